This is an optimization exercise on Yosys and OpenROAD, whose aim is small area, a short achievable clock period and few clock cycles per item, not a production implementation.
Where RTL was checked, it was by simulation tests only, not by an equivalence proof against the original.
The runs stand in the order in which they began. Some may have run side by side, so a run need not build on the results above it, and the first need not be the original design.
The series may have gaps, and a smaller design here may also do less where the tests do not look.
Only the layout flow was run in runs 5 to 8, 12, 16, 18, 22, 23, 26, 31, 34 and 35; the RTL was not checked for function there.
Power is estimated from default activity; no workload was simulated.

--- design/flow/config.mk ---
export PLATFORM = sky130hd
export DESIGN_NAME = MUL
export DESIGN_NICKNAME = MUL
export VERILOG_FILES = /design/flow/design.v
export SDC_FILE = /design/flow/constraint.sdc
export NUM_CORES = 4
export LEC_CHECK = 0
export CAP_MARGIN = 20
export CORE_MARGIN = 2
export CORE_UTILIZATION = 40
export SLEW_MARGIN = 20
--- design/flow/constraint.sdc ---
create_clock -name core_clock -period 4.0 [get_ports {clk}]
set_input_delay 0.8000 -clock core_clock [delete_from_list [all_inputs] [get_ports {clk}]]
set_output_delay 0.8000 -clock core_clock [all_outputs]
set_load 0.01 [all_outputs]
--- design/flow/design.v ---
module MUL #(
    parameter                               WIDTH = 32
) (
    input                   [ 0 : 0]            clk,
    input                   [ 0 : 0]            rst,
    input                   [ 0 : 0]            start,
    input                   [ 31 : 0]            a,
    input                   [ 31 : 0]            b,
    output      reg         [ 63 : 0]            res,
    output      reg         [ 0 : 0]            finish
);
reg [30 : 0]     multiplicand;        
reg [62 : 0]     product;             
reg [30 : 0]     add;
localparam IDLE = 2'b00;             
localparam INIT = 2'b01;             
localparam CALC = 2'b10;             
localparam DONE = 2'b11;             
reg [1:0] current_state, next_state;
reg [0:0] calc;
reg [4:0] count;
reg [0:0] flag;
always @(posedge clk) begin
    if(rst) begin
        current_state <= IDLE;
    end
    else begin
        current_state <= next_state;
    end
end
always @(*) begin
    next_state = current_state;
    calc = 0;
    case (current_state)
            IDLE: begin
                if(start) begin
                    next_state = INIT;
                end
            end
            INIT: begin
                next_state = CALC;
                calc = 0;
            end
            CALC: begin
                calc = 1;
                if(count==5'b11110) begin
                    calc = 0;
                    next_state = DONE;
                end
            end
            DONE: begin
                next_state = IDLE;
            end
    endcase
end
always @(posedge clk) begin
    if(current_state==INIT) begin
        multiplicand <= a[30:0];
        product <= {32'b0,{b[30:0]}};
        count <= 0;
        flag <= a[31]^b[31];
    end
    if(current_state==CALC)begin
        if(calc)begin
            product <= {1'b0,{product[62:31] + {1'b0,{add[30:0]}}},{product[30:1]}};
            count <= count+1;
        end
        else begin
            product <= {{product[62:31] + {1'b0,{add[30:0]}}},{product[30:0]}};
        end
    end
end
always @(*) begin
    if(product[0]==1)
        add = multiplicand;
    else
        add = 0;
end
always @(*)
    finish = (current_state == DONE);
always @(*) begin
    res = {{flag[0]},1'b0,{product[62:1]}};
end
endmodule
--- design/flow/run.sh ---
#!/bin/bash
# synth_recipe.tcl (not shown) runs the flow's synth.tcl, then flattens the netlist and writes it again
# the make line also repeats each setting of config.mk as NAME=value (left out here)
make -C /OpenROAD-flow-scripts/flow DESIGN_CONFIG=/design/flow/config.mk WORK_HOME=/design/flow/orfs CLKGATE_MAP_FILE= SYNTH_SCRIPT=/design/flow/synth_recipe.tcl finish
==> results of run 1 <==
==> state kept, by name (all words and copies together) (netlist names) <==
name,flops
current_state,2
product,63
count,5
multiplicand,31
flag,1
==> through the flow <==
stage               worst slack, ns  hold WS, ns
floorplan                    0.6071       0.4753
global placement             0.6204       0.4874
detailed placement           0.5449       0.5153
CTS                          0.5265       0.5259
global route                 0.3381       0.5490
finish                       0.5303       0.5249
==> layout make-up <==
type,instances,area (um^2)
tap,216,270.3
inverter,12,45.04
fill,1469,8039
sequential,102,2993
clock buffer,9,225.2
multi-input combinational,442,2882
clock inverter,7,62.56
timing repair buffer,139,1369
==> cells in the mapped netlist, types with 5 or more instances <==
| master | n | area, um^2 |
|---|---|---|
| clkbuf_1 | 29 | 108.9 |
| nor2_1 | 33 | 123.9 |
| nand4_1 | 9 | 56.30 |
| xnor2_1 | 16 | 140.1 |
| buf_4 | 64 | 480.5 |
| o22ai_1 | 5 | 31.28 |
| dfxtp_1 | 7 | 140.1 |
| nand2_1 | 82 | 307.8 |
| and2_1 | 37 | 231.5 |
| o21ai_1 | 7 | 35.03 |
| edfxtp_1 | 95 | 2853 |
| o2bb2ai_1 | 31 | 271.5 |
| o21ai_0 | 23 | 115.1 |
| ha_1 | 38 | 475.5 |
| a21o_1 | 13 | 97.59 |
| o21bai_1 | 9 | 67.56 |
| a21oi_1 | 45 | 225.2 |
| inv_1 | 11 | 41.29 |
| nand3_1 | 20 | 100.1 |
| xor2_1 | 11 | 96.34 |
| and3_1 | 7 | 43.79 |
| a211oi_1 | 5 | 37.54 |
==> worst max-delay path, delay by kind of cell (launching register included) <==
family | cells | cell delay [ns]
adder cells (fa/ha/maj) | 1 | 0.43
flip-flops | 1 | 0.43
buffers and inverters | 1 | 0.25
AO/OA/AOI/OAI | 5 | 0.98
AND/OR/NAND/NOR | 4 | 1.10
==> cell families (layout without fill, tap and decap cells) <==
group / Yosys count / count (layout)
and+or+nand+nor: 211 / 211
AOI/OAI and AO/OA: 162 / 162
buffers and inverters: 109 / 167
DFF: 102 / 102
adders and majority gates: 39 / 39
xor gates and xnor gates: 27 / 27
muxes: 2 / 2
other: 1 / 1
==> worst min path at each step <==
| stage | end | slack [ns] | cells past startpoint |
|---|---|---|---|
| global route | count[4]$_DFF_P_ | 0.55 | 2 |
| CTS | count[0]$_DFF_P_ | 0.53 | 2 |
| detailed placement | count[0]$_DFF_P_ | 0.52 | 2 |
| global placement | count[4]$_DFF_P_ | 0.49 | 2 |
| finish | count[0]$_DFF_P_ | 0.52 | 2 |
| floorplan | count[4]$_DFF_P_ | 0.48 | 2 |
==> power groups by stage <==
| stage | clock, mW | combinational (mW) | sequential (mW) |
|---|---|---|---|
| after detailed placement | 0 | 3.76 | 2.03 |
| after CTS | 0.911 | 3.78 | 2.02 |
| after floorplan | 0 | 2.84 | 1.94 |
| after global placement | 0 | 3.73 | 2.03 |
| final | 0.887 | 3.76 | 2.01 |
| after global routing | 0.950 | 4.14 | 2.06 |
==> routing by layer <==
metal / up-vias / routed length [um] / GRT usage / part of all wire
li1: 2409 / - / - / -
met5: - / 0 / 0 / 0
met1: 2344 / 7136 / 0.2323 / 0.44
met2: 164 / 7549 / 0.3109 / 0.47
met3: 18 / 1177 / 0.05941 / 0.073
met4: 0 / 212 / 0.05676 / 0.013
==> metrics.cfg, run 1 <==
[pwr]
vdd_ir_drop_max_v = 0.0003687
combPwrFrac = 0.565
finalPower_mw = 6.655
clkPwrFrac = 0.133
p_int_mw = 3.776
p_per_area_nw_per_um2 = 848.2
p_sw_frac = 0.4326
leakage_nw = 2.902
switching_power_mw = 2.879
p_seq_frac = 0.302

[synth]
yosys.area_share.adder = 0.07602
synth_top_family_by_area = compound AO/OA/AOI/OAI gates
avgSynthCellArea_um2 = 9.981
synth_xor_area_frac = 0.03628
yosysSeqAreaShare = 0.4592
yosys_warnings = 1
synthFlopType = edfxtp_1
async_reset_ff_frac = 0
ys_seq_elements = 102
muxShareOfSynthArea = 0.003264
synth_nets = 759
syn_area_um2 = 6518
synth-simple-area-share = 0.1559
synth-edff-count = 95
synth_compound_area_frac = 0.1691
syn_inst = 653
synth_cell_types = 58

[critical_path]
cp_max_fo = 28
reg2reg_from = product[0]$_DFFE_PP_
rrSetupSlack_ns = 0.53
arrival_ns = 3.55
cp_slowest_stage_delay_ns = 0.43
cp-start-kind = flip-flop
cp-endpoint = product[58]$_SDFFCE_PN0P_
path_cells = buf_4 -> and2_1 -> fa_1 -> a21o_1 -> a221oi_2 -> o21ai_2 -> or2_1 -> and3_1 -> or4_1 -> o211ai_2 -> o221ai_2
slowest_stage = edfxtp_1
end_kind = flip-flop
critPathKind = reg2reg
crit_start = product[0]$_DFFE_PP_
cp_data_required_time_ns = 4.08
r2r-end = product[58]$_SDFFCE_PN0P_
worstRegToRegCells = 11

[grt]
grt_pass1_wl_um = 26030
grt.overflow.total = 0
grt_max_degree = 57
grt_usage = 0.1870
antenna_found_initial = 0
grt_pass1_vias = 5149

[floorplanning]
dieArea_um2 = 17330
num_rows = 46
coreArea_um2 = 15890
start_util = 0.4103
dieWidth_um = 131.6
chipHeight_um = 131.6
io_pins = 132

[route]
vias = 4935
vias_per_cell = 5.324
post-route-drc-count = 0
drt-pass1-iter-count = 5
drtIter0Drc = 349
wire_per_inst_um = 17.34
drtAntennaViolNets = 0
wirelength_um = 16080

[layout]
synthToLayoutAreaGrowth_pct = 20.39
final_util = 0.4939
layout.cells.most_common = clkdlybuf4s50_1
diodes = 0
most-common-layout-cells = 130 x clkdlybuf4s50_1, 95 x edfxtp_1, 81 x nand2_1
num-nets-final = 812
design_area_um2 = 7846
finalNonFillerCells = 927
drive_gt1_frac = 0.05345

[placement]
dp_cells = 911
gp_congestion = 0.8416
dp_hpwl_um = 11460
portBuffers = 130
place_area_um2 = 7559

[timing]
grt_setup_unrepaired = no
fin_setup_tns_ns = 0
report.final.slew_viol_count = 0
min_period_ns = 3.470
fmaxAchievable_ghz = 0.2882
clock-skew-final_ns = 0.01304
fin_crit_sh = 0.8674
hold_viol_final = 0
setup_viol = 0
slew_headroom = 0.4869
tightestPinTransition_ns = 0.7697

[cts]
hold_buffers = 0
clock_latency_ns = 0.36
htree_num_levels = 3
cts_tree = done
cts_root_buffer = clkbuf_16
cts_resized = 0
clk_path_buf_depth = 2
clkSinkCount = 102
clk_pin_slew_ns = 0.08
numCtsBuffers = 9
cts_setup_buffers = 0

[job]
maxCapViolations = 0

[hold_path]
min_from = count[0]$_DFF_P_
hold_class = reg2reg

[outcome]
status = no timing/DRC/antenna violations

Testbench counts, summed over its fixed seeds: cycles 26,112, items 768.
==> run 2, diff against run 1 <==
==> design/flow/design.v (replaced) <==
module MUL #(
    parameter WIDTH = 32
) (
    input  [ 0:0] clk,
    input  [ 0:0] rst,
    input  [ 0:0] start,
    input  [31:0] a,
    input  [31:0] b,
    output [63:0] res,
    output [ 0:0] finish
);
reg  [5:0] p;
reg  [31:0] s_q, c_q;         
reg  [7:0] ls_q, lc_q;       
reg         cy_q;             
reg  [31:0] l_q;              
reg  [3:0] one_q, two_q, neg_q;  
reg         sgn_q;
wire first = p[0];
wire [31:0] sfb = first ? 32'h80000000 : s_q;
wire [31:0] cfb = first ? 32'h0 : c_q;
wire [32:0] am = {1'b0, a[30:0], 1'b0};    
wire [31:0] pp0;
wire [31:0] pp1;
wire [31:0] pp2;
wire [31:0] pp3;
genvar gj;
generate for (gj = 0; gj < 32; gj = gj + 1) begin : g_pp
    assign pp0[gj] = ((one_q[0] & am[gj+1]) | (two_q[0] & am[gj])) ^ neg_q[0];
    assign pp1[gj] = ((one_q[1] & am[gj+1]) | (two_q[1] & am[gj])) ^ neg_q[1];
    assign pp2[gj] = ((one_q[2] & am[gj+1]) | (two_q[2] & am[gj])) ^ neg_q[2];
    assign pp3[gj] = ((one_q[3] & am[gj+1]) | (two_q[3] & am[gj])) ^ neg_q[3];
end endgenerate
wire hs0;
wire hc0;
wire hs1;
wire hc1;
wire hs2;
wire hc2;
wire hs3;
wire hc3;
wire hs4;
wire hc4;
wire hs5;
wire hc5;
wire hs6;
wire hc6;
wire hs7;
wire hc7;
wire hs8;
wire hc8;
wire hs9;
wire hc9;
wire hs10;
wire hc10;
wire hs11;
wire hc11;
wire hs12;
wire hc12;
wire hs13;
wire hc13;
wire hs14;
wire hc14;
wire hs15;
wire hc15;
wire hs16;
wire hc16;
wire hs17;
wire hc17;
wire hs18;
wire hc18;
wire hs19;
wire hc19;
wire hs20;
wire hc20;
wire hs21;
wire hc21;
wire hs22;
wire hc22;
wire hs23;
wire hc23;
wire hs24;
wire hc24;
wire fs0;
wire fc0;
wire hs25;
wire hc25;
wire hs26;
wire hc26;
wire fs1;
wire fc1;
wire hs27;
wire hc27;
wire fs2;
wire fc2;
wire hs28;
wire hc28;
wire fs3;
wire fc3;
wire fs4;
wire fc4;
wire fs5;
wire fc5;
wire fs6;
wire fc6;
wire fs7;
wire fc7;
wire fs8;
wire fc8;
wire fs9;
wire fc9;
wire fs10;
wire fc10;
wire fs11;
wire fc11;
wire fs12;
wire fc12;
wire fs13;
wire fc13;
wire fs14;
wire fc14;
wire fs15;
wire fc15;
wire fs16;
wire fc16;
wire fs17;
wire fc17;
wire fs18;
wire fc18;
wire fs19;
wire fc19;
wire fs20;
wire fc20;
wire fs21;
wire fc21;
wire fs22;
wire fc22;
wire fs23;
wire fc23;
wire fs24;
wire fc24;
wire fs25;
wire fc25;
wire fs26;
wire fc26;
wire fs27;
wire fc27;
wire fs28;
wire fc28;
wire fs29;
wire fc29;
wire fs30;
wire fc30;
wire fs31;
wire fc31;
wire fs32;
wire fc32;
wire fs33;
wire fc33;
wire fs34;
wire fc34;
wire fs35;
wire fc35;
wire fs36;
wire fc36;
wire fs37;
wire fc37;
wire fs38;
wire fc38;
wire fs39;
wire fc39;
wire fs40;
wire fc40;
wire fs41;
wire fc41;
wire fs42;
wire fc42;
wire fs43;
wire fc43;
wire fs44;
wire fc44;
wire fs45;
wire fc45;
wire fs46;
wire fc46;
wire fs47;
wire fc47;
wire fs48;
wire fc48;
wire fs49;
wire fc49;
wire fs50;
wire fc50;
wire fs51;
wire fc51;
wire fs52;
wire fc52;
wire fs53;
wire fc53;
wire fs54;
wire fc54;
wire fs55;
wire fc55;
wire hs29;
wire hc29;
wire fs56;
wire fc56;
wire hs30;
wire hc30;
wire hs31;
wire hc31;
wire fs57;
wire fc57;
wire fs58;
wire fc58;
wire fs59;
wire fc59;
wire fs60;
wire fc60;
wire fs61;
wire fc61;
wire fs62;
wire fc62;
wire fs63;
wire fc63;
wire fs64;
wire fc64;
wire fs65;
wire fc65;
wire fs66;
wire fc66;
wire fs67;
wire fc67;
wire fs68;
wire fc68;
wire fs69;
wire fc69;
wire fs70;
wire fc70;
wire fs71;
wire fc71;
wire fs72;
wire fc72;
wire fs73;
wire fc73;
wire fs74;
wire fc74;
wire fs75;
wire fc75;
wire fs76;
wire fc76;
wire fs77;
wire fc77;
wire fs78;
wire fc78;
wire fs79;
wire fc79;
wire fs80;
wire fc80;
wire fs81;
wire fc81;
wire fs82;
wire fc82;
wire fs83;
wire fc83;
wire fs84;
wire fc84;
wire fs85;
wire fc85;
wire fs86;
wire fc86;
wire fs87;
wire fc87;
wire fs88;
wire fc88;
wire fs89;
wire fc89;
wire hs32;
wire hc32;
wire hs33;
wire hc33;
wire fs90;
wire fc90;
wire fs91;
wire fc91;
wire fs92;
wire fc92;
wire fs93;
wire fc93;
wire fs94;
wire fc94;
wire fs95;
wire fc95;
wire fs96;
wire fc96;
wire fs97;
wire fc97;
wire fs98;
wire fc98;
wire fs99;
wire fc99;
wire fs100;
wire fc100;
wire fs101;
wire fc101;
wire fs102;
wire fc102;
wire fs103;
wire fc103;
wire fs104;
wire fc104;
wire fs105;
wire fc105;
wire fs106;
wire fc106;
wire fs107;
wire fc107;
wire fs108;
wire fc108;
wire fs109;
wire fc109;
wire fs110;
wire fc110;
wire fs111;
wire fc111;
wire fs112;
wire fc112;
wire fs113;
wire fc113;
wire fs114;
wire fc114;
wire fs115;
wire fc115;
wire fs116;
wire fc116;
wire fs117;
wire fc117;
wire fs118;
wire fc118;
wire fs119;
wire fc119;
wire fs120;
wire fc120;
wire fs121;
wire fc121;
wire fs122;
wire fc122;
wire fs123;
wire fc123;
wire fs124;
wire fc124;
wire fs125;
wire fc125;
wire hs34;
wire hc34;
assign hs0 = sfb[6] ^ cfb[6];
assign hc0 = sfb[6] & cfb[6];
assign hs1 = sfb[7] ^ cfb[7];
assign hc1 = sfb[7] & cfb[7];
assign hs2 = sfb[8] ^ cfb[8];
assign hc2 = sfb[8] & cfb[8];
assign hs3 = sfb[9] ^ cfb[9];
assign hc3 = sfb[9] & cfb[9];
assign hs4 = sfb[10] ^ cfb[10];
assign hc4 = sfb[10] & cfb[10];
assign hs5 = sfb[11] ^ cfb[11];
assign hc5 = sfb[11] & cfb[11];
assign hs6 = sfb[12] ^ cfb[12];
assign hc6 = sfb[12] & cfb[12];
assign hs7 = sfb[13] ^ cfb[13];
assign hc7 = sfb[13] & cfb[13];
assign hs8 = sfb[14] ^ cfb[14];
assign hc8 = sfb[14] & cfb[14];
assign hs9 = sfb[15] ^ cfb[15];
assign hc9 = sfb[15] & cfb[15];
assign hs10 = sfb[16] ^ cfb[16];
assign hc10 = sfb[16] & cfb[16];
assign hs11 = sfb[17] ^ cfb[17];
assign hc11 = sfb[17] & cfb[17];
assign hs12 = sfb[18] ^ cfb[18];
assign hc12 = sfb[18] & cfb[18];
assign hs13 = sfb[19] ^ cfb[19];
assign hc13 = sfb[19] & cfb[19];
assign hs14 = sfb[20] ^ cfb[20];
assign hc14 = sfb[20] & cfb[20];
assign hs15 = sfb[21] ^ cfb[21];
assign hc15 = sfb[21] & cfb[21];
assign hs16 = sfb[22] ^ cfb[22];
assign hc16 = sfb[22] & cfb[22];
assign hs17 = sfb[23] ^ cfb[23];
assign hc17 = sfb[23] & cfb[23];
assign hs18 = sfb[24] ^ cfb[24];
assign hc18 = sfb[24] & cfb[24];
assign hs19 = sfb[25] ^ cfb[25];
assign hc19 = sfb[25] & cfb[25];
assign hs20 = sfb[26] ^ cfb[26];
assign hc20 = sfb[26] & cfb[26];
assign hs21 = sfb[27] ^ cfb[27];
assign hc21 = sfb[27] & cfb[27];
assign hs22 = sfb[28] ^ cfb[28];
assign hc22 = sfb[28] & cfb[28];
assign hs23 = sfb[29] ^ cfb[29];
assign hc23 = sfb[29] & cfb[29];
assign hs24 = sfb[30] ^ cfb[30];
assign hc24 = sfb[30] & cfb[30];
assign fs0 = 1'b1 ^ sfb[31] ^ cfb[31];
assign fc0 = (1'b1 & sfb[31]) | (1'b1 & cfb[31]) | (sfb[31] & cfb[31]);
assign hs25 = sfb[2] ^ cfb[2];
assign hc25 = sfb[2] & cfb[2];
assign hs26 = sfb[3] ^ cfb[3];
assign hc26 = sfb[3] & cfb[3];
assign fs1 = sfb[4] ^ cfb[4] ^ neg_q[2];
assign fc1 = (sfb[4] & cfb[4]) | (sfb[4] & neg_q[2]) | (cfb[4] & neg_q[2]);
assign hs27 = pp0[4] ^ pp1[2];
assign hc27 = pp0[4] & pp1[2];
assign fs2 = sfb[5] ^ cfb[5] ^ pp0[5];
assign fc2 = (sfb[5] & cfb[5]) | (sfb[5] & pp0[5]) | (cfb[5] & pp0[5]);
assign hs28 = pp1[3] ^ pp2[1];
assign hc28 = pp1[3] & pp2[1];
assign fs3 = neg_q[3] ^ hs0 ^ pp0[6];
assign fc3 = (neg_q[3] & hs0) | (neg_q[3] & pp0[6]) | (hs0 & pp0[6]);
assign fs4 = pp1[4] ^ pp2[2] ^ pp3[0];
assign fc4 = (pp1[4] & pp2[2]) | (pp1[4] & pp3[0]) | (pp2[2] & pp3[0]);
assign fs5 = hc0 ^ hs1 ^ pp0[7];
assign fc5 = (hc0 & hs1) | (hc0 & pp0[7]) | (hs1 & pp0[7]);
assign fs6 = pp1[5] ^ pp2[3] ^ pp3[1];
assign fc6 = (pp1[5] & pp2[3]) | (pp1[5] & pp3[1]) | (pp2[3] & pp3[1]);
assign fs7 = hc1 ^ hs2 ^ pp0[8];
assign fc7 = (hc1 & hs2) | (hc1 & pp0[8]) | (hs2 & pp0[8]);
assign fs8 = pp1[6] ^ pp2[4] ^ pp3[2];
assign fc8 = (pp1[6] & pp2[4]) | (pp1[6] & pp3[2]) | (pp2[4] & pp3[2]);
assign fs9 = hc2 ^ hs3 ^ pp0[9];
assign fc9 = (hc2 & hs3) | (hc2 & pp0[9]) | (hs3 & pp0[9]);
assign fs10 = pp1[7] ^ pp2[5] ^ pp3[3];
assign fc10 = (pp1[7] & pp2[5]) | (pp1[7] & pp3[3]) | (pp2[5] & pp3[3]);
assign fs11 = hc3 ^ hs4 ^ pp0[10];
assign fc11 = (hc3 & hs4) | (hc3 & pp0[10]) | (hs4 & pp0[10]);
assign fs12 = pp1[8] ^ pp2[6] ^ pp3[4];
assign fc12 = (pp1[8] & pp2[6]) | (pp1[8] & pp3[4]) | (pp2[6] & pp3[4]);
assign fs13 = hc4 ^ hs5 ^ pp0[11];
assign fc13 = (hc4 & hs5) | (hc4 & pp0[11]) | (hs5 & pp0[11]);
assign fs14 = pp1[9] ^ pp2[7] ^ pp3[5];
assign fc14 = (pp1[9] & pp2[7]) | (pp1[9] & pp3[5]) | (pp2[7] & pp3[5]);
assign fs15 = hc5 ^ hs6 ^ pp0[12];
assign fc15 = (hc5 & hs6) | (hc5 & pp0[12]) | (hs6 & pp0[12]);
assign fs16 = pp1[10] ^ pp2[8] ^ pp3[6];
assign fc16 = (pp1[10] & pp2[8]) | (pp1[10] & pp3[6]) | (pp2[8] & pp3[6]);
assign fs17 = hc6 ^ hs7 ^ pp0[13];
assign fc17 = (hc6 & hs7) | (hc6 & pp0[13]) | (hs7 & pp0[13]);
assign fs18 = pp1[11] ^ pp2[9] ^ pp3[7];
assign fc18 = (pp1[11] & pp2[9]) | (pp1[11] & pp3[7]) | (pp2[9] & pp3[7]);
assign fs19 = hc7 ^ hs8 ^ pp0[14];
assign fc19 = (hc7 & hs8) | (hc7 & pp0[14]) | (hs8 & pp0[14]);
assign fs20 = pp1[12] ^ pp2[10] ^ pp3[8];
assign fc20 = (pp1[12] & pp2[10]) | (pp1[12] & pp3[8]) | (pp2[10] & pp3[8]);
assign fs21 = hc8 ^ hs9 ^ pp0[15];
assign fc21 = (hc8 & hs9) | (hc8 & pp0[15]) | (hs9 & pp0[15]);
assign fs22 = pp1[13] ^ pp2[11] ^ pp3[9];
assign fc22 = (pp1[13] & pp2[11]) | (pp1[13] & pp3[9]) | (pp2[11] & pp3[9]);
assign fs23 = hc9 ^ hs10 ^ pp0[16];
assign fc23 = (hc9 & hs10) | (hc9 & pp0[16]) | (hs10 & pp0[16]);
assign fs24 = pp1[14] ^ pp2[12] ^ pp3[10];
assign fc24 = (pp1[14] & pp2[12]) | (pp1[14] & pp3[10]) | (pp2[12] & pp3[10]);
assign fs25 = hc10 ^ hs11 ^ pp0[17];
assign fc25 = (hc10 & hs11) | (hc10 & pp0[17]) | (hs11 & pp0[17]);
assign fs26 = pp1[15] ^ pp2[13] ^ pp3[11];
assign fc26 = (pp1[15] & pp2[13]) | (pp1[15] & pp3[11]) | (pp2[13] & pp3[11]);
assign fs27 = hc11 ^ hs12 ^ pp0[18];
assign fc27 = (hc11 & hs12) | (hc11 & pp0[18]) | (hs12 & pp0[18]);
assign fs28 = pp1[16] ^ pp2[14] ^ pp3[12];
assign fc28 = (pp1[16] & pp2[14]) | (pp1[16] & pp3[12]) | (pp2[14] & pp3[12]);
assign fs29 = hc12 ^ hs13 ^ pp0[19];
assign fc29 = (hc12 & hs13) | (hc12 & pp0[19]) | (hs13 & pp0[19]);
assign fs30 = pp1[17] ^ pp2[15] ^ pp3[13];
assign fc30 = (pp1[17] & pp2[15]) | (pp1[17] & pp3[13]) | (pp2[15] & pp3[13]);
assign fs31 = hc13 ^ hs14 ^ pp0[20];
assign fc31 = (hc13 & hs14) | (hc13 & pp0[20]) | (hs14 & pp0[20]);
assign fs32 = pp1[18] ^ pp2[16] ^ pp3[14];
assign fc32 = (pp1[18] & pp2[16]) | (pp1[18] & pp3[14]) | (pp2[16] & pp3[14]);
assign fs33 = hc14 ^ hs15 ^ pp0[21];
assign fc33 = (hc14 & hs15) | (hc14 & pp0[21]) | (hs15 & pp0[21]);
assign fs34 = pp1[19] ^ pp2[17] ^ pp3[15];
assign fc34 = (pp1[19] & pp2[17]) | (pp1[19] & pp3[15]) | (pp2[17] & pp3[15]);
assign fs35 = hc15 ^ hs16 ^ pp0[22];
assign fc35 = (hc15 & hs16) | (hc15 & pp0[22]) | (hs16 & pp0[22]);
assign fs36 = pp1[20] ^ pp2[18] ^ pp3[16];
assign fc36 = (pp1[20] & pp2[18]) | (pp1[20] & pp3[16]) | (pp2[18] & pp3[16]);
assign fs37 = hc16 ^ hs17 ^ pp0[23];
assign fc37 = (hc16 & hs17) | (hc16 & pp0[23]) | (hs17 & pp0[23]);
assign fs38 = pp1[21] ^ pp2[19] ^ pp3[17];
assign fc38 = (pp1[21] & pp2[19]) | (pp1[21] & pp3[17]) | (pp2[19] & pp3[17]);
assign fs39 = hc17 ^ hs18 ^ pp0[24];
assign fc39 = (hc17 & hs18) | (hc17 & pp0[24]) | (hs18 & pp0[24]);
assign fs40 = pp1[22] ^ pp2[20] ^ pp3[18];
assign fc40 = (pp1[22] & pp2[20]) | (pp1[22] & pp3[18]) | (pp2[20] & pp3[18]);
assign fs41 = hc18 ^ hs19 ^ pp0[25];
assign fc41 = (hc18 & hs19) | (hc18 & pp0[25]) | (hs19 & pp0[25]);
assign fs42 = pp1[23] ^ pp2[21] ^ pp3[19];
assign fc42 = (pp1[23] & pp2[21]) | (pp1[23] & pp3[19]) | (pp2[21] & pp3[19]);
assign fs43 = hc19 ^ hs20 ^ pp0[26];
assign fc43 = (hc19 & hs20) | (hc19 & pp0[26]) | (hs20 & pp0[26]);
assign fs44 = pp1[24] ^ pp2[22] ^ pp3[20];
assign fc44 = (pp1[24] & pp2[22]) | (pp1[24] & pp3[20]) | (pp2[22] & pp3[20]);
assign fs45 = hc20 ^ hs21 ^ pp0[27];
assign fc45 = (hc20 & hs21) | (hc20 & pp0[27]) | (hs21 & pp0[27]);
assign fs46 = pp1[25] ^ pp2[23] ^ pp3[21];
assign fc46 = (pp1[25] & pp2[23]) | (pp1[25] & pp3[21]) | (pp2[23] & pp3[21]);
assign fs47 = hc21 ^ hs22 ^ pp0[28];
assign fc47 = (hc21 & hs22) | (hc21 & pp0[28]) | (hs22 & pp0[28]);
assign fs48 = pp1[26] ^ pp2[24] ^ pp3[22];
assign fc48 = (pp1[26] & pp2[24]) | (pp1[26] & pp3[22]) | (pp2[24] & pp3[22]);
assign fs49 = hc22 ^ hs23 ^ pp0[29];
assign fc49 = (hc22 & hs23) | (hc22 & pp0[29]) | (hs23 & pp0[29]);
assign fs50 = pp1[27] ^ pp2[25] ^ pp3[23];
assign fc50 = (pp1[27] & pp2[25]) | (pp1[27] & pp3[23]) | (pp2[25] & pp3[23]);
assign fs51 = hc23 ^ hs24 ^ pp0[30];
assign fc51 = (hc23 & hs24) | (hc23 & pp0[30]) | (hs24 & pp0[30]);
assign fs52 = pp1[28] ^ pp2[26] ^ pp3[24];
assign fc52 = (pp1[28] & pp2[26]) | (pp1[28] & pp3[24]) | (pp2[26] & pp3[24]);
assign fs53 = hc24 ^ fs0 ^ pp0[31];
assign fc53 = (hc24 & fs0) | (hc24 & pp0[31]) | (fs0 & pp0[31]);
assign fs54 = pp1[29] ^ pp2[27] ^ pp3[25];
assign fc54 = (pp1[29] & pp2[27]) | (pp1[29] & pp3[25]) | (pp2[27] & pp3[25]);
assign fs55 = ~neg_q[0] ^ fc0 ^ pp1[30];
assign fc55 = (~neg_q[0] & fc0) | (~neg_q[0] & pp1[30]) | (fc0 & pp1[30]);
assign hs29 = pp2[28] ^ pp3[26];
assign hc29 = pp2[28] & pp3[26];
assign fs56 = 1'b1 ^ pp1[31] ^ pp2[29];
assign fc56 = (1'b1 & pp1[31]) | (1'b1 & pp2[29]) | (pp1[31] & pp2[29]);
assign hs30 = sfb[0] ^ cfb[0];
assign hc30 = sfb[0] & cfb[0];
assign hs31 = sfb[1] ^ cfb[1];
assign hc31 = sfb[1] & cfb[1];
assign fs57 = neg_q[1] ^ hs25 ^ pp0[2];
assign fc57 = (neg_q[1] & hs25) | (neg_q[1] & pp0[2]) | (hs25 & pp0[2]);
assign fs58 = hc25 ^ hs26 ^ pp0[3];
assign fc58 = (hc25 & hs26) | (hc25 & pp0[3]) | (hs26 & pp0[3]);
assign fs59 = hc26 ^ fs1 ^ pp2[0];
assign fc59 = (hc26 & fs1) | (hc26 & pp2[0]) | (fs1 & pp2[0]);
assign fs60 = fc1 ^ hc27 ^ hs28;
assign fc60 = (fc1 & hc27) | (fc1 & hs28) | (hc27 & hs28);
assign fs61 = hc28 ^ fc2 ^ fs3;
assign fc61 = (hc28 & fc2) | (hc28 & fs3) | (fc2 & fs3);
assign fs62 = fc3 ^ fc4 ^ fs5;
assign fc62 = (fc3 & fc4) | (fc3 & fs5) | (fc4 & fs5);
assign fs63 = fc5 ^ fc6 ^ fs7;
assign fc63 = (fc5 & fc6) | (fc5 & fs7) | (fc6 & fs7);
assign fs64 = fc7 ^ fc8 ^ fs9;
assign fc64 = (fc7 & fc8) | (fc7 & fs9) | (fc8 & fs9);
assign fs65 = fc9 ^ fc10 ^ fs11;
assign fc65 = (fc9 & fc10) | (fc9 & fs11) | (fc10 & fs11);
assign fs66 = fc11 ^ fc12 ^ fs13;
assign fc66 = (fc11 & fc12) | (fc11 & fs13) | (fc12 & fs13);
assign fs67 = fc13 ^ fc14 ^ fs15;
assign fc67 = (fc13 & fc14) | (fc13 & fs15) | (fc14 & fs15);
assign fs68 = fc15 ^ fc16 ^ fs17;
assign fc68 = (fc15 & fc16) | (fc15 & fs17) | (fc16 & fs17);
assign fs69 = fc17 ^ fc18 ^ fs19;
assign fc69 = (fc17 & fc18) | (fc17 & fs19) | (fc18 & fs19);
assign fs70 = fc19 ^ fc20 ^ fs21;
assign fc70 = (fc19 & fc20) | (fc19 & fs21) | (fc20 & fs21);
assign fs71 = fc21 ^ fc22 ^ fs23;
assign fc71 = (fc21 & fc22) | (fc21 & fs23) | (fc22 & fs23);
assign fs72 = fc23 ^ fc24 ^ fs25;
assign fc72 = (fc23 & fc24) | (fc23 & fs25) | (fc24 & fs25);
assign fs73 = fc25 ^ fc26 ^ fs27;
assign fc73 = (fc25 & fc26) | (fc25 & fs27) | (fc26 & fs27);
assign fs74 = fc27 ^ fc28 ^ fs29;
assign fc74 = (fc27 & fc28) | (fc27 & fs29) | (fc28 & fs29);
assign fs75 = fc29 ^ fc30 ^ fs31;
assign fc75 = (fc29 & fc30) | (fc29 & fs31) | (fc30 & fs31);
assign fs76 = fc31 ^ fc32 ^ fs33;
assign fc76 = (fc31 & fc32) | (fc31 & fs33) | (fc32 & fs33);
assign fs77 = fc33 ^ fc34 ^ fs35;
assign fc77 = (fc33 & fc34) | (fc33 & fs35) | (fc34 & fs35);
assign fs78 = fc35 ^ fc36 ^ fs37;
assign fc78 = (fc35 & fc36) | (fc35 & fs37) | (fc36 & fs37);
assign fs79 = fc37 ^ fc38 ^ fs39;
assign fc79 = (fc37 & fc38) | (fc37 & fs39) | (fc38 & fs39);
assign fs80 = fc39 ^ fc40 ^ fs41;
assign fc80 = (fc39 & fc40) | (fc39 & fs41) | (fc40 & fs41);
assign fs81 = fc41 ^ fc42 ^ fs43;
assign fc81 = (fc41 & fc42) | (fc41 & fs43) | (fc42 & fs43);
assign fs82 = fc43 ^ fc44 ^ fs45;
assign fc82 = (fc43 & fc44) | (fc43 & fs45) | (fc44 & fs45);
assign fs83 = fc45 ^ fc46 ^ fs47;
assign fc83 = (fc45 & fc46) | (fc45 & fs47) | (fc46 & fs47);
assign fs84 = fc47 ^ fc48 ^ fs49;
assign fc84 = (fc47 & fc48) | (fc47 & fs49) | (fc48 & fs49);
assign fs85 = fc49 ^ fc50 ^ fs51;
assign fc85 = (fc49 & fc50) | (fc49 & fs51) | (fc50 & fs51);
assign fs86 = fc51 ^ fc52 ^ fs53;
assign fc86 = (fc51 & fc52) | (fc51 & fs53) | (fc52 & fs53);
assign fs87 = hs29 ^ fc53 ^ fc54;
assign fc87 = (hs29 & fc53) | (hs29 & fc54) | (fc53 & fc54);
assign fs88 = pp3[27] ^ hc29 ^ fc55;
assign fc88 = (pp3[27] & hc29) | (pp3[27] & fc55) | (hc29 & fc55);
assign fs89 = ~neg_q[1] ^ pp2[30] ^ pp3[28];
assign fc89 = (~neg_q[1] & pp2[30]) | (~neg_q[1] & pp3[28]) | (pp2[30] & pp3[28]);
assign hs32 = 1'b1 ^ pp2[31];
assign hc32 = 1'b1 & pp2[31];
assign hs33 = neg_q[0] ^ hs30;
assign hc33 = neg_q[0] & hs30;
assign fs90 = hc30 ^ hs31 ^ pp0[1];
assign fc90 = (hc30 & hs31) | (hc30 & pp0[1]) | (hs31 & pp0[1]);
assign fs91 = hc31 ^ pp1[0] ^ fs57;
assign fc91 = (hc31 & pp1[0]) | (hc31 & fs57) | (pp1[0] & fs57);
assign fs92 = pp1[1] ^ fc57 ^ fs58;
assign fc92 = (pp1[1] & fc57) | (pp1[1] & fs58) | (fc57 & fs58);
assign fs93 = hs27 ^ fc58 ^ fs59;
assign fc93 = (hs27 & fc58) | (hs27 & fs59) | (fc58 & fs59);
assign fs94 = fc59 ^ fs2 ^ fs60;
assign fc94 = (fc59 & fs2) | (fc59 & fs60) | (fs2 & fs60);
assign fs95 = fs4 ^ fc60 ^ fs61;
assign fc95 = (fs4 & fc60) | (fs4 & fs61) | (fc60 & fs61);
assign fs96 = fs6 ^ fc61 ^ fs62;
assign fc96 = (fs6 & fc61) | (fs6 & fs62) | (fc61 & fs62);
assign fs97 = fs8 ^ fc62 ^ fs63;
assign fc97 = (fs8 & fc62) | (fs8 & fs63) | (fc62 & fs63);
assign fs98 = fs10 ^ fc63 ^ fs64;
assign fc98 = (fs10 & fc63) | (fs10 & fs64) | (fc63 & fs64);
assign fs99 = fs12 ^ fc64 ^ fs65;
assign fc99 = (fs12 & fc64) | (fs12 & fs65) | (fc64 & fs65);
assign fs100 = fs14 ^ fc65 ^ fs66;
assign fc100 = (fs14 & fc65) | (fs14 & fs66) | (fc65 & fs66);
assign fs101 = fs16 ^ fc66 ^ fs67;
assign fc101 = (fs16 & fc66) | (fs16 & fs67) | (fc66 & fs67);
assign fs102 = fs18 ^ fc67 ^ fs68;
assign fc102 = (fs18 & fc67) | (fs18 & fs68) | (fc67 & fs68);
assign fs103 = fs20 ^ fc68 ^ fs69;
assign fc103 = (fs20 & fc68) | (fs20 & fs69) | (fc68 & fs69);
assign fs104 = fs22 ^ fc69 ^ fs70;
assign fc104 = (fs22 & fc69) | (fs22 & fs70) | (fc69 & fs70);
assign fs105 = fs24 ^ fc70 ^ fs71;
assign fc105 = (fs24 & fc70) | (fs24 & fs71) | (fc70 & fs71);
assign fs106 = fs26 ^ fc71 ^ fs72;
assign fc106 = (fs26 & fc71) | (fs26 & fs72) | (fc71 & fs72);
assign fs107 = fs28 ^ fc72 ^ fs73;
assign fc107 = (fs28 & fc72) | (fs28 & fs73) | (fc72 & fs73);
assign fs108 = fs30 ^ fc73 ^ fs74;
assign fc108 = (fs30 & fc73) | (fs30 & fs74) | (fc73 & fs74);
assign fs109 = fs32 ^ fc74 ^ fs75;
assign fc109 = (fs32 & fc74) | (fs32 & fs75) | (fc74 & fs75);
assign fs110 = fs34 ^ fc75 ^ fs76;
assign fc110 = (fs34 & fc75) | (fs34 & fs76) | (fc75 & fs76);
assign fs111 = fs36 ^ fc76 ^ fs77;
assign fc111 = (fs36 & fc76) | (fs36 & fs77) | (fc76 & fs77);
assign fs112 = fs38 ^ fc77 ^ fs78;
assign fc112 = (fs38 & fc77) | (fs38 & fs78) | (fc77 & fs78);
assign fs113 = fs40 ^ fc78 ^ fs79;
assign fc113 = (fs40 & fc78) | (fs40 & fs79) | (fc78 & fs79);
assign fs114 = fs42 ^ fc79 ^ fs80;
assign fc114 = (fs42 & fc79) | (fs42 & fs80) | (fc79 & fs80);
assign fs115 = fs44 ^ fc80 ^ fs81;
assign fc115 = (fs44 & fc80) | (fs44 & fs81) | (fc80 & fs81);
assign fs116 = fs46 ^ fc81 ^ fs82;
assign fc116 = (fs46 & fc81) | (fs46 & fs82) | (fc81 & fs82);
assign fs117 = fs48 ^ fc82 ^ fs83;
assign fc117 = (fs48 & fc82) | (fs48 & fs83) | (fc82 & fs83);
assign fs118 = fs50 ^ fc83 ^ fs84;
assign fc118 = (fs50 & fc83) | (fs50 & fs84) | (fc83 & fs84);
assign fs119 = fs52 ^ fc84 ^ fs85;
assign fc119 = (fs52 & fc84) | (fs52 & fs85) | (fc84 & fs85);
assign fs120 = fs54 ^ fc85 ^ fs86;
assign fc120 = (fs54 & fc85) | (fs54 & fs86) | (fc85 & fs86);
assign fs121 = fs55 ^ fs87 ^ fc86;
assign fc121 = (fs55 & fs87) | (fs55 & fc86) | (fs87 & fc86);
assign fs122 = fs56 ^ fc87 ^ fs88;
assign fc122 = (fs56 & fc87) | (fs56 & fs88) | (fc87 & fs88);
assign fs123 = fc56 ^ fs89 ^ fc88;
assign fc123 = (fc56 & fs89) | (fc56 & fc88) | (fs89 & fc88);
assign fs124 = pp3[29] ^ hs32 ^ fc89;
assign fc124 = (pp3[29] & hs32) | (pp3[29] & fc89) | (hs32 & fc89);
assign fs125 = ~neg_q[2] ^ pp3[30] ^ hc32;
assign fc125 = (~neg_q[2] & pp3[30]) | (~neg_q[2] & hc32) | (pp3[30] & hc32);
assign hs34 = 1'b1 ^ pp3[31];
assign hc34 = 1'b1 & pp3[31];
wire [31:0] s_t = {1'b0, hc34, fc125, fc124, fc123, fc122, fc121, fc120, fc119, fc118, fc117, fc116, fc115, fc114, fc113, fc112, fc111, fc110, fc109, fc108, fc107, fc106, fc105, fc104, fc103, fc102, fc101, fc100, fc99, fc98, fc97, fc96};
wire [31:0] c_t = {1'b0, ~neg_q[3], hs34, fs125, fs124, fs123, fs122, fs121, fs120, fs119, fs118, fs117, fs116, fs115, fs114, fs113, fs112, fs111, fs110, fs109, fs108, fs107, fs106, fs105, fs104, fs103, fs102, fs101, fs100, fs99, fs98, fs97};
wire [7:0] ls_t = {fc95, fc94, fc93, fc92, fc91, fc90, hc33, hs33};
wire [7:0] lc_t = {fs96, fs95, fs94, fs93, fs92, fs91, fs90, pp0[0]};
wire cy_fb = cy_q & ~p[1];
wire [8:0] low = {1'b0, ls_q} + {1'b0, lc_q} + {8'b0, cy_fb};
wire [37:0] fin = {s_q[29:0], ls_q} + {c_q[29:0], lc_q} + {37'b0, cy_fb};
wire [32:0] bm = {1'b0, b[30:0], 1'b0};    
wire [8:0] w0 = bm[8:0];
wire [8:0] w1 = bm[16:8];
wire [8:0] w2 = bm[24:16];
wire [8:0] w3 = bm[32:24];
wire [8:0] wn = ({9{~|p[2:0]}} & w0) |
                  ({9{p[0]}} & w1) |
                  ({9{p[1]}} & w2) |
                  ({9{p[2]}} & w3);
wire [3:0] one_n, two_n, neg_n;
generate for (gj = 0; gj < 4; gj = gj + 1) begin : g_enc
    assign one_n[gj] = wn[2*gj+1] ^ wn[2*gj];
    assign two_n[gj] = (wn[2*gj+2] & ~wn[2*gj+1] & ~wn[2*gj]) | (~wn[2*gj+2] & wn[2*gj+1] & wn[2*gj]);
    assign neg_n[gj] = wn[2*gj+2];
end endgenerate
always @(posedge clk) begin
    if (rst)
        p <= 6'b0;
    else
        p <= {p[4:0], start};
    one_q <= one_n;
    two_q <= two_n;
    neg_q <= neg_n;
    c_q   <= c_t;
    s_q   <= p[4] ? {s_t[31:30], fin[37:8]} : s_t;
    ls_q  <= ls_t;
    lc_q  <= lc_t;
    cy_q  <= low[8];
    l_q   <= {low[7:0], l_q[31:8]};
    sgn_q <= a[31] ^ b[31];
end
assign finish = p[5];
assign res = {sgn_q, 1'b0, s_q[29:0], l_q};
endmodule
==> run 2 against run 1 <==
  * Flip-flop and latch count up 28
  * Final area grew 79%
  * Clock-buffer cell count up 8
  * Synthesized cell count is 100% higher
  * Critical path depth did not move
  * Core utilization fell by 2.2 points
  * Critical path type unchanged
==> metrics.cfg, run 2 <==
[outcome]
status = no timing/DRC/antenna violations

[synth]
yosys_warnings = 1
async_reset_ff_frac = 0
synth_nets = 1568
ys_seq_elements = 130
synthTopCellsByArea = dfxtp_1 22%, fa_1 21%, xnor2_1 10%
synth_area_leader_cell = dfxtp_1
yosysSeqAreaShare = 0.2150
yosysMostFrequentCell = xnor2_1
synth_cell_types = 70
synth_top_area_share = 0.2150
syn_inst = 1306
ys_top_cells_by_count = 139 x xnor2_1, 130 x dfxtp_1, 125 x fa_1, 125 x inv_1, 122 x a22oi_1
syn_area_um2 = 12100
avgSynthCellArea_um2 = 9.267
synth-edff-count = 0
synthFlopType = dfxtp_1

[cts]
numCtsBuffers = 17
clock_latency_ns = 0.45
clkSinkCount = 130
clk_path_buf_depth = 2
clk_pin_slew_ns = 0.07
cts_tree = done
htree_num_levels = 4
cts_setup_buffers = 0
cts_root_buffer = clkbuf_16
cts_resized = 0
hold_buffers = 0

[critical_path]
arrival_ns = 3.74
cp_max_fo = 6
end_kind = flip-flop
cpMostUsedCell = fa_1
crit_family = compound AO/OA/AOI/OAI gates
cp_slowest_stage_delay_ns = 0.78
cp-start-kind = flip-flop
rrSetupSlack_ns = 0.53
critPathBufInv = 1
slowest_stage = o311ai_0
path_cells = nor2b_1 -> fa_1 -> inv_1 -> fa_1 -> nor2b_4 -> o31a_4 -> o31ai_4 -> o211ai_4 -> and3_4 -> o311ai_0 -> nand3_1
cp_data_required_time_ns = 4.27
critPathKind = reg2reg

[placement]
gp_congestion = 0.9555
portBuffers = 130
dp_hpwl_um = 27410

[grt]
antenna_found_initial = 1
grt_max_degree = 37
grt_pass1_vias = 9690
grt.overflow.total = 0
grt_usage = 0.2305
grt_pass1_wl_um = 54860

[timing]
tightestPinTransition_ns = 0.8933
min_period_ns = 3.472
clock-skew-final_ns = 0.009177
fin_crit_sh = 0.8680
report.final.slew_viol_count = 0
fin_setup_tns_ns = 0
fmaxAchievable_ghz = 0.2880
slew_headroom = 0.3969
setup_viol = 0
grt_setup_unrepaired = no
hold_viol_final = 0

[floorplanning]
dieWidth_um = 177.9
chipHeight_um = 177.9
start_util = 0.4073
io_pins = 132
num_rows = 63
coreArea_um2 = 29720
dieArea_um2 = 31660

[layout]
synthToLayoutAreaGrowth_pct = 15.80
largest_reg_flops = 32
num-nets-final = 1603
final_util = 0.4716
largest_register = l_q
most-common-layout-cells = 139 x xnor2_1, 130 x clkdlybuf4s50_1, 126 x dfxtp_1
drive_gt1_frac = 0.07238
largest_registers = l_q: 32 flops, c_q: 31 flops, s_q: 31 flops
diodes = 0
layout.cells.most_common = xnor2_1

[route]
wire_per_inst_um = 19.89
vias = 9565
vias_per_cell = 5.485
drtIter0Drc = 823
drtAntennaViolNets = 0
post-route-drc-count = 0
wirelength_um = 34690
drt-pass1-iter-count = 5

[job]
maxCapViolations = 0

[hold_path]
hold_class = reg2reg

## run 2: changes by cell type in the layout (fill, tap and decap cells not counted), sizes merged, moves of 64 or more
cell | previous run | this run
nor2b | 2 | 66
edfxtp | 95 | 0
dfxtp | 7 | 130
fa | 1 | 125
a22oi | 0 | 122
xnor2 | 16 | 139
inv | 18 | 135
## run 2: final cells by class
| cell class | instances | area, um^2 |
|---|---|---|
| clock inverters | 15 | 183.9 |
| multi-input cells | 907 | 8284 |
| clock buffers | 17 | 425.4 |
| repair buffers | 158 | 1549 |
| well taps | 390 | 488.0 |
| inverters | 127 | 476.7 |
| fillers | 2809 | 15700 |
| flip-flops and latches | 130 | 2608 |
## run 2: kinds of logic after synthesis
| family | count (synthesis) | share of synthesized area |
|---|---|---|
| buffers and inverters | 269 | 0.1005 |
| AO/OA/AOI/OAI | 282 | 0.1639 |
| AND/OR/NAND/NOR | 248 | 0.1061 |
| other | 1 | 0.0003098 |
| flip-flops | 130 | 0.2150 |
| XOR/XNOR | 159 | 0.1151 |
| multiplexers | 22 | 0.02006 |
| adder cells (fa/ha/maj) | 195 | 0.2791 |
## run 2: through the flow
step | hold WS [ns] | setup slack (ns) | cell area (um^2) | cells
finish | 0.3412 | 0.5281 | 14010 | 1744
global route | 0.3489 | 0.3438 | 14010 | 1744
CTS | 0.3411 | 0.5823 | 14010 | 1744
detailed placement | 0.3352 | 0.1870 | 13410 | 1712
global placement | 0.3323 | 0.1803 | 13410 | 1712
floorplan | 0.3817 | 0.5888 | 12100 | 1306
## run 2: worst paths after layout
check	start	to	cells after the start
worst max-delay path	cy_q$_DFF_P_	s_q[24]$_DFF_P_	11
worst min-delay path	l_q[9]$_DFF_P_	l_q[1]$_DFF_P_	0
worst max register to register	cy_q$_DFF_P_	s_q[24]$_DFF_P_	11
worst min register to register	l_q[9]$_DFF_P_	l_q[1]$_DFF_P_	0
## run 2: layer usage
metal,up-vias,wire length (um),track usage
met5,-,8,0
met4,2,905,0.07343
met3,53,2354,0.04284
met2,371,16740,0.3882
met1,4718,14690,0.2983
li1,4421,-,-
Testbench counts for the RTL of run 2, summed over its fixed seeds: cycles 5,376, items 768.
Power of run 2 is not shown: the default activity estimate is doubtful for this run.
==> run 3, diff against run 2 <==
--- a/design/flow/config.mk
+++ b/design/flow/config.mk
@@ -9,3 +9,4 @@
 export CORE_MARGIN = 2
 export CORE_UTILIZATION = 40
+export SETUP_SLACK_MARGIN = 1.6
 export SLEW_MARGIN = 20
==> run 3 against run 2 <==
  * Final area up 7.2%
  * Worst setup slack improved by 0.57 ns
  * Synthesized cell count did not move
  * Via count is 0.25% higher
  * Fmax rose by 20%
  * Flip-flop and latch count unchanged
  * Synthesized area unchanged
  * Register-to-register slack better by 0.57 ns
  * Worst hold slack improved by 0.0066 ns
  * Critical endpoint is now s_q[15]$_DFF_P_
==> metrics.cfg, run 3 <==
[outcome]
status = no timing/DRC/antenna violations

[synth]
synthTopCellsByArea = dfxtp_1 22%, fa_1 21%, xnor2_1 10%
ys_top_cells_by_count = 139 x xnor2_1, 130 x dfxtp_1, 125 x fa_1, 125 x inv_1, 122 x a22oi_1
synth-edff-count = 0
avgSynthCellArea_um2 = 9.267
synth_top_area_share = 0.2150
synthFlopType = dfxtp_1
syn_area_um2 = 12100
synth_cell_types = 70
async_reset_ff_frac = 0
ys_seq_elements = 130
yosys_warnings = 1
synth_nets = 1568
yosysMostFrequentCell = xnor2_1
syn_inst = 1306
synth_area_leader_cell = dfxtp_1
yosysSeqAreaShare = 0.2150

[route]
vias_per_cell = 5.433
drtAntennaViolNets = 0
post-route-drc-count = 0
wirelength_um = 35150
drt-pass1-iter-count = 6
met3_length_um = 2578
maxUsedRoutingLayer = met4
wl_met1_um = 16890
drtIter0Drc = 758
vias = 9589
wire_per_inst_um = 19.91
route.met2.wl_um = 15170

[critical_path]
arrival_ns = 3.21
slowest_stage = fa_1
worstRegToRegCells = 10
crit_family = adder cells
reg2reg_from = p[0]$_SDFF_PP0_
critPathBufInv = 3
rrSetupSlack_ns = 1.10
end_kind = flip-flop
crit_start = p[0]$_SDFF_PP0_
cp_max_fo = 7
worstSetupPathDepth = 10
cpMostUsedCell = fa_1
cp_data_required_time_ns = 4.31
cp-endpoint = s_q[15]$_DFF_P_
path_cells = buf_12 -> nor2b_4 -> ha_4 -> inv_2 -> fa_1 -> inv_1 -> fa_1 -> fa_2 -> o2bb2ai_2 -> or3_1
r2r-end = s_q[15]$_DFF_P_
critPathKind = reg2reg
cp_slowest_stage_delay_ns = 0.49
cp-start-kind = flip-flop

[cts]
clkSinkCount = 130
clk_path_buf_depth = 2
clk_pin_slew_ns = 0.07
cts_tree = done
cts_root_buffer = clkbuf_16
numCtsBuffers = 17
htree_num_levels = 4
clock_latency_ns = 0.44
hold_buffers = 0

[hold_path]
hold-path-cell-count = 0
hold_class = reg2reg

[placement]
portBuffers = 130
dp_hpwl_um = 26900
place_ws_ns = 0.2172
gp_congestion = 0.9012

[floorplanning]
coreArea_um2 = 29720
start_util = 0.4073
num_rows = 63
chipHeight_um = 177.9
dieArea_um2 = 31660
dieWidth_um = 177.9
io_pins = 132

[timing]
fin_crit_sh = 0.7253
hold_viol_final = 0
slew_headroom = 0.4825
grt_setup_unrepaired = yes
tightestPinTransition_ns = 0.7714
report.final.slew_viol_count = 0
fin_ws_ns = 1.099
fmaxAchievable_ghz = 0.3447
clock-skew-final_ns = 0.01572
fin_setup_tns_ns = 0
min_period_ns = 2.901
setup_viol = 0

[layout]
largest_reg_flops = 32
diodes = 0
layout.cells.most_common = xnor2_1
largest_registers = l_q: 32 flops, c_q: 31 flops, s_q: 31 flops
largest_register = l_q
num-nets-final = 1624
most-common-layout-cells = 132 x xnor2_1, 116 x dfxtp_1, 115 x inv_1
drive_gt1_frac = 0.2349
synthToLayoutAreaGrowth_pct = 24.19

[job]
maxCapViolations = 0

[grt]
grt_max_degree = 39
grt.overflow.total = 0
grt_pass1_wl_um = 53720
antenna_found_initial = 0
grt_pass1_vias = 9403
grt_usage = 0.2247

-- run 3: cells by family after synthesis --
family,Yosys count,synth area share
other,1,0.0003098
multiplexers,22,0.02006
buffers and inverters,269,0.1005
AND/OR/NAND/NOR,248,0.1061
XOR/XNOR,159,0.1151
AO/OA/AOI/OAI,282,0.1639
flip-flops,130,0.2150
adder cells (fa/ha/maj),195,0.2791
-- run 3: layout make-up --
| type | count | area, um^2 |
|---|---|---|
| Fill cell | 2742 | 14690 |
| Multi-Input combinational cell | 907 | 9030 |
| Sequential cell | 130 | 2643 |
| Timing Repair Buffer | 179 | 1805 |
| Tap cell | 390 | 488.0 |
| Inverter | 127 | 483.0 |
| Clock buffer | 17 | 425.4 |
| Clock inverter | 15 | 156.4 |
-- run 3: how the worst min path moves through the flow --
stage / from / end / slack (ns)
6_report: l_q[8]$_DFF_P_ / l_q[0]$_DFF_P_ / 0.35
5_1_grt: l_q[14]$_DFF_P_ / l_q[6]$_DFF_P_ / 0.36
4_1_cts: l_q[8]$_DFF_P_ / l_q[0]$_DFF_P_ / 0.35
3_5_place_dp: l_q[8]$_DFF_P_ / l_q[0]$_DFF_P_ / 0.33
3_3_place_gp: l_q[24]$_DFF_P_ / l_q[16]$_DFF_P_ / 0.33
2_1_floorplan: l_q[8]$_DFF_P_ / l_q[0]$_DFF_P_ / 0.38
-- run 3: metrics by stage --
step | hold WS (ns) | cells | cell area [um^2] | utilization
floorplan | 0.3817 | 1306 | 13020 | -
CTS | 0.3485 | 1759 | 14780 | 0.4975
detailed placement | 0.3338 | 1714 | 13730 | 0.4620
finish | 0.3478 | 1765 | 15030 | 0.5058
global route | 0.3560 | 1765 | 15030 | 0.5058
global placement | 0.3324 | 1714 | 13730 | 0.4620
-- run 3: timing repair --
action                                  4_1_cts  5_1_grt
endpoints found under the hold margin         0        0
gates resized for setup                     169       65
buffers inserted                             12        5
pin swaps                                    24       20
endpoints found under the setup margin       70       62
gates cloned                                  1        1
-- run 3: per-layer routing --
metal / vias up / GRT usage
met5: - / 0
met4: 0 / 0.05840
met3: 34 / 0.04542
met2: 357 / 0.3314
met1: 4728 / 0.3328
li1: 4470 / -
Power of run 3 is not shown: the default activity estimate is doubtful for this run.
==> run 4, diff against run 3 <==
--- a/design/flow/config.mk
+++ b/design/flow/config.mk
@@ -9,4 +9,4 @@
 export CORE_MARGIN = 2
 export CORE_UTILIZATION = 40
-export SETUP_SLACK_MARGIN = 1.6
+export SETUP_SLACK_MARGIN = 2.0
 export SLEW_MARGIN = 20
==> run 4 against run 3 <==
  * Register-to-register slack better by 0.02 ns
  * Routed wire length up 1.7%
  * Final cell count up 1.3%
  * Sequential share of layout area about the same
  * Global-route usage up 0.37 points
  * Worst setup slack better by 0.020 ns
  * Synthesized cell count unchanged
  * First-iteration DRC count up 20%
  * Core utilization up 0.34 points
  * Clock-buffer cell count unchanged
  * Via count up 1.0%
  * Fmax up 0.69%
  * Critical path type unchanged
  * Critical endpoint is now s_q[0]$_DFF_P_
  * Largest cell class unchanged
==> metrics.cfg, run 4 <==
[critical_path]
worstRegToRegCells = 9
arrival_ns = 3.20
cp_data_required_time_ns = 4.32
r2r-end = s_q[0]$_DFF_P_
crit_start = p[0]$_SDFF_PP0_
rrSetupSlack_ns = 1.12
cp_max_fo = 30
cp-endpoint = s_q[0]$_DFF_P_
end_kind = flip-flop
critPathKind = reg2reg
cp-start-kind = flip-flop
reg2reg_from = p[0]$_SDFF_PP0_

[floorplanning]
dieWidth_um = 177.9
start_util = 0.4073
dieArea_um2 = 31660
io_pins = 132
num_rows = 63
chipHeight_um = 177.9
coreArea_um2 = 29720

[grt]
grt_max_degree = 38
grt_usage = 0.2284
antenna_found_initial = 0
grt.overflow.total = 0
grt_pass1_vias = 9461
grt_pass1_wl_um = 54790

[route]
wire_per_inst_um = 19.98
drt-pass1-iter-count = 5
vias_per_cell = 5.419
maxUsedRoutingLayer = met4
met3_length_um = 1949
drtAntennaViolNets = 0
drtIter0Drc = 908
wirelength_um = 35730
vias = 9689
wl_met1_um = 17560
post-route-drc-count = 0
route.met2.wl_um = 15720

[layout]
layout.cells.most_common = xnor2_1
diodes = 0
largest_reg_flops = 32
synthToLayoutAreaGrowth_pct = 25.02
fillerInstances = 2688
largest_registers = l_q: 32 flops, c_q: 31 flops, s_q: 31 flops
final_util = 0.5092
most-common-layout-cells = 132 x xnor2_1, 118 x inv_1, 107 x dfxtp_1
largest_register = l_q
drive_gt1_frac = 0.2589
num-nets-final = 1647

[synth]
yosys_warnings = 1
ys_top_cells_by_count = 139 x xnor2_1, 130 x dfxtp_1, 125 x fa_1, 125 x inv_1, 122 x a22oi_1
yosysSeqAreaShare = 0.2150
synth_area_leader_cell = dfxtp_1
syn_area_um2 = 12100
synth_top_area_share = 0.2150
ys_seq_elements = 130
synth_nets = 1568
async_reset_ff_frac = 0
syn_inst = 1306
synthFlopType = dfxtp_1
avgSynthCellArea_um2 = 9.267
synth-edff-count = 0
yosysMostFrequentCell = xnor2_1
synthTopCellsByArea = dfxtp_1 22%, fa_1 21%, xnor2_1 10%
synth_cell_types = 70

[timing]
slew_headroom = 0.5883
fin_crit_sh = 0.7204
clock-skew-final_ns = 0.01824
tightestPinTransition_ns = 0.6119
hold_viol_final = 0
setup_viol = 0
grt_setup_unrepaired = yes
fin_setup_tns_ns = 0
min_period_ns = 2.881
report.final.slew_viol_count = 0
fmaxAchievable_ghz = 0.3471

[cts]
numCtsBuffers = 17
clk_pin_slew_ns = 0.07
clock_latency_ns = 0.44
hold_buffers = 0
clk_path_buf_depth = 2
cts_tree = done
cts_root_buffer = clkbuf_16
clkSinkCount = 130
htree_num_levels = 4

[outcome]
status = no timing/DRC/antenna violations

[placement]
gp_congestion = 0.9091
portBuffers = 130
dp_hpwl_um = 27300

[hold_path]
hold_class = reg2reg

[job]
maxCapViolations = 0

## run 4: cell counts after synthesis
Identical to the previous run, type by type.
## run 4: what timing repair did
action | in CTS | in global routing
setup buffers | 21 | 19
pin swaps | 23 | 17
endpoints found under the setup margin | 138 | 81
gates cloned | 1 | 1
resized for setup | 273 | 38
## run 4: worst max-delay path, cell delays in order (launching register included)
cell and delay, ns:
dfxtp_4 0.44, buf_12 0.20, nor2b_1 0.09, ha_1 0.29, inv_1 0.06, fa_1 0.51
inv_1 0.06, fa_1 0.47, fa_2 0.36, mux2_2 0.28
## run 4: final cells by class
cell class / count / area [um^2] / share of cell area
multi-input combinational: 907 / 9034 / 0.5970
sequential: 130 / 2656 / 0.1756
timing repair buffer: 202 / 1882 / 0.1244
tap: 390 / 488.0 / 0.03225
inverter: 127 / 486.7 / 0.03217
clock buffer: 17 / 425.4 / 0.02812
clock inverter: 15 / 158.9 / 0.01050
## run 4: how the worst min path moves through the flow
stage	start	to	slack, ns	depth (start not counted)
final	l_q[24]$_DFF_P_	l_q[16]$_DFF_P_	0.34	0
after floorplan	l_q[8]$_DFF_P_	l_q[0]$_DFF_P_	0.38	0
after detailed placement	l_q[24]$_DFF_P_	l_q[16]$_DFF_P_	0.33	0
after global routing	l_q[22]$_DFF_P_	l_q[14]$_DFF_P_	0.35	0
after CTS	l_q[24]$_DFF_P_	l_q[16]$_DFF_P_	0.35	0
after global placement	l_q[16]$_DFF_P_	l_q[8]$_DFF_P_	0.33	0
## run 4: logic make-up after synthesis
family                   Yosys count  share of synthesized area
AO/OA/AOI/OAI                    282                     0.1639
XOR/XNOR                         159                     0.1151
adder cells (fa/ha/maj)          195                     0.2791
buffers and inverters            269                     0.1005
flip-flops                       130                     0.2150
multiplexers                      22                    0.02006
other                              1                  0.0003098
AND/OR/NAND/NOR                  248                     0.1061
## run 4: routing by layer
layer / global-route usage / vias to the layer above
met5: 0 / -
met4: 0.05020 / 0
met3: 0.03899 / 42
met2: 0.3422 / 339
met1: 0.3422 / 4810
li1: - / 4498
## run 4: metrics by stage
stage | hold WS, ns | instance area, um^2 | instances | setup slack, ns
after detailed placement | 0.3345 | 13780 | 1714 | 0.2507
after global placement | 0.3320 | 13780 | 1714 | 0.2356
after CTS | 0.3453 | 14840 | 1768 | 1.142
after floorplan | 0.3817 | 13130 | 1306 | 0.9992
final | 0.3438 | 15130 | 1788 | 1.119
after global routing | 0.3512 | 15130 | 1788 | 1.042
Power of run 4 is not shown: the default activity estimate is doubtful for this run.
--- run 5: outline of the changes from run 4 ---
design/flow/design.v: 718 -> 618 lines; modules unchanged: 0
  MUL: edited, 718 -> 618 lines, shown in part
==> module MUL, changes in run 5, first 119 of 742 lines <==
@@ -11,13 +11,15 @@
 );
 reg  [5:0] p;
-reg  [31:0] s_q, c_q;         
+reg  [32:0] s_q, c_q;         
 reg  [7:0] ls_q, lc_q;       
-reg         cy_q;             
+reg         n3_q;             
+reg  [1:0]  cy_q;             
 reg  [31:0] l_q;              
+reg  [29:0] h_q;              
 reg  [3:0] one_q, two_q, neg_q;  
 reg         sgn_q;
 wire first = p[0];
-wire [31:0] sfb = first ? 32'h80000000 : s_q;
-wire [31:0] cfb = first ? 32'h0 : c_q;
+wire [32:0] sfb = first ? 33'h100000000 : s_q;
+wire [32:0] cfb = first ? 33'h0 : c_q;
 wire [32:0] am = {1'b0, a[30:0], 1'b0};    
 wire [31:0] pp0;
@@ -36,64 +38,14 @@
 wire hs1;
 wire hc1;
-wire hs2;
-wire hc2;
-wire hs3;
-wire hc3;
-wire hs4;
-wire hc4;
-wire hs5;
-wire hc5;
-wire hs6;
-wire hc6;
-wire hs7;
-wire hc7;
-wire hs8;
-wire hc8;
-wire hs9;
-wire hc9;
-wire hs10;
-wire hc10;
-wire hs11;
-wire hc11;
-wire hs12;
-wire hc12;
-wire hs13;
-wire hc13;
-wire hs14;
-wire hc14;
-wire hs15;
-wire hc15;
-wire hs16;
-wire hc16;
-wire hs17;
-wire hc17;
-wire hs18;
-wire hc18;
-wire hs19;
-wire hc19;
-wire hs20;
-wire hc20;
-wire hs21;
-wire hc21;
-wire hs22;
-wire hc22;
-wire hs23;
-wire hc23;
-wire hs24;
-wire hc24;
 wire fs0;
 wire fc0;
-wire hs25;
-wire hc25;
-wire hs26;
-wire hc26;
+wire hs2;
+wire hc2;
 wire fs1;
 wire fc1;
-wire hs27;
-wire hc27;
+wire hs3;
+wire hc3;
 wire fs2;
 wire fc2;
-wire hs28;
-wire hc28;
 wire fs3;
 wire fc3;
@@ -202,12 +154,10 @@
 wire fs55;
 wire fc55;
-wire hs29;
-wire hc29;
 wire fs56;
 wire fc56;
-wire hs30;
-wire hc30;
-wire hs31;
-wire hc31;
+wire hs4;
+wire hc4;
+wire hs5;
+wire hc5;
 wire fs57;
 wire fc57;
@@ -276,8 +226,8 @@
 wire fs89;
 wire fc89;
-wire hs32;
-wire hc32;
-wire hs33;
-wire hc33;
+wire hs6;
+wire hc6;
+wire hs7;
+wire hc7;
 wire fs90;
 wire fc90;
--- a/design/flow/config.mk
+++ b/design/flow/config.mk
@@ -9,4 +9,4 @@
 export CORE_MARGIN = 2
 export CORE_UTILIZATION = 40
-export SETUP_SLACK_MARGIN = 2.0
+export SETUP_SLACK_MARGIN = 1.5
 export SLEW_MARGIN = 20
==> run 5 against run 4 <==
  * Still clean
  * Via count decreased by 7.3%
  * Synthesized area decreased by 1.8%
  * Worst setup slack got worse by 0.11 ns
  * Routed wire length decreased by 9.7%
  * Worst hold slack improved by 0.0071 ns
  * Flip-flop and latch count increased by 32
  * Final area increased by 1.8%
  * Clock skew increased by 0.0018 ns
  * Critical path type unchanged
==> metrics.cfg, run 5 <==
[critical_path]
worstRegToRegCells = 12
cp_max_fo = 3
arrival_ns = 3.34
end_kind = flip-flop
r2r-end = h_q[27]$_DFF_P_
reg2reg_from = p[1]$_SDFF_PP0_
cp_data_required_time_ns = 4.35
critPathKind = reg2reg
rrSetupSlack_ns = 1.00
cp-start-kind = flip-flop

[timing]
clock-skew-final_ns = 0.02003
fmaxAchievable_ghz = 0.3338
tightestPinTransition_ns = 0.5200
report.final.slew_viol_count = 0
slew_headroom = 0.6533
fin_crit_sh = 0.7489
hold_viol_final = 0
setup_viol = 0
fin_hold_ws_ns = 0.3509
fin_setup_tns_ns = 0
grt_setup_unrepaired = yes
min_period_ns = 2.996

[layout]
finalNonFillerCells = 1726
fillerInstances = 2666
multi_input_area_um2 = 8643
most-common-layout-cells = 153 x dfxtp_1, 109 x xnor2_1, 108 x nand2_1
drive_gt1_frac = 0.2431
seq_area_um2 = 3272
largest_register = l_q
synthToLayoutAreaGrowth_pct = 29.59
largest_registers = l_q: 32 flops, c_q: 31 flops, s_q: 31 flops
num-nets-final = 1593
layout.cells.most_common = dfxtp_1
largest_reg_flops = 32

[synth]
avgSynthCellArea_um2 = 9.830
syn_area_um2 = 11880
synth_top_area_share = 0.2729
ys_top_cells_by_count = 162 x dfxtp_1, 128 x xnor2_1, 126 x fa_1
yosys_warnings = 1
ys_seq_elements = 162
async_reset_ff_frac = 0
synth-edff-count = 0
yosysMostFrequentCell = dfxtp_1
synthFlopType = dfxtp_1
yosysSeqAreaShare = 0.2729
synth_area_leader_cell = dfxtp_1
synth_cell_types = 62
synth_nets = 1482
syn_inst = 1209
synthTopCellsByArea = dfxtp_1 27%, fa_1 21%, xnor2_1 9.4%

[cts]
clk_path_buf_depth = 2
numCtsBuffers = 17
clkSinkCount = 162
clk_pin_slew_ns = 0.09
htree_num_levels = 4
clock_latency_ns = 0.45
cts_root_buffer = clkbuf_16
cts_tree = done

[route]
vias_per_cell = 5.203
vias = 8980
drtIter0Drc = 493
post-route-drc-count = 0
drt-pass1-iter-count = 5
drtAntennaViolNets = 0
wire_per_inst_um = 18.70
wirelength_um = 32270

[grt]
grt.overflow.total = 0
grt_pass1_wl_um = 49960
grt_usage = 0.2073
grt_max_degree = 36
antenna_found_initial = 4
grt_pass1_vias = 9034

[floorplanning]
dieArea_um2 = 31100
chipHeight_um = 176.4
start_util = 0.4031
dieWidth_um = 176.4
coreArea_um2 = 29480
num_rows = 63
io_pins = 132

[placement]
dp_cells = 1651
gp_congestion = 0.8763
dp_hpwl_um = 22990
portBuffers = 130

[hold_path]
min_from = l_q[21]$_DFF_P_
hold-path-cell-count = 0
hold_class = reg2reg
worst_hold_path.endpoint = l_q[13]$_DFF_P_

[outcome]
status = no timing/DRC/antenna violations

[job]
maxCapViolations = 0

==> run 5: layer usage <==
metal / GRT usage / routed length (um) / up-vias
li1: - / - / 4269
met3: 0.03747 / 1739 / 37
met4: 0.06061 / 579 / 2
met5: 0 / 7 / -
met2: 0.3438 / 15500 / 271
met1: 0.2770 / 14450 / 4401
==> run 5: kinds of logic after synthesis <==
family	after synthesis	share of synthesized area
AOI/OAI and AO/OA	264	0.1595
xor gates and xnor gates	168	0.1238
adders and majority gates	206	0.2965
buffers and inverters	208	0.07128
DFF	162	0.2729
muxes	1	0.0009475
other	1	0.0003156
and+or+nand+nor	199	0.07475
==> run 5: layout make-up <==
| class | instances | share of cell area |
|---|---|---|
| multi-input combinational | 839 | 0.5613 |
| sequential | 162 | 0.2125 |
| timing repair buffer | 187 | 0.1234 |
| tap | 390 | 0.03169 |
| inverter | 112 | 0.02974 |
| clock buffer | 17 | 0.02762 |
| clock inverter | 15 | 0.01276 |
| timing repair inverter | 1 | 0.0005687 |
| antenna | 3 | 0.0004875 |
==> run 5: worst max-delay path by stage <==
stage / startpoint / endpoint / depth (start not counted)
after floorplan: a[21] / c_q[14]$_DFF_P_ / 7
after global placement: a[6] / lc_q[7]$_DFF_P_ / 7
after detailed placement: a[6] / lc_q[7]$_DFF_P_ / 7
after CTS: p[1]$_SDFF_PP0_ / h_q[29]$_DFF_P_ / 13
after global routing: p[1]$_SDFF_PP0_ / h_q[29]$_DFF_P_ / 13
final: p[1]$_SDFF_PP0_ / h_q[27]$_DFF_P_ / 12
==> run 5: critical path: stages, from the launching register on <==
cell and delay (ns):
dfxtp_4 0.39, nor2b_4 0.04, fa_2 0.55, ha_4 0.15
inv_2 0.03, fa_2 0.36, nor2b_4 0.16, o2111ai_4 0.14
a21oi_4 0.24, o31a_1 0.33, a31oi_4 0.13, o21a_1 0.20
nor4_1 0.15
==> run 5: timing repair <==
action | 4_1_cts | 5_1_grt
cloned | 5 | 2
hold buffers | 0 | 0
setup endpoints to repair | 93 | 80
pin swaps | 62 | 59
buffers inserted | 21 | 12
resized for setup | 269 | 104
==> run 5: through the flow <==
| stage | cell area [um^2] | setup slack, ns | util |
|---|---|---|---|
| after detailed placement | 13560 | 0.4844 | 0.4601 |
| after floorplan | 12170 | 1.200 | - |
| after CTS | 15000 | 1.002 | 0.5087 |
| final | 15400 | 1.004 | 0.5224 |
| after global routing | 15390 | 0.9240 | 0.5221 |
| after global placement | 13560 | 0.5073 | 0.4601 |
Power of run 5 is not shown: the default activity estimate is doubtful for this run.
==> run 6, diff against run 5 <==
--- a/design/flow/config.mk
+++ b/design/flow/config.mk
@@ -9,4 +9,4 @@
 export CORE_MARGIN = 2
 export CORE_UTILIZATION = 40
-export SETUP_SLACK_MARGIN = 1.5
+export SETUP_SLACK_MARGIN = 2.0
 export SLEW_MARGIN = 20
==> run 6 against run 5 <==
  * Worst hold slack got worse by 0.0031 ns
  * Die area unchanged
  * Worst setup slack gained 0.0011 ns
  * Clock skew shrank 0.012 ns
  * Via count rose by 2.8%
  * Critical path type unchanged
  * Routed wire length increased by 3.0%
  * First-iteration DRC count fell by 3.9%
  * Highest routed layer unchanged
  * Sequential share of layout area shrank 0.54 points
  * Final area grew 3.0%
==> metrics.cfg, run 6 <==
[route]
drt-pass1-iter-count = 5
drtAntennaViolNets = 0
drtIter0Drc = 474
vias = 9235
vias_per_cell = 5.304
wire_per_inst_um = 19.09
wirelength_um = 33230
post-route-drc-count = 0

[synth]
avgSynthCellArea_um2 = 9.830
synth_nets = 1482
syn_inst = 1209
synth_cell_types = 62
syn_area_um2 = 11880
yosys_warnings = 1
yosysMostFrequentCell = dfxtp_1
ys_top_cells_by_count = 162 x dfxtp_1, 128 x xnor2_1, 126 x fa_1
synth_area_leader_cell = dfxtp_1
ys_seq_elements = 162
synthFlopType = dfxtp_1
synth_top_area_share = 0.2729
synth-edff-count = 0
synthTopCellsByArea = dfxtp_1 27%, fa_1 21%, xnor2_1 9.4%
yosysSeqAreaShare = 0.2729
async_reset_ff_frac = 0

[grt]
grt.overflow.total = 0
use_met3 = 0.05103
grt_pass1_wl_um = 50770
antenna_found_initial = 7
grt_pass1_vias = 9321
grt_max_degree = 34
grt_usage = 0.2114
top_usage_layer = met2
grt_use_met2 = 0.3359
grtUsageMet1 = 0.2755

[critical_path]
arrival_ns = 3.37
end_kind = flip-flop
cp-start-kind = flip-flop
critPathKind = reg2reg
cp_max_fo = 3
cp_data_required_time_ns = 4.37

[timing]
min_period_ns = 2.995
fin_ws_ns = 1.006
report.final.slew_viol_count = 0
setup_viol = 0
clock-skew-final_ns = 0.008033
fin_setup_tns_ns = 0
fin_crit_sh = 0.7486
hold_viol_final = 0
slew_headroom = 0.5935
grt_setup_unrepaired = yes
fmaxAchievable_ghz = 0.3339
tightestPinTransition_ns = 0.6098

[floorplanning]
coreArea_um2 = 29480
start_util = 0.4031
chipHeight_um = 176.4
num_rows = 63
dieArea_um2 = 31100
io_pins = 132
dieWidth_um = 176.4

[hold_path]
hold_class = reg2reg

[layout]
finalNonFillerCells = 1741
num-nets-final = 1607
largest_reg_flops = 32
drive_gt1_frac = 0.2880
design_area_um2 = 15860
layout.cells.most_common = dfxtp_1
largest_registers = l_q: 32 flops, c_q: 31 flops, s_q: 31 flops
multi_input_area_um2 = 8890
synthToLayoutAreaGrowth_pct = 33.49
seq_area_um2 = 3284
most-common-layout-cells = 149 x dfxtp_1, 108 x nand2_1, 99 x inv_1
largest_register = l_q
fillerInstances = 2601

[cts]
clk_path_buf_depth = 2
hold_buffers = 0
numCtsBuffers = 17
cts_root_buffer = clkbuf_16
clk_pin_slew_ns = 0.08
htree_num_levels = 4
cts_tree = done
clkSinkCount = 162
clock_latency_ns = 0.44

[placement]
place_ws_ns = 0.5001
portBuffers = 130
dp_hpwl_um = 22900
gp_congestion = 0.8444
place_area_um2 = 13600
dp_cells = 1650

[job]
maxCapViolations = 0

[outcome]
status = no timing/DRC/antenna violations

-- run 6: cell count changes in the layout (fill, tap and decap cells not counted), moves of 12 or more --
| cell | before | now |
|---|---|---|
| a22oi_2 | 53 | 69 |
| fa_2 | 59 | 75 |
| clkdlybuf4s50_1 | 99 | 35 |
| fa_1 | 67 | 51 |
| xnor2_1 | 109 | 97 |
| dlygate4sd2_1 | 0 | 64 |
| xnor2_2 | 19 | 31 |
| a22oi_1 | 67 | 51 |
-- run 6: final cells by class --
cell class / count / share of cell area
sequential: 162 / 0.2070
multi-input combinational: 839 / 0.5604
inverter: 112 / 0.02816
antenna: 4 / 0.0006310
clock inverter: 15 / 0.01286
clock buffer: 17 / 0.02682
tap: 390 / 0.03076
timing repair buffer: 202 / 0.1334
-- run 6: cells by family (layout without fill, tap and decap cells) --
group | count (synthesis) | in the layout | synth area share
fa+ha+maj | 206 | 206 | 0.2965
xor+xnor | 168 | 168 | 0.1238
other cells | 1 | 5 | 0.0003156
flops | 162 | 162 | 0.2729
mux | 1 | 1 | 0.0009475
buf+inv | 208 | 346 | 0.07128
simple gates | 199 | 199 | 0.07475
compound gates | 264 | 264 | 0.1595
-- run 6: timing repair --
action / 4_1_cts / 5_1_grt
pin swaps: 79 / 66
resized for setup: 433 / 64
setup endpoints to repair: 168 / 102
setup buffers: 28 / 13
cloned: 10 / 4
-- run 6: final timing paths --
| path | end | cells past startpoint | slack (ns) | start |
|---|---|---|---|---|
| worst max-delay path | h_q[23]$_DFF_P_ | 12 | 1.01 | p[1]$_SDFF_PP0_ |
| worst max register to register | h_q[23]$_DFF_P_ | 12 | 1.01 | p[1]$_SDFF_PP0_ |
| worst min-delay path | l_q[15]$_DFF_P_ | 0 | 0.35 | l_q[23]$_DFF_P_ |
| worst min register to register | l_q[15]$_DFF_P_ | 0 | 0.35 | l_q[23]$_DFF_P_ |
-- run 6: worst max-delay path, cell delays in order, from the launching register on --
cell and delay (ns):
dfxtp_4 0.39, nor2b_4 0.04, fa_2 0.54, ha_4 0.14
inv_2 0.04, fa_2 0.36, nor2b_4 0.15, o2111ai_4 0.15
a21oi_4 0.25, o31a_1 0.32, o211ai_1 0.20, o21ai_1 0.20
xnor2_1 0.13
-- run 6: metal layers --
metal	share of wire	up-vias	wire length, um
met1	0.43	4492	14280
li1	-	4312	-
met3	0.068	81	2269
met4	0.038	4	1277
met5	0.00060	-	20
met2	0.46	346	15380
-- run 6: stage by stage --
stage / util / hold slack (ns)
2_1_floorplan: - / 0.3290
3_3_place_gp: 0.4613 / 0.3307
3_5_place_dp: 0.4613 / 0.3362
4_1_cts: 0.5208 / 0.3495
5_1_grt: 0.5379 / 0.3530
6_report: 0.5381 / 0.3478
Power of run 6 is not shown: the default activity estimate is doubtful for this run.
==> run 7: too many edits to list; what changed since run 6 <==
design/flow/design.v: 618 -> 624 lines; modules unchanged: 0
  MUL: edited, 618 -> 624 lines, shown in part
==> module MUL, changes in run 7, first 74 of 612 lines <==
@@ -14,5 +14,4 @@
 reg  [7:0] ls_q, lc_q;       
 reg         n3_q;             
-reg  [1:0]  cy_q;             
 reg  [31:0] l_q;              
 reg  [29:0] h_q;              
@@ -48,4 +47,6 @@
 wire fs2;
 wire fc2;
+wire hs4;
+wire hc4;
 wire fs3;
 wire fc3;
@@ -156,10 +157,8 @@
 wire fs56;
 wire fc56;
-wire hs4;
-wire hc4;
-wire hs5;
-wire hc5;
 wire fs57;
 wire fc57;
+wire hs5;
+wire hc5;
 wire fs58;
 wire fc58;
@@ -226,12 +225,12 @@
 wire fs89;
 wire fc89;
-wire hs6;
-wire hc6;
-wire hs7;
-wire hc7;
 wire fs90;
 wire fc90;
 wire fs91;
 wire fc91;
+wire hs6;
+wire hc6;
+wire hs7;
+wire hc7;
 wire fs92;
 wire fc92;
@@ -302,283 +301,291 @@
 wire fs125;
 wire fc125;
+wire fs126;
+wire fc126;
+wire fs127;
+wire fc127;
 wire hs8;
 wire hc8;
-assign hs0 = neg_q[1] ^ sfb[2];
-assign hc0 = neg_q[1] & sfb[2];
-assign hs1 = sfb[3] ^ cfb[3];
-assign hc1 = sfb[3] & cfb[3];
-assign fs0 = neg_q[2] ^ sfb[4] ^ cfb[4];
-assign fc0 = (neg_q[2] & sfb[4]) | (neg_q[2] & cfb[4]) | (sfb[4] & cfb[4]);
-assign hs2 = pp0[4] ^ pp1[2];
-assign hc2 = pp0[4] & pp1[2];
-assign fs1 = sfb[5] ^ cfb[5] ^ pp0[5];
-assign fc1 = (sfb[5] & cfb[5]) | (sfb[5] & pp0[5]) | (cfb[5] & pp0[5]);
-assign hs3 = pp1[3] ^ pp2[1];
-assign hc3 = pp1[3] & pp2[1];
-assign fs2 = sfb[6] ^ cfb[6] ^ pp0[6];
-assign fc2 = (sfb[6] & cfb[6]) | (sfb[6] & pp0[6]) | (cfb[6] & pp0[6]);
-assign fs3 = pp1[4] ^ pp2[2] ^ pp3[0];
-assign fc3 = (pp1[4] & pp2[2]) | (pp1[4] & pp3[0]) | (pp2[2] & pp3[0]);
-assign fs4 = sfb[7] ^ cfb[7] ^ pp0[7];
-assign fc4 = (sfb[7] & cfb[7]) | (sfb[7] & pp0[7]) | (cfb[7] & pp0[7]);
-assign fs5 = pp1[5] ^ pp2[3] ^ pp3[1];
-assign fc5 = (pp1[5] & pp2[3]) | (pp1[5] & pp3[1]) | (pp2[3] & pp3[1]);
-assign fs6 = sfb[8] ^ cfb[8] ^ pp0[8];
-assign fc6 = (sfb[8] & cfb[8]) | (sfb[8] & pp0[8]) | (cfb[8] & pp0[8]);
--- a/design/flow/config.mk
+++ b/design/flow/config.mk
@@ -9,4 +9,4 @@
 export CORE_MARGIN = 2
 export CORE_UTILIZATION = 40
-export SETUP_SLACK_MARGIN = 2.0
+export SETUP_SLACK_MARGIN = 1.5
 export SLEW_MARGIN = 20
==> run 7 against run 6 <==
  * Final area fell by 5.4%
  * Critical path depth rose by 1
  * Global-route usage is 0.26 points higher
  * Fmax is 14% higher
  * Worst hold slack improved by 0.0016 ns
  * First-iteration DRC count rose by 49%
  * Die area fell by 0.93%
  * Clock-buffer cell count unchanged
  * Critical endpoint is now lc_q[1]$_DFF_P_
  * Largest cell class unchanged
  * Core utilization shrank 1.8 points
==> metrics.cfg, run 7 <==
[layout]
most-common-layout-cells = 145 x dfxtp_1, 116 x xnor2_1, 111 x nand2_1, 111 x inv_1, 99 x clkdlybuf4s50_1
design_area_um2 = 15010
drive_gt1_frac = 0.2247
seq_area_um2 = 3242
final_util = 0.5202
diodes = 0
fillerInstances = 2655
multi_input_area_um2 = 8443
synthToLayoutAreaGrowth_pct = 27.53
largest_registers = l_q: 32 flops, c_q: 31 flops, s_q: 31 flops
layout.cells.most_common = dfxtp_1
largest_reg_flops = 32
num-nets-final = 1560
largest_register = l_q

[critical_path]
cp_slowest_stage_delay_ns = 0.50
reg2reg_from = ls_q[1]$_DFF_P_
worstRegToRegCells = 13
cp_data_required_time_ns = 4.35
cpMostUsedCell = ha_4
r2r-end = lc_q[1]$_DFF_P_
crit_start = ls_q[1]$_DFF_P_
arrival_ns = 2.97
critPathBufInv = 2
path_cells = ha_4 -> ha_4 -> inv_2 -> fa_2 -> o21bai_1 -> a21oi_2 -> nor2b_1 -> o21ai_1 -> nand2b_1 -> maj3_2 -> nand3_2 -> fa_1 -> inv_1
end_kind = flip-flop
rrSetupSlack_ns = 1.38
cp_max_fo = 2
cp-start-kind = flip-flop
slowest_stage = fa_1
critPathKind = reg2reg
crit_family = adder cells

[cts]
hold_buffers = 0
cts_root_buffer = clkbuf_16
clk_pin_slew_ns = 0.07
htree_num_levels = 4
clock_latency_ns = 0.45
numCtsBuffers = 17
cts_tree = done
clkSinkCount = 160
clk_path_buf_depth = 2

[timing]
slew_headroom = 0.6608
fin_crit_sh = 0.6555
tightestPinTransition_ns = 0.5081
report.final.slew_viol_count = 0
fin_setup_tns_ns = 0
fmaxAchievable_ghz = 0.3814
min_period_ns = 2.622
clock-skew-final_ns = 0.01343
hold_viol_final = 0
setup_viol = 0
grt_setup_unrepaired = yes

[placement]
gp_congestion = 0.8547
dp_hpwl_um = 23570
portBuffers = 130
place_area_um2 = 13490

[synth]
synthFlopType = dfxtp_1
ys_seq_elements = 160
synth-edff-count = 0
synth_xor_area_frac = 0.1235
syn_area_um2 = 11770
synth_compound_area_frac = 0.1581
avgSynthCellArea_um2 = 9.688
synth_top_family_by_area = adder cells
synth_top_area_share = 0.2721
yosys_warnings = 1
yosysMostFrequentCell = dfxtp_1
yosys.area_share.adder = 0.2808
syn_inst = 1215
synth_area_leader_cell = dfxtp_1
synth_cell_types = 64
ys_top_cells_by_count = 160 x dfxtp_1, 141 x xnor2_1, 131 x fa_1
synth_nets = 1466
yosysSeqAreaShare = 0.2721
synthTopCellsByArea = dfxtp_1 27%, fa_1 22%, xnor2_1 10%
synth-simple-area-share = 0.08642
muxShareOfSynthArea = 0.002764
async_reset_ff_frac = 0

[route]
vias_per_cell = 5.304
wirelength_um = 32670
post-route-drc-count = 0
drt-pass1-iter-count = 5
drtIter0Drc = 707
vias = 9049
wire_per_inst_um = 19.15
drtAntennaViolNets = 0

[hold_path]
hold-path-cell-count = 0
min_from = l_q[22]$_DFF_P_
hold_class = reg2reg
worst_hold_path.endpoint = l_q[14]$_DFF_P_

[floorplanning]
start_util = 0.4079
dieWidth_um = 175.5
dieArea_um2 = 30820
chipHeight_um = 175.5
num_rows = 62
coreArea_um2 = 28860
io_pins = 132

[grt]
antenna_found_initial = 0
grt_usage = 0.2141
grt_pass1_wl_um = 51070
grt.overflow.total = 0
grt_pass1_vias = 9292
grt_max_degree = 35

[job]
maxCapViolations = 0

[outcome]
status = no timing/DRC/antenna violations

run 7: through the flow:
step	hold slack (ns)	worst slack [ns]	instances
detailed placement	0.3355	0.4252	1650
floorplan	0.3290	1.216	1215
global route	0.3591	1.247	1706
CTS	0.3511	1.375	1698
finish	0.3494	1.378	1706
global placement	0.3301	0.4741	1650
run 7: cell families (layout without fill, tap and decap cells):
family                     Yosys count  in the layout
DFF                                160            160
buffers and inverters              217            324
adders and majority gates          186            186
xor gates and xnor gates           166            166
and+or+nand+nor                    216            216
other                                1              1
muxes                                3              3
AOI/OAI and AO/OA                  266            266
run 7: how the worst max path moves through the flow:
| stage | endpoint | slack (ns) | cells after the start |
|---|---|---|---|
| after floorplan | c_q[21]$_DFF_P_ | 1.22 | 7 |
| after global placement | c_q[1]$_DFF_P_ | 0.47 | 7 |
| after detailed placement | c_q[1]$_DFF_P_ | 0.43 | 7 |
| after CTS | lc_q[1]$_DFF_P_ | 1.38 | 13 |
| after global routing | lc_q[1]$_DFF_P_ | 1.25 | 13 |
| final | lc_q[1]$_DFF_P_ | 1.38 | 13 |
run 7: cell type report:
class / instances / share of cell area
inverters: 121 / 0.03142
repair buffers: 170 / 0.1168
multi-input cells: 838 / 0.5624
repair inverters: 1 / 0.0005834
well taps: 384 / 0.03201
clock buffers: 17 / 0.02834
clock inverters: 15 / 0.01250
flip-flops and latches: 160 / 0.2160
run 7: layer usage:
layer	vias to the layer above	global-route usage	share of wire
li1	4230	-	-
met2	372	0.3402	0.46
met5	-	0	0
met4	0	0.07404	0.031
met1	4390	0.2936	0.45
met3	57	0.03983	0.068
run 7: repair_timing:
| item | CTS | global route |
|---|---|---|
| setup endpoints to repair | 73 | 50 |
| pin swaps | 58 | 60 |
| gates cloned | 7 | 2 |
| buffers inserted | 9 | 6 |
| resized for setup | 258 | 68 |
| endpoints found under the hold margin | 0 | 0 |
Power of run 7 is not shown: the default activity estimate is doubtful for this run.
==> run 8, diff against run 7 <==
--- a/design/flow/config.mk
+++ b/design/flow/config.mk
@@ -6,4 +6,5 @@
 export NUM_CORES = 4
 export LEC_CHECK = 0
+export ABC_CLOCK_PERIOD_IN_PS = 2000
 export CAP_MARGIN = 20
 export CORE_MARGIN = 2
==> run 8 against run 7 <==
  * Worst hold slack unchanged
  * Global-route usage unchanged
  * Final cell count stayed put
  * Via count is the same
  * Flip-flop and latch count did not move
  * Critical path depth stayed put
  * Die area did not move
  * Fmax did not move
  * First-iteration DRC count did not move
  * Core utilization unchanged
  * Critical path type unchanged
==> metrics.cfg, run 8 <==
[layout]
num-nets-final = 1560
diodes = 0
most-common-layout-cells = 145 x dfxtp_1, 116 x xnor2_1, 111 x nand2_1, 111 x inv_1, 99 x clkdlybuf4s50_1
drive_gt1_frac = 0.2247
multi_input_area_um2 = 8443
largest_reg_flops = 32
synthToLayoutAreaGrowth_pct = 27.53
final_util = 0.5202
largest_register = l_q
fillerInstances = 2655
seq_area_um2 = 3242
layout.cells.most_common = dfxtp_1
largest_registers = l_q: 32 flops, c_q: 31 flops, s_q: 31 flops

[timing]
fmaxAchievable_ghz = 0.3814
report.final.slew_viol_count = 0
clock-skew-final_ns = 0.01343
fin_crit_sh = 0.6555
slew_headroom = 0.6608
fin_setup_tns_ns = 0
tightestPinTransition_ns = 0.5081
setup_viol = 0
grt_setup_unrepaired = yes
min_period_ns = 2.622
hold_viol_final = 0

[floorplanning]
dieWidth_um = 175.5
io_pins = 132
num_rows = 62
coreArea_um2 = 28860
chipHeight_um = 175.5
start_util = 0.4079
dieArea_um2 = 30820

[cts]
htree_num_levels = 4
clkSinkCount = 160
clk_path_buf_depth = 2
clk_pin_slew_ns = 0.07
cts_root_buffer = clkbuf_16
clock_latency_ns = 0.45
numCtsBuffers = 17
cts_tree = done
hold_buffers = 0

[route]
vias = 9049
drt-pass1-iter-count = 5
post-route-drc-count = 0
vias_per_cell = 5.304
wire_per_inst_um = 19.15
drtIter0Drc = 707
wirelength_um = 32670
drtAntennaViolNets = 0

[grt]
grt_pass1_wl_um = 51070
grt_usage = 0.2141
grt_max_degree = 35
grt_pass1_vias = 9292
grt.overflow.total = 0
antenna_found_initial = 0

[critical_path]
cp-start-kind = flip-flop
end_kind = flip-flop
cp_max_fo = 2
arrival_ns = 2.97
critPathKind = reg2reg
cp_data_required_time_ns = 4.35

[outcome]
status = no timing/DRC/antenna violations

[synth]
synth-edff-count = 0
syn_inst = 1215
synth_nets = 1466
avgSynthCellArea_um2 = 9.688
syn_area_um2 = 11770
synthFlopType = dfxtp_1
yosysMostFrequentCell = dfxtp_1
async_reset_ff_frac = 0
synth_area_leader_cell = dfxtp_1
yosysSeqAreaShare = 0.2721
synthTopCellsByArea = dfxtp_1 27%, fa_1 22%, xnor2_1 10%
ys_seq_elements = 160
yosys_warnings = 1
synth_cell_types = 64
ys_top_cells_by_count = 160 x dfxtp_1, 141 x xnor2_1, 131 x fa_1
synth_top_area_share = 0.2721

[placement]
portBuffers = 130
dp_hpwl_um = 23570
gp_congestion = 0.8547

[job]
maxCapViolations = 0

[hold_path]
hold_class = reg2reg

[run 8: critical path, stage by stage (launching register included)]
cell and delay, ns:
dfxtp_2 0.34, ha_4 0.28, ha_4 0.13, inv_2 0.03
fa_2 0.34, o21bai_1 0.21, a21oi_2 0.09, nor2b_1 0.12
o21ai_1 0.07, nand2b_1 0.11, maj3_2 0.20, nand3_2 0.07
fa_1 0.50, inv_1 0.04
[run 8: repair_timing]
action	4_1_cts	5_1_grt
gates resized for setup	258	68
pin swaps	58	60
endpoints found under the setup margin	73	50
setup buffers	9	6
gates cloned	7	2
[run 8: cell type report]
cell class	count	share of cell area
multi-input combinational	838	0.5624
inverter	121	0.03142
sequential	160	0.2160
timing repair buffer	170	0.1168
clock buffer	17	0.02834
timing repair inverter	1	0.0005834
tap	384	0.03201
clock inverter	15	0.01250
[run 8: path summary, 6_finish.rpt]
path | start | to | slack (ns) | depth (start not counted)
min reg2reg | l_q[22]$_DFF_P_ | l_q[14]$_DFF_P_ | 0.35 | 0
min | l_q[22]$_DFF_P_ | l_q[14]$_DFF_P_ | 0.35 | 0
max | ls_q[1]$_DFF_P_ | lc_q[1]$_DFF_P_ | 1.38 | 13
max reg2reg | ls_q[1]$_DFF_P_ | lc_q[1]$_DFF_P_ | 1.38 | 13
[run 8: stage by stage]
step	cells	instance area, um^2	setup WS [ns]	hold WS (ns)
final	1706	15010	1.378	0.3494
after floorplan	1215	12430	1.216	0.3290
after global placement	1650	13490	0.4741	0.3301
after CTS	1698	14650	1.375	0.3511
after global routing	1706	15010	1.247	0.3591
after detailed placement	1650	13490	0.4252	0.3355
[run 8: logic make-up after synthesis]
logic type / synth area share
buffers and inverters: 0.07600
and+or+nand+nor: 0.08642
DFF: 0.2721
AOI/OAI and AO/OA: 0.1581
xor gates and xnor gates: 0.1235
adders and majority gates: 0.2808
other: 0.0003186
muxes: 0.002764
[run 8: layer usage]
layer,vias up,GRT usage,part of all wire
li1,4230,-,-
met1,4390,0.2936,0.45
met2,372,0.3402,0.46
met3,57,0.03983,0.068
met4,0,0.07404,0.031
met5,-,0,0
Power of run 8 is not shown: the default activity estimate is doubtful for this run.
==> run 9, diff against run 8 <==
--- a/design/flow/design.v
+++ b/design/flow/design.v
@@ -33,20 +33,18 @@
     assign pp3[gj] = ((one_q[3] & am[gj+1]) | (two_q[3] & am[gj])) ^ neg_q[3];
 end endgenerate
+wire fs0;
+wire fc0;
 wire hs0;
 wire hc0;
 wire hs1;
 wire hc1;
-wire fs0;
-wire fc0;
-wire hs2;
-wire hc2;
 wire fs1;
 wire fc1;
-wire hs3;
-wire hc3;
+wire hs2;
+wire hc2;
 wire fs2;
 wire fc2;
-wire hs4;
-wire hc4;
+wire hs3;
+wire hc3;
 wire fs3;
 wire fc3;
@@ -159,6 +157,6 @@
 wire fs57;
 wire fc57;
-wire hs5;
-wire hc5;
+wire hs4;
+wire hc4;
 wire fs58;
 wire fc58;
@@ -229,8 +227,8 @@
 wire fs91;
 wire fc91;
+wire hs5;
+wire hc5;
 wire hs6;
 wire hc6;
-wire hs7;
-wire hc7;
 wire fs92;
 wire fc92;
@@ -305,22 +303,20 @@
 wire fs127;
 wire fc127;
-wire hs8;
-wire hc8;
-assign hs0 = neg_q[0] ^ sfb[0];
-assign hc0 = neg_q[0] & sfb[0];
-assign hs1 = sfb[1] ^ cfb[1];
-assign hc1 = sfb[1] & cfb[1];
-assign fs0 = neg_q[1] ^ sfb[2] ^ cfb[2];
-assign fc0 = (neg_q[1] & sfb[2]) | (neg_q[1] & cfb[2]) | (sfb[2] & cfb[2]);
-assign hs2 = sfb[3] ^ cfb[3];
-assign hc2 = sfb[3] & cfb[3];
+wire hs7;
+wire hc7;
+assign fs0 = neg_q[0] ^ sfb[0] ^ cfb[0];
+assign fc0 = (neg_q[0] & sfb[0]) | (neg_q[0] & cfb[0]) | (sfb[0] & cfb[0]);
+assign hs0 = neg_q[1] ^ sfb[2];
+assign hc0 = neg_q[1] & sfb[2];
+assign hs1 = sfb[3] ^ cfb[3];
+assign hc1 = sfb[3] & cfb[3];
 assign fs1 = neg_q[2] ^ sfb[4] ^ cfb[4];
 assign fc1 = (neg_q[2] & sfb[4]) | (neg_q[2] & cfb[4]) | (sfb[4] & cfb[4]);
-assign hs3 = pp0[4] ^ pp1[2];
-assign hc3 = pp0[4] & pp1[2];
+assign hs2 = pp0[4] ^ pp1[2];
+assign hc2 = pp0[4] & pp1[2];
 assign fs2 = sfb[5] ^ cfb[5] ^ pp0[5];
 assign fc2 = (sfb[5] & cfb[5]) | (sfb[5] & pp0[5]) | (cfb[5] & pp0[5]);
-assign hs4 = pp1[3] ^ pp2[1];
-assign hc4 = pp1[3] & pp2[1];
+assign hs3 = pp1[3] ^ pp2[1];
+assign hc3 = pp1[3] & pp2[1];
 assign fs3 = sfb[6] ^ cfb[6] ^ pp0[6];
 assign fc3 = (sfb[6] & cfb[6]) | (sfb[6] & pp0[6]) | (cfb[6] & pp0[6]);
@@ -433,18 +429,18 @@
 assign fs57 = 1'b1 ^ pp1[31] ^ pp2[29];
 assign fc57 = (1'b1 & pp1[31]) | (1'b1 & pp2[29]) | (pp1[31] & pp2[29]);
-assign hs5 = cfb[0] ^ pp0[0];
-assign hc5 = cfb[0] & pp0[0];
-assign fs58 = pp0[1] ^ hc0 ^ hs1;
-assign fc58 = (pp0[1] & hc0) | (pp0[1] & hs1) | (hc0 & hs1);
-assign fs59 = pp0[2] ^ pp1[0] ^ hc1;
-assign fc59 = (pp0[2] & pp1[0]) | (pp0[2] & hc1) | (pp1[0] & hc1);
-assign fs60 = pp0[3] ^ pp1[1] ^ hs2;
-assign fc60 = (pp0[3] & pp1[1]) | (pp0[3] & hs2) | (pp1[1] & hs2);
-assign fs61 = pp2[0] ^ hc2 ^ hs3;
-assign fc61 = (pp2[0] & hc2) | (pp2[0] & hs3) | (hc2 & hs3);
-assign fs62 = hc3 ^ hs4 ^ fc1;
-assign fc62 = (hc3 & hs4) | (hc3 & fc1) | (hs4 & fc1);
-assign fs63 = hc4 ^ fc2 ^ fs3;
-assign fc63 = (hc4 & fc2) | (hc4 & fs3) | (fc2 & fs3);
+assign hs4 = pp0[0] ^ lowc[0];
+assign hc4 = pp0[0] & lowc[0];
+assign fs58 = sfb[1] ^ cfb[1] ^ pp0[1];
+assign fc58 = (sfb[1] & cfb[1]) | (sfb[1] & pp0[1]) | (cfb[1] & pp0[1]);
+assign fs59 = cfb[2] ^ pp0[2] ^ pp1[0];
+assign fc59 = (cfb[2] & pp0[2]) | (cfb[2] & pp1[0]) | (pp0[2] & pp1[0]);
+assign fs60 = pp0[3] ^ pp1[1] ^ hc0;
+assign fc60 = (pp0[3] & pp1[1]) | (pp0[3] & hc0) | (pp1[1] & hc0);
+assign fs61 = pp2[0] ^ hc1 ^ hs2;
+assign fc61 = (pp2[0] & hc1) | (pp2[0] & hs2) | (hc1 & hs2);
+assign fs62 = hc2 ^ hs3 ^ fc1;
+assign fc62 = (hc2 & hs3) | (hc2 & fc1) | (hs3 & fc1);
+assign fs63 = hc3 ^ fc2 ^ fs3;
+assign fc63 = (hc3 & fc2) | (hc3 & fs3) | (fc2 & fs3);
 assign fs64 = fc3 ^ fc4 ^ fs5;
 assign fc64 = (fc3 & fc4) | (fc3 & fs5) | (fc4 & fs5);
@@ -503,14 +499,14 @@
 assign fs91 = ~neg_q[1] ^ pp2[30] ^ pp3[28];
 assign fc91 = (~neg_q[1] & pp2[30]) | (~neg_q[1] & pp3[28]) | (pp2[30] & pp3[28]);
-assign hs6 = 1'b1 ^ pp2[31];
-assign hc6 = 1'b1 & pp2[31];
-assign hs7 = hs0 ^ hs5;
-assign hc7 = hs0 & hs5;
-assign fs92 = hc5 ^ lowc[1] ^ fs58;
-assign fc92 = (hc5 & lowc[1]) | (hc5 & fs58) | (lowc[1] & fs58);
-assign fs93 = fs0 ^ fc58 ^ fs59;
-assign fc93 = (fs0 & fc58) | (fs0 & fs59) | (fc58 & fs59);
-assign fs94 = fc0 ^ fc59 ^ fs60;
-assign fc94 = (fc0 & fc59) | (fc0 & fs60) | (fc59 & fs60);
+assign hs5 = 1'b1 ^ pp2[31];
+assign hc5 = 1'b1 & pp2[31];
+assign hs6 = lowc[1] ^ fs0;
+assign hc6 = lowc[1] & fs0;
+assign fs92 = fc0 ^ fs58 ^ hc4;
+assign fc92 = (fc0 & fs58) | (fc0 & hc4) | (fs58 & hc4);
+assign fs93 = hs0 ^ fc58 ^ fs59;
+assign fc93 = (hs0 & fc58) | (hs0 & fs59) | (fc58 & fs59);
+assign fs94 = hs1 ^ fc59 ^ fs60;
+assign fc94 = (hs1 & fc59) | (hs1 & fs60) | (fc59 & fs60);
 assign fs95 = fs1 ^ fc60 ^ fs61;
 assign fc95 = (fs1 & fc60) | (fs1 & fs61) | (fc60 & fs61);
@@ -575,16 +571,17 @@
 assign fs125 = fc57 ^ fs91 ^ fc90;
 assign fc125 = (fc57 & fs91) | (fc57 & fc90) | (fs91 & fc90);
-assign fs126 = pp3[29] ^ hs6 ^ fc91;
-assign fc126 = (pp3[29] & hs6) | (pp3[29] & fc91) | (hs6 & fc91);
-assign fs127 = ~neg_q[2] ^ pp3[30] ^ hc6;
-assign fc127 = (~neg_q[2] & pp3[30]) | (~neg_q[2] & hc6) | (pp3[30] & hc6);
-assign hs8 = 1'b1 ^ pp3[31];
-assign hc8 = 1'b1 & pp3[31];
-wire [32:0] s_t = {1'b0, 1'b1, hc8, fc127, fc126, fc125, fc124, fc123, fc122, fc121, fc120, fc119, fc118, fc117, fc116, fc115, fc114, fc113, fc112, fc111, fc110, fc109, fc108, fc107, fc106, fc105, fc104, fc103, fc102, fc101, fc100, fc99, fc98};
-wire [32:0] c_t = {1'b0, 1'b0, ~neg_q[3], hs8, fs127, fs126, fs125, fs124, fs123, fs122, fs121, fs120, fs119, fs118, fs117, fs116, fs115, fs114, fs113, fs112, fs111, fs110, fs109, fs108, fs107, fs106, fs105, fs104, fs103, fs102, fs101, fs100, fs99};
-wire [7:0] ls_t = {fc97, fc96, fc95, fc94, fc93, fc92, hc7, hs7};
-wire [7:0] lc_t = {fs98, fs97, fs96, fs95, fs94, fs93, fs92, lowc[0]};
-wire [9:0] low = {2'b0, ls_q} + {2'b0, lc_q} + {2'b0, n3_q, 6'b0};
-wire [1:0] lowc = low[9:8] & {2{~first}};
+assign fs126 = pp3[29] ^ hs5 ^ fc91;
+assign fc126 = (pp3[29] & hs5) | (pp3[29] & fc91) | (hs5 & fc91);
+assign fs127 = ~neg_q[2] ^ pp3[30] ^ hc5;
+assign fc127 = (~neg_q[2] & pp3[30]) | (~neg_q[2] & hc5) | (pp3[30] & hc5);
+assign hs7 = 1'b1 ^ pp3[31];
+assign hc7 = 1'b1 & pp3[31];
+wire [32:0] s_t = {1'b0, 1'b1, hc7, fc127, fc126, fc125, fc124, fc123, fc122, fc121, fc120, fc119, fc118, fc117, fc116, fc115, fc114, fc113, fc112, fc111, fc110, fc109, fc108, fc107, fc106, fc105, fc104, fc103, fc102, fc101, fc100, fc99, fc98};
+wire [32:0] c_t = {1'b0, 1'b0, ~neg_q[3], hs7, fs127, fs126, fs125, fs124, fs123, fs122, fs121, fs120, fs119, fs118, fs117, fs116, fs115, fs114, fs113, fs112, fs111, fs110, fs109, fs108, fs107, fs106, fs105, fs104, fs103, fs102, fs101, fs100, fs99};
+wire [7:0] ls_t = {fc97, fc96, fc95, fc94, fc93, fc92, hc6, hs6};
+wire [7:0] lc_t = {fs98, fs97, fs96, fs95, fs94, fs93, fs92, hs4};
+wire [8:0] u = {1'b0, ls_q} + {1'b0, lc_q};
+wire [7:0] low = {u[7] ^ (u[6] & n3_q), u[6] ^ n3_q, u[5:0]};
+wire [1:0] lowc = {u[7] & u[6] & n3_q, u[8]} & {2{~first}};
 wire [37:0] fin = {s_q[29:0], ls_q} + {c_q[29:0], lc_q};
 wire [32:0] bm = {1'b0, b[30:0], 1'b0};    
--- a/design/flow/config.mk
+++ b/design/flow/config.mk
@@ -6,8 +6,7 @@
 export NUM_CORES = 4
 export LEC_CHECK = 0
-export ABC_CLOCK_PERIOD_IN_PS = 2000
 export CAP_MARGIN = 20
 export CORE_MARGIN = 2
 export CORE_UTILIZATION = 40
-export SETUP_SLACK_MARGIN = 1.5
+export SETUP_SLACK_MARGIN = 2.0
 export SLEW_MARGIN = 20
==> run 9 against run 8 <==
  * Synthesized cell count down 5.1%
  * Clock-buffer cell count is the same
  * Worst hold slack got worse by 0.0056 ns
  * Critical path type unchanged
  * Die area is 3.7% lower
  * Largest cell class unchanged
  * Final cell count down 0.88%
  * Clock skew is 0.0027 ns higher
  * Routed wire length is 2.9% higher
  * Global-route usage rose by 1.6 points
  * Core utilization rose by 4.8 points
  * Final area is 5.5% higher
==> metrics.cfg, run 9 <==
[synth]
avgSynthCellArea_um2 = 9.825
synth_top_area_share = 0.2827
synth_nets = 1392
synth_compound_area_frac = 0.1645
synth_top_family_by_area = adder cells
synthFlopType = dfxtp_1
muxShareOfSynthArea = 0.0009940
syn_area_um2 = 11330
synth_area_leader_cell = dfxtp_1
synth-simple-area-share = 0.07510
async_reset_ff_frac = 0
yosysMostFrequentCell = dfxtp_1
ys_seq_elements = 160
synthTopCellsByArea = dfxtp_1 28%, fa_1 22%, xnor2_1 11%
yosysSeqAreaShare = 0.2827
syn_inst = 1153
ys_top_cells_by_count = 160 x dfxtp_1, 145 x xnor2_1, 125 x fa_1
synth_xor_area_frac = 0.1314
yosys_warnings = 1
yosys.area_share.adder = 0.2728
synth_cell_types = 63
synth-edff-count = 0

[floorplanning]
num_rows = 61
dieArea_um2 = 29680
start_util = 0.4066
chipHeight_um = 172.3
dieWidth_um = 172.3
io_pins = 132
coreArea_um2 = 27860

[layout]
design_area_um2 = 15830
fillerInstances = 2377
largest_registers = l_q: 32 flops, c_q: 31 flops, s_q: 31 flops
largest_reg_flops = 32
largest_register = l_q
layout.cells.most_common = dfxtp_1
most-common-layout-cells = 135 x dfxtp_1, 103 x xnor2_1, 100 x nand2_1
num-nets-final = 1535
drive_gt1_frac = 0.3491
synthToLayoutAreaGrowth_pct = 39.76
finalNonFillerCells = 1691

[grt]
antenna_found_initial = 5
grt_pass1_vias = 9305
grt_usage = 0.2297
grt.overflow.total = 0
grt_pass1_wl_um = 51580
grt_max_degree = 36

[placement]
dp_hpwl_um = 22800
portBuffers = 130
place_area_um2 = 13240
place_ws_ns = 0.4732
gp_congestion = 0.8574
dp_cells = 1584

[job]
maxCapViolations = 0

[cts]
cts_root_buffer = clkbuf_16
clock_latency_ns = 0.44
numCtsBuffers = 17
clk_pin_slew_ns = 0.08
clk_path_buf_depth = 2
htree_num_levels = 4
clkSinkCount = 160
cts_tree = done

[critical_path]
end_kind = flip-flop
cp-start-kind = flip-flop
cp_data_required_time_ns = 4.39
cp_max_fo = 16
critPathKind = reg2reg
arrival_ns = 2.92

[timing]
slew_headroom = 0.6499
hold_viol_final = 0
fin_ws_ns = 1.475
fmaxAchievable_ghz = 0.3961
tightestPinTransition_ns = 0.5252
clock-skew-final_ns = 0.01610
setup_viol = 0
grt_setup_unrepaired = yes
fin_setup_tns_ns = 0
fin_crit_sh = 0.6312
report.final.slew_viol_count = 0
min_period_ns = 2.525

[route]
vias = 8947
vias_per_cell = 5.291
drt-pass1-iter-count = 5
wirelength_um = 33620
drtIter0Drc = 561
wire_per_inst_um = 19.88
drtAntennaViolNets = 0
post-route-drc-count = 0

[hold_path]
hold_class = reg2reg

[outcome]
status = no timing/DRC/antenna violations

run 9: path summary, 6_finish.rpt:
kind	start	cells after the start	endpoint	slack, ns
hold / removal	l_q[29]$_DFF_P_	0	l_q[21]$_DFF_P_	0.34
hold reg to reg	l_q[29]$_DFF_P_	0	l_q[21]$_DFF_P_	0.34
setup / recovery	one_q[0]$_DFF_P_	7	c_q[22]$_DFF_P_	1.48
setup reg to reg	one_q[0]$_DFF_P_	7	c_q[22]$_DFF_P_	1.48
run 9: cell type report:
type,count,area (um^2),share of cell area
clock inverters,15,211.5,0.01336
well taps,378,473.0,0.02987
multi-input cells,789,8768,0.5538
inverters,109,420.4,0.02655
flip-flops and latches,160,3267,0.2063
repair inverters,1,3.754,0.0002371
diodes,4,10.01,0.0006322
clock buffers,17,425.4,0.02687
repair buffers,218,2253,0.1423
run 9: worst max-delay path: stages, from the launching register on:
cell	delay (ns)
dfxtp_4	0.38
buf_12	0.16
a22oi_2	0.22
xnor2_2	0.15
fa_2	0.49
fa_1	0.49
inv_1	0.05
fa_2	0.51
run 9: cell families after synthesis:
kind of cell,count (synthesis)
compound gates,259
other cells,1
xor+xnor,170
flops,160
fa+ha+maj,172
simple gates,186
mux,1
buf+inv,204
run 9: through the flow:
step	hold slack, ns	util
after floorplan	0.3290	-
after global placement	0.3316	0.4752
after detailed placement	0.3371	0.4752
after CTS	0.3472	0.5419
after global routing	0.3533	0.5681
final	0.3438	0.5683
run 9: layer usage:
layer | wire length [um] | part of all wire | track usage
met1 | 14020 | 0.42 | 0.2889
met2 | 16970 | 0.50 | 0.4075
met3 | 1673 | 0.050 | 0.03548
met4 | 951 | 0.028 | 0.06759
met5 | 7 | 0.00021 | 0
run 9: timing repair:
item | 4_1_cts | 5_1_grt
resized for setup | 428 | 103
buffers inserted | 34 | 24
pin swaps | 121 | 79
setup endpoints to repair | 163 | 100
gates cloned | 8 | 5
hold buffers | 0 | 0
Testbench counts for the RTL of run 9, summed over its fixed seeds: cycles 5,376, items 768.
Power of run 9 is not shown: the default activity estimate is doubtful for this run.
==> run 10, diff against run 9 <==
--- a/design/flow/config.mk
+++ b/design/flow/config.mk
@@ -9,4 +9,4 @@
 export CORE_MARGIN = 2
 export CORE_UTILIZATION = 40
-export SETUP_SLACK_MARGIN = 2.0
+export SETUP_SLACK_MARGIN = 1.5
 export SLEW_MARGIN = 20
==> run 10 against run 9 <==
  * Flip-flop and latch count unchanged
  * Critical endpoint is now c_q[14]$_DFF_P_
  * Final area down 6.2%
  * Clock skew up 0.00097 ns
  * Clock-buffer cell count unchanged
  * Die area unchanged
  * Synthesized cell count unchanged
  * Global-route usage down 2.1 points
==> metrics.cfg, run 10 <==
[outcome]
status = no timing/DRC/antenna violations

[synth]
yosysSeqAreaShare = 0.2827
synth_nets = 1392
syn_area_um2 = 11330
synthFlopType = dfxtp_1
ys_seq_elements = 160
synth_area_leader_cell = dfxtp_1
synth_top_family_by_area = adder cells
synth_cell_types = 63
yosys_warnings = 1
synth-simple-area-share = 0.07510
yosys.area_share.adder = 0.2728
muxShareOfSynthArea = 0.0009940
ys_top_cells_by_count = 160 x dfxtp_1, 145 x xnor2_1, 125 x fa_1
synth_top_area_share = 0.2827
synth_compound_area_frac = 0.1645
avgSynthCellArea_um2 = 9.825
synth_xor_area_frac = 0.1314
yosysMostFrequentCell = dfxtp_1
syn_inst = 1153
synthTopCellsByArea = dfxtp_1 28%, fa_1 22%, xnor2_1 11%
synth-edff-count = 0
async_reset_ff_frac = 0

[critical_path]
cp-start-kind = flip-flop
cp_data_required_time_ns = 4.37
slowest_stage = fa_2
critPathKind = reg2reg
reg2reg_from = two_q[0]$_DFF_P_
arrival_ns = 2.94
cpMostUsedCell = fa_2
worstRegToRegCells = 7
cp_slowest_stage_delay_ns = 0.52
end_kind = flip-flop
path_cells = clkbuf_16 -> a22oi_2 -> xnor2_4 -> fa_2 -> fa_1 -> inv_1 -> fa_2
cp_max_fo = 6
crit_start = two_q[0]$_DFF_P_

[job]
maxCapViolations = 0

[timing]
report.final.slew_viol_count = 0
tightestPinTransition_ns = 0.5976
fin_hold_ws_ns = 0.3327
fin_setup_tns_ns = 0
hold_viol_final = 0
fin_crit_sh = 0.6421
fmaxAchievable_ghz = 0.3894
clock-skew-final_ns = 0.01707
slew_headroom = 0.6016
setup_viol = 0
min_period_ns = 2.568
grt_setup_unrepaired = yes

[cts]
clock_latency_ns = 0.43
clk_pin_slew_ns = 0.08
clk_path_buf_depth = 2
clkSinkCount = 160
htree_num_levels = 4
numCtsBuffers = 17
cts_root_buffer = clkbuf_16
cts_tree = done

[floorplanning]
dieArea_um2 = 29680
coreArea_um2 = 27860
start_util = 0.4066
num_rows = 61
chipHeight_um = 172.3
dieWidth_um = 172.3
io_pins = 132

[route]
vias = 8709
wirelength_um = 31470
drtAntennaViolNets = 0
wire_per_inst_um = 18.99
post-route-drc-count = 0
wl_met1_um = 13110
vias_per_cell = 5.256
route.met2.wl_um = 15720
met3_length_um = 1676
maxUsedRoutingLayer = met5
drtIter0Drc = 571
drt-pass1-iter-count = 5

[layout]
num-nets-final = 1502
layout.cells.most_common = dfxtp_1
fillerInstances = 2430
largest_registers = l_q: 32 flops, c_q: 31 flops, s_q: 31 flops
most-common-layout-cells = 146 x dfxtp_1, 117 x xnor2_1, 106 x nand2_1
drive_gt1_frac = 0.2524
largest_reg_flops = 32
synthToLayoutAreaGrowth_pct = 31.15
largest_register = l_q

[grt]
grt.overflow.total = 0
grt_max_degree = 48
grt_usage = 0.2084
antenna_found_initial = 5
grt_pass1_vias = 8805
grt_pass1_wl_um = 47460

[placement]
portBuffers = 130
gp_congestion = 0.8731
dp_hpwl_um = 22560

[hold_path]
hold-path-cell-count = 0
hold_class = reg2reg
min_from = l_q[15]$_DFF_P_

[run 10: path summary, 6_finish.rpt]
kind	to	slack, ns
hold / removal	l_q[7]$_DFF_P_	0.33
setup reg to reg	c_q[14]$_DFF_P_	1.43
setup / recovery	c_q[14]$_DFF_P_	1.43
hold reg to reg	l_q[7]$_DFF_P_	0.33
[run 10: logic make-up after synthesis]
group / after synthesis
AOI/OAI and AO/OA: 259
buffers and inverters: 204
and+or+nand+nor: 186
adders and majority gates: 172
xor gates and xnor gates: 170
DFF: 160
other: 1
muxes: 1
[run 10: area by class of cell]
type	count	area [um^2]	share of cell area
multi-input cells	789	8182	0.5507
flip-flops and latches	160	3236	0.2178
repair buffers	185	1921	0.1293
well taps	378	473.0	0.03183
clock buffers	17	425.4	0.02863
inverters	109	421.7	0.02838
clock inverters	15	182.7	0.01230
repair inverters	1	8.758	0.0005895
diodes	3	7.507	0.0005053
[run 10: per-layer routing]
layer,up-vias,track usage
met2,295,0.3665
met3,55,0.03868
li1,4064,-
met4,4,0.07125
met1,4291,0.2566
met5,-,0
[run 10: repair_timing]
| action | 4_1_cts | 5_1_grt |
|---|---|---|
| gates resized for setup | 266 | 90 |
| setup buffers | 12 | 15 |
| setup endpoints to repair | 74 | 47 |
| hold buffers | 0 | 0 |
| pin swaps | 35 | 65 |
| cloned | 1 | 9 |
[run 10: per-stage QoR]
stage               area (um^2)  setup WS (ns)  cells  utilization
floorplan                 12040          1.215   1153            -
detailed placement        13080         0.4427   1585       0.4697
global route              14850          1.394   1656       0.5332
CTS                       14200          1.443   1630       0.5098
global placement          13080         0.4614   1585       0.4697
finish                    14860          1.432   1657       0.5333
[run 10: critical path: cells and delay by family (launching register included)]
kind / cells / cell delay (ns)
AOI/OAI and AO/OA: 1 / 0.27
xor gates and xnor gates: 1 / 0.16
adders and majority gates: 3 / 1.46
buffers and inverters: 2 / 0.23
DFF: 1 / 0.39
Power of run 10 is not shown: the default activity estimate is doubtful for this run.
==> run 11, diff against run 10 <==
--- a/design/flow/config.mk
+++ b/design/flow/config.mk
@@ -9,4 +9,4 @@
 export CORE_MARGIN = 2
 export CORE_UTILIZATION = 40
-export SETUP_SLACK_MARGIN = 1.5
+export SETUP_SLACK_MARGIN = 1.2
 export SLEW_MARGIN = 20
==> run 11 against run 10 <==
  * Worst hold slack better by 0.013 ns
  * Global-route usage about the same
  * Clock-buffer cell count stayed put
  * Non-clock buffer count is 33 lower
  * Fmax decreased by 7.1%
  * Final cell count down 2.2%
  * Die area unchanged
  * Synthesized cell count did not move
  * Synthesized area unchanged
  * Sequential share of layout area rose by 1.9 points
  * Critical endpoint is now c_q[23]$_DFF_P_
==> metrics.cfg, run 11 <==
[hold_path]
min_from = l_q[24]$_DFF_P_
hold_class = reg2reg
hold-path-cell-count = 0
worst_hold_path.endpoint = l_q[16]$_DFF_P_

[synth]
yosys_warnings = 1
async_reset_ff_frac = 0
syn_inst = 1153
ys_seq_elements = 160
yosysMostFrequentCell = dfxtp_1
yosysSeqAreaShare = 0.2827
synth-edff-count = 0
synth_nets = 1392
syn_area_um2 = 11330
synth_cell_types = 63
synthTopCellsByArea = dfxtp_1 28%, fa_1 22%, xnor2_1 11%
synth_area_leader_cell = dfxtp_1
avgSynthCellArea_um2 = 9.825
synth_top_area_share = 0.2827
synthFlopType = dfxtp_1
ys_top_cells_by_count = 160 x dfxtp_1, 145 x xnor2_1, 125 x fa_1

[cts]
numCtsBuffers = 17
hold_buffers = 0
clk_pin_slew_ns = 0.07
clock_latency_ns = 0.45
cts_root_buffer = clkbuf_16
htree_num_levels = 4
cts_tree = done
clk_path_buf_depth = 2
clkSinkCount = 160

[grt]
grt_pass1_vias = 8540
grt_usage = 0.2084
antenna_found_initial = 2
grt_pass1_wl_um = 47040
grt_max_degree = 37
grt.overflow.total = 0

[job]
maxCapViolations = 0

[layout]
largest_reg_flops = 32
drive_gt1_frac = 0.08937
layout.cells.most_common = dfxtp_1
seq_area_um2 = 3213
synthToLayoutAreaGrowth_pct = 19.57
largest_registers = l_q: 32 flops, c_q: 31 flops, s_q: 31 flops
most-common-layout-cells = 156 x dfxtp_1, 144 x xnor2_1, 124 x fa_1
multi_input_area_um2 = 7426
fillerInstances = 2590
finalNonFillerCells = 1620
diodes = 0
num-nets-final = 1468
design_area_um2 = 13550
largest_register = l_q

[floorplanning]
coreArea_um2 = 27860
dieWidth_um = 172.3
dieArea_um2 = 29680
num_rows = 61
chipHeight_um = 172.3
start_util = 0.4066
io_pins = 132

[critical_path]
worstRegToRegCells = 7
worstSetupPathDepth = 7
cp_data_required_time_ns = 4.31
crit_family = adder cells
cp-start-kind = input port
arrival_ns = 3.08
reg2reg_from = one_q[0]$_DFF_P_
cpMostUsedCell = fa_1
critPathBufInv = 2
crit_start = a[30]
cp_max_fo = 3
rrSetupSlack_ns = 1.28
slowest_stage = fa_1
critPathKind = in2reg
r2r-end = c_q[17]$_DFF_P_
path_cells = clkdlybuf4s50_1 -> a22oi_1 -> xnor2_1 -> fa_1 -> fa_1 -> inv_1 -> fa_1
end_kind = flip-flop
cp_slowest_stage_delay_ns = 0.56

[timing]
clock-skew-final_ns = 0.01564
min_period_ns = 2.766
tightestPinTransition_ns = 0.6580
fmaxAchievable_ghz = 0.3615
fin_setup_tns_ns = 0
fin_ws_ns = 1.234
setup_viol = 0
fin_crit_sh = 0.6915
hold_viol_final = 0
grt_setup_unrepaired = yes
slew_headroom = 0.5613
report.final.slew_viol_count = 0

[route]
drtIter0Drc = 695
drtAntennaViolNets = 0
vias_per_cell = 5.194
post-route-drc-count = 0
wire_per_inst_um = 18.22
wirelength_um = 29510
vias = 8415
drt-pass1-iter-count = 5

[placement]
place_area_um2 = 12920
portBuffers = 130
dp_cells = 1584
gp_congestion = 0.8329
place_ws_ns = 0.5178
dp_hpwl_um = 21950

[outcome]
status = no timing/DRC/antenna violations

run 11: cell counts after synthesis:
Identical to the previous run, type by type.
run 11: per-layer routing:
| metal | GRT usage | share of wire | vias to the layer above |
|---|---|---|---|
| met3 | 0.03021 | 0.046 | 42 |
| li1 | - | - | 3971 |
| met2 | 0.3518 | 0.49 | 254 |
| met4 | 0.06796 | 0.022 | 4 |
| met5 | 0 | 0.00088 | - |
| met1 | 0.2753 | 0.44 | 4144 |
run 11: kinds of logic after synthesis:
family / count (synthesis) / synth area share
DFF: 160 / 0.2827
buffers and inverters: 204 / 0.07212
xor gates and xnor gates: 170 / 0.1314
muxes: 1 / 0.0009940
other: 1 / 0.0003310
AOI/OAI and AO/OA: 259 / 0.1645
adders and majority gates: 172 / 0.2728
and+or+nand+nor: 186 / 0.07511
run 11: area by class of cell:
type | instances | share of cell area
repair buffers | 152 | 0.1039
flip-flops and latches | 160 | 0.2372
clock buffers | 17 | 0.03141
inverters | 109 | 0.03085
well taps | 378 | 0.03492
multi-input cells | 789 | 0.5482
clock inverters | 15 | 0.01349
run 11: repair_timing:
item | CTS | global route
pin swaps | 0 | 4
resized for setup | 37 | 29
endpoints found under the setup margin | 59 | 35
setup buffers | 2 | 2
run 11: how the worst max path moves through the flow:
stage	endpoint	slack [ns]
floorplan	c_q[10]$_DFF_P_	1.19
global placement	c_q[7]$_DFF_P_	0.53
detailed placement	c_q[7]$_DFF_P_	0.52
CTS	c_q[7]$_DFF_P_	1.20
global route	c_q[22]$_DFF_P_	1.15
finish	c_q[23]$_DFF_P_	1.23
run 11: metrics by stage:
| stage | util | hold WS (ns) |
|---|---|---|
| floorplan | - | 0.3290 |
| global placement | 0.4636 | 0.3312 |
| detailed placement | 0.4636 | 0.3364 |
| CTS | 0.4856 | 0.3437 |
| global route | 0.4862 | 0.3479 |
| finish | 0.4862 | 0.3455 |
Power of run 11 is not shown: the default activity estimate is doubtful for this run.
==> run 12, diff against run 11 <==
--- a/design/flow/design.v
+++ b/design/flow/design.v
@@ -584,5 +584,142 @@
 wire [7:0] low = {u[7] ^ (u[6] & n3_q), u[6] ^ n3_q, u[5:0]};
 wire [1:0] lowc = {u[7] & u[6] & n3_q, u[8]} & {2{~first}};
-wire [37:0] fin = {s_q[29:0], ls_q} + {c_q[29:0], lc_q};
+wire [37:0] fa_x = {s_q[29:0], ls_q}, fa_y = {c_q[29:0], lc_q};
+wire [37:0] fg0 = fa_x & fa_y, fp0 = fa_x ^ fa_y;
+wire bg0 = fg0[1] | (fp0[1] & fg0[0]);
+wire bp0 = fp0[1] & fp0[0];
+wire bg1 = fg0[3] | (fp0[3] & fg0[2]);
+wire bp1 = fp0[3] & fp0[2];
+wire bg2 = fg0[5] | (fp0[5] & fg0[4]);
+wire bp2 = fp0[5] & fp0[4];
+wire bg3 = fg0[7] | (fp0[7] & fg0[6]);
+wire bp3 = fp0[7] & fp0[6];
+wire bg4 = fg0[9] | (fp0[9] & fg0[8]);
+wire bp4 = fp0[9] & fp0[8];
+wire bg5 = fg0[11] | (fp0[11] & fg0[10]);
+wire bp5 = fp0[11] & fp0[10];
+wire bg6 = fg0[13] | (fp0[13] & fg0[12]);
+wire bp6 = fp0[13] & fp0[12];
+wire bg7 = fg0[15] | (fp0[15] & fg0[14]);
+wire bp7 = fp0[15] & fp0[14];
+wire bg8 = fg0[17] | (fp0[17] & fg0[16]);
+wire bp8 = fp0[17] & fp0[16];
+wire bg9 = fg0[19] | (fp0[19] & fg0[18]);
+wire bp9 = fp0[19] & fp0[18];
+wire bg10 = fg0[21] | (fp0[21] & fg0[20]);
+wire bp10 = fp0[21] & fp0[20];
+wire bg11 = fg0[23] | (fp0[23] & fg0[22]);
+wire bp11 = fp0[23] & fp0[22];
+wire bg12 = fg0[25] | (fp0[25] & fg0[24]);
+wire bp12 = fp0[25] & fp0[24];
+wire bg13 = fg0[27] | (fp0[27] & fg0[26]);
+wire bp13 = fp0[27] & fp0[26];
+wire bg14 = fg0[29] | (fp0[29] & fg0[28]);
+wire bp14 = fp0[29] & fp0[28];
+wire bg15 = fg0[31] | (fp0[31] & fg0[30]);
+wire bp15 = fp0[31] & fp0[30];
+wire bg16 = fg0[33] | (fp0[33] & fg0[32]);
+wire bp16 = fp0[33] & fp0[32];
+wire bg17 = fg0[35] | (fp0[35] & fg0[34]);
+wire bp17 = fp0[35] & fp0[34];
+wire bg18 = fg0[37] | (fp0[37] & fg0[36]);
+wire bp18 = fp0[37] & fp0[36];
+wire bg19 = bg1 | (bp1 & bg0);
+wire bp19 = bp1 & bp0;
+wire bg20 = bg3 | (bp3 & bg2);
+wire bp20 = bp3 & bp2;
+wire bg21 = bg5 | (bp5 & bg4);
+wire bp21 = bp5 & bp4;
+wire bg22 = bg7 | (bp7 & bg6);
+wire bp22 = bp7 & bp6;
+wire bg23 = bg9 | (bp9 & bg8);
+wire bp23 = bp9 & bp8;
+wire bg24 = bg11 | (bp11 & bg10);
+wire bp24 = bp11 & bp10;
+wire bg25 = bg13 | (bp13 & bg12);
+wire bp25 = bp13 & bp12;
+wire bg26 = bg15 | (bp15 & bg14);
+wire bp26 = bp15 & bp14;
+wire bg27 = bg17 | (bp17 & bg16);
+wire bp27 = bp17 & bp16;
+wire bg28 = bg20 | (bp20 & bg19);
+wire bp28 = bp20 & bp19;
+wire bg29 = bg22 | (bp22 & bg21);
+wire bp29 = bp22 & bp21;
+wire bg30 = bg24 | (bp24 & bg23);
+wire bp30 = bp24 & bp23;
+wire bg31 = bg26 | (bp26 & bg25);
+wire bp31 = bp26 & bp25;
+wire bg32 = bg29 | (bp29 & bg28);
+wire bp32 = bp29 & bp28;
+wire bg33 = bg31 | (bp31 & bg30);
+wire bp33 = bp31 & bp30;
+wire bg34 = bg33 | (bp33 & bg32);
+wire bp34 = bp33 & bp32;
+wire bg35 = bg30 | (bp30 & bg32);
+wire bp35 = bp30 & bp32;
+wire bg36 = bg21 | (bp21 & bg28);
+wire bp36 = bp21 & bp28;
+wire bg37 = bg23 | (bp23 & bg32);
+wire bp37 = bp23 & bp32;
+wire bg38 = bg25 | (bp25 & bg35);
+wire bp38 = bp25 & bp35;
+wire bg39 = bg27 | (bp27 & bg34);
+wire bp39 = bp27 & bp34;
+wire bg40 = bg2 | (bp2 & bg19);
+wire bp40 = bp2 & bp19;
+wire bg41 = bg4 | (bp4 & bg28);
+wire bp41 = bp4 & bp28;
+wire bg42 = bg6 | (bp6 & bg36);
+wire bp42 = bp6 & bp36;
+wire bg43 = bg8 | (bp8 & bg32);
+wire bp43 = bp8 & bp32;
+wire bg44 = bg10 | (bp10 & bg37);
+wire bp44 = bp10 & bp37;
+wire bg45 = bg12 | (bp12 & bg35);
+wire bp45 = bp12 & bp35;
+wire bg46 = bg14 | (bp14 & bg38);
+wire bp46 = bp14 & bp38;
+wire bg47 = bg16 | (bp16 & bg34);
+wire bp47 = bp16 & bp34;
+wire bg48 = bg18 | (bp18 & bg39);
+wire bp48 = bp18 & bp39;
+wire bg49 = fg0[2] | (fp0[2] & bg0);
+wire bp49 = fp0[2] & bp0;
+wire bg50 = fg0[4] | (fp0[4] & bg19);
+wire bp50 = fp0[4] & bp19;
+wire bg51 = fg0[6] | (fp0[6] & bg40);
+wire bp51 = fp0[6] & bp40;
+wire bg52 = fg0[8] | (fp0[8] & bg28);
+wire bp52 = fp0[8] & bp28;
+wire bg53 = fg0[10] | (fp0[10] & bg41);
+wire bp53 = fp0[10] & bp41;
+wire bg54 = fg0[12] | (fp0[12] & bg36);
+wire bp54 = fp0[12] & bp36;
+wire bg55 = fg0[14] | (fp0[14] & bg42);
+wire bp55 = fp0[14] & bp42;
+wire bg56 = fg0[16] | (fp0[16] & bg32);
+wire bp56 = fp0[16] & bp32;
+wire bg57 = fg0[18] | (fp0[18] & bg43);
+wire bp57 = fp0[18] & bp43;
+wire bg58 = fg0[20] | (fp0[20] & bg37);
+wire bp58 = fp0[20] & bp37;
+wire bg59 = fg0[22] | (fp0[22] & bg44);
+wire bp59 = fp0[22] & bp44;
+wire bg60 = fg0[24] | (fp0[24] & bg35);
+wire bp60 = fp0[24] & bp35;
+wire bg61 = fg0[26] | (fp0[26] & bg45);
+wire bp61 = fp0[26] & bp45;
+wire bg62 = fg0[28] | (fp0[28] & bg38);
+wire bp62 = fp0[28] & bp38;
+wire bg63 = fg0[30] | (fp0[30] & bg46);
+wire bp63 = fp0[30] & bp46;
+wire bg64 = fg0[32] | (fp0[32] & bg34);
+wire bp64 = fp0[32] & bp34;
+wire bg65 = fg0[34] | (fp0[34] & bg47);
+wire bp65 = fp0[34] & bp47;
+wire bg66 = fg0[36] | (fp0[36] & bg39);
+wire bp66 = fp0[36] & bp39;
+wire [37:0] fcg = {bg48, bg66, bg39, bg65, bg47, bg64, bg34, bg63, bg46, bg62, bg38, bg61, bg45, bg60, bg35, bg59, bg44, bg58, bg37, bg57, bg43, bg56, bg32, bg55, bg42, bg54, bg36, bg53, bg41, bg52, bg28, bg51, bg40, bg50, bg19, bg49, bg0, fg0[0]};
+wire [37:0] fin = fp0 ^ {fcg[36:0], 1'b0};
 wire [32:0] bm = {1'b0, b[30:0], 1'b0};    
 wire [8:0] w0 = bm[8:0];
==> run 12 against run 11 <==
  * Flip-flop and latch count unchanged
  * Clock-buffer cell count unchanged
  * Synthesized area decreased by 5.1%
  * Non-clock buffer count rose by 10
  * Via count decreased by 9.6%
  * Critical endpoint is now h_q[28]$_DFF_P_
  * First-iteration DRC count fell by 29%
  * Clock skew is essentially flat
  * Sequential share of layout area up 0.45 points
  * Die area is 5.0% lower
==> metrics.cfg, run 12 <==
[outcome]
status = no timing/DRC/antenna violations

[pwr]
leakage_nw = 5.643
p_per_area_nw_per_um2 = 952.3
vdd_ir_drop_max_v = 0.0003759
finalPower_mw = 12.74

[cts]
clk_path_buf_depth = 2
hold_buffers = 0
clkSinkCount = 160
numCtsBuffers = 17
cts_tree = done
cts_root_buffer = clkbuf_16
clock_latency_ns = 0.45
htree_num_levels = 4
clk_pin_slew_ns = 0.08

[timing]
slew_headroom = 0.6353
grt_setup_unrepaired = yes
hold_viol_final = 0
fin_crit_sh = 0.7153
fmaxAchievable_ghz = 0.3495
min_period_ns = 2.861
report.final.slew_viol_count = 0
clock-skew-final_ns = 0.01601
fin_setup_tns_ns = 0
tightestPinTransition_ns = 0.5471
setup_viol = 0

[synth]
synth-edff-count = 0
yosys.area_share.adder = 0.3142
muxShareOfSynthArea = 0.0009310
yosys_warnings = 1
synth_nets = 1286
synth_xor_area_frac = 0.1271
synth-simple-area-share = 0.05283
syn_inst = 1033
synth_area_leader_cell = dfxtp_1
yosysSeqAreaShare = 0.2979
synth_compound_area_frac = 0.1321
synth_top_family_by_area = adder cells
yosysMostFrequentCell = dfxtp_1
async_reset_ff_frac = 0
synth_top_area_share = 0.2979
avgSynthCellArea_um2 = 10.41
syn_area_um2 = 10750
synth_cell_types = 46
ys_top_cells_by_count = 160 x dfxtp_1, 140 x fa_1, 140 x xnor2_1
synthTopCellsByArea = dfxtp_1 30%, fa_1 26%, xnor2_1 11%
ys_seq_elements = 160
synthFlopType = dfxtp_1

[grt]
grt.overflow.total = 0
antenna_found_initial = 4
grt_max_degree = 39
grt_pass1_wl_um = 44260
grt_pass1_vias = 8110
grt_usage = 0.2027

[route]
met3_length_um = 1699
vias = 7608
drtIter0Drc = 495
wirelength_um = 27270
route.met2.wl_um = 12620
maxUsedRoutingLayer = met5
wire_per_inst_um = 18.36
drt-pass1-iter-count = 5
vias_per_cell = 5.123
drtAntennaViolNets = 0
wl_met1_um = 12130
post-route-drc-count = 0

[critical_path]
cp-start-kind = flip-flop
end_kind = flip-flop
worstRegToRegCells = 9
critPathKind = reg2reg
cp_max_fo = 3
arrival_ns = 3.18
cp_data_required_time_ns = 4.32

[floorplanning]
start_util = 0.4034
coreArea_um2 = 26650
dieWidth_um = 167.9
dieArea_um2 = 28210
num_rows = 60
chipHeight_um = 167.9
io_pins = 132

[placement]
portBuffers = 130
gp_congestion = 0.8452
place_area_um2 = 12450
dp_hpwl_um = 20070

[hold_path]
hold-path-cell-count = 0
hold_class = reg2reg

[layout]
largest_registers = l_q: 32 flops, c_q: 31 flops, s_q: 31 flops
largest_reg_flops = 32
layout.cells.most_common = dfxtp_1
design_area_um2 = 13380
most-common-layout-cells = 142 x dfxtp_1, 139 x xnor2_1, 134 x fa_1
drive_gt1_frac = 0.1321
final_util = 0.5019
synthToLayoutAreaGrowth_pct = 24.42
num-nets-final = 1383
largest_register = l_q

[job]
maxCapViolations = 0

## run 12: cell types whose count changed after synthesis, moves of 5 or more
cell	previous run	this run
a21oi_1	38	14
buf_1	17	25
buf_2	5	0
clkbuf_1	46	39
clkbuf_2	24	17
fa_1	125	140
inv_1	108	118
nand2_1	106	89
nand3_1	13	1
nor2_1	24	8
o21ai_0	27	19
xnor2_1	145	140
xor2_1	25	16
## run 12: cells by family (layout without fill, tap and decap cells)
kind of cell | count (synthesis) | count (layout)
muxes | 1 | 1
DFF | 160 | 160
buffers and inverters | 205 | 315
and+or+nand+nor | 128 | 128
adders and majority gates | 186 | 186
AOI/OAI and AO/OA | 196 | 196
other | 1 | 2
xor gates and xnor gates | 156 | 156
## run 12: power by group
part | switching (mW) | internal, mW | leakage, nW | total [mW]
Sequential | 0.547 | 2.61 | 1.35 | 3.15
Combinational | 4.09 | 3.73 | 3.99 | 7.83
Clock | 0.880 | 0.879 | 0.308 | 1.76
Total | 5.52 | 7.22 | 5.64 | 12.7
## run 12: layout make-up
| cell class | count | area, um^2 |
|---|---|---|
| Tap cell | 341 | 426.7 |
| Clock inverter | 15 | 219.0 |
| Fill cell | 2391 | 13270 |
| Antenna cell | 1 | 2.502 |
| Clock buffer | 17 | 425.4 |
| Timing Repair Buffer | 162 | 1541 |
| Sequential cell | 160 | 3233 |
| Multi-Input combinational cell | 668 | 7064 |
| Inverter | 121 | 464.2 |
## run 12: repair_timing
| item | 4_1_cts | 5_1_grt |
|---|---|---|
| setup endpoints to repair | 70 | 51 |
| gates resized for setup | 73 | 55 |
| setup buffers | 9 | 6 |
| pin swaps | 17 | 7 |
## run 12: path summary, 6_finish.rpt
path                                       from         endpoint  slack (ns)
worst max-delay path             c_q[8]$_DFF_P_  h_q[28]$_DFF_P_        1.14
worst min-delay path            l_q[31]$_DFF_P_  l_q[23]$_DFF_P_        0.34
worst max register to register   c_q[8]$_DFF_P_  h_q[28]$_DFF_P_        1.14
worst min register to register  l_q[31]$_DFF_P_  l_q[23]$_DFF_P_        0.34
## run 12: stage by stage
| step | hold WS (ns) | std cells | setup slack [ns] |
|---|---|---|---|
| after CTS | 0.3462 | 1478 | 1.050 |
| after detailed placement | 0.3339 | 1437 | 0.4135 |
| after global placement | 0.3313 | 1437 | 0.4119 |
| final | 0.3445 | 1485 | 1.139 |
| after floorplan | 0.3290 | 1033 | 1.180 |
| after global routing | 0.3496 | 1484 | 1.035 |
## run 12: worst max-delay path: stages, from the launching register on
cell and delay, ns:
dfxtp_2 0.35, ha_1 0.28, nand2_1 0.09, or3_4 0.41, or3b_1 0.41, o211a_4 0.18
o211a_4 0.25, a21oi_4 0.15, a31o_1 0.18, fa_2 0.43
## run 12: routing by layer
layer / up-vias / track usage
met5: - / 0
met4: 4 / 0.07788
met3: 57 / 0.04748
met2: 252 / 0.3263
met1: 3767 / 0.2658
li1: 3528 / -
==> run 13, diff against run 12 <==
==> design/flow/design.v: back to that of run 9 <==
--- a/design/flow/config.mk
+++ b/design/flow/config.mk
@@ -9,4 +9,4 @@
 export CORE_MARGIN = 2
 export CORE_UTILIZATION = 40
-export SETUP_SLACK_MARGIN = 1.2
+export SETUP_SLACK_MARGIN = 0.9
 export SLEW_MARGIN = 20
==> run 13 against run 12 <==
  * Still clean on timing, DRC and antenna
  * Die area rose by 5.2%
  * Critical path depth fell by 2
  * Global-route usage rose by 0.22 points
  * Register-to-register slack got worse by 0.04 ns
  * Sequential share of layout area fell by 0.34 points
  * Worst setup slack got worse by 0.18 ns
  * First-iteration DRC count rose by 48%
  * Via count rose by 10%
  * Clock skew rose by 0.0013 ns
==> metrics.cfg, run 13 <==
[critical_path]
cp-start-kind = input port
cp_data_required_time_ns = 4.31
cp_max_fo = 8
critPathKind = in2reg
arrival_ns = 3.35
worstRegToRegCells = 7
reg2reg_from = neg_q[0]$_DFF_P_
r2r-end = c_q[7]$_DFF_P_
cp_slowest_stage_delay_ns = 0.71
path_cells = clkdlybuf4s50_1 -> a22oi_1 -> xnor2_1 -> fa_1 -> fa_1 -> inv_1 -> fa_1
slowest_stage = clkdlybuf4s50_1
cpMostUsedCell = fa_1
rrSetupSlack_ns = 1.10
end_kind = flip-flop

[route]
drtIter0Drc = 733
drt-pass1-iter-count = 5
wirelength_um = 28690
drtAntennaViolNets = 0
wire_per_inst_um = 17.78
post-route-drc-count = 0
vias = 8377
vias_per_cell = 5.190

[floorplanning]
chipHeight_um = 172.3
num_rows = 61
dieWidth_um = 172.3
coreArea_um2 = 27860
dieArea_um2 = 29680
start_util = 0.4066
io_pins = 132

[grt]
grt.overflow.total = 0
antenna_found_initial = 2
grt_max_degree = 45
grt_pass1_vias = 8581
grt_usage = 0.2049
grt_pass1_wl_um = 46620

[layout]
most-common-layout-cells = 157 x dfxtp_1, 145 x xnor2_1, 125 x fa_1, 125 x clkdlybuf4s50_1, 120 x a22oi_1
largest_reg_flops = 32
layout.cells.most_common = dfxtp_1
seq_area_um2 = 3207
multi_input_area_um2 = 7312
fillerInstances = 2632
drive_gt1_frac = 0.05749
num-nets-final = 1461
largest_register = l_q
synthToLayoutAreaGrowth_pct = 18.79
largest_registers = l_q: 32 flops, c_q: 31 flops, s_q: 31 flops

[hold_path]
hold_class = reg2reg
hold-path-cell-count = 0
worst_hold_path.endpoint = l_q[16]$_DFF_P_
min_from = l_q[24]$_DFF_P_

[synth]
synthFlopType = dfxtp_1
ys_seq_elements = 160
synth_area_leader_cell = dfxtp_1
ys_top_cells_by_count = 160 x dfxtp_1, 145 x xnor2_1, 125 x fa_1
avgSynthCellArea_um2 = 9.825
yosysMostFrequentCell = dfxtp_1
async_reset_ff_frac = 0
synth-edff-count = 0
syn_area_um2 = 11330
synth_nets = 1392
yosys_warnings = 1
yosysSeqAreaShare = 0.2827
syn_inst = 1153
synth_cell_types = 63
synthTopCellsByArea = dfxtp_1 28%, fa_1 22%, xnor2_1 11%
synth_top_area_share = 0.2827

[cts]
cts_tree = done
numCtsBuffers = 17
clkSinkCount = 160
clk_path_buf_depth = 2
clk_pin_slew_ns = 0.07
cts_setup_buffers = 0
clock_latency_ns = 0.44
cts_root_buffer = clkbuf_16
htree_num_levels = 4

[placement]
dp_hpwl_um = 22070
place_ws_ns = 0.4665
gp_congestion = 0.8168
portBuffers = 130

[timing]
fin_ws_ns = 0.9588
min_period_ns = 3.041
fin_hold_ws_ns = 0.3470
grt_setup_unrepaired = no
report.final.slew_viol_count = 0
clock-skew-final_ns = 0.01730
setup_viol = 0
fin_crit_sh = 0.7603
fmaxAchievable_ghz = 0.3288
slew_headroom = 0.3401
hold_viol_final = 0
fin_setup_tns_ns = 0
tightestPinTransition_ns = 0.9898

[outcome]
status = no timing/DRC/antenna violations

[job]
maxCapViolations = 0

[run 13: cell types whose count changed in the layout (fill, tap and decap cells not counted), moves of 11 or more]
cell             before  now
a22oi_2              26    0
clkbuf_2             14    0
clkdlybuf4s50_1      99  125
dfxtp_1             142  157
nor2_1                8   24
a22oi_1              93  120
inv_1               118  107
nand2_1              88  106
nand3_1               1   13
dfxtp_2              15    3
a21oi_1              12   37
[run 13: what timing repair did]
item | 4_1_cts | 5_1_grt
endpoints found under the setup margin | 0 | 7
hold buffers | 0 | 0
resized for setup | 0 | 6
[run 13: critical path, delay by kind of cell]
kind | cells | cell delay, ns
adders and majority gates | 3 | 1.38
buffers and inverters | 2 | 0.77
xor gates and xnor gates | 1 | 0.22
AOI/OAI and AO/OA | 1 | 0.17
[run 13: worst max path at each step]
stage / from / end / slack, ns / depth (start not counted)
final: a[18] / c_q[11]$_DFF_P_ / 0.96 / 7
after global routing: a[25] / c_q[18]$_DFF_P_ / 0.91 / 7
after CTS: a[14] / c_q[7]$_DFF_P_ / 0.93 / 7
after detailed placement: a[14] / c_q[7]$_DFF_P_ / 0.47 / 7
after global placement: a[15] / c_q[8]$_DFF_P_ / 0.49 / 7
after floorplan: neg_q[0]$_DFF_P_ / c_q[10]$_DFF_P_ / 1.06 / 9
[run 13: layout make-up]
cell class,instances,share of cell area
inverters,109,0.03040
clock inverters,15,0.01311
diodes,1,0.0001860
multi-input cells,789,0.5434
flip-flops and latches,160,0.2383
repair buffers,145,0.1079
well taps,378,0.03515
clock buffers,17,0.03161
[run 13: cell families after synthesis]
group                      count (synthesis)  synth area share
and+or+nand+nor                          186           0.07511
muxes                                      1         0.0009940
DFF                                      160            0.2827
adders and majority gates                172            0.2728
xor gates and xnor gates                 170            0.1314
other                                      1         0.0003310
AOI/OAI and AO/OA                        259            0.1645
buffers and inverters                    204           0.07212
[run 13: stage by stage]
step	instances	utilization	area [um^2]
final	1614	0.4830	13460
after detailed placement	1581	0.4608	12840
after global placement	1581	0.4608	12840
after global routing	1614	0.4830	13460
after CTS	1613	0.4824	13440
after floorplan	1153	-	11330
[run 13: metal layers]
metal	GRT usage	vias up	routed length, um
met1	0.2698	4103	12540
li1	-	3972	-
met3	0.02907	37	1390
met5	0	-	11
met2	0.3508	263	14140
met4	0.05992	2	608
Testbench counts for the RTL of run 13, summed over its fixed seeds: cycles 5,376, items 768.
Power of run 13 is not shown: the default activity estimate is doubtful for this run.
==> run 14, diff against run 13 <==
--- a/design/flow/config.mk
+++ b/design/flow/config.mk
@@ -6,7 +6,8 @@
 export NUM_CORES = 4
 export LEC_CHECK = 0
+export ABC_AREA = 1
 export CAP_MARGIN = 20
 export CORE_MARGIN = 2
 export CORE_UTILIZATION = 40
-export SETUP_SLACK_MARGIN = 0.9
+export SETUP_SLACK_MARGIN = 1.2
 export SLEW_MARGIN = 20
==> run 14 against run 13 <==
  * Final area rose by 9.8%
  * Flip-flop and latch count stayed put
  * Clock skew fell by 0.0087 ns
  * Synthesized cell count up 27%
  * First-iteration DRC count shrank 18%
  * Worst setup slack gained 0.28 ns
  * Worst hold slack hardly changed
  * Non-clock buffer count rose by 25
  * Register-to-register slack better by 0.14 ns
  * Fmax grew 10%
  * Synthesized area is 5.6% higher
  * Core utilization increased by 1.7 points
  * Critical path type is now reg2reg
  * Largest cell class unchanged
==> metrics.cfg, run 14 <==
[job]
maxCapViolations = 0

[critical_path]
cpMostUsedCell = fa_1
worstRegToRegCells = 8
crit_start = neg_q[0]$_DFF_P_
slowest_stage = fa_1
critPathBufInv = 4
r2r-end = c_q[16]$_DFF_P_
cp_max_fo = 16
end_kind = flip-flop
crit_family = adder cells
reg2reg_from = neg_q[0]$_DFF_P_
cp-start-kind = flip-flop
path_cells = clkinvlp_4 -> buf_4 -> buf_12 -> xor2_1 -> fa_1 -> fa_1 -> inv_1 -> fa_1
arrival_ns = 3.09
cp_slowest_stage_delay_ns = 0.52
rrSetupSlack_ns = 1.24
critPathKind = reg2reg
cp_data_required_time_ns = 4.32

[timing]
fin_ws_ns = 1.238
grt_setup_unrepaired = yes
fin_crit_sh = 0.6906
fin_setup_tns_ns = 0
min_period_ns = 2.762
hold_viol_final = 0
setup_viol = 0
tightestPinTransition_ns = 0.5900
fmaxAchievable_ghz = 0.3620
slew_headroom = 0.6067
report.final.slew_viol_count = 0
clock-skew-final_ns = 0.008639

[cts]
htree_num_levels = 4
cts_tree = done
hold_buffers = 0
clk_pin_slew_ns = 0.07
numCtsBuffers = 17
clkSinkCount = 160
clock_latency_ns = 0.45
clk_path_buf_depth = 2
cts_root_buffer = clkbuf_16

[route]
post-route-drc-count = 0
vias_per_cell = 4.844
wire_per_inst_um = 15.69
drt-pass1-iter-count = 5
wirelength_um = 31470
drtAntennaViolNets = 0
vias = 9712
drtIter0Drc = 602

[synth]
syn_inst = 1464
syn_area_um2 = 11960
synth-edff-count = 0
synth-simple-area-share = 0.1655
synth_nets = 1703
async_reset_ff_frac = 0
synth_cell_types = 39
yosys.area_share.adder = 0.2584
synthTopCellsByArea = dfxtp_1 27%, fa_1 21%, xor2_1 11%
synth_xor_area_frac = 0.1149
synth_top_area_share = 0.2679
synth_area_leader_cell = dfxtp_1
avgSynthCellArea_um2 = 8.168
synth_top_family_by_area = adder cells
yosysSeqAreaShare = 0.2679
ys_seq_elements = 160
muxShareOfSynthArea = 0
synthFlopType = dfxtp_1
synth_compound_area_frac = 0.08727
yosys_warnings = 1
yosysMostFrequentCell = nand2_1
ys_top_cells_by_count = 332 x nand2_1, 273 x inv_1, 160 x dfxtp_1

[layout]
largest_register = l_q
layout.cells.most_common = nand2_1
largest_reg_flops = 32
drive_gt1_frac = 0.1115
most-common-layout-cells = 332 x nand2_1, 236 x inv_1, 158 x dfxtp_1
synthToLayoutAreaGrowth_pct = 23.58
diodes = 0
largest_registers = l_q: 32 flops, c_q: 31 flops, s_q: 31 flops
num-nets-final = 1841
final_util = 0.4999

[hold_path]
hold-path-cell-count = 0
hold_class = reg2reg
min_from = l_q[15]$_DFF_P_
worst_hold_path.endpoint = l_q[7]$_DFF_P_

[outcome]
status = no timing/DRC/antenna violations

[floorplanning]
dieWidth_um = 176.9
io_pins = 132
dieArea_um2 = 31290
num_rows = 63
start_util = 0.4045
coreArea_um2 = 29560
chipHeight_um = 176.9

[grt]
grt_pass1_wl_um = 50240
antenna_found_initial = 0
grt_usage = 0.2068
grt_pass1_vias = 9555
grt_max_degree = 37
grt.overflow.total = 0

[placement]
place_ws_ns = 0.5452
dp_hpwl_um = 24910
portBuffers = 130
gp_congestion = 0.8806

[run 14: worst max path at each step]
stage,slack (ns),cells after the start,end
after floorplan,1.26,7,lc_q[7]$_DFF_P_
after global placement,0.57,8,lc_q[7]$_DFF_P_
after detailed placement,0.55,8,lc_q[6]$_DFF_P_
after CTS,1.15,8,c_q[16]$_DFF_P_
after global routing,1.18,9,c_q[0]$_DFF_P_
final,1.24,8,c_q[16]$_DFF_P_
[run 14: kinds of logic (layout without fill, tap and decap cells)]
family                   Yosys count  after routing
other                              1              1
buffers and inverters            326            477
AND/OR/NAND/NOR                  475            475
XOR/XNOR                         156            156
AO/OA/AOI/OAI                    174            174
adder cells (fa/ha/maj)          172            172
flip-flops                       160            160
[run 14: final cells by class]
type	count	area (um^2)
Multi-Input combinational cell	978	7749
Fill cell	2832	14780
Timing Repair Buffer	170	1649
Clock inverter	15	186.4
Tap cell	390	488.0
Inverter	275	1070
Sequential cell	160	3211
Clock buffer	17	425.4
[run 14: timing repair]
action,in CTS,in global routing
gates cloned,0,1
resized for setup,99,34
setup endpoints to repair,54,43
setup buffers,20,1
pin swaps,55,6
[run 14: per-layer routing]
layer | track usage | share of wire | up-vias
met5 | 0 | 0 | -
met4 | 0.04924 | 0.016 | 0
met3 | 0.04038 | 0.065 | 47
met2 | 0.3312 | 0.45 | 338
met1 | 0.2880 | 0.47 | 4517
li1 | - | - | 4810
[run 14: through the flow]
| step | hold WS (ns) | instance area, um^2 | cells |
|---|---|---|---|
| 3_5_place_dp | 0.3352 | 13680 | 1951 |
| 2_1_floorplan | 0.3572 | 11960 | 1464 |
| 4_1_cts | 0.3499 | 14630 | 2003 |
| 3_3_place_gp | 0.3320 | 13680 | 1951 |
| 5_1_grt | 0.3549 | 14780 | 2005 |
| 6_report | 0.3470 | 14780 | 2005 |
Power of run 14 is not shown: the default activity estimate is doubtful for this run.
==> run 15, diff against run 14 <==
--- a/design/flow/config.mk
+++ b/design/flow/config.mk
@@ -6,8 +6,7 @@
 export NUM_CORES = 4
 export LEC_CHECK = 0
-export ABC_AREA = 1
 export CAP_MARGIN = 20
 export CORE_MARGIN = 2
-export CORE_UTILIZATION = 40
+export CORE_UTILIZATION = 60
 export SETUP_SLACK_MARGIN = 1.2
 export SLEW_MARGIN = 20
==> run 15 against run 14 <==
  * Worst setup slack worse by 0.022 ns
  * Register-to-register slack gained 0.04 ns
  * Routed wire length decreased by 11%
  * First-iteration DRC count increased by 1.7%
  * Largest cell class unchanged
  * Highest routed layer is now met5
==> metrics.cfg, run 15 <==
[outcome]
status = no timing/DRC/antenna violations

[timing]
tightestPinTransition_ns = 0.5532
grt_setup_unrepaired = yes
fin_setup_tns_ns = 0
hold_viol_final = 0
min_period_ns = 2.784
fin_crit_sh = 0.6961
setup_viol = 0
fmaxAchievable_ghz = 0.3591
clock-skew-final_ns = 0.01101
fin_hold_ws_ns = 0.3466
fin_ws_ns = 1.216
report.final.slew_viol_count = 0
slew_headroom = 0.6312

[critical_path]
reg2reg_from = neg_q[0]$_DFF_P_
end_kind = flip-flop
arrival_ns = 3.11
cp_data_required_time_ns = 4.32
worstRegToRegCells = 7
critPathKind = in2reg
cp-start-kind = input port
r2r-end = lc_q[6]$_DFF_P_
rrSetupSlack_ns = 1.28
cp_max_fo = 8

[layout]
largest_registers = l_q: 32 flops, c_q: 31 flops, s_q: 31 flops
final_util = 0.7167
largest_reg_flops = 32
layout.cells.most_common = dfxtp_1
most-common-layout-cells = 157 x dfxtp_1, 145 x xnor2_1, 124 x fa_1
largest_register = l_q
synthToLayoutAreaGrowth_pct = 17.95
num-nets-final = 1465
drive_gt1_frac = 0.08475

[route]
drt-pass1-iter-count = 5
wirelength_um = 27940
drtAntennaViolNets = 0
vias_per_cell = 5.761
post-route-drc-count = 0
wire_per_inst_um = 18.95
drtIter0Drc = 612
vias = 8491

[cts]
clkSinkCount = 160
clk_path_buf_depth = 2
clk_pin_slew_ns = 0.08
htree_num_levels = 4
hold_buffers = 0
clock_latency_ns = 0.44
numCtsBuffers = 17
cts_root_buffer = clkbuf_16
cts_tree = done

[grt]
grt_pass1_vias = 8460
grt.overflow.total = 0
antenna_found_initial = 2
grt_pass1_wl_um = 44810
grt_max_degree = 36
grt_usage = 0.2913

[floorplanning]
dieArea_um2 = 20000
start_util = 0.6077
io_pins = 132
num_rows = 50
coreArea_um2 = 18640
dieWidth_um = 141.4
chipHeight_um = 141.4

[synth]
ys_seq_elements = 160
syn_area_um2 = 11330
synthTopCellsByArea = dfxtp_1 28%, fa_1 22%, xnor2_1 11%
yosysSeqAreaShare = 0.2827
async_reset_ff_frac = 0
yosys_warnings = 1
synthFlopType = dfxtp_1
synth_area_leader_cell = dfxtp_1
synth_cell_types = 63
synth_top_area_share = 0.2827
synth_nets = 1392
yosysMostFrequentCell = dfxtp_1
ys_top_cells_by_count = 160 x dfxtp_1, 145 x xnor2_1, 125 x fa_1
syn_inst = 1153
avgSynthCellArea_um2 = 9.825
synth-edff-count = 0

[job]
maxCapViolations = 0

[placement]
portBuffers = 130
gp_congestion = 0.8694
place_ws_ns = 0.5305
dp_hpwl_um = 20730

[hold_path]
worst_hold_path.endpoint = l_q[18]$_DFF_P_
min_from = l_q[26]$_DFF_P_
hold-path-cell-count = 0
hold_class = reg2reg

==> run 15: cell types whose count changed after synthesis, moves of 17 or more <==
cell / previous run / this run
nor2_1: 67 / 24
clkbuf_2: 0 / 24
a22oi_1: 0 / 120
clkbuf_1: 26 / 46
xnor2_1: 6 / 145
o22ai_1: 120 / 0
inv_1: 273 / 108
xor2_1: 149 / 25
nand3_1: 30 / 13
nand2_1: 332 / 106
==> run 15: logic make-up after synthesis <==
logic type | synth area share
AOI/OAI and AO/OA | 0.1645
buffers and inverters | 0.07212
and+or+nand+nor | 0.07511
adders and majority gates | 0.2728
xor gates and xnor gates | 0.1314
DFF | 0.2827
other | 0.0003310
muxes | 0.0009940
==> run 15: worst max-delay path by stage <==
| stage | start | end | slack [ns] | depth (start not counted) |
|---|---|---|---|---|
| 6_report | a[5] | lc_q[6]$_DFF_P_ | 1.22 | 7 |
| 3_3_place_gp | a[6] | lc_q[6]$_DFF_P_ | 0.55 | 7 |
| 4_1_cts | neg_q[0]$_DFF_P_ | c_q[19]$_DFF_P_ | 1.22 | 7 |
| 5_1_grt | a[6] | c_q[4]$_DFF_P_ | 1.19 | 8 |
| 2_1_floorplan | a[17] | c_q[10]$_DFF_P_ | 1.19 | 7 |
| 3_5_place_dp | a[18] | c_q[11]$_DFF_P_ | 0.53 | 7 |
==> run 15: worst max-delay path, cell delays in order <==
cell and delay, ns:
dlygate4sd2_1 0.39, a22oi_1 0.16, xnor2_1 0.36, fa_1 0.47, inv_1 0.08, fa_1 0.42
fa_1 0.43
==> run 15: area by class of cell <==
type                       count  area (um^2)
clock inverter                15        163.9
timing repair buffer         149         1413
multi-input combinational    789         7441
antenna                        1        2.502
clock buffer                  17        425.4
fill                        1470         5281
tap                          234        292.8
sequential                   160         3212
inverter                     109        411.6
==> run 15: layer usage <==
layer	vias to the layer above	routed length, um	global-route usage
li1	3975	-	-
met1	4181	12170	0.3903
met2	277	13490	0.4734
met3	56	1483	0.06075
met4	2	777	0.1016
met5	-	13	0
==> run 15: through the flow <==
stage | instances | area (um^2)
6_report | 1474 | 13360
2_1_floorplan | 1153 | 11410
5_1_grt | 1473 | 13360
3_3_place_gp | 1439 | 12730
3_5_place_dp | 1439 | 12730
4_1_cts | 1472 | 13310
==> run 15: repair_timing <==
item	in CTS	in global routing
setup buffers	1	1
resized for setup	38	24
endpoints found under the setup margin	58	42
pin swaps	3	1
Power of run 15 is not shown: the default activity estimate is doubtful for this run.
==> run 16, diff against run 15 <==
--- a/design/flow/design.v
+++ b/design/flow/design.v
@@ -18,8 +18,9 @@
 reg  [3:0] one_q, two_q, neg_q;  
 reg         sgn_q;
+reg  [30:0] a_q;              
 wire first = p[0];
 wire [32:0] sfb = first ? 33'h100000000 : s_q;
 wire [32:0] cfb = first ? 33'h0 : c_q;
-wire [32:0] am = {1'b0, a[30:0], 1'b0};    
+wire [32:0] am = {1'b0, a_q, 1'b0};    
 wire [31:0] pp0;
 wire [31:0] pp1;
@@ -616,4 +617,5 @@
     h_q   <= fin[37:8];
     sgn_q <= a[31] ^ b[31];
+    a_q   <= a[30:0];
 end
 assign finish = p[5];
--- a/design/flow/config.mk
+++ b/design/flow/config.mk
@@ -8,5 +8,6 @@
 export CAP_MARGIN = 20
 export CORE_MARGIN = 2
-export CORE_UTILIZATION = 60
-export SETUP_SLACK_MARGIN = 1.2
+export CORE_UTILIZATION = 40
+export CTS_BUF_LIST = sky130_fd_sc_hd__clkbuf_8
+export SETUP_SLACK_MARGIN = 1.5
 export SLEW_MARGIN = 20
==> run 16 against run 15 <==
  * Critical path depth unchanged
  * Non-clock buffer count up 23
  * Largest cell class unchanged
  * Final area up 10%
  * Die area up 56%
  * Register-to-register slack better by 0.19 ns
  * Synthesized cell count up 2.7%
  * Synthesized area up 5.5%
  * Final cell count up 14%
  * Sequential share of layout area up 2.3 points
  * Fmax up 9.9%
==> metrics.cfg, run 16 <==
[outcome]
status = no timing/DRC/antenna violations

[timing]
slew_headroom = 0.6557
setup_viol = 0
fin_setup_tns_ns = 0
report.final.slew_viol_count = 0
fin_crit_sh = 0.6337
grt_setup_unrepaired = yes
min_period_ns = 2.535
clock-skew-final_ns = 0.01391
fmaxAchievable_ghz = 0.3945
hold_viol_final = 0
tightestPinTransition_ns = 0.5158

[synth]
synth_top_area_share = 0.3200
synth_cell_types = 63
syn_inst = 1184
avgSynthCellArea_um2 = 10.09
synth_area_leader_cell = dfxtp_1
yosys_warnings = 1
synth_nets = 1423
synth-edff-count = 0
yosysSeqAreaShare = 0.3200
synthTopCellsByArea = dfxtp_1 32%, fa_1 21%, xnor2_1 11%
syn_area_um2 = 11950
yosysMostFrequentCell = dfxtp_1
ys_seq_elements = 191
async_reset_ff_frac = 0
ys_top_cells_by_count = 191 x dfxtp_1, 145 x xnor2_1, 125 x fa_1
synthFlopType = dfxtp_1

[critical_path]
cp_data_required_time_ns = 4.37
cpMostUsedCell = fa_1
critPathBufInv = 2
end_kind = flip-flop
cp_slowest_stage_delay_ns = 0.50
path_cells = buf_12 -> a22oi_2 -> xnor2_1 -> fa_1 -> fa_1 -> inv_1 -> fa_1
crit_family = adder cells
arrival_ns = 2.91
worstRegToRegCells = 7
cp-start-kind = flip-flop
reg2reg_from = two_q[0]$_DFF_P_
r2r-end = c_q[20]$_DFF_P_
critPathKind = reg2reg
cp_max_fo = 16
slowest_stage = fa_1
rrSetupSlack_ns = 1.47

[placement]
dp_hpwl_um = 22280
place_area_um2 = 13480
portBuffers = 130
gp_congestion = 0.8563

[cts]
clkSinkCount = 191
cts_tree = done
cts_root_buffer = clkbuf_8
numCtsBuffers = 17
clk_pin_slew_ns = 0.12
htree_num_levels = 4
clock_latency_ns = 0.49
clk_path_buf_depth = 2

[layout]
num-nets-final = 1519
design_area_um2 = 14730
largest_reg_flops = 32
drive_gt1_frac = 0.1377
layout.cells.most_common = dfxtp_1
diodes = 0
synthToLayoutAreaGrowth_pct = 23.30
largest_register = l_q
most-common-layout-cells = 165 x dfxtp_1, 142 x xnor2_1, 130 x clkdlybuf4s50_1

[route]
drtAntennaViolNets = 0
post-route-drc-count = 0
wirelength_um = 30910
vias = 8717
vias_per_cell = 5.179
drt-pass1-iter-count = 5
drtIter0Drc = 585
wire_per_inst_um = 18.37

[grt]
grt_pass1_vias = 8887
grt.overflow.total = 0
grt_usage = 0.2001
antenna_found_initial = 0
grt_pass1_wl_um = 47960
grt_max_degree = 36

[hold_path]
min_from = l_q[23]$_DFF_P_
worst_hold_path.endpoint = l_q[15]$_DFF_P_
hold_class = reg2reg
hold-path-cell-count = 0

[floorplanning]
dieWidth_um = 176.8
dieArea_um2 = 31270
start_util = 0.4042
coreArea_um2 = 29560
chipHeight_um = 176.8
io_pins = 132
num_rows = 63

[job]
maxCapViolations = 0

==> run 16: metrics by stage <==
step                worst slack [ns]    util  hold slack, ns  std cells
detailed placement             1.221  0.4560          0.3359       1624
finish                         1.465  0.4984          0.3478       1683
global placement               1.218  0.4560          0.3317       1624
global route                   1.393  0.4984          0.3502       1683
CTS                            1.454  0.4846          0.3444       1667
floorplan                      1.509       -          0.3290       1184
==> run 16: worst max-delay path by stage <==
stage          cells after the start  slack (ns)        startpoint         endpoint
6_report                           7        1.47  two_q[0]$_DFF_P_  c_q[20]$_DFF_P_
5_1_grt                            7        1.39  neg_q[0]$_DFF_P_   c_q[1]$_DFF_P_
4_1_cts                            7        1.45  neg_q[0]$_DFF_P_  c_q[22]$_DFF_P_
3_5_place_dp                       7        1.22  neg_q[0]$_DFF_P_  c_q[19]$_DFF_P_
3_3_place_gp                       7        1.22  neg_q[0]$_DFF_P_  c_q[22]$_DFF_P_
2_1_floorplan                      9        1.51  neg_q[0]$_DFF_P_  c_q[10]$_DFF_P_
==> run 16: cells by family (layout without fill, tap and decap cells) <==
group / Yosys count / after routing / share of synthesized area
compound gates: 259 / 259 / 0.1559
buf+inv: 204 / 313 / 0.06838
flops: 191 / 191 / 0.3200
simple gates: 186 / 186 / 0.07121
fa+ha+maj: 172 / 172 / 0.2586
xor+xnor: 170 / 170 / 0.1246
other cells: 1 / 1 / 0.0003138
mux: 1 / 1 / 0.0009423
==> run 16: worst reg2reg max path, delay by kind of cell, from the launching register on <==
family	cells	cell delay (ns)
XOR/XNOR	1	0.18
AO/OA/AOI/OAI	1	0.23
buffers and inverters	2	0.22
flip-flops	1	0.40
adder cells (fa/ha/maj)	3	1.41
==> run 16: cell type report <==
cell class	instances	area, um^2
multi-input combinational	789	7675
inverter	109	411.6
sequential	191	3874
clock buffer	17	234.0
tap	390	488.0
fill	2722	14830
timing repair buffer	172	1847
clock inverter	15	203.9
==> run 16: repair_timing <==
item / CTS / global route
gates resized for setup: 67 / 62
hold endpoints to repair: 0 / 0
pin swaps: 13 / 20
endpoints found under the setup margin: 70 / 60
gates cloned: 1 / 4
buffers inserted: 10 / 12
hold buffers: 0 / 0
==> run 16: routing by layer <==
metal  track usage  part of all wire  wire length, um
met1        0.2546              0.42            13020
met2        0.3470              0.50            15510
met3       0.03157             0.048             1494
met4       0.06543             0.029              884
met5             0                 0                0
Power of run 16 is not shown: the default activity estimate is doubtful for this run.
==> run 17, diff against run 16 <==
--- a/design/flow/design.v
+++ b/design/flow/design.v
@@ -18,9 +18,8 @@
 reg  [3:0] one_q, two_q, neg_q;  
 reg         sgn_q;
-reg  [30:0] a_q;              
 wire first = p[0];
 wire [32:0] sfb = first ? 33'h100000000 : s_q;
 wire [32:0] cfb = first ? 33'h0 : c_q;
-wire [32:0] am = {1'b0, a_q, 1'b0};    
+wire [32:0] am = {1'b0, a[30:0], 1'b0};    
 wire [31:0] pp0;
 wire [31:0] pp1;
@@ -617,5 +616,4 @@
     h_q   <= fin[37:8];
     sgn_q <= a[31] ^ b[31];
-    a_q   <= a[30:0];
 end
 assign finish = p[5];
--- a/design/flow/config.mk
+++ b/design/flow/config.mk
@@ -10,4 +10,4 @@
 export CORE_UTILIZATION = 40
 export CTS_BUF_LIST = sky130_fd_sc_hd__clkbuf_8
-export SETUP_SLACK_MARGIN = 1.5
+export SETUP_SLACK_MARGIN = 1.2
 export SLEW_MARGIN = 20
==> run 17 against run 16 <==
  * Register-to-register slack got worse by 0.17 ns
  * Worst setup slack worse by 0.20 ns
  * Fmax is 7.4% lower
  * Largest cell class unchanged
  * Routed wire length down 5.4%
  * First-iteration DRC count increased by 19%
  * Still clean
  * Highest routed layer is now met5
  * Non-clock buffer count decreased by 20
  * Via count decreased by 4.2%
  * Synthesized area decreased by 5.2%
  * Clock-buffer cell count stayed put
  * Sequential share of layout area shrank 2.3 points
  * Critical endpoint is now c_q[14]$_DFF_P_
  * Final area is 9.3% lower
  * Global-route usage increased by 0.68 points
==> metrics.cfg, run 17 <==
[timing]
fin_crit_sh = 0.6846
hold_viol_final = 0
fmaxAchievable_ghz = 0.3652
setup_viol = 0
grt_setup_unrepaired = yes
min_period_ns = 2.738
slew_headroom = 0.5718
clock-skew-final_ns = 0.02349
report.final.slew_viol_count = 0
fin_setup_tns_ns = 0
tightestPinTransition_ns = 0.6423
fin_hold_ws_ns = 0.3476

[synth]
synth_area_leader_cell = dfxtp_1
syn_inst = 1153
synthTopCellsByArea = dfxtp_1 28%, fa_1 22%, xnor2_1 11%
synth_cell_types = 63
yosysMostFrequentCell = dfxtp_1
synth_top_area_share = 0.2827
yosysSeqAreaShare = 0.2827
synthFlopType = dfxtp_1
synth_nets = 1392
synth-edff-count = 0
async_reset_ff_frac = 0
syn_area_um2 = 11330
yosys_warnings = 1
avgSynthCellArea_um2 = 9.825
ys_top_cells_by_count = 160 x dfxtp_1, 145 x xnor2_1, 125 x fa_1
ys_seq_elements = 160

[critical_path]
cp-start-kind = input port
critPathKind = in2reg
cp_data_required_time_ns = 4.35
cp_max_fo = 8
arrival_ns = 3.09
worstRegToRegCells = 8
end_kind = flip-flop

[floorplanning]
io_pins = 132
chipHeight_um = 172.3
num_rows = 61
dieArea_um2 = 29680
start_util = 0.4066
dieWidth_um = 172.3
coreArea_um2 = 27860

[route]
wire_per_inst_um = 18.03
drtAntennaViolNets = 0
drt-pass1-iter-count = 5
vias_per_cell = 5.151
drtIter0Drc = 698
post-route-drc-count = 0
wirelength_um = 29240
vias = 8355

[grt]
grt_usage = 0.2069
grt.overflow.total = 0
antenna_found_initial = 3
grt_pass1_wl_um = 46710
grt_pass1_vias = 8512
grt_max_degree = 37

[layout]
fillerInstances = 2610
layout.cells.most_common = dfxtp_1
drive_gt1_frac = 0.08293
largest_reg_flops = 32
most-common-layout-cells = 156 x dfxtp_1, 145 x xnor2_1, 124 x fa_1
largest_register = l_q
design_area_um2 = 13370
synthToLayoutAreaGrowth_pct = 18.00
num-nets-final = 1468
largest_registers = l_q: 32 flops, c_q: 31 flops, s_q: 31 flops
finalNonFillerCells = 1622

[cts]
clock_latency_ns = 0.48
clkSinkCount = 160
clk_pin_slew_ns = 0.11
hold_buffers = 0
clk_path_buf_depth = 2
numCtsBuffers = 17
cts_root_buffer = clkbuf_8
htree_num_levels = 4
cts_tree = done

[hold_path]
hold-path-cell-count = 0
hold_class = reg2reg

[placement]
gp_congestion = 0.8329
dp_hpwl_um = 21950
place_area_um2 = 12920
portBuffers = 130
dp_cells = 1584

[job]
maxCapViolations = 0

[outcome]
status = no timing/DRC/antenna violations

==> run 17: what timing repair did <==
| item | CTS | global route |
|---|---|---|
| gates resized for setup | 36 | 15 |
| endpoints found under the setup margin | 58 | 17 |
| buffers inserted | 2 | 2 |
| pin swaps | 0 | 4 |
==> run 17: cell families (layout without fill, tap and decap cells) <==
| family | Yosys count | count (layout) | synth area share |
|---|---|---|---|
| muxes | 1 | 1 | 0.0009940 |
| DFF | 160 | 160 | 0.2827 |
| xor gates and xnor gates | 170 | 170 | 0.1314 |
| and+or+nand+nor | 186 | 186 | 0.07511 |
| AOI/OAI and AO/OA | 259 | 259 | 0.1645 |
| buffers and inverters | 204 | 293 | 0.07212 |
| adders and majority gates | 172 | 172 | 0.2728 |
| other | 1 | 3 | 0.0003310 |
==> run 17: final cells by class <==
cell class	instances	area (um^2)	area share
diodes	2	5.005	0.0003744
clock buffers	17	234.0	0.01750
clock inverters	15	182.7	0.01367
inverters	109	417.9	0.03126
multi-input cells	789	7405	0.5539
flip-flops and latches	160	3213	0.2404
well taps	378	473.0	0.03538
repair buffers	152	1438	0.1075
==> run 17: layer usage <==
metal  vias to the layer above  share of wire  GRT usage
met5                         -        0.00044          0
met1                      4103           0.44     0.2738
li1                       3977              -          -
met3                        42          0.042    0.03090
met2                       231           0.49     0.3475
met4                         2          0.024    0.06832
==> run 17: worst paths after layout <==
path / startpoint / to / slack (ns)
hold / removal: l_q[11]$_DFF_P_ / l_q[3]$_DFF_P_ / 0.35
hold reg to reg: l_q[11]$_DFF_P_ / l_q[3]$_DFF_P_ / 0.35
setup / recovery: a[21] / c_q[14]$_DFF_P_ / 1.26
setup reg to reg: neg_q[0]$_DFF_P_ / c_q[6]$_DFF_P_ / 1.30
==> run 17: per-stage QoR <==
stage	setup slack, ns	util
5_1_grt	1.174	0.4797
3_5_place_dp	0.5178	0.4636
4_1_cts	1.205	0.4789
3_3_place_gp	0.5299	0.4636
2_1_floorplan	1.192	-
6_report	1.262	0.4799
==> run 17: critical path, cell delays in order <==
cell and delay (ns):
dlygate4sd2_1 0.48, a22oi_2 0.15, xnor2_1 0.20, fa_1 0.45, fa_1 0.50, inv_1 0.05, fa_1 0.44
Testbench counts for the RTL of run 17, summed over its fixed seeds: cycles 5,376, items 768.
Power of run 17 is not shown: the default activity estimate is doubtful for this run.
==> run 18, diff against run 17 <==
==> design/flow/design.v: back to that of run 12 <==
--- a/design/flow/config.mk
+++ b/design/flow/config.mk
@@ -10,4 +10,4 @@
 export CORE_UTILIZATION = 40
 export CTS_BUF_LIST = sky130_fd_sc_hd__clkbuf_8
-export SETUP_SLACK_MARGIN = 1.2
+export SETUP_SLACK_MARGIN = 1.4
 export SLEW_MARGIN = 20
==> run 18 against run 17 <==
  * Still clean on timing, DRC and antenna
  * Fmax fell by 4.9%
  * Core utilization rose by 3.4 points
  * Routed wire length fell by 6.1%
  * Critical endpoint is now h_q[28]$_DFF_P_
  * Largest cell class unchanged
==> metrics.cfg, run 18 <==
[synth]
yosys_warnings = 1
synthTopCellsByArea = dfxtp_1 30%, fa_1 26%, xnor2_1 11%
ys_seq_elements = 160
ys_top_cells_by_count = 160 x dfxtp_1, 140 x fa_1, 140 x xnor2_1
synth_cell_types = 46
synth_top_family_by_area = adder cells
syn_area_um2 = 10750
synth_xor_area_frac = 0.1271
syn_inst = 1033
synth-simple-area-share = 0.05283
muxShareOfSynthArea = 0.0009310
yosysMostFrequentCell = dfxtp_1
yosysSeqAreaShare = 0.2979
yosys.area_share.adder = 0.3142
avgSynthCellArea_um2 = 10.41
synth_nets = 1286
synth_area_leader_cell = dfxtp_1
synth_compound_area_frac = 0.1321
synth_top_area_share = 0.2979
async_reset_ff_frac = 0
synthFlopType = dfxtp_1
synth-edff-count = 0

[timing]
slew_headroom = 0.6207
fmaxAchievable_ghz = 0.3473
fin_ws_ns = 1.120
report.final.slew_viol_count = 0
min_period_ns = 2.880
fin_setup_tns_ns = 0
grt_setup_unrepaired = yes
fin_crit_sh = 0.7199
tightestPinTransition_ns = 0.5682
clock-skew-final_ns = 0.01879
setup_viol = 0
hold_viol_final = 0

[layout]
fillerInstances = 2346
largest_reg_flops = 32
num-nets-final = 1399
design_area_um2 = 13700
multi_input_area_um2 = 7343
largest_registers = l_q: 32 flops, c_q: 31 flops, s_q: 31 flops
final_util = 0.5141
layout.cells.most_common = dfxtp_1
seq_area_um2 = 3241
largest_register = l_q
synthToLayoutAreaGrowth_pct = 27.44
drive_gt1_frac = 0.2062
most-common-layout-cells = 144 x dfxtp_1, 120 x xnor2_1, 117 x fa_1

[placement]
place_area_um2 = 12540
portBuffers = 130
place_ws_ns = 0.4517
dp_hpwl_um = 19610
gp_congestion = 0.8009

[job]
maxCapViolations = 0

[cts]
htree_num_levels = 4
cts_root_buffer = clkbuf_8
clk_path_buf_depth = 2
cts_tree = done
numCtsBuffers = 17
clock_latency_ns = 0.48
clk_pin_slew_ns = 0.12
hold_buffers = 0
clkSinkCount = 160

[grt]
grt_max_degree = 39
antenna_found_initial = 3
grt_pass1_wl_um = 43790
grt_usage = 0.1997
grt.overflow.total = 0
grt_pass1_vias = 8048

[critical_path]
slowest_stage = fa_2
r2r-end = h_q[28]$_DFF_P_
cp_data_required_time_ns = 4.37
critPathKind = reg2reg
end_kind = flip-flop
crit_family = simple AND/OR/NAND/NOR gates
cpMostUsedCell = o211a_1
critPathBufInv = 0
reg2reg_from = c_q[13]$_DFF_P_
path_cells = ha_4 -> nand4_1 -> or3_4 -> or3b_1 -> o211a_1 -> o211a_1 -> a21oi_2 -> a31o_1 -> fa_2
cp_slowest_stage_delay_ns = 0.43
cp-start-kind = flip-flop
worstRegToRegCells = 9
rrSetupSlack_ns = 1.12
cp_max_fo = 4
arrival_ns = 3.25

[route]
vias = 7731
wirelength_um = 27460
post-route-drc-count = 0
drtIter0Drc = 443
vias_per_cell = 5.151
drt-pass1-iter-count = 5
wire_per_inst_um = 18.29
drtAntennaViolNets = 0

[floorplanning]
coreArea_um2 = 26650
start_util = 0.4034
io_pins = 132
dieArea_um2 = 28210
num_rows = 60
chipHeight_um = 167.9
dieWidth_um = 167.9

[hold_path]
worst_hold_path.endpoint = l_q[14]$_DFF_P_
hold_class = reg2reg
min_from = l_q[22]$_DFF_P_
hold-path-cell-count = 0

[outcome]
status = no timing/DRC/antenna violations

-- run 18: cell count changes in the layout (fill, tap and decap cells not counted), sizes merged, moves of 15 or more --
cell and delta:
buf +36, a21oi -27, dlygate4sd2 -24, nand2 -18
nor2 -16, fa +15
-- run 18: kinds of logic after synthesis --
| logic type | after synthesis |
|---|---|
| buffers and inverters | 205 |
| AO/OA/AOI/OAI | 196 |
| adder cells (fa/ha/maj) | 186 |
| flip-flops | 160 |
| XOR/XNOR | 156 |
| AND/OR/NAND/NOR | 128 |
| other | 1 |
| multiplexers | 1 |
-- run 18: routing by layer --
layer / GRT usage / wire length, um / up-vias
met2: 0.3342 / 13420 / 242
met4: 0.05520 / 438 / 4
met1: 0.2648 / 12000 / 3873
li1: - / - / 3574
met3: 0.03902 / 1569 / 38
met5: 0 / 33 / -
-- run 18: what timing repair did --
action,4_1_cts,5_1_grt
resized for setup,135,101
setup buffers,14,12
gates cloned,1,3
endpoints found under the setup margin,80,67
pin swaps,13,87
-- run 18: cell type report --
cell class / instances / share of cell area
Antenna cell: 1 / 0.0001826
Clock buffer: 17 / 0.01708
Clock inverter: 15 / 0.01598
Inverter: 121 / 0.03443
Multi-Input combinational cell: 668 / 0.5359
Sequential cell: 160 / 0.2365
Tap cell: 341 / 0.03114
Timing Repair Buffer: 178 / 0.1288
-- run 18: worst max path at each step --
stage                                 end            start  depth (start not counted)
after CTS                 h_q[29]$_DFF_P_  lc_q[0]$_DFF_P_                         11
after global placement     c_q[5]$_DFF_P_            a[12]                          7
after global routing      h_q[15]$_DFF_P_  lc_q[0]$_DFF_P_                         11
after detailed placement  c_q[20]$_DFF_P_            a[27]                          7
final                     h_q[28]$_DFF_P_  c_q[13]$_DFF_P_                          9
after floorplan           c_q[10]$_DFF_P_            a[17]                          7
-- run 18: through the flow --
| step | std cells | hold WS, ns |
|---|---|---|
| 2_1_floorplan | 1033 | 0.3290 |
| 3_3_place_gp | 1438 | 0.3317 |
| 3_5_place_dp | 1438 | 0.3339 |
| 4_1_cts | 1485 | 0.3485 |
| 5_1_grt | 1500 | 0.3479 |
| 6_report | 1501 | 0.3471 |
Power of run 18 is not shown: the default activity estimate is doubtful for this run.
==> run 19, diff against run 18 <==
==> design/flow/design.v: back to that of run 9 <==
--- a/design/flow/config.mk
+++ b/design/flow/config.mk
@@ -10,4 +10,4 @@
 export CORE_UTILIZATION = 40
 export CTS_BUF_LIST = sky130_fd_sc_hd__clkbuf_8
-export SETUP_SLACK_MARGIN = 1.4
+export SETUP_SLACK_MARGIN = 1.6
 export SLEW_MARGIN = 20
==> run 19 against run 18 <==
  * Synthesized area rose by 5.4%
  * Routed wire length up 18%
  * Synthesized cell count up 12%
  * Clock-buffer cell count stayed put
  * Non-clock buffer count increased by 39
  * Worst hold slack gained 0.0025 ns
  * Die area up 5.2%
  * Register-to-register slack gained 0.30 ns
  * Global-route usage rose by 2.3 points
==> metrics.cfg, run 19 <==
[synth]
ys_seq_elements = 160
synthTopCellsByArea = dfxtp_1 28%, fa_1 22%, xnor2_1 11%
ys_top_cells_by_count = 160 x dfxtp_1, 145 x xnor2_1, 125 x fa_1
synth_area_leader_cell = dfxtp_1
yosys_warnings = 1
synth_nets = 1392
async_reset_ff_frac = 0
syn_inst = 1153
syn_area_um2 = 11330
yosysSeqAreaShare = 0.2827
synth_top_area_share = 0.2827
avgSynthCellArea_um2 = 9.825
synthFlopType = dfxtp_1
synth-edff-count = 0
yosysMostFrequentCell = dfxtp_1
synth_cell_types = 63

[grt]
grt.overflow.total = 0
grt_pass1_wl_um = 50180
grt_max_degree = 46
use_met3 = 0.04669
grtUsageMet1 = 0.2687
grt_pass1_vias = 9340
grt_use_met2 = 0.3841
grt_usage = 0.2223
top_usage_layer = met2
antenna_found_initial = 5

[layout]
largest_registers = l_q: 32 flops, c_q: 31 flops, s_q: 31 flops
fillerInstances = 2416
largest_register = l_q
num-nets-final = 1533
largest_reg_flops = 32
most-common-layout-cells = 138 x dfxtp_1, 120 x xnor2_1, 103 x nand2_1
synthToLayoutAreaGrowth_pct = 34.33
final_util = 0.5462
layout.cells.most_common = dfxtp_1
drive_gt1_frac = 0.3022

[cts]
clk_path_buf_depth = 2
clkSinkCount = 160
cts_tree = done
cts_root_buffer = clkbuf_8
clock_latency_ns = 0.47
htree_num_levels = 4
numCtsBuffers = 17
clk_pin_slew_ns = 0.11
hold_buffers = 0

[timing]
report.final.slew_viol_count = 0
hold_viol_final = 0
fin_crit_sh = 0.6439
fin_setup_tns_ns = 0
setup_viol = 0
fin_ws_ns = 1.424
grt_setup_unrepaired = yes
min_period_ns = 2.576
fmaxAchievable_ghz = 0.3883
tightestPinTransition_ns = 0.5858
slew_headroom = 0.6095
clock-skew-final_ns = 0.02714

[floorplanning]
num_rows = 61
dieWidth_um = 172.3
chipHeight_um = 172.3
start_util = 0.4066
io_pins = 132
dieArea_um2 = 29680
coreArea_um2 = 27860

[hold_path]
hold_class = reg2reg
hold-path-cell-count = 0

[placement]
dp_hpwl_um = 22600
gp_congestion = 0.8303
place_ws_ns = 0.4450
portBuffers = 130

[route]
vias = 8899
vias_per_cell = 5.269
drtIter0Drc = 538
wirelength_um = 32480
wire_per_inst_um = 19.23
post-route-drc-count = 0
drtAntennaViolNets = 0
drt-pass1-iter-count = 5

[critical_path]
rrSetupSlack_ns = 1.42
worstRegToRegCells = 8
critPathKind = reg2reg
end_kind = flip-flop
cp-start-kind = flip-flop
arrival_ns = 2.99
cp_data_required_time_ns = 4.41
cp_max_fo = 8

[job]
maxCapViolations = 0

[outcome]
status = no timing/DRC/antenna violations

run 19: repair_timing:
action	CTS	global route
gates cloned	8	5
pin swaps	87	97
endpoints found under the setup margin	80	75
buffers inserted	27	8
resized for setup	298	89
run 19: per-layer routing:
layer	vias up	part of all wire
li1	4129	-
met1	4396	0.41
met5	-	0.00040
met4	2	0.041
met2	288	0.49
met3	84	0.054
run 19: final timing paths:
path | from | end
setup / recovery | one_q[0]$_DFF_P_ | c_q[18]$_DFF_P_
hold / removal | l_q[22]$_DFF_P_ | l_q[14]$_DFF_P_
setup reg to reg | one_q[0]$_DFF_P_ | c_q[18]$_DFF_P_
hold reg to reg | l_q[22]$_DFF_P_ | l_q[14]$_DFF_P_
run 19: cells by family after synthesis:
family	Yosys count	share of synthesized area
AOI/OAI and AO/OA	259	0.1645
buffers and inverters	204	0.07212
and+or+nand+nor	186	0.07511
adders and majority gates	172	0.2728
xor gates and xnor gates	170	0.1314
DFF	160	0.2827
other	1	0.0003310
muxes	1	0.0009940
run 19: metrics by stage:
stage                     hold WS [ns]  cell area, um^2  instances
after floorplan                 0.3290            12060       1153
after global placement          0.3323            13260       1605
after detailed placement        0.3372            13260       1605
after CTS                       0.3489            14680       1672
after global routing            0.3564            15210       1688
final                           0.3496            15220       1689
run 19: critical path: stages (launching register included):
cell and delay, ns:
dfxtp_4 0.41, buf_12 0.16, a22oi_2 0.17, xnor2_1 0.14
buf_4 0.13, fa_2 0.44, fa_1 0.50, inv_1 0.05
fa_2 0.51
run 19: area by class of cell:
class | count | area (um^2) | area share
sequential | 160 | 3253 | 0.2138
inverter | 109 | 416.7 | 0.02738
multi-input combinational | 789 | 8329 | 0.5474
clock inverter | 15 | 211.5 | 0.01390
tap | 378 | 473.0 | 0.03108
timing repair buffer | 217 | 2290 | 0.1505
clock buffer | 17 | 234.0 | 0.01538
antenna | 4 | 10.01 | 0.0006578
Testbench counts for the RTL of run 19, summed over its fixed seeds: cycles 5,376, items 768.
Power of run 19 is not shown: the default activity estimate is doubtful for this run.
==> run 20, diff against run 19 <==
--- a/design/flow/config.mk
+++ b/design/flow/config.mk
@@ -8,6 +8,7 @@
 export CAP_MARGIN = 20
 export CORE_MARGIN = 2
-export CORE_UTILIZATION = 40
+export CORE_UTILIZATION = 50
 export CTS_BUF_LIST = sky130_fd_sc_hd__clkbuf_8
-export SETUP_SLACK_MARGIN = 1.6
+export PLACE_DENSITY = 0.7
+export SETUP_SLACK_MARGIN = 1.4
 export SLEW_MARGIN = 20
==> run 20 against run 19 <==
  * Synthesized cell count stayed put
  * Sequential share of layout area is 1.7 points higher
  * Flip-flop and latch count stayed put
  * Register-to-register slack hardly changed
  * Routed wire length is 12% lower
  * Synthesized area stayed put
  * Core utilization is 7.6 points higher
  * Die area is 20% lower
  * Clock-buffer cell count stayed put
  * Critical endpoint is now c_q[7]$_DFF_P_
  * Largest cell class unchanged
==> metrics.cfg, run 20 <==
[synth]
synthFlopType = dfxtp_1
synth_cell_types = 63
yosys_warnings = 1
ys_top_cells_by_count = 160 x dfxtp_1, 145 x xnor2_1, 125 x fa_1
yosysSeqAreaShare = 0.2827
synth_top_area_share = 0.2827
synth_area_leader_cell = dfxtp_1
synthTopCellsByArea = dfxtp_1 28%, fa_1 22%, xnor2_1 11%
avgSynthCellArea_um2 = 9.825
syn_area_um2 = 11330
ys_seq_elements = 160
synth-edff-count = 0
synth_nets = 1392
yosysMostFrequentCell = dfxtp_1
async_reset_ff_frac = 0
syn_inst = 1153

[floorplanning]
dieArea_um2 = 23880
coreArea_um2 = 22430
io_pins = 132
num_rows = 55
chipHeight_um = 154.5
dieWidth_um = 154.5
start_util = 0.5050

[route]
wirelength_um = 28500
post-route-drc-count = 0
vias_per_cell = 5.512
wire_per_inst_um = 18.52
drtIter0Drc = 583
vias = 8483
drtAntennaViolNets = 0
drt-pass1-iter-count = 5

[layout]
seq_area_um2 = 3226
diodes = 0
multi_input_area_um2 = 7840
largest_registers = l_q: 32 flops, c_q: 31 flops, s_q: 31 flops
largest_register = l_q
drive_gt1_frac = 0.1858
design_area_um2 = 13950
largest_reg_flops = 32
fillerInstances = 1835
final_util = 0.6218
synthToLayoutAreaGrowth_pct = 23.13
layout.cells.most_common = dfxtp_1
most-common-layout-cells = 150 x dfxtp_1, 135 x xnor2_1, 108 x inv_1
num-nets-final = 1480

[placement]
portBuffers = 130
dp_hpwl_um = 21240
gp_congestion = 0.8498
place_area_um2 = 12940

[timing]
fin_hold_ws_ns = 0.3492
fmaxAchievable_ghz = 0.3838
clock-skew-final_ns = 0.01439
fin_setup_tns_ns = 0
tightestPinTransition_ns = 0.5547
slew_headroom = 0.6302
setup_viol = 0
hold_viol_final = 0
report.final.slew_viol_count = 0
min_period_ns = 2.605
grt_setup_unrepaired = yes
fin_crit_sh = 0.6513

[grt]
top_usage_layer = met2
grt_usage = 0.2388
grt_max_degree = 47
grt.overflow.total = 0
grt_use_met2 = 0.4077
antenna_found_initial = 2
grt_pass1_vias = 8509
grtUsageMet1 = 0.3104
use_met3 = 0.03839
grt_pass1_wl_um = 44730

[critical_path]
rrSetupSlack_ns = 1.43
reg2reg_from = neg_q[0]$_DFF_P_
cpMostUsedCell = fa_1
critPathKind = in2reg
cp_max_fo = 8
cp_slowest_stage_delay_ns = 0.51
cp_data_required_time_ns = 4.41
r2r-end = c_q[13]$_DFF_P_
arrival_ns = 3.01
crit_start = a[14]
path_cells = clkdlybuf4s15_2 -> a22oi_2 -> xnor2_2 -> fa_1 -> fa_1 -> inv_1 -> fa_2
end_kind = flip-flop
cp-endpoint = c_q[7]$_DFF_P_
worstRegToRegCells = 7
cp-start-kind = input port
slowest_stage = fa_1

[cts]
clkSinkCount = 160
hold_buffers = 0
htree_num_levels = 4
cts_root_buffer = clkbuf_8
clk_path_buf_depth = 2
clk_pin_slew_ns = 0.11
numCtsBuffers = 17
clock_latency_ns = 0.47
cts_tree = done

[outcome]
status = no timing/DRC/antenna violations

[job]
maxCapViolations = 0

[hold_path]
hold_class = reg2reg

## run 20: what timing repair did
item                       CTS  global route
cloned                       0             3
gates resized for setup    105           107
setup endpoints to repair   65            39
pin swaps                    3            25
setup buffers                5            10
## run 20: area by class of cell
type                            instances  area share
Clock buffer                           17     0.01677
Inverter                              109     0.02969
Timing Repair Buffer                  164      0.1198
Multi-Input combinational cell        789      0.5621
Tap cell                              285     0.02557
Clock inverter                         15     0.01480
Sequential cell                       160      0.2313
## run 20: worst min path at each step
stage                     start         endpoint  slack (ns)  cells past startpoint
2_1_floorplan  neg_q[3]$_DFF_P_     n3_q$_DFF_P_        0.33                      0
3_3_place_gp     l_q[9]$_DFF_P_   l_q[1]$_DFF_P_        0.33                      0
3_5_place_dp    l_q[11]$_DFF_P_   l_q[3]$_DFF_P_        0.34                      0
4_1_cts         l_q[14]$_DFF_P_   l_q[6]$_DFF_P_        0.35                      0
5_1_grt         l_q[14]$_DFF_P_   l_q[6]$_DFF_P_        0.36                      0
6_report        l_q[31]$_DFF_P_  l_q[23]$_DFF_P_        0.35                      0
## run 20: metrics by stage
step	worst slack, ns	std cells
3_5_place_dp	0.4806	1489
2_1_floorplan	1.215	1153
3_3_place_gp	0.5066	1489
6_report	1.395	1539
4_1_cts	1.383	1526
5_1_grt	1.336	1539
## run 20: logic make-up after synthesis
| logic type | count (synthesis) | synth area share |
|---|---|---|
| fa+ha+maj | 172 | 0.2728 |
| other cells | 1 | 0.0003310 |
| mux | 1 | 0.0009940 |
| simple gates | 186 | 0.07511 |
| xor+xnor | 170 | 0.1314 |
| flops | 160 | 0.2827 |
| buf+inv | 204 | 0.07212 |
| compound gates | 259 | 0.1645 |
## run 20: critical path, delay by kind of cell
family                     cells  cell delay, ns
xor gates and xnor gates       1            0.15
adders and majority gates      3            1.49
buffers and inverters          2            0.33
AOI/OAI and AO/OA              1            0.25
## run 20: per-layer routing
metal  up-vias  share of wire
met5         -        0.00095
met4         4          0.027
met3        46          0.050
met2       254           0.50
met1      4176           0.42
li1       4003              -
Power of run 20 is not shown: the default activity estimate is doubtful for this run.
==> run 21, diff against run 20 <==
--- a/design/flow/config.mk
+++ b/design/flow/config.mk
@@ -8,7 +8,6 @@
 export CAP_MARGIN = 20
 export CORE_MARGIN = 2
-export CORE_UTILIZATION = 50
+export CORE_UTILIZATION = 40
 export CTS_BUF_LIST = sky130_fd_sc_hd__clkbuf_8
-export PLACE_DENSITY = 0.7
 export SETUP_SLACK_MARGIN = 1.4
 export SLEW_MARGIN = 20
==> run 21 against run 20 <==
  * Still clean
  * Non-clock buffer count up 6
  * Clock skew up 0.013 ns
  * Synthesized cell count unchanged
  * Critical path depth up 1
  * Via count about the same
  * Synthesized area unchanged
  * Routed wire length up 6.2%
  * Die area up 24%
==> metrics.cfg, run 21 <==
[timing]
fmaxAchievable_ghz = 0.3894
report.final.slew_viol_count = 0
fin_hold_ws_ns = 0.3449
setup_viol = 0
hold_viol_final = 0
clock-skew-final_ns = 0.02729
slew_headroom = 0.6063
tightestPinTransition_ns = 0.5885
min_period_ns = 2.568
fin_crit_sh = 0.6420
grt_setup_unrepaired = yes
fin_setup_tns_ns = 0

[hold_path]
hold-path-cell-count = 0
hold_class = reg2reg
min_from = l_q[24]$_DFF_P_

[layout]
largest_reg_flops = 32
synthToLayoutAreaGrowth_pct = 23.87
fillerInstances = 2606
largest_registers = l_q: 32 flops, c_q: 31 flops, s_q: 31 flops
drive_gt1_frac = 0.1840
layout.cells.most_common = dfxtp_1
most-common-layout-cells = 152 x dfxtp_1, 132 x xnor2_1, 107 x inv_1
largest_register = l_q
num-nets-final = 1487
diodes = 0

[placement]
portBuffers = 130
dp_hpwl_um = 22380
gp_congestion = 0.8496

[critical_path]
worstSetupPathDepth = 8
worstRegToRegCells = 9
arrival_ns = 2.91
slowest_stage = fa_1
path_cells = clkdlybuf4s15_2 -> a22oi_2 -> xnor2_1 -> fa_1 -> inv_1 -> fa_1 -> inv_1 -> fa_2
cp_data_required_time_ns = 4.34
critPathBufInv = 3
cp_max_fo = 8
crit_family = adder cells
end_kind = flip-flop
cp-start-kind = input port
critPathKind = in2reg
reg2reg_from = ls_q[1]$_DFF_P_
cp_slowest_stage_delay_ns = 0.44
crit_start = a[5]

[grt]
grt.overflow.total = 0
grt_pass1_vias = 8701
grt_usage = 0.2077
antenna_found_initial = 1
grt_pass1_wl_um = 47550
grt_max_degree = 48

[floorplanning]
start_util = 0.4066
num_rows = 61
coreArea_um2 = 27860
dieWidth_um = 172.3
chipHeight_um = 172.3
dieArea_um2 = 29680
io_pins = 132

[synth]
synthFlopType = dfxtp_1
syn_inst = 1153
yosysSeqAreaShare = 0.2827
synth_area_leader_cell = dfxtp_1
synth-edff-count = 0
yosysMostFrequentCell = dfxtp_1
avgSynthCellArea_um2 = 9.825
synth_top_area_share = 0.2827
ys_seq_elements = 160
synth_nets = 1392
synthTopCellsByArea = dfxtp_1 28%, fa_1 22%, xnor2_1 11%
yosys_warnings = 1
async_reset_ff_frac = 0
syn_area_um2 = 11330
synth_cell_types = 63
ys_top_cells_by_count = 160 x dfxtp_1, 145 x xnor2_1, 125 x fa_1

[cts]
clock_latency_ns = 0.48
numCtsBuffers = 17
clkSinkCount = 160
htree_num_levels = 4
clk_path_buf_depth = 2
cts_root_buffer = clkbuf_8
clk_pin_slew_ns = 0.12
cts_tree = done

[route]
wire_per_inst_um = 18.46
post-route-drc-count = 0
vias = 8475
wirelength_um = 30260
vias_per_cell = 5.171
drtAntennaViolNets = 0
drtIter0Drc = 539
drt-pass1-iter-count = 5

[job]
maxCapViolations = 0

[outcome]
status = no timing/DRC/antenna violations

## run 21: cell counts after synthesis
Identical to the previous run, type by type.
## run 21: final cells by class
cell class,count,area (um^2),share of cell area
Clock buffer,17,234.0,0.01667
Clock inverter,15,185.2,0.01320
Inverter,109,429.2,0.03058
Multi-Input combinational cell,789,7799,0.5558
Sequential cell,160,3226,0.2299
Tap cell,378,473.0,0.03370
Timing Repair Buffer,170,1678,0.1196
Timing Repair inverter,1,8.758,0.0006242
## run 21: cell families (layout without fill, tap and decap cells)
family | Yosys count | in the layout | synth area share
AOI/OAI and AO/OA | 259 | 259 | 0.1645
xor gates and xnor gates | 170 | 170 | 0.1314
adders and majority gates | 172 | 172 | 0.2728
buffers and inverters | 204 | 312 | 0.07212
DFF | 160 | 160 | 0.2827
muxes | 1 | 1 | 0.0009940
other | 1 | 1 | 0.0003310
and+or+nand+nor | 186 | 186 | 0.07511
## run 21: timing repair
action | in CTS | in global routing
cloned | 0 | 4
endpoints found under the hold margin | 0 | 0
buffers inserted | 2 | 15
gates resized for setup | 115 | 104
endpoints found under the setup margin | 70 | 42
hold buffers | 0 | 0
pin swaps | 4 | 22
## run 21: path summary, 6_finish.rpt
kind | slack, ns | to
setup / recovery | 1.43 | c_q[2]$_DFF_P_
hold / removal | 0.34 | l_q[16]$_DFF_P_
setup reg to reg | 1.45 | h_q[27]$_DFF_P_
hold reg to reg | 0.34 | l_q[16]$_DFF_P_
## run 21: through the flow
| step | utilization | setup WS (ns) | std cells | area, um^2 |
|---|---|---|---|---|
| floorplan | - | 1.215 | 1153 | 11980 |
| global placement | 0.4683 | 0.4978 | 1586 | 13050 |
| detailed placement | 0.4683 | 0.4770 | 1586 | 13050 |
| CTS | 0.4893 | 1.392 | 1620 | 13630 |
| global route | 0.5037 | 1.355 | 1639 | 14030 |
| finish | 0.5037 | 1.432 | 1639 | 14030 |
## run 21: per-layer routing
| metal | global-route usage | vias to the layer above | share of wire |
|---|---|---|---|
| met2 | 0.3686 | 223 | 0.51 |
| li1 | - | 4028 | - |
| met3 | 0.03250 | 40 | 0.044 |
| met1 | 0.2584 | 4182 | 0.42 |
| met4 | 0.06686 | 2 | 0.025 |
| met5 | 0 | - | 0.00036 |
Power of run 21 is not shown: the default activity estimate is doubtful for this run.
==> run 22, diff against run 21 <==
==> design/flow/design.v (replaced) <==
module MUL #(
    parameter WIDTH = 32
) (
    input  [ 0:0] clk,
    input  [ 0:0] rst,
    input  [ 0:0] start,
    input  [31:0] a,
    input  [31:0] b,
    output [63:0] res,
    output [ 0:0] finish
);
reg  [5:0] p;
reg  [32:0] s_q, c_q;         
reg  [7:0] ls_q, lc_q;       
reg         n3_q;             
reg  [31:0] l_q;              
reg  [29:0] h_q;              
reg  [3:0] one_q, two_q, neg_q;  
reg         sgn_q;
wire first = p[0];
wire [32:0] sfb = first ? 33'h100000000 : s_q;
wire [32:0] cfb = first ? 33'h0 : c_q;
wire [32:0] am = {1'b0, a[30:0], 1'b0};    
wire [31:0] pp0;
wire [31:0] pp1;
wire [31:0] pp2;
wire [31:0] pp3;
genvar gj;
generate for (gj = 0; gj < 32; gj = gj + 1) begin : g_pp
    assign pp0[gj] = ((one_q[0] & am[gj+1]) | (two_q[0] & am[gj])) ^ neg_q[0];
    assign pp1[gj] = ((one_q[1] & am[gj+1]) | (two_q[1] & am[gj])) ^ neg_q[1];
    assign pp2[gj] = ((one_q[2] & am[gj+1]) | (two_q[2] & am[gj])) ^ neg_q[2];
    assign pp3[gj] = ((one_q[3] & am[gj+1]) | (two_q[3] & am[gj])) ^ neg_q[3];
end endgenerate
wire fs0;
wire fc0;
wire hs0;
wire hc0;
wire hs1;
wire hc1;
wire fs1;
wire fc1;
wire hs2;
wire hc2;
wire fs2;
wire fc2;
wire hs3;
wire hc3;
wire fs3;
wire fc3;
wire fs4;
wire fc4;
wire fs5;
wire fc5;
wire fs6;
wire fc6;
wire fs7;
wire fc7;
wire fs8;
wire fc8;
wire fs9;
wire fc9;
wire fs10;
wire fc10;
wire fs11;
wire fc11;
wire fs12;
wire fc12;
wire fs13;
wire fc13;
wire fs14;
wire fc14;
wire fs15;
wire fc15;
wire fs16;
wire fc16;
wire fs17;
wire fc17;
wire fs18;
wire fc18;
wire fs19;
wire fc19;
wire fs20;
wire fc20;
wire fs21;
wire fc21;
wire fs22;
wire fc22;
wire fs23;
wire fc23;
wire fs24;
wire fc24;
wire fs25;
wire fc25;
wire fs26;
wire fc26;
wire fs27;
wire fc27;
wire fs28;
wire fc28;
wire fs29;
wire fc29;
wire fs30;
wire fc30;
wire fs31;
wire fc31;
wire fs32;
wire fc32;
wire fs33;
wire fc33;
wire fs34;
wire fc34;
wire fs35;
wire fc35;
wire fs36;
wire fc36;
wire fs37;
wire fc37;
wire fs38;
wire fc38;
wire fs39;
wire fc39;
wire fs40;
wire fc40;
wire fs41;
wire fc41;
wire fs42;
wire fc42;
wire fs43;
wire fc43;
wire fs44;
wire fc44;
wire fs45;
wire fc45;
wire fs46;
wire fc46;
wire fs47;
wire fc47;
wire fs48;
wire fc48;
wire fs49;
wire fc49;
wire fs50;
wire fc50;
wire fs51;
wire fc51;
wire fs52;
wire fc52;
wire fs53;
wire fc53;
wire fs54;
wire fc54;
wire fs55;
wire fc55;
wire fs56;
wire fc56;
wire fs57;
wire fc57;
wire hs4;
wire hc4;
wire fs58;
wire fc58;
wire fs59;
wire fc59;
wire fs60;
wire fc60;
wire fs61;
wire fc61;
wire fs62;
wire fc62;
wire fs63;
wire fc63;
wire fs64;
wire fc64;
wire fs65;
wire fc65;
wire fs66;
wire fc66;
wire fs67;
wire fc67;
wire fs68;
wire fc68;
wire fs69;
wire fc69;
wire fs70;
wire fc70;
wire fs71;
wire fc71;
wire fs72;
wire fc72;
wire fs73;
wire fc73;
wire fs74;
wire fc74;
wire fs75;
wire fc75;
wire fs76;
wire fc76;
wire fs77;
wire fc77;
wire fs78;
wire fc78;
wire fs79;
wire fc79;
wire fs80;
wire fc80;
wire fs81;
wire fc81;
wire fs82;
wire fc82;
wire fs83;
wire fc83;
wire fs84;
wire fc84;
wire fs85;
wire fc85;
wire fs86;
wire fc86;
wire fs87;
wire fc87;
wire fs88;
wire fc88;
wire fs89;
wire fc89;
wire fs90;
wire fc90;
wire fs91;
wire fc91;
wire hs5;
wire hc5;
wire hs6;
wire hc6;
wire fs92;
wire fc92;
wire fs93;
wire fc93;
wire fs94;
wire fc94;
wire fs95;
wire fc95;
wire fs96;
wire fc96;
wire fs97;
wire fc97;
wire fs98;
wire fc98;
wire fs99;
wire fc99;
wire fs100;
wire fc100;
wire fs101;
wire fc101;
wire fs102;
wire fc102;
wire fs103;
wire fc103;
wire fs104;
wire fc104;
wire fs105;
wire fc105;
wire fs106;
wire fc106;
wire fs107;
wire fc107;
wire fs108;
wire fc108;
wire fs109;
wire fc109;
wire fs110;
wire fc110;
wire fs111;
wire fc111;
wire fs112;
wire fc112;
wire fs113;
wire fc113;
wire fs114;
wire fc114;
wire fs115;
wire fc115;
wire fs116;
wire fc116;
wire fs117;
wire fc117;
wire fs118;
wire fc118;
wire fs119;
wire fc119;
wire fs120;
wire fc120;
wire fs121;
wire fc121;
wire fs122;
wire fc122;
wire fs123;
wire fc123;
wire fs124;
wire fc124;
wire fs125;
wire fc125;
wire fs126;
wire fc126;
wire fs127;
wire fc127;
wire hs7;
wire hc7;
assign fs0 = neg_q[0] ^ sfb[0] ^ cfb[0];
assign fc0 = (neg_q[0] ^ sfb[0]) ? cfb[0] : neg_q[0];
assign hs0 = neg_q[1] ^ sfb[2];
assign hc0 = neg_q[1] & sfb[2];
assign hs1 = sfb[3] ^ cfb[3];
assign hc1 = sfb[3] & cfb[3];
assign fs1 = neg_q[2] ^ sfb[4] ^ cfb[4];
assign fc1 = (neg_q[2] ^ sfb[4]) ? cfb[4] : neg_q[2];
assign hs2 = pp0[4] ^ pp1[2];
assign hc2 = pp0[4] & pp1[2];
assign fs2 = sfb[5] ^ cfb[5] ^ pp0[5];
assign fc2 = (sfb[5] ^ cfb[5]) ? pp0[5] : sfb[5];
assign hs3 = pp1[3] ^ pp2[1];
assign hc3 = pp1[3] & pp2[1];
assign fs3 = sfb[6] ^ cfb[6] ^ pp0[6];
assign fc3 = (sfb[6] ^ cfb[6]) ? pp0[6] : sfb[6];
assign fs4 = pp1[4] ^ pp2[2] ^ pp3[0];
assign fc4 = (pp1[4] ^ pp2[2]) ? pp3[0] : pp1[4];
assign fs5 = sfb[7] ^ cfb[7] ^ pp0[7];
assign fc5 = (sfb[7] ^ cfb[7]) ? pp0[7] : sfb[7];
assign fs6 = pp1[5] ^ pp2[3] ^ pp3[1];
assign fc6 = (pp1[5] ^ pp2[3]) ? pp3[1] : pp1[5];
assign fs7 = sfb[8] ^ cfb[8] ^ pp0[8];
assign fc7 = (sfb[8] ^ cfb[8]) ? pp0[8] : sfb[8];
assign fs8 = pp1[6] ^ pp2[4] ^ pp3[2];
assign fc8 = (pp1[6] ^ pp2[4]) ? pp3[2] : pp1[6];
assign fs9 = sfb[9] ^ cfb[9] ^ pp0[9];
assign fc9 = (sfb[9] ^ cfb[9]) ? pp0[9] : sfb[9];
assign fs10 = pp1[7] ^ pp2[5] ^ pp3[3];
assign fc10 = (pp1[7] ^ pp2[5]) ? pp3[3] : pp1[7];
assign fs11 = sfb[10] ^ cfb[10] ^ pp0[10];
assign fc11 = (sfb[10] ^ cfb[10]) ? pp0[10] : sfb[10];
assign fs12 = pp1[8] ^ pp2[6] ^ pp3[4];
assign fc12 = (pp1[8] ^ pp2[6]) ? pp3[4] : pp1[8];
assign fs13 = sfb[11] ^ cfb[11] ^ pp0[11];
assign fc13 = (sfb[11] ^ cfb[11]) ? pp0[11] : sfb[11];
assign fs14 = pp1[9] ^ pp2[7] ^ pp3[5];
assign fc14 = (pp1[9] ^ pp2[7]) ? pp3[5] : pp1[9];
assign fs15 = sfb[12] ^ cfb[12] ^ pp0[12];
assign fc15 = (sfb[12] ^ cfb[12]) ? pp0[12] : sfb[12];
assign fs16 = pp1[10] ^ pp2[8] ^ pp3[6];
assign fc16 = (pp1[10] ^ pp2[8]) ? pp3[6] : pp1[10];
assign fs17 = sfb[13] ^ cfb[13] ^ pp0[13];
assign fc17 = (sfb[13] ^ cfb[13]) ? pp0[13] : sfb[13];
assign fs18 = pp1[11] ^ pp2[9] ^ pp3[7];
assign fc18 = (pp1[11] ^ pp2[9]) ? pp3[7] : pp1[11];
assign fs19 = sfb[14] ^ cfb[14] ^ pp0[14];
assign fc19 = (sfb[14] ^ cfb[14]) ? pp0[14] : sfb[14];
assign fs20 = pp1[12] ^ pp2[10] ^ pp3[8];
assign fc20 = (pp1[12] ^ pp2[10]) ? pp3[8] : pp1[12];
assign fs21 = sfb[15] ^ cfb[15] ^ pp0[15];
assign fc21 = (sfb[15] ^ cfb[15]) ? pp0[15] : sfb[15];
assign fs22 = pp1[13] ^ pp2[11] ^ pp3[9];
assign fc22 = (pp1[13] ^ pp2[11]) ? pp3[9] : pp1[13];
assign fs23 = sfb[16] ^ cfb[16] ^ pp0[16];
assign fc23 = (sfb[16] ^ cfb[16]) ? pp0[16] : sfb[16];
assign fs24 = pp1[14] ^ pp2[12] ^ pp3[10];
assign fc24 = (pp1[14] ^ pp2[12]) ? pp3[10] : pp1[14];
assign fs25 = sfb[17] ^ cfb[17] ^ pp0[17];
assign fc25 = (sfb[17] ^ cfb[17]) ? pp0[17] : sfb[17];
assign fs26 = pp1[15] ^ pp2[13] ^ pp3[11];
assign fc26 = (pp1[15] ^ pp2[13]) ? pp3[11] : pp1[15];
assign fs27 = sfb[18] ^ cfb[18] ^ pp0[18];
assign fc27 = (sfb[18] ^ cfb[18]) ? pp0[18] : sfb[18];
assign fs28 = pp1[16] ^ pp2[14] ^ pp3[12];
assign fc28 = (pp1[16] ^ pp2[14]) ? pp3[12] : pp1[16];
assign fs29 = sfb[19] ^ cfb[19] ^ pp0[19];
assign fc29 = (sfb[19] ^ cfb[19]) ? pp0[19] : sfb[19];
assign fs30 = pp1[17] ^ pp2[15] ^ pp3[13];
assign fc30 = (pp1[17] ^ pp2[15]) ? pp3[13] : pp1[17];
assign fs31 = sfb[20] ^ cfb[20] ^ pp0[20];
assign fc31 = (sfb[20] ^ cfb[20]) ? pp0[20] : sfb[20];
assign fs32 = pp1[18] ^ pp2[16] ^ pp3[14];
assign fc32 = (pp1[18] ^ pp2[16]) ? pp3[14] : pp1[18];
assign fs33 = sfb[21] ^ cfb[21] ^ pp0[21];
assign fc33 = (sfb[21] ^ cfb[21]) ? pp0[21] : sfb[21];
assign fs34 = pp1[19] ^ pp2[17] ^ pp3[15];
assign fc34 = (pp1[19] ^ pp2[17]) ? pp3[15] : pp1[19];
assign fs35 = sfb[22] ^ cfb[22] ^ pp0[22];
assign fc35 = (sfb[22] ^ cfb[22]) ? pp0[22] : sfb[22];
assign fs36 = pp1[20] ^ pp2[18] ^ pp3[16];
assign fc36 = (pp1[20] ^ pp2[18]) ? pp3[16] : pp1[20];
assign fs37 = sfb[23] ^ cfb[23] ^ pp0[23];
assign fc37 = (sfb[23] ^ cfb[23]) ? pp0[23] : sfb[23];
assign fs38 = pp1[21] ^ pp2[19] ^ pp3[17];
assign fc38 = (pp1[21] ^ pp2[19]) ? pp3[17] : pp1[21];
assign fs39 = sfb[24] ^ cfb[24] ^ pp0[24];
assign fc39 = (sfb[24] ^ cfb[24]) ? pp0[24] : sfb[24];
assign fs40 = pp1[22] ^ pp2[20] ^ pp3[18];
assign fc40 = (pp1[22] ^ pp2[20]) ? pp3[18] : pp1[22];
assign fs41 = sfb[25] ^ cfb[25] ^ pp0[25];
assign fc41 = (sfb[25] ^ cfb[25]) ? pp0[25] : sfb[25];
assign fs42 = pp1[23] ^ pp2[21] ^ pp3[19];
assign fc42 = (pp1[23] ^ pp2[21]) ? pp3[19] : pp1[23];
assign fs43 = sfb[26] ^ cfb[26] ^ pp0[26];
assign fc43 = (sfb[26] ^ cfb[26]) ? pp0[26] : sfb[26];
assign fs44 = pp1[24] ^ pp2[22] ^ pp3[20];
assign fc44 = (pp1[24] ^ pp2[22]) ? pp3[20] : pp1[24];
assign fs45 = sfb[27] ^ cfb[27] ^ pp0[27];
assign fc45 = (sfb[27] ^ cfb[27]) ? pp0[27] : sfb[27];
assign fs46 = pp1[25] ^ pp2[23] ^ pp3[21];
assign fc46 = (pp1[25] ^ pp2[23]) ? pp3[21] : pp1[25];
assign fs47 = sfb[28] ^ cfb[28] ^ pp0[28];
assign fc47 = (sfb[28] ^ cfb[28]) ? pp0[28] : sfb[28];
assign fs48 = pp1[26] ^ pp2[24] ^ pp3[22];
assign fc48 = (pp1[26] ^ pp2[24]) ? pp3[22] : pp1[26];
assign fs49 = sfb[29] ^ cfb[29] ^ pp0[29];
assign fc49 = (sfb[29] ^ cfb[29]) ? pp0[29] : sfb[29];
assign fs50 = pp1[27] ^ pp2[25] ^ pp3[23];
assign fc50 = (pp1[27] ^ pp2[25]) ? pp3[23] : pp1[27];
assign fs51 = sfb[30] ^ cfb[30] ^ pp0[30];
assign fc51 = (sfb[30] ^ cfb[30]) ? pp0[30] : sfb[30];
assign fs52 = pp1[28] ^ pp2[26] ^ pp3[24];
assign fc52 = (pp1[28] ^ pp2[26]) ? pp3[24] : pp1[28];
assign fs53 = sfb[31] ^ cfb[31] ^ pp0[31];
assign fc53 = (sfb[31] ^ cfb[31]) ? pp0[31] : sfb[31];
assign fs54 = pp1[29] ^ pp2[27] ^ pp3[25];
assign fc54 = (pp1[29] ^ pp2[27]) ? pp3[25] : pp1[29];
assign fs55 = ~neg_q[0] ^ sfb[32] ^ cfb[32];
assign fc55 = (~neg_q[0] ^ sfb[32]) ? cfb[32] : ~neg_q[0];
assign fs56 = pp1[30] ^ pp2[28] ^ pp3[26];
assign fc56 = (pp1[30] ^ pp2[28]) ? pp3[26] : pp1[30];
assign fs57 = 1'b1 ^ pp1[31] ^ pp2[29];
assign fc57 = (1'b1 ^ pp1[31]) ? pp2[29] : 1'b1;
assign hs4 = pp0[0] ^ lowc[0];
assign hc4 = pp0[0] & lowc[0];
assign fs58 = sfb[1] ^ cfb[1] ^ pp0[1];
assign fc58 = (sfb[1] ^ cfb[1]) ? pp0[1] : sfb[1];
assign fs59 = cfb[2] ^ pp0[2] ^ pp1[0];
assign fc59 = (cfb[2] ^ pp0[2]) ? pp1[0] : cfb[2];
assign fs60 = pp0[3] ^ pp1[1] ^ hc0;
assign fc60 = (pp0[3] ^ pp1[1]) ? hc0 : pp0[3];
assign fs61 = pp2[0] ^ hc1 ^ hs2;
assign fc61 = (pp2[0] ^ hc1) ? hs2 : pp2[0];
assign fs62 = hc2 ^ hs3 ^ fc1;
assign fc62 = (hc2 ^ hs3) ? fc1 : hc2;
assign fs63 = hc3 ^ fc2 ^ fs3;
assign fc63 = (hc3 ^ fc2) ? fs3 : hc3;
assign fs64 = fc3 ^ fc4 ^ fs5;
assign fc64 = (fc3 ^ fc4) ? fs5 : fc3;
assign fs65 = fc5 ^ fc6 ^ fs7;
assign fc65 = (fc5 ^ fc6) ? fs7 : fc5;
assign fs66 = fc7 ^ fc8 ^ fs9;
assign fc66 = (fc7 ^ fc8) ? fs9 : fc7;
assign fs67 = fc9 ^ fc10 ^ fs11;
assign fc67 = (fc9 ^ fc10) ? fs11 : fc9;
assign fs68 = fc11 ^ fc12 ^ fs13;
assign fc68 = (fc11 ^ fc12) ? fs13 : fc11;
assign fs69 = fc13 ^ fc14 ^ fs15;
assign fc69 = (fc13 ^ fc14) ? fs15 : fc13;
assign fs70 = fc15 ^ fc16 ^ fs17;
assign fc70 = (fc15 ^ fc16) ? fs17 : fc15;
assign fs71 = fc17 ^ fc18 ^ fs19;
assign fc71 = (fc17 ^ fc18) ? fs19 : fc17;
assign fs72 = fc19 ^ fc20 ^ fs21;
assign fc72 = (fc19 ^ fc20) ? fs21 : fc19;
assign fs73 = fc21 ^ fc22 ^ fs23;
assign fc73 = (fc21 ^ fc22) ? fs23 : fc21;
assign fs74 = fc23 ^ fc24 ^ fs25;
assign fc74 = (fc23 ^ fc24) ? fs25 : fc23;
assign fs75 = fc25 ^ fc26 ^ fs27;
assign fc75 = (fc25 ^ fc26) ? fs27 : fc25;
assign fs76 = fc27 ^ fc28 ^ fs29;
assign fc76 = (fc27 ^ fc28) ? fs29 : fc27;
assign fs77 = fc29 ^ fc30 ^ fs31;
assign fc77 = (fc29 ^ fc30) ? fs31 : fc29;
assign fs78 = fc31 ^ fc32 ^ fs33;
assign fc78 = (fc31 ^ fc32) ? fs33 : fc31;
assign fs79 = fc33 ^ fc34 ^ fs35;
assign fc79 = (fc33 ^ fc34) ? fs35 : fc33;
assign fs80 = fc35 ^ fc36 ^ fs37;
assign fc80 = (fc35 ^ fc36) ? fs37 : fc35;
assign fs81 = fc37 ^ fc38 ^ fs39;
assign fc81 = (fc37 ^ fc38) ? fs39 : fc37;
assign fs82 = fc39 ^ fc40 ^ fs41;
assign fc82 = (fc39 ^ fc40) ? fs41 : fc39;
assign fs83 = fc41 ^ fc42 ^ fs43;
assign fc83 = (fc41 ^ fc42) ? fs43 : fc41;
assign fs84 = fc43 ^ fc44 ^ fs45;
assign fc84 = (fc43 ^ fc44) ? fs45 : fc43;
assign fs85 = fc45 ^ fc46 ^ fs47;
assign fc85 = (fc45 ^ fc46) ? fs47 : fc45;
assign fs86 = fc47 ^ fc48 ^ fs49;
assign fc86 = (fc47 ^ fc48) ? fs49 : fc47;
assign fs87 = fc49 ^ fc50 ^ fs51;
assign fc87 = (fc49 ^ fc50) ? fs51 : fc49;
assign fs88 = fc51 ^ fc52 ^ fs53;
assign fc88 = (fc51 ^ fc52) ? fs53 : fc51;
assign fs89 = fc53 ^ fc54 ^ fs55;
assign fc89 = (fc53 ^ fc54) ? fs55 : fc53;
assign fs90 = pp3[27] ^ fc55 ^ fc56;
assign fc90 = (pp3[27] ^ fc55) ? fc56 : pp3[27];
assign fs91 = ~neg_q[1] ^ pp2[30] ^ pp3[28];
assign fc91 = (~neg_q[1] ^ pp2[30]) ? pp3[28] : ~neg_q[1];
assign hs5 = 1'b1 ^ pp2[31];
assign hc5 = 1'b1 & pp2[31];
assign hs6 = lowc[1] ^ fs0;
assign hc6 = lowc[1] & fs0;
assign fs92 = fc0 ^ fs58 ^ hc4;
assign fc92 = (fc0 ^ fs58) ? hc4 : fc0;
assign fs93 = hs0 ^ fc58 ^ fs59;
assign fc93 = (hs0 ^ fc58) ? fs59 : hs0;
assign fs94 = hs1 ^ fc59 ^ fs60;
assign fc94 = (hs1 ^ fc59) ? fs60 : hs1;
assign fs95 = fs1 ^ fc60 ^ fs61;
assign fc95 = (fs1 ^ fc60) ? fs61 : fs1;
assign fs96 = fs2 ^ fc61 ^ fs62;
assign fc96 = (fs2 ^ fc61) ? fs62 : fs2;
assign fs97 = fs4 ^ fc62 ^ fs63;
assign fc97 = (fs4 ^ fc62) ? fs63 : fs4;
assign fs98 = fs6 ^ fc63 ^ fs64;
assign fc98 = (fs6 ^ fc63) ? fs64 : fs6;
assign fs99 = fs8 ^ fc64 ^ fs65;
assign fc99 = (fs8 ^ fc64) ? fs65 : fs8;
assign fs100 = fs10 ^ fc65 ^ fs66;
assign fc100 = (fs10 ^ fc65) ? fs66 : fs10;
assign fs101 = fs12 ^ fc66 ^ fs67;
assign fc101 = (fs12 ^ fc66) ? fs67 : fs12;
assign fs102 = fs14 ^ fc67 ^ fs68;
assign fc102 = (fs14 ^ fc67) ? fs68 : fs14;
assign fs103 = fs16 ^ fc68 ^ fs69;
assign fc103 = (fs16 ^ fc68) ? fs69 : fs16;
assign fs104 = fs18 ^ fc69 ^ fs70;
assign fc104 = (fs18 ^ fc69) ? fs70 : fs18;
assign fs105 = fs20 ^ fc70 ^ fs71;
assign fc105 = (fs20 ^ fc70) ? fs71 : fs20;
assign fs106 = fs22 ^ fc71 ^ fs72;
assign fc106 = (fs22 ^ fc71) ? fs72 : fs22;
assign fs107 = fs24 ^ fc72 ^ fs73;
assign fc107 = (fs24 ^ fc72) ? fs73 : fs24;
assign fs108 = fs26 ^ fc73 ^ fs74;
assign fc108 = (fs26 ^ fc73) ? fs74 : fs26;
assign fs109 = fs28 ^ fc74 ^ fs75;
assign fc109 = (fs28 ^ fc74) ? fs75 : fs28;
assign fs110 = fs30 ^ fc75 ^ fs76;
assign fc110 = (fs30 ^ fc75) ? fs76 : fs30;
assign fs111 = fs32 ^ fc76 ^ fs77;
assign fc111 = (fs32 ^ fc76) ? fs77 : fs32;
assign fs112 = fs34 ^ fc77 ^ fs78;
assign fc112 = (fs34 ^ fc77) ? fs78 : fs34;
assign fs113 = fs36 ^ fc78 ^ fs79;
assign fc113 = (fs36 ^ fc78) ? fs79 : fs36;
assign fs114 = fs38 ^ fc79 ^ fs80;
assign fc114 = (fs38 ^ fc79) ? fs80 : fs38;
assign fs115 = fs40 ^ fc80 ^ fs81;
assign fc115 = (fs40 ^ fc80) ? fs81 : fs40;
assign fs116 = fs42 ^ fc81 ^ fs82;
assign fc116 = (fs42 ^ fc81) ? fs82 : fs42;
assign fs117 = fs44 ^ fc82 ^ fs83;
assign fc117 = (fs44 ^ fc82) ? fs83 : fs44;
assign fs118 = fs46 ^ fc83 ^ fs84;
assign fc118 = (fs46 ^ fc83) ? fs84 : fs46;
assign fs119 = fs48 ^ fc84 ^ fs85;
assign fc119 = (fs48 ^ fc84) ? fs85 : fs48;
assign fs120 = fs50 ^ fc85 ^ fs86;
assign fc120 = (fs50 ^ fc85) ? fs86 : fs50;
assign fs121 = fs52 ^ fc86 ^ fs87;
assign fc121 = (fs52 ^ fc86) ? fs87 : fs52;
assign fs122 = fs54 ^ fc87 ^ fs88;
assign fc122 = (fs54 ^ fc87) ? fs88 : fs54;
assign fs123 = fs56 ^ fs89 ^ fc88;
assign fc123 = (fs56 ^ fs89) ? fc88 : fs56;
assign fs124 = fs57 ^ fc89 ^ fs90;
assign fc124 = (fs57 ^ fc89) ? fs90 : fs57;
assign fs125 = fc57 ^ fs91 ^ fc90;
assign fc125 = (fc57 ^ fs91) ? fc90 : fc57;
assign fs126 = pp3[29] ^ hs5 ^ fc91;
assign fc126 = (pp3[29] ^ hs5) ? fc91 : pp3[29];
assign fs127 = ~neg_q[2] ^ pp3[30] ^ hc5;
assign fc127 = (~neg_q[2] ^ pp3[30]) ? hc5 : ~neg_q[2];
assign hs7 = 1'b1 ^ pp3[31];
assign hc7 = 1'b1 & pp3[31];
wire [32:0] s_t = {1'b0, 1'b1, hc7, fc127, fc126, fc125, fc124, fc123, fc122, fc121, fc120, fc119, fc118, fc117, fc116, fc115, fc114, fc113, fc112, fc111, fc110, fc109, fc108, fc107, fc106, fc105, fc104, fc103, fc102, fc101, fc100, fc99, fc98};
wire [32:0] c_t = {1'b0, 1'b0, ~neg_q[3], hs7, fs127, fs126, fs125, fs124, fs123, fs122, fs121, fs120, fs119, fs118, fs117, fs116, fs115, fs114, fs113, fs112, fs111, fs110, fs109, fs108, fs107, fs106, fs105, fs104, fs103, fs102, fs101, fs100, fs99};
wire [7:0] ls_t = {fc97, fc96, fc95, fc94, fc93, fc92, hc6, hs6};
wire [7:0] lc_t = {fs98, fs97, fs96, fs95, fs94, fs93, fs92, hs4};
wire [8:0] u = {1'b0, ls_q} + {1'b0, lc_q};
wire [7:0] low = {u[7] ^ (u[6] & n3_q), u[6] ^ n3_q, u[5:0]};
wire [1:0] lowc = {u[7] & u[6] & n3_q, u[8]} & {2{~first}};
wire [37:0] fin = {s_q[29:0], ls_q} + {c_q[29:0], lc_q};
wire [32:0] bm = {1'b0, b[30:0], 1'b0};    
wire [8:0] w0 = bm[8:0];
wire [8:0] w1 = bm[16:8];
wire [8:0] w2 = bm[24:16];
wire [8:0] w3 = bm[32:24];
wire [8:0] wn = ({9{~|p[2:0]}} & w0) |
                  ({9{p[0]}} & w1) |
                  ({9{p[1]}} & w2) |
                  ({9{p[2]}} & w3);
wire [3:0] one_n, two_n, neg_n;
generate for (gj = 0; gj < 4; gj = gj + 1) begin : g_enc
    assign one_n[gj] = wn[2*gj+1] ^ wn[2*gj];
    assign two_n[gj] = (wn[2*gj+2] & ~wn[2*gj+1] & ~wn[2*gj]) | (~wn[2*gj+2] & wn[2*gj+1] & wn[2*gj]);
    assign neg_n[gj] = wn[2*gj+2];
end endgenerate
always @(posedge clk) begin
    if (rst)
        p <= 6'b0;
    else
        p <= {p[4:0], start};
    one_q <= one_n;
    two_q <= two_n;
    neg_q <= neg_n;
    s_q   <= s_t;
    c_q   <= c_t;
    ls_q  <= ls_t;
    lc_q  <= lc_t;
    n3_q  <= neg_q[3];
    l_q   <= {low[7:0], l_q[31:8]};
    h_q   <= fin[37:8];
    sgn_q <= a[31] ^ b[31];
end
assign finish = p[5];
assign res = {sgn_q, 1'b0, h_q, l_q};
endmodule
==> run 22 against run 21 <==
  * Still clean
  * Synthesized cell count increased by 18%
  * Non-clock buffer count down 7
  * Routed wire length is 8.9% higher
  * Final cell count up 13%
  * Flip-flop and latch count is the same
  * Critical path depth increased by 1
  * Sequential share of layout area is 0.39 points lower
  * Worst setup slack got worse by 0.29 ns
  * Register-to-register slack lost 0.31 ns
  * Synthesized area rose by 5.8%
==> metrics.cfg, run 22 <==
[outcome]
status = no timing/DRC/antenna violations

[critical_path]
cp_data_required_time_ns = 4.38
crit_family = compound AO/OA/AOI/OAI gates
slowest_stage = dfxtp_2
cp-start-kind = flip-flop
cp_max_fo = 7
arrival_ns = 3.24
cp_slowest_stage_delay_ns = 0.43
end_kind = flip-flop
cpMostUsedCell = a221oi_4
critPathKind = reg2reg
path_cells = ha_4 -> and3_2 -> a221oi_4 -> o21ai_2 -> a221o_1 -> a221o_2 -> a221oi_4 -> o21ai_1 -> xor2_1
critPathBufInv = 0

[hold_path]
hold_class = reg2reg

[timing]
clock-skew-final_ns = 0.02079
slew_headroom = 0.4339
grt_setup_unrepaired = yes
hold_viol_final = 0
fin_crit_sh = 0.7139
report.final.slew_viol_count = 0
setup_viol = 0
fin_setup_tns_ns = 0
fin_hold_ws_ns = 0.3479
tightestPinTransition_ns = 0.8478
min_period_ns = 2.856
fmaxAchievable_ghz = 0.3502

[synth]
yosysSeqAreaShare = 0.2673
ys_top_cells_by_count = 365 x xnor2_1, 160 x dfxtp_1, 122 x a22oi_1
ys_seq_elements = 160
synth_top_area_share = 0.2673
syn_area_um2 = 11980
synth_area_leader_cell = dfxtp_1
syn_inst = 1366
async_reset_ff_frac = 0
synthFlopType = dfxtp_1
synth-edff-count = 0
synth_cell_types = 61
yosys_warnings = 1
yosysMostFrequentCell = xnor2_1
avgSynthCellArea_um2 = 8.771
synthTopCellsByArea = dfxtp_1 27%, xnor2_1 27%, maj3_1 7.8%
synth_nets = 1481

[route]
wire_per_inst_um = 17.80
post-route-drc-count = 0
drtAntennaViolNets = 0
vias = 9850
drt-pass1-iter-count = 6
drtIter0Drc = 581
wirelength_um = 32940
vias_per_cell = 5.321

[cts]
clkSinkCount = 160
cts_tree = done
hold_buffers = 0
clock_latency_ns = 0.50
clk_pin_slew_ns = 0.10
htree_num_levels = 4
cts_root_buffer = clkbuf_8
clk_path_buf_depth = 2
numCtsBuffers = 17

[placement]
portBuffers = 130
dp_cells = 1801
dp_hpwl_um = 24060
gp_congestion = 0.8362
place_area_um2 = 13540

[layout]
finalNonFillerCells = 1851
synthToLayoutAreaGrowth_pct = 20.06
drive_gt1_frac = 0.08973
design_area_um2 = 14390
layout.cells.most_common = xnor2_1
largest_register = l_q
largest_reg_flops = 32
largest_registers = l_q: 32 flops, c_q: 31 flops, s_q: 31 flops
fillerInstances = 2874
num-nets-final = 1563
most-common-layout-cells = 363 x xnor2_1, 142 x dfxtp_1, 120 x a22oi_1

[grt]
grt_max_degree = 46
grt_pass1_vias = 9579
antenna_found_initial = 4
grt.overflow.total = 0
grt_pass1_wl_um = 51850
grt_usage = 0.2134

[floorplanning]
chipHeight_um = 177.1
start_util = 0.4053
dieArea_um2 = 31350
coreArea_um2 = 29560
dieWidth_um = 177.1
io_pins = 132
num_rows = 63

[job]
maxCapViolations = 0

[run 22: final cells by class]
class	count	area [um^2]	share of cell area
tap	390	488.0	0.03392
clock inverter	14	156.4	0.01087
multi-input combinational	1084	8571	0.5958
sequential	160	3251	0.2260
inverter	22	82.58	0.005741
antenna	1	2.502	0.0001740
timing repair buffer	163	1600	0.1112
clock buffer	17	234.0	0.01627
[run 22: logic make-up (layout without fill, tap and decap cells)]
group           count (synthesis)  in the layout  share of synthesized area
mux                             1              1                  0.0009398
xor+xnor                      416            416                     0.3041
compound gates                321            321                     0.1814
flops                         160            160                     0.2673
simple gates                  204            204                    0.07571
other cells                     1              2                  0.0003130
fa+ha+maj                     141            141                     0.1284
buf+inv                       122            216                    0.04177
[run 22: what timing repair did]
item / CTS / global route
setup endpoints to repair: 57 / 67
setup buffers: 7 / 11
pin swaps: 13 / 30
gates resized for setup: 43 / 50
gates cloned: 0 / 0
[run 22: worst paths after layout]
path,from,to,slack (ns),depth (start not counted)
hold reg to reg,l_q[9]$_DFF_P_,l_q[1]$_DFF_P_,0.35,0
hold / removal,l_q[9]$_DFF_P_,l_q[1]$_DFF_P_,0.35,0
setup reg to reg,s_q[7]$_DFF_P_,h_q[24]$_DFF_P_,1.14,9
setup / recovery,s_q[7]$_DFF_P_,h_q[24]$_DFF_P_,1.14,9
[run 22: worst reg2reg max path: cells and delay by family, from the launching register on]
family                   cells  cell delay (ns)
AND/OR/NAND/NOR              1             0.22
flip-flops                   1             0.43
XOR/XNOR                     1             0.16
adder cells (fa/ha/maj)      1             0.26
AO/OA/AOI/OAI                6             1.68
[run 22: metrics by stage]
step	utilization	worst slack (ns)
3_3_place_gp	0.4581	0.7974
5_1_grt	0.4866	1.062
6_report	0.4866	1.144
2_1_floorplan	-	1.404
3_5_place_dp	0.4581	0.7628
4_1_cts	0.4778	1.089
[run 22: routing by layer]
metal,wire [um],part of all wire,track usage
met5,23,0.00070,0
met4,626,0.019,0.06853
met3,1635,0.050,0.03286
met2,15450,0.47,0.3533
met1,15200,0.46,0.2835
Power of run 22 is not shown: the default activity estimate is doubtful for this run.
==> run 23, diff against run 22 <==
--- a/design/flow/config.mk
+++ b/design/flow/config.mk
@@ -10,4 +10,4 @@
 export CORE_UTILIZATION = 40
 export CTS_BUF_LIST = sky130_fd_sc_hd__clkbuf_8
-export SETUP_SLACK_MARGIN = 1.4
+export SETUP_SLACK_MARGIN = 1.7
 export SLEW_MARGIN = 20
==> run 23 against run 22 <==
  * Clock-buffer cell count stayed put
  * Sequential share of layout area decreased by 1.8 points
  * Final cell count is 1.1% higher
  * Die area did not move
  * First-iteration DRC count shrank 9.0%
  * Worst setup slack about the same
  * Core utilization is 4.1 points higher
  * Still clean on timing, DRC and antenna
  * Clock skew is 0.00067 ns lower
  * Synthesized cell count stayed put
  * Synthesized area unchanged
  * Final area is 8.5% higher
==> metrics.cfg, run 23 <==
[critical_path]
reg2reg_from = s_q[9]$_DFF_P_
worstRegToRegCells = 9
rrSetupSlack_ns = 1.14
cp_max_fo = 7
cp_data_required_time_ns = 4.41
cp-start-kind = flip-flop
critPathKind = reg2reg
end_kind = flip-flop
r2r-end = h_q[28]$_DFF_P_
arrival_ns = 3.27

[floorplanning]
io_pins = 132
start_util = 0.4053
coreArea_um2 = 29560
num_rows = 63
dieArea_um2 = 31350
dieWidth_um = 177.1
chipHeight_um = 177.1

[layout]
largest_register = l_q
largest_registers = l_q: 32 flops, c_q: 31 flops, s_q: 31 flops
num-nets-final = 1580
drive_gt1_frac = 0.2869
fillerInstances = 2755
most-common-layout-cells = 328 x xnor2_1, 139 x dfxtp_1, 109 x nand2_1
final_util = 0.5280
synthToLayoutAreaGrowth_pct = 30.25
layout.cells.most_common = xnor2_1
largest_reg_flops = 32

[synth]
yosys_warnings = 1
synth-edff-count = 0
synth_top_area_share = 0.2673
synthFlopType = dfxtp_1
ys_top_cells_by_count = 365 x xnor2_1, 160 x dfxtp_1, 122 x a22oi_1
synthTopCellsByArea = dfxtp_1 27%, xnor2_1 27%, maj3_1 7.8%
synth_cell_types = 61
muxShareOfSynthArea = 0.0009398
syn_inst = 1366
ys_seq_elements = 160
synth-simple-area-share = 0.07571
yosysMostFrequentCell = xnor2_1
async_reset_ff_frac = 0
synth_area_leader_cell = dfxtp_1
synth_nets = 1481
synth_compound_area_frac = 0.1814
syn_area_um2 = 11980
synth_xor_area_frac = 0.3041
yosys.area_share.adder = 0.1284
yosysSeqAreaShare = 0.2673
avgSynthCellArea_um2 = 8.771
synth_top_family_by_area = XOR/XNOR gates

[grt]
grt_max_degree = 46
grt.overflow.total = 0
grt_pass1_vias = 9743
grt_usage = 0.2189
antenna_found_initial = 2
grt_pass1_wl_um = 53480

[hold_path]
hold_class = reg2reg
hold-path-cell-count = 0
min_from = l_q[15]$_DFF_P_
worst_hold_path.endpoint = l_q[7]$_DFF_P_

[route]
drtAntennaViolNets = 0
drt-pass1-iter-count = 5
vias = 9945
wirelength_um = 33740
route.met2.wl_um = 16670
wire_per_inst_um = 18.03
maxUsedRoutingLayer = met4
drtIter0Drc = 529
post-route-drc-count = 0
met3_length_um = 1145
vias_per_cell = 5.315
wl_met1_um = 15430

[cts]
clk_pin_slew_ns = 0.11
clkSinkCount = 160
cts_tree = done
clock_latency_ns = 0.49
numCtsBuffers = 17
cts_root_buffer = clkbuf_8
hold_buffers = 0
htree_num_levels = 4
clk_path_buf_depth = 2

[timing]
fin_crit_sh = 0.7139
report.final.slew_viol_count = 0
grt_setup_unrepaired = yes
fin_setup_tns_ns = 0
hold_viol_final = 0
slew_headroom = 0.6495
clock-skew-final_ns = 0.02013
setup_viol = 0
fin_hold_ws_ns = 0.3546
min_period_ns = 2.856
fmaxAchievable_ghz = 0.3502
tightestPinTransition_ns = 0.5258

[placement]
dp_hpwl_um = 24550
gp_congestion = 0.8306
portBuffers = 130

[outcome]
status = no timing/DRC/antenna violations

[job]
maxCapViolations = 0

==> run 23: what timing repair did <==
item / CTS / global route
pin swaps: 26 / 27
endpoints found under the setup margin: 88 / 84
resized for setup: 111 / 97
buffers inserted: 14 / 21
==> run 23: area by class of cell <==
class / instances / area (um^2) / share of cell area
well taps: 390 / 488.0 / 0.03127
multi-input cells: 1084 / 9639 / 0.6177
inverters: 22 / 85.08 / 0.005452
repair buffers: 180 / 1717 / 0.1100
flip-flops and latches: 160 / 3249 / 0.2082
clock inverters: 15 / 186.4 / 0.01195
diodes: 3 / 7.507 / 0.0004810
clock buffers: 17 / 234.0 / 0.01499
==> run 23: critical path, stage by stage (launching register included) <==
cell	delay, ns
dfxtp_1	0.46
ha_2	0.38
a21o_1	0.19
a21oi_1	0.17
o21ai_2	0.10
a221o_1	0.40
a221o_2	0.42
a221oi_4	0.36
o41a_1	0.19
xnor2_1	0.12
==> run 23: worst max-delay path by stage <==
stage	from	endpoint	slack (ns)	cells past startpoint
floorplan	ls_q[6]$_DFF_P_	h_q[24]$_DFF_P_	1.43	10
global placement	a[15]	s_q[10]$_DFF_P_	0.73	8
detailed placement	a[4]	lc_q[7]$_DFF_P_	0.69	9
CTS	ls_q[0]$_DFF_P_	h_q[28]$_DFF_P_	1.14	11
global route	c_q[6]$_DFF_P_	h_q[28]$_DFF_P_	1.07	9
finish	s_q[9]$_DFF_P_	h_q[28]$_DFF_P_	1.14	9
==> run 23: through the flow <==
stage	worst slack (ns)	cell area (um^2)	instances
2_1_floorplan	1.434	13360	1366
3_5_place_dp	0.6906	14430	1801
4_1_cts	1.135	15250	1847
5_1_grt	1.067	15600	1868
6_report	1.145	15610	1871
3_3_place_gp	0.7261	14430	1801
==> run 23: cell families (layout without fill, tap and decap cells) <==
family | after synthesis | after routing
buf+inv | 122 | 234
compound gates | 321 | 321
other cells | 1 | 4
mux | 1 | 1
xor+xnor | 416 | 416
flops | 160 | 160
simple gates | 204 | 204
fa+ha+maj | 141 | 141
==> run 23: per-layer routing <==
metal / GRT usage / vias to the layer above
met4: 0.05475 / 0
met3: 0.03243 / 31
li1: - / 4926
met2: 0.3854 / 169
met1: 0.2791 / 4819
met5: 0 / -
Power of run 23 is not shown: the default activity estimate is doubtful for this run.
==> run 24, diff against run 23 <==
==> design/flow/design.v: back to that of run 9 <==
--- a/design/flow/config.mk
+++ b/design/flow/config.mk
@@ -10,4 +10,4 @@
 export CORE_UTILIZATION = 40
 export CTS_BUF_LIST = sky130_fd_sc_hd__clkbuf_8
-export SETUP_SLACK_MARGIN = 1.7
+export SETUP_SLACK_MARGIN = 1.3
 export SLEW_MARGIN = 20
==> run 24 against run 23 <==
  * Synthesized area decreased by 5.5%
  * Synthesized cell count decreased by 16%
  * Critical path depth decreased by 2
  * Routed wire length decreased by 13%
  * Flip-flop and latch count unchanged
  * First-iteration DRC count decreased by 5.7%
  * Non-clock buffer count decreased by 26
  * Sequential share of layout area increased by 3.1 points
  * Die area decreased by 5.3%
  * Via count decreased by 16%
  * Clock-buffer cell count unchanged
  * Clock skew increased by 0.0080 ns
  * Largest cell class unchanged
==> metrics.cfg, run 24 <==
[grt]
grt_usage = 0.2048
grt.overflow.total = 0
grt_pass1_wl_um = 46440
antenna_found_initial = 0
grt_max_degree = 59
grt_pass1_vias = 8699

[timing]
slew_headroom = 0.6212
clock-skew-final_ns = 0.02813
hold_viol_final = 0
min_period_ns = 2.660
fin_crit_sh = 0.6649
tightestPinTransition_ns = 0.5683
report.final.slew_viol_count = 0
fin_ws_ns = 1.340
grt_setup_unrepaired = yes
fmaxAchievable_ghz = 0.3760
fin_setup_tns_ns = 0
setup_viol = 0

[layout]
num-nets-final = 1470
layout.cells.most_common = dfxtp_1
synthToLayoutAreaGrowth_pct = 18.90
drive_gt1_frac = 0.1141
fillerInstances = 2609
largest_reg_flops = 32
most-common-layout-cells = 155 x dfxtp_1, 143 x xnor2_1, 123 x fa_1
largest_registers = l_q: 32 flops, c_q: 31 flops, s_q: 31 flops
largest_register = l_q

[job]
maxCapViolations = 0

[critical_path]
cp_data_required_time_ns = 4.37
cp_max_fo = 8
cp-start-kind = input port
end_kind = flip-flop
arrival_ns = 3.03
critPathKind = in2reg

[route]
post-route-drc-count = 0
drtAntennaViolNets = 0
wire_per_inst_um = 18.07
vias = 8369
vias_per_cell = 5.153
wirelength_um = 29350
drt-pass1-iter-count = 5
drtIter0Drc = 499

[placement]
gp_congestion = 0.8385
place_ws_ns = 0.4837
dp_hpwl_um = 22120
portBuffers = 130

[cts]
clkSinkCount = 160
clk_path_buf_depth = 2
htree_num_levels = 4
clock_latency_ns = 0.48
cts_tree = done
clk_pin_slew_ns = 0.11
numCtsBuffers = 17
cts_root_buffer = clkbuf_8

[floorplanning]
coreArea_um2 = 27860
io_pins = 132
dieArea_um2 = 29680
start_util = 0.4066
num_rows = 61
dieWidth_um = 172.3
chipHeight_um = 172.3

[hold_path]
hold_class = reg2reg

[synth]
syn_inst = 1153
avgSynthCellArea_um2 = 9.825
synth_area_leader_cell = dfxtp_1
synth-edff-count = 0
yosys_warnings = 1
synthTopCellsByArea = dfxtp_1 28%, fa_1 22%, xnor2_1 11%
ys_top_cells_by_count = 160 x dfxtp_1, 145 x xnor2_1, 125 x fa_1
syn_area_um2 = 11330
synth_cell_types = 63
ys_seq_elements = 160
yosysSeqAreaShare = 0.2827
synthFlopType = dfxtp_1
yosysMostFrequentCell = dfxtp_1
async_reset_ff_frac = 0
synth_top_area_share = 0.2827
synth_nets = 1392

[outcome]
status = no timing/DRC/antenna violations

==> run 24: final timing paths <==
| kind | start | end | slack, ns | depth (start not counted) |
|---|---|---|---|---|
| setup reg to reg | one_q[0]$_DFF_P_ | c_q[20]$_DFF_P_ | 1.38 | 7 |
| hold / removal | l_q[22]$_DFF_P_ | l_q[14]$_DFF_P_ | 0.35 | 0 |
| setup / recovery | a[5] | lc_q[6]$_DFF_P_ | 1.34 | 7 |
| hold reg to reg | l_q[22]$_DFF_P_ | l_q[14]$_DFF_P_ | 0.35 | 0 |
==> run 24: metal layers <==
layer  GRT usage  routed length [um]  share of wire
met5           0                   0              0
met4     0.06978                 649          0.022
met3     0.03250                1397          0.048
met2      0.3649               14970           0.51
met1      0.2516               12340           0.42
==> run 24: final cells by class <==
type	instances	area, um^2	area share
well taps	378	473.0	0.03511
clock buffers	17	234.0	0.01737
inverters	109	412.9	0.03065
flip-flops and latches	160	3219	0.2390
diodes	2	5.005	0.0003716
repair buffers	154	1439	0.1068
clock inverters	15	178.9	0.01328
multi-input cells	789	7507	0.5574
==> run 24: what timing repair did <==
item,CTS,global route
resized for setup,44,66
cloned,0,1
hold buffers,0,0
pin swaps,1,5
setup buffers,2,3
setup endpoints to repair,60,45
==> run 24: cells by family (layout without fill, tap and decap cells) <==
group | count (synthesis) | after routing | share of synthesized area
multiplexers | 1 | 1 | 0.0009940
XOR/XNOR | 170 | 170 | 0.1314
flip-flops | 160 | 160 | 0.2827
adder cells (fa/ha/maj) | 172 | 172 | 0.2728
other | 1 | 3 | 0.0003310
AO/OA/AOI/OAI | 259 | 259 | 0.1645
buffers and inverters | 204 | 295 | 0.07212
AND/OR/NAND/NOR | 186 | 186 | 0.07511
==> run 24: worst max-delay path, cell delays in order <==
cell and delay, ns:
dlygate4sd2_1 0.44, a22oi_1 0.17, xnor2_1 0.25, fa_1 0.45
inv_1 0.08, fa_1 0.42, fa_1 0.43
==> run 24: through the flow <==
| step | hold WS [ns] | area (um^2) | util | std cells |
|---|---|---|---|---|
| after floorplan | 0.3290 | 11680 | - | 1153 |
| after global placement | 0.3327 | 12980 | 0.4659 | 1584 |
| after detailed placement | 0.3352 | 12980 | 0.4659 | 1584 |
| after CTS | 0.3372 | 13410 | 0.4813 | 1618 |
| after global routing | 0.3503 | 13460 | 0.4833 | 1622 |
| final | 0.3491 | 13470 | 0.4835 | 1624 |
Testbench counts for the RTL of run 24, summed over its fixed seeds: cycles 5,376, items 768.
Power of run 24 is not shown: the default activity estimate is doubtful for this run.
==> run 25, diff against run 24 <==
--- a/design/flow/config.mk
+++ b/design/flow/config.mk
@@ -8,6 +8,6 @@
 export CAP_MARGIN = 20
 export CORE_MARGIN = 2
-export CORE_UTILIZATION = 40
+export CORE_UTILIZATION = 45
 export CTS_BUF_LIST = sky130_fd_sc_hd__clkbuf_8
-export SETUP_SLACK_MARGIN = 1.3
+export SETUP_SLACK_MARGIN = 1.45
 export SLEW_MARGIN = 20
==> run 25 against run 24 <==
  * Worst hold slack got worse by 0.0011 ns
  * Critical endpoint is now c_q[19]$_DFF_P_
  * Global-route usage increased by 2.7 points
  * Final area grew 7.1%
  * Die area shrank 11%
  * Clock-buffer cell count did not move
  * Routed wire length rose by 5.7%
==> metrics.cfg, run 25 <==
[layout]
synthToLayoutAreaGrowth_pct = 27.32
most-common-layout-cells = 147 x dfxtp_1, 121 x xnor2_1, 106 x nand2_1, 106 x inv_1, 99 x clkdlybuf4s50_1
drive_gt1_frac = 0.2278
final_util = 0.5778
design_area_um2 = 14420
largest_reg_flops = 32
num-nets-final = 1512
largest_registers = l_q: 32 flops, c_q: 31 flops, s_q: 31 flops
largest_register = l_q
layout.cells.most_common = dfxtp_1

[critical_path]
slowest_stage = fa_2
path_cells = clkbuf_16 -> a22oi_2 -> xnor2_2 -> fa_1 -> fa_1 -> inv_1 -> fa_2
arrival_ns = 3.00
cp-start-kind = flip-flop
crit_family = adder cells
critPathBufInv = 2
cp_max_fo = 8
cp_slowest_stage_delay_ns = 0.51
critPathKind = reg2reg
end_kind = flip-flop
cpMostUsedCell = fa_1
cp_data_required_time_ns = 4.43

[synth]
synthTopCellsByArea = dfxtp_1 28%, fa_1 22%, xnor2_1 11%
synth_top_area_share = 0.2827
syn_inst = 1153
synthFlopType = dfxtp_1
synth_top_family_by_area = adder cells
synth-simple-area-share = 0.07510
yosys_warnings = 1
syn_area_um2 = 11330
synth_cell_types = 63
yosysMostFrequentCell = dfxtp_1
synth_compound_area_frac = 0.1645
muxShareOfSynthArea = 0.0009940
ys_top_cells_by_count = 160 x dfxtp_1, 145 x xnor2_1, 125 x fa_1
avgSynthCellArea_um2 = 9.825
yosysSeqAreaShare = 0.2827
synth-edff-count = 0
synth_xor_area_frac = 0.1314
ys_seq_elements = 160
synth_nets = 1392
async_reset_ff_frac = 0
synth_area_leader_cell = dfxtp_1
yosys.area_share.adder = 0.2728

[hold_path]
hold_class = reg2reg

[route]
post-route-drc-count = 0
drt-pass1-iter-count = 6
wirelength_um = 31030
wire_per_inst_um = 19.18
drtAntennaViolNets = 0
vias = 8686
vias_per_cell = 5.368
drtIter0Drc = 619

[grt]
grt_max_degree = 32
grt_usage = 0.2314
antenna_found_initial = 4
grt_pass1_wl_um = 46800
grt_pass1_vias = 8673
grt.overflow.total = 0

[placement]
gp_congestion = 0.8674
portBuffers = 130
place_area_um2 = 13010
place_ws_ns = 0.4545
dp_hpwl_um = 21990

[timing]
min_period_ns = 2.569
slew_headroom = 0.5832
fin_crit_sh = 0.6421
fin_ws_ns = 1.431
setup_viol = 0
tightestPinTransition_ns = 0.6253
report.final.slew_viol_count = 0
grt_setup_unrepaired = yes
clock-skew-final_ns = 0.02337
fin_setup_tns_ns = 0
hold_viol_final = 0
fmaxAchievable_ghz = 0.3893

[floorplanning]
dieWidth_um = 162.7
chipHeight_um = 162.7
coreArea_um2 = 24960
dieArea_um2 = 26460
num_rows = 58
io_pins = 132
start_util = 0.4538

[outcome]
status = no timing/DRC/antenna violations

[cts]
clkSinkCount = 160
clk_path_buf_depth = 2
numCtsBuffers = 17
cts_tree = done
clk_pin_slew_ns = 0.11
hold_buffers = 0
cts_root_buffer = clkbuf_8
clock_latency_ns = 0.48
htree_num_levels = 4

[job]
maxCapViolations = 0

==> run 25: cell counts after synthesis <==
No cell type changed its count.
==> run 25: routing by layer <==
layer | wire, um | vias up | GRT usage
met1 | 13300 | 4245 | 0.3007
li1 | - | 4083 | -
met5 | 14 | - | 0
met4 | 828 | 4 | 0.07080
met3 | 1861 | 55 | 0.04151
met2 | 15030 | 299 | 0.3944
==> run 25: final cells by class <==
type	count	area [um^2]
fillers	2184	10540
multi-input cells	789	7991
flip-flops and latches	160	3237
repair buffers	196	1941
inverters	109	417.9
well taps	330	412.9
clock buffers	17	234.0
clock inverters	15	185.2
diodes	2	5.005
==> run 25: timing repair <==
| item | CTS | global route |
|---|---|---|
| endpoints found under the setup margin | 75 | 43 |
| resized for setup | 153 | 115 |
| cloned | 2 | 4 |
| pin swaps | 19 | 63 |
| buffers inserted | 15 | 27 |
==> run 25: final timing paths <==
check                           slack [ns]         endpoint  depth (start not counted)        startpoint
worst max-delay path                  1.43  c_q[19]$_DFF_P_                          7  two_q[0]$_DFF_P_
worst min-delay path                  0.35   l_q[3]$_DFF_P_                          0   l_q[11]$_DFF_P_
worst max register to register        1.43  c_q[19]$_DFF_P_                          7  two_q[0]$_DFF_P_
worst min register to register        0.35   l_q[3]$_DFF_P_                          0   l_q[11]$_DFF_P_
==> run 25: logic make-up (layout without fill, tap and decap cells) <==
logic type	after synthesis	count (layout)
other	1	3
DFF	160	160
and+or+nand+nor	186	186
muxes	1	1
AOI/OAI and AO/OA	259	259
xor gates and xnor gates	170	170
adders and majority gates	172	172
buffers and inverters	204	337
==> run 25: stage by stage <==
stage / hold slack (ns) / std cells
after floorplan: 0.3290 / 1153
after global placement: 0.3312 / 1536
after detailed placement: 0.3352 / 1536
after CTS: 0.3526 / 1585
after global routing: 0.3607 / 1617
final: 0.3481 / 1618
Power of run 25 is not shown: the default activity estimate is doubtful for this run.
==> run 26, diff against run 25 <==
==> design/flow/design.v: back to that of run 22 <==
--- a/design/flow/config.mk
+++ b/design/flow/config.mk
@@ -8,6 +8,6 @@
 export CAP_MARGIN = 20
 export CORE_MARGIN = 2
-export CORE_UTILIZATION = 45
+export CORE_UTILIZATION = 40
 export CTS_BUF_LIST = sky130_fd_sc_hd__clkbuf_8
-export SETUP_SLACK_MARGIN = 1.45
+export SETUP_SLACK_MARGIN = 1.2
 export SLEW_MARGIN = 20
==> run 26 against run 25 <==
  * Synthesized cell count rose by 18%
  * Worst setup slack worse by 0.26 ns
  * Highest routed layer unchanged
  * Clock-buffer cell count did not move
  * Sequential share of layout area increased by 0.42 points
  * Routed wire length is 5.7% higher
  * Fmax fell by 9.3%
  * Global-route usage shrank 2.0 points
  * Via count increased by 14%
==> metrics.cfg, run 26 <==
[outcome]
status = no timing/DRC/antenna violations

[synth]
syn_inst = 1366
synth_nets = 1481
yosysSeqAreaShare = 0.2673
yosysMostFrequentCell = xnor2_1
ys_top_cells_by_count = 365 x xnor2_1, 160 x dfxtp_1, 122 x a22oi_1
avgSynthCellArea_um2 = 8.771
synth-edff-count = 0
synth_top_area_share = 0.2673
async_reset_ff_frac = 0
syn_area_um2 = 11980
synth_area_leader_cell = dfxtp_1
ys_seq_elements = 160
yosys_warnings = 1
synth_cell_types = 61
synthTopCellsByArea = dfxtp_1 27%, xnor2_1 27%, maj3_1 7.8%
synthFlopType = dfxtp_1

[placement]
dp_cells = 1800
gp_congestion = 0.8487
dp_hpwl_um = 24070
portBuffers = 130
place_area_um2 = 13460

[route]
drtAntennaViolNets = 0
wire_per_inst_um = 17.77
drtIter0Drc = 661
wirelength_um = 32800
vias = 9938
vias_per_cell = 5.384
post-route-drc-count = 0
drt-pass1-iter-count = 6

[cts]
clk_pin_slew_ns = 0.10
hold_buffers = 0
numCtsBuffers = 17
clkSinkCount = 160
htree_num_levels = 4
clock_latency_ns = 0.50
clk_path_buf_depth = 2
cts_root_buffer = clkbuf_8
cts_tree = done

[grt]
grt_max_degree = 46
grt_pass1_wl_um = 51660
antenna_found_initial = 3
grt_usage = 0.2118
grt.overflow.total = 0
grt_pass1_vias = 9456

[layout]
largest_register = l_q
design_area_um2 = 14180
seq_area_um2 = 3242
drive_gt1_frac = 0.07698
most-common-layout-cells = 364 x xnor2_1, 141 x dfxtp_1, 125 x clkdlybuf4s50_1
finalNonFillerCells = 1846
largest_reg_flops = 32
layout.cells.most_common = xnor2_1
num-nets-final = 1557
multi_input_area_um2 = 8467
largest_registers = l_q: 32 flops, c_q: 31 flops, s_q: 31 flops
fillerInstances = 2847
synthToLayoutAreaGrowth_pct = 18.38

[floorplanning]
start_util = 0.4053
chipHeight_um = 177.1
dieArea_um2 = 31350
dieWidth_um = 177.1
coreArea_um2 = 29560
num_rows = 63
io_pins = 132

[timing]
slew_headroom = 0.3766
hold_viol_final = 0
fmaxAchievable_ghz = 0.3530
report.final.slew_viol_count = 0
grt_setup_unrepaired = yes
fin_crit_sh = 0.7083
min_period_ns = 2.833
clock-skew-final_ns = 0.03042
tightestPinTransition_ns = 0.9351
setup_viol = 0
fin_setup_tns_ns = 0

[critical_path]
arrival_ns = 3.25
cp_data_required_time_ns = 4.41
critPathKind = reg2reg
cp_max_fo = 5
rrSetupSlack_ns = 1.17
cp-start-kind = flip-flop
end_kind = flip-flop

[hold_path]
hold_class = reg2reg

[job]
maxCapViolations = 0

run 26: cell count changes after synthesis, moves of 17 or more:
| cell | change |
|---|---|
| a21oi_1 | +26 |
| fa_1 | -124 |
| inv_1 | -88 |
| maj3_1 | +93 |
| o21ai_0 | +17 |
| xnor2_1 | +220 |
| xor2_1 | +26 |
run 26: logic make-up (layout without fill, tap and decap cells):
family | Yosys count | in the layout | share of synthesized area
muxes | 1 | 1 | 0.0009398
other | 1 | 2 | 0.0003130
and+or+nand+nor | 204 | 204 | 0.07571
AOI/OAI and AO/OA | 321 | 321 | 0.1814
xor gates and xnor gates | 416 | 416 | 0.3041
buffers and inverters | 122 | 211 | 0.04177
adders and majority gates | 141 | 141 | 0.1284
DFF | 160 | 160 | 0.2673
run 26: per-stage QoR:
step / hold WS (ns) / util / setup WS [ns]
final: 0.3455 / 0.4798 / 1.167
after detailed placement: 0.3358 / 0.4555 / 0.7738
after global routing: 0.3478 / 0.4798 / 1.069
after global placement: 0.3322 / 0.4555 / 0.7478
after CTS: 0.3444 / 0.4753 / 1.150
after floorplan: 0.3258 / - / 1.272
run 26: worst paths after layout:
path / to / startpoint / depth (start not counted)
max: h_q[28]$_DFF_P_ / s_q[4]$_DFF_P_ / 9
min: l_q[18]$_DFF_P_ / l_q[26]$_DFF_P_ / 0
max reg2reg: h_q[28]$_DFF_P_ / s_q[4]$_DFF_P_ / 9
min reg2reg: l_q[18]$_DFF_P_ / l_q[26]$_DFF_P_ / 0
run 26: area by class of cell:
cell class / instances / share of cell area
antenna: 1 / 0.0001764
timing repair buffer: 157 / 0.1069
sequential: 160 / 0.2286
inverter: 22 / 0.005822
tap: 390 / 0.03440
multi-input combinational: 1084 / 0.5969
clock inverter: 15 / 0.01067
clock buffer: 17 / 0.01650
run 26: worst max-delay path, stage by stage, from the launching register on:
cell      delay, ns
dfxtp_4        0.38
ha_4           0.26
a21o_4         0.24
a221oi_4       0.31
o21ai_2        0.10
a221o_1        0.40
a221o_2        0.41
a221oi_4       0.33
o41a_1         0.20
xnor2_1        0.12
run 26: timing repair:
action / CTS / global route
resized for setup: 33 / 23
hold endpoints to repair: 0 / 0
buffers inserted: 7 / 6
endpoints found under the setup margin: 12 / 36
pin swaps: 11 / 4
gates cloned: 0 / 0
run 26: per-layer routing:
| metal | part of all wire | up-vias | wire length, um | GRT usage |
|---|---|---|---|---|
| met5 | 0.00091 | - | 30 | 0 |
| met4 | 0.029 | 4 | 947 | 0.08471 |
| met3 | 0.054 | 57 | 1774 | 0.03114 |
| met2 | 0.46 | 292 | 15030 | 0.3372 |
| met1 | 0.46 | 4709 | 15020 | 0.2868 |
| li1 | - | 4876 | - | - |
Power of run 26 is not shown: the default activity estimate is doubtful for this run.
==> run 27, diff against run 26 <==
==> design/flow/design.v: back to that of run 9 <==
--- a/design/flow/config.mk
+++ b/design/flow/config.mk
@@ -10,4 +10,5 @@
 export CORE_UTILIZATION = 40
 export CTS_BUF_LIST = sky130_fd_sc_hd__clkbuf_8
-export SETUP_SLACK_MARGIN = 1.2
+export GPL_ROUTABILITY_DRIVEN = 0
+export SETUP_SLACK_MARGIN = 1.4
 export SLEW_MARGIN = 20
==> run 27 against run 26 <==
  * Still clean
  * Register-to-register slack better by 0.28 ns
  * First-iteration DRC count fell by 18%
  * Non-clock buffer count rose by 13
  * Die area decreased by 5.3%
  * Largest cell class unchanged
==> metrics.cfg, run 27 <==
[layout]
largest_reg_flops = 32
largest_registers = l_q: 32 flops, c_q: 31 flops, s_q: 31 flops
most-common-layout-cells = 152 x dfxtp_1, 132 x xnor2_1, 107 x inv_1
final_util = 0.5037
drive_gt1_frac = 0.1840
synthToLayoutAreaGrowth_pct = 23.87
layout.cells.most_common = dfxtp_1
num-nets-final = 1487
seq_area_um2 = 3226
fillerInstances = 2606
multi_input_area_um2 = 7799
diodes = 0
largest_register = l_q
design_area_um2 = 14030

[synth]
async_reset_ff_frac = 0
ys_top_cells_by_count = 160 x dfxtp_1, 145 x xnor2_1, 125 x fa_1
synth_cell_types = 63
synthTopCellsByArea = dfxtp_1 28%, fa_1 22%, xnor2_1 11%
synth_nets = 1392
synth_top_area_share = 0.2827
syn_inst = 1153
synth_area_leader_cell = dfxtp_1
ys_seq_elements = 160
yosys_warnings = 1
synth-edff-count = 0
yosysMostFrequentCell = dfxtp_1
yosysSeqAreaShare = 0.2827
synthFlopType = dfxtp_1
syn_area_um2 = 11330
avgSynthCellArea_um2 = 9.825

[timing]
fin_hold_ws_ns = 0.3449
slew_headroom = 0.6063
fin_crit_sh = 0.6420
fmaxAchievable_ghz = 0.3894
min_period_ns = 2.568
hold_viol_final = 0
setup_viol = 0
clock-skew-final_ns = 0.02729
grt_setup_unrepaired = yes
report.final.slew_viol_count = 0
tightestPinTransition_ns = 0.5885
fin_setup_tns_ns = 0

[grt]
grt_max_degree = 48
grt_pass1_vias = 8701
antenna_found_initial = 1
grt_usage = 0.2077
grt_pass1_wl_um = 47550
grt.overflow.total = 0

[placement]
portBuffers = 130
dp_hpwl_um = 22380
place_area_um2 = 13050

[floorplanning]
dieArea_um2 = 29680
dieWidth_um = 172.3
start_util = 0.4066
io_pins = 132
coreArea_um2 = 27860
num_rows = 61
chipHeight_um = 172.3

[route]
vias_per_cell = 5.171
wl_met1_um = 12670
vias = 8475
maxUsedRoutingLayer = met5
met3_length_um = 1335
post-route-drc-count = 0
wire_per_inst_um = 18.46
wirelength_um = 30260
drtAntennaViolNets = 0
drt-pass1-iter-count = 5
route.met2.wl_um = 15470
drtIter0Drc = 539

[cts]
cts_root_buffer = clkbuf_8
clkSinkCount = 160
clk_pin_slew_ns = 0.12
clk_path_buf_depth = 2
htree_num_levels = 4
numCtsBuffers = 17
cts_tree = done
clock_latency_ns = 0.48

[critical_path]
cp-start-kind = input port
critPathKind = in2reg
crit_family = adder cells
cp_slowest_stage_delay_ns = 0.44
path_cells = clkdlybuf4s15_2 -> a22oi_2 -> xnor2_1 -> fa_1 -> inv_1 -> fa_1 -> inv_1 -> fa_2
end_kind = flip-flop
reg2reg_from = ls_q[1]$_DFF_P_
arrival_ns = 2.91
cp_data_required_time_ns = 4.34
slowest_stage = fa_1
cp_max_fo = 8
rrSetupSlack_ns = 1.45
critPathBufInv = 3
r2r-end = h_q[27]$_DFF_P_
worstRegToRegCells = 9

[outcome]
status = no timing/DRC/antenna violations

[hold_path]
worst_hold_path.endpoint = l_q[16]$_DFF_P_
hold-path-cell-count = 0
min_from = l_q[24]$_DFF_P_
hold_class = reg2reg

[job]
maxCapViolations = 0

run 27: through the flow:
| stage | cells | setup slack (ns) |
|---|---|---|
| floorplan | 1153 | 1.215 |
| global placement | 1586 | 0.4978 |
| detailed placement | 1586 | 0.4770 |
| CTS | 1620 | 1.392 |
| global route | 1639 | 1.355 |
| finish | 1639 | 1.432 |
run 27: layout make-up:
cell class,count,share of cell area
Sequential cell,160,0.2299
Timing Repair Buffer,170,0.1196
Timing Repair inverter,1,0.0006242
Tap cell,378,0.03370
Multi-Input combinational cell,789,0.5558
Inverter,109,0.03058
Clock inverter,15,0.01320
Clock buffer,17,0.01667
run 27: cell families (layout without fill, tap and decap cells):
| family | count (synthesis) | after routing | synth area share |
|---|---|---|---|
| AO/OA/AOI/OAI | 259 | 259 | 0.1645 |
| XOR/XNOR | 170 | 170 | 0.1314 |
| adder cells (fa/ha/maj) | 172 | 172 | 0.2728 |
| buffers and inverters | 204 | 312 | 0.07212 |
| flip-flops | 160 | 160 | 0.2827 |
| multiplexers | 1 | 1 | 0.0009940 |
| other | 1 | 1 | 0.0003310 |
| AND/OR/NAND/NOR | 186 | 186 | 0.07511 |
run 27: how the worst max path moves through the flow:
| stage | startpoint | to | slack [ns] | depth (start not counted) |
|---|---|---|---|---|
| 2_1_floorplan | a[30] | c_q[22]$_DFF_P_ | 1.21 | 7 |
| 4_1_cts | a[27] | c_q[22]$_DFF_P_ | 1.39 | 8 |
| 3_5_place_dp | a[8] | c_q[1]$_DFF_P_ | 0.48 | 7 |
| 6_report | a[5] | c_q[2]$_DFF_P_ | 1.43 | 8 |
| 5_1_grt | ls_q[0]$_DFF_P_ | lc_q[1]$_DFF_P_ | 1.35 | 10 |
| 3_3_place_gp | a[28] | c_q[21]$_DFF_P_ | 0.50 | 7 |
run 27: timing repair:
item	CTS	global route
buffers inserted	2	15
hold buffers	0	0
gates cloned	0	4
gates resized for setup	115	104
endpoints found under the hold margin	0	0
pin swaps	4	22
setup endpoints to repair	70	42
run 27: routing by layer:
metal	vias up	track usage
met1	4182	0.2584
met5	-	0
li1	4028	-
met4	2	0.06686
met2	223	0.3686
met3	40	0.03250
Testbench counts for the RTL of run 27, summed over its fixed seeds: cycles 5,376, items 768.
Power of run 27 is not shown: the default activity estimate is doubtful for this run.
==> run 28, diff against run 27 <==
--- a/design/flow/config.mk
+++ b/design/flow/config.mk
@@ -10,5 +10,5 @@
 export CORE_UTILIZATION = 40
 export CTS_BUF_LIST = sky130_fd_sc_hd__clkbuf_8
-export GPL_ROUTABILITY_DRIVEN = 0
+export PLACE_DENSITY = 0.8
 export SETUP_SLACK_MARGIN = 1.4
 export SLEW_MARGIN = 20
==> run 28 against run 27 <==
  * Still clean on timing, DRC and antenna
  * Die area unchanged
  * Sequential share of layout area rose by 0.21 points
  * Core utilization is 0.45 points lower
  * Clock skew is 0.0062 ns lower
  * Final cell count down 0.31%
  * Fmax fell by 1.2%
  * Via count is 2.9% higher
  * Worst setup slack worse by 0.032 ns
  * Critical path depth is 1 lower
  * Clock-buffer cell count unchanged
  * Highest routed layer unchanged
==> metrics.cfg, run 28 <==
[job]
maxCapViolations = 0

[timing]
tightestPinTransition_ns = 0.5605
report.final.slew_viol_count = 0
clock-skew-final_ns = 0.02112
fin_hold_ws_ns = 0.3484
fmaxAchievable_ghz = 0.3845
setup_viol = 0
fin_crit_sh = 0.6501
grt_setup_unrepaired = yes
hold_viol_final = 0
slew_headroom = 0.6263
fin_setup_tns_ns = 0
min_period_ns = 2.600

[cts]
hold_buffers = 0
clk_path_buf_depth = 2
numCtsBuffers = 17
cts_root_buffer = clkbuf_8
cts_tree = done
clkSinkCount = 160
clock_latency_ns = 0.48
clk_pin_slew_ns = 0.11
htree_num_levels = 4

[layout]
num-nets-final = 1479
finalNonFillerCells = 1634
layout.cells.most_common = dfxtp_1
largest_register = l_q
design_area_um2 = 13910
fillerInstances = 2467
most-common-layout-cells = 152 x dfxtp_1, 136 x xnor2_1, 106 x nand2_1, 106 x inv_1, 100 x fa_1
synthToLayoutAreaGrowth_pct = 22.76
largest_registers = l_q: 32 flops, c_q: 31 flops, s_q: 31 flops
largest_reg_flops = 32
drive_gt1_frac = 0.1788

[critical_path]
cp_data_required_time_ns = 4.43
cpMostUsedCell = fa_1
cp_max_fo = 8
path_cells = clkdlybuf4s15_2 -> a22oi_2 -> xnor2_2 -> fa_1 -> fa_1 -> inv_1 -> fa_2
slowest_stage = fa_1
end_kind = flip-flop
critPathKind = in2reg
cp_slowest_stage_delay_ns = 0.57
arrival_ns = 3.03
cp-start-kind = input port

[synth]
synth-edff-count = 0
yosysSeqAreaShare = 0.2827
syn_area_um2 = 11330
yosys_warnings = 1
synthFlopType = dfxtp_1
async_reset_ff_frac = 0
synth_area_leader_cell = dfxtp_1
ys_seq_elements = 160
avgSynthCellArea_um2 = 9.825
syn_inst = 1153
synth_top_area_share = 0.2827
synth_cell_types = 63
synthTopCellsByArea = dfxtp_1 28%, fa_1 22%, xnor2_1 11%
yosysMostFrequentCell = dfxtp_1
synth_nets = 1392
ys_top_cells_by_count = 160 x dfxtp_1, 145 x xnor2_1, 125 x fa_1

[floorplanning]
io_pins = 132
dieWidth_um = 172.3
start_util = 0.4066
chipHeight_um = 172.3
num_rows = 61
coreArea_um2 = 27860
dieArea_um2 = 29680

[placement]
gp_congestion = 0.8958
place_area_um2 = 13050
dp_hpwl_um = 22150
dp_cells = 1586
portBuffers = 130

[grt]
grt_usage = 0.1993
grt.overflow.total = 0
grt_pass1_vias = 8627
grt_max_degree = 55
antenna_found_initial = 4
grt_pass1_wl_um = 45720

[route]
drt-pass1-iter-count = 6
wire_per_inst_um = 18.23
wirelength_um = 29790
vias_per_cell = 5.338
drtAntennaViolNets = 0
post-route-drc-count = 0
vias = 8723
drtIter0Drc = 560

[outcome]
status = no timing/DRC/antenna violations

[hold_path]
hold_class = reg2reg

-- run 28: cell families (layout without fill, tap and decap cells) --
group / Yosys count / in the layout / share of synthesized area
AO/OA/AOI/OAI: 259 / 259 / 0.1645
XOR/XNOR: 170 / 170 / 0.1314
adder cells (fa/ha/maj): 172 / 172 / 0.2728
buffers and inverters: 204 / 304 / 0.07212
flip-flops: 160 / 160 / 0.2827
multiplexers: 1 / 1 / 0.0009940
other: 1 / 4 / 0.0003310
AND/OR/NAND/NOR: 186 / 186 / 0.07511
-- run 28: per-layer routing --
layer,track usage,vias to the layer above,share of wire
li1,-,4014,-
met1,0.2434,4276,0.40
met2,0.3506,362,0.50
met3,0.03822,69,0.066
met4,0.07125,2,0.031
met5,0,-,0.00044
-- run 28: worst paths after layout --
check,depth (start not counted),to,slack (ns),startpoint
min reg2reg,0,l_q[18]$_DFF_P_,0.35,l_q[26]$_DFF_P_
max,7,c_q[19]$_DFF_P_,1.40,a[25]
min,0,l_q[18]$_DFF_P_,0.35,l_q[26]$_DFF_P_
max reg2reg,10,lc_q[1]$_DFF_P_,1.43,ls_q[0]$_DFF_P_
-- run 28: area by class of cell --
| class | instances | area [um^2] | area share |
|---|---|---|---|
| diodes | 3 | 7.507 | 0.0005398 |
| clock buffers | 17 | 234.0 | 0.01682 |
| clock inverters | 15 | 167.7 | 0.01206 |
| inverters | 109 | 435.4 | 0.03131 |
| multi-input cells | 789 | 7805 | 0.5612 |
| flip-flops and latches | 160 | 3226 | 0.2319 |
| well taps | 378 | 473.0 | 0.03401 |
| repair buffers | 163 | 1559 | 0.1121 |
-- run 28: worst max-delay path, delay by kind of cell --
family,cells,cell delay [ns]
XOR/XNOR,1,0.12
buffers and inverters,2,0.31
adder cells (fa/ha/maj),3,1.54
AO/OA/AOI/OAI,1,0.26
-- run 28: what timing repair did --
item / 4_1_cts / 5_1_grt
cloned: 0 / 2
endpoints found under the setup margin: 68 / 47
pin swaps: 2 / 28
buffers inserted: 2 / 9
gates resized for setup: 102 / 117
-- run 28: through the flow --
| step | setup WS, ns | util |
|---|---|---|
| 2_1_floorplan | 1.215 | - |
| 3_3_place_gp | 0.5027 | 0.4683 |
| 3_5_place_dp | 0.4924 | 0.4683 |
| 4_1_cts | 1.362 | 0.4873 |
| 5_1_grt | 1.333 | 0.4990 |
| 6_report | 1.400 | 0.4992 |
Power of run 28 is not shown: the default activity estimate is doubtful for this run.
==> run 29, diff against run 28 <==
--- a/design/flow/config.mk
+++ b/design/flow/config.mk
@@ -6,9 +6,8 @@
 export NUM_CORES = 4
 export LEC_CHECK = 0
-export CAP_MARGIN = 20
+export CAP_MARGIN = 10
 export CORE_MARGIN = 2
 export CORE_UTILIZATION = 40
 export CTS_BUF_LIST = sky130_fd_sc_hd__clkbuf_8
-export PLACE_DENSITY = 0.8
 export SETUP_SLACK_MARGIN = 1.4
-export SLEW_MARGIN = 20
+export SLEW_MARGIN = 10
==> run 29 against run 28 <==
  * Still clean
  * Final area increased by 0.90%
  * Critical path depth increased by 1
  * Synthesized cell count unchanged
  * Flip-flop and latch count unchanged
  * Via count decreased by 2.8%
  * Synthesized area unchanged
  * Routed wire length increased by 1.6%
  * Global-route usage increased by 0.84 points
  * Clock-buffer cell count unchanged
  * Sequential share of layout area decreased by 0.21 points
  * Highest routed layer unchanged
==> metrics.cfg, run 29 <==
[floorplanning]
dieArea_um2 = 29680
start_util = 0.4066
num_rows = 61
dieWidth_um = 172.3
chipHeight_um = 172.3
io_pins = 132
coreArea_um2 = 27860

[route]
drtIter0Drc = 539
vias_per_cell = 5.171
drt-pass1-iter-count = 5
vias = 8475
post-route-drc-count = 0
drtAntennaViolNets = 0
wirelength_um = 30260
wire_per_inst_um = 18.46

[synth]
synth_nets = 1392
synth-edff-count = 0
syn_area_um2 = 11330
synthFlopType = dfxtp_1
synth_cell_types = 63
yosysSeqAreaShare = 0.2827
ys_seq_elements = 160
syn_inst = 1153
async_reset_ff_frac = 0
ys_top_cells_by_count = 160 x dfxtp_1, 145 x xnor2_1, 125 x fa_1
avgSynthCellArea_um2 = 9.825
synth_area_leader_cell = dfxtp_1
yosys_warnings = 1
synth_top_area_share = 0.2827
synthTopCellsByArea = dfxtp_1 28%, fa_1 22%, xnor2_1 11%
yosysMostFrequentCell = dfxtp_1

[cts]
clk_pin_slew_ns = 0.12
htree_num_levels = 4
cts_tree = done
clock_latency_ns = 0.48
clk_path_buf_depth = 2
cts_root_buffer = clkbuf_8
clkSinkCount = 160
numCtsBuffers = 17

[critical_path]
critPathKind = in2reg
arrival_ns = 2.91
cp-start-kind = input port
cp_data_required_time_ns = 4.34
cp_max_fo = 8
end_kind = flip-flop

[timing]
min_period_ns = 2.568
setup_viol = 0
grt_setup_unrepaired = yes
fin_setup_tns_ns = 0
clock-skew-final_ns = 0.02729
hold_viol_final = 0
fin_hold_ws_ns = 0.3449
slew_headroom = 0.6063
fin_crit_sh = 0.6420
fmaxAchievable_ghz = 0.3894
report.final.slew_viol_count = 0
tightestPinTransition_ns = 0.5885

[placement]
portBuffers = 130
gp_congestion = 0.8496
dp_hpwl_um = 22380
place_area_um2 = 13050

[grt]
grt_pass1_wl_um = 47550
grt_max_degree = 48
grt_pass1_vias = 8701
grt_usage = 0.2077
grt.overflow.total = 0
antenna_found_initial = 1

[layout]
drive_gt1_frac = 0.1840
largest_reg_flops = 32
largest_register = l_q
design_area_um2 = 14030
most-common-layout-cells = 152 x dfxtp_1, 132 x xnor2_1, 107 x inv_1
layout.cells.most_common = dfxtp_1
diodes = 0
largest_registers = l_q: 32 flops, c_q: 31 flops, s_q: 31 flops
synthToLayoutAreaGrowth_pct = 23.87
num-nets-final = 1487

[job]
maxCapViolations = 0

[hold_path]
hold_class = reg2reg

[outcome]
status = no timing/DRC/antenna violations

run 29: cell types whose count changed in the layout (fill, tap and decap cells not counted), moves of 3 or more:
cell	delta
buf_4	+5
xnor2_1	-4
xnor2_2	+4
clkbuf_2	-3
diode_2	-3
run 29: critical path, stage by stage:
cell and delay (ns):
clkdlybuf4s15_2 0.30, a22oi_2 0.23, xnor2_1 0.11, fa_1 0.44, inv_1 0.10, fa_1 0.41, inv_1 0.08, fa_2 0.43
run 29: cell families (layout without fill, tap and decap cells):
group / after synthesis / in the layout / synth area share
compound gates: 259 / 259 / 0.1645
fa+ha+maj: 172 / 172 / 0.2728
other cells: 1 / 1 / 0.0003310
xor+xnor: 170 / 170 / 0.1314
buf+inv: 204 / 312 / 0.07212
mux: 1 / 1 / 0.0009940
flops: 160 / 160 / 0.2827
simple gates: 186 / 186 / 0.07511
run 29: final cells by class:
cell class / count / area, um^2
clock buffers: 17 / 234.0
clock inverters: 15 / 185.2
fillers: 2606 / 13830
inverters: 109 / 429.2
multi-input cells: 789 / 7799
flip-flops and latches: 160 / 3226
well taps: 378 / 473.0
repair buffers: 170 / 1678
repair inverters: 1 / 8.758
run 29: repair_timing:
action	in CTS	in global routing
hold buffers	0	0
resized for setup	115	104
setup buffers	2	15
cloned	0	4
pin swaps	4	22
endpoints found under the setup margin	70	42
endpoints found under the hold margin	0	0
run 29: metrics by stage:
step	util	worst slack, ns	instances
final	0.5037	1.432	1639
after floorplan	-	1.215	1153
after CTS	0.4893	1.392	1620
after detailed placement	0.4683	0.4770	1586
after global routing	0.5037	1.355	1639
after global placement	0.4683	0.4978	1586
run 29: layer usage:
| metal | global-route usage | vias to the layer above | share of wire |
|---|---|---|---|
| met1 | 0.2584 | 4182 | 0.42 |
| met2 | 0.3686 | 223 | 0.51 |
| li1 | - | 4028 | - |
| met4 | 0.06686 | 2 | 0.025 |
| met5 | 0 | - | 0.00036 |
| met3 | 0.03250 | 40 | 0.044 |
run 29: worst paths after layout:
check / startpoint / endpoint / slack, ns / cells after the start
setup / recovery: a[5] / c_q[2]$_DFF_P_ / 1.43 / 8
hold / removal: l_q[24]$_DFF_P_ / l_q[16]$_DFF_P_ / 0.34 / 0
setup reg to reg: ls_q[1]$_DFF_P_ / h_q[27]$_DFF_P_ / 1.45 / 9
hold reg to reg: l_q[24]$_DFF_P_ / l_q[16]$_DFF_P_ / 0.34 / 0
Power of run 29 is not shown: the default activity estimate is doubtful for this run.
==> run 30, diff against run 29 <==
--- a/design/flow/config.mk
+++ b/design/flow/config.mk
@@ -6,8 +6,8 @@
 export NUM_CORES = 4
 export LEC_CHECK = 0
-export CAP_MARGIN = 10
+export CAP_MARGIN = 0
 export CORE_MARGIN = 2
 export CORE_UTILIZATION = 40
 export CTS_BUF_LIST = sky130_fd_sc_hd__clkbuf_8
 export SETUP_SLACK_MARGIN = 1.4
-export SLEW_MARGIN = 10
+export SLEW_MARGIN = 0
==> run 30 against run 29 <==
  * Critical path depth did not move
  * First-iteration DRC count unchanged
  * Synthesized area unchanged
  * Non-clock buffer count stayed put
  * Sequential share of layout area stayed put
  * Flip-flop and latch count stayed put
  * Die area unchanged
  * Still clean
  * Critical endpoint unchanged
  * Largest cell class unchanged
  * Synthesized cell count unchanged
==> metrics.cfg, run 30 <==
[outcome]
status = no timing/DRC/antenna violations

[synth]
synth_nets = 1392
syn_inst = 1153
synth_top_area_share = 0.2827
ys_seq_elements = 160
synthFlopType = dfxtp_1
async_reset_ff_frac = 0
avgSynthCellArea_um2 = 9.825
synthTopCellsByArea = dfxtp_1 28%, fa_1 22%, xnor2_1 11%
synth_area_leader_cell = dfxtp_1
synth_cell_types = 63
yosysSeqAreaShare = 0.2827
syn_area_um2 = 11330
yosysMostFrequentCell = dfxtp_1
synth-edff-count = 0
yosys_warnings = 1
ys_top_cells_by_count = 160 x dfxtp_1, 145 x xnor2_1, 125 x fa_1

[timing]
setup_viol = 0
hold_viol_final = 0
grt_setup_unrepaired = yes
slew_headroom = 0.6063
fmaxAchievable_ghz = 0.3894
fin_ws_ns = 1.432
fin_crit_sh = 0.6420
report.final.slew_viol_count = 0
clock-skew-final_ns = 0.02729
min_period_ns = 2.568
tightestPinTransition_ns = 0.5885
fin_setup_tns_ns = 0

[floorplanning]
dieArea_um2 = 29680
coreArea_um2 = 27860
start_util = 0.4066
num_rows = 61
dieWidth_um = 172.3
chipHeight_um = 172.3
io_pins = 132

[layout]
multi_input_area_um2 = 7799
drive_gt1_frac = 0.1840
largest_register = l_q
num-nets-final = 1487
diodes = 0
largest_registers = l_q: 32 flops, c_q: 31 flops, s_q: 31 flops
final_util = 0.5037
most-common-layout-cells = 152 x dfxtp_1, 132 x xnor2_1, 107 x inv_1
layout.cells.most_common = dfxtp_1
seq_area_um2 = 3226
synthToLayoutAreaGrowth_pct = 23.87
fillerInstances = 2606
largest_reg_flops = 32

[cts]
numCtsBuffers = 17
cts_tree = done
clock_latency_ns = 0.48
clkSinkCount = 160
cts_root_buffer = clkbuf_8
clk_path_buf_depth = 2
htree_num_levels = 4
clk_pin_slew_ns = 0.12

[route]
wire_per_inst_um = 18.46
drt-pass1-iter-count = 5
post-route-drc-count = 0
vias = 8475
vias_per_cell = 5.171
drtAntennaViolNets = 0
wirelength_um = 30260
drtIter0Drc = 539

[grt]
grt_usage = 0.2077
grt_pass1_wl_um = 47550
grt.overflow.total = 0
antenna_found_initial = 1
grt_max_degree = 48
grt_pass1_vias = 8701

[placement]
place_ws_ns = 0.4770
gp_congestion = 0.8496
portBuffers = 130
dp_hpwl_um = 22380

[hold_path]
worst_hold_path.endpoint = l_q[16]$_DFF_P_
hold_class = reg2reg
hold-path-cell-count = 0
min_from = l_q[24]$_DFF_P_

[critical_path]
rrSetupSlack_ns = 1.45
cp_slowest_stage_delay_ns = 0.44
slowest_stage = fa_1
critPathKind = in2reg
critPathBufInv = 3
arrival_ns = 2.91
cp-start-kind = input port
cp_max_fo = 8
r2r-end = h_q[27]$_DFF_P_
cp_data_required_time_ns = 4.34
crit_family = adder cells
end_kind = flip-flop
reg2reg_from = ls_q[1]$_DFF_P_
path_cells = clkdlybuf4s15_2 -> a22oi_2 -> xnor2_1 -> fa_1 -> inv_1 -> fa_1 -> inv_1 -> fa_2
worstRegToRegCells = 9

[job]
maxCapViolations = 0

## run 30: how the worst max path moves through the flow
stage | startpoint | slack [ns] | cells past startpoint | end
after floorplan | a[30] | 1.21 | 7 | c_q[22]$_DFF_P_
after global placement | a[28] | 0.50 | 7 | c_q[21]$_DFF_P_
after detailed placement | a[8] | 0.48 | 7 | c_q[1]$_DFF_P_
after CTS | a[27] | 1.39 | 8 | c_q[22]$_DFF_P_
after global routing | ls_q[0]$_DFF_P_ | 1.35 | 10 | lc_q[1]$_DFF_P_
final | a[5] | 1.43 | 8 | c_q[2]$_DFF_P_
## run 30: repair_timing
item / 4_1_cts / 5_1_grt
resized for setup: 115 / 104
hold buffers: 0 / 0
gates cloned: 0 / 4
pin swaps: 4 / 22
setup endpoints to repair: 70 / 42
buffers inserted: 2 / 15
## run 30: cell families after synthesis
family | synth area share
AOI/OAI and AO/OA | 0.1645
buffers and inverters | 0.07212
and+or+nand+nor | 0.07511
adders and majority gates | 0.2728
xor gates and xnor gates | 0.1314
DFF | 0.2827
other | 0.0003310
muxes | 0.0009940
## run 30: final cells by class
cell class	count	area share
sequential	160	0.2299
timing repair buffer	170	0.1196
timing repair inverter	1	0.0006242
inverter	109	0.03058
clock buffer	17	0.01667
multi-input combinational	789	0.5558
clock inverter	15	0.01320
tap	378	0.03370
## run 30: metal layers
layer  GRT usage  routed length [um]  vias up
met5           0                  11        -
met1      0.2584               12670     4182
met3     0.03250                1335       40
met2      0.3686               15470      223
li1            -                   -     4028
met4     0.06686                 767        2
## run 30: worst register-to-register path: cells and delay by family (launching register included)
family	cells	cell delay, ns
flip-flops	1	0.35
AO/OA/AOI/OAI	6	1.56
XOR/XNOR	1	0.16
adder cells (fa/ha/maj)	1	0.30
AND/OR/NAND/NOR	1	0.11
## run 30: stage by stage
stage,hold WS [ns],area (um^2),instances
detailed placement,0.3352,13050,1586
floorplan,0.3290,11980,1153
finish,0.3449,14030,1639
global placement,0.3317,13050,1586
CTS,0.3496,13630,1620
global route,0.3624,14030,1639
Power of run 30 is not shown: the default activity estimate is doubtful for this run.
==> run 31, diff against run 30 <==
--- a/design/flow/design.v
+++ b/design/flow/design.v
@@ -18,8 +18,9 @@
 reg  [3:0] one_q, two_q, neg_q;  
 reg         sgn_q;
+reg  [30:0] a_q;              
 wire first = p[0];
 wire [32:0] sfb = first ? 33'h100000000 : s_q;
 wire [32:0] cfb = first ? 33'h0 : c_q;
-wire [32:0] am = {1'b0, a[30:0], 1'b0};    
+wire [32:0] am = {1'b0, a_q, 1'b0};    
 wire [31:0] pp0;
 wire [31:0] pp1;
@@ -504,75 +505,75 @@
 assign hc6 = lowc[1] & fs0;
 assign fs92 = fc0 ^ fs58 ^ hc4;
-assign fc92 = (fc0 & fs58) | (fc0 & hc4) | (fs58 & hc4);
+assign fc92 = (fc0 ^ fs58) ? hc4 : fc0;
 assign fs93 = hs0 ^ fc58 ^ fs59;
-assign fc93 = (hs0 & fc58) | (hs0 & fs59) | (fc58 & fs59);
+assign fc93 = (hs0 ^ fc58) ? fs59 : hs0;
 assign fs94 = hs1 ^ fc59 ^ fs60;
-assign fc94 = (hs1 & fc59) | (hs1 & fs60) | (fc59 & fs60);
+assign fc94 = (hs1 ^ fc59) ? fs60 : hs1;
 assign fs95 = fs1 ^ fc60 ^ fs61;
-assign fc95 = (fs1 & fc60) | (fs1 & fs61) | (fc60 & fs61);
+assign fc95 = (fs1 ^ fc60) ? fs61 : fs1;
 assign fs96 = fs2 ^ fc61 ^ fs62;
-assign fc96 = (fs2 & fc61) | (fs2 & fs62) | (fc61 & fs62);
+assign fc96 = (fs2 ^ fc61) ? fs62 : fs2;
 assign fs97 = fs4 ^ fc62 ^ fs63;
-assign fc97 = (fs4 & fc62) | (fs4 & fs63) | (fc62 & fs63);
+assign fc97 = (fs4 ^ fc62) ? fs63 : fs4;
 assign fs98 = fs6 ^ fc63 ^ fs64;
-assign fc98 = (fs6 & fc63) | (fs6 & fs64) | (fc63 & fs64);
+assign fc98 = (fs6 ^ fc63) ? fs64 : fs6;
 assign fs99 = fs8 ^ fc64 ^ fs65;
-assign fc99 = (fs8 & fc64) | (fs8 & fs65) | (fc64 & fs65);
+assign fc99 = (fs8 ^ fc64) ? fs65 : fs8;
 assign fs100 = fs10 ^ fc65 ^ fs66;
-assign fc100 = (fs10 & fc65) | (fs10 & fs66) | (fc65 & fs66);
+assign fc100 = (fs10 ^ fc65) ? fs66 : fs10;
 assign fs101 = fs12 ^ fc66 ^ fs67;
-assign fc101 = (fs12 & fc66) | (fs12 & fs67) | (fc66 & fs67);
+assign fc101 = (fs12 ^ fc66) ? fs67 : fs12;
 assign fs102 = fs14 ^ fc67 ^ fs68;
-assign fc102 = (fs14 & fc67) | (fs14 & fs68) | (fc67 & fs68);
+assign fc102 = (fs14 ^ fc67) ? fs68 : fs14;
 assign fs103 = fs16 ^ fc68 ^ fs69;
-assign fc103 = (fs16 & fc68) | (fs16 & fs69) | (fc68 & fs69);
+assign fc103 = (fs16 ^ fc68) ? fs69 : fs16;
 assign fs104 = fs18 ^ fc69 ^ fs70;
-assign fc104 = (fs18 & fc69) | (fs18 & fs70) | (fc69 & fs70);
+assign fc104 = (fs18 ^ fc69) ? fs70 : fs18;
 assign fs105 = fs20 ^ fc70 ^ fs71;
-assign fc105 = (fs20 & fc70) | (fs20 & fs71) | (fc70 & fs71);
+assign fc105 = (fs20 ^ fc70) ? fs71 : fs20;
 assign fs106 = fs22 ^ fc71 ^ fs72;
-assign fc106 = (fs22 & fc71) | (fs22 & fs72) | (fc71 & fs72);
+assign fc106 = (fs22 ^ fc71) ? fs72 : fs22;
 assign fs107 = fs24 ^ fc72 ^ fs73;
-assign fc107 = (fs24 & fc72) | (fs24 & fs73) | (fc72 & fs73);
+assign fc107 = (fs24 ^ fc72) ? fs73 : fs24;
 assign fs108 = fs26 ^ fc73 ^ fs74;
-assign fc108 = (fs26 & fc73) | (fs26 & fs74) | (fc73 & fs74);
+assign fc108 = (fs26 ^ fc73) ? fs74 : fs26;
 assign fs109 = fs28 ^ fc74 ^ fs75;
-assign fc109 = (fs28 & fc74) | (fs28 & fs75) | (fc74 & fs75);
+assign fc109 = (fs28 ^ fc74) ? fs75 : fs28;
 assign fs110 = fs30 ^ fc75 ^ fs76;
-assign fc110 = (fs30 & fc75) | (fs30 & fs76) | (fc75 & fs76);
+assign fc110 = (fs30 ^ fc75) ? fs76 : fs30;
 assign fs111 = fs32 ^ fc76 ^ fs77;
-assign fc111 = (fs32 & fc76) | (fs32 & fs77) | (fc76 & fs77);
+assign fc111 = (fs32 ^ fc76) ? fs77 : fs32;
 assign fs112 = fs34 ^ fc77 ^ fs78;
-assign fc112 = (fs34 & fc77) | (fs34 & fs78) | (fc77 & fs78);
+assign fc112 = (fs34 ^ fc77) ? fs78 : fs34;
 assign fs113 = fs36 ^ fc78 ^ fs79;
-assign fc113 = (fs36 & fc78) | (fs36 & fs79) | (fc78 & fs79);
+assign fc113 = (fs36 ^ fc78) ? fs79 : fs36;
 assign fs114 = fs38 ^ fc79 ^ fs80;
-assign fc114 = (fs38 & fc79) | (fs38 & fs80) | (fc79 & fs80);
+assign fc114 = (fs38 ^ fc79) ? fs80 : fs38;
 assign fs115 = fs40 ^ fc80 ^ fs81;
-assign fc115 = (fs40 & fc80) | (fs40 & fs81) | (fc80 & fs81);
+assign fc115 = (fs40 ^ fc80) ? fs81 : fs40;
 assign fs116 = fs42 ^ fc81 ^ fs82;
-assign fc116 = (fs42 & fc81) | (fs42 & fs82) | (fc81 & fs82);
+assign fc116 = (fs42 ^ fc81) ? fs82 : fs42;
 assign fs117 = fs44 ^ fc82 ^ fs83;
-assign fc117 = (fs44 & fc82) | (fs44 & fs83) | (fc82 & fs83);
+assign fc117 = (fs44 ^ fc82) ? fs83 : fs44;
 assign fs118 = fs46 ^ fc83 ^ fs84;
-assign fc118 = (fs46 & fc83) | (fs46 & fs84) | (fc83 & fs84);
+assign fc118 = (fs46 ^ fc83) ? fs84 : fs46;
 assign fs119 = fs48 ^ fc84 ^ fs85;
-assign fc119 = (fs48 & fc84) | (fs48 & fs85) | (fc84 & fs85);
+assign fc119 = (fs48 ^ fc84) ? fs85 : fs48;
 assign fs120 = fs50 ^ fc85 ^ fs86;
-assign fc120 = (fs50 & fc85) | (fs50 & fs86) | (fc85 & fs86);
+assign fc120 = (fs50 ^ fc85) ? fs86 : fs50;
 assign fs121 = fs52 ^ fc86 ^ fs87;
-assign fc121 = (fs52 & fc86) | (fs52 & fs87) | (fc86 & fs87);
+assign fc121 = (fs52 ^ fc86) ? fs87 : fs52;
 assign fs122 = fs54 ^ fc87 ^ fs88;
-assign fc122 = (fs54 & fc87) | (fs54 & fs88) | (fc87 & fs88);
+assign fc122 = (fs54 ^ fc87) ? fs88 : fs54;
 assign fs123 = fs56 ^ fs89 ^ fc88;
-assign fc123 = (fs56 & fs89) | (fs56 & fc88) | (fs89 & fc88);
+assign fc123 = (fs56 ^ fs89) ? fc88 : fs56;
 assign fs124 = fs57 ^ fc89 ^ fs90;
-assign fc124 = (fs57 & fc89) | (fs57 & fs90) | (fc89 & fs90);
+assign fc124 = (fs57 ^ fc89) ? fs90 : fs57;
 assign fs125 = fc57 ^ fs91 ^ fc90;
-assign fc125 = (fc57 & fs91) | (fc57 & fc90) | (fs91 & fc90);
+assign fc125 = (fc57 ^ fs91) ? fc90 : fc57;
 assign fs126 = pp3[29] ^ hs5 ^ fc91;
-assign fc126 = (pp3[29] & hs5) | (pp3[29] & fc91) | (hs5 & fc91);
+assign fc126 = (pp3[29] ^ hs5) ? fc91 : pp3[29];
 assign fs127 = ~neg_q[2] ^ pp3[30] ^ hc5;
-assign fc127 = (~neg_q[2] & pp3[30]) | (~neg_q[2] & hc5) | (pp3[30] & hc5);
+assign fc127 = (~neg_q[2] ^ pp3[30]) ? hc5 : ~neg_q[2];
 assign hs7 = 1'b1 ^ pp3[31];
 assign hc7 = 1'b1 & pp3[31];
@@ -616,4 +617,5 @@
     h_q   <= fin[37:8];
     sgn_q <= a[31] ^ b[31];
+    a_q   <= a[30:0];
 end
 assign finish = p[5];
==> design/flow/config.mk (replaced) <==
export PLATFORM = sky130hd
export DESIGN_NAME = MUL
export DESIGN_NICKNAME = MUL
export VERILOG_FILES = /design/flow/design.v
export SDC_FILE = /design/flow/constraint.sdc
export NUM_CORES = 4
export LEC_CHECK = 0
export CAP_MARGIN = 20
export CORE_MARGIN = 2
export CORE_UTILIZATION = 40
export SETUP_SLACK_MARGIN = 1.5
export SLEW_MARGIN = 20
==> run 31 against run 30 <==
  * Still clean
  * Die area grew 8.1%
  * Non-clock buffer count shrank 11
  * Critical path depth shrank 2
  * Clock-buffer cell count is the same
  * Final cell count grew 6.0%
  * Critical path type is now reg2reg
  * Largest cell class unchanged
==> metrics.cfg, run 31 <==
[outcome]
status = no timing/DRC/antenna violations

[floorplanning]
chipHeight_um = 179.1
dieWidth_um = 179.1
coreArea_um2 = 30430
start_util = 0.4031
num_rows = 64
dieArea_um2 = 32080
io_pins = 132

[timing]
clock-skew-final_ns = 0.01189
setup_viol = 0
fin_setup_tns_ns = 0
report.final.slew_viol_count = 0
min_period_ns = 2.473
hold_viol_final = 0
slew_headroom = 0.6570
fin_crit_sh = 0.6183
grt_setup_unrepaired = yes
fmaxAchievable_ghz = 0.4044
fin_ws_ns = 1.527
tightestPinTransition_ns = 0.5138

[grt]
use_met3 = 0.03159
top_usage_layer = met2
grt_usage = 0.1966
grt.overflow.total = 0
grt_use_met2 = 0.3253
grt_pass1_wl_um = 48560
grt_pass1_vias = 8938
grt_max_degree = 36
grtUsageMet1 = 0.2638
antenna_found_initial = 0

[cts]
hold_buffers = 0
clock_latency_ns = 0.45
htree_num_levels = 4
cts_tree = done
clk_path_buf_depth = 2
clkSinkCount = 191
numCtsBuffers = 17
cts_root_buffer = clkbuf_16
clk_pin_slew_ns = 0.09

[critical_path]
path_cells = clkbuf_16 -> a22oi_1 -> xnor2_1 -> fa_1 -> fa_1 -> maj3_1
rrSetupSlack_ns = 1.53
cpMostUsedCell = fa_1
critPathKind = reg2reg
cp_max_fo = 15
cp_slowest_stage_delay_ns = 0.48
arrival_ns = 2.81
cp-start-kind = flip-flop
slowest_stage = fa_1
cp_data_required_time_ns = 4.33
end_kind = flip-flop

[layout]
largest_register = l_q
fillerInstances = 2863
most-common-layout-cells = 176 x dfxtp_1, 155 x xnor2_1, 130 x clkdlybuf4s50_1
largest_reg_flops = 32
num-nets-final = 1532
diodes = 0
finalNonFillerCells = 1737
synthToLayoutAreaGrowth_pct = 20.79
drive_gt1_frac = 0.08203
layout.cells.most_common = dfxtp_1

[synth]
async_reset_ff_frac = 0
synth-edff-count = 0
synth_cell_types = 62
syn_inst = 1249
synth_nets = 1453
ys_seq_elements = 191
ys_top_cells_by_count = 191 x dfxtp_1, 156 x xnor2_1, 120 x a22oi_1
avgSynthCellArea_um2 = 9.820
yosysSeqAreaShare = 0.3117
synth_area_leader_cell = dfxtp_1
syn_area_um2 = 12270
synth_top_area_share = 0.3117
yosys_warnings = 1
synthFlopType = dfxtp_1
synthTopCellsByArea = dfxtp_1 31%, fa_1 15%, xnor2_1 11%
yosysMostFrequentCell = dfxtp_1

[route]
drtAntennaViolNets = 0
wire_per_inst_um = 17.81
drtIter0Drc = 746
drt-pass1-iter-count = 7
vias_per_cell = 5.190
post-route-drc-count = 0
wirelength_um = 30930
vias = 9015

[placement]
dp_cells = 1692
portBuffers = 130
place_ws_ns = 1.263
gp_congestion = 0.8327
dp_hpwl_um = 23230

[job]
maxCapViolations = 0

[hold_path]
hold_class = reg2reg

-- run 31: timing repair --
action | in CTS | in global routing
setup endpoints to repair | 60 | 46
pin swaps | 2 | 9
gates resized for setup | 21 | 45
buffers inserted | 1 | 9
gates cloned | 0 | 3
-- run 31: worst paths after layout --
path / cells after the start / end / startpoint
worst max-delay path: 6 / s_q[10]$_DFF_P_ / two_q[0]$_DFF_P_
worst min-delay path: 0 / l_q[20]$_DFF_P_ / l_q[28]$_DFF_P_
worst max register to register: 6 / s_q[10]$_DFF_P_ / two_q[0]$_DFF_P_
worst min register to register: 0 / l_q[20]$_DFF_P_ / l_q[28]$_DFF_P_
-- run 31: per-stage QoR --
| stage | cell area [um^2] | hold WS, ns | utilization |
|---|---|---|---|
| after global placement | 13780 | 0.3317 | 0.4528 |
| after global routing | 14820 | 0.3559 | 0.4869 |
| final | 14820 | 0.3504 | 0.4869 |
| after floorplan | 12270 | 0.3290 | - |
| after CTS | 14510 | 0.3496 | 0.4768 |
| after detailed placement | 13780 | 0.3358 | 0.4528 |
-- run 31: logic make-up after synthesis --
logic type / Yosys count / synth area share
buffers and inverters: 177 / 0.05702
other: 1 / 0.0003057
AOI/OAI and AO/OA: 265 / 0.1536
and+or+nand+nor: 206 / 0.08487
DFF: 191 / 0.3117
adders and majority gates: 168 / 0.2201
xor gates and xnor gates: 240 / 0.1714
muxes: 1 / 0.0009180
-- run 31: per-layer routing --
metal,part of all wire,up-vias
li1,-,4354
met1,0.46,4360
met2,0.47,268
met3,0.047,33
met4,0.019,0
met5,0,-
-- run 31: critical path: cells and delay by family (launching register included) --
| family | cells | cell delay, ns |
|---|---|---|
| AOI/OAI and AO/OA | 1 | 0.27 |
| xor gates and xnor gates | 1 | 0.19 |
| adders and majority gates | 3 | 1.32 |
| buffers and inverters | 1 | 0.19 |
| DFF | 1 | 0.39 |
-- run 31: final cells by class --
| class | instances | area [um^2] | area share |
|---|---|---|---|
| Multi-Input combinational cell | 881 | 7830 | 0.5285 |
| Sequential cell | 191 | 3860 | 0.2605 |
| Timing Repair Buffer | 159 | 1675 | 0.1131 |
| Tap cell | 396 | 495.5 | 0.03344 |
| Clock buffer | 17 | 425.4 | 0.02871 |
| Inverter | 78 | 300.3 | 0.02027 |
| Clock inverter | 15 | 229.0 | 0.01545 |
Power of run 31 is not shown: the default activity estimate is doubtful for this run.
==> run 32, diff against run 31 <==
--- a/design/flow/design.v
+++ b/design/flow/design.v
@@ -18,9 +18,8 @@
 reg  [3:0] one_q, two_q, neg_q;  
 reg         sgn_q;
-reg  [30:0] a_q;              
 wire first = p[0];
 wire [32:0] sfb = first ? 33'h100000000 : s_q;
 wire [32:0] cfb = first ? 33'h0 : c_q;
-wire [32:0] am = {1'b0, a_q, 1'b0};    
+wire [32:0] am = {1'b0, a[30:0], 1'b0};    
 wire [31:0] pp0;
 wire [31:0] pp1;
@@ -617,5 +616,4 @@
     h_q   <= fin[37:8];
     sgn_q <= a[31] ^ b[31];
-    a_q   <= a[30:0];
 end
 assign finish = p[5];
--- a/design/flow/config.mk
+++ b/design/flow/config.mk
@@ -9,4 +9,5 @@
 export CORE_MARGIN = 2
 export CORE_UTILIZATION = 40
-export SETUP_SLACK_MARGIN = 1.5
+export CTS_BUF_LIST = sky130_fd_sc_hd__clkbuf_8
+export SETUP_SLACK_MARGIN = 1.3
 export SLEW_MARGIN = 20
==> run 32 against run 31 <==
  * Still clean
  * Worst setup slack got worse by 0.16 ns
  * Die area fell by 4.9%
  * First-iteration DRC count down 20%
  * Routed wire length shrank 3.9%
  * Core utilization down 1.1 points
  * Critical path type is now in2reg
==> metrics.cfg, run 32 <==
[layout]
synthToLayoutAreaGrowth_pct = 17.27
drive_gt1_frac = 0.06385
fillerInstances = 2705
num-nets-final = 1491
largest_reg_flops = 32
layout.cells.most_common = xnor2_1
most-common-layout-cells = 156 x xnor2_1, 152 x dfxtp_1, 117 x a22oi_1
design_area_um2 = 13660
largest_register = l_q
largest_registers = l_q: 32 flops, c_q: 31 flops, s_q: 31 flops

[critical_path]
cp_data_required_time_ns = 4.36
slowest_stage = fa_1
cpMostUsedCell = fa_1
cp-start-kind = input port
end_kind = flip-flop
path_cells = dlygate4sd2_1 -> a22oi_1 -> xor2_1 -> fa_1 -> inv_1 -> fa_1 -> maj3_1
critPathKind = in2reg
arrival_ns = 3.00
rrSetupSlack_ns = 1.42
cp_max_fo = 8
cp_slowest_stage_delay_ns = 0.48

[grt]
grt_max_degree = 36
grt.overflow.total = 0
antenna_found_initial = 4
grt_pass1_wl_um = 48510
grt_pass1_vias = 8961
grt_usage = 0.2025

[synth]
synthTopCellsByArea = dfxtp_1 28%, fa_1 15%, xnor2_1 12%
yosysMostFrequentCell = dfxtp_1
ys_top_cells_by_count = 160 x dfxtp_1, 156 x xnor2_1, 120 x a22oi_1
synth-edff-count = 0
synth_top_area_share = 0.2751
async_reset_ff_frac = 0
avgSynthCellArea_um2 = 9.561
yosysSeqAreaShare = 0.2751
synth_cell_types = 62
syn_inst = 1218
synth_nets = 1422
synth_area_leader_cell = dfxtp_1
ys_seq_elements = 160
syn_area_um2 = 11640
synthFlopType = dfxtp_1
yosys_warnings = 1

[placement]
dp_hpwl_um = 23310
gp_congestion = 0.8170
portBuffers = 130
place_area_um2 = 13170

[cts]
clk_pin_slew_ns = 0.10
cts_tree = done
clock_latency_ns = 0.49
cts_root_buffer = clkbuf_8
clk_path_buf_depth = 2
htree_num_levels = 4
numCtsBuffers = 17
hold_buffers = 0
clkSinkCount = 160

[timing]
setup_viol = 0
hold_viol_final = 0
tightestPinTransition_ns = 0.5660
fin_setup_tns_ns = 0
min_period_ns = 2.634
report.final.slew_viol_count = 0
fin_hold_ws_ns = 0.3533
grt_setup_unrepaired = no
clock-skew-final_ns = 0.02474
slew_headroom = 0.6227
fin_crit_sh = 0.6586
fmaxAchievable_ghz = 0.3796

[floorplanning]
coreArea_um2 = 28700
dieWidth_um = 174.6
start_util = 0.4057
io_pins = 132
dieArea_um2 = 30490
chipHeight_um = 174.6
num_rows = 62

[route]
wire_per_inst_um = 17.63
vias = 8852
wirelength_um = 29730
drtIter0Drc = 597
drtAntennaViolNets = 0
drt-pass1-iter-count = 5
post-route-drc-count = 0
vias_per_cell = 5.250

[job]
maxCapViolations = 0

[outcome]
status = no timing/DRC/antenna violations

[hold_path]
hold_class = reg2reg

==> run 32: cell types whose count changed in the layout (fill, tap and decap cells not counted), moves of 6 or more <==
cell / before / now
clkbuf_8: 0 / 17
dlygate4sd2_1: 0 / 28
clkbuf_16: 20 / 0
dfxtp_1: 176 / 152
inv_12: 6 / 0
clkdlybuf4s50_1: 130 / 99
==> run 32: layer usage <==
metal,share of wire,vias to the layer above,global-route usage
met3,0.055,56,0.03612
met1,0.44,4235,0.2661
met5,0.00091,-,0
li1,-,4251,-
met4,0.025,4,0.07049
met2,0.47,306,0.3365
==> run 32: area by class of cell <==
class / instances / area, um^2 / share of cell area
inverter: 78 / 294.0 / 0.02153
clock buffer: 17 / 234.0 / 0.01713
sequential: 160 / 3226 / 0.2362
multi-input combinational: 881 / 7766 / 0.5687
tap: 384 / 480.5 / 0.03518
clock inverter: 15 / 210.2 / 0.01539
timing repair buffer: 149 / 1440 / 0.1055
antenna: 2 / 5.005 / 0.0003665
==> run 32: cell families (layout without fill, tap and decap cells) <==
logic type	after synthesis	in the layout	share of synthesized area
adders and majority gates	168	168	0.2319
xor gates and xnor gates	240	240	0.1805
DFF	160	160	0.2751
buffers and inverters	177	259	0.06006
AOI/OAI and AO/OA	265	265	0.1618
other	1	3	0.0003220
and+or+nand+nor	206	206	0.08940
muxes	1	1	0.0009669
==> run 32: stage by stage <==
stage          cells  setup slack (ns)  utilization
4_1_cts         1683             1.245       0.4739
3_5_place_dp    1651            0.6096       0.4589
5_1_grt         1685             1.314       0.4757
6_report        1686             1.366       0.4758
2_1_floorplan   1218             1.320            -
3_3_place_gp    1651            0.6352       0.4589
==> run 32: timing repair <==
action                                  in CTS  in global routing
endpoints found under the hold margin        0                  0
endpoints found under the setup margin      52                 38
pin swaps                                    0                  1
gates resized for setup                     36                 14
setup buffers                                0                  1
==> run 32: path summary, 6_finish.rpt <==
check	from	to	cells past startpoint
setup reg to reg	neg_q[0]$_DFF_P_	s_q[16]$_DFF_P_	5
hold / removal	l_q[31]$_DFF_P_	l_q[23]$_DFF_P_	0
hold reg to reg	l_q[31]$_DFF_P_	l_q[23]$_DFF_P_	0
setup / recovery	a[6]	s_q[3]$_DFF_P_	7
==> run 32: worst max-delay path: cells and delay by family <==
| family | cells | cell delay, ns |
|---|---|---|
| buf+inv | 2 | 0.56 |
| xor+xnor | 1 | 0.18 |
| compound gates | 1 | 0.16 |
| fa+ha+maj | 3 | 1.29 |
Testbench counts for the RTL of run 32, summed over its fixed seeds: cycles 5,376, items 768.
Power of run 32 is not shown: the default activity estimate is doubtful for this run.
==> run 33, diff against run 32 <==
--- a/design/flow/config.mk
+++ b/design/flow/config.mk
@@ -10,4 +10,4 @@
 export CORE_UTILIZATION = 40
 export CTS_BUF_LIST = sky130_fd_sc_hd__clkbuf_8
-export SETUP_SLACK_MARGIN = 1.3
+export SETUP_SLACK_MARGIN = 1.4
 export SLEW_MARGIN = 20
==> run 33 against run 32 <==
  * Still clean
  * First-iteration DRC count is 0.67% lower
  * Synthesized area stayed put
  * Sequential share of layout area is 0.14 points lower
  * Global-route usage is 0.36 points lower
  * Clock skew is 0.0075 ns lower
  * Core utilization is 0.13 points higher
  * Via count is 0.17% lower
  * Final cell count is 0.12% lower
  * Critical path depth is 1 lower
  * Worst hold slack hardly changed
  * Synthesized cell count stayed put
  * Critical endpoint is now ls_q[7]$_DFF_P_
  * Largest cell class unchanged
==> metrics.cfg, run 33 <==
[grt]
grt_pass1_wl_um = 47320
grt_pass1_vias = 8681
antenna_found_initial = 2
grt_usage = 0.1989
grt_max_degree = 57
grt.overflow.total = 0

[critical_path]
cp_max_fo = 8
arrival_ns = 2.95
r2r-end = s_q[2]$_DFF_P_
rrSetupSlack_ns = 1.49
end_kind = flip-flop
path_cells = dlygate4sd2_1 -> a22oi_1 -> xnor2_1 -> fa_1 -> fa_1 -> maj3_1
critPathKind = in2reg
cp_data_required_time_ns = 4.37
cpMostUsedCell = fa_1
reg2reg_from = two_q[0]$_DFF_P_
cp-start-kind = input port
critPathBufInv = 1
crit_start = a[6]
cp_slowest_stage_delay_ns = 0.50
worstRegToRegCells = 6
slowest_stage = fa_1
crit_family = adder cells

[floorplanning]
dieWidth_um = 174.6
num_rows = 62
start_util = 0.4057
io_pins = 132
chipHeight_um = 174.6
dieArea_um2 = 30490
coreArea_um2 = 28700

[synth]
synth-edff-count = 0
synth_cell_types = 62
async_reset_ff_frac = 0
synth_top_area_share = 0.2751
yosys_warnings = 1
synth_area_leader_cell = dfxtp_1
synth_nets = 1422
synthFlopType = dfxtp_1
syn_inst = 1218
ys_top_cells_by_count = 160 x dfxtp_1, 156 x xnor2_1, 120 x a22oi_1
ys_seq_elements = 160
avgSynthCellArea_um2 = 9.561
yosysMostFrequentCell = dfxtp_1
yosysSeqAreaShare = 0.2751
synthTopCellsByArea = dfxtp_1 28%, fa_1 15%, xnor2_1 12%
syn_area_um2 = 11640

[cts]
cts_root_buffer = clkbuf_8
hold_buffers = 0
clk_path_buf_depth = 2
numCtsBuffers = 17
cts_tree = done
clk_pin_slew_ns = 0.11
htree_num_levels = 4
clkSinkCount = 160
clock_latency_ns = 0.49

[timing]
min_period_ns = 2.582
fin_setup_tns_ns = 0
hold_viol_final = 0
report.final.slew_viol_count = 0
setup_viol = 0
tightestPinTransition_ns = 0.5775
fin_crit_sh = 0.6456
fmaxAchievable_ghz = 0.3872
grt_setup_unrepaired = yes
clock-skew-final_ns = 0.01723
slew_headroom = 0.6150

[route]
drtIter0Drc = 593
post-route-drc-count = 0
wire_per_inst_um = 17.67
vias = 8837
drtAntennaViolNets = 0
wirelength_um = 29760
drt-pass1-iter-count = 5
vias_per_cell = 5.248

[hold_path]
hold_class = reg2reg
min_from = l_q[31]$_DFF_P_
worst_hold_path.endpoint = l_q[23]$_DFF_P_
hold-path-cell-count = 0

[layout]
most-common-layout-cells = 155 x xnor2_1, 154 x dfxtp_1, 108 x a22oi_1
drive_gt1_frac = 0.07852
layout.cells.most_common = xnor2_1
largest_registers = l_q: 32 flops, c_q: 31 flops, s_q: 31 flops
synthToLayoutAreaGrowth_pct = 17.58
seq_area_um2 = 3216
largest_register = l_q
num-nets-final = 1490
largest_reg_flops = 32
multi_input_area_um2 = 7844
fillerInstances = 2759

[placement]
dp_hpwl_um = 23090
gp_congestion = 0.8324
portBuffers = 130

[outcome]
status = no timing/DRC/antenna violations

[job]
maxCapViolations = 0

## run 33: cell counts after synthesis
No cell type changed its count.
## run 33: area by class of cell
cell class / instances / area share
multi-input cells: 881 / 0.5729
clock inverters: 15 / 0.01581
repair buffers: 148 / 0.1027
clock buffers: 17 / 0.01709
inverters: 78 / 0.02138
diodes: 1 / 0.0001828
flip-flops and latches: 160 / 0.2349
well taps: 384 / 0.03509
## run 33: routing by layer
layer,track usage,up-vias,part of all wire
met2,0.3310,294,0.48
li1,-,4235,-
met4,0.06563,2,0.026
met1,0.2590,4261,0.44
met5,0,-,0.00027
met3,0.04091,45,0.058
## run 33: worst max-delay path by stage
stage | end | slack, ns | cells after the start
after global placement | s_q[10]$_DFF_P_ | 0.59 | 6
after CTS | s_q[2]$_DFF_P_ | 1.40 | 6
after floorplan | s_q[10]$_DFF_P_ | 1.32 | 6
after detailed placement | s_q[11]$_DFF_P_ | 0.61 | 6
final | ls_q[7]$_DFF_P_ | 1.42 | 6
after global routing | h_q[27]$_DFF_P_ | 1.34 | 8
## run 33: through the flow
step	area, um^2	worst slack [ns]	util	instances	hold slack [ns]
2_1_floorplan	11670	1.321	-	1218	0.3290
3_5_place_dp	13160	0.6149	0.4585	1649	0.3382
5_1_grt	13690	1.344	0.4769	1683	0.3580
3_3_place_gp	13160	0.5910	0.4585	1649	0.3318
4_1_cts	13630	1.398	0.4747	1681	0.3526
6_report	13690	1.418	0.4770	1684	0.3533
## run 33: timing repair
action	in CTS	in global routing
setup buffers	0	2
endpoints found under the setup margin	64	35
cloned	0	0
gates resized for setup	44	45
pin swaps	2	2
## run 33: kinds of logic (layout without fill, tap and decap cells)
group	Yosys count	after routing	synth area share
mux	1	1	0.0009669
flops	160	160	0.2751
simple gates	206	206	0.08940
xor+xnor	240	240	0.1805
other cells	1	2	0.0003220
compound gates	265	265	0.1618
fa+ha+maj	168	168	0.2319
buf+inv	177	258	0.06006
## run 33: worst reg2reg max path: stages (launching register included)
cell and delay (ns):
dfxtp_1 0.35, buf_8 0.25, a22oi_1 0.17, xnor2_1 0.28, fa_1 0.50, fa_1 0.49, maj3_1 0.36
Power of run 33 is not shown: the default activity estimate is doubtful for this run.
==> run 34, diff against run 33 <==
--- a/design/flow/design.v
+++ b/design/flow/design.v
@@ -306,5 +306,5 @@
 wire hc7;
 assign fs0 = neg_q[0] ^ sfb[0] ^ cfb[0];
-assign fc0 = (neg_q[0] & sfb[0]) | (neg_q[0] & cfb[0]) | (sfb[0] & cfb[0]);
+assign fc0 = (neg_q[0] ^ sfb[0]) ? cfb[0] : neg_q[0];
 assign hs0 = neg_q[1] ^ sfb[2];
 assign hc0 = neg_q[1] & sfb[2];
@@ -312,121 +312,121 @@
 assign hc1 = sfb[3] & cfb[3];
 assign fs1 = neg_q[2] ^ sfb[4] ^ cfb[4];
-assign fc1 = (neg_q[2] & sfb[4]) | (neg_q[2] & cfb[4]) | (sfb[4] & cfb[4]);
+assign fc1 = (neg_q[2] ^ sfb[4]) ? cfb[4] : neg_q[2];
 assign hs2 = pp0[4] ^ pp1[2];
 assign hc2 = pp0[4] & pp1[2];
 assign fs2 = sfb[5] ^ cfb[5] ^ pp0[5];
-assign fc2 = (sfb[5] & cfb[5]) | (sfb[5] & pp0[5]) | (cfb[5] & pp0[5]);
+assign fc2 = (sfb[5] ^ cfb[5]) ? pp0[5] : sfb[5];
 assign hs3 = pp1[3] ^ pp2[1];
 assign hc3 = pp1[3] & pp2[1];
 assign fs3 = sfb[6] ^ cfb[6] ^ pp0[6];
-assign fc3 = (sfb[6] & cfb[6]) | (sfb[6] & pp0[6]) | (cfb[6] & pp0[6]);
+assign fc3 = (sfb[6] ^ cfb[6]) ? pp0[6] : sfb[6];
 assign fs4 = pp1[4] ^ pp2[2] ^ pp3[0];
-assign fc4 = (pp1[4] & pp2[2]) | (pp1[4] & pp3[0]) | (pp2[2] & pp3[0]);
+assign fc4 = (pp1[4] ^ pp2[2]) ? pp3[0] : pp1[4];
 assign fs5 = sfb[7] ^ cfb[7] ^ pp0[7];
-assign fc5 = (sfb[7] & cfb[7]) | (sfb[7] & pp0[7]) | (cfb[7] & pp0[7]);
+assign fc5 = (sfb[7] ^ cfb[7]) ? pp0[7] : sfb[7];
 assign fs6 = pp1[5] ^ pp2[3] ^ pp3[1];
-assign fc6 = (pp1[5] & pp2[3]) | (pp1[5] & pp3[1]) | (pp2[3] & pp3[1]);
+assign fc6 = (pp1[5] ^ pp2[3]) ? pp3[1] : pp1[5];
 assign fs7 = sfb[8] ^ cfb[8] ^ pp0[8];
-assign fc7 = (sfb[8] & cfb[8]) | (sfb[8] & pp0[8]) | (cfb[8] & pp0[8]);
+assign fc7 = (sfb[8] ^ cfb[8]) ? pp0[8] : sfb[8];
 assign fs8 = pp1[6] ^ pp2[4] ^ pp3[2];
-assign fc8 = (pp1[6] & pp2[4]) | (pp1[6] & pp3[2]) | (pp2[4] & pp3[2]);
+assign fc8 = (pp1[6] ^ pp2[4]) ? pp3[2] : pp1[6];
 assign fs9 = sfb[9] ^ cfb[9] ^ pp0[9];
-assign fc9 = (sfb[9] & cfb[9]) | (sfb[9] & pp0[9]) | (cfb[9] & pp0[9]);
+assign fc9 = (sfb[9] ^ cfb[9]) ? pp0[9] : sfb[9];
 assign fs10 = pp1[7] ^ pp2[5] ^ pp3[3];
-assign fc10 = (pp1[7] & pp2[5]) | (pp1[7] & pp3[3]) | (pp2[5] & pp3[3]);
+assign fc10 = (pp1[7] ^ pp2[5]) ? pp3[3] : pp1[7];
 assign fs11 = sfb[10] ^ cfb[10] ^ pp0[10];
-assign fc11 = (sfb[10] & cfb[10]) | (sfb[10] & pp0[10]) | (cfb[10] & pp0[10]);
+assign fc11 = (sfb[10] ^ cfb[10]) ? pp0[10] : sfb[10];
 assign fs12 = pp1[8] ^ pp2[6] ^ pp3[4];
-assign fc12 = (pp1[8] & pp2[6]) | (pp1[8] & pp3[4]) | (pp2[6] & pp3[4]);
+assign fc12 = (pp1[8] ^ pp2[6]) ? pp3[4] : pp1[8];
 assign fs13 = sfb[11] ^ cfb[11] ^ pp0[11];
-assign fc13 = (sfb[11] & cfb[11]) | (sfb[11] & pp0[11]) | (cfb[11] & pp0[11]);
+assign fc13 = (sfb[11] ^ cfb[11]) ? pp0[11] : sfb[11];
 assign fs14 = pp1[9] ^ pp2[7] ^ pp3[5];
-assign fc14 = (pp1[9] & pp2[7]) | (pp1[9] & pp3[5]) | (pp2[7] & pp3[5]);
+assign fc14 = (pp1[9] ^ pp2[7]) ? pp3[5] : pp1[9];
 assign fs15 = sfb[12] ^ cfb[12] ^ pp0[12];
-assign fc15 = (sfb[12] & cfb[12]) | (sfb[12] & pp0[12]) | (cfb[12] & pp0[12]);
+assign fc15 = (sfb[12] ^ cfb[12]) ? pp0[12] : sfb[12];
 assign fs16 = pp1[10] ^ pp2[8] ^ pp3[6];
-assign fc16 = (pp1[10] & pp2[8]) | (pp1[10] & pp3[6]) | (pp2[8] & pp3[6]);
+assign fc16 = (pp1[10] ^ pp2[8]) ? pp3[6] : pp1[10];
 assign fs17 = sfb[13] ^ cfb[13] ^ pp0[13];
-assign fc17 = (sfb[13] & cfb[13]) | (sfb[13] & pp0[13]) | (cfb[13] & pp0[13]);
+assign fc17 = (sfb[13] ^ cfb[13]) ? pp0[13] : sfb[13];
 assign fs18 = pp1[11] ^ pp2[9] ^ pp3[7];
-assign fc18 = (pp1[11] & pp2[9]) | (pp1[11] & pp3[7]) | (pp2[9] & pp3[7]);
+assign fc18 = (pp1[11] ^ pp2[9]) ? pp3[7] : pp1[11];
 assign fs19 = sfb[14] ^ cfb[14] ^ pp0[14];
-assign fc19 = (sfb[14] & cfb[14]) | (sfb[14] & pp0[14]) | (cfb[14] & pp0[14]);
+assign fc19 = (sfb[14] ^ cfb[14]) ? pp0[14] : sfb[14];
 assign fs20 = pp1[12] ^ pp2[10] ^ pp3[8];
-assign fc20 = (pp1[12] & pp2[10]) | (pp1[12] & pp3[8]) | (pp2[10] & pp3[8]);
+assign fc20 = (pp1[12] ^ pp2[10]) ? pp3[8] : pp1[12];
 assign fs21 = sfb[15] ^ cfb[15] ^ pp0[15];
-assign fc21 = (sfb[15] & cfb[15]) | (sfb[15] & pp0[15]) | (cfb[15] & pp0[15]);
+assign fc21 = (sfb[15] ^ cfb[15]) ? pp0[15] : sfb[15];
 assign fs22 = pp1[13] ^ pp2[11] ^ pp3[9];
-assign fc22 = (pp1[13] & pp2[11]) | (pp1[13] & pp3[9]) | (pp2[11] & pp3[9]);
+assign fc22 = (pp1[13] ^ pp2[11]) ? pp3[9] : pp1[13];
 assign fs23 = sfb[16] ^ cfb[16] ^ pp0[16];
-assign fc23 = (sfb[16] & cfb[16]) | (sfb[16] & pp0[16]) | (cfb[16] & pp0[16]);
+assign fc23 = (sfb[16] ^ cfb[16]) ? pp0[16] : sfb[16];
 assign fs24 = pp1[14] ^ pp2[12] ^ pp3[10];
-assign fc24 = (pp1[14] & pp2[12]) | (pp1[14] & pp3[10]) | (pp2[12] & pp3[10]);
+assign fc24 = (pp1[14] ^ pp2[12]) ? pp3[10] : pp1[14];
 assign fs25 = sfb[17] ^ cfb[17] ^ pp0[17];
-assign fc25 = (sfb[17] & cfb[17]) | (sfb[17] & pp0[17]) | (cfb[17] & pp0[17]);
+assign fc25 = (sfb[17] ^ cfb[17]) ? pp0[17] : sfb[17];
 assign fs26 = pp1[15] ^ pp2[13] ^ pp3[11];
-assign fc26 = (pp1[15] & pp2[13]) | (pp1[15] & pp3[11]) | (pp2[13] & pp3[11]);
+assign fc26 = (pp1[15] ^ pp2[13]) ? pp3[11] : pp1[15];
 assign fs27 = sfb[18] ^ cfb[18] ^ pp0[18];
-assign fc27 = (sfb[18] & cfb[18]) | (sfb[18] & pp0[18]) | (cfb[18] & pp0[18]);
+assign fc27 = (sfb[18] ^ cfb[18]) ? pp0[18] : sfb[18];
 assign fs28 = pp1[16] ^ pp2[14] ^ pp3[12];
-assign fc28 = (pp1[16] & pp2[14]) | (pp1[16] & pp3[12]) | (pp2[14] & pp3[12]);
+assign fc28 = (pp1[16] ^ pp2[14]) ? pp3[12] : pp1[16];
 assign fs29 = sfb[19] ^ cfb[19] ^ pp0[19];
-assign fc29 = (sfb[19] & cfb[19]) | (sfb[19] & pp0[19]) | (cfb[19] & pp0[19]);
+assign fc29 = (sfb[19] ^ cfb[19]) ? pp0[19] : sfb[19];
 assign fs30 = pp1[17] ^ pp2[15] ^ pp3[13];
-assign fc30 = (pp1[17] & pp2[15]) | (pp1[17] & pp3[13]) | (pp2[15] & pp3[13]);
+assign fc30 = (pp1[17] ^ pp2[15]) ? pp3[13] : pp1[17];
 assign fs31 = sfb[20] ^ cfb[20] ^ pp0[20];
-assign fc31 = (sfb[20] & cfb[20]) | (sfb[20] & pp0[20]) | (cfb[20] & pp0[20]);
+assign fc31 = (sfb[20] ^ cfb[20]) ? pp0[20] : sfb[20];
 assign fs32 = pp1[18] ^ pp2[16] ^ pp3[14];
-assign fc32 = (pp1[18] & pp2[16]) | (pp1[18] & pp3[14]) | (pp2[16] & pp3[14]);
+assign fc32 = (pp1[18] ^ pp2[16]) ? pp3[14] : pp1[18];
 assign fs33 = sfb[21] ^ cfb[21] ^ pp0[21];
-assign fc33 = (sfb[21] & cfb[21]) | (sfb[21] & pp0[21]) | (cfb[21] & pp0[21]);
+assign fc33 = (sfb[21] ^ cfb[21]) ? pp0[21] : sfb[21];
 assign fs34 = pp1[19] ^ pp2[17] ^ pp3[15];
-assign fc34 = (pp1[19] & pp2[17]) | (pp1[19] & pp3[15]) | (pp2[17] & pp3[15]);
+assign fc34 = (pp1[19] ^ pp2[17]) ? pp3[15] : pp1[19];
 assign fs35 = sfb[22] ^ cfb[22] ^ pp0[22];
-assign fc35 = (sfb[22] & cfb[22]) | (sfb[22] & pp0[22]) | (cfb[22] & pp0[22]);
+assign fc35 = (sfb[22] ^ cfb[22]) ? pp0[22] : sfb[22];
 assign fs36 = pp1[20] ^ pp2[18] ^ pp3[16];
-assign fc36 = (pp1[20] & pp2[18]) | (pp1[20] & pp3[16]) | (pp2[18] & pp3[16]);
+assign fc36 = (pp1[20] ^ pp2[18]) ? pp3[16] : pp1[20];
 assign fs37 = sfb[23] ^ cfb[23] ^ pp0[23];
-assign fc37 = (sfb[23] & cfb[23]) | (sfb[23] & pp0[23]) | (cfb[23] & pp0[23]);
+assign fc37 = (sfb[23] ^ cfb[23]) ? pp0[23] : sfb[23];
 assign fs38 = pp1[21] ^ pp2[19] ^ pp3[17];
-assign fc38 = (pp1[21] & pp2[19]) | (pp1[21] & pp3[17]) | (pp2[19] & pp3[17]);
+assign fc38 = (pp1[21] ^ pp2[19]) ? pp3[17] : pp1[21];
 assign fs39 = sfb[24] ^ cfb[24] ^ pp0[24];
-assign fc39 = (sfb[24] & cfb[24]) | (sfb[24] & pp0[24]) | (cfb[24] & pp0[24]);
+assign fc39 = (sfb[24] ^ cfb[24]) ? pp0[24] : sfb[24];
 assign fs40 = pp1[22] ^ pp2[20] ^ pp3[18];
-assign fc40 = (pp1[22] & pp2[20]) | (pp1[22] & pp3[18]) | (pp2[20] & pp3[18]);
+assign fc40 = (pp1[22] ^ pp2[20]) ? pp3[18] : pp1[22];
 assign fs41 = sfb[25] ^ cfb[25] ^ pp0[25];
-assign fc41 = (sfb[25] & cfb[25]) | (sfb[25] & pp0[25]) | (cfb[25] & pp0[25]);
+assign fc41 = (sfb[25] ^ cfb[25]) ? pp0[25] : sfb[25];
 assign fs42 = pp1[23] ^ pp2[21] ^ pp3[19];
-assign fc42 = (pp1[23] & pp2[21]) | (pp1[23] & pp3[19]) | (pp2[21] & pp3[19]);
+assign fc42 = (pp1[23] ^ pp2[21]) ? pp3[19] : pp1[23];
 assign fs43 = sfb[26] ^ cfb[26] ^ pp0[26];
-assign fc43 = (sfb[26] & cfb[26]) | (sfb[26] & pp0[26]) | (cfb[26] & pp0[26]);
+assign fc43 = (sfb[26] ^ cfb[26]) ? pp0[26] : sfb[26];
 assign fs44 = pp1[24] ^ pp2[22] ^ pp3[20];
-assign fc44 = (pp1[24] & pp2[22]) | (pp1[24] & pp3[20]) | (pp2[22] & pp3[20]);
+assign fc44 = (pp1[24] ^ pp2[22]) ? pp3[20] : pp1[24];
 assign fs45 = sfb[27] ^ cfb[27] ^ pp0[27];
-assign fc45 = (sfb[27] & cfb[27]) | (sfb[27] & pp0[27]) | (cfb[27] & pp0[27]);
+assign fc45 = (sfb[27] ^ cfb[27]) ? pp0[27] : sfb[27];
 assign fs46 = pp1[25] ^ pp2[23] ^ pp3[21];
-assign fc46 = (pp1[25] & pp2[23]) | (pp1[25] & pp3[21]) | (pp2[23] & pp3[21]);
+assign fc46 = (pp1[25] ^ pp2[23]) ? pp3[21] : pp1[25];
 assign fs47 = sfb[28] ^ cfb[28] ^ pp0[28];
-assign fc47 = (sfb[28] & cfb[28]) | (sfb[28] & pp0[28]) | (cfb[28] & pp0[28]);
+assign fc47 = (sfb[28] ^ cfb[28]) ? pp0[28] : sfb[28];
 assign fs48 = pp1[26] ^ pp2[24] ^ pp3[22];
-assign fc48 = (pp1[26] & pp2[24]) | (pp1[26] & pp3[22]) | (pp2[24] & pp3[22]);
+assign fc48 = (pp1[26] ^ pp2[24]) ? pp3[22] : pp1[26];
 assign fs49 = sfb[29] ^ cfb[29] ^ pp0[29];
-assign fc49 = (sfb[29] & cfb[29]) | (sfb[29] & pp0[29]) | (cfb[29] & pp0[29]);
+assign fc49 = (sfb[29] ^ cfb[29]) ? pp0[29] : sfb[29];
 assign fs50 = pp1[27] ^ pp2[25] ^ pp3[23];
-assign fc50 = (pp1[27] & pp2[25]) | (pp1[27] & pp3[23]) | (pp2[25] & pp3[23]);
+assign fc50 = (pp1[27] ^ pp2[25]) ? pp3[23] : pp1[27];
 assign fs51 = sfb[30] ^ cfb[30] ^ pp0[30];
-assign fc51 = (sfb[30] & cfb[30]) | (sfb[30] & pp0[30]) | (cfb[30] & pp0[30]);
+assign fc51 = (sfb[30] ^ cfb[30]) ? pp0[30] : sfb[30];
 assign fs52 = pp1[28] ^ pp2[26] ^ pp3[24];
-assign fc52 = (pp1[28] & pp2[26]) | (pp1[28] & pp3[24]) | (pp2[26] & pp3[24]);
+assign fc52 = (pp1[28] ^ pp2[26]) ? pp3[24] : pp1[28];
 assign fs53 = sfb[31] ^ cfb[31] ^ pp0[31];
-assign fc53 = (sfb[31] & cfb[31]) | (sfb[31] & pp0[31]) | (cfb[31] & pp0[31]);
+assign fc53 = (sfb[31] ^ cfb[31]) ? pp0[31] : sfb[31];
 assign fs54 = pp1[29] ^ pp2[27] ^ pp3[25];
-assign fc54 = (pp1[29] & pp2[27]) | (pp1[29] & pp3[25]) | (pp2[27] & pp3[25]);
+assign fc54 = (pp1[29] ^ pp2[27]) ? pp3[25] : pp1[29];
 assign fs55 = ~neg_q[0] ^ sfb[32] ^ cfb[32];
-assign fc55 = (~neg_q[0] & sfb[32]) | (~neg_q[0] & cfb[32]) | (sfb[32] & cfb[32]);
+assign fc55 = (~neg_q[0] ^ sfb[32]) ? cfb[32] : ~neg_q[0];
 assign fs56 = pp1[30] ^ pp2[28] ^ pp3[26];
-assign fc56 = (pp1[30] & pp2[28]) | (pp1[30] & pp3[26]) | (pp2[28] & pp3[26]);
+assign fc56 = (pp1[30] ^ pp2[28]) ? pp3[26] : pp1[30];
 assign fs57 = 1'b1 ^ pp1[31] ^ pp2[29];
-assign fc57 = (1'b1 & pp1[31]) | (1'b1 & pp2[29]) | (pp1[31] & pp2[29]);
+assign fc57 = (1'b1 ^ pp1[31]) ? pp2[29] : 1'b1;
 assign hs4 = pp0[0] ^ lowc[0];
 assign hc4 = pp0[0] & lowc[0];
--- a/design/flow/config.mk
+++ b/design/flow/config.mk
@@ -10,4 +10,4 @@
 export CORE_UTILIZATION = 40
 export CTS_BUF_LIST = sky130_fd_sc_hd__clkbuf_8
-export SETUP_SLACK_MARGIN = 1.4
+export SETUP_SLACK_MARGIN = 1.55
 export SLEW_MARGIN = 20
==> run 34 against run 33 <==
  * Still clean on timing, DRC and antenna
  * Flip-flop and latch count unchanged
  * Final cell count grew 10%
  * Sequential share of layout area decreased by 2.7 points
  * Synthesized area up 4.1%
  * Routed wire length up 12%
  * Die area rose by 4.0%
  * Global-route usage rose by 1.3 points
  * Clock-buffer cell count did not move
  * Worst setup slack better by 0.20 ns
  * Via count increased by 14%
  * Critical path type is now reg2reg
  * Largest cell class unchanged
==> metrics.cfg, run 34 <==
[critical_path]
worstRegToRegCells = 9
cp_max_fo = 6
critPathKind = reg2reg
cp-start-kind = flip-flop
arrival_ns = 2.74
cp_data_required_time_ns = 4.36
end_kind = flip-flop

[cts]
hold_buffers = 0
clk_pin_slew_ns = 0.11
htree_num_levels = 4
clock_latency_ns = 0.49
cts_root_buffer = clkbuf_8
clkSinkCount = 160
cts_tree = done
numCtsBuffers = 17
clk_path_buf_depth = 2

[layout]
synthToLayoutAreaGrowth_pct = 28.61
multi_input_area_um2 = 9684
fillerInstances = 2713
num-nets-final = 1606
most-common-layout-cells = 237 x xnor2_1, 143 x dfxtp_1, 123 x nand2_1
largest_reg_flops = 32
layout.cells.most_common = xnor2_1
diodes = 0
seq_area_um2 = 3242
largest_registers = l_q: 32 flops, c_q: 31 flops, s_q: 31 flops
largest_register = l_q
drive_gt1_frac = 0.2653
design_area_um2 = 15590

[timing]
fin_ws_ns = 1.617
clock-skew-final_ns = 0.02069
setup_viol = 0
slew_headroom = 0.5851
grt_setup_unrepaired = yes
min_period_ns = 2.383
tightestPinTransition_ns = 0.6203
fin_setup_tns_ns = 0
hold_viol_final = 0
fin_crit_sh = 0.5957
report.final.slew_viol_count = 0
fmaxAchievable_ghz = 0.4197

[route]
drt-pass1-iter-count = 5
post-route-drc-count = 0
wire_per_inst_um = 17.99
drtIter0Drc = 589
drtAntennaViolNets = 0
wirelength_um = 33460
vias = 10114
vias_per_cell = 5.438

[synth]
synthTopCellsByArea = dfxtp_1 26%, xnor2_1 21%, a22oi_1 7.4%
async_reset_ff_frac = 0
syn_area_um2 = 12120
syn_inst = 1359
synth-edff-count = 0
synth_nets = 1508
synth_top_area_share = 0.2642
avgSynthCellArea_um2 = 8.920
ys_top_cells_by_count = 290 x xnor2_1, 160 x dfxtp_1, 123 x nand2_1
synth_cell_types = 75
yosys_warnings = 1
synthFlopType = dfxtp_1
ys_seq_elements = 160
synth_area_leader_cell = dfxtp_1
yosysSeqAreaShare = 0.2642
yosysMostFrequentCell = xnor2_1

[grt]
grt_pass1_vias = 9577
antenna_found_initial = 0
grt_max_degree = 47
grt.overflow.total = 0
grt_pass1_wl_um = 52640
grt_usage = 0.2117

[placement]
portBuffers = 130
gp_congestion = 0.8900
place_ws_ns = 0.6269
place_area_um2 = 14610
dp_hpwl_um = 25560

[floorplanning]
num_rows = 63
io_pins = 132
dieWidth_um = 178.1
coreArea_um2 = 29720
chipHeight_um = 178.1
start_util = 0.4079
dieArea_um2 = 31720

[hold_path]
hold_class = reg2reg
hold-path-cell-count = 0

[outcome]
status = no timing/DRC/antenna violations

[job]
maxCapViolations = 0

## run 34: cell types whose count changed after synthesis, moves of 20 or more
cell and delta:
nor2b_1 -49, inv_1 -58, o21ai_0 +20, buf_2 +21, xor2_1 -33, fa_1 -55, a21oi_1 +38, maj3_1 +26
xnor2_1 +134, nand2_1 +55
## run 34: cell type report
cell class / instances / share of cell area
Clock buffer: 17 / 0.01501
Clock inverter: 15 / 0.01436
Inverter: 19 / 0.004815
Multi-Input combinational cell: 1080 / 0.6211
Sequential cell: 160 / 0.2079
Tap cell: 390 / 0.03130
Timing Repair Buffer: 179 / 0.1054
## run 34: cells by family (layout without fill, tap and decap cells)
group | Yosys count | after routing | share of synthesized area
AOI/OAI and AO/OA | 359 | 359 | 0.2006
xor gates and xnor gates | 341 | 341 | 0.2464
and+or+nand+nor | 236 | 236 | 0.09041
DFF | 160 | 160 | 0.2642
adders and majority gates | 139 | 139 | 0.1534
buffers and inverters | 119 | 230 | 0.04118
muxes | 4 | 4 | 0.003509
other | 1 | 1 | 0.0003093
## run 34: critical path, stage by stage, from the launching register on
cell and delay (ns):
dfxtp_2 0.35, ha_4 0.13, fa_2 0.21, a21oi_2 0.07, o211ai_1 0.27, a21oi_2 0.09, buf_4 0.17, o311ai_4 0.41
or3b_1 0.38, nor4b_2 0.16
## run 34: worst paths after layout
| check | to | slack (ns) | start |
|---|---|---|---|
| worst max-delay path | h_q[26]$_DFF_P_ | 1.62 | lc_q[0]$_DFF_P_ |
| worst min-delay path | l_q[22]$_DFF_P_ | 0.34 | l_q[30]$_DFF_P_ |
| worst max register to register | h_q[26]$_DFF_P_ | 1.62 | lc_q[0]$_DFF_P_ |
| worst min register to register | l_q[22]$_DFF_P_ | 0.34 | l_q[30]$_DFF_P_ |
## run 34: layer usage
layer	up-vias	part of all wire	global-route usage
li1	4979	-	-
met1	4827	0.49	0.2988
met2	270	0.45	0.3341
met3	38	0.050	0.03645
met4	0	0.016	0.05294
met5	-	0	0
## run 34: per-stage QoR
| stage | util | hold WS [ns] | std cells |
|---|---|---|---|
| after floorplan | - | 0.3258 | 1359 |
| after global placement | 0.4916 | 0.3316 | 1799 |
| after detailed placement | 0.4916 | 0.3354 | 1799 |
| after CTS | 0.5108 | 0.3434 | 1835 |
| after global routing | 0.5247 | 0.3399 | 1860 |
| final | 0.5247 | 0.3447 | 1860 |
## run 34: timing repair
| item | in CTS | in global routing |
|---|---|---|
| resized for setup | 77 | 112 |
| endpoints found under the setup margin | 72 | 73 |
| pin swaps | 6 | 6 |
| buffers inserted | 4 | 25 |
| hold endpoints to repair | 0 | 0 |
Power of run 34 is not shown: the default activity estimate is doubtful for this run.
==> run 35, diff against run 34 <==
--- a/design/flow/config.mk
+++ b/design/flow/config.mk
@@ -10,4 +10,4 @@
 export CORE_UTILIZATION = 40
 export CTS_BUF_LIST = sky130_fd_sc_hd__clkbuf_8
-export SETUP_SLACK_MARGIN = 1.55
+export SETUP_SLACK_MARGIN = 1.4
 export SLEW_MARGIN = 20
==> run 35 against run 34 <==
  * Sequential share of layout area is 1.9 points higher
  * Highest routed layer is now met5
  * Critical path depth is 3 lower
  * Critical path type is now in2reg
  * Global-route usage is 0.20 points lower
  * Critical endpoint is now s_q[15]$_DFF_P_
==> metrics.cfg, run 35 <==
[grt]
grt_pass1_vias = 9659
grt_usage = 0.2097
grt_max_degree = 47
antenna_found_initial = 2
grt.overflow.total = 0
grt_pass1_wl_um = 51860

[route]
drt-pass1-iter-count = 5
vias_per_cell = 5.462
drtIter0Drc = 727
drtAntennaViolNets = 0
post-route-drc-count = 0
wire_per_inst_um = 17.76
vias = 10012
wirelength_um = 32560

[placement]
place_ws_ns = 0.7223
portBuffers = 130
gp_congestion = 0.8696
dp_hpwl_um = 24870
place_area_um2 = 13620

[synth]
synthTopCellsByArea = dfxtp_1 26%, xnor2_1 21%, a22oi_1 7.4%
ys_top_cells_by_count = 290 x xnor2_1, 160 x dfxtp_1, 123 x nand2_1
synth_area_leader_cell = dfxtp_1
ys_seq_elements = 160
yosysMostFrequentCell = xnor2_1
synth_nets = 1508
avgSynthCellArea_um2 = 8.920
synth_cell_types = 75
async_reset_ff_frac = 0
yosys_warnings = 1
syn_inst = 1359
synth_top_area_share = 0.2642
yosysSeqAreaShare = 0.2642
synth-edff-count = 0
syn_area_um2 = 12120
synthFlopType = dfxtp_1

[critical_path]
cp_slowest_stage_delay_ns = 0.51
slowest_stage = fa_1
cpMostUsedCell = maj3_1
cp_max_fo = 8
cp_data_required_time_ns = 4.38
end_kind = flip-flop
critPathKind = in2reg
arrival_ns = 2.88
path_cells = dlygate4sd2_1 -> a22oi_1 -> xnor2_1 -> maj3_1 -> fa_1 -> maj3_1
cp-start-kind = input port

[timing]
fin_setup_tns_ns = 0
grt_setup_unrepaired = yes
clock-skew-final_ns = 0.008306
hold_viol_final = 0
min_period_ns = 2.505
report.final.slew_viol_count = 0
tightestPinTransition_ns = 0.7019
slew_headroom = 0.5305
fin_ws_ns = 1.495
fmaxAchievable_ghz = 0.3993
fin_crit_sh = 0.6261
setup_viol = 0

[layout]
largest_register = l_q
layout.cells.most_common = xnor2_1
largest_registers = l_q: 32 flops, c_q: 31 flops, s_q: 31 flops
synthToLayoutAreaGrowth_pct = 17.04
largest_reg_flops = 32
most-common-layout-cells = 288 x xnor2_1, 155 x dfxtp_1, 123 x nand2_1
design_area_um2 = 14190
num-nets-final = 1579
diodes = 0
drive_gt1_frac = 0.06445

[cts]
clkSinkCount = 160
clk_path_buf_depth = 2
cts_tree = done
clk_pin_slew_ns = 0.10
clock_latency_ns = 0.50
cts_root_buffer = clkbuf_8
htree_num_levels = 4
hold_buffers = 0
numCtsBuffers = 17

[floorplanning]
io_pins = 132
dieWidth_um = 178.1
dieArea_um2 = 31720
coreArea_um2 = 29720
num_rows = 63
start_util = 0.4079
chipHeight_um = 178.1

[hold_path]
hold_class = reg2reg

[job]
maxCapViolations = 0

[outcome]
status = no timing/DRC/antenna violations

## run 35: cell types whose count changed in the layout (fill, tap and decap cells not counted), sizes merged
cell / before / now
clkbuf: 41 / 18
bufinv: 0 / 2
buf: 49 / 22
inv: 23 / 27
clkinv: 10 / 3
clkdlybuf4s15: 6 / 4
dlygate4sd2: 1 / 27
## run 35: final timing paths
kind | start | end | slack [ns] | cells past startpoint
setup reg to reg | two_q[1]$_DFF_P_ | s_q[11]$_DFF_P_ | 1.51 | 6
hold / removal | l_q[25]$_DFF_P_ | l_q[17]$_DFF_P_ | 0.35 | 0
setup / recovery | a[18] | s_q[15]$_DFF_P_ | 1.50 | 6
hold reg to reg | l_q[25]$_DFF_P_ | l_q[17]$_DFF_P_ | 0.35 | 0
## run 35: cell families (layout without fill, tap and decap cells)
logic type	count (synthesis)	count (layout)	synth area share
multiplexers	4	4	0.003509
buffers and inverters	119	203	0.04118
AO/OA/AOI/OAI	359	359	0.2006
XOR/XNOR	341	341	0.2464
AND/OR/NAND/NOR	236	236	0.09041
adder cells (fa/ha/maj)	139	139	0.1534
flip-flops	160	160	0.2642
other	1	1	0.0003093
## run 35: area by class of cell
cell class | count | area, um^2
Tap cell | 390 | 488.0
Timing Repair Buffer | 152 | 1451
Clock buffer | 18 | 247.7
Clock inverter | 14 | 188.9
Fill cell | 2811 | 15530
Sequential cell | 160 | 3214
Multi-Input combinational cell | 1080 | 8527
Inverter | 19 | 71.32
## run 35: worst max-delay path, delay by kind of cell
| family | cells | cell delay (ns) |
|---|---|---|
| AOI/OAI and AO/OA | 1 | 0.18 |
| xor gates and xnor gates | 1 | 0.19 |
| adders and majority gates | 3 | 1.26 |
| buffers and inverters | 1 | 0.45 |
## run 35: repair_timing
action                                  CTS  global route
endpoints found under the setup margin   60            47
hold endpoints to repair                  0             0
pin swaps                                 3             5
gates resized for setup                  41            32
buffers inserted                          2             3
## run 35: per-stage QoR
stage / hold WS, ns / cells / utilization
after detailed placement: 0.3368 / 1796 / 0.4582
after floorplan: 0.3258 / 1359 / -
after global routing: 0.3576 / 1833 / 0.4775
final: 0.3514 / 1833 / 0.4775
after global placement: 0.3327 / 1796 / 0.4582
after CTS: 0.3563 / 1830 / 0.4735
## run 35: metal layers
metal,up-vias,track usage,share of wire
met1,4753,0.2965,0.49
met5,-,0,0.00040
met4,2,0.06318,0.016
li1,4900,-,-
met3,37,0.04028,0.058
met2,320,0.3222,0.44
Power of run 35 is not shown: the default activity estimate is doubtful for this run.
==> run 36, diff against run 35 <==
==> design/flow/design.v: back to that of run 32 <==
--- a/design/flow/config.mk
+++ b/design/flow/config.mk
@@ -10,4 +10,4 @@
 export CORE_UTILIZATION = 40
 export CTS_BUF_LIST = sky130_fd_sc_hd__clkbuf_8
-export SETUP_SLACK_MARGIN = 1.4
+export SETUP_SLACK_MARGIN = 1.5
 export SLEW_MARGIN = 20
==> run 36 against run 35 <==
  * Still clean
  * Clock-buffer cell count shrank 1
  * Synthesized area down 3.9%
  * Core utilization grew 0.97 points
  * Sequential share of layout area up 0.38 points
  * Critical path type unchanged
  * Critical endpoint is now s_q[18]$_DFF_P_
  * Largest cell class unchanged
==> metrics.cfg, run 36 <==
[route]
vias = 8893
post-route-drc-count = 0
vias_per_cell = 5.253
drt-pass1-iter-count = 6
wirelength_um = 30470
drtAntennaViolNets = 0
wire_per_inst_um = 17.99
drtIter0Drc = 569

[cts]
htree_num_levels = 4
cts_root_buffer = clkbuf_8
numCtsBuffers = 17
clkSinkCount = 160
clock_latency_ns = 0.49
cts_tree = done
clk_path_buf_depth = 2
clk_pin_slew_ns = 0.12

[critical_path]
path_cells = clkdlybuf4s15_2 -> a22oi_2 -> xnor2_1 -> fa_1 -> fa_2 -> maj3_1
cp_max_fo = 8
crit_family = adder cells
arrival_ns = 2.84
cp-start-kind = input port
cp_data_required_time_ns = 4.35
end_kind = flip-flop
critPathBufInv = 1
slowest_stage = fa_1
cp_slowest_stage_delay_ns = 0.48
critPathKind = in2reg

[timing]
report.final.slew_viol_count = 0
tightestPinTransition_ns = 0.5765
fin_setup_tns_ns = 0
setup_viol = 0
hold_viol_final = 0
fin_crit_sh = 0.6232
grt_setup_unrepaired = yes
clock-skew-final_ns = 0.02624
fmaxAchievable_ghz = 0.4012
slew_headroom = 0.6157
min_period_ns = 2.493

[layout]
most-common-layout-cells = 154 x dfxtp_1, 151 x xnor2_1, 99 x clkdlybuf4s50_1
synthToLayoutAreaGrowth_pct = 20.07
largest_registers = l_q: 32 flops, c_q: 31 flops, s_q: 31 flops
drive_gt1_frac = 0.1277
largest_reg_flops = 32
largest_register = l_q
layout.cells.most_common = dfxtp_1
num-nets-final = 1499

[synth]
synth-edff-count = 0
yosys_warnings = 1
syn_inst = 1218
synth_area_leader_cell = dfxtp_1
ys_top_cells_by_count = 160 x dfxtp_1, 156 x xnor2_1, 120 x a22oi_1
async_reset_ff_frac = 0
synthTopCellsByArea = dfxtp_1 28%, fa_1 15%, xnor2_1 12%
syn_area_um2 = 11640
synth_nets = 1422
yosysSeqAreaShare = 0.2751
avgSynthCellArea_um2 = 9.561
synthFlopType = dfxtp_1
synth_cell_types = 62
synth_top_area_share = 0.2751
yosysMostFrequentCell = dfxtp_1
ys_seq_elements = 160

[grt]
grt_pass1_wl_um = 48350
grt_max_degree = 36
grt_usage = 0.2016
antenna_found_initial = 1
grt.overflow.total = 0
grt_pass1_vias = 8827

[hold_path]
hold_class = reg2reg

[floorplanning]
dieWidth_um = 174.6
dieArea_um2 = 30490
start_util = 0.4057
coreArea_um2 = 28700
io_pins = 132
num_rows = 62
chipHeight_um = 174.6

[outcome]
status = no timing/DRC/antenna violations

[placement]
dp_hpwl_um = 23110
portBuffers = 130
gp_congestion = 0.8687

[job]
maxCapViolations = 0

==> run 36: cell count changes in the layout (fill, tap and decap cells not counted), sizes merged, moves of 26 or more <==
| cell | change |
|---|---|
| xnor2 | -134 |
| inv | +57 |
| fa | +55 |
| nand2 | -54 |
| nor2b | +49 |
| a21oi | -37 |
| xor2 | +33 |
| maj3 | -26 |
==> run 36: through the flow <==
step | util | instances | hold WS [ns] | setup slack [ns] | instance area (um^2)
finish | 0.4871 | 1693 | 0.3369 | 1.507 | 13980
detailed placement | 0.4605 | 1651 | 0.3368 | 0.5855 | 13220
global placement | 0.4605 | 1651 | 0.3319 | 0.6000 | 13220
floorplan | - | 1218 | 0.3290 | 1.321 | 11780
global route | 0.4871 | 1692 | 0.3370 | 1.430 | 13980
CTS | 0.4809 | 1685 | 0.3362 | 1.470 | 13800
==> run 36: final cells by class <==
type	count	area [um^2]
clock buffers	17	234.0
flip-flops and latches	160	3221
diodes	1	2.502
inverters	78	301.5
well taps	384	480.5
multi-input cells	881	8004
clock inverters	15	201.4
fillers	2761	14720
repair buffers	157	1538
==> run 36: logic make-up after synthesis <==
logic type / share of synthesized area
AOI/OAI and AO/OA: 0.1618
xor gates and xnor gates: 0.1805
and+or+nand+nor: 0.08940
buffers and inverters: 0.06006
adders and majority gates: 0.2319
DFF: 0.2751
other: 0.0003220
muxes: 0.0009669
==> run 36: metal layers <==
| layer | up-vias | GRT usage | share of wire |
|---|---|---|---|
| li1 | 4254 | - | - |
| met1 | 4298 | 0.2692 | 0.45 |
| met2 | 300 | 0.3266 | 0.47 |
| met3 | 41 | 0.04178 | 0.055 |
| met4 | 0 | 0.06771 | 0.025 |
| met5 | - | 0 | 0 |
==> run 36: timing repair <==
item | CTS | global route
pin swaps | 3 | 10
resized for setup | 81 | 81
buffers inserted | 2 | 7
endpoints found under the setup margin | 69 | 45
hold buffers | 0 | 0
==> run 36: path summary, 6_finish.rpt <==
kind / cells past startpoint / slack [ns] / startpoint / endpoint
max reg2reg: 6 / 1.56 / two_q[0]$_DFF_P_ / s_q[18]$_DFF_P_
max: 6 / 1.51 / a[24] / s_q[18]$_DFF_P_
min reg2reg: 0 / 0.34 / l_q[24]$_DFF_P_ / l_q[16]$_DFF_P_
min: 0 / 0.34 / l_q[24]$_DFF_P_ / l_q[16]$_DFF_P_
==> run 36: worst reg2reg max path, stage by stage, from the launching register on <==
cell,delay [ns]
dfxtp_1,0.37
buf_12,0.23
a22oi_2,0.15
xnor2_1,0.24
fa_1,0.48
fa_2,0.45
maj3_1,0.40
Testbench counts for the RTL of run 36, summed over its fixed seeds: cycles 5,376, items 768.
Power of run 36 is not shown: the default activity estimate is doubtful for this run.
==> run 37, diff against run 36 <==
--- a/design/flow/config.mk
+++ b/design/flow/config.mk
@@ -9,5 +9,5 @@
 export CORE_MARGIN = 2
 export CORE_UTILIZATION = 40
-export CTS_BUF_LIST = sky130_fd_sc_hd__clkbuf_8
-export SETUP_SLACK_MARGIN = 1.5
+export CTS_BUF_LIST = sky130_fd_sc_hd__clkbuf_8 sky130_fd_sc_hd__clkbuf_16
+export SETUP_SLACK_MARGIN = 1.45
 export SLEW_MARGIN = 20
==> run 37 against run 36 <==
  * Still clean
  * Clock skew fell by 0.0045 ns
  * Core utilization increased by 0.14 points
  * Worst hold slack gained 0.0049 ns
  * Non-clock buffer count is 8 lower
  * Final cell count is 0.47% lower
  * Clock-buffer cell count stayed put
  * Worst setup slack got worse by 0.045 ns
  * Fmax fell by 1.8%
==> metrics.cfg, run 37 <==
[route]
post-route-drc-count = 0
vias_per_cell = 5.199
drtAntennaViolNets = 0
drtIter0Drc = 493
drt-pass1-iter-count = 5
wire_per_inst_um = 17.80
wirelength_um = 29990
vias = 8761

[critical_path]
slowest_stage = fa_1
cp_max_fo = 8
cpMostUsedCell = fa_1
cp_data_required_time_ns = 4.31
end_kind = flip-flop
path_cells = clkdlybuf4s15_2 -> a22oi_2 -> xor2_1 -> fa_1 -> inv_1 -> fa_1 -> maj3_1
cp-start-kind = input port
cp_slowest_stage_delay_ns = 0.50
critPathKind = in2reg
arrival_ns = 2.85

[cts]
numCtsBuffers = 17
cts_root_buffer = clkbuf_16
cts_tree = done
clock_latency_ns = 0.45
hold_buffers = 0
clk_pin_slew_ns = 0.08
clkSinkCount = 160
clk_path_buf_depth = 2
htree_num_levels = 4

[layout]
largest_registers = l_q: 32 flops, c_q: 31 flops, s_q: 31 flops
synthToLayoutAreaGrowth_pct = 20.41
num-nets-final = 1491
design_area_um2 = 14020
most-common-layout-cells = 156 x dfxtp_1, 155 x xnor2_1, 99 x clkdlybuf4s50_1
largest_reg_flops = 32
fillerInstances = 2762
largest_register = l_q
drive_gt1_frac = 0.1085
layout.cells.most_common = dfxtp_1

[synth]
ys_seq_elements = 160
yosysSeqAreaShare = 0.2751
yosysMostFrequentCell = dfxtp_1
synth_nets = 1422
syn_inst = 1218
synth_area_leader_cell = dfxtp_1
ys_top_cells_by_count = 160 x dfxtp_1, 156 x xnor2_1, 120 x a22oi_1
avgSynthCellArea_um2 = 9.561
syn_area_um2 = 11640
synthFlopType = dfxtp_1
synthTopCellsByArea = dfxtp_1 28%, fa_1 15%, xnor2_1 12%
synth_cell_types = 62
synth_top_area_share = 0.2751
synth-edff-count = 0
async_reset_ff_frac = 0
yosys_warnings = 1

[timing]
report.final.slew_viol_count = 0
grt_setup_unrepaired = yes
clock-skew-final_ns = 0.02173
tightestPinTransition_ns = 0.5700
setup_viol = 0
fin_crit_sh = 0.6344
slew_headroom = 0.6200
fin_setup_tns_ns = 0
hold_viol_final = 0
min_period_ns = 2.538
fmaxAchievable_ghz = 0.3941

[outcome]
status = no timing/DRC/antenna violations

[floorplanning]
start_util = 0.4057
chipHeight_um = 174.6
io_pins = 132
coreArea_um2 = 28700
num_rows = 62
dieArea_um2 = 30490
dieWidth_um = 174.6

[grt]
grt_usage = 0.2028
antenna_found_initial = 2
grt.overflow.total = 0
grt_pass1_wl_um = 48580
grt_max_degree = 60
grt_pass1_vias = 8995

[placement]
place_area_um2 = 13180
portBuffers = 130
dp_hpwl_um = 22850
gp_congestion = 0.8201

[job]
maxCapViolations = 0

[hold_path]
hold_class = reg2reg

run 37: final timing paths:
kind         slack [ns]        startpoint  cells past startpoint               to
max                1.46             a[15]                      7  s_q[11]$_DFF_P_
min                0.34   l_q[18]$_DFF_P_                      0  l_q[10]$_DFF_P_
max reg2reg        1.49  two_q[1]$_DFF_P_                      7  s_q[11]$_DFF_P_
min reg2reg        0.34   l_q[18]$_DFF_P_                      0  l_q[10]$_DFF_P_
run 37: layout make-up:
| type | count | area (um^2) | area share |
|---|---|---|---|
| multi-input cells | 881 | 7948 | 0.5668 |
| flip-flops and latches | 160 | 3213 | 0.2291 |
| repair buffers | 149 | 1455 | 0.1038 |
| well taps | 384 | 480.5 | 0.03426 |
| clock buffers | 17 | 425.4 | 0.03034 |
| inverters | 78 | 296.5 | 0.02115 |
| clock inverters | 15 | 201.4 | 0.01437 |
| diodes | 1 | 2.502 | 0.0001785 |
run 37: per-layer routing:
layer	up-vias	GRT usage	wire (um)
li1	4240	-	-
met3	38	0.03438	1359
met2	225	0.3446	14410
met4	0	0.06563	648
met5	-	0	0
met1	4258	0.2632	13570
run 37: logic make-up after synthesis:
| group | after synthesis | synth area share |
|---|---|---|
| AO/OA/AOI/OAI | 265 | 0.1618 |
| flip-flops | 160 | 0.2751 |
| adder cells (fa/ha/maj) | 168 | 0.2319 |
| other | 1 | 0.0003220 |
| XOR/XNOR | 240 | 0.1805 |
| AND/OR/NAND/NOR | 206 | 0.08940 |
| multiplexers | 1 | 0.0009669 |
| buffers and inverters | 177 | 0.06006 |
run 37: metrics by stage:
stage	hold slack, ns	util	worst slack [ns]	cells
2_1_floorplan	0.3290	-	1.321	1218
3_3_place_gp	0.3312	0.4590	0.6118	1647
3_5_place_dp	0.3351	0.4590	0.6149	1647
4_1_cts	0.3434	0.4831	1.430	1679
5_1_grt	0.3535	0.4884	1.395	1684
6_report	0.3418	0.4885	1.462	1685
run 37: critical path, delay by kind of cell:
family                   cells  cell delay, ns
AO/OA/AOI/OAI                1            0.09
adder cells (fa/ha/maj)      3            1.33
buffers and inverters        2            0.43
XOR/XNOR                     1            0.19
run 37: what timing repair did:
item	in CTS	in global routing
setup buffers	0	5
setup endpoints to repair	64	45
resized for setup	80	63
pin swaps	0	6
Power of run 37 is not shown: the default activity estimate is doubtful for this run.
==> run 38, diff against run 37 <==
--- a/design/flow/config.mk
+++ b/design/flow/config.mk
@@ -9,5 +9,4 @@
 export CORE_MARGIN = 2
 export CORE_UTILIZATION = 40
-export CTS_BUF_LIST = sky130_fd_sc_hd__clkbuf_8 sky130_fd_sc_hd__clkbuf_16
 export SETUP_SLACK_MARGIN = 1.45
 export SLEW_MARGIN = 20
==> run 38 against run 37 <==
  * Still clean
  * Synthesized area unchanged
  * Synthesized cell count did not move
  * Register-to-register slack is essentially flat
  * Critical path type unchanged
==> metrics.cfg, run 38 <==
[synth]
synthTopCellsByArea = dfxtp_1 28%, fa_1 15%, xnor2_1 12%
synth_area_leader_cell = dfxtp_1
synthFlopType = dfxtp_1
synth-edff-count = 0
syn_inst = 1218
avgSynthCellArea_um2 = 9.561
syn_area_um2 = 11640
yosysMostFrequentCell = dfxtp_1
synth_top_area_share = 0.2751
ys_top_cells_by_count = 160 x dfxtp_1, 156 x xnor2_1, 120 x a22oi_1
synth_cell_types = 62
yosys_warnings = 1
ys_seq_elements = 160
synth_nets = 1422
async_reset_ff_frac = 0
yosysSeqAreaShare = 0.2751

[layout]
num-nets-final = 1491
finalNonFillerCells = 1685
most-common-layout-cells = 156 x dfxtp_1, 155 x xnor2_1, 99 x clkdlybuf4s50_1
largest_register = l_q
largest_registers = l_q: 32 flops, c_q: 31 flops, s_q: 31 flops
layout.cells.most_common = dfxtp_1
drive_gt1_frac = 0.1085
synthToLayoutAreaGrowth_pct = 20.41
largest_reg_flops = 32
design_area_um2 = 14020

[timing]
clock-skew-final_ns = 0.02173
fin_hold_ws_ns = 0.3418
slew_headroom = 0.6200
setup_viol = 0
hold_viol_final = 0
fin_crit_sh = 0.6344
report.final.slew_viol_count = 0
fmaxAchievable_ghz = 0.3941
min_period_ns = 2.538
tightestPinTransition_ns = 0.5700
fin_setup_tns_ns = 0
grt_setup_unrepaired = yes

[grt]
grt_pass1_wl_um = 48580
grt_pass1_vias = 8995
grt_max_degree = 60
grt_usage = 0.2028
antenna_found_initial = 2
grt.overflow.total = 0

[outcome]
status = no timing/DRC/antenna violations

[cts]
clk_path_buf_depth = 2
cts_tree = done
htree_num_levels = 4
clkSinkCount = 160
clk_pin_slew_ns = 0.08
clock_latency_ns = 0.45
numCtsBuffers = 17
cts_root_buffer = clkbuf_16

[floorplanning]
chipHeight_um = 174.6
start_util = 0.4057
dieWidth_um = 174.6
num_rows = 62
coreArea_um2 = 28700
io_pins = 132
dieArea_um2 = 30490

[critical_path]
critPathBufInv = 2
cp_slowest_stage_delay_ns = 0.50
critPathKind = in2reg
path_cells = clkdlybuf4s15_2 -> a22oi_2 -> xor2_1 -> fa_1 -> inv_1 -> fa_1 -> maj3_1
crit_family = adder cells
slowest_stage = fa_1
cpMostUsedCell = fa_1
arrival_ns = 2.85
cp_max_fo = 8
cp_data_required_time_ns = 4.31
cp-start-kind = input port
end_kind = flip-flop

[route]
drtIter0Drc = 493
drtAntennaViolNets = 0
post-route-drc-count = 0
vias_per_cell = 5.199
drt-pass1-iter-count = 5
vias = 8761
wirelength_um = 29990
wire_per_inst_um = 17.80

[placement]
place_area_um2 = 13180
dp_cells = 1647
dp_hpwl_um = 22850
portBuffers = 130
gp_congestion = 0.8201

[job]
maxCapViolations = 0

[hold_path]
hold_class = reg2reg

[run 38: cell counts in the layout (fill, tap and decap cells not counted)]
Identical to the previous run, type by type.
[run 38: metal layers]
metal	vias up	GRT usage	part of all wire
met3	38	0.03438	0.045
met2	225	0.3446	0.48
met1	4258	0.2632	0.45
met5	-	0	0
met4	0	0.06563	0.022
li1	4240	-	-
[run 38: repair_timing]
action                                  4_1_cts  5_1_grt
gates cloned                                  0        0
hold buffers                                  0        0
endpoints found under the setup margin       64       45
gates resized for setup                      80       63
buffers inserted                              0        5
pin swaps                                     0        6
[run 38: cells by family after synthesis]
logic type	Yosys count	synth area share
compound gates	265	0.1618
mux	1	0.0009669
simple gates	206	0.08940
xor+xnor	240	0.1805
buf+inv	177	0.06006
fa+ha+maj	168	0.2319
flops	160	0.2751
other cells	1	0.0003220
[run 38: worst paths after layout]
kind	cells past startpoint	to	slack [ns]	from
setup / recovery	7	s_q[11]$_DFF_P_	1.46	a[15]
hold / removal	0	l_q[10]$_DFF_P_	0.34	l_q[18]$_DFF_P_
setup reg to reg	7	s_q[11]$_DFF_P_	1.49	two_q[1]$_DFF_P_
hold reg to reg	0	l_q[10]$_DFF_P_	0.34	l_q[18]$_DFF_P_
[run 38: layout make-up]
cell class                      instances  area (um^2)
Timing Repair Buffer                  149         1455
Clock buffer                           17        425.4
Clock inverter                         15        201.4
Tap cell                              384        480.5
Multi-Input combinational cell        881         7948
Inverter                               78        296.5
Fill cell                            2762        14680
Antenna cell                            1        2.502
Sequential cell                       160         3213
[run 38: through the flow]
step | setup WS (ns) | util
final | 1.462 | 0.4885
after global routing | 1.395 | 0.4884
after CTS | 1.430 | 0.4831
after detailed placement | 0.6149 | 0.4590
after global placement | 0.6118 | 0.4590
after floorplan | 1.321 | -
Power of run 38 is not shown: the default activity estimate is doubtful for this run.
==> run 39, diff against run 38 <==
--- a/design/flow/config.mk
+++ b/design/flow/config.mk
@@ -9,4 +9,5 @@
 export CORE_MARGIN = 2
 export CORE_UTILIZATION = 40
+export CTS_BUF_LIST = sky130_fd_sc_hd__clkbuf_8
 export SETUP_SLACK_MARGIN = 1.45
 export SLEW_MARGIN = 20
==> run 39 against run 38 <==
  * Still clean on timing, DRC and antenna
  * Fmax increased by 1.3%
  * Flip-flop and latch count unchanged
  * Worst hold slack improved by 0.0019 ns
==> metrics.cfg, run 39 <==
[synth]
avgSynthCellArea_um2 = 9.561
async_reset_ff_frac = 0
synth_nets = 1422
synth_top_area_share = 0.2751
syn_area_um2 = 11640
synth_cell_types = 62
synthTopCellsByArea = dfxtp_1 28%, fa_1 15%, xnor2_1 12%
synth-edff-count = 0
ys_seq_elements = 160
yosysSeqAreaShare = 0.2751
synthFlopType = dfxtp_1
ys_top_cells_by_count = 160 x dfxtp_1, 156 x xnor2_1, 120 x a22oi_1
synth_area_leader_cell = dfxtp_1
yosysMostFrequentCell = dfxtp_1
syn_inst = 1218
yosys_warnings = 1

[floorplanning]
dieArea_um2 = 30490
num_rows = 62
io_pins = 132
chipHeight_um = 174.6
start_util = 0.4057
dieWidth_um = 174.6
coreArea_um2 = 28700

[timing]
setup_viol = 0
tightestPinTransition_ns = 0.5049
min_period_ns = 2.505
slew_headroom = 0.6629
grt_setup_unrepaired = yes
fmaxAchievable_ghz = 0.3993
fin_setup_tns_ns = 0
report.final.slew_viol_count = 0
clock-skew-final_ns = 0.02944
hold_viol_final = 0
fin_crit_sh = 0.6261

[grt]
grt_usage = 0.2019
antenna_found_initial = 2
grt_max_degree = 60
grt_pass1_wl_um = 48220
grt.overflow.total = 0
grt_pass1_vias = 8895

[layout]
seq_area_um2 = 3213
final_util = 0.4795
largest_registers = l_q: 32 flops, c_q: 31 flops, s_q: 31 flops
drive_gt1_frac = 0.1015
synthToLayoutAreaGrowth_pct = 18.19
largest_reg_flops = 32
largest_register = l_q
num-nets-final = 1492
multi_input_area_um2 = 7915
fillerInstances = 2796
most-common-layout-cells = 156 x xnor2_1, 156 x dfxtp_1, 99 x clkdlybuf4s50_1

[route]
post-route-drc-count = 0
vias_per_cell = 5.195
drt-pass1-iter-count = 5
wire_per_inst_um = 17.76
drtAntennaViolNets = 0
wirelength_um = 29950
drtIter0Drc = 550
vias = 8759

[critical_path]
cp_slowest_stage_delay_ns = 0.48
cp_data_required_time_ns = 4.37
cpMostUsedCell = fa_1
path_cells = clkdlybuf4s15_1 -> a22oi_1 -> xnor2_1 -> fa_1 -> fa_1 -> maj3_1
arrival_ns = 2.87
rrSetupSlack_ns = 1.52
cp-start-kind = input port
cp_max_fo = 8
critPathBufInv = 1
crit_family = adder cells
end_kind = flip-flop
slowest_stage = fa_1
critPathKind = in2reg

[cts]
cts_tree = done
clk_path_buf_depth = 2
htree_num_levels = 4
clock_latency_ns = 0.50
numCtsBuffers = 17
hold_buffers = 0
cts_root_buffer = clkbuf_8
clkSinkCount = 160
clk_pin_slew_ns = 0.13

[outcome]
status = no timing/DRC/antenna violations

[placement]
portBuffers = 130
gp_congestion = 0.8201
dp_hpwl_um = 22850

[hold_path]
hold_class = reg2reg

[job]
maxCapViolations = 0

## run 39: stage by stage
stage	instance area (um^2)	hold WS [ns]	cells	worst slack, ns
after floorplan	11750	0.3290	1218	1.321
after global placement	13180	0.3312	1647	0.6118
after detailed placement	13180	0.3351	1647	0.6149
after CTS	13630	0.3430	1679	1.430
after global routing	13760	0.3512	1685	1.391
final	13760	0.3437	1686	1.495
## run 39: cells by family (layout without fill, tap and decap cells)
kind of cell / after synthesis / count (layout) / synth area share
buffers and inverters: 177 / 260 / 0.06006
adder cells (fa/ha/maj): 168 / 168 / 0.2319
other: 1 / 2 / 0.0003220
flip-flops: 160 / 160 / 0.2751
multiplexers: 1 / 1 / 0.0009669
AND/OR/NAND/NOR: 206 / 206 / 0.08940
AO/OA/AOI/OAI: 265 / 265 / 0.1618
XOR/XNOR: 240 / 240 / 0.1805
## run 39: path summary, 6_finish.rpt
kind,start,depth (start not counted),endpoint
hold / removal,l_q[18]$_DFF_P_,0,l_q[10]$_DFF_P_
setup / recovery,a[20],6,s_q[13]$_DFF_P_
setup reg to reg,p[0]$_SDFF_PP0_,5,s_q[2]$_DFF_P_
hold reg to reg,l_q[18]$_DFF_P_,0,l_q[10]$_DFF_P_
## run 39: final cells by class
class / count / area share
Clock inverter: 15 / 0.01464
Inverter: 78 / 0.02155
Multi-Input combinational cell: 881 / 0.5751
Tap cell: 384 / 0.03491
Timing Repair Buffer: 150 / 0.1032
Sequential cell: 160 / 0.2335
Clock buffer: 17 / 0.01700
Antenna cell: 1 / 0.0001818
## run 39: per-layer routing
layer	track usage	up-vias	wire, um
met4	0.06806	0	675
met1	0.2639	4226	13250
met2	0.3414	254	14470
met5	0	-	0
met3	0.03177	41	1553
li1	-	4238	-
## run 39: what timing repair did
action / 4_1_cts / 5_1_grt
buffers inserted: 0 / 6
setup endpoints to repair: 64 / 47
resized for setup: 48 / 82
pin swaps: 0 / 2
Power of run 39 is not shown: the default activity estimate is doubtful for this run.
==> run 40, diff against run 39 <==
--- a/design/flow/config.mk
+++ b/design/flow/config.mk
@@ -10,4 +10,5 @@
 export CORE_UTILIZATION = 40
 export CTS_BUF_LIST = sky130_fd_sc_hd__clkbuf_8
+export CTS_CLUSTER_SIZE = 12
 export SETUP_SLACK_MARGIN = 1.45
 export SLEW_MARGIN = 20
==> run 40 against run 39 <==
  * Worst setup slack stayed put
  * Synthesized cell count is the same
  * Flip-flop and latch count stayed put
  * Final cell count is the same
  * First-iteration DRC count unchanged
  * Via count is the same
  * Clock skew unchanged
  * Routed wire length stayed put
  * Die area unchanged
  * Register-to-register slack barely moved
  * Clock-buffer cell count unchanged
  * Non-clock buffer count is the same
==> metrics.cfg, run 40 <==
[route]
wirelength_um = 29950
vias = 8759
drt-pass1-iter-count = 5
drtIter0Drc = 550
drtAntennaViolNets = 0
post-route-drc-count = 0
vias_per_cell = 5.195
wire_per_inst_um = 17.76

[layout]
synthToLayoutAreaGrowth_pct = 18.19
largest_register = l_q
largest_reg_flops = 32
drive_gt1_frac = 0.1015
largest_registers = l_q: 32 flops, c_q: 31 flops, s_q: 31 flops
most-common-layout-cells = 156 x xnor2_1, 156 x dfxtp_1, 99 x clkdlybuf4s50_1
num-nets-final = 1492
final_util = 0.4795

[synth]
synthFlopType = dfxtp_1
ys_top_cells_by_count = 160 x dfxtp_1, 156 x xnor2_1, 120 x a22oi_1
yosysMostFrequentCell = dfxtp_1
synth_area_leader_cell = dfxtp_1
yosys_warnings = 1
synth_nets = 1422
ys_seq_elements = 160
synth-edff-count = 0
async_reset_ff_frac = 0
synth_cell_types = 62
syn_area_um2 = 11640
synth_top_area_share = 0.2751
syn_inst = 1218
synthTopCellsByArea = dfxtp_1 28%, fa_1 15%, xnor2_1 12%
yosysSeqAreaShare = 0.2751
avgSynthCellArea_um2 = 9.561

[cts]
clkSinkCount = 160
clk_path_buf_depth = 2
clock_latency_ns = 0.50
htree_num_levels = 4
cts_tree = done
cts_root_buffer = clkbuf_8
clk_pin_slew_ns = 0.13
numCtsBuffers = 17

[floorplanning]
dieArea_um2 = 30490
coreArea_um2 = 28700
chipHeight_um = 174.6
io_pins = 132
num_rows = 62
start_util = 0.4057
dieWidth_um = 174.6

[placement]
portBuffers = 130
dp_hpwl_um = 22850
gp_congestion = 0.8201
place_ws_ns = 0.6149

[timing]
clock-skew-final_ns = 0.02944
fin_crit_sh = 0.6261
grt_setup_unrepaired = yes
fmaxAchievable_ghz = 0.3993
fin_ws_ns = 1.495
min_period_ns = 2.505
slew_headroom = 0.6629
tightestPinTransition_ns = 0.5049
report.final.slew_viol_count = 0
setup_viol = 0
hold_viol_final = 0
fin_setup_tns_ns = 0

[grt]
grt.overflow.total = 0
antenna_found_initial = 2
grt_max_degree = 60
grt_pass1_wl_um = 48220
grt_usage = 0.2019
grt_pass1_vias = 8895

[critical_path]
crit_start = a[20]
slowest_stage = fa_1
reg2reg_from = p[0]$_SDFF_PP0_
arrival_ns = 2.87
cpMostUsedCell = fa_1
end_kind = flip-flop
cp_slowest_stage_delay_ns = 0.48
r2r-end = s_q[2]$_DFF_P_
cp-endpoint = s_q[13]$_DFF_P_
rrSetupSlack_ns = 1.52
cp_data_required_time_ns = 4.37
worstRegToRegCells = 5
path_cells = clkdlybuf4s15_1 -> a22oi_1 -> xnor2_1 -> fa_1 -> fa_1 -> maj3_1
cp-start-kind = input port
cp_max_fo = 8
critPathKind = in2reg

[job]
maxCapViolations = 0

[outcome]
status = no timing/DRC/antenna violations

[hold_path]
hold_class = reg2reg

-- run 40: cell counts in the layout (fill, tap and decap cells not counted) --
Identical to the previous run, type by type.
-- run 40: worst max-delay path, delay by kind of cell --
family	cells	cell delay, ns
XOR/XNOR	1	0.19
AO/OA/AOI/OAI	1	0.25
adder cells (fa/ha/maj)	3	1.31
buffers and inverters	1	0.32
-- run 40: kinds of logic after synthesis --
family	after synthesis	share of synthesized area
AOI/OAI and AO/OA	265	0.1618
other	1	0.0003220
DFF	160	0.2751
buffers and inverters	177	0.06006
adders and majority gates	168	0.2319
and+or+nand+nor	206	0.08940
muxes	1	0.0009669
xor gates and xnor gates	240	0.1805
-- run 40: layout make-up --
class | count | area (um^2)
fill | 2796 | 14940
multi-input combinational | 881 | 7915
sequential | 160 | 3213
timing repair buffer | 150 | 1420
tap | 384 | 480.5
inverter | 78 | 296.5
clock buffer | 17 | 234.0
clock inverter | 15 | 201.4
antenna | 1 | 2.502
-- run 40: layer usage --
layer / share of wire / vias up / GRT usage
met5: 0 / - / 0
met4: 0.023 / 0 / 0.06806
met3: 0.052 / 41 / 0.03177
met2: 0.48 / 254 / 0.3414
met1: 0.44 / 4226 / 0.2639
li1: - / 4238 / -
-- run 40: repair_timing --
item | CTS | global route
resized for setup | 48 | 82
setup buffers | 0 | 6
pin swaps | 0 | 2
endpoints found under the setup margin | 64 | 47
hold buffers | 0 | 0
-- run 40: worst min-delay path by stage --
stage / from / cells after the start / to
3_3_place_gp: l_q[8]$_DFF_P_ / 0 / l_q[0]$_DFF_P_
3_5_place_dp: l_q[9]$_DFF_P_ / 0 / l_q[1]$_DFF_P_
4_1_cts: l_q[24]$_DFF_P_ / 0 / l_q[16]$_DFF_P_
5_1_grt: l_q[24]$_DFF_P_ / 0 / l_q[16]$_DFF_P_
6_report: l_q[18]$_DFF_P_ / 0 / l_q[10]$_DFF_P_
2_1_floorplan: neg_q[3]$_DFF_P_ / 0 / n3_q$_DFF_P_
-- run 40: stage by stage --
stage	area (um^2)	hold WS (ns)	std cells
3_5_place_dp	13180	0.3351	1647
2_1_floorplan	11750	0.3290	1218
6_report	13760	0.3437	1686
4_1_cts	13630	0.3430	1679
5_1_grt	13760	0.3512	1685
3_3_place_gp	13180	0.3312	1647
Power of run 40 is not shown: the default activity estimate is doubtful for this run.
==> run 41, diff against run 40 <==
--- a/design/flow/config.mk
+++ b/design/flow/config.mk
@@ -8,7 +8,6 @@
 export CAP_MARGIN = 20
 export CORE_MARGIN = 2
-export CORE_UTILIZATION = 40
+export CORE_UTILIZATION = 45
 export CTS_BUF_LIST = sky130_fd_sc_hd__clkbuf_8
-export CTS_CLUSTER_SIZE = 12
-export SETUP_SLACK_MARGIN = 1.45
+export SETUP_SLACK_MARGIN = 1.5
 export SLEW_MARGIN = 20
==> run 41 against run 40 <==
  * Worst hold slack gained 0.0082 ns
  * Fmax rose by 0.60%
  * Core utilization grew 7.4 points
  * First-iteration DRC count grew 6.7%
  * Still clean
  * Critical path type is now reg2reg
  * Die area decreased by 11%
  * Synthesized area is the same
  * Critical endpoint is now h_q[27]$_DFF_P_
  * Final area rose by 1.8%
  * Non-clock buffer count rose by 10
==> metrics.cfg, run 41 <==
[synth]
synth_area_leader_cell = dfxtp_1
synth-edff-count = 0
avgSynthCellArea_um2 = 9.561
yosysMostFrequentCell = dfxtp_1
yosysSeqAreaShare = 0.2751
async_reset_ff_frac = 0
synthTopCellsByArea = dfxtp_1 28%, fa_1 15%, xnor2_1 12%
synth_nets = 1422
syn_area_um2 = 11640
yosys_warnings = 1
ys_seq_elements = 160
syn_inst = 1218
ys_top_cells_by_count = 160 x dfxtp_1, 156 x xnor2_1, 120 x a22oi_1
synthFlopType = dfxtp_1
synth_cell_types = 62
synth_top_area_share = 0.2751

[route]
drtAntennaViolNets = 0
drt-pass1-iter-count = 5
wirelength_um = 29830
wire_per_inst_um = 18.18
vias_per_cell = 5.435
vias = 8919
post-route-drc-count = 0
drtIter0Drc = 587

[floorplanning]
start_util = 0.4598
chipHeight_um = 164.9
dieArea_um2 = 27180
num_rows = 58
coreArea_um2 = 25330
dieWidth_um = 164.9
io_pins = 132

[cts]
cts_root_buffer = clkbuf_8
htree_num_levels = 4
cts_tree = done
clock_latency_ns = 0.48
numCtsBuffers = 17
clk_pin_slew_ns = 0.12
clkSinkCount = 160
clk_path_buf_depth = 2

[critical_path]
cp_data_required_time_ns = 4.39
cp-start-kind = flip-flop
arrival_ns = 2.88
cp_max_fo = 7
cp_slowest_stage_delay_ns = 0.43
rrSetupSlack_ns = 1.51
end_kind = flip-flop
critPathKind = reg2reg
slowest_stage = ha_1
path_cells = ha_1 -> a21oi_4 -> o21ai_0 -> a31oi_1 -> buf_4 -> nand4_1 -> o211ai_1 -> nand2_1 -> o311ai_1

[placement]
portBuffers = 130
dp_hpwl_um = 23100
dp_cells = 1597
place_ws_ns = 0.6112
gp_congestion = 0.8652

[timing]
report.final.slew_viol_count = 0
slew_headroom = 0.6412
grt_setup_unrepaired = yes
fin_crit_sh = 0.6224
fin_ws_ns = 1.510
clock-skew-final_ns = 0.02427
hold_viol_final = 0
tightestPinTransition_ns = 0.5382
setup_viol = 0
fmaxAchievable_ghz = 0.4017
fin_setup_tns_ns = 0
min_period_ns = 2.490

[layout]
diodes = 0
finalNonFillerCells = 1641
largest_reg_flops = 32
drive_gt1_frac = 0.1373
layout.cells.most_common = dfxtp_1
most-common-layout-cells = 155 x dfxtp_1, 151 x xnor2_1, 99 x clkdlybuf4s50_1
largest_registers = l_q: 32 flops, c_q: 31 flops, s_q: 31 flops
largest_register = l_q
synthToLayoutAreaGrowth_pct = 20.31
num-nets-final = 1502

[hold_path]
hold_class = reg2reg

[grt]
antenna_found_initial = 2
grt.overflow.total = 0
grt_max_degree = 34
grt_pass1_wl_um = 46990
grt_pass1_vias = 8659
grt_usage = 0.2250

[job]
maxCapViolations = 0

[outcome]
status = no timing/DRC/antenna violations

run 41: cell counts after synthesis:
No cell type changed its count.
run 41: worst paths after layout:
| check | start | end | cells past startpoint |
|---|---|---|---|
| worst max-delay path | s_q[6]$_DFF_P_ | h_q[27]$_DFF_P_ | 9 |
| worst min register to register | l_q[24]$_DFF_P_ | l_q[16]$_DFF_P_ | 0 |
| worst max register to register | s_q[6]$_DFF_P_ | h_q[27]$_DFF_P_ | 9 |
| worst min-delay path | l_q[24]$_DFF_P_ | l_q[16]$_DFF_P_ | 0 |
run 41: repair_timing:
| action | in CTS | in global routing |
|---|---|---|
| setup buffers | 3 | 9 |
| pin swaps | 3 | 9 |
| resized for setup | 91 | 80 |
| setup endpoints to repair | 67 | 43 |
| hold buffers | 0 | 0 |
run 41: layer usage:
layer	vias up	GRT usage	part of all wire
met3	45	0.04068	0.056
met2	291	0.3726	0.48
met5	-	0	0.0011
li1	4263	-	-
met1	4316	0.3039	0.45
met4	4	0.05771	0.018
run 41: layout make-up:
class | instances | area (um^2)
tap | 330 | 412.9
timing repair buffer | 160 | 1574
clock buffer | 17 | 234.0
fill | 2327 | 11320
clock inverter | 15 | 216.5
inverter | 78 | 296.5
multi-input combinational | 881 | 8054
sequential | 160 | 3222
run 41: stage by stage:
stage | cell area (um^2) | hold slack, ns | util
after global routing | 14010 | 0.3530 | 0.5532
after floorplan | 11780 | 0.3290 | -
after detailed placement | 13160 | 0.3356 | 0.5198
final | 14010 | 0.3519 | 0.5532
after global placement | 13160 | 0.3311 | 0.5198
after CTS | 13760 | 0.3491 | 0.5434
run 41: cell families (layout without fill, tap and decap cells):
| family | Yosys count | after routing | share of synthesized area |
|---|---|---|---|
| AO/OA/AOI/OAI | 265 | 265 | 0.1618 |
| XOR/XNOR | 240 | 240 | 0.1805 |
| AND/OR/NAND/NOR | 206 | 206 | 0.08940 |
| buffers and inverters | 177 | 270 | 0.06006 |
| adder cells (fa/ha/maj) | 168 | 168 | 0.2319 |
| flip-flops | 160 | 160 | 0.2751 |
| other | 1 | 1 | 0.0003220 |
| multiplexers | 1 | 1 | 0.0009669 |
run 41: critical path, delay by kind of cell, from the launching register on:
family	cells	cell delay (ns)
buffers and inverters	1	0.14
adders and majority gates	1	0.43
and+or+nand+nor	2	0.29
DFF	1	0.35
AOI/OAI and AO/OA	5	1.19
Power of run 41 is not shown: the default activity estimate is doubtful for this run.
==> run 42, diff against run 41 <==
--- a/design/flow/config.mk
+++ b/design/flow/config.mk
@@ -8,6 +8,6 @@
 export CAP_MARGIN = 20
 export CORE_MARGIN = 2
-export CORE_UTILIZATION = 45
+export CORE_UTILIZATION = 50
 export CTS_BUF_LIST = sky130_fd_sc_hd__clkbuf_8
-export SETUP_SLACK_MARGIN = 1.5
+export SETUP_SLACK_MARGIN = 1.45
 export SLEW_MARGIN = 20
==> run 42 against run 41 <==
  * Core utilization increased by 4.6 points
  * Global-route usage increased by 2.1 points
  * Synthesized area unchanged
  * Still clean on timing, DRC and antenna
  * Worst hold slack got worse by 0.0060 ns
  * Die area decreased by 9.8%
  * Clock skew decreased by 0.0051 ns
  * Worst setup slack got worse by 0.048 ns
  * Via count decreased by 1.4%
  * Synthesized cell count unchanged
  * Fmax decreased by 1.9%
  * Non-clock buffer count decreased by 15
  * Final area decreased by 2.6%
==> metrics.cfg, run 42 <==
[outcome]
status = no timing/DRC/antenna violations

[synth]
async_reset_ff_frac = 0
yosys_warnings = 1
ys_top_cells_by_count = 160 x dfxtp_1, 156 x xnor2_1, 120 x a22oi_1
synth_nets = 1422
yosysMostFrequentCell = dfxtp_1
synthFlopType = dfxtp_1
avgSynthCellArea_um2 = 9.561
syn_inst = 1218
synth-edff-count = 0
yosysSeqAreaShare = 0.2751
ys_seq_elements = 160
syn_area_um2 = 11640
synthTopCellsByArea = dfxtp_1 28%, fa_1 15%, xnor2_1 12%
synth_top_area_share = 0.2751
synth_cell_types = 62
synth_area_leader_cell = dfxtp_1

[layout]
largest_registers = l_q: 32 flops, c_q: 31 flops, s_q: 31 flops
num-nets-final = 1487
diodes = 0
layout.cells.most_common = xnor2_1
drive_gt1_frac = 0.09954
largest_reg_flops = 32
largest_register = l_q
most-common-layout-cells = 154 x xnor2_1, 153 x dfxtp_1, 100 x a22oi_1
synthToLayoutAreaGrowth_pct = 17.15
fillerInstances = 2071

[critical_path]
worstRegToRegCells = 7
cp-endpoint = s_q[0]$_DFF_P_
reg2reg_from = neg_q[2]$_DFF_P_
crit_start = a[3]
rrSetupSlack_ns = 1.51
end_kind = flip-flop
critPathKind = in2reg
cp-start-kind = input port
arrival_ns = 2.88
cp_max_fo = 8
r2r-end = s_q[13]$_DFF_P_
cp_data_required_time_ns = 4.35

[route]
vias_per_cell = 5.466
maxUsedRoutingLayer = met4
drtAntennaViolNets = 0
wl_met1_um = 14920
met3_length_um = 1647
wire_per_inst_um = 18.17
drtIter0Drc = 582
route.met2.wl_um = 12140
post-route-drc-count = 0
vias = 8795
drt-pass1-iter-count = 5
wirelength_um = 29240

[floorplanning]
coreArea_um2 = 22780
start_util = 0.5112
io_pins = 132
dieWidth_um = 156.6
dieArea_um2 = 24530
chipHeight_um = 156.6
num_rows = 55

[grt]
grt_max_degree = 68
grt_usage = 0.2459
grt_pass1_vias = 8466
grt.overflow.total = 0
antenna_found_initial = 0
grt_pass1_wl_um = 46820

[cts]
clk_path_buf_depth = 2
clk_pin_slew_ns = 0.11
numCtsBuffers = 17
htree_num_levels = 4
hold_buffers = 0
cts_setup_buffers = 0
cts_tree = done
cts_root_buffer = clkbuf_8
clock_latency_ns = 0.47
clkSinkCount = 160

[timing]
clock-skew-final_ns = 0.01922
fin_crit_sh = 0.6345
fin_setup_tns_ns = 0
report.final.slew_viol_count = 0
slew_headroom = 0.6586
setup_viol = 0
grt_setup_unrepaired = yes
tightestPinTransition_ns = 0.5121
fin_ws_ns = 1.462
hold_viol_final = 0
min_period_ns = 2.538
fmaxAchievable_ghz = 0.3940

[job]
maxCapViolations = 0

[placement]
dp_hpwl_um = 22560
place_ws_ns = 0.5853
portBuffers = 130
gp_congestion = 0.8748

[hold_path]
hold_class = reg2reg

-- run 42: repair_timing --
| action | CTS | global route |
|---|---|---|
| pin swaps | 1 | 5 |
| endpoints found under the setup margin | 60 | 41 |
| gates resized for setup | 62 | 76 |
| gates cloned | 0 | 0 |
-- run 42: per-layer routing --
| metal | GRT usage | vias up |
|---|---|---|
| met2 | 0.3554 | 294 |
| met3 | 0.04514 | 35 |
| met4 | 0.06378 | 0 |
| met1 | 0.3759 | 4238 |
| met5 | 0 | - |
| li1 | - | 4228 |
-- run 42: cell type report --
cell class / instances / area [um^2] / share of cell area
multi-input combinational: 881 / 7909 / 0.5798
sequential: 160 / 3217 / 0.2358
timing repair buffer: 145 / 1389 / 0.1018
tap: 313 / 391.6 / 0.02871
inverter: 78 / 292.8 / 0.02146
clock buffer: 17 / 234.0 / 0.01715
clock inverter: 15 / 209.0 / 0.01532
-- run 42: how the worst min path moves through the flow --
stage | endpoint | cells after the start | startpoint
2_1_floorplan | n3_q$_DFF_P_ | 0 | neg_q[3]$_DFF_P_
3_3_place_gp | l_q[8]$_DFF_P_ | 0 | l_q[16]$_DFF_P_
3_5_place_dp | l_q[18]$_DFF_P_ | 0 | l_q[26]$_DFF_P_
4_1_cts | l_q[14]$_DFF_P_ | 0 | l_q[22]$_DFF_P_
5_1_grt | l_q[14]$_DFF_P_ | 0 | l_q[22]$_DFF_P_
6_report | l_q[14]$_DFF_P_ | 0 | l_q[22]$_DFF_P_
-- run 42: metrics by stage --
step / cells / util / hold WS, ns / cell area, um^2
after floorplan: 1218 / - / 0.3290 / 11750
after global placement: 1577 / 0.5749 / 0.3327 / 13100
after detailed placement: 1577 / 0.5749 / 0.3349 / 13100
after CTS: 1609 / 0.5962 / 0.3476 / 13580
after global routing: 1609 / 0.5989 / 0.3602 / 13640
final: 1609 / 0.5989 / 0.3458 / 13640
-- run 42: cell families (layout without fill, tap and decap cells) --
family | count (synthesis) | after routing | synth area share
AO/OA/AOI/OAI | 265 | 265 | 0.1618
XOR/XNOR | 240 | 240 | 0.1805
AND/OR/NAND/NOR | 206 | 206 | 0.08940
buffers and inverters | 177 | 255 | 0.06006
adder cells (fa/ha/maj) | 168 | 168 | 0.2319
flip-flops | 160 | 160 | 0.2751
other | 1 | 1 | 0.0003220
multiplexers | 1 | 1 | 0.0009669
-- run 42: critical path, stage by stage --
cell and delay [ns]:
dlygate4sd2_1 0.38, a22oi_1 0.16, xor2_1 0.19, fa_1 0.43, inv_1 0.08, fa_1 0.45
maj3_1 0.39
Power of run 42 is not shown: the default activity estimate is doubtful for this run.
==> run 43, diff against run 42 <==
--- a/design/flow/config.mk
+++ b/design/flow/config.mk
@@ -8,5 +8,5 @@
 export CAP_MARGIN = 20
 export CORE_MARGIN = 2
-export CORE_UTILIZATION = 50
+export CORE_UTILIZATION = 60
 export CTS_BUF_LIST = sky130_fd_sc_hd__clkbuf_8
 export SETUP_SLACK_MARGIN = 1.45
==> run 43 against run 42 <==
  * Worst setup slack better by 0.0097 ns
  * Register-to-register slack worse by 0.04 ns
  * Core utilization up 12 points
  * Sequential share of layout area about the same
  * Clock skew down 0.0073 ns
  * Worst hold slack better by 0.0034 ns
  * Non-clock buffer count up 9
  * Die area down 16%
  * Clock-buffer cell count unchanged
  * Critical path depth up 1
  * Still clean on timing, DRC and antenna
  * Critical path type is now reg2reg
==> metrics.cfg, run 43 <==
[critical_path]
critPathKind = reg2reg
cp_max_fo = 8
path_cells = ha_1 -> a21oi_2 -> o21bai_1 -> a21oi_1 -> o31ai_1 -> a311o_1 -> a211oi_4 -> xnor2_1
slowest_stage = ha_1
rrSetupSlack_ns = 1.47
cp-start-kind = flip-flop
end_kind = flip-flop
cp_data_required_time_ns = 4.36
arrival_ns = 2.89
cp_slowest_stage_delay_ns = 0.44

[synth]
async_reset_ff_frac = 0
synth-simple-area-share = 0.08940
synthFlopType = dfxtp_1
yosys.area_share.adder = 0.2319
muxShareOfSynthArea = 0.0009670
syn_area_um2 = 11640
synth_top_family_by_area = adder cells
yosys_warnings = 1
synth_compound_area_frac = 0.1618
ys_top_cells_by_count = 160 x dfxtp_1, 156 x xnor2_1, 120 x a22oi_1
synth_cell_types = 62
synth_xor_area_frac = 0.1805
syn_inst = 1218
yosysSeqAreaShare = 0.2751
avgSynthCellArea_um2 = 9.561
synth-edff-count = 0
yosysMostFrequentCell = dfxtp_1
synth_top_area_share = 0.2751
synth_area_leader_cell = dfxtp_1
synth_nets = 1422
ys_seq_elements = 160
synthTopCellsByArea = dfxtp_1 28%, fa_1 15%, xnor2_1 12%

[floorplanning]
dieWidth_um = 143.3
start_util = 0.6164
coreArea_um2 = 18890
chipHeight_um = 143.3
num_rows = 50
dieArea_um2 = 20540
io_pins = 132

[placement]
gp_congestion = 0.9023
portBuffers = 130
dp_hpwl_um = 21850
place_ws_ns = 0.5843

[cts]
htree_num_levels = 4
hold_buffers = 0
cts_tree = done
clock_latency_ns = 0.49
clk_path_buf_depth = 2
clk_pin_slew_ns = 0.11
clkSinkCount = 160
cts_root_buffer = clkbuf_8
numCtsBuffers = 17

[route]
drt-pass1-iter-count = 5
drtAntennaViolNets = 0
post-route-drc-count = 0
vias_per_cell = 5.665
drtIter0Drc = 790
wire_per_inst_um = 18.43
vias = 8871
wirelength_um = 28860

[grt]
grt_pass1_wl_um = 45480
grt_max_degree = 57
grt.overflow.total = 0
grt_usage = 0.2877
antenna_found_initial = 0
grt_pass1_vias = 8500

[timing]
setup_viol = 0
slew_headroom = 0.5951
hold_viol_final = 0
fin_setup_tns_ns = 0
fmaxAchievable_ghz = 0.3955
tightestPinTransition_ns = 0.6073
clock-skew-final_ns = 0.01194
grt_setup_unrepaired = yes
min_period_ns = 2.528
fin_crit_sh = 0.6321
fin_ws_ns = 1.472
report.final.slew_viol_count = 0

[layout]
synthToLayoutAreaGrowth_pct = 17.04
drive_gt1_frac = 0.1057
largest_reg_flops = 32
fillerInstances = 1497
final_util = 0.7214
multi_input_area_um2 = 7901
layout.cells.most_common = dfxtp_1
largest_register = l_q
seq_area_um2 = 3221
largest_registers = l_q: 32 flops, c_q: 31 flops, s_q: 31 flops
most-common-layout-cells = 154 x dfxtp_1, 152 x xnor2_1, 99 x a22oi_1, 99 x clkdlybuf4s50_1, 89 x fa_1
num-nets-final = 1496

[hold_path]
hold_class = reg2reg

[outcome]
status = no timing/DRC/antenna violations

[job]
maxCapViolations = 0

[run 43: cell types whose count changed in the layout (fill, tap and decap cells not counted), moves of 2 or more]
cell,change
a21oi_4,-2
buf_12,-2
buf_4,+11
clkdlybuf4s15_1,+2
dfxtp_2,-3
dfxtp_4,+2
inv_12,+2
xnor2_1,-2
xnor2_2,+2
[run 43: stage by stage]
stage                     hold WS [ns]  cell area, um^2  cells
final                           0.3492            13630   1566
after global routing            0.3448            13630   1565
after CTS                       0.3453            13540   1557
after detailed placement        0.3339            13020   1523
after global placement          0.3318            13020   1523
after floorplan                 0.3290            11750   1218
[run 43: final timing paths]
path	start	depth (start not counted)	to
min	l_q[15]$_DFF_P_	0	l_q[7]$_DFF_P_
min reg2reg	l_q[15]$_DFF_P_	0	l_q[7]$_DFF_P_
max	s_q[18]$_DFF_P_	8	h_q[29]$_DFF_P_
max reg2reg	s_q[18]$_DFF_P_	8	h_q[29]$_DFF_P_
[run 43: what timing repair did]
| action | 4_1_cts | 5_1_grt |
|---|---|---|
| setup endpoints to repair | 60 | 41 |
| buffers inserted | 2 | 8 |
| gates cloned | 0 | 0 |
| pin swaps | 0 | 3 |
| gates resized for setup | 64 | 68 |
[run 43: critical path, delay by kind of cell, from the launching register on]
kind,cells,cell delay [ns]
adder cells (fa/ha/maj),1,0.44
XOR/XNOR,1,0.13
AO/OA/AOI/OAI,6,1.49
flip-flops,1,0.35
[run 43: layer usage]
layer / vias up / global-route usage / wire (um)
met5: - / 0 / 0
met3: 38 / 0.05998 / 2322
li1: 4250 / - / -
met2: 369 / 0.4377 / 12720
met4: 0 / 0.06244 / 410
met1: 4214 / 0.4247 / 13410
[run 43: area by class of cell]
type / count / share of cell area
Clock buffer: 17 / 0.01717
Antenna cell: 1 / 0.0001836
Inverter: 78 / 0.02148
Multi-Input combinational cell: 881 / 0.5797
Clock inverter: 15 / 0.01607
Sequential cell: 160 / 0.2363
Timing Repair Buffer: 154 / 0.1052
Tap cell: 260 / 0.02387
[run 43: cell families (layout without fill, tap and decap cells)]
family	count (synthesis)	count (layout)
DFF	160	160
and+or+nand+nor	206	206
muxes	1	1
other	1	2
adders and majority gates	168	168
buffers and inverters	177	264
AOI/OAI and AO/OA	265	265
xor gates and xnor gates	240	240
Power of run 43 is not shown: the default activity estimate is doubtful for this run.
==> run 44, diff against run 43 <==
--- a/design/flow/config.mk
+++ b/design/flow/config.mk
@@ -8,6 +8,6 @@
 export CAP_MARGIN = 20
 export CORE_MARGIN = 2
-export CORE_UTILIZATION = 60
+export CORE_UTILIZATION = 50
 export CTS_BUF_LIST = sky130_fd_sc_hd__clkbuf_8
-export SETUP_SLACK_MARGIN = 1.45
+export SETUP_SLACK_MARGIN = 1.5
 export SLEW_MARGIN = 20
==> run 44 against run 43 <==
  * Fmax grew 0.55%
  * Highest routed layer unchanged
  * Clock-buffer cell count is the same
  * Global-route usage shrank 3.9 points
  * Clock skew grew 0.0086 ns
  * Flip-flop and latch count is the same
  * Non-clock buffer count grew 5
  * Worst hold slack is essentially flat
  * Register-to-register slack gained 0.07 ns
  * Sequential share of layout area shrank 0.62 points
  * Final cell count grew 3.6%
  * Still clean
  * Critical endpoint is now s_q[6]$_DFF_P_
  * Routed wire length grew 3.1%
  * Core utilization shrank 10 points
==> metrics.cfg, run 44 <==
[timing]
min_period_ns = 2.515
hold_viol_final = 0
fin_setup_tns_ns = 0
grt_setup_unrepaired = yes
fin_crit_sh = 0.6286
report.final.slew_viol_count = 0
clock-skew-final_ns = 0.02059
slew_headroom = 0.6269
tightestPinTransition_ns = 0.5455
fmaxAchievable_ghz = 0.3977
setup_viol = 0

[layout]
most-common-layout-cells = 154 x xnor2_1, 149 x dfxtp_1, 99 x clkdlybuf4s50_1
largest_reg_flops = 32
num-nets-final = 1501
layout.cells.most_common = xnor2_1
largest_register = l_q
synthToLayoutAreaGrowth_pct = 20.62
largest_registers = l_q: 32 flops, c_q: 31 flops, s_q: 31 flops
drive_gt1_frac = 0.1473
fillerInstances = 1987
diodes = 0

[synth]
synthTopCellsByArea = dfxtp_1 28%, fa_1 15%, xnor2_1 12%
muxShareOfSynthArea = 0.0009670
synth_xor_area_frac = 0.1805
synth_top_area_share = 0.2751
synth_nets = 1422
synthFlopType = dfxtp_1
syn_inst = 1218
ys_seq_elements = 160
yosysSeqAreaShare = 0.2751
avgSynthCellArea_um2 = 9.561
ys_top_cells_by_count = 160 x dfxtp_1, 156 x xnor2_1, 120 x a22oi_1
syn_area_um2 = 11640
yosys_warnings = 1
synth_compound_area_frac = 0.1618
synth_top_family_by_area = adder cells
synth-edff-count = 0
yosys.area_share.adder = 0.2319
async_reset_ff_frac = 0
synth_area_leader_cell = dfxtp_1
synth_cell_types = 62
yosysMostFrequentCell = dfxtp_1
synth-simple-area-share = 0.08940

[placement]
gp_congestion = 0.8491
portBuffers = 130
dp_hpwl_um = 22960

[route]
vias = 8833
wirelength_um = 29750
wl_met1_um = 14600
wire_per_inst_um = 18.33
maxUsedRoutingLayer = met4
drt-pass1-iter-count = 5
route.met2.wl_um = 12920
drtAntennaViolNets = 0
vias_per_cell = 5.442
met3_length_um = 1770
drtIter0Drc = 597
post-route-drc-count = 0

[outcome]
status = no timing/DRC/antenna violations

[hold_path]
hold_class = reg2reg
min_from = l_q[30]$_DFF_P_
hold-path-cell-count = 0

[floorplanning]
coreArea_um2 = 22780
dieArea_um2 = 24530
start_util = 0.5112
num_rows = 55
dieWidth_um = 156.6
io_pins = 132
chipHeight_um = 156.6

[cts]
hold_buffers = 0
clock_latency_ns = 0.48
cts_tree = done
numCtsBuffers = 17
htree_num_levels = 4
cts_root_buffer = clkbuf_8
clkSinkCount = 160
clk_pin_slew_ns = 0.11
clk_path_buf_depth = 2

[grt]
grt_pass1_vias = 8582
grt_max_degree = 34
grt.overflow.total = 0
grt_usage = 0.2486
grt_pass1_wl_um = 47090
antenna_found_initial = 0

[critical_path]
critPathKind = in2reg
cp_data_required_time_ns = 4.35
cp_max_fo = 8
crit_start = a[12]
worstRegToRegCells = 6
reg2reg_from = two_q[0]$_DFF_P_
end_kind = flip-flop
cp-start-kind = input port
rrSetupSlack_ns = 1.54
arrival_ns = 2.86

[job]
maxCapViolations = 0

-- run 44: cell counts after synthesis --
Identical to the previous run, type by type.
-- run 44: worst paths after layout --
kind	to
worst min register to register	l_q[22]$_DFF_P_
worst max register to register	s_q[22]$_DFF_P_
worst min-delay path	l_q[22]$_DFF_P_
worst max-delay path	s_q[6]$_DFF_P_
-- run 44: metrics by stage --
stage                     area (um^2)  hold WS [ns]  setup WS (ns)  std cells    util
after CTS                       13680        0.3447          1.475       1612  0.6006
after floorplan                 11780        0.3290          1.321       1218       -
after global routing            14050        0.3468          1.456       1623  0.6166
after detailed placement        13130        0.3344         0.6011       1580  0.5764
final                           14050        0.3496          1.485       1623  0.6166
after global placement          13130        0.3316         0.6100       1580  0.5764
-- run 44: what timing repair did --
item	in CTS	in global routing
gates resized for setup	88	108
pin swaps	2	15
setup buffers	0	11
endpoints found under the setup margin	61	48
-- run 44: cell type report --
cell class / count / area [um^2] / share of cell area
clock buffers: 17 / 234.0 / 0.01666
repair buffers: 159 / 1551 / 0.1105
clock inverters: 15 / 216.5 / 0.01541
well taps: 313 / 391.6 / 0.02788
inverters: 78 / 296.5 / 0.02111
flip-flops and latches: 160 / 3232 / 0.2301
multi-input cells: 881 / 8124 / 0.5784
-- run 44: critical path, cell delays in order --
cell and delay [ns]:
clkdlybuf4s15_2 0.29, a22oi_2 0.26, xnor2_2 0.17, fa_1 0.49, fa_1 0.49, maj3_1 0.36
-- run 44: cell families after synthesis --
family / Yosys count
other cells: 1
buf+inv: 177
fa+ha+maj: 168
flops: 160
compound gates: 265
simple gates: 206
mux: 1
xor+xnor: 240
-- run 44: metal layers --
metal | up-vias | GRT usage
li1 | 4257 | -
met1 | 4245 | 0.3710
met3 | 28 | 0.04459
met5 | - | 0
met2 | 303 | 0.3736
met4 | 0 | 0.05941
Power of run 44 is not shown: the default activity estimate is doubtful for this run.
